Background: an optimization exercise with open tools, aiming at small area and a short achievable clock period. Do not read the settings as production practice.
Only simulation tests tie the RTL to the original design; equivalence was not proved.
Runs are listed by start time; runs that overlapped did not see each other's results, and the first one shown may already differ from the original design.
Not every run is shown, and edits may drop behaviour that the tests do not exercise.

## flow/config.mk

```make
export PLATFORM = sky130hd
export DESIGN_NAME = filter
export DESIGN_NICKNAME = filter
export VERILOG_FILES = /design/flow/design.v
export SDC_FILE = /design/flow/constraint.sdc
export NUM_CORES = 4
export LEC_CHECK = 0
export CAP_MARGIN = 20
export CORE_MARGIN = 2
export CORE_UTILIZATION = 40
export SLEW_MARGIN = 20
```

## flow/constraint.sdc

```tcl
create_clock -name core_clock -period 10.5 [get_ports {clk}]
set_input_delay 2.1000 -clock core_clock [delete_from_list [all_inputs] [get_ports {clk}]]
set_output_delay 2.1000 -clock core_clock [all_outputs]
set_load 0.01 [all_outputs]
```

## flow/design.v

```verilog
module dff #(
    parameter DATA_WIDTH = 33
) (
    input clk,
    input rst_n,
    input [DATA_WIDTH-1:0] d,
    output reg [DATA_WIDTH-1:0] q
);
always @(posedge clk or negedge rst_n) begin
    if (!rst_n) begin
        q <= 0;
    end else begin
        q <= d;
    end
end
endmodule
module filter #(
    parameter DATA_WIDTH = 16
) 
(
    input                               clk,
    input                               rst_n,
    input   signed [DATA_WIDTH-1:0]     FilterIn,
    input                               ValidIn,
    output reg signed [32:0]           data_out,
    output reg                         ValidOut
);
localparam signed [16:0] h1     =   17'b00000001010110111; 
localparam signed [16:0] h2     =   17'b00000000011111101;
localparam signed [16:0] h3     =   17'b11111101100110010;
localparam signed [16:0] h4     =   17'b11111010111110110;
localparam signed [16:0] h5     =   17'b11111100100110101;
localparam signed [16:0] h6     =   17'b00000101000001001;
localparam signed [16:0] h7     =   17'b00010010100001000;
localparam signed [16:0] h8     =   17'b00011111001011110;
localparam signed [16:0] h9     =   17'b00100100010111110;
localparam signed [16:0] h10    =   17'b00011111001011110;
localparam signed [16:0] h11    =   17'b00010010100001000;
localparam signed [16:0] h12    =   17'b00000101000001001;
localparam signed [16:0] h13    =   17'b11111100100110101;
localparam signed [16:0] h14    =   17'b11111010111110110;
localparam signed [16:0] h15    =   17'b11111101100110010; 
localparam signed [16:0] h16    =   17'b00000000011111101;
localparam signed [16:0] h17    =   17'b00000001010110111;
reg signed [15:0] data_in_0;
wire signed [15:0] data_in_delay_0_0;
wire signed [32:0] data_in_delay_1;
wire signed [32:0] data_in_delay_2;
wire signed [32:0] data_in_delay_3;
wire signed [32:0] data_in_delay_4;
wire signed [32:0] data_in_delay_5;
wire signed [32:0] data_in_delay_6;
wire signed [32:0] data_in_delay_7;
wire signed [32:0] data_in_delay_8;
wire signed [32:0] data_in_delay_9;
wire signed [32:0] data_in_delay_10;
wire signed [32:0] data_in_delay_11;
wire signed [32:0] data_in_delay_12;
wire signed [32:0] data_in_delay_13;
wire signed [32:0] data_in_delay_14;
wire signed [32:0] data_in_delay_15;
wire signed [32:0] data_in_delay_16;
wire signed [32:0] mul1;
wire signed [32:0] mul2;
wire signed [32:0] mul3;    
wire signed [32:0] mul4;
wire signed [32:0] mul5;
wire signed [32:0] mul6;    
wire signed [32:0] mul7;
wire signed [32:0] mul8;
wire signed [32:0] mul9;
wire signed [32:0] mul10;
wire signed [32:0] mul11;
wire signed [32:0] mul12;
wire signed [32:0] mul13;
wire signed [32:0] mul14;
wire signed [32:0] mul15;
wire signed [32:0] mul16;
wire signed [32:0] mul17;
wire signed [32:0] add1;
wire signed [32:0] add2;
wire signed [32:0] add3;
wire signed [32:0] add4;
wire signed [32:0] add5;
wire signed [32:0] add6;
wire signed [32:0] add7;
wire signed [32:0] add8;
wire signed [32:0] add9;
wire signed [32:0] add10;
wire signed [32:0] add11;
wire signed [32:0] add12;
wire signed [32:0] add13;
wire signed [32:0] add14;
wire signed [32:0] add15;
wire signed [32:0] add16;
reg [4:0] num_taps_and_delay;
always @(*) begin
    if (ValidIn) begin
        data_in_0 = FilterIn;
    end else begin
        data_in_0 = 0;
    end
end
always @(posedge clk or negedge rst_n) begin
    if (!rst_n) begin
        ValidOut <= 0;
        data_out <= 0;
        num_taps_and_delay <= 0;
    end else if (ValidIn) begin
        ValidOut <= 1;
        data_out <= add16;
        num_taps_and_delay <= 5'd17;
    end else if (num_taps_and_delay > 1) begin
        num_taps_and_delay <= num_taps_and_delay - 1;
        ValidOut <= 1;
        data_out <= add16;
    end else begin
        ValidOut <= 0;
        data_out <= 0;
    end
end
dff dff_0 (.clk(clk), .rst_n(rst_n), .d(mul1), .q(data_in_delay_1));
dff dff_1 (.clk(clk), .rst_n(rst_n), .d(add1), .q(data_in_delay_2));
dff dff_2 (.clk(clk), .rst_n(rst_n), .d(add2), .q(data_in_delay_3));
dff dff_3 (.clk(clk), .rst_n(rst_n), .d(add3), .q(data_in_delay_4));
dff dff_4 (.clk(clk), .rst_n(rst_n), .d(add4), .q(data_in_delay_5));
dff dff_5 (.clk(clk), .rst_n(rst_n), .d(add5), .q(data_in_delay_6));
dff dff_6 (.clk(clk), .rst_n(rst_n), .d(add6), .q(data_in_delay_7));
dff dff_7 (.clk(clk), .rst_n(rst_n), .d(add7), .q(data_in_delay_8));
dff dff_8 (.clk(clk), .rst_n(rst_n), .d(add8), .q(data_in_delay_9));
dff dff_9 (.clk(clk), .rst_n(rst_n), .d(add9), .q(data_in_delay_10));
dff dff_10 (.clk(clk), .rst_n(rst_n), .d(add10), .q(data_in_delay_11));
dff dff_11 (.clk(clk), .rst_n(rst_n), .d(add11), .q(data_in_delay_12));
dff dff_12 (.clk(clk), .rst_n(rst_n), .d(add12), .q(data_in_delay_13));
dff dff_13 (.clk(clk), .rst_n(rst_n), .d(add13), .q(data_in_delay_14));
dff dff_14 (.clk(clk), .rst_n(rst_n), .d(add14), .q(data_in_delay_15));
dff dff_15 (.clk(clk), .rst_n(rst_n), .d(add15), .q(data_in_delay_16));
assign mul1     = data_in_0 * h17; 
assign mul2     = data_in_0 * h16;
assign mul3     = data_in_0 * h15;
assign mul4     = data_in_0 * h14;
assign mul5     = data_in_0 * h13;
assign mul6     = data_in_0 * h12; 
assign mul7     = data_in_0 * h11;
assign mul8     = data_in_0 * h10;
assign mul9     = data_in_0 * h9;
assign mul10    = data_in_0 * h8;
assign mul11    = data_in_0 * h7; 
assign mul12    = data_in_0 * h6;
assign mul13    = data_in_0 * h5;
assign mul14    = data_in_0 * h4;
assign mul15    = data_in_0 * h3;
assign mul16    = data_in_0 * h2;
assign mul17    = data_in_0 * h1;
assign add1 = data_in_delay_1 + mul2;
assign add2 = data_in_delay_2 + mul3;
assign add3 = data_in_delay_3 + mul4;
assign add4 = data_in_delay_4 + mul5;
assign add5 = data_in_delay_5 + mul6;
assign add6 = data_in_delay_6 + mul7;
assign add7 = data_in_delay_7 + mul8;
assign add8 = data_in_delay_8 + mul9;
assign add9 = data_in_delay_9 + mul10;
assign add10 = data_in_delay_10 + mul11;
assign add11 = data_in_delay_11 + mul12;
assign add12 = data_in_delay_12 + mul13;
assign add13 = data_in_delay_13 + mul14;
assign add14 = data_in_delay_14 + mul15;
assign add15 = data_in_delay_15 + mul16;
assign add16 = data_in_delay_16 + mul17;
endmodule
```

## flow/run.sh

```bash
#!/bin/bash
# synth_recipe.tcl (not shown) runs the flow's synth.tcl, then flattens the netlist and writes it again
# the make line also repeats each setting of config.mk as NAME=value (left out here)
make -C /OpenROAD-flow-scripts/flow DESIGN_CONFIG=/design/flow/config.mk WORK_HOME=/design/flow/orfs CLKGATE_MAP_FILE= SYNTH_SCRIPT=/design/flow/synth_recipe.tcl finish
```

==> summary.txt, run 1 <==
CTS buffer count=72; sequential cell area fraction in the yosys report=21.1%; Post-CTS Setup Inserts=0; Finished Layout Cells=9749; Period minus WS final=9810 ps; final period utilization=93.4%; Chip Width=410 um; Synth Register Bits=556; CP required=11100 ps; io pins=53; final slew viol count=0; DP HPWL=190000 um; CTS-repair resized insts=0; core area=163000 um^2; CP max FO=10; first-pass GRT wire length=341000 um; Final setup viols=0; outcome=complete, no violations; average size of a mapped cell=9.25 um^2; Pre-Repair DR Iteration Count=5; CP endpoint=dff_7.q[31]; gr ovfl total=0; Critical R2R Capture=dff_13.q[31]; CTS H-tree depth=3; num rows=148; Design Area, Final=73900 um^2; die height=410 um; dpl cell area=71500 um^2; Stages on worst setup path=30; Post-Syn Area=65800 um^2; RSZ-0062 raised after global routing=no; area leader, netlist=dfrtp_1; routed wire length=227000 um; skew final=30.6 ps; Cell variety after synth=95; fin util=45.3%; area growth from synthesis to layout=12.2%; FF-to-FF setup slack=6320 ps; Worst Setup SP=FilterIn[8]; crit-path max cell delay=840 ps; Rel. slew slack=14.4%; drt drc=0; hold depth=0; drt initial violations=4087; most common cell in the netlist=inv_1; Slowest-stage cell, CP=clkdlybuf4s50_1; Die ar.=168000 um^2; Ys Warns=2; IO buf count=52; WP buf/inv=5; Clock Path Buffers=3; GRT Overall Usage=27.0%; Crit Path Class=input port to flop; pin count of the biggest net entering global routing=158; Final Hold Vio Count=0; number of synthesized flops with an enable pin=0; cells taking the most area after synthesis=dfrtp_1, ha_1, fa_1; crit start category=input port; Max Cap Violations=0; top-area cell type share of the netlist area=21.1%; Skew-Pair Late Insertion Delay=700 ps; post-synthesis instance total=7120; crit path capture type=flop; Worst-Margin Slew=1270 ps; Synth top cells by count=inv_1, ha_1, xnor2_1; Synth Flop Type=dfrtp_1; Initial Util=40.4%; most frequent CP cell=fa_1; Final nets=9040; Worst Hold Class=flop to flop; vias in the first global route=55.0k; vias=53.2k; FFs w/ async S/R, synth=100%; DR vias/cell=5.46; share of cells above drive strength 1=7.46%; crit-path leading delay family=adder cells; CTS tree=yes; initial antenna violation count=7; cell count after placement=9620; hold buffer count at cts=0; r2r worst-path depth=15; clk root buf=clkbuf_16; Routed Antenna Nets=0; Worst EP arrival=10410 ps; syn nets=8641; drt wl/cell=23.3 um; TNS Setup=0 ps; worst r2r src=dff_12.q[2]; clock sink count=556; CTS clk-pin slew, worst paths=50 ps; max frequency=0.102 GHz; Routability Congestion=1.02
flip-flops by register name (all words and copies together), names as in the netlist, 28 cells and up:
signal	flops
data_out	33
dff_10.q	33
dff_11.q	33
dff_12.q	33
dff_13.q	33
dff_14.q	33
dff_15.q	33
dff_2.q	33
dff_3.q	33
dff_4.q	33
dff_5.q	33
dff_6.q	33
dff_7.q	33
dff_8.q	33
dff_9.q	33
dff_1.q	28
cell families (layout without fill, tap and decap cells):
| logic type | count (synthesis) | after routing | synth area share (%) |
|---|---|---|---|
| multiplexers | 12 | 12 | 0.184 |
| AO/OA/AOI/OAI | 1769 | 1769 | 17.5 |
| XOR/XNOR | 778 | 778 | 10.4 |
| buffers and inverters | 1098 | 1550 | 6.34 |
| flip-flops | 556 | 556 | 21.1 |
| adder cells (fa/ha/maj) | 1502 | 1502 | 34.3 |
| other | 0 | 2 | 0 |
| AND/OR/NAND/NOR | 1405 | 1405 | 10.2 |
layer usage:
layer	part of all wire, %	up-vias	GRT usage [%]
met3	5.1	382	3.19
met4	5.4	2	13.1
met5	0.0057	-	0
li1	-	25094	-
met1	43	26271	35.0
met2	46	1461	44.6
worst min-delay path by stage:
stage,slack [ps],endpoint,startpoint
finish,350,dff_6.q[0],dff_5.q[0]
global route,350,dff_8.q[0],dff_7.q[0]
CTS,350,dff_8.q[0],dff_7.q[0]
detailed placement,330,dff_6.q[0],dff_5.q[0]
global placement,330,dff_8.q[0],dff_7.q[0]
floorplan,330,dff_10.q[0],dff_9.q[0]
through the flow:
| stage | setup slack, ps | hold WS [ps] |
|---|---|---|
| finish | 692 | 346 |
| global route | 188 | 348 |
| CTS | 760 | 348 |
| detailed placement | 84.8 | 335 |
| global placement | 101 | 332 |
| floorplan | 10.1 | 331 |
area by class of cell:
cell class	instances	area [um^2]
antenna	2	5.00
clock inverter	30	338
timing repair buffer	413	3300
tap	2175	2720
sequential	556	13900
fill	15715	89200
clock buffer	97	2070
inverter	1010	3790
multi-input combinational	5466	47800
layout by cell type, fill, tap and decap left out, types with 90 or more instances in the layout:
cell      netlist  routed
nor2_1        415     414
a21o_1        309     309
nand2_1       348     348
nand3_1       112     112
dfrtp_1       556     556
buf_4           4     356
ha_1          998     998
o21ai_0       285     285
a21oi_1       555     555
xnor2_1       592     592
xor2_1        183     183
nand2b_1       94      94
nor3_1         95      95
and3_1         90      90
fa_1          504     504
inv_1        1001    1000
o21bai_1       98      98
Power of run 1 is left out: the tool's default activity adds up to more than one toggle a clock period on the data nets, which glitch-free logic cannot reach.
--- run 2: outline of the changes from run 1 ---
flow/design.v: 171 -> 3433 lines; modules unchanged: 1
  filter: edited, 155 -> 3413 lines, not shown
  fa_cell: new, 4 lines
==> module fa_cell as of run 2 <==
module fa_cell (input a, input b, input c, output s, output co);
assign s = a ^ b ^ c;
assign co = (a & b) | (a & c) | (b & c);
endmodule
--- a/flow/config.mk
+++ b/flow/config.mk
@@ -7,5 +7,6 @@
 export LEC_CHECK = 0
 export CAP_MARGIN = 20
 export CORE_MARGIN = 2
-export CORE_UTILIZATION = 40
+export CORE_UTILIZATION = 50
 export SLEW_MARGIN = 20
+export SYNTH_HIERARCHICAL = 1
==> summary.txt, run 2 <==
Worst-Margin Slew=1130 ps; sequential cell area fraction in the yosys report=34.7%; Pre-Repair DR Iteration Count=5; Clock Path Buffers=3; Cell variety after synth=68; CTS-repair resized insts=0; fill cell count=5788; crit path capture type=primary output; Crit Path Class=flop to primary output; DR vias/cell=5.57; Final setup viols=0; average size of a mapped cell=15.0 um^2; post-synthesis instance total=2460; Post-CTS Setup Inserts=0; drt wl/cell=27.7 um; share of cells above drive strength 1=6.93%; Routed Antenna Nets=0; CTS buffer count=57; cells taking the most area after synthesis=fa_1, dfrtp_1, ha_1; num rows=99; first-pass GRT wire length=148000 um; Worst EP arrival=4260 ps; Ant. Diodes=0; fin util=55.9%; CTS H-tree depth=2; final slew viol count=0; initial antenna violation count=5; Design Area, Final=40800 um^2; most common cell in the netlist=fa_1; dpl cell area=38600 um^2; Synth Register Bits=520; CTS clk-pin slew, worst paths=60 ps; top layer in use=met4; vias=19.9k; core area=73000 um^2; pin count of the biggest net entering global routing=163; Initial Util=50.5%; Final nets=3604; CTS tree=yes; DP HPWL=81100 um; CP max FO=3; Period minus WS final=6360 ps; wl on met1=39700 um; GRT Overall Usage=27.9%; io pins=53; hold buffer count at cts=0; vias in the first global route=23.1k; Routability Congestion=0.958; Rel. slew slack=23.5%; Chip Width=276 um; routed wire length=99000 um; crit start category=flop; final period utilization=60.6%; Final Hold Vio Count=0; Worst Hold Class=flop to flop; drt initial violations=1441; Post-Syn Area=36900 um^2; RSZ-0062 raised after global routing=no; Skew-Pair Late Insertion Delay=650 ps; syn nets=3499; area growth from synthesis to layout=10.6%; area leader, netlist=fa_1; commonest non-fill, non-tap cell in the layout=fa_1; DR WL met2=49500 um; Synth top cells by count=fa_1, dfrtp_1, inv_1; Ys Warns=7; Max Cap Violations=0; clock sink count=520; max frequency=0.157 GHz; Die ar.=75900 um^2; gr ovfl total=0; outcome=complete, no violations; IO buf count=52; most frequent cells in the layout=fa_1, dfrtp_1, inv_1, ha_1, xnor2_1; skew final=31.0 ps; worst-case hold slack=337 ps; TNS Setup=0 ps; top-area cell type share of the netlist area=44.0%; WL met3=6350 um; clk root buf=clkbuf_16; FFs w/ async S/R, synth=88.8%; number of synthesized flops with an enable pin=0; CP required=8400 ps; drt drc=0; Synth Flop Type=dfrtp_1; die height=276 um
==> run 2: changes by cell type after synthesis, sizes merged, moves of 84 or more <==
cell,change
fa,+306
inv,-770
o21ai,-229
xnor2,-506
nand2,-286
nor2,-356
dfrtp,-150
a21oi,-475
a21o,-261
nand3,-84
xor2,-150
ha,-788
nand2b,-85
==> run 2: area by class of cell <==
type                            count  area, um^2  area share (%)
Clock inverter                     37         599            1.47
Clock buffer                       70        1580            3.87
Multi-Input combinational cell   1696       23100            56.8
Inverter                          235         882            2.16
Sequential cell                   520       12800            31.4
Timing Repair Buffer               55         573            1.41
Tap cell                          959        1200            2.94
==> run 2: logic make-up (layout without fill, tap and decap cells) <==
logic type,Yosys count,in the layout,share of synthesized area (%)
flops,520,520,34.7
fa+ha+maj,1020,1020,51.1
buf+inv,244,397,2.50
simple gates,240,240,3.13
mux,1,1,0.0272
compound gates,316,316,5.69
xor+xnor,119,119,2.83
==> run 2: worst max-delay path, stage by stage (launching register included) <==
cell and delay [ps]:
dfxtp_1 310, ha_1 170, inv_1 50, fa_1 410, nor2b_1 200, o2111ai_2 210
a31oi_4 270, o221ai_2 190, a2111oi_2 600, o311ai_1 250, a21oi_1 210, xor2_1 170
clkdlybuf4s50_1 550
==> run 2: final timing paths <==
path                       startpoint      endpoint  slack, ps  cells past startpoint
hold / removal                 d10[8]        d11[8]        340                      0
hold reg to reg                d10[8]        d11[8]        340                      0
setup reg to reg              r1_13_0       r0_15_1       5400                     10
setup / recovery               r0_0_0  data_out[30]       4140                     12
min in group asynchronous       rst_n       r2_28_1       1500                      1
max in group asynchronous       rst_n         d2[1]       7590                      2
==> run 2: metrics by stage <==
step,setup WS [ps],instances
after CTS,4030,3572
after floorplan,5860,2460
after global placement,4800,3465
after detailed placement,4780,3465
final,4140,3572
after global routing,3920,3572
==> run 2: Yosys stat by module, one instance, submodules excluded <==
| module | flops+latches | area (um^2) | times used | cells inside |
|---|---|---|---|---|
| filter | 520 | 20800 | 1 | 1657 |
| fa_cell | 0 | 20.0 | 803 | 1 |
==> run 2: routing by layer <==
layer | GRT usage, % | up-vias
met5 | 0 | -
met2 | 46.7 | 664
met3 | 5.99 | 192
met1 | 36.5 | 10846
li1 | - | 8200
met4 | 9.02 | 0
Power of run 2 is left out for the same reason.
## Run 3: large edit since run 2, in outline
flow/design.v: 3433 -> 4940 lines; modules unchanged: 2
  filter: edited, 3413 -> 4920 lines, not shown
--- a/flow/config.mk
+++ b/flow/config.mk
@@ -8,5 +8,6 @@
 export CAP_MARGIN = 20
 export CORE_MARGIN = 2
 export CORE_UTILIZATION = 50
+export SETUP_SLACK_MARGIN = 5
 export SLEW_MARGIN = 20
 export SYNTH_HIERARCHICAL = 1
==> summary.txt, run 3 <==
outcome=complete, no violations; Ys Warns=7; DR vias/cell=5.56; Synth Area in XOR/XNOR=2.53%; vias in the first global route=22.8k; GRT Overall Usage=27.2%; most frequent cells in the layout=fa_1, dfrtp_1, inv_1, ha_1, a21oi_1; sequential cell area fraction in the yosys report=35.0%; hold buffer count at cts=0; CP required=8400 ps; Clock Path Buffers=3; Worst Hold Class=flop to flop; Synth Register Bits=523; Post-Syn Area=36700 um^2; syn nets=3431; crit path capture type=primary output; Compound-Gate Fraction of Synth Area=6.22%; simple-gate share of the synthesized area=3.05%; Final setup viols=0; CP cell instances=ha_4, fa_2, a211oi_4, o21ai_4, a31oi_4, a21oi_4, o41a_1, buf_6, a221oi_2, xor2_1, buf_2; area growth from synthesis to layout=10.4%; CTS tree=yes; core area=72800 um^2; first-pass GRT wire length=146000 um; cells taking the most area after synthesis=fa_1, dfrtp_1, ha_1; CTS buffer count=58; CP max FO=3; Skew-Pair Late Insertion Delay=630 ps; Chip Width=275 um; Pre-Repair DR Iteration Count=5; RSZ-0062 raised after global routing=yes; final period utilization=52.5%; pin count of the biggest net entering global routing=114; CTS H-tree depth=2; CTS clk-pin slew, worst paths=60 ps; io pins=53; Worst EP arrival=3410 ps; num rows=99; area leader, netlist=fa_1; clk root buf=clkbuf_16; FFs w/ async S/R, synth=88.3%; Routability Congestion=0.971; IO buf count=52; portion of netlist area occupied by mux cells=0.0819%; crit start category=flop; routed wire length=96500 um; clock sink count=523; Max Cap Violations=0; Synth Flop Type=dfrtp_1; TNS Setup=0 ps; vias=19.6k; Synth top cells by count=fa_1, dfrtp_1, inv_1; synthesized-area fraction occupied by adder cells=50.2%; Slowest-stage cell, CP=o41a_1; final slew viol count=0; initial antenna violation count=1; share of cells above drive strength 1=8.79%; Initial Util=50.4%; skew final=15.8 ps; DP HPWL=78400 um; drt drc=0; number of synthesized flops with an enable pin=0; Final nets=3524; commonest non-fill, non-tap cell in the layout=fa_1; Cell variety after synth=71; drt initial violations=1362; Die ar.=75600 um^2; post-synthesis instance total=2429; Period minus WS final=5510 ps; Rel. slew slack=36.6%; Crit Path Class=flop to primary output; Routed Antenna Nets=0; drt wl/cell=27.3 um; gr ovfl total=0; fill cell count=5818; Final Hold Vio Count=0; top-area cell type share of the netlist area=44.5%; most common cell in the netlist=fa_1; die height=275 um; crit-path max cell delay=480 ps; average size of a mapped cell=15.1 um^2; largest family of logic cells by synthesized area=adder cells; Worst-Margin Slew=952 ps; fin util=55.6%; max frequency=0.181 GHz
run 3: cell types whose count changed after synthesis, moves of 13 or more:
cell     change
ha_1        -43
o21ai_0     -16
inv_1       -30
nand3_1     -13
buf_4       +33
xnor2_1     -16
run 3: final timing paths:
| path | startpoint | to | slack, ps | cells after the start |
|---|---|---|---|---|
| min in group asynchronous | rst_n | d4[2] | 1530 | 1 |
| max in group asynchronous | rst_n | r1_1_0 | 7380 | 2 |
| worst max-delay path | r0_0_1 | data_out[32] | 4990 | 11 |
| worst max register to register | r1_11_1 | r0_19_1 | 5580 | 15 |
| worst min register to register | d5[3] | d6[3] | 340 | 0 |
| worst min-delay path | d5[3] | d6[3] | 340 | 0 |
run 3: metal layers:
layer | up-vias | wire length (um) | global-route usage, %
met5 | - | 0 | 0
met3 | 189 | 4960 | 4.31
li1 | 8071 | - | -
met4 | 0 | 3640 | 9.00
met1 | 10761 | 39700 | 36.5
met2 | 611 | 48200 | 45.7
run 3: what timing repair did:
action | 4_1_cts | 5_1_grt
buffers inserted | 10 | 4
resized for setup | 24 | 23
pin swaps | 12 | 13
hold endpoints to repair | 0 | 0
gates cloned | 0 | 0
endpoints found under the setup margin | 14 | 9
run 3: through the flow:
step / setup WS [ps] / hold WS [ps] / cell area [um^2] / cells
3_5_place_dp: 4810 / 336 / 38200 / 3406
2_1_floorplan: 5820 / 331 / 36700 / 2429
3_3_place_gp: 4880 / 332 / 38200 / 3406
6_report: 4990 / 341 / 40500 / 3534
4_1_cts: 4920 / 349 / 40300 / 3525
5_1_grt: 4900 / 340 / 40500 / 3530
run 3: cell type report:
class                   instances  area (um^2)  area share [%]
diodes                          4         10.0          0.0247
multi-input cells            1660        23000            56.7
well taps                     959         1200            2.96
clock buffers                  77         1650            4.06
repair buffers                 75          728            1.80
inverters                     204          766            1.89
clock inverters                32          349           0.862
flip-flops and latches        523        12900            31.7
run 3: kinds of logic after synthesis:
logic type / count (synthesis)
muxes: 3
DFF: 523
AOI/OAI and AO/OA: 335
xor gates and xnor gates: 106
and+or+nand+nor: 233
adders and majority gates: 983
buffers and inverters: 246
run 3: modules after synthesis, one instance, submodules excluded:
| module | times used | flip-flops and latches | cells | cell area (um^2) |
|---|---|---|---|---|
| fa_cell | 809 | 0 | 1 | 20.0 |
| filter | 1 | 523 | 1620 | 20500 |
run 3: worst max-delay path, delay by kind of cell (launching register included):
| kind | cells | cell delay (ps) |
|---|---|---|
| XOR/XNOR | 1 | 170 |
| flip-flops | 1 | 330 |
| buffers and inverters | 2 | 310 |
| adder cells (fa/ha/maj) | 2 | 540 |
| AO/OA/AOI/OAI | 6 | 1440 |
Power of run 3 is left out for the same reason.
==> run 4: changes to the inputs <==
--- a/flow/config.mk
+++ b/flow/config.mk
@@ -7,7 +7,8 @@
 export LEC_CHECK = 0
 export CAP_MARGIN = 20
 export CORE_MARGIN = 2
-export CORE_UTILIZATION = 50
+export CORE_UTILIZATION = 65
 export SETUP_SLACK_MARGIN = 5
 export SLEW_MARGIN = 20
 export SYNTH_HIERARCHICAL = 1
+export TNS_END_PERCENT = 100
==> summary.txt, run 4 <==
post-synthesis instance total=2429; Period minus WS final=5460 ps; Chip Width=242 um; Slowest-stage cell, CP=o41a_1; FFs w/ async S/R, synth=88.3%; Clock Path Buffers=3; gr ovfl total=0; Routability Congestion=1.04; commonest non-fill, non-tap cell in the layout=fa_1; WP buf/inv=1; top-area cell type share of the netlist area=44.5%; syn nets=3431; Design Area, Final=40100 um^2; Max Cap Violations=0; crit-path max cell delay=470 ps; hold buffer count at cts=0; drt wl/cell=27.7 um; max frequency=0.183 GHz; Cell variety after synth=71; num rows=87; vias=19.8k; Synth Register Bits=523; Initial Util=65.4%; CP max FO=4; Skew-Pair Late Insertion Delay=620 ps; share of cells above drive strength 1=8.36%; fin util=71.5%; Rel. slew slack=29.9%; crit path capture type=primary output; crit-path leading delay family=compound AO/OA/AOI/OAI gates; CTS buffer count=54; drt drc=0; DR vias/cell=5.99; Die ar.=58400 um^2; most common cell in the netlist=fa_1; IO buf count=52; Worst EP arrival=3360 ps; FF-to-FF setup slack=5530 ps; sequential cell area fraction in the yosys report=35.0%; average size of a mapped cell=15.1 um^2; Final Hold Vio Count=0; area growth from synthesis to layout=9.26%; first-pass GRT wire length=141000 um; Worst Hold Class=flop to flop; Min-Delay Startpoint=d10[4]; core area=56100 um^2; CTS H-tree depth=2; most frequent cells in the layout=fa_1, dfrtp_1, inv_1, ha_1, a21oi_1; worst r2r src=r1_11_0; CTS tree=yes; clock sink count=523; GRT Overall Usage=33.6%; final slew viol count=0; RSZ-0062 raised after global routing=yes; Ys Warns=7; CTS clk-pin slew, worst paths=60 ps; Post-Syn Area=36700 um^2; Worst Setup SP=r0_0_1; final period utilization=52.0%; Final nets=3507; die height=242 um; clk root buf=clkbuf_16; CP required=8400 ps; dpl cell area=37900 um^2; crit start category=flop; vias in the first global route=23.1k; TNS Setup=0 ps; initial antenna violation count=1; area leader, netlist=fa_1; Crit Path Class=flop to primary output; Pre-Repair DR Iteration Count=7; routed wire length=91600 um; Synth Flop Type=dfrtp_1; Synth top cells by count=fa_1, dfrtp_1, inv_1; DP HPWL=74100 um; Final setup viols=0; drt initial violations=1401; Routed Antenna Nets=0; CP cell instances=ha_4, fa_2, a211oi_2, o21ai_2, a31oi_4, a21oi_4, o41a_1, a221oi_2, xor2_1, buf_2; Worst-Margin Slew=1050 ps; cells taking the most area after synthesis=fa_1, dfrtp_1, ha_1; pin count of the biggest net entering global routing=174; number of synthesized flops with an enable pin=0; io pins=53; outcome=complete, no violations; skew final=21.0 ps
[run 4: timing repair]
action                     4_1_cts  5_1_grt
setup buffers                    5        3
pin swaps                       10       16
resized for setup               21       30
setup endpoints to repair       14       12
[run 4: area by class of cell]
cell class,instances,area (um^2)
inverter,204,766
timing repair buffer,62,619
antenna,1,2.50
sequential,523,12900
multi-input combinational,1660,23000
fill,3666,16000
tap,756,946
clock inverter,32,412
clock buffer,68,1520
[run 4: metal layers]
metal / vias up / share of wire (%) / global-route usage, %
met2: 803 / 50 / 55.5
met4: 0 / 4.6 / 13.5
met5: - / 0 / 0
met3: 234 / 7.1 / 6.53
li1: 8051 / - / -
met1: 10705 / 38 / 44.6
[run 4: worst register-to-register path: stages (launching register included)]
cell      delay, ps
dfrtp_1         370
ha_1            270
inv_1            40
ha_1            260
inv_1            50
fa_1            470
ha_1            350
a21oi_1         190
a21boi_1        130
o31a_1          300
o41ai_1         710
and2_1          240
xnor2_1         100
fa_1            450
fa_1            510
fa_1            400
[run 4: worst paths after layout]
path / endpoint / cells past startpoint
setup / recovery: data_out[32] / 10
max in group asynchronous: d14[4] / 2
setup reg to reg: r0_19_1 / 15
hold / removal: d11[4] / 0
min in group asynchronous: d3[14] / 1
hold reg to reg: d11[4] / 0
[run 4: Yosys stat by module, one instance, submodules excluded]
module,area [um^2],flip-flops and latches,copies in the design
filter,20500,523,1
fa_cell,20.0,0,809
[run 4: cell families (layout without fill, tap and decap cells)]
family,after synthesis,count (layout),synth area share [%]
muxes,3,3,0.0819
and+or+nand+nor,233,233,3.05
other,0,1,0
adders and majority gates,983,983,50.2
DFF,523,523,35.0
xor gates and xnor gates,106,106,2.53
buffers and inverters,246,366,2.85
AOI/OAI and AO/OA,335,335,6.22
[run 4: through the flow]
step,cells,hold WS [ps],setup slack (ps)
after floorplan,2429,331,5820
after global placement,3197,331,4890
after detailed placement,3197,335,4750
after CTS,3302,348,4900
after global routing,3305,349,4930
final,3306,347,5040
Power of run 4 is left out for the same reason.
==> run 5: changes to the inputs <==
==> flow/flow/run.sh (new file) <==
#!/bin/bash
# Layout: the standard flow (standard.sh) unchanged, except that timing repair
# aims at a larger setup margin (a shorter period than the 10.5 ns clock) and the
# port buffers are plain buffers instead of delay cells.  make's full output goes
# to make_finish.log here; each ORFS step keeps its own log under orfs/logs/.
set -uo pipefail
bash standard.sh SETUP_SLACK_MARGIN=6.5 'BUFFER_PORTS_ARGS=-buffer_cell sky130_fd_sc_hd__buf_4' finish > make_finish.log 2>&1
status=$?
tail -n 40 make_finish.log
exit $status
==> flow/standard.sh (new file) <==
#!/bin/bash
# synth_recipe.tcl (not shown) runs the flow's synth.tcl, then flattens the netlist and writes it again
# the make line also repeats each setting of config.mk as NAME=value (left out here)
make -C /OpenROAD-flow-scripts/flow DESIGN_CONFIG=/design/flow/config.mk WORK_HOME=/design/flow/orfs CLKGATE_MAP_FILE= SYNTH_SCRIPT=/design/flow/synth_recipe.tcl "${@:-finish}"
removed: flow/run.sh
==> summary.txt, run 5 <==
outcome=complete, no violations; Post-Syn Area=36700 um^2; Synth Register Bits=523; final slew viol count=0; die height=242 um; most frequent cells in the layout=fa_1, dfrtp_1, fa_2, buf_4, inv_1; dpl cell area=37900 um^2; Rel. slew slack=37.2%; Min-Delay Startpoint=d10[3]; drt wl/cell=29.7 um; Routed Antenna Nets=0; Finished Layout Cells=3497; share of cells above drive strength 1=33.0%; num rows=87; DR vias/cell=6.13; GRT Overall Usage=37.1%; clock sink count=523; crit start category=flop; Clock Path Buffers=3; FF+latch area=13100 um^2; Worst EP arrival=3310 ps; Worst-Margin Slew=942 ps; clk root buf=clkbuf_16; crit path capture type=primary output; commonest non-fill, non-tap cell in the layout=fa_1; Skew-Pair Late Insertion Delay=640 ps; first-pass GRT wire length=154000 um; initial antenna violation count=5; CP cell instances=ha_4, fa_2, a211oi_4, o21ai_2, a31oi_4, a21oi_4, o41a_1, a221oi_2, xor2_1, buf_4; skew final=40.8 ps; CTS clk-pin slew, worst paths=70 ps; Final nets=3698; syn nets=3431; CTS tree=yes; Multi-input gate area=24000 um^2; sequential cell area fraction in the yosys report=35.0%; RSZ-0062 raised after global routing=yes; cell count after placement=3201; area growth from synthesis to layout=17.1%; Routability Congestion=1.03; core area=56100 um^2; Synth top cells by count=fa_1, dfrtp_1, inv_1; Max Cap Violations=0; Chip Width=242 um; CTS buffer count=55; top-area cell type share of the netlist area=44.5%; Initial Util=65.4%; final period utilization=51.6%; vias in the first global route=24.3k; post-synthesis instance total=2429; Crit Path Class=flop to primary output; DP HPWL=78100 um; fill cell count=3265; hold depth=0; Worst Hold Class=flop to flop; Ys Warns=7; average size of a mapped cell=15.1 um^2; CTS H-tree depth=2; worst-case hold slack=339 ps; Cell variety after synth=71; drt drc=0; gr ovfl total=0; r2r worst-path depth=15; vias=21.4k; FF-to-FF setup slack=6010 ps; Period minus WS final=5410 ps; area leader, netlist=fa_1; cells taking the most area after synthesis=fa_1, dfrtp_1, ha_1; Slowest-stage cell, CP=o41a_1; max frequency=0.185 GHz; Final setup viols=0; Final Hold Vio Count=0; Min-Delay Endpoint=d11[3]; FFs w/ async S/R, synth=88.3%; worst r2r src=r1_11_0; Synth Flop Type=dfrtp_1; TNS Setup=0 ps; Pre-Repair DR Iteration Count=6; crit-path max cell delay=410 ps; io pins=53; pin count of the biggest net entering global routing=79; CP max FO=2; routed wire length=104000 um; most common cell in the netlist=fa_1; IO buf count=52; drt initial violations=1785; Design Area, Final=43000 um^2; CP required=8400 ps; Die ar.=58400 um^2; Critical R2R Capture=r0_17_1; number of synthesized flops with an enable pin=0
-- run 5: per-module statistics from Yosys (local to each module, per instance) --
module   area [um^2]  copies in the design  flops+latches  cells inside
filter         20500                     1            523          1620
fa_cell         20.0                   809              0             1
-- run 5: worst max path at each step --
stage	startpoint	to	slack, ps
2_1_floorplan	r0_0_0	data_out[32]	6030
3_3_place_gp	r0_0_0	data_out[32]	5730
3_5_place_dp	r0_0_0	data_out[32]	5710
4_1_cts	r0_0_1	data_out[32]	5060
5_1_grt	r0_0_1	data_out[32]	4980
6_report	r0_0_1	data_out[32]	5090
-- run 5: metal layers --
metal	part of all wire, %	track usage [%]	routed length (um)
met4	5.3	14.7	5560
met5	0	0	0
met3	7.1	5.94	7380
met2	50	62.5	52400
met1	37	49.1	38500
-- run 5: final cells by class --
| class | instances | area share (%) |
|---|---|---|
| Tap cell | 756 | 2.20 |
| Antenna cell | 2 | 0.0116 |
| Clock buffer | 68 | 3.43 |
| Inverter | 204 | 1.83 |
| Clock inverter | 32 | 0.935 |
| Timing Repair Buffer | 252 | 5.19 |
| Sequential cell | 523 | 30.5 |
| Multi-Input combinational cell | 1660 | 55.9 |
-- run 5: repair_timing --
item / 4_1_cts / 5_1_grt
resized for setup: 396 / 139
pin swaps: 128 / 114
buffers inserted: 120 / 74
hold buffers: 0 / 0
endpoints found under the setup margin: 103 / 132
-- run 5: critical path: cells and delay by family, from the launching register on --
kind	cells	cell delay (ps)
adder cells (fa/ha/maj)	2	540
XOR/XNOR	1	180
AO/OA/AOI/OAI	6	1490
buffers and inverters	1	150
flip-flops	1	330
-- run 5: through the flow --
step | worst slack [ps] | util (%)
final | 5090 | 76.6
after global routing | 4980 | 76.6
after CTS | 5060 | 74.7
after detailed placement | 5710 | 67.7
after global placement | 5730 | 67.7
after floorplan | 6030 | -
-- run 5: kinds of logic (layout without fill, tap and decap cells) --
| logic type | after synthesis | count (layout) | share of synthesized area, % |
|---|---|---|---|
| adder cells (fa/ha/maj) | 983 | 983 | 50.2 |
| flip-flops | 523 | 523 | 35.0 |
| AO/OA/AOI/OAI | 335 | 335 | 6.22 |
| buffers and inverters | 246 | 556 | 2.85 |
| AND/OR/NAND/NOR | 233 | 233 | 3.05 |
| XOR/XNOR | 106 | 106 | 2.53 |
| multiplexers | 3 | 3 | 0.0819 |
| other | 0 | 2 | 0 |
Power of run 5 is left out for the same reason.
==> run 6: changes to the inputs <==
==> flow/flow/run.sh (replaced) <==
#!/bin/bash
# Layout: the standard flow (standard.sh) unchanged, except that timing repair
# aims at a larger setup margin (a shorter period than the 10.5 ns clock) and the
# port buffers are plain buffers instead of delay cells.  make's full output goes
# to make_finish.log here; each ORFS step keeps its own log under orfs/logs/.
set -uo pipefail
bash standard.sh SETUP_SLACK_MARGIN=6.0 'BUFFER_PORTS_ARGS=-buffer_cell sky130_fd_sc_hd__buf_4' finish > make_finish.log 2>&1
status=$?
tail -n 40 make_finish.log
exit $status
==> summary.txt, run 6 <==
outcome=complete, no violations; Worst Hold Class=flop to flop; hold buffer count at cts=0; average size of a mapped cell=15.1 um^2; most common cell in the netlist=fa_1; post-synthesis instance total=2429; TNS Setup=0 ps; CTS clk-pin slew, worst paths=70 ps; Pre-Repair DR Iteration Count=5; cells taking the most area after synthesis=fa_1, dfrtp_1, ha_1; core area=56100 um^2; area growth from synthesis to layout=10.0%; Finished Layout Cells=3336; Routability Congestion=0.998; pin count of the biggest net entering global routing=175; vias in the first global route=23.5k; clk root buf=clkbuf_16; Rel. slew slack=30.1%; vias=20.4k; GRT Overall Usage=35.4%; FFs w/ async S/R, synth=88.3%; commonest non-fill, non-tap cell in the layout=fa_1; Die ar.=58400 um^2; RSZ-0062 raised after global routing=yes; clock sink count=523; CTS buffer count=55; sequential cell area fraction in the yosys report=35.0%; Crit Path Class=flop to primary output; drt wl/cell=29.3 um; Period minus WS final=5280 ps; DP HPWL=76800 um; IO buf count=52; final worst slack=5220 ps; initial antenna violation count=4; area leader, netlist=fa_1; Clock Path Buffers=3; CP max FO=2; Final Hold Vio Count=0; Final nets=3536; CP required=8400 ps; Cell variety after synth=71; DR vias/cell=6.11; io pins=53; Final setup viols=0; drt initial violations=1449; Worst-Margin Slew=1050 ps; drt drc=0; Synth Register Bits=523; Post-Syn Area=36700 um^2; Max Cap Violations=0; fin util=72.0%; Chip Width=242 um; first-pass GRT wire length=148000 um; CTS tree=yes; max frequency=0.190 GHz; Place WS=5610 ps; routed wire length=97600 um; skew final=17.1 ps; Multi-input gate area=23200 um^2; gr ovfl total=0; Ys Warns=7; crit path capture type=primary output; Initial Util=65.4%; CTS H-tree depth=2; Skew-Pair Late Insertion Delay=620 ps; final slew viol count=0; num rows=87; share of cells above drive strength 1=13.1%; most frequent cells in the layout=fa_1, dfrtp_1, inv_1, ha_1; top-area cell type share of the netlist area=44.5%; Synth Flop Type=dfrtp_1; final period utilization=50.2%; Routed Antenna Nets=0; syn nets=3431; crit start category=flop; Synth top cells by count=fa_1, dfrtp_1, inv_1; Worst EP arrival=3180 ps; die height=242 um; FF+latch area=12900 um^2; cell count after placement=3199; fill cell count=3587; number of synthesized flops with an enable pin=0
-- run 6: final cells by class --
class                           count  share of cell area [%]
Multi-Input combinational cell   1660                    57.5
Sequential cell                   523                    31.9
Tap cell                          756                    2.34
Antenna cell                        2                  0.0124
Timing Repair Buffer               90                    1.81
Clock inverter                     21                   0.437
Inverter                          204                    1.90
Clock buffer                       80                    4.10
-- run 6: metal layers --
metal / routed length, um / track usage (%)
met5: 0 / 0
met4: 4330 / 13.1
met3: 7450 / 6.85
met2: 49100 / 58.6
met1: 36800 / 47.7
-- run 6: path summary, 6_finish.rpt --
path	slack [ps]	cells past startpoint	end	from
worst min-delay path	340	0	d6[15]	d5[15]
min in group asynchronous	1500	1	d5[13]	rst_n
worst min register to register	340	0	d6[15]	d5[15]
worst max-delay path	5220	10	data_out[32]	r0_0_0
max in group asynchronous	6970	3	num_taps_and_delay[2]	rst_n
worst max register to register	6030	7	r2_18_2	pr4[11]
-- run 6: worst max-delay path: stages, from the launching register on --
cell and delay, ps:
dfxtp_2 330, ha_4 160, fa_2 390, a211oi_4 280, o21ai_4 100, a31oi_4 200
a21oi_4 100, o41a_1 400, a221oi_2 280, xor2_1 170, buf_4 140
-- run 6: metrics by stage --
stage | hold WS [ps] | area (um^2)
floorplan | 331 | 36700
global placement | 331 | 37800
detailed placement | 335 | 37800
CTS | 348 | 40100
global route | 354 | 40400
finish | 345 | 40400
-- run 6: cell families (layout without fill, tap and decap cells) --
group,after synthesis,count (layout),share of synthesized area [%]
compound gates,335,335,6.22
xor+xnor,106,106,2.53
fa+ha+maj,983,983,50.2
buf+inv,246,395,2.85
flops,523,523,35.0
mux,3,3,0.0819
other cells,0,2,0
simple gates,233,233,3.05
-- run 6: modules after synthesis, one instance, submodules excluded --
module | cell area (um^2) | cells
filter | 20500 | 1620
fa_cell | 20.0 | 1
-- run 6: what timing repair did --
action	in CTS	in global routing
setup buffers	19	15
cloned	0	0
pin swaps	31	35
setup endpoints to repair	41	58
gates resized for setup	59	50
Power of run 6 is left out for the same reason.
## Run 7: large edit since run 6, in outline
flow/design.v: 4940 -> 4846 lines; modules unchanged: 2
  filter: edited, 4920 -> 4826 lines, not shown
==> summary.txt, run 7 <==
outcome=complete, no violations; CTS H-tree depth=2; average size of a mapped cell=15.5 um^2; TNS Setup=0 ps; top-area cell type share of the netlist area=44.2%; Chip Width=242 um; IO buf count=52; worst r2r src=r1_9_1; CTS buffer count=57; CP max FO=3; FFs w/ async S/R, synth=83.1%; commonest non-fill, non-tap cell in the layout=fa_1; Final Hold Vio Count=0; Skew-Pair Late Insertion Delay=630 ps; Synth top cells by count=fa_1, dfrtp_1, inv_1; Synth Flop Type=dfrtp_1; Initial Util=65.6%; CP endpoint=data_out[30]; Routability Congestion=0.986; final slew viol count=0; Worst Setup SP=rg_1; Die ar.=58700 um^2; max frequency=0.213 GHz; vias in the first global route=23.2k; final period utilization=44.8%; Ant. Diodes=0; Final setup viols=0; CTS tree=yes; io pins=53; num rows=87; die height=242 um; drt wl/cell=29.1 um; Post-Syn Area=36900 um^2; crit start category=flop; drt drc=0; DR vias/cell=6.01; area leader, netlist=fa_1; share of cells above drive strength 1=14.3%; sequential cell area fraction in the yosys report=36.6%; clk root buf=clkbuf_16; drt initial violations=1515; Worst-Margin Slew=970 ps; pin count of the biggest net entering global routing=184; cells taking the most area after synthesis=fa_1, dfrtp_1, ha_1; FF-to-FF setup slack=5880 ps; DP HPWL=76400 um; post-synthesis instance total=2387; Synth Register Bits=556; Ys Warns=7; Cell variety after synth=65; Critical R2R Capture=rg_16; vias=19.8k; Clock Path Buffers=3; most common cell in the netlist=fa_1; Rel. slew slack=35.3%; GRT Overall Usage=34.8%; r2r worst-path depth=14; clock sink count=556; crit path capture type=primary output; Period minus WS final=4710 ps; initial antenna violation count=1; core area=56300 um^2; most frequent cells in the layout=fa_1, dfrtp_1, inv_1, ha_1, dfxtp_1; area growth from synthesis to layout=10.6%; gr ovfl total=0; Max Cap Violations=0; routed wire length=96000 um; Worst Hold Class=flop to flop; number of synthesized flops with an enable pin=0; Routed Antenna Nets=0; Worst EP arrival=2610 ps; Pre-Repair DR Iteration Count=7; Final nets=3500; Crit Path Class=flop to primary output; skew final=24.3 ps; RSZ-0062 raised after global routing=yes; syn nets=3390; CP required=8400 ps; fill cell count=3551; CTS clk-pin slew, worst paths=60 ps; first-pass GRT wire length=146000 um
[run 7: cell types whose count changed after synthesis, sizes merged, moves of 11 or more]
| cell | previous run | this run |
|---|---|---|
| nor2 | 63 | 51 |
| o21ai | 61 | 38 |
| nand2 | 62 | 50 |
| dfxtp | 61 | 94 |
| a21oi | 90 | 76 |
| and2 | 3 | 33 |
| inv | 204 | 193 |
[run 7: worst min path at each step]
stage                     startpoint      end  cells past startpoint
final                          d5[8]    d6[8]                      0
after global routing          d10[0]   d11[0]                      0
after CTS                    d10[14]  d11[14]                      0
after detailed placement     d10[14]  d11[14]                      0
after floorplan               d10[0]   d11[0]                      0
after global placement        d10[2]   d11[2]                      0
[run 7: final cells by class]
type	count	area (um^2)	share of cell area, %
multi-input cells	1602	23000	56.3
flip-flops and latches	556	13500	33.2
clock buffers	84	1680	4.12
well taps	756	946	2.32
inverters	193	739	1.81
repair buffers	87	718	1.76
clock inverters	21	218	0.533
[run 7: through the flow]
step / cell area (um^2) / setup WS, ps / hold WS (ps) / instances / utilization (%)
after global placement: 38100 / 5670 / 332 / 3162 / 67.7
after CTS: 40500 / 5750 / 348 / 3288 / 71.9
after detailed placement: 38100 / 5580 / 335 / 3162 / 67.7
after floorplan: 37000 / 6010 / 331 / 2387 / -
final: 40800 / 5790 / 347 / 3299 / 72.6
after global routing: 40800 / 5670 / 353 / 3299 / 72.6
[run 7: logic make-up (layout without fill, tap and decap cells)]
logic type               after synthesis  count (layout)  share of synthesized area [%]
AO/OA/AOI/OAI                        274             274                           5.01
XOR/XNOR                             105             105                           2.49
adder cells (fa/ha/maj)              984             984                           49.9
buffers and inverters                229             385                           2.66
flip-flops                           556             556                           36.6
multiplexers                           3               3                         0.0813
AND/OR/NAND/NOR                      236             236                           3.23
[run 7: what timing repair did]
| action | in CTS | in global routing |
|---|---|---|
| hold buffers | 0 | 0 |
| endpoints found under the setup margin | 41 | 61 |
| pin swaps | 45 | 50 |
| buffers inserted | 21 | 11 |
| gates resized for setup | 54 | 62 |
[run 7: worst max-delay path, stage by stage, from the launching register on]
cell and delay (ps):
dfxtp_2 320, a21o_1 170, a21o_4 240, a21oi_4 180, o21ai_4 100, a211o_1 330, o31a_1 300, xor2_1 190
buf_4 150
[run 7: metal layers]
layer | vias to the layer above | global-route usage, % | wire [um]
met5 | - | 0 | 13
met4 | 2 | 11.4 | 3440
met3 | 194 | 6.57 | 6260
met2 | 772 | 56.3 | 47400
met1 | 10969 | 48.7 | 38900
li1 | 7879 | - | -
[run 7: Yosys stat by module (local to each module, per instance)]
module / flip-flops and latches / cell area (um^2) / copies in the design / cells
fa_cell: 0 / 20.0 / 810 / 1
filter: 556 / 20700 / 1 / 1577
Power of run 7 is left out for the same reason.
==> run 8: changes to the inputs <==
--- a/flow/design.v
+++ b/flow/design.v
@@ -258,8 +258,6 @@
 reg rg_30;
 reg rg_31;
 reg rg_32;
-reg rq_2;
-reg rq_3;
 reg rq_4;
 reg rq_5;
 reg rq_6;
@@ -4037,196 +4035,196 @@
 assign g2106 = g2015 & r1_30_0;
 assign g2107 = 1'b1 & g2016;
 assign g2108 = 1'b1 & g2015;
-assign g2109 = rq_2 & rg_0;
-assign g2110 = rg_2 | g2109;
-assign g2111 = rq_2 & g1955;
-assign g2112 = rq_3 & rg_1;
-assign g2113 = rg_3 | g2112;
-assign g2114 = rq_3 & g2019;
-assign g2115 = rq_4 & rg_2;
-assign g2116 = rg_4 | g2115;
-assign g2117 = rq_4 & rq_2;
-assign g2118 = rq_5 & rg_3;
-assign g2119 = rg_5 | g2118;
-assign g2120 = rq_5 & rq_3;
-assign g2121 = rq_6 & rg_4;
-assign g2122 = rg_6 | g2121;
-assign g2123 = rq_6 & rq_4;
-assign g2124 = rq_7 & rg_5;
-assign g2125 = rg_7 | g2124;
-assign g2126 = rq_7 & rq_5;
-assign g2127 = rq_8 & rg_6;
-assign g2128 = rg_8 | g2127;
-assign g2129 = rq_8 & rq_6;
-assign g2130 = rq_9 & rg_7;
-assign g2131 = rg_9 | g2130;
-assign g2132 = rq_9 & rq_7;
-assign g2133 = rq_10 & rg_8;
-assign g2134 = rg_10 | g2133;
-assign g2135 = rq_10 & rq_8;
-assign g2136 = rq_11 & rg_9;
-assign g2137 = rg_11 | g2136;
-assign g2138 = rq_11 & rq_9;
-assign g2139 = rq_12 & rg_10;
-assign g2140 = rg_12 | g2139;
-assign g2141 = rq_12 & rq_10;
-assign g2142 = rq_13 & rg_11;
-assign g2143 = rg_13 | g2142;
-assign g2144 = rq_13 & rq_11;
-assign g2145 = rq_14 & rg_12;
-assign g2146 = rg_14 | g2145;
-assign g2147 = rq_14 & rq_12;
-assign g2148 = rq_15 & rg_13;
-assign g2149 = rg_15 | g2148;
-assign g2150 = rq_15 & rq_13;
-assign g2151 = rq_16 & rg_14;
-assign g2152 = rg_16 | g2151;
-assign g2153 = rq_16 & rq_14;
-assign g2154 = rq_17 & rg_15;
-assign g2155 = rg_17 | g2154;
-assign g2156 = rq_17 & rq_15;
-assign g2157 = rq_18 & rg_16;
-assign g2158 = rg_18 | g2157;
-assign g2159 = rq_18 & rq_16;
-assign g2160 = rq_19 & rg_17;
-assign g2161 = rg_19 | g2160;
-assign g2162 = rq_19 & rq_17;
-assign g2163 = rq_20 & rg_18;
-assign g2164 = rg_20 | g2163;
-assign g2165 = rq_20 & rq_18;
-assign g2166 = rq_21 & rg_19;
-assign g2167 = rg_21 | g2166;
-assign g2168 = rq_21 & rq_19;
-assign g2169 = rq_22 & rg_20;
-assign g2170 = rg_22 | g2169;
-assign g2171 = rq_22 & rq_20;
-assign g2172 = rq_23 & rg_21;
-assign g2173 = rg_23 | g2172;
-assign g2174 = rq_23 & rq_21;
-assign g2175 = rq_24 & rg_22;
-assign g2176 = rg_24 | g2175;
-assign g2177 = rq_24 & rq_22;
-assign g2178 = rq_25 & rg_23;
-assign g2179 = rg_25 | g2178;
-assign g2180 = rq_25 & rq_23;
-assign g2181 = rq_26 & rg_24;
-assign g2182 = rg_26 | g2181;
-assign g2183 = rq_26 & rq_24;
-assign g2184 = rq_27 & rg_25;
-assign g2185 = rg_27 | g2184;
-assign g2186 = rq_27 & rq_25;
-assign g2187 = rq_28 & rg_26;
-assign g2188 = rg_28 | g2187;
-assign g2189 = rq_28 & rq_26;
-assign g2190 = rq_29 & rg_27;
-assign g2191 = rg_29 | g2190;
-assign g2192 = rq_29 & rq_27;
-assign g2193 = rq_30 & rg_28;
-assign g2194 = rg_30 | g2193;
-assign g2195 = rq_30 & rq_28;
-assign g2196 = rq_31 & rg_29;
-assign g2197 = rg_31 | g2196;
-assign g2198 = rq_31 & rq_29;
-assign g2199 = rq_32 & rg_30;
-assign g2200 = rg_32 | g2199;
-assign g2201 = rq_32 & rq_30;
-assign g2202 = g2117 & rg_0;
-assign g2203 = g2116 | g2202;
-assign g2204 = g2117 & g1955;
-assign g2205 = g2120 & rg_1;
-assign g2206 = g2119 | g2205;
-assign g2207 = g2120 & g2019;
-assign g2208 = g2123 & g2110;
-assign g2209 = g2122 | g2208;
-assign g2210 = g2123 & g2111;
-assign g2211 = g2126 & g2113;
-assign g2212 = g2125 | g2211;
-assign g2213 = g2126 & g2114;
-assign g2214 = g2129 & g2116;
-assign g2215 = g2128 | g2214;
-assign g2216 = g2129 & g2117;
-assign g2217 = g2132 & g2119;
-assign g2218 = g2131 | g2217;
-assign g2219 = g2132 & g2120;
-assign g2220 = g2135 & g2122;
-assign g2221 = g2134 | g2220;
-assign g2222 = g2135 & g2123;
-assign g2223 = g2138 & g2125;
-assign g2224 = g2137 | g2223;
-assign g2225 = g2138 & g2126;
-assign g2226 = g2141 & g2128;
-assign g2227 = g2140 | g2226;
-assign g2228 = g2141 & g2129;
-assign g2229 = g2144 & g2131;
-assign g2230 = g2143 | g2229;
-assign g2231 = g2144 & g2132;
-assign g2232 = g2147 & g2134;
-assign g2233 = g2146 | g2232;
-assign g2234 = g2147 & g2135;
-assign g2235 = g2150 & g2137;
-assign g2236 = g2149 | g2235;
-assign g2237 = g2150 & g2138;
-assign g2238 = g2153 & g2140;
-assign g2239 = g2152 | g2238;
-assign g2240 = g2153 & g2141;
-assign g2241 = g2156 & g2143;
-assign g2242 = g2155 | g2241;
-assign g2243 = g2156 & g2144;
-assign g2244 = g2159 & g2146;
-assign g2245 = g2158 | g2244;
-assign g2246 = g2159 & g2147;
-assign g2247 = g2162 & g2149;
-assign g2248 = g2161 | g2247;
-assign g2249 = g2162 & g2150;
-assign g2250 = g2165 & g2152;
-assign g2251 = g2164 | g2250;
-assign g2252 = g2165 & g2153;
-assign g2253 = g2168 & g2155;
-assign g2254 = g2167 | g2253;
-assign g2255 = g2168 & g2156;
-assign g2256 = g2171 & g2158;
-assign g2257 = g2170 | g2256;
-assign g2258 = g2171 & g2159;
-assign g2259 = g2174 & g2161;
-assign g2260 = g2173 | g2259;
-assign g2261 = g2174 & g2162;
-assign g2262 = g2177 & g2164;
-assign g2263 = g2176 | g2262;
-assign g2264 = g2177 & g2165;
-assign g2265 = g2180 & g2167;
-assign g2266 = g2179 | g2265;
-assign g2267 = g2180 & g2168;
-assign g2268 = g2183 & g2170;
-assign g2269 = g2182 | g2268;
-assign g2270 = g2183 & g2171;
-assign g2271 = g2186 & g2173;
-assign g2272 = g2185 | g2271;
-assign g2273 = g2186 & g2174;
-assign g2274 = g2189 & g2176;
-assign g2275 = g2188 | g2274;
-assign g2276 = g2189 & g2177;
-assign g2277 = g2192 & g2179;
-assign g2278 = g2191 | g2277;
-assign g2279 = g2192 & g2180;
-assign g2280 = g2195 & g2182;
-assign g2281 = g2194 | g2280;
-assign g2282 = g2195 & g2183;
-assign g2283 = g2198 & g2185;
-assign g2284 = g2197 | g2283;
-assign g2285 = g2198 & g2186;
-assign g2286 = g2201 & g2188;
-assign g2287 = g2200 | g2286;
-assign g2288 = g2201 & g2189;
+assign g2109 = g2022 & g1956;
+assign g2110 = g2021 | g2109;
+assign g2111 = g2022 & g1955;
+assign g2112 = g2025 & g2018;
+assign g2113 = g2024 | g2112;
+assign g2114 = g2025 & g2019;
+assign g2115 = g2028 & g2021;
+assign g2116 = g2027 | g2115;
+assign g2117 = g2028 & g2022;
+assign g2118 = g2031 & g2024;
+assign g2119 = g2030 | g2118;
+assign g2120 = g2031 & g2025;
+assign g2121 = g2034 & g2027;
+assign g2122 = g2033 | g2121;
+assign g2123 = g2034 & g2028;
+assign g2124 = g2037 & g2030;
+assign g2125 = g2036 | g2124;
+assign g2126 = g2037 & g2031;
+assign g2127 = g2040 & g2033;
+assign g2128 = g2039 | g2127;
+assign g2129 = g2040 & g2034;
+assign g2130 = g2043 & g2036;
+assign g2131 = g2042 | g2130;
+assign g2132 = g2043 & g2037;
+assign g2133 = g2046 & g2039;
+assign g2134 = g2045 | g2133;
+assign g2135 = g2046 & g2040;
+assign g2136 = g2049 & g2042;
+assign g2137 = g2048 | g2136;
+assign g2138 = g2049 & g2043;
+assign g2139 = g2052 & g2045;
+assign g2140 = g2051 | g2139;
+assign g2141 = g2052 & g2046;
+assign g2142 = g2055 & g2048;
+assign g2143 = g2054 | g2142;
+assign g2144 = g2055 & g2049;
+assign g2145 = g2058 & g2051;
+assign g2146 = g2057 | g2145;
+assign g2147 = g2058 & g2052;
+assign g2148 = g2061 & g2054;
+assign g2149 = g2060 | g2148;
+assign g2150 = g2061 & g2055;
+assign g2151 = g2064 & g2057;
+assign g2152 = g2063 | g2151;
+assign g2153 = g2064 & g2058;
+assign g2154 = g2067 & g2060;
+assign g2155 = g2066 | g2154;
+assign g2156 = g2067 & g2061;
+assign g2157 = g2070 & g2063;
+assign g2158 = g2069 | g2157;
+assign g2159 = g2070 & g2064;
+assign g2160 = g2073 & g2066;
+assign g2161 = g2072 | g2160;
+assign g2162 = g2073 & g2067;
+assign g2163 = g2076 & g2069;
+assign g2164 = g2075 | g2163;
+assign g2165 = g2076 & g2070;
+assign g2166 = g2079 & g2072;
+assign g2167 = g2078 | g2166;
+assign g2168 = g2079 & g2073;
+assign g2169 = g2082 & g2075;
+assign g2170 = g2081 | g2169;
+assign g2171 = g2082 & g2076;
+assign g2172 = g2085 & g2078;
+assign g2173 = g2084 | g2172;
+assign g2174 = g2085 & g2079;
+assign g2175 = g2088 & g2081;
+assign g2176 = g2087 | g2175;
+assign g2177 = g2088 & g2082;
+assign g2178 = g2091 & g2084;
+assign g2179 = g2090 | g2178;
+assign g2180 = g2091 & g2085;
+assign g2181 = g2094 & g2087;
+assign g2182 = g2093 | g2181;
+assign g2183 = g2094 & g2088;
+assign g2184 = g2097 & g2090;
+assign g2185 = g2096 | g2184;
+assign g2186 = g2097 & g2091;
+assign g2187 = g2100 & g2093;
+assign g2188 = g2099 | g2187;
+assign g2189 = g2100 & g2094;
+assign g2190 = g2103 & g2096;
+assign g2191 = g2102 | g2190;
+assign g2192 = g2103 & g2097;
+assign g2193 = g2105 & g2099;
+assign g2194 = g2104 | g2193;
+assign g2195 = g2105 & g2100;
+assign g2196 = g2106 & g2102;
+assign g2197 = g2016 | g2196;
+assign g2198 = g2106 & g2103;
+assign g2199 = g2108 & g2104;
+assign g2200 = g2107 | g2199;
+assign g2201 = g2108 & g2105;
+assign g2202 = rq_4 & rg_0;
+assign g2203 = rg_4 | g2202;
+assign g2204 = rq_4 & g1955;
+assign g2205 = rq_5 & rg_1;
+assign g2206 = rg_5 | g2205;
+assign g2207 = rq_5 & g2019;
+assign g2208 = rq_6 & rg_2;
+assign g2209 = rg_6 | g2208;
+assign g2210 = rq_6 & g2111;
+assign g2211 = rq_7 & rg_3;
+assign g2212 = rg_7 | g2211;
+assign g2213 = rq_7 & g2114;
+assign g2214 = rq_8 & rg_4;
+assign g2215 = rg_8 | g2214;
+assign g2216 = rq_8 & rq_4;
+assign g2217 = rq_9 & rg_5;
+assign g2218 = rg_9 | g2217;
+assign g2219 = rq_9 & rq_5;
+assign g2220 = rq_10 & rg_6;
+assign g2221 = rg_10 | g2220;
+assign g2222 = rq_10 & rq_6;
+assign g2223 = rq_11 & rg_7;
+assign g2224 = rg_11 | g2223;
+assign g2225 = rq_11 & rq_7;
+assign g2226 = rq_12 & rg_8;
+assign g2227 = rg_12 | g2226;
+assign g2228 = rq_12 & rq_8;
+assign g2229 = rq_13 & rg_9;
+assign g2230 = rg_13 | g2229;
+assign g2231 = rq_13 & rq_9;
+assign g2232 = rq_14 & rg_10;
+assign g2233 = rg_14 | g2232;
+assign g2234 = rq_14 & rq_10;
+assign g2235 = rq_15 & rg_11;
+assign g2236 = rg_15 | g2235;
+assign g2237 = rq_15 & rq_11;
+assign g2238 = rq_16 & rg_12;
+assign g2239 = rg_16 | g2238;
+assign g2240 = rq_16 & rq_12;
+assign g2241 = rq_17 & rg_13;
+assign g2242 = rg_17 | g2241;
+assign g2243 = rq_17 & rq_13;
+assign g2244 = rq_18 & rg_14;
+assign g2245 = rg_18 | g2244;
+assign g2246 = rq_18 & rq_14;
+assign g2247 = rq_19 & rg_15;
+assign g2248 = rg_19 | g2247;
+assign g2249 = rq_19 & rq_15;
+assign g2250 = rq_20 & rg_16;
+assign g2251 = rg_20 | g2250;
+assign g2252 = rq_20 & rq_16;
+assign g2253 = rq_21 & rg_17;
+assign g2254 = rg_21 | g2253;
+assign g2255 = rq_21 & rq_17;
+assign g2256 = rq_22 & rg_18;
+assign g2257 = rg_22 | g2256;
+assign g2258 = rq_22 & rq_18;
+assign g2259 = rq_23 & rg_19;
+assign g2260 = rg_23 | g2259;
+assign g2261 = rq_23 & rq_19;
+assign g2262 = rq_24 & rg_20;
+assign g2263 = rg_24 | g2262;
+assign g2264 = rq_24 & rq_20;
+assign g2265 = rq_25 & rg_21;
+assign g2266 = rg_25 | g2265;
+assign g2267 = rq_25 & rq_21;
+assign g2268 = rq_26 & rg_22;
+assign g2269 = rg_26 | g2268;
+assign g2270 = rq_26 & rq_22;
+assign g2271 = rq_27 & rg_23;
+assign g2272 = rg_27 | g2271;
+assign g2273 = rq_27 & rq_23;
+assign g2274 = rq_28 & rg_24;
+assign g2275 = rg_28 | g2274;
+assign g2276 = rq_28 & rq_24;
+assign g2277 = rq_29 & rg_25;
+assign g2278 = rg_29 | g2277;
+assign g2279 = rq_29 & rq_25;
+assign g2280 = rq_30 & rg_26;
+assign g2281 = rg_30 | g2280;
+assign g2282 = rq_30 & rq_26;
+assign g2283 = rq_31 & rg_27;
+assign g2284 = rg_31 | g2283;
+assign g2285 = rq_31 & rq_27;
+assign g2286 = rq_32 & rg_28;
+assign g2287 = rg_32 | g2286;
+assign g2288 = rq_32 & rq_28;
 assign g2289 = g2216 & rg_0;
 assign g2290 = g2215 | g2289;
 assign g2291 = g2216 & g1955;
 assign g2292 = g2219 & rg_1;
 assign g2293 = g2218 | g2292;
 assign g2294 = g2219 & g2019;
-assign g2295 = g2222 & g2110;
+assign g2295 = g2222 & rg_2;
 assign g2296 = g2221 | g2295;
 assign g2297 = g2222 & g2111;
-assign g2298 = g2225 & g2113;
+assign g2298 = g2225 & rg_3;
 assign g2299 = g2224 | g2298;
 assign g2300 = g2225 & g2114;
 assign g2301 = g2228 & g2203;
@@ -4298,10 +4296,10 @@
 assign g2367 = g2318 & rg_1;
 assign g2368 = g2317 | g2367;
 assign g2369 = g2318 & g2019;
-assign g2370 = g2321 & g2110;
+assign g2370 = g2321 & rg_2;
 assign g2371 = g2320 | g2370;
 assign g2372 = g2321 & g2111;
-assign g2373 = g2324 & g2113;
+assign g2373 = g2324 & rg_3;
 assign g2374 = g2323 | g2373;
 assign g2375 = g2324 & g2114;
 assign g2376 = g2327 & g2203;
@@ -4348,8 +4346,8 @@
 assign g2417 = g2414 & g1955;
 assign g2418 = rp_1 ^ rg_0;
 assign g2419 = rp_2 ^ rg_1;
-assign g2420 = rp_3 ^ g2110;
-assign g2421 = rp_4 ^ g2113;
+assign g2420 = rp_3 ^ rg_2;
+assign g2421 = rp_4 ^ rg_3;
 assign g2422 = rp_5 ^ g2203;
 assign g2423 = rp_6 ^ g2206;
 assign g2424 = rp_7 ^ g2209;
@@ -4760,68 +4758,66 @@
   rp_31 <= g2015;
   rg_0 <= g1956;
   rg_1 <= g2018;
-  rg_2 <= g2021;
-  rg_3 <= g2024;
-  rg_4 <= g2027;
-  rg_5 <= g2030;
-  rg_6 <= g2033;
-  rg_7 <= g2036;
-  rg_8 <= g2039;
-  rg_9 <= g2042;
-  rg_10 <= g2045;
-  rg_11 <= g2048;
-  rg_12 <= g2051;
-  rg_13 <= g2054;
-  rg_14 <= g2057;
-  rg_15 <= g2060;
-  rg_16 <= g2063;
-  rg_17 <= g2066;
-  rg_18 <= g2069;
-  rg_19 <= g2072;
-  rg_20 <= g2075;
-  rg_21 <= g2078;
-  rg_22 <= g2081;
-  rg_23 <= g2084;
-  rg_24 <= g2087;
-  rg_25 <= g2090;
-  rg_26 <= g2093;
-  rg_27 <= g2096;
-  rg_28 <= g2099;
-  rg_29 <= g2102;
-  rg_30 <= g2104;
-  rg_31 <= g2016;
-  rg_32 <= g2107;
-  rq_2 <= g2022;
-  rq_3 <= g2025;
-  rq_4 <= g2028;
-  rq_5 <= g2031;
-  rq_6 <= g2034;
-  rq_7 <= g2037;
-  rq_8 <= g2040;
-  rq_9 <= g2043;
-  rq_10 <= g2046;
-  rq_11 <= g2049;
-  rq_12 <= g2052;
-  rq_13 <= g2055;
-  rq_14 <= g2058;
-  rq_15 <= g2061;
-  rq_16 <= g2064;
-  rq_17 <= g2067;
-  rq_18 <= g2070;
-  rq_19 <= g2073;
-  rq_20 <= g2076;
-  rq_21 <= g2079;
-  rq_22 <= g2082;
-  rq_23 <= g2085;
-  rq_24 <= g2088;
-  rq_25 <= g2091;
-  rq_26 <= g2094;
-  rq_27 <= g2097;
-  rq_28 <= g2100;
-  rq_29 <= g2103;
-  rq_30 <= g2105;
-  rq_31 <= g2106;
-  rq_32 <= g2108;
+  rg_2 <= g2110;
+  rg_3 <= g2113;
+  rg_4 <= g2116;
+  rg_5 <= g2119;
+  rg_6 <= g2122;
+  rg_7 <= g2125;
+  rg_8 <= g2128;
+  rg_9 <= g2131;
+  rg_10 <= g2134;
+  rg_11 <= g2137;
+  rg_12 <= g2140;
+  rg_13 <= g2143;
+  rg_14 <= g2146;
+  rg_15 <= g2149;
+  rg_16 <= g2152;
+  rg_17 <= g2155;
+  rg_18 <= g2158;
+  rg_19 <= g2161;
+  rg_20 <= g2164;
+  rg_21 <= g2167;
+  rg_22 <= g2170;
+  rg_23 <= g2173;
+  rg_24 <= g2176;
+  rg_25 <= g2179;
+  rg_26 <= g2182;
+  rg_27 <= g2185;
+  rg_28 <= g2188;
+  rg_29 <= g2191;
+  rg_30 <= g2194;
+  rg_31 <= g2197;
+  rg_32 <= g2200;
+  rq_4 <= g2117;
+  rq_5 <= g2120;
+  rq_6 <= g2123;
+  rq_7 <= g2126;
+  rq_8 <= g2129;
+  rq_9 <= g2132;
+  rq_10 <= g2135;
+  rq_11 <= g2138;
+  rq_12 <= g2141;
+  rq_13 <= g2144;
+  rq_14 <= g2147;
+  rq_15 <= g2150;
+  rq_16 <= g2153;
+  rq_17 <= g2156;
+  rq_18 <= g2159;
+  rq_19 <= g2162;
+  rq_20 <= g2165;
+  rq_21 <= g2168;
+  rq_22 <= g2171;
+  rq_23 <= g2174;
+  rq_24 <= g2177;
+  rq_25 <= g2180;
+  rq_26 <= g2183;
+  rq_27 <= g2186;
+  rq_28 <= g2189;
+  rq_29 <= g2192;
+  rq_30 <= g2195;
+  rq_31 <= g2198;
+  rq_32 <= g2201;
 end
 assign data_out = {g2449, g2448, g2447, g2446, g2445, g2444, g2443, g2442, g2441, g2440, g2439, g2438, g2437, g2436, g2435, g2434, g2433, g2432, g2431, g2430, g2429, g2428, g2427, g2426, g2425, g2424, g2423, g2422, g2421, g2420, g2419, g2418, rp_0};
 reg [4:0] num_taps_and_delay;
==> summary.txt, run 8 <==
hold buffer count at cts=0; Cell variety after synth=65; pin count of the biggest net entering global routing=124; Final nets=3545; CTS tree=yes; number of synthesized flops with an enable pin=0; average size of a mapped cell=15.1 um^2; crit path capture type=flop; outcome=complete, no violations; DR vias/cell=6.02; CP required=11060 ps; Routability Congestion=1.01; RSZ-0062 raised after global routing=yes; Min-Delay Startpoint=d5[7]; final worst slack=5960 ps; Post-Syn Area=37100 um^2; Min-Delay Endpoint=d6[7]; hold depth=0; CP cell instances=fa_1, fa_1, fa_2, a21o_1, a221oi_4, o21bai_2, a21oi_2, xnor2_1, ha_1, fa_1, fa_1, ha_4, nand2_1, o21ai_1; Routed Antenna Nets=0; most frequent CP cell=fa_1; Initial Util=65.8%; CTS buffer count=57; Place WS=5310 ps; vias in the first global route=23.3k; crit start category=flop; Synth top cells by count=fa_1, dfrtp_1, inv_1; Pre-Repair DR Iteration Count=5; initial antenna violation count=6; most frequent cells in the layout=fa_1, dfrtp_1, inv_1, ha_1; Worst Setup SP=r1_9_1; FF-to-FF setup slack=5960 ps; Max Cap Violations=0; Worst-Margin Slew=928 ps; die height=243 um; GRT Overall Usage=35.1%; Synth Flop Type=dfrtp_1; clock sink count=554; CP max FO=4; Chip Width=243 um; final slew viol count=0; IO buf count=52; skew final=21.2 ps; Rel. slew slack=38.1%; syn nets=3456; Skew-Pair Late Insertion Delay=630 ps; drt initial violations=1401; max frequency=0.220 GHz; crit-path max cell delay=530 ps; routed wire length=96800 um; first-pass GRT wire length=147000 um; cells taking the most area after synthesis=fa_1, dfrtp_1, ha_1; TNS Setup=0 ps; Synth Register Bits=554; vias=20.1k; Ys Warns=7; final period utilization=43.2%; Worst EP arrival=5100 ps; io pins=53; drt drc=0; clk root buf=clkbuf_16; r2r worst-path depth=14; core area=56400 um^2; Final setup viols=0; sequential cell area fraction in the yosys report=36.3%; drt wl/cell=28.9 um; gr ovfl total=0; area leader, netlist=fa_1; post-synthesis instance total=2453; CTS clk-pin slew, worst paths=60 ps; Clock Path Buffers=3; CTS H-tree depth=2; most common cell in the netlist=fa_1; Die ar.=59000 um^2; num rows=87; Crit Path Class=flop to flop; top-area cell type share of the netlist area=44.0%; Finished Layout Cells=3346; share of cells above drive strength 1=13.6%; Final Hold Vio Count=0; area growth from synthesis to layout=10.0%; Period minus WS final=4540 ps; FFs w/ async S/R, synth=83.4%; worst r2r src=r1_9_1; commonest non-fill, non-tap cell in the layout=fa_1; cell count after placement=3227; Slowest-stage cell, CP=dfstp_2; Worst Hold Class=flop to flop; Critical R2R Capture=rg_17; DP HPWL=78800 um
[run 8: how the worst max path moves through the flow]
stage                  to  slack [ps]  cells after the start
floorplan           rg_14        5950                      9
global placement    rg_14        5390                      9
detailed placement  rg_10        5310                      9
CTS                 rg_17        5950                     13
global route        rg_16        5810                     14
finish              rg_17        5960                     14
[run 8: repair_timing]
| action | CTS | global route |
|---|---|---|
| setup endpoints to repair | 45 | 42 |
| cloned | 0 | 0 |
| setup buffers | 8 | 4 |
| pin swaps | 13 | 26 |
| gates resized for setup | 38 | 62 |
[run 8: final cells by class]
type | count | area (um^2)
tap | 756 | 946
clock inverter | 24 | 312
inverter | 193 | 754
antenna | 2 | 5.00
multi-input combinational | 1668 | 23100
fill | 3659 | 15600
clock buffer | 81 | 1640
sequential | 554 | 13500
timing repair buffer | 68 | 538
[run 8: critical path, delay by kind of cell (launching register included)]
kind | cells | cell delay [ps]
simple gates | 1 | 90
compound gates | 5 | 880
fa+ha+maj | 7 | 2840
xor+xnor | 1 | 130
flops | 1 | 530
[run 8: logic make-up after synthesis]
group | Yosys count | share of synthesized area, %
AND/OR/NAND/NOR | 256 | 3.23
flip-flops | 554 | 36.3
multiplexers | 3 | 0.0810
AO/OA/AOI/OAI | 321 | 5.50
buffers and inverters | 231 | 2.69
adder cells (fa/ha/maj) | 984 | 49.7
XOR/XNOR | 104 | 2.46
[run 8: through the flow]
step / util, % / instance area [um^2] / hold slack (ps)
6_report: 72.4 / 40800 / 347
5_1_grt: 72.3 / 40800 / 351
4_1_cts: 72.0 / 40600 / 348
3_5_place_dp: 68.2 / 38400 / 335
3_3_place_gp: 68.2 / 38400 / 332
2_1_floorplan: - / 37400 / 331
[run 8: modules after synthesis (local to each module, per instance)]
module   times used  cells inside  flip-flops and latches  area [um^2]
fa_cell         810             1                       0         20.0
filter            1          1643                     554        20900
[run 8: routing by layer]
metal	GRT usage [%]	part of all wire [%]	routed length, um
met5	0	0	0
met4	13.9	4.7	4550
met3	8.08	7.8	7540
met2	57.5	50	48100
met1	46.4	38	36600
Power of run 8 is left out for the same reason.
==> run 9: too many edits to list; what changed since run 8 <==
flow/design.v: 4842 -> 5155 lines; modules unchanged: 2
  filter: edited, 4822 -> 5135 lines, not shown
==> flow/flow/run.sh (replaced) <==
#!/bin/bash
# Layout: the standard flow (standard.sh) unchanged, except that timing repair
# aims at a larger setup margin (a shorter period than the 10.5 ns clock) and the
# port buffers are plain buffers instead of delay cells.  make's full output goes
# to make_finish.log here; each ORFS step keeps its own log under orfs/logs/.
set -uo pipefail
bash standard.sh SETUP_SLACK_MARGIN=6.2 'BUFFER_PORTS_ARGS=-buffer_cell sky130_fd_sc_hd__buf_4' finish > make_finish.log 2>&1
status=$?
tail -n 40 make_finish.log
exit $status
==> summary.txt, run 9 <==
syn nets=3551; cells taking the most area after synthesis=fa_1, dfrtp_1, ha_1; clk root buf=clkbuf_16; crit start category=flop; routed wire length=96500 um; drt wl/cell=27.4 um; first-pass GRT wire length=149000 um; FFs w/ async S/R, synth=83.8%; core area=56500 um^2; CP max FO=3; Final Hold Vio Count=0; Ys Warns=7; Final setup viols=0; DP HPWL=77000 um; CTS clk-pin slew, worst paths=60 ps; CTS buffer count=57; Synth Area in XOR/XNOR=2.57%; drt initial violations=1529; largest family of logic cells by synthesized area=adder cells; drt drc=0; crit path capture type=primary output; Synth top cells by count=fa_1, dfrtp_1, inv_1; Chip Width=243 um; CTS H-tree depth=2; RSZ-0062 raised after global routing=yes; Initial Util=65.8%; synthesized-area fraction occupied by adder cells=46.7%; number of synthesized flops with an enable pin=0; Final nets=3680; Post-Syn Area=37100 um^2; Crit Path Class=flop to primary output; skew final=26.9 ps; outcome=complete, no violations; vias=20.9k; Pre-Repair DR Iteration Count=5; clock sink count=567; Routed Antenna Nets=0; Max Cap Violations=0; Clock Path Buffers=3; Routability Congestion=0.994; most common cell in the netlist=fa_1; fill cell count=3539; CP required=8400 ps; post-synthesis instance total=2589; pin count of the biggest net entering global routing=165; max frequency=0.221 GHz; top-area cell type share of the netlist area=39.9%; Compound-Gate Fraction of Synth Area=6.62%; Cell variety after synth=62; simple-gate share of the synthesized area=3.98%; initial antenna violation count=1; io pins=53; Synth Flop Type=dfrtp_1; gr ovfl total=0; Worst-Margin Slew=921 ps; commonest non-fill, non-tap cell in the layout=fa_1; share of cells above drive strength 1=16.6%; TNS Setup=0 ps; DR vias/cell=5.94; final slew viol count=0; Skew-Pair Late Insertion Delay=640 ps; hold buffer count at cts=0; Period minus WS final=4520 ps; sequential cell area fraction in the yosys report=37.2%; area growth from synthesis to layout=12.6%; most frequent cells in the layout=fa_1, dfrtp_1, inv_1, ha_1, a21oi_1; Die ar.=59100 um^2; Worst EP arrival=2420 ps; CTS tree=yes; area leader, netlist=fa_1; Worst Hold Class=flop to flop; Synth Register Bits=567; average size of a mapped cell=14.3 um^2; final period utilization=43.0%; Rel. slew slack=38.6%; Ant. Diodes=0; portion of netlist area occupied by mux cells=0.0269%; num rows=87; GRT Overall Usage=35.0%; IO buf count=52; die height=243 um; vias in the first global route=24.2k
run 9: what timing repair did:
item                                    4_1_cts  5_1_grt
endpoints found under the setup margin       79       67
cloned                                        2        0
buffers inserted                             40       15
gates resized for setup                     126       69
pin swaps                                    66       42
run 9: layer usage:
metal  global-route usage [%]  wire length [um]  part of all wire, %
met2                     58.8             48500                   50
met1                     44.4             36400                   38
met4                     16.9              5560                  5.8
met5                        0                 0                    0
met3                     6.48              5980                  6.2
run 9: per-module statistics from Yosys (local to each module, per instance):
module   flops+latches  cells
filter             567   1856
fa_cell              0      1
run 9: final cells by class:
| type | count | area (um^2) | area share (%) |
|---|---|---|---|
| Tap cell | 756 | 946 | 2.26 |
| Timing Repair Buffer | 113 | 955 | 2.28 |
| Clock buffer | 74 | 1650 | 3.93 |
| Multi-Input combinational cell | 1765 | 23100 | 55.3 |
| Inverter | 214 | 882 | 2.11 |
| Clock inverter | 34 | 403 | 0.963 |
| Sequential cell | 567 | 13900 | 33.2 |
run 9: stage by stage:
| stage | hold WS [ps] | util, % | area (um^2) | instances | setup WS (ps) |
|---|---|---|---|---|---|
| 2_1_floorplan | 331 | - | 37600 | 2589 | 5520 |
| 3_3_place_gp | 331 | 68.4 | 38600 | 3358 | 4910 |
| 3_5_place_dp | 335 | 68.4 | 38600 | 3358 | 4890 |
| 4_1_cts | 349 | 73.5 | 41500 | 3508 | 5900 |
| 5_1_grt | 350 | 74.0 | 41800 | 3523 | 5900 |
| 6_report | 344 | 74.0 | 41800 | 3523 | 5980 |
run 9: final timing paths:
check / start / end / slack (ps) / cells after the start
max: rq_4 / data_out[29] / 5980 / 7
min: d5[3] / d6[3] / 340 / 0
max reg2reg: r1_14_1 / rg_25 / 6270 / 14
min reg2reg: d5[3] / d6[3] / 340 / 0
max in group asynchronous: rst_n / r1_29_1 / 6800 / 3
min in group asynchronous: rst_n / d3[1] / 1520 / 1
run 9: kinds of logic after synthesis:
kind of cell	count (synthesis)
xor gates and xnor gates	109
muxes	1
adders and majority gates	943
AOI/OAI and AO/OA	393
DFF	567
buffers and inverters	257
and+or+nand+nor	319
run 9: critical path, stage by stage (launching register included):
cell	delay [ps]
dfxtp_2	310
a21o_1	210
a21oi_4	210
o211ai_1	220
or3_4	410
a31oi_4	150
xnor2_1	130
buf_4	140
Power of run 9 is left out for the same reason.
==> run 10: changes to the inputs <==
--- a/flow/design.v
+++ b/flow/design.v
@@ -250,10 +250,6 @@
 reg rg_30;
 reg rg_31;
 reg rg_32;
-reg rq_4;
-reg rq_5;
-reg rq_6;
-reg rq_7;
 reg rq_8;
 reg rq_9;
 reg rq_10;
@@ -4457,168 +4453,168 @@
 assign g2329 = g2238 & g2234;
 assign g2330 = g2237 | g2329;
 assign g2331 = g2238 & g2235;
-assign g2332 = rq_4 & rg_0;
-assign g2333 = rg_4 | g2332;
-assign g2334 = rq_4 & g2085;
-assign g2335 = rq_5 & rg_1;
-assign g2336 = rg_5 | g2335;
-assign g2337 = rq_5 & g2149;
-assign g2338 = rq_6 & rg_2;
-assign g2339 = rg_6 | g2338;
-assign g2340 = rq_6 & g2241;
-assign g2341 = rq_7 & rg_3;
-assign g2342 = rg_7 | g2341;
-assign g2343 = rq_7 & g2244;
-assign g2344 = rq_8 & rg_4;
-assign g2345 = rg_8 | g2344;
-assign g2346 = rq_8 & rq_4;
-assign g2347 = rq_9 & rg_5;
-assign g2348 = rg_9 | g2347;
-assign g2349 = rq_9 & rq_5;
-assign g2350 = rq_10 & rg_6;
-assign g2351 = rg_10 | g2350;
-assign g2352 = rq_10 & rq_6;
-assign g2353 = rq_11 & rg_7;
-assign g2354 = rg_11 | g2353;
-assign g2355 = rq_11 & rq_7;
-assign g2356 = rq_12 & rg_8;
-assign g2357 = rg_12 | g2356;
-assign g2358 = rq_12 & rq_8;
-assign g2359 = rq_13 & rg_9;
-assign g2360 = rg_13 | g2359;
-assign g2361 = rq_13 & rq_9;
-assign g2362 = rq_14 & rg_10;
-assign g2363 = rg_14 | g2362;
-assign g2364 = rq_14 & rq_10;
-assign g2365 = rq_15 & rg_11;
-assign g2366 = rg_15 | g2365;
-assign g2367 = rq_15 & rq_11;
-assign g2368 = rq_16 & rg_12;
-assign g2369 = rg_16 | g2368;
-assign g2370 = rq_16 & rq_12;
-assign g2371 = rq_17 & rg_13;
-assign g2372 = rg_17 | g2371;
-assign g2373 = rq_17 & rq_13;
-assign g2374 = rq_18 & rg_14;
-assign g2375 = rg_18 | g2374;
-assign g2376 = rq_18 & rq_14;
-assign g2377 = rq_19 & rg_15;
-assign g2378 = rg_19 | g2377;
-assign g2379 = rq_19 & rq_15;
-assign g2380 = rq_20 & rg_16;
-assign g2381 = rg_20 | g2380;
-assign g2382 = rq_20 & rq_16;
-assign g2383 = rq_21 & rg_17;
-assign g2384 = rg_21 | g2383;
-assign g2385 = rq_21 & rq_17;
-assign g2386 = rq_22 & rg_18;
-assign g2387 = rg_22 | g2386;
-assign g2388 = rq_22 & rq_18;
-assign g2389 = rq_23 & rg_19;
-assign g2390 = rg_23 | g2389;
-assign g2391 = rq_23 & rq_19;
-assign g2392 = rq_24 & rg_20;
-assign g2393 = rg_24 | g2392;
-assign g2394 = rq_24 & rq_20;
-assign g2395 = rq_25 & rg_21;
-assign g2396 = rg_25 | g2395;
-assign g2397 = rq_25 & rq_21;
-assign g2398 = rq_26 & rg_22;
-assign g2399 = rg_26 | g2398;
-assign g2400 = rq_26 & rq_22;
-assign g2401 = rq_27 & rg_23;
-assign g2402 = rg_27 | g2401;
-assign g2403 = rq_27 & rq_23;
-assign g2404 = rq_28 & rg_24;
-assign g2405 = rg_28 | g2404;
-assign g2406 = rq_28 & rq_24;
-assign g2407 = rq_29 & rg_25;
-assign g2408 = rg_29 | g2407;
-assign g2409 = rq_29 & rq_25;
-assign g2410 = rq_30 & rg_26;
-assign g2411 = rg_30 | g2410;
-assign g2412 = rq_30 & rq_26;
-assign g2413 = rq_31 & rg_27;
-assign g2414 = rg_31 | g2413;
-assign g2415 = rq_31 & rq_27;
-assign g2416 = rq_32 & rg_28;
-assign g2417 = rg_32 | g2416;
-assign g2418 = rq_32 & rq_28;
-assign g2419 = g2346 & rg_0;
-assign g2420 = g2345 | g2419;
-assign g2421 = g2346 & g2085;
-assign g2422 = g2349 & rg_1;
-assign g2423 = g2348 | g2422;
-assign g2424 = g2349 & g2149;
-assign g2425 = g2352 & rg_2;
-assign g2426 = g2351 | g2425;
-assign g2427 = g2352 & g2241;
-assign g2428 = g2355 & rg_3;
-assign g2429 = g2354 | g2428;
-assign g2430 = g2355 & g2244;
-assign g2431 = g2358 & g2333;
-assign g2432 = g2357 | g2431;
-assign g2433 = g2358 & g2334;
-assign g2434 = g2361 & g2336;
-assign g2435 = g2360 | g2434;
-assign g2436 = g2361 & g2337;
-assign g2437 = g2364 & g2339;
-assign g2438 = g2363 | g2437;
-assign g2439 = g2364 & g2340;
-assign g2440 = g2367 & g2342;
-assign g2441 = g2366 | g2440;
-assign g2442 = g2367 & g2343;
-assign g2443 = g2370 & g2345;
-assign g2444 = g2369 | g2443;
-assign g2445 = g2370 & g2346;
-assign g2446 = g2373 & g2348;
-assign g2447 = g2372 | g2446;
-assign g2448 = g2373 & g2349;
-assign g2449 = g2376 & g2351;
-assign g2450 = g2375 | g2449;
-assign g2451 = g2376 & g2352;
-assign g2452 = g2379 & g2354;
-assign g2453 = g2378 | g2452;
-assign g2454 = g2379 & g2355;
-assign g2455 = g2382 & g2357;
-assign g2456 = g2381 | g2455;
-assign g2457 = g2382 & g2358;
-assign g2458 = g2385 & g2360;
-assign g2459 = g2384 | g2458;
-assign g2460 = g2385 & g2361;
-assign g2461 = g2388 & g2363;
-assign g2462 = g2387 | g2461;
-assign g2463 = g2388 & g2364;
-assign g2464 = g2391 & g2366;
-assign g2465 = g2390 | g2464;
-assign g2466 = g2391 & g2367;
-assign g2467 = g2394 & g2369;
-assign g2468 = g2393 | g2467;
-assign g2469 = g2394 & g2370;
-assign g2470 = g2397 & g2372;
-assign g2471 = g2396 | g2470;
-assign g2472 = g2397 & g2373;
-assign g2473 = g2400 & g2375;
-assign g2474 = g2399 | g2473;
-assign g2475 = g2400 & g2376;
-assign g2476 = g2403 & g2378;
-assign g2477 = g2402 | g2476;
-assign g2478 = g2403 & g2379;
-assign g2479 = g2406 & g2381;
-assign g2480 = g2405 | g2479;
-assign g2481 = g2406 & g2382;
-assign g2482 = g2409 & g2384;
-assign g2483 = g2408 | g2482;
-assign g2484 = g2409 & g2385;
-assign g2485 = g2412 & g2387;
-assign g2486 = g2411 | g2485;
-assign g2487 = g2412 & g2388;
-assign g2488 = g2415 & g2390;
-assign g2489 = g2414 | g2488;
-assign g2490 = g2415 & g2391;
-assign g2491 = g2418 & g2393;
-assign g2492 = g2417 | g2491;
-assign g2493 = g2418 & g2394;
+assign g2332 = g2247 & g2086;
+assign g2333 = g2246 | g2332;
+assign g2334 = g2247 & g2085;
+assign g2335 = g2250 & g2148;
+assign g2336 = g2249 | g2335;
+assign g2337 = g2250 & g2149;
+assign g2338 = g2253 & g2240;
+assign g2339 = g2252 | g2338;
+assign g2340 = g2253 & g2241;
+assign g2341 = g2256 & g2243;
+assign g2342 = g2255 | g2341;
+assign g2343 = g2256 & g2244;
+assign g2344 = g2259 & g2246;
+assign g2345 = g2258 | g2344;
+assign g2346 = g2259 & g2247;
+assign g2347 = g2262 & g2249;
+assign g2348 = g2261 | g2347;
+assign g2349 = g2262 & g2250;
+assign g2350 = g2265 & g2252;
+assign g2351 = g2264 | g2350;
+assign g2352 = g2265 & g2253;
+assign g2353 = g2268 & g2255;
+assign g2354 = g2267 | g2353;
+assign g2355 = g2268 & g2256;
+assign g2356 = g2271 & g2258;
+assign g2357 = g2270 | g2356;
+assign g2358 = g2271 & g2259;
+assign g2359 = g2274 & g2261;
+assign g2360 = g2273 | g2359;
+assign g2361 = g2274 & g2262;
+assign g2362 = g2277 & g2264;
+assign g2363 = g2276 | g2362;
+assign g2364 = g2277 & g2265;
+assign g2365 = g2280 & g2267;
+assign g2366 = g2279 | g2365;
+assign g2367 = g2280 & g2268;
+assign g2368 = g2283 & g2270;
+assign g2369 = g2282 | g2368;
+assign g2370 = g2283 & g2271;
+assign g2371 = g2286 & g2273;
+assign g2372 = g2285 | g2371;
+assign g2373 = g2286 & g2274;
+assign g2374 = g2289 & g2276;
+assign g2375 = g2288 | g2374;
+assign g2376 = g2289 & g2277;
+assign g2377 = g2292 & g2279;
+assign g2378 = g2291 | g2377;
+assign g2379 = g2292 & g2280;
+assign g2380 = g2295 & g2282;
+assign g2381 = g2294 | g2380;
+assign g2382 = g2295 & g2283;
+assign g2383 = g2298 & g2285;
+assign g2384 = g2297 | g2383;
+assign g2385 = g2298 & g2286;
+assign g2386 = g2301 & g2288;
+assign g2387 = g2300 | g2386;
+assign g2388 = g2301 & g2289;
+assign g2389 = g2304 & g2291;
+assign g2390 = g2303 | g2389;
+assign g2391 = g2304 & g2292;
+assign g2392 = g2307 & g2294;
+assign g2393 = g2306 | g2392;
+assign g2394 = g2307 & g2295;
+assign g2395 = g2310 & g2297;
+assign g2396 = g2309 | g2395;
+assign g2397 = g2310 & g2298;
+assign g2398 = g2313 & g2300;
+assign g2399 = g2312 | g2398;
+assign g2400 = g2313 & g2301;
+assign g2401 = g2316 & g2303;
+assign g2402 = g2315 | g2401;
+assign g2403 = g2316 & g2304;
+assign g2404 = g2319 & g2306;
+assign g2405 = g2318 | g2404;
+assign g2406 = g2319 & g2307;
+assign g2407 = g2322 & g2309;
+assign g2408 = g2321 | g2407;
+assign g2409 = g2322 & g2310;
+assign g2410 = g2325 & g2312;
+assign g2411 = g2324 | g2410;
+assign g2412 = g2325 & g2313;
+assign g2413 = g2328 & g2315;
+assign g2414 = g2327 | g2413;
+assign g2415 = g2328 & g2316;
+assign g2416 = g2331 & g2318;
+assign g2417 = g2330 | g2416;
+assign g2418 = g2331 & g2319;
+assign g2419 = rq_8 & rg_0;
+assign g2420 = rg_8 | g2419;
+assign g2421 = rq_8 & g2085;
+assign g2422 = rq_9 & rg_1;
+assign g2423 = rg_9 | g2422;
+assign g2424 = rq_9 & g2149;
+assign g2425 = rq_10 & rg_2;
+assign g2426 = rg_10 | g2425;
+assign g2427 = rq_10 & g2241;
+assign g2428 = rq_11 & rg_3;
+assign g2429 = rg_11 | g2428;
+assign g2430 = rq_11 & g2244;
+assign g2431 = rq_12 & rg_4;
+assign g2432 = rg_12 | g2431;
+assign g2433 = rq_12 & g2334;
+assign g2434 = rq_13 & rg_5;
+assign g2435 = rg_13 | g2434;
+assign g2436 = rq_13 & g2337;
+assign g2437 = rq_14 & rg_6;
+assign g2438 = rg_14 | g2437;
+assign g2439 = rq_14 & g2340;
+assign g2440 = rq_15 & rg_7;
+assign g2441 = rg_15 | g2440;
+assign g2442 = rq_15 & g2343;
+assign g2443 = rq_16 & rg_8;
+assign g2444 = rg_16 | g2443;
+assign g2445 = rq_16 & rq_8;
+assign g2446 = rq_17 & rg_9;
+assign g2447 = rg_17 | g2446;
+assign g2448 = rq_17 & rq_9;
+assign g2449 = rq_18 & rg_10;
+assign g2450 = rg_18 | g2449;
+assign g2451 = rq_18 & rq_10;
+assign g2452 = rq_19 & rg_11;
+assign g2453 = rg_19 | g2452;
+assign g2454 = rq_19 & rq_11;
+assign g2455 = rq_20 & rg_12;
+assign g2456 = rg_20 | g2455;
+assign g2457 = rq_20 & rq_12;
+assign g2458 = rq_21 & rg_13;
+assign g2459 = rg_21 | g2458;
+assign g2460 = rq_21 & rq_13;
+assign g2461 = rq_22 & rg_14;
+assign g2462 = rg_22 | g2461;
+assign g2463 = rq_22 & rq_14;
+assign g2464 = rq_23 & rg_15;
+assign g2465 = rg_23 | g2464;
+assign g2466 = rq_23 & rq_15;
+assign g2467 = rq_24 & rg_16;
+assign g2468 = rg_24 | g2467;
+assign g2469 = rq_24 & rq_16;
+assign g2470 = rq_25 & rg_17;
+assign g2471 = rg_25 | g2470;
+assign g2472 = rq_25 & rq_17;
+assign g2473 = rq_26 & rg_18;
+assign g2474 = rg_26 | g2473;
+assign g2475 = rq_26 & rq_18;
+assign g2476 = rq_27 & rg_19;
+assign g2477 = rg_27 | g2476;
+assign g2478 = rq_27 & rq_19;
+assign g2479 = rq_28 & rg_20;
+assign g2480 = rg_28 | g2479;
+assign g2481 = rq_28 & rq_20;
+assign g2482 = rq_29 & rg_21;
+assign g2483 = rg_29 | g2482;
+assign g2484 = rq_29 & rq_21;
+assign g2485 = rq_30 & rg_22;
+assign g2486 = rg_30 | g2485;
+assign g2487 = rq_30 & rq_22;
+assign g2488 = rq_31 & rg_23;
+assign g2489 = rg_31 | g2488;
+assign g2490 = rq_31 & rq_23;
+assign g2491 = rq_32 & rg_24;
+assign g2492 = rg_32 | g2491;
+assign g2493 = rq_32 & rq_24;
 assign g2494 = g2445 & rg_0;
 assign g2495 = g2444 | g2494;
 assign g2496 = g2445 & g2085;
@@ -4631,16 +4627,16 @@
 assign g2503 = g2454 & rg_3;
 assign g2504 = g2453 | g2503;
 assign g2505 = g2454 & g2244;
-assign g2506 = g2457 & g2333;
+assign g2506 = g2457 & rg_4;
 assign g2507 = g2456 | g2506;
 assign g2508 = g2457 & g2334;
-assign g2509 = g2460 & g2336;
+assign g2509 = g2460 & rg_5;
 assign g2510 = g2459 | g2509;
 assign g2511 = g2460 & g2337;
-assign g2512 = g2463 & g2339;
+assign g2512 = g2463 & rg_6;
 assign g2513 = g2462 | g2512;
 assign g2514 = g2463 & g2340;
-assign g2515 = g2466 & g2342;
+assign g2515 = g2466 & rg_7;
 assign g2516 = g2465 | g2515;
 assign g2517 = g2466 & g2343;
 assign g2518 = g2469 & g2420;
@@ -4677,10 +4673,10 @@
 assign g2549 = rp_2 ^ rg_1;
 assign g2550 = rp_3 ^ rg_2;
 assign g2551 = rp_4 ^ rg_3;
-assign g2552 = rp_5 ^ g2333;
-assign g2553 = rp_6 ^ g2336;
-assign g2554 = rp_7 ^ g2339;
-assign g2555 = rp_8 ^ g2342;
+assign g2552 = rp_5 ^ rg_4;
+assign g2553 = rp_6 ^ rg_5;
+assign g2554 = rp_7 ^ rg_6;
+assign g2555 = rp_8 ^ rg_7;
 assign g2556 = rp_9 ^ g2420;
 assign g2557 = rp_10 ^ g2423;
 assign g2558 = rp_11 ^ g2426;
@@ -5073,64 +5069,60 @@
   rg_1 <= g2148;
   rg_2 <= g2240;
   rg_3 <= g2243;
-  rg_4 <= g2246;
-  rg_5 <= g2249;
-  rg_6 <= g2252;
-  rg_7 <= g2255;
-  rg_8 <= g2258;
-  rg_9 <= g2261;
-  rg_10 <= g2264;
-  rg_11 <= g2267;
-  rg_12 <= g2270;
-  rg_13 <= g2273;
-  rg_14 <= g2276;
-  rg_15 <= g2279;
-  rg_16 <= g2282;
-  rg_17 <= g2285;
-  rg_18 <= g2288;
-  rg_19 <= g2291;
-  rg_20 <= g2294;
-  rg_21 <= g2297;
-  rg_22 <= g2300;
-  rg_23 <= g2303;
-  rg_24 <= g2306;
-  rg_25 <= g2309;
-  rg_26 <= g2312;
-  rg_27 <= g2315;
-  rg_28 <= g2318;
-  rg_29 <= g2321;
-  rg_30 <= g2324;
-  rg_31 <= g2327;
-  rg_32 <= g2330;
-  rq_4 <= g2247;
-  rq_5 <= g2250;
-  rq_6 <= g2253;
-  rq_7 <= g2256;
-  rq_8 <= g2259;
-  rq_9 <= g2262;
-  rq_10 <= g2265;
-  rq_11 <= g2268;
-  rq_12 <= g2271;
-  rq_13 <= g2274;
-  rq_14 <= g2277;
-  rq_15 <= g2280;
-  rq_16 <= g2283;
-  rq_17 <= g2286;
-  rq_18 <= g2289;
-  rq_19 <= g2292;
-  rq_20 <= g2295;
-  rq_21 <= g2298;
-  rq_22 <= g2301;
-  rq_23 <= g2304;
-  rq_24 <= g2307;
-  rq_25 <= g2310;
-  rq_26 <= g2313;
-  rq_27 <= g2316;
-  rq_28 <= g2319;
-  rq_29 <= g2322;
-  rq_30 <= g2325;
-  rq_31 <= g2328;
-  rq_32 <= g2331;
+  rg_4 <= g2333;
+  rg_5 <= g2336;
+  rg_6 <= g2339;
+  rg_7 <= g2342;
+  rg_8 <= g2345;
+  rg_9 <= g2348;
+  rg_10 <= g2351;
+  rg_11 <= g2354;
+  rg_12 <= g2357;
+  rg_13 <= g2360;
+  rg_14 <= g2363;
+  rg_15 <= g2366;
+  rg_16 <= g2369;
+  rg_17 <= g2372;
+  rg_18 <= g2375;
+  rg_19 <= g2378;
+  rg_20 <= g2381;
+  rg_21 <= g2384;
+  rg_22 <= g2387;
+  rg_23 <= g2390;
+  rg_24 <= g2393;
+  rg_25 <= g2396;
+  rg_26 <= g2399;
+  rg_27 <= g2402;
+  rg_28 <= g2405;
+  rg_29 <= g2408;
+  rg_30 <= g2411;
+  rg_31 <= g2414;
+  rg_32 <= g2417;
+  rq_8 <= g2346;
+  rq_9 <= g2349;
+  rq_10 <= g2352;
+  rq_11 <= g2355;
+  rq_12 <= g2358;
+  rq_13 <= g2361;
+  rq_14 <= g2364;
+  rq_15 <= g2367;
+  rq_16 <= g2370;
+  rq_17 <= g2373;
+  rq_18 <= g2376;
+  rq_19 <= g2379;
+  rq_20 <= g2382;
+  rq_21 <= g2385;
+  rq_22 <= g2388;
+  rq_23 <= g2391;
+  rq_24 <= g2394;
+  rq_25 <= g2397;
+  rq_26 <= g2400;
+  rq_27 <= g2403;
+  rq_28 <= g2406;
+  rq_29 <= g2409;
+  rq_30 <= g2412;
+  rq_31 <= g2415;
+  rq_32 <= g2418;
 end
 assign data_out = {g2579, g2578, g2577, g2576, g2575, g2574, g2573, g2572, g2571, g2570, g2569, g2568, g2567, g2566, g2565, g2564, g2563, g2562, g2561, g2560, g2559, g2558, g2557, g2556, g2555, g2554, g2553, g2552, g2551, g2550, g2549, g2548, rp_0};
 reg [4:0] num_taps_and_delay;
==> summary.txt, run 10 <==
commonest non-fill, non-tap cell in the layout=fa_1; drt initial violations=1285; number of synthesized flops with an enable pin=0; Post-Syn Area=37300 um^2; crit-path max cell delay=540 ps; Critical R2R Capture=rg_28; IO buf count=52; Worst-Margin Slew=1070 ps; area leader, netlist=fa_1; Routed Antenna Nets=0; max frequency=0.218 GHz; CTS tree=yes; Skew-Pair Late Insertion Delay=660 ps; Synth top cells by count=fa_1, dfrtp_1, inv_1; CTS buffer count=59; Routability Congestion=0.984; clk root buf=clkbuf_16; outcome=complete, no violations; CP max FO=8; routed wire length=99800 um; fill cell count=3411; most frequent CP cell=fa_1; Synth Flop Type=dfrtp_1; io pins=53; Synth Register Bits=563; CTS H-tree depth=2; Ys Warns=7; Final setup viols=0; GRT Overall Usage=35.9%; final slew viol count=0; crit path capture type=flop; share of cells above drive strength 1=17.4%; Final nets=3684; pin count of the biggest net entering global routing=169; Crit Path Class=input port to flop; most frequent cells in the layout=fa_1, dfrtp_1, inv_1, ha_1, buf_4; Worst Hold Class=flop to flop; Max Cap Violations=0; DR vias/cell=6.06; worst r2r src=r1_14_2; average size of a mapped cell=14.4 um^2; Slowest-stage cell, CP=fa_1; clock sink count=563; CP required=11090 ps; gr ovfl total=0; post-synthesis instance total=2587; Initial Util=66.0%; final period utilization=43.6%; cells taking the most area after synthesis=fa_1, dfrtp_1, ha_1; first-pass GRT wire length=153000 um; CP cell instances=buf_16, nand2_8, inv_8, fa_1, fa_1, fa_1, fa_1, ha_4, nand4_1, buf_4, nor2_1; r2r worst-path depth=14; Ant. Diodes=0; core area=56500 um^2; Chip Width=243 um; drt wl/cell=28.3 um; vias in the first global route=24.9k; hold depth=0; top-area cell type share of the netlist area=39.7%; Min-Delay Endpoint=d11[9]; skew final=47.9 ps; Worst EP arrival=5170 ps; Cell variety after synth=67; Rel. slew slack=27.9%; most common cell in the netlist=fa_1; Pre-Repair DR Iteration Count=6; Clock Path Buffers=3; num rows=87; RSZ-0062 raised after global routing=yes; die height=243 um; Min-Delay Startpoint=d10[9]; sequential cell area fraction in the yosys report=36.8%; FF-to-FF setup slack=6150 ps; vias=21.4k; Final Hold Vio Count=0; CTS clk-pin slew, worst paths=60 ps; syn nets=3550; drt drc=0; FFs w/ async S/R, synth=84.4%; Period minus WS final=4580 ps; crit start category=input port; TNS Setup=0 ps; DP HPWL=79600 um; Die ar.=59300 um^2; area growth from synthesis to layout=13.3%; initial antenna violation count=3
[run 10: cell type report]
class | instances | area [um^2] | area share, %
multi-input combinational | 1764 | 23600 | 55.8
sequential | 563 | 13800 | 32.6
timing repair buffer | 117 | 982 | 2.33
clock inverter | 26 | 305 | 0.723
inverter | 216 | 920 | 2.18
clock buffer | 83 | 1740 | 4.12
tap | 756 | 946 | 2.24
[run 10: cell families after synthesis]
group                    count (synthesis)  synth area share, %
adder cells (fa/ha/maj)                944                 46.6
flip-flops                             563                 36.8
AO/OA/AOI/OAI                          394                 6.92
AND/OR/NAND/NOR                        305                 3.88
buffers and inverters                  260                 2.95
XOR/XNOR                               118                 2.77
multiplexers                             3               0.0806
[run 10: timing repair]
action | 4_1_cts | 5_1_grt
cloned | 2 | 0
pin swaps | 52 | 60
gates resized for setup | 86 | 88
buffers inserted | 29 | 29
setup endpoints to repair | 83 | 62
hold buffers | 0 | 0
[run 10: worst max path at each step]
stage                        from     to  slack (ps)  cells after the start
after floorplan           ValidIn  rg_17        5330                     11
after global placement    ValidIn  rg_21        4590                     12
after detailed placement  ValidIn  rg_21        4520                     13
after CTS                 ValidIn  rq_19        5940                     11
after global routing      ValidIn  rg_12        5840                     11
final                     ValidIn  rq_15        5920                     11
[run 10: layer usage]
metal,global-route usage (%),vias to the layer above,share of wire (%)
met5,0,-,0
met4,18.3,0,6.6
met3,6.16,347,6.2
met2,62.0,886,51
met1,44.1,11360,36
li1,-,8763,-
[run 10: worst max-delay path, delay by kind of cell]
kind / cells / cell delay, ps
fa+ha+maj: 5 / 2310
buf+inv: 3 / 380
simple gates: 3 / 370
[run 10: Yosys stat by module (local to each module, per instance)]
module | flops+latches | cells inside | times used
filter | 563 | 1854 | 1
fa_cell | 0 | 1 | 733
[run 10: per-stage QoR]
step	utilization [%]	cell area [um^2]	hold WS [ps]	cells	setup slack [ps]
finish	74.7	42200	313	3525	5920
global route	74.7	42200	336	3525	5840
CTS	73.8	41700	324	3496	5940
detailed placement	69.1	39100	335	3356	4520
global placement	69.1	39100	331	3356	4590
floorplan	-	38000	331	2587	5330
Power of run 10 is left out for the same reason.
==> run 11: changes to the inputs <==
==> flow/design.v: back to that of run 8 <==
==> flow/flow/run.sh (replaced) <==
#!/bin/bash
# Layout: the standard flow (standard.sh) unchanged, except that timing repair
# aims at a larger setup margin (a shorter period than the 10.5 ns clock) and the
# port buffers are plain buffers instead of delay cells.  make's full output goes
# to make_finish.log here; each ORFS step keeps its own log under orfs/logs/.
set -uo pipefail
bash standard.sh SETUP_SLACK_MARGIN=6.0 'BUFFER_PORTS_ARGS=-buffer_cell sky130_fd_sc_hd__buf_4' finish > make_finish.log 2>&1
status=$?
tail -n 40 make_finish.log
exit $status
--- a/flow/config.mk
+++ b/flow/config.mk
@@ -8,6 +8,8 @@
 export CAP_MARGIN = 20
 export CORE_MARGIN = 2
 export CORE_UTILIZATION = 65
+export CTS_BUF_LIST = sky130_fd_sc_hd__clkbuf_4 sky130_fd_sc_hd__clkbuf_8
+export CTS_CLUSTER_SIZE = 24
 export SETUP_SLACK_MARGIN = 5
 export SLEW_MARGIN = 20
 export SYNTH_HIERARCHICAL = 1
==> summary.txt, run 11 <==
clock sink count=554; CP max FO=4; area growth from synthesis to layout=10.6%; TNS Setup=0 ps; initial antenna violation count=5; FF-to-FF setup slack=5920 ps; fill cell count=3651; num rows=87; gr ovfl total=0; Pre-Repair DR Iteration Count=5; CP cell instances=fa_1, fa_1, fa_2, a21o_1, a221oi_4, o21bai_2, a21oi_2, xnor2_1, ha_1, fa_1, fa_1, ha_4, a21oi_2, o21ai_1; outcome=complete, no violations; CTS clk-pin slew, worst paths=60 ps; CTS buffer count=88; number of synthesized flops with an enable pin=0; hold depth=0; final worst slack=5920 ps; commonest non-fill, non-tap cell in the layout=fa_1; Post-Syn Area=37100 um^2; core area=56400 um^2; GRT Overall Usage=35.4%; cell count after placement=3227; die height=243 um; pin count of the biggest net entering global routing=124; Synth top cells by count=fa_1, dfrtp_1, inv_1; average size of a mapped cell=15.1 um^2; syn nets=3456; Routability Congestion=1.01; Rel. slew slack=37.2%; vias in the first global route=23.8k; first-pass GRT wire length=148000 um; final period utilization=43.6%; Finished Layout Cells=3416; hold buffer count at cts=0; Slowest-stage cell, CP=dfstp_2; portion of netlist area occupied by mux cells=0.0810%; Ys Warns=7; CP required=11080 ps; Routed Antenna Nets=0; vias=20.4k; skew final=35.1 ps; io pins=53; Final setup viols=0; Stages on worst setup path=14; RSZ-0062 raised after global routing=yes; cells taking the most area after synthesis=fa_1, dfrtp_1, ha_1; crit path capture type=flop; drt wl/cell=28.5 um; FFs w/ async S/R, synth=83.4%; most frequent cells in the layout=fa_1, dfrtp_1, inv_1, ha_1, clkbuf_8; WP buf/inv=0; crit-path max cell delay=530 ps; CTS tree=yes; most common cell in the netlist=fa_1; Worst Hold Class=flop to flop; Die ar.=59000 um^2; most frequent CP cell=fa_1; synthesized-area fraction occupied by adder cells=49.7%; Cell variety after synth=65; Worst EP arrival=5160 ps; Final Hold Vio Count=0; clk root buf=clkbuf_8; crit-path leading delay family=adder cells; Initial Util=65.8%; Final nets=3591; Clock Path Buffers=3; Place WS=5310 ps; Compound-Gate Fraction of Synth Area=5.50%; DR vias/cell=5.97; Worst-Margin Slew=941 ps; post-synthesis instance total=2453; largest family of logic cells by synthesized area=adder cells; area leader, netlist=fa_1; CTS H-tree depth=3; DP HPWL=78800 um; share of cells above drive strength 1=16.9%; Chip Width=243 um; routed wire length=97500 um; crit start category=flop; Crit Path Class=flop to flop; top-area cell type share of the netlist area=44.0%; Skew-Pair Late Insertion Delay=710 ps; Synth Flop Type=dfrtp_1; final slew viol count=0; Synth Register Bits=554; simple-gate share of the synthesized area=3.23%; IO buf count=52; drt initial violations=1519; drt drc=0; Max Cap Violations=0; Period minus WS final=4580 ps; max frequency=0.218 GHz; r2r worst-path depth=14; sequential cell area fraction in the yosys report=36.3%; Synth Area in XOR/XNOR=2.46%
[run 11: cell count changes in the layout (fill, tap and decap cells not counted), moves of 18 or more]
| cell | before | now |
|---|---|---|
| clkbuf_4 | 0 | 28 |
| inv_1 | 200 | 177 |
| fa_2 | 28 | 8 |
| nand4_1 | 25 | 7 |
| fa_1 | 712 | 808 |
| clkbuf_8 | 11 | 106 |
| ha_4 | 34 | 10 |
| o21a_1 | 28 | 8 |
| clkbuf_16 | 62 | 0 |
| buf_4 | 108 | 78 |
[run 11: timing repair]
item                       4_1_cts  5_1_grt
resized for setup               47       69
setup buffers                   19        8
pin swaps                       36       30
setup endpoints to repair       46       48
[run 11: kinds of logic after synthesis]
| family | Yosys count |
|---|---|
| fa+ha+maj | 984 |
| simple gates | 256 |
| flops | 554 |
| buf+inv | 231 |
| mux | 3 |
| xor+xnor | 104 |
| compound gates | 321 |
[run 11: routing by layer]
layer	share of wire [%]	up-vias	track usage (%)
li1	-	8200	-
met1	38	11048	46.2
met2	49	855	57.3
met3	7.8	274	8.78
met4	4.8	0	15.6
met5	0	-	0
[run 11: worst reg2reg max path: cells and delay by family (launching register included)]
kind | cells | cell delay, ps
DFF | 1 | 530
AOI/OAI and AO/OA | 6 | 1000
adders and majority gates | 7 | 2810
xor gates and xnor gates | 1 | 130
[run 11: path summary, 6_finish.rpt]
check | from | endpoint
max | r1_9_1 | rg_16
min | d5[0] | d6[0]
max reg2reg | r1_9_1 | rg_16
min reg2reg | d5[0] | d6[0]
max in group asynchronous | rst_n | d12[9]
min in group asynchronous | rst_n | d5[14]
[run 11: final cells by class]
class	instances	area, um^2	share of cell area (%)
Tap cell	756	946	2.31
Timing Repair Buffer	83	654	1.59
Multi-Input combinational cell	1668	23200	56.5
Clock inverter	27	322	0.784
Sequential cell	554	13500	32.9
Inverter	193	754	1.84
Clock buffer	134	1670	4.07
Antenna cell	1	2.50	0.00610
[run 11: through the flow]
step | hold WS, ps | cell area, um^2 | utilization, %
after global routing | 346 | 41000 | 72.8
after detailed placement | 335 | 38400 | 68.2
after floorplan | 331 | 37400 | -
final | 346 | 41000 | 72.8
after CTS | 346 | 40800 | 72.3
after global placement | 332 | 38400 | 68.2
[run 11: Yosys stat by module (local to each module, per instance)]
module,cell area [um^2],cells inside
filter,20900,1643
fa_cell,20.0,1
Power of run 11 is left out for the same reason.
==> run 12: changes to the inputs <==
==> flow/design.v: back to that of run 9 <==
==> summary.txt, run 12 <==
outcome=complete, no violations; Routability Congestion=0.973; Die ar.=59100 um^2; area growth from synthesis to layout=10.9%; Min-Delay Startpoint=d5[8]; CTS buffer count=94; busiest grt layer=met2; Clock Path Buffers=3; Ys Warns=7; CTS tree=yes; Worst EP arrival=2540 ps; Worst Hold Class=flop to flop; CTS H-tree depth=3; drt wl/cell=27.1 um; share of cells above drive strength 1=14.0%; cells taking the most area after synthesis=fa_1, dfrtp_1, ha_1; synthesized-area fraction occupied by adder cells=46.7%; max frequency=0.215 GHz; io pins=53; Synth Area in XOR/XNOR=2.57%; met2 Usage GRT=59.5%; num rows=87; die height=243 um; Pre-Repair DR Iteration Count=7; drt drc=0; CP required=8400 ps; Final setup viols=0; largest family of logic cells by synthesized area=adder cells; RSZ-0062 raised after global routing=yes; gr ovfl total=0; Initial Util=65.8%; post-synthesis instance total=2589; area leader, netlist=fa_1; Period minus WS final=4640 ps; portion of netlist area occupied by mux cells=0.0269%; clock sink count=567; hold buffer count at cts=0; crit start category=flop; initial antenna violation count=2; met1 usage=43.8%; drt initial violations=1440; syn nets=3551; Crit Path Class=flop to primary output; Skew-Pair Late Insertion Delay=700 ps; TNS Setup=0 ps; clk root buf=clkbuf_8; FFs w/ async S/R, synth=83.8%; routed wire length=96400 um; final slew viol count=0; Synth Register Bits=567; average size of a mapped cell=14.3 um^2; CTS clk-pin slew, worst paths=60 ps; FF-to-FF setup slack=6060 ps; hold depth=0; top-area cell type share of the netlist area=39.9%; IO buf count=52; DP HPWL=77500 um; number of synthesized flops with an enable pin=0; Worst-Margin Slew=944 ps; most common cell in the netlist=fa_1; Post-Syn Area=37100 um^2; Compound-Gate Fraction of Synth Area=6.62%; r2r worst-path depth=7; first-pass GRT wire length=148000 um; Final nets=3682; final period utilization=44.2%; pin count of the biggest net entering global routing=154; crit path capture type=primary output; Rel. slew slack=37.1%; Critical R2R Capture=r2_9_0; worst r2r src=pr7[2]; Min-Delay Endpoint=d6[8]; DR vias/cell=5.94; Chip Width=243 um; Max Cap Violations=0; core area=56500 um^2; simple-gate share of the synthesized area=3.98%; most frequent cells in the layout=fa_1, dfrtp_1, inv_1, ha_1, clkbuf_8; Routed Antenna Nets=0; CP max FO=3; Cell variety after synth=62; grt met3 use=6.09%; vias in the first global route=24.5k; vias=21.1k; skew final=34.8 ps; commonest non-fill, non-tap cell in the layout=fa_1; fill cell count=3631; sequential cell area fraction in the yosys report=37.2%; Final Hold Vio Count=0; Synth Flop Type=dfrtp_1; Synth top cells by count=fa_1, dfrtp_1, inv_1; GRT Overall Usage=34.9%
run 12: cell families (layout without fill, tap and decap cells):
| logic type | after synthesis | in the layout |
|---|---|---|
| and+or+nand+nor | 319 | 319 |
| adders and majority gates | 943 | 943 |
| DFF | 567 | 567 |
| muxes | 1 | 1 |
| other | 0 | 2 |
| buffers and inverters | 257 | 462 |
| AOI/OAI and AO/OA | 393 | 393 |
| xor gates and xnor gates | 109 | 109 |
run 12: metal layers:
metal / vias up / share of wire, % / wire length (um)
met2: 846 / 51 / 49100
met3: 250 / 6.0 / 5800
met1: 11258 / 38 / 36500
met4: 0 / 5.2 / 4980
li1: 8739 / - / -
met5: - / 0 / 0
run 12: cell type report:
type | instances | area (um^2) | area share [%]
diodes | 2 | 5.00 | 0.0122
clock buffers | 133 | 1710 | 4.16
clock inverters | 37 | 429 | 1.04
inverters | 214 | 852 | 2.07
multi-input cells | 1765 | 22800 | 55.3
flip-flops and latches | 567 | 13800 | 33.5
well taps | 756 | 946 | 2.30
repair buffers | 78 | 676 | 1.64
run 12: how the worst max path moves through the flow:
stage	endpoint	cells after the start	start	slack, ps
2_1_floorplan	rg_14	10	ValidIn	5520
3_3_place_gp	rg_17	11	ValidIn	4910
3_5_place_dp	rg_17	11	ValidIn	4810
4_1_cts	data_out[29]	7	rg_0	5740
5_1_grt	data_out[29]	7	rg_0	5760
6_report	data_out[29]	7	rg_0	5860
run 12: timing repair:
item                       CTS  global route
buffers inserted             7            13
gates cloned                 1             1
setup endpoints to repair   45            24
pin swaps                    9            11
resized for setup           29            28
run 12: per-module statistics from Yosys, one instance, submodules excluded:
module	copies in the design	cell area (um^2)
fa_cell	733	20.0
filter	1	22500
run 12: metrics by stage:
step | util [%] | setup slack, ps | instance area, um^2 | hold slack, ps | std cells
6_report | 72.9 | 5860 | 41200 | 340 | 3552
5_1_grt | 72.9 | 5760 | 41200 | 337 | 3551
4_1_cts | 72.5 | 5740 | 40900 | 323 | 3536
3_5_place_dp | 68.3 | 4810 | 38600 | 335 | 3358
3_3_place_gp | 68.3 | 4910 | 38600 | 332 | 3358
2_1_floorplan | - | 5520 | 37500 | 331 | 2589
run 12: worst max-delay path, cell delays in order (launching register included):
cell	delay, ps
dfxtp_1	320
a21o_1	210
a21oi_4	170
o211ai_1	230
or3_4	410
a31oi_4	190
xnor2_1	150
buf_4	150
Power of run 12 is left out for the same reason.
--- run 13: outline of the changes from run 12 ---
flow/design.v: 5155 -> 5012 lines; modules unchanged: 2
  filter: edited, 5135 -> 4992 lines, not shown
--- a/flow/config.mk
+++ b/flow/config.mk
@@ -8,8 +8,6 @@
 export CAP_MARGIN = 20
 export CORE_MARGIN = 2
 export CORE_UTILIZATION = 65
-export CTS_BUF_LIST = sky130_fd_sc_hd__clkbuf_4 sky130_fd_sc_hd__clkbuf_8
-export CTS_CLUSTER_SIZE = 24
 export SETUP_SLACK_MARGIN = 5
 export SLEW_MARGIN = 20
 export SYNTH_HIERARCHICAL = 1
==> summary.txt, run 13 <==
area leader, netlist=fa_1; drt initial violations=1373; Die ar.=58000 um^2; pin count of the biggest net entering global routing=109; most frequent cells in the layout=fa_1, dfrtp_1, ha_1, inv_1, a21oi_1; Synth Register Bits=557; Worst-Margin Slew=919 ps; Compound-Gate Fraction of Synth Area=5.73%; first-pass GRT wire length=137000 um; die height=241 um; average size of a mapped cell=14.6 um^2; Post-Syn Area=36400 um^2; io pins=53; final period utilization=42.4%; synthesized-area fraction occupied by adder cells=47.7%; Skew-Pair Late Insertion Delay=640 ps; outcome=complete, no violations; Worst Hold Class=flop to flop; hold buffer count at cts=0; TNS Setup=0 ps; area growth from synthesis to layout=10.3%; portion of netlist area occupied by mux cells=0.110%; Synth Area in XOR/XNOR=2.74%; CTS tree=yes; syn nets=3453; core area=55300 um^2; Synth top cells by count=fa_1, dfrtp_1, inv_1; DP HPWL=73400 um; DR vias/cell=5.91; Pre-Repair DR Iteration Count=6; clock sink count=557; RSZ-0062 raised after global routing=no; Design Area, Final=40200 um^2; r2r worst-path depth=7; Max Cap Violations=0; post-synthesis instance total=2491; Routability Congestion=0.991; IO buf count=52; max frequency=0.224 GHz; FFs w/ async S/R, synth=83.3%; initial antenna violation count=2; Final setup viols=0; Worst EP arrival=4930 ps; Ys Warns=7; sequential cell area fraction in the yosys report=37.2%; Final Hold Vio Count=0; crit start category=flop; skew final=22.5 ps; Final nets=3541; drt drc=0; CTS buffer count=57; routed wire length=90200 um; Initial Util=65.9%; hold depth=0; most common cell in the netlist=fa_1; Crit Path Class=flop to flop; simple-gate share of the synthesized area=3.64%; Chip Width=241 um; GRT Overall Usage=33.3%; Period minus WS final=4460 ps; CTS H-tree depth=2; dpl cell area=37800 um^2; Cell variety after synth=63; CP required=10970 ps; drt wl/cell=26.7 um; final slew viol count=0; Synth Flop Type=dfrtp_1; Routed Antenna Nets=0; Clock Path Buffers=3; cells taking the most area after synthesis=fa_1, dfrtp_1, ha_1; CTS clk-pin slew, worst paths=80 ps; vias=19.9k; crit path capture type=flop; vias in the first global route=22.6k; gr ovfl total=0; Rel. slew slack=38.7%; num rows=86; clk root buf=clkbuf_16; share of cells above drive strength 1=12.7%; commonest non-fill, non-tap cell in the layout=fa_1; top-area cell type share of the netlist area=40.9%; number of synthesized flops with an enable pin=0; CP max FO=6; largest family of logic cells by synthesized area=adder cells
-- run 13: cell count changes after synthesis, sizes merged, moves of 11 or more --
cell	previous run	this run
a21o	42	31
o21ai	93	78
o21a	24	12
nand2	105	90
inv	214	201
dfrtp	417	405
-- run 13: path summary, 6_finish.rpt --
path | slack, ps | start | to
worst max-delay path | 6040 | pr4[10] | r2_15_1
worst min-delay path | 340 | d10[2] | d11[2]
worst max register to register | 6040 | pr4[10] | r2_15_1
worst min register to register | 340 | d10[2] | d11[2]
max in group asynchronous | 6910 | rst_n | pl2[14]
min in group asynchronous | 1490 | rst_n | d4[13]
-- run 13: layout make-up --
type	count	area, um^2
inverter	201	781
multi-input combinational	1690	22300
clock inverter	30	369
antenna	1	2.50
clock buffer	77	1680
timing repair buffer	72	563
sequential	557	13600
fill	3614	15100
tap	748	936
-- run 13: modules after synthesis (local to each module, per instance) --
module | cells | cell area (um^2)
fa_cell | 1 | 20.0
filter | 1753 | 21700
-- run 13: worst max-delay path, stage by stage, from the launching register on --
cell     delay [ps]
dfrtp_1         790
fa_1            590
fa_1            540
fa_1            440
fa_1            490
fa_1            430
fa_1            520
fa_1            480
-- run 13: stage by stage --
step                      utilization, %  hold slack [ps]  setup WS, ps  instances
after floorplan                        -              331          5860       2491
after global placement              68.4              332          5190       3254
after detailed placement            68.4              335          5100       3254
after CTS                           72.4              339          6000       3366
after global routing                72.7              346          5980       3375
final                               72.7              343          6040       3376
-- run 13: layer usage --
metal / global-route usage (%) / up-vias / wire (um)
met3: 6.03 / 207 / 5530
met5: 0 / - / 0
met4: 12.6 / 0 / 3900
met2: 55.0 / 724 / 44600
met1: 45.0 / 10757 / 36300
li1: - / 8258 / -
-- run 13: timing repair --
action	in CTS	in global routing
buffers inserted	5	9
endpoints found under the setup margin	39	29
pin swaps	17	17
gates resized for setup	28	35
-- run 13: cells by family after synthesis --
logic type	Yosys count
flip-flops	557
multiplexers	4
adder cells (fa/ha/maj)	944
XOR/XNOR	114
buffers and inverters	244
AO/OA/AOI/OAI	340
AND/OR/NAND/NOR	288
Power of run 13 is left out for the same reason.
==> run 14: changes to the inputs <==
--- a/flow/design.v
+++ b/flow/design.v
@@ -241,10 +241,6 @@
 reg rg_30;
 reg rg_31;
 reg rg_32;
-reg rq_4;
-reg rq_5;
-reg rq_6;
-reg rq_7;
 reg rq_8;
 reg rq_9;
 reg rq_10;
@@ -4333,168 +4329,168 @@
 assign g2274 = g2183 & g2176;
 assign g2275 = g2182 | g2274;
 assign g2276 = g2183 & g2177;
-assign g2277 = rq_4 & rg_0;
-assign g2278 = rg_4 | g2277;
-assign g2279 = rq_4 & g2022;
-assign g2280 = rq_5 & rg_1;
-assign g2281 = rg_5 | g2280;
-assign g2282 = rq_5 & g2090;
-assign g2283 = rq_6 & rg_2;
-assign g2284 = rg_6 | g2283;
-assign g2285 = rq_6 & g2186;
-assign g2286 = rq_7 & rg_3;
-assign g2287 = rg_7 | g2286;
-assign g2288 = rq_7 & g2189;
-assign g2289 = rq_8 & rg_4;
-assign g2290 = rg_8 | g2289;
-assign g2291 = rq_8 & rq_4;
-assign g2292 = rq_9 & rg_5;
-assign g2293 = rg_9 | g2292;
-assign g2294 = rq_9 & rq_5;
-assign g2295 = rq_10 & rg_6;
-assign g2296 = rg_10 | g2295;
-assign g2297 = rq_10 & rq_6;
-assign g2298 = rq_11 & rg_7;
-assign g2299 = rg_11 | g2298;
-assign g2300 = rq_11 & rq_7;
-assign g2301 = rq_12 & rg_8;
-assign g2302 = rg_12 | g2301;
-assign g2303 = rq_12 & rq_8;
-assign g2304 = rq_13 & rg_9;
-assign g2305 = rg_13 | g2304;
-assign g2306 = rq_13 & rq_9;
-assign g2307 = rq_14 & rg_10;
-assign g2308 = rg_14 | g2307;
-assign g2309 = rq_14 & rq_10;
-assign g2310 = rq_15 & rg_11;
-assign g2311 = rg_15 | g2310;
-assign g2312 = rq_15 & rq_11;
-assign g2313 = rq_16 & rg_12;
-assign g2314 = rg_16 | g2313;
-assign g2315 = rq_16 & rq_12;
-assign g2316 = rq_17 & rg_13;
-assign g2317 = rg_17 | g2316;
-assign g2318 = rq_17 & rq_13;
-assign g2319 = rq_18 & rg_14;
-assign g2320 = rg_18 | g2319;
-assign g2321 = rq_18 & rq_14;
-assign g2322 = rq_19 & rg_15;
-assign g2323 = rg_19 | g2322;
-assign g2324 = rq_19 & rq_15;
-assign g2325 = rq_20 & rg_16;
-assign g2326 = rg_20 | g2325;
-assign g2327 = rq_20 & rq_16;
-assign g2328 = rq_21 & rg_17;
-assign g2329 = rg_21 | g2328;
-assign g2330 = rq_21 & rq_17;
-assign g2331 = rq_22 & rg_18;
-assign g2332 = rg_22 | g2331;
-assign g2333 = rq_22 & rq_18;
-assign g2334 = rq_23 & rg_19;
-assign g2335 = rg_23 | g2334;
-assign g2336 = rq_23 & rq_19;
-assign g2337 = rq_24 & rg_20;
-assign g2338 = rg_24 | g2337;
-assign g2339 = rq_24 & rq_20;
-assign g2340 = rq_25 & rg_21;
-assign g2341 = rg_25 | g2340;
-assign g2342 = rq_25 & rq_21;
-assign g2343 = rq_26 & rg_22;
-assign g2344 = rg_26 | g2343;
-assign g2345 = rq_26 & rq_22;
-assign g2346 = rq_27 & rg_23;
-assign g2347 = rg_27 | g2346;
-assign g2348 = rq_27 & rq_23;
-assign g2349 = rq_28 & rg_24;
-assign g2350 = rg_28 | g2349;
-assign g2351 = rq_28 & rq_24;
-assign g2352 = rq_29 & rg_25;
-assign g2353 = rg_29 | g2352;
-assign g2354 = rq_29 & rq_25;
-assign g2355 = rq_30 & rg_26;
-assign g2356 = rg_30 | g2355;
-assign g2357 = rq_30 & rq_26;
-assign g2358 = rq_31 & rg_27;
-assign g2359 = rg_31 | g2358;
-assign g2360 = rq_31 & rq_27;
-assign g2361 = rq_32 & rg_28;
-assign g2362 = rg_32 | g2361;
-assign g2363 = rq_32 & rq_28;
-assign g2364 = g2291 & rg_0;
-assign g2365 = g2290 | g2364;
-assign g2366 = g2291 & g2022;
-assign g2367 = g2294 & rg_1;
-assign g2368 = g2293 | g2367;
-assign g2369 = g2294 & g2090;
-assign g2370 = g2297 & rg_2;
-assign g2371 = g2296 | g2370;
-assign g2372 = g2297 & g2186;
-assign g2373 = g2300 & rg_3;
-assign g2374 = g2299 | g2373;
-assign g2375 = g2300 & g2189;
-assign g2376 = g2303 & g2278;
-assign g2377 = g2302 | g2376;
-assign g2378 = g2303 & g2279;
-assign g2379 = g2306 & g2281;
-assign g2380 = g2305 | g2379;
-assign g2381 = g2306 & g2282;
-assign g2382 = g2309 & g2284;
-assign g2383 = g2308 | g2382;
-assign g2384 = g2309 & g2285;
-assign g2385 = g2312 & g2287;
-assign g2386 = g2311 | g2385;
-assign g2387 = g2312 & g2288;
-assign g2388 = g2315 & g2290;
-assign g2389 = g2314 | g2388;
-assign g2390 = g2315 & g2291;
-assign g2391 = g2318 & g2293;
-assign g2392 = g2317 | g2391;
-assign g2393 = g2318 & g2294;
-assign g2394 = g2321 & g2296;
-assign g2395 = g2320 | g2394;
-assign g2396 = g2321 & g2297;
-assign g2397 = g2324 & g2299;
-assign g2398 = g2323 | g2397;
-assign g2399 = g2324 & g2300;
-assign g2400 = g2327 & g2302;
-assign g2401 = g2326 | g2400;
-assign g2402 = g2327 & g2303;
-assign g2403 = g2330 & g2305;
-assign g2404 = g2329 | g2403;
-assign g2405 = g2330 & g2306;
-assign g2406 = g2333 & g2308;
-assign g2407 = g2332 | g2406;
-assign g2408 = g2333 & g2309;
-assign g2409 = g2336 & g2311;
-assign g2410 = g2335 | g2409;
-assign g2411 = g2336 & g2312;
-assign g2412 = g2339 & g2314;
-assign g2413 = g2338 | g2412;
-assign g2414 = g2339 & g2315;
-assign g2415 = g2342 & g2317;
-assign g2416 = g2341 | g2415;
-assign g2417 = g2342 & g2318;
-assign g2418 = g2345 & g2320;
-assign g2419 = g2344 | g2418;
-assign g2420 = g2345 & g2321;
-assign g2421 = g2348 & g2323;
-assign g2422 = g2347 | g2421;
-assign g2423 = g2348 & g2324;
-assign g2424 = g2351 & g2326;
-assign g2425 = g2350 | g2424;
-assign g2426 = g2351 & g2327;
-assign g2427 = g2354 & g2329;
-assign g2428 = g2353 | g2427;
-assign g2429 = g2354 & g2330;
-assign g2430 = g2357 & g2332;
-assign g2431 = g2356 | g2430;
-assign g2432 = g2357 & g2333;
-assign g2433 = g2360 & g2335;
-assign g2434 = g2359 | g2433;
-assign g2435 = g2360 & g2336;
-assign g2436 = g2363 & g2338;
-assign g2437 = g2362 | g2436;
-assign g2438 = g2363 & g2339;
+assign g2277 = g2192 & g2023;
+assign g2278 = g2191 | g2277;
+assign g2279 = g2192 & g2022;
+assign g2280 = g2195 & g2089;
+assign g2281 = g2194 | g2280;
+assign g2282 = g2195 & g2090;
+assign g2283 = g2198 & g2185;
+assign g2284 = g2197 | g2283;
+assign g2285 = g2198 & g2186;
+assign g2286 = g2201 & g2188;
+assign g2287 = g2200 | g2286;
+assign g2288 = g2201 & g2189;
+assign g2289 = g2204 & g2191;
+assign g2290 = g2203 | g2289;
+assign g2291 = g2204 & g2192;
+assign g2292 = g2207 & g2194;
+assign g2293 = g2206 | g2292;
+assign g2294 = g2207 & g2195;
+assign g2295 = g2210 & g2197;
+assign g2296 = g2209 | g2295;
+assign g2297 = g2210 & g2198;
+assign g2298 = g2213 & g2200;
+assign g2299 = g2212 | g2298;
+assign g2300 = g2213 & g2201;
+assign g2301 = g2216 & g2203;
+assign g2302 = g2215 | g2301;
+assign g2303 = g2216 & g2204;
+assign g2304 = g2219 & g2206;
+assign g2305 = g2218 | g2304;
+assign g2306 = g2219 & g2207;
+assign g2307 = g2222 & g2209;
+assign g2308 = g2221 | g2307;
+assign g2309 = g2222 & g2210;
+assign g2310 = g2225 & g2212;
+assign g2311 = g2224 | g2310;
+assign g2312 = g2225 & g2213;
+assign g2313 = g2228 & g2215;
+assign g2314 = g2227 | g2313;
+assign g2315 = g2228 & g2216;
+assign g2316 = g2231 & g2218;
+assign g2317 = g2230 | g2316;
+assign g2318 = g2231 & g2219;
+assign g2319 = g2234 & g2221;
+assign g2320 = g2233 | g2319;
+assign g2321 = g2234 & g2222;
+assign g2322 = g2237 & g2224;
+assign g2323 = g2236 | g2322;
+assign g2324 = g2237 & g2225;
+assign g2325 = g2240 & g2227;
+assign g2326 = g2239 | g2325;
+assign g2327 = g2240 & g2228;
+assign g2328 = g2243 & g2230;
+assign g2329 = g2242 | g2328;
+assign g2330 = g2243 & g2231;
+assign g2331 = g2246 & g2233;
+assign g2332 = g2245 | g2331;
+assign g2333 = g2246 & g2234;
+assign g2334 = g2249 & g2236;
+assign g2335 = g2248 | g2334;
+assign g2336 = g2249 & g2237;
+assign g2337 = g2252 & g2239;
+assign g2338 = g2251 | g2337;
+assign g2339 = g2252 & g2240;
+assign g2340 = g2255 & g2242;
+assign g2341 = g2254 | g2340;
+assign g2342 = g2255 & g2243;
+assign g2343 = g2258 & g2245;
+assign g2344 = g2257 | g2343;
+assign g2345 = g2258 & g2246;
+assign g2346 = g2261 & g2248;
+assign g2347 = g2260 | g2346;
+assign g2348 = g2261 & g2249;
+assign g2349 = g2264 & g2251;
+assign g2350 = g2263 | g2349;
+assign g2351 = g2264 & g2252;
+assign g2352 = g2267 & g2254;
+assign g2353 = g2266 | g2352;
+assign g2354 = g2267 & g2255;
+assign g2355 = g2270 & g2257;
+assign g2356 = g2269 | g2355;
+assign g2357 = g2270 & g2258;
+assign g2358 = g2273 & g2260;
+assign g2359 = g2272 | g2358;
+assign g2360 = g2273 & g2261;
+assign g2361 = g2276 & g2263;
+assign g2362 = g2275 | g2361;
+assign g2363 = g2276 & g2264;
+assign g2364 = rq_8 & rg_0;
+assign g2365 = rg_8 | g2364;
+assign g2366 = rq_8 & g2022;
+assign g2367 = rq_9 & rg_1;
+assign g2368 = rg_9 | g2367;
+assign g2369 = rq_9 & g2090;
+assign g2370 = rq_10 & rg_2;
+assign g2371 = rg_10 | g2370;
+assign g2372 = rq_10 & g2186;
+assign g2373 = rq_11 & rg_3;
+assign g2374 = rg_11 | g2373;
+assign g2375 = rq_11 & g2189;
+assign g2376 = rq_12 & rg_4;
+assign g2377 = rg_12 | g2376;
+assign g2378 = rq_12 & g2279;
+assign g2379 = rq_13 & rg_5;
+assign g2380 = rg_13 | g2379;
+assign g2381 = rq_13 & g2282;
+assign g2382 = rq_14 & rg_6;
+assign g2383 = rg_14 | g2382;
+assign g2384 = rq_14 & g2285;
+assign g2385 = rq_15 & rg_7;
+assign g2386 = rg_15 | g2385;
+assign g2387 = rq_15 & g2288;
+assign g2388 = rq_16 & rg_8;
+assign g2389 = rg_16 | g2388;
+assign g2390 = rq_16 & rq_8;
+assign g2391 = rq_17 & rg_9;
+assign g2392 = rg_17 | g2391;
+assign g2393 = rq_17 & rq_9;
+assign g2394 = rq_18 & rg_10;
+assign g2395 = rg_18 | g2394;
+assign g2396 = rq_18 & rq_10;
+assign g2397 = rq_19 & rg_11;
+assign g2398 = rg_19 | g2397;
+assign g2399 = rq_19 & rq_11;
+assign g2400 = rq_20 & rg_12;
+assign g2401 = rg_20 | g2400;
+assign g2402 = rq_20 & rq_12;
+assign g2403 = rq_21 & rg_13;
+assign g2404 = rg_21 | g2403;
+assign g2405 = rq_21 & rq_13;
+assign g2406 = rq_22 & rg_14;
+assign g2407 = rg_22 | g2406;
+assign g2408 = rq_22 & rq_14;
+assign g2409 = rq_23 & rg_15;
+assign g2410 = rg_23 | g2409;
+assign g2411 = rq_23 & rq_15;
+assign g2412 = rq_24 & rg_16;
+assign g2413 = rg_24 | g2412;
+assign g2414 = rq_24 & rq_16;
+assign g2415 = rq_25 & rg_17;
+assign g2416 = rg_25 | g2415;
+assign g2417 = rq_25 & rq_17;
+assign g2418 = rq_26 & rg_18;
+assign g2419 = rg_26 | g2418;
+assign g2420 = rq_26 & rq_18;
+assign g2421 = rq_27 & rg_19;
+assign g2422 = rg_27 | g2421;
+assign g2423 = rq_27 & rq_19;
+assign g2424 = rq_28 & rg_20;
+assign g2425 = rg_28 | g2424;
+assign g2426 = rq_28 & rq_20;
+assign g2427 = rq_29 & rg_21;
+assign g2428 = rg_29 | g2427;
+assign g2429 = rq_29 & rq_21;
+assign g2430 = rq_30 & rg_22;
+assign g2431 = rg_30 | g2430;
+assign g2432 = rq_30 & rq_22;
+assign g2433 = rq_31 & rg_23;
+assign g2434 = rg_31 | g2433;
+assign g2435 = rq_31 & rq_23;
+assign g2436 = rq_32 & rg_24;
+assign g2437 = rg_32 | g2436;
+assign g2438 = rq_32 & rq_24;
 assign g2439 = g2390 & rg_0;
 assign g2440 = g2389 | g2439;
 assign g2441 = g2390 & g2022;
@@ -4507,16 +4503,16 @@
 assign g2448 = g2399 & rg_3;
 assign g2449 = g2398 | g2448;
 assign g2450 = g2399 & g2189;
-assign g2451 = g2402 & g2278;
+assign g2451 = g2402 & rg_4;
 assign g2452 = g2401 | g2451;
 assign g2453 = g2402 & g2279;
-assign g2454 = g2405 & g2281;
+assign g2454 = g2405 & rg_5;
 assign g2455 = g2404 | g2454;
 assign g2456 = g2405 & g2282;
-assign g2457 = g2408 & g2284;
+assign g2457 = g2408 & rg_6;
 assign g2458 = g2407 | g2457;
 assign g2459 = g2408 & g2285;
-assign g2460 = g2411 & g2287;
+assign g2460 = g2411 & rg_7;
 assign g2461 = g2410 | g2460;
 assign g2462 = g2411 & g2288;
 assign g2463 = g2414 & g2365;
@@ -4553,10 +4549,10 @@
 assign g2494 = rp_2 ^ rg_1;
 assign g2495 = rp_3 ^ rg_2;
 assign g2496 = rp_4 ^ rg_3;
-assign g2497 = rp_5 ^ g2278;
-assign g2498 = rp_6 ^ g2281;
-assign g2499 = rp_7 ^ g2284;
-assign g2500 = rp_8 ^ g2287;
+assign g2497 = rp_5 ^ rg_4;
+assign g2498 = rp_6 ^ rg_5;
+assign g2499 = rp_7 ^ rg_6;
+assign g2500 = rp_8 ^ rg_7;
 assign g2501 = rp_9 ^ g2365;
 assign g2502 = rp_10 ^ g2368;
 assign g2503 = rp_11 ^ g2371;
@@ -4930,64 +4926,60 @@
   rg_1 <= g2089;
   rg_2 <= g2185;
   rg_3 <= g2188;
-  rg_4 <= g2191;
-  rg_5 <= g2194;
-  rg_6 <= g2197;
-  rg_7 <= g2200;
-  rg_8 <= g2203;
-  rg_9 <= g2206;
-  rg_10 <= g2209;
-  rg_11 <= g2212;
-  rg_12 <= g2215;
-  rg_13 <= g2218;
-  rg_14 <= g2221;
-  rg_15 <= g2224;
-  rg_16 <= g2227;
-  rg_17 <= g2230;
-  rg_18 <= g2233;
-  rg_19 <= g2236;
-  rg_20 <= g2239;
-  rg_21 <= g2242;
-  rg_22 <= g2245;
-  rg_23 <= g2248;
-  rg_24 <= g2251;
-  rg_25 <= g2254;
-  rg_26 <= g2257;
-  rg_27 <= g2260;
-  rg_28 <= g2263;
-  rg_29 <= g2266;
-  rg_30 <= g2269;
-  rg_31 <= g2272;
-  rg_32 <= g2275;
-  rq_4 <= g2192;
-  rq_5 <= g2195;
-  rq_6 <= g2198;
-  rq_7 <= g2201;
-  rq_8 <= g2204;
-  rq_9 <= g2207;
-  rq_10 <= g2210;
-  rq_11 <= g2213;
-  rq_12 <= g2216;
-  rq_13 <= g2219;
-  rq_14 <= g2222;
-  rq_15 <= g2225;
-  rq_16 <= g2228;
-  rq_17 <= g2231;
-  rq_18 <= g2234;
-  rq_19 <= g2237;
-  rq_20 <= g2240;
-  rq_21 <= g2243;
-  rq_22 <= g2246;
-  rq_23 <= g2249;
-  rq_24 <= g2252;
-  rq_25 <= g2255;
-  rq_26 <= g2258;
-  rq_27 <= g2261;
-  rq_28 <= g2264;
-  rq_29 <= g2267;
-  rq_30 <= g2270;
-  rq_31 <= g2273;
-  rq_32 <= g2276;
+  rg_4 <= g2278;
+  rg_5 <= g2281;
+  rg_6 <= g2284;
+  rg_7 <= g2287;
+  rg_8 <= g2290;
+  rg_9 <= g2293;
+  rg_10 <= g2296;
+  rg_11 <= g2299;
+  rg_12 <= g2302;
+  rg_13 <= g2305;
+  rg_14 <= g2308;
+  rg_15 <= g2311;
+  rg_16 <= g2314;
+  rg_17 <= g2317;
+  rg_18 <= g2320;
+  rg_19 <= g2323;
+  rg_20 <= g2326;
+  rg_21 <= g2329;
+  rg_22 <= g2332;
+  rg_23 <= g2335;
+  rg_24 <= g2338;
+  rg_25 <= g2341;
+  rg_26 <= g2344;
+  rg_27 <= g2347;
+  rg_28 <= g2350;
+  rg_29 <= g2353;
+  rg_30 <= g2356;
+  rg_31 <= g2359;
+  rg_32 <= g2362;
+  rq_8 <= g2291;
+  rq_9 <= g2294;
+  rq_10 <= g2297;
+  rq_11 <= g2300;
+  rq_12 <= g2303;
+  rq_13 <= g2306;
+  rq_14 <= g2309;
+  rq_15 <= g2312;
+  rq_16 <= g2315;
+  rq_17 <= g2318;
+  rq_18 <= g2321;
+  rq_19 <= g2324;
+  rq_20 <= g2327;
+  rq_21 <= g2330;
+  rq_22 <= g2333;
+  rq_23 <= g2336;
+  rq_24 <= g2339;
+  rq_25 <= g2342;
+  rq_26 <= g2345;
+  rq_27 <= g2348;
+  rq_28 <= g2351;
+  rq_29 <= g2354;
+  rq_30 <= g2357;
+  rq_31 <= g2360;
+  rq_32 <= g2363;
 end
 assign data_out = {g2524, g2523, g2522, g2521, g2520, g2519, g2518, g2517, g2516, g2515, g2514, g2513, g2512, g2511, g2510, g2509, g2508, g2507, g2506, g2505, g2504, g2503, g2502, g2501, g2500, g2499, g2498, g2497, g2496, g2495, g2494, g2493, rp_0};
 reg [4:0] num_taps_and_delay;
==> summary.txt, run 14 <==
outcome=complete, no violations; Worst EP arrival=4980 ps; drt wl/cell=28.2 um; most frequent cells in the layout=fa_1, dfrtp_1, inv_1, ha_1, a21oi_1; DR WL met2=47600 um; Clock Path Buffers=3; Max Cap Violations=0; first-pass GRT wire length=143000 um; clk root buf=clkbuf_16; number of synthesized flops with an enable pin=0; gr ovfl total=0; portion of netlist area occupied by mux cells=0.109%; Synth Flop Type=dfrtp_1; Cell variety after synth=66; Synth top cells by count=fa_1, dfrtp_1, inv_1; area growth from synthesis to layout=10.0%; core area=55400 um^2; Compound-Gate Fraction of Synth Area=6.60%; CTS clk-pin slew, worst paths=60 ps; hold buffer count at cts=0; Pre-Repair DR Iteration Count=5; final period utilization=42.4%; largest family of logic cells by synthesized area=adder cells; CTS buffer count=56; GRT Overall Usage=34.8%; synthesized-area fraction occupied by adder cells=47.5%; Synth Area in XOR/XNOR=3.01%; share of cells above drive strength 1=12.1%; Skew-Pair Late Insertion Delay=610 ps; Worst Hold Class=flop to flop; Ys Warns=7; CTS tree=yes; CTS H-tree depth=2; RSZ-0062 raised after global routing=yes; Final nets=3523; pin count of the biggest net entering global routing=147; Routability Congestion=0.981; crit start category=input port; cells taking the most area after synthesis=fa_1, dfrtp_1, ha_1; top-area cell type share of the netlist area=40.7%; clock sink count=553; num rows=86; DR vias/cell=6.00; Ant. Diodes=0; routed wire length=94400 um; Worst-Margin Slew=920 ps; Routed Antenna Nets=0; initial antenna violation count=0; most common cell in the netlist=fa_1; drt initial violations=1387; Multi-input gate area=22600 um^2; TNS Setup=0 ps; vias=20.1k; FFs w/ async S/R, synth=83.9%; skew final=19.0 ps; simple-gate share of the synthesized area=3.06%; final slew viol count=0; die height=241 um; Rel. slew slack=38.7%; vias in the first global route=23.1k; Final setup viols=0; area leader, netlist=fa_1; Period minus WS final=4450 ps; crit path capture type=flop; Final Hold Vio Count=0; top layer in use=met4; syn nets=3454; commonest non-fill, non-tap cell in the layout=fa_1; Initial Util=66.1%; WL met3=6030 um; CP max FO=32; io pins=53; average size of a mapped cell=14.7 um^2; wl on met1=35900 um; Post-Syn Area=36600 um^2; Crit Path Class=input port to flop; post-synthesis instance total=2492; Chip Width=241 um; sequential cell area fraction in the yosys report=36.8%; Synth Register Bits=553; max frequency=0.225 GHz; DP HPWL=76200 um; fill cell count=3557; drt drc=0; FF+latch area=13500 um^2; Die ar.=58200 um^2; CP required=11030 ps; IO buf count=52
[run 14: changes by cell type in the layout (fill, tap and decap cells not counted), sizes merged, moves of 8 or more]
cell    previous run  this run
o21a              12        24
a21o              31        70
nor2              90        57
clkinv            14         6
nand2             90        80
a21oi            133       124
nand4              5        29
buf               72        61
o21ai             78        66
xor2              42        56
[run 14: area by class of cell]
cell class / count / share of cell area [%]
clock buffer: 83 / 4.21
tap: 748 / 2.32
inverter: 205 / 2.01
multi-input combinational: 1684 / 56.1
clock inverter: 19 / 0.693
timing repair buffer: 61 / 1.24
sequential: 553 / 33.4
[run 14: final timing paths]
kind                          from       to  slack [ps]  cells after the start
max                        ValidIn    rg_28        6050                     11
min                          d5[6]    d6[6]         350                      0
max reg2reg                  d6[6]  r2_13_1        6070                      7
min reg2reg                  d5[6]    d6[6]         350                      0
max in group asynchronous    rst_n  r1_17_0        6740                      3
min in group asynchronous    rst_n   d4[12]        1520                      1
[run 14: through the flow]
stage / area [um^2] / setup WS, ps / cells / util, % / hold slack, ps
2_1_floorplan: 37200 / 5760 / 2492 / - / 331
3_3_place_gp: 38200 / 5070 / 3248 / 68.9 / 332
3_5_place_dp: 38200 / 4980 / 3248 / 68.9 / 335
4_1_cts: 40200 / 6000 / 3350 / 72.5 / 349
5_1_grt: 40300 / 5960 / 3353 / 72.7 / 353
6_report: 40300 / 6050 / 3353 / 72.7 / 349
[run 14: cell families after synthesis]
kind of cell	after synthesis
mux	4
compound gates	376
buf+inv	255
fa+ha+maj	943
flops	553
xor+xnor	126
simple gates	235
[run 14: routing by layer]
layer  GRT usage [%]  vias up
li1                -     8263
met1            44.9    10828
met2            58.8      774
met3            6.15      255
met4            15.5        0
met5               0        -
[run 14: modules after synthesis, one instance, submodules excluded]
| module | copies in the design | cell area [um^2] |
|---|---|---|
| fa_cell | 738 | 20.0 |
| filter | 1 | 21800 |
[run 14: worst max-delay path, cell delays in order]
cell and delay [ps]:
buf_16 240, nand2_8 150, fa_2 370, fa_1 520
fa_2 470, ha_4 340, a21oi_2 70, o21bai_1 220
a21oi_2 110, o21a_1 170, o21ai_0 160
[run 14: repair_timing]
action	4_1_cts	5_1_grt
cloned	0	0
buffers inserted	0	3
pin swaps	2	8
endpoints found under the setup margin	51	38
resized for setup	6	18
Power of run 14 is left out for the same reason.
==> run 15: changes to the inputs <==
==> flow/design.v: back to that of run 13 <==
==> flow/flow/run.sh (replaced) <==
#!/bin/bash
# Layout: the standard flow (standard.sh) unchanged, except that timing repair
# aims at a larger setup margin (a shorter period than the 10.5 ns clock) and the
# port buffers are plain buffers instead of delay cells.  make's full output goes
# to make_finish.log here; each ORFS step keeps its own log under orfs/logs/.
set -uo pipefail
bash standard.sh SETUP_SLACK_MARGIN=6.25 'BUFFER_PORTS_ARGS=-buffer_cell sky130_fd_sc_hd__buf_4' finish > make_finish.log 2>&1
status=$?
tail -n 40 make_finish.log
exit $status
==> summary.txt, run 15 <==
crit start category=flop; cells taking the most area after synthesis=fa_1, dfrtp_1, ha_1; final period utilization=41.4%; Skew-Pair Late Insertion Delay=640 ps; most frequent cells in the layout=fa_1, dfrtp_1, ha_1, inv_1, a21oi_1; number of synthesized flops with an enable pin=0; crit-path leading delay family=compound AO/OA/AOI/OAI gates; Ys Warns=7; CTS tree=yes; DR vias/cell=5.89; Place WS=5040 ps; average size of a mapped cell=14.6 um^2; RSZ-0062 raised after global routing=yes; DP HPWL=73100 um; Initial Util=65.9%; Worst-Margin Slew=934 ps; Routed Antenna Nets=0; clock sink count=557; share of cells above drive strength 1=16.3%; pin count of the biggest net entering global routing=161; FFs w/ async S/R, synth=83.3%; Synth Register Bits=557; drt initial violations=1350; clk root buf=clkbuf_16; GRT Overall Usage=34.0%; most common cell in the netlist=fa_1; drt drc=0; final worst slack=6150 ps; routed wire length=91000 um; top-area cell type share of the netlist area=40.9%; WP buf/inv=1; final slew viol count=0; die height=241 um; Synth top cells by count=fa_1, dfrtp_1, inv_1; Clock Path Buffers=3; worst-case hold slack=344 ps; syn nets=3453; Rel. slew slack=37.7%; Final Hold Vio Count=0; max frequency=0.230 GHz; sequential cell area fraction in the yosys report=37.2%; Worst Hold Class=flop to flop; CTS buffer count=58; core area=55300 um^2; vias in the first global route=23.0k; Worst EP arrival=2250 ps; TNS Setup=0 ps; most frequent CP cell=a21oi_4; hold buffer count at cts=0; IO buf count=52; area growth from synthesis to layout=11.2%; CP cell instances=a21oi_4, o21bai_2, a21o_1, a21oi_4, o21ai_4, a21oi_2, xnor2_1, buf_4; Cell variety after synth=63; Routability Congestion=0.991; Period minus WS final=4350 ps; Synth Flop Type=dfrtp_1; Slowest-stage cell, CP=dfxtp_2; crit-path max cell delay=340 ps; CP required=8400 ps; io pins=53; drt wl/cell=26.8 um; num rows=86; Post-Syn Area=36400 um^2; CP max FO=3; outcome=complete, no violations; CTS H-tree depth=2; vias=20.0k; skew final=16.7 ps; Pre-Repair DR Iteration Count=5; post-synthesis instance total=2491; Final nets=3553; CTS clk-pin slew, worst paths=60 ps; Chip Width=241 um; Final setup viols=0; commonest non-fill, non-tap cell in the layout=fa_1; crit path capture type=primary output; Die ar.=58000 um^2; Max Cap Violations=0; area leader, netlist=fa_1; gr ovfl total=0; first-pass GRT wire length=140000 um; Crit Path Class=flop to primary output; initial antenna violation count=4
-- run 15: area by class of cell --
cell class | instances | area [um^2]
fillers | 3571 | 14800
multi-input cells | 1690 | 22500
diodes | 2 | 5.00
clock buffers | 78 | 1640
well taps | 748 | 936
flip-flops and latches | 557 | 13700
repair buffers | 83 | 663
inverters | 201 | 786
clock inverters | 31 | 343
-- run 15: cell families after synthesis --
kind of cell             count (synthesis)  share of synthesized area, %
adder cells (fa/ha/maj)                944                          47.7
buffers and inverters                  244                          2.87
flip-flops                             557                          37.2
AO/OA/AOI/OAI                          340                          5.73
multiplexers                             4                         0.110
AND/OR/NAND/NOR                        288                          3.64
XOR/XNOR                               114                          2.74
-- run 15: metrics by stage --
| stage | area (um^2) | instances | util [%] |
|---|---|---|---|
| 2_1_floorplan | 36900 | 2491 | - |
| 3_3_place_gp | 37900 | 3252 | 68.6 |
| 3_5_place_dp | 37900 | 3252 | 68.6 |
| 4_1_cts | 40300 | 3376 | 72.8 |
| 5_1_grt | 40500 | 3388 | 73.2 |
| 6_report | 40500 | 3390 | 73.2 |
-- run 15: worst register-to-register path, cell delays in order (launching register included) --
cell,delay (ps)
dfrtp_4,590
fa_1,620
fa_1,460
fa_1,550
fa_1,440
fa_1,440
fa_1,570
fa_1,430
-- run 15: Yosys stat by module (local to each module, per instance) --
module,cell area [um^2],flops+latches,cells inside,copies in the design
fa_cell,20.0,0,1,738
filter,21700,557,1753,1
-- run 15: layer usage --
| layer | GRT usage, % | wire length (um) |
|---|---|---|
| met5 | 0 | 0 |
| met4 | 14.4 | 4600 |
| met3 | 6.93 | 6340 |
| met2 | 55.7 | 44100 |
| met1 | 45.1 | 36000 |
-- run 15: worst paths after layout --
| check | cells past startpoint | start | to | slack, ps |
|---|---|---|---|---|
| max in group asynchronous | 3 | rst_n | d13[11] | 6860 |
| min reg2reg | 0 | d5[8] | d6[8] | 340 |
| max reg2reg | 7 | d6[2] | r2_9_0 | 6270 |
| max | 8 | rg_0 | data_out[29] | 6150 |
| min in group asynchronous | 1 | rst_n | d4[2] | 1500 |
| min | 0 | d5[8] | d6[8] | 340 |
-- run 15: what timing repair did --
item / in CTS / in global routing
setup endpoints to repair: 89 / 51
gates resized for setup: 90 / 63
pin swaps: 29 / 15
buffers inserted: 15 / 12
Power of run 15 is left out for the same reason.
==> run 16: changes to the inputs <==
==> flow/design.v: back to that of run 14 <==
==> summary.txt, run 16 <==
outcome=complete, no violations; DR vias/cell=6.01; Die ar.=58200 um^2; post-synthesis instance total=2492; average size of a mapped cell=14.7 um^2; Period minus WS final=4280 ps; most common cell in the netlist=fa_1; final slew viol count=0; Crit Path Class=flop to flop; Chip Width=241 um; crit start category=flop; FFs w/ async S/R, synth=83.9%; skew final=19.4 ps; first-pass GRT wire length=145000 um; IO buf count=52; vias=20.2k; Max Cap Violations=0; DP HPWL=77100 um; Cell variety after synth=66; share of cells above drive strength 1=15.5%; core area=55400 um^2; Multi-input gate area=22700 um^2; final period utilization=40.8%; dpl cell area=38200 um^2; drt drc=0; CP required=11070 ps; Routability Congestion=0.986; Synth top cells by count=fa_1, dfrtp_1, inv_1; portion of netlist area occupied by mux cells=0.109%; sequential cell area fraction in the yosys report=36.8%; FF-to-FF setup slack=6220 ps; Post-Syn Area=36600 um^2; Min-Delay Startpoint=d10[15]; worst r2r src=r1_9_1; Worst Hold Class=flop to flop; drt initial violations=1440; Synth Flop Type=dfrtp_1; Worst EP arrival=4850 ps; CTS H-tree depth=2; fill cell count=3461; Synth Register Bits=553; Final Hold Vio Count=0; Design Area, Final=40600 um^2; top-area cell type share of the netlist area=40.7%; crit path capture type=flop; gr ovfl total=0; r2r worst-path depth=16; synthesized-area fraction occupied by adder cells=47.5%; CTS tree=yes; RSZ-0062 raised after global routing=yes; wl on met1=36500 um; Pre-Repair DR Iteration Count=5; clock sink count=553; drt wl/cell=28.4 um; pin count of the biggest net entering global routing=156; Skew-Pair Late Insertion Delay=630 ps; CP max FO=8; hold buffer count at cts=0; Rel. slew slack=36.8%; Routed Antenna Nets=0; routed wire length=95600 um; simple-gate share of the synthesized area=3.06%; vias in the first global route=23.4k; largest family of logic cells by synthesized area=adder cells; commonest non-fill, non-tap cell in the layout=fa_1; FF+latch area=13500 um^2; max frequency=0.234 GHz; WL met3=5870 um; CTS clk-pin slew, worst paths=60 ps; Critical R2R Capture=rg_19; hold depth=0; CTS buffer count=55; area leader, netlist=fa_1; Initial Util=66.1%; TNS Setup=0 ps; Synth Area in XOR/XNOR=3.01%; area growth from synthesis to layout=10.9%; initial antenna violation count=3; Clock Path Buffers=3; top layer in use=met5; Final nets=3538; Ys Warns=7; Ant. Diodes=0; Final setup viols=0; num rows=86; syn nets=3454; DR WL met2=49400 um; Compound-Gate Fraction of Synth Area=6.60%; die height=241 um; cells taking the most area after synthesis=fa_1, dfrtp_1, ha_1; Min-Delay Endpoint=d11[15]; number of synthesized flops with an enable pin=0; clk root buf=clkbuf_16; Worst-Margin Slew=936 ps; most frequent cells in the layout=fa_1, dfrtp_1, inv_1, ha_1, a21oi_1; GRT Overall Usage=35.3%; io pins=53
==> run 16: changes by cell type in the layout (fill, tap and decap cells not counted), sizes merged, moves of 7 or more <==
| cell | change |
|---|---|
| o21a | +12 |
| xor2 | +14 |
| nor2 | -33 |
| buf | -7 |
| nand2 | -10 |
| o21ai | -12 |
| a21oi | -9 |
| a21o | +39 |
| nand3 | -7 |
| o21bai | +7 |
| nand4 | +24 |
==> run 16: area by class of cell <==
type	instances	area share, %
well taps	748	2.31
clock inverters	17	0.493
flip-flops and latches	553	33.4
multi-input cells	1684	56.0
inverters	205	2.02
clock buffers	83	4.13
repair buffers	77	1.71
==> run 16: what timing repair did <==
action,CTS,global route
endpoints found under the setup margin,94,63
gates resized for setup,65,60
buffers inserted,9,8
gates cloned,2,0
pin swaps,14,39
==> run 16: worst max-delay path: stages, from the launching register on <==
cell	delay, ps
dfrtp_1	370
ha_2	190
fa_2	350
a21o_1	180
a21oi_2	170
inv_2	60
a21oi_2	170
o21ai_2	80
a21o_1	190
a21o_1	190
fa_2	540
fa_2	440
fa_1	480
ha_4	350
nand4_1	190
nand2b_1	200
nand2_1	50
==> run 16: metal layers <==
| layer | vias up | global-route usage [%] |
|---|---|---|
| li1 | 8297 | - |
| met1 | 10906 | 45.6 |
| met2 | 804 | 60.6 |
| met3 | 219 | 6.72 |
| met4 | 2 | 13.1 |
| met5 | - | 0 |
==> run 16: Yosys stat by module, one instance, submodules excluded <==
module / flip-flops and latches / cell area [um^2]
fa_cell: 0 / 20.0
filter: 553 / 21800
==> run 16: cells by family after synthesis <==
logic type | Yosys count
compound gates | 376
xor+xnor | 126
fa+ha+maj | 943
buf+inv | 255
flops | 553
mux | 4
simple gates | 235
==> run 16: through the flow <==
stage | utilization (%) | std cells | setup WS (ps) | hold slack [ps]
2_1_floorplan | - | 2492 | 5760 | 331
6_report | 73.3 | 3367 | 6220 | 345
5_1_grt | 73.3 | 3367 | 6100 | 351
3_5_place_dp | 68.9 | 3248 | 5000 | 336
3_3_place_gp | 68.9 | 3248 | 5060 | 332
4_1_cts | 72.9 | 3359 | 6210 | 338
==> run 16: how the worst max path moves through the flow <==
stage | from | endpoint | slack, ps | depth (start not counted)
finish | r1_9_1 | rg_19 | 6220 | 16
global route | r1_9_1 | rg_19 | 6100 | 16
global placement | ValidIn | rg_16 | 5060 | 11
detailed placement | ValidIn | rg_15 | 5000 | 10
CTS | ValidIn | rg_15 | 6210 | 10
floorplan | ValidIn | rg_15 | 5760 | 11
Power of run 16 is left out for the same reason.
==> run 17: changes to the inputs <==
==> flow/flow/run.sh (replaced) <==
#!/bin/bash
# Layout: the standard flow (standard.sh) unchanged, except that timing repair
# aims at a larger setup margin (a shorter period than the 10.5 ns clock) and the
# port buffers are plain buffers instead of delay cells.  make's full output goes
# to make_finish.log here; each ORFS step keeps its own log under orfs/logs/.
set -uo pipefail
bash standard.sh SETUP_SLACK_MARGIN=6.5 'BUFFER_PORTS_ARGS=-buffer_cell sky130_fd_sc_hd__buf_4' finish > make_finish.log 2>&1
status=$?
tail -n 40 make_finish.log
exit $status
==> summary.txt, run 17 <==
outcome=complete, no violations; CP required=11000 ps; wl on met1=37800 um; Pre-Repair DR Iteration Count=5; syn nets=3454; hold buffer count at cts=0; vias=21.0k; fill cell count=3220; gr ovfl total=0; Chip Width=241 um; FF+latch area=13600 um^2; Post-Syn Area=36600 um^2; Finished Layout Cells=3497; Multi-input gate area=23500 um^2; Final nets=3664; vias in the first global route=23.9k; core area=55400 um^2; Initial Util=66.1%; cells taking the most area after synthesis=fa_1, dfrtp_1, ha_1; routed wire length=101000 um; Routed Antenna Nets=0; CTS tree=yes; final period utilization=41.1%; RSZ-0062 raised after global routing=yes; pin count of the biggest net entering global routing=172; Worst-Margin Slew=954 ps; area leader, netlist=fa_1; final slew viol count=0; Worst Hold Class=flop to flop; most common cell in the netlist=fa_1; Die ar.=58200 um^2; Worst EP arrival=4810 ps; post-synthesis instance total=2492; top-area cell type share of the netlist area=40.7%; Clock Path Buffers=3; FFs w/ async S/R, synth=83.9%; most frequent cells in the layout=fa_1, dfrtp_1, inv_1, buf_4, fa_2; drt drc=0; share of cells above drive strength 1=28.9%; Rel. slew slack=36.4%; CTS buffer count=55; drt wl/cell=28.8 um; skew final=31.7 ps; crit start category=flop; crit path capture type=flop; Crit Path Class=flop to flop; first-pass GRT wire length=150000 um; Synth top cells by count=fa_1, dfrtp_1, inv_1; drt initial violations=1528; commonest non-fill, non-tap cell in the layout=fa_1; GRT Overall Usage=36.7%; Routability Congestion=0.970; WL met3=6490 um; DR vias/cell=5.99; io pins=53; sequential cell area fraction in the yosys report=36.8%; CTS clk-pin slew, worst paths=70 ps; area growth from synthesis to layout=16.5%; top layer in use=met4; clk root buf=clkbuf_16; IO buf count=52; die height=241 um; number of synthesized flops with an enable pin=0; num rows=86; Final Hold Vio Count=0; Final setup viols=0; max frequency=0.232 GHz; CP max FO=7; Max Cap Violations=0; Synth Flop Type=dfrtp_1; DP HPWL=77200 um; Cell variety after synth=66; TNS Setup=0 ps; dpl cell area=38300 um^2; Design Area, Final=42600 um^2; Period minus WS final=4310 ps; Skew-Pair Late Insertion Delay=630 ps; average size of a mapped cell=14.7 um^2; initial antenna violation count=2; cell count after placement=3247; DR WL met2=51200 um; Ys Warns=7; Synth Register Bits=553; clock sink count=553; CTS H-tree depth=2
## run 17: cell types whose count changed in the layout (fill, tap and decap cells not counted), sizes merged
cell / previous run / this run
buf: 76 / 202
inv: 208 / 204
bufinv: 3 / 6
diode: 0 / 1
clkinv: 9 / 20
clkbuf: 83 / 70
clkinvlp: 2 / 8
## run 17: final timing paths
kind / start / end / slack (ps) / depth (start not counted)
max: r1_9_1 / rg_25 / 6190 / 16
min: d10[14] / d11[14] / 330 / 0
max reg2reg: r1_9_1 / rg_25 / 6190 / 16
min reg2reg: d10[14] / d11[14] / 330 / 0
max in group asynchronous: rst_n / pl2[12] / 6990 / 3
min in group asynchronous: rst_n / d5[14] / 1460 / 1
## run 17: metrics by stage
step | setup slack [ps] | hold WS, ps | util [%]
2_1_floorplan | 5760 | 331 | -
3_3_place_gp | 5050 | 332 | 69.0
3_5_place_dp | 5020 | 335 | 69.0
4_1_cts | 6080 | 340 | 75.6
5_1_grt | 6070 | 343 | 77.0
6_report | 6190 | 328 | 77.0
## run 17: modules after synthesis (local to each module, per instance)
module	area [um^2]	times used	cells inside	flops+latches
fa_cell	20.0	738	1	0
filter	21800	1	1754	553
## run 17: cell families (layout without fill, tap and decap cells)
logic type               after synthesis  after routing  share of synthesized area, %
AND/OR/NAND/NOR                      235            235                          3.06
AO/OA/AOI/OAI                        376            376                          6.60
multiplexers                           4              4                         0.109
buffers and inverters                255            511                          2.96
other                                  0              1                             0
XOR/XNOR                             126            126                          3.01
adder cells (fa/ha/maj)              943            943                          47.5
flip-flops                           553            553                          36.8
## run 17: worst max-delay path, cell delays in order, from the launching register on
cell	delay, ps
dfrtp_1	410
ha_4	180
fa_2	340
a21o_1	190
a21oi_2	180
inv_2	60
a21oi_2	160
o21ai_2	90
a21o_1	180
a21o_1	180
fa_2	550
fa_2	450
fa_2	580
ha_4	230
a21oi_4	140
o21a_1	180
o21ai_0	90
## run 17: final cells by class
type	count	area share [%]
Multi-Input combinational cell	1684	55.2
Clock inverter	33	0.827
Clock buffer	70	3.63
Timing Repair Buffer	203	4.19
Sequential cell	553	32.0
Inverter	205	2.03
Antenna cell	1	0.00587
Tap cell	748	2.19
## run 17: per-layer routing
layer	track usage, %	vias up
met4	15.2	0
met5	0	-
met2	62.9	904
met1	47.3	11228
li1	-	8559
met3	6.22	263
## run 17: timing repair
| action | CTS | global route |
|---|---|---|
| pin swaps | 121 | 104 |
| cloned | 2 | 0 |
| endpoints found under the setup margin | 141 | 109 |
| resized for setup | 328 | 116 |
| setup buffers | 101 | 43 |
Power of run 17 is left out for the same reason.
==> run 18: changes to the inputs <==
==> flow/flow/run.sh (replaced) <==
#!/bin/bash
# Layout: the standard flow (standard.sh) unchanged, except that timing repair
# aims at a larger setup margin (a shorter period than the 10.5 ns clock) and the
# port buffers are plain buffers instead of delay cells.  make's full output goes
# to make_finish.log here; each ORFS step keeps its own log under orfs/logs/.
set -uo pipefail
bash standard.sh SETUP_SLACK_MARGIN=6.8 'BUFFER_PORTS_ARGS=-buffer_cell sky130_fd_sc_hd__buf_4' finish > make_finish.log 2>&1
status=$?
tail -n 40 make_finish.log
exit $status
==> summary.txt, run 18 <==
outcome=complete, no violations; Worst EP arrival=4950 ps; Clock Path Buffers=3; CTS clk-pin slew, worst paths=60 ps; core area=55400 um^2; num rows=86; FFs w/ async S/R, synth=83.9%; io pins=53; post-synthesis instance total=2492; skew final=42.8 ps; gr ovfl total=0; TNS Setup=0 ps; Routability Congestion=0.993; GRT Overall Usage=38.7%; Skew-Pair Late Insertion Delay=660 ps; vias=22.0k; final period utilization=42.3%; crit start category=flop; crit path capture type=flop; number of synthesized flops with an enable pin=0; CTS tree=yes; commonest non-fill, non-tap cell in the layout=fa_1; Final nets=3715; DP HPWL=78900 um; first-pass GRT wire length=158000 um; syn nets=3454; die height=241 um; Die ar.=58200 um^2; drt wl/cell=30.4 um; Synth Register Bits=553; share of cells above drive strength 1=36.4%; Crit Path Class=flop to flop; Synth top cells by count=fa_1, dfrtp_1, inv_1; hold buffer count at cts=0; fin util=79.1%; drt drc=0; area growth from synthesis to layout=19.7%; most common cell in the netlist=fa_1; CP max FO=8; Final Hold Vio Count=0; CTS buffer count=56; DR vias/cell=6.19; most frequent cells in the layout=fa_1, fa_2, dfrtp_1, buf_4, inv_1; final slew viol count=0; IO buf count=52; Post-Syn Area=36600 um^2; top-area cell type share of the netlist area=40.7%; Worst Hold Class=flop to flop; Routed Antenna Nets=0; initial antenna violation count=3; sequential cell area fraction in the yosys report=36.8%; Period minus WS final=4440 ps; Synth Flop Type=dfrtp_1; Design Area, Final=43800 um^2; CP required=11010 ps; RSZ-0062 raised after global routing=yes; cells taking the most area after synthesis=fa_1, dfrtp_1, ha_1; Pre-Repair DR Iteration Count=5; dpl cell area=38700 um^2; pin count of the biggest net entering global routing=161; clk root buf=clkbuf_16; Cell variety after synth=66; Final setup viols=0; Initial Util=66.1%; routed wire length=108000 um; CTS H-tree depth=2; area leader, netlist=fa_1; clock sink count=553; Ant. Diodes=0; Max Cap Violations=0; Rel. slew slack=39.2%; max frequency=0.225 GHz; Worst-Margin Slew=911 ps; average size of a mapped cell=14.7 um^2; Chip Width=241 um; vias in the first global route=24.9k; Ys Warns=7; drt initial violations=1754
run 18: cell counts after synthesis:
Identical to the previous run, type by type.
run 18: final cells by class:
| cell class | instances | area [um^2] |
|---|---|---|
| Tap cell | 748 | 936 |
| Sequential cell | 553 | 13700 |
| Fill cell | 2917 | 11600 |
| Clock buffer | 74 | 1620 |
| Clock inverter | 32 | 314 |
| Timing Repair Buffer | 253 | 2330 |
| Inverter | 205 | 876 |
| Multi-Input combinational cell | 1684 | 24100 |
run 18: critical path, cell delays in order (launching register included):
cell,delay (ps)
dfrtp_1,410
ha_4,170
fa_2,350
a21o_1,220
a21oi_2,190
inv_2,70
a21oi_2,140
o21ai_2,90
a21o_1,190
a21o_1,200
fa_2,540
fa_2,440
fa_2,560
ha_4,240
a21oi_4,180
o21a_1,200
o21ai_1,90
run 18: final timing paths:
path / start / end / slack (ps) / cells past startpoint
min: d5[1] / d6[1] / 350 / 0
max reg2reg: r1_9_1 / rg_25 / 6060 / 16
min in group asynchronous: rst_n / d5[1] / 1480 / 1
max: r1_9_1 / rg_25 / 6060 / 16
min reg2reg: d5[1] / d6[1] / 350 / 0
max in group asynchronous: rst_n / d13[14] / 7150 / 3
run 18: cells by family (layout without fill, tap and decap cells):
| family | Yosys count | after routing | share of synthesized area, % |
|---|---|---|---|
| adder cells (fa/ha/maj) | 943 | 943 | 47.5 |
| flip-flops | 553 | 553 | 36.8 |
| AO/OA/AOI/OAI | 376 | 376 | 6.60 |
| buffers and inverters | 255 | 564 | 2.96 |
| AND/OR/NAND/NOR | 235 | 235 | 3.06 |
| XOR/XNOR | 126 | 126 | 3.01 |
| multiplexers | 4 | 4 | 0.109 |
run 18: layer usage:
metal / GRT usage, % / wire (um)
met2: 66.2 / 54900
met4: 19.6 / 6770
met3: 6.98 / 7540
met5: 0 / 14
met1: 48.1 / 38700
run 18: modules after synthesis, one instance, submodules excluded:
module / area, um^2 / times used / flops+latches
filter: 21800 / 1 / 553
fa_cell: 20.0 / 738 / 0
run 18: timing repair:
| item | CTS | global route |
|---|---|---|
| gates cloned | 2 | 0 |
| setup buffers | 157 | 36 |
| gates resized for setup | 339 | 118 |
| hold endpoints to repair | 0 | 0 |
| pin swaps | 179 | 166 |
| setup endpoints to repair | 264 | 235 |
run 18: stage by stage:
step	instances	hold WS [ps]	worst slack, ps
after floorplan	2492	331	5760
after global placement	3248	331	5030
final	3549	346	6060
after detailed placement	3248	335	4920
after global routing	3549	354	5960
after CTS	3513	349	6190
Power of run 18 is left out for the same reason.
==> run 19: changes to the inputs <==
--- a/flow/design.v
+++ b/flow/design.v
@@ -3596,67 +3596,67 @@
 assign c1265 = pl2[9] & pl2[6];
 fa_cell us1266 (.a(pl2[10]), .b(pl2[7]), .c(pl2[6]), .s(s1266), .co(c1267));
 fa_cell us1268 (.a(pl2[11]), .b(pl2[8]), .c(pl2[7]), .s(s1268), .co(c1269));
-assign s1270 = ~pr3[11] ^ ~pr3[9];
-assign c1271 = ~pr3[11] & ~pr3[9];
+assign s1270 = pr3[11] ^ pr3[9];
+assign c1271 = pr3[11] & pr3[9];
 fa_cell us1272 (.a(pl2[12]), .b(pl2[9]), .c(pl2[8]), .s(s1272), .co(c1273));
-assign s1274 = ~pr3[12] ^ ~pr3[10];
-assign c1275 = ~pr3[12] & ~pr3[10];
+assign s1274 = pr3[12] ^ pr3[10];
+assign c1275 = pr3[12] & pr3[10];
 fa_cell us1276 (.a(pl2[13]), .b(pl2[10]), .c(pl2[9]), .s(s1276), .co(c1277));
-fa_cell us1278 (.a(~pr3[13]), .b(~pr3[11]), .c(~pr3[5]), .s(s1278), .co(c1279));
+fa_cell us1278 (.a(pr3[13]), .b(pr3[11]), .c(pr3[5]), .s(s1278), .co(c1279));
 fa_cell us1280 (.a(pl2[14]), .b(pl2[11]), .c(pl2[10]), .s(s1280), .co(c1281));
-fa_cell us1282 (.a(~pr3[14]), .b(~pr3[12]), .c(~pr3[6]), .s(s1282), .co(c1283));
-assign s1284 = ~pr3[4] ^ r2_15_0;
-assign c1285 = ~pr3[4] & r2_15_0;
+fa_cell us1282 (.a(pr3[14]), .b(pr3[12]), .c(pr3[6]), .s(s1282), .co(c1283));
+assign s1284 = pr3[4] ^ r2_15_0;
+assign c1285 = pr3[4] & r2_15_0;
 fa_cell us1286 (.a(pl2[15]), .b(pl2[12]), .c(pl2[11]), .s(s1286), .co(c1287));
-fa_cell us1288 (.a(~pr3[15]), .b(~pr3[13]), .c(~pr3[7]), .s(s1288), .co(c1289));
-fa_cell us1290 (.a(pl2[13]), .b(pl2[12]), .c(pr3[16]), .s(s1290), .co(c1291));
-assign s1292 = ~pr3[14] ^ ~pr3[8];
-assign c1293 = ~pr3[14] & ~pr3[8];
+fa_cell us1288 (.a(pr3[15]), .b(pr3[13]), .c(pr3[7]), .s(s1288), .co(c1289));
+fa_cell us1290 (.a(pl2[13]), .b(pl2[12]), .c(~pr3[16]), .s(s1290), .co(c1291));
+assign s1292 = pr3[14] ^ pr3[8];
+assign c1293 = pr3[14] & pr3[8];
 fa_cell us1294 (.a(pl2[7]), .b(pl2[4]), .c(pl2[3]), .s(s1294), .co(c1295));
 fa_cell us1296 (.a(pl2[8]), .b(pl2[5]), .c(pl2[4]), .s(s1296), .co(c1297));
-assign s1298 = ~pr3[8] ^ ~pr3[6];
-assign c1299 = ~pr3[8] & ~pr3[6];
-fa_cell us1300 (.a(pl2[5]), .b(~pr3[9]), .c(~pr3[7]), .s(s1300), .co(c1301));
-fa_cell us1302 (.a(~pr3[1]), .b(r2_10_0), .c(r2_10_1), .s(s1302), .co(c1303));
+assign s1298 = pr3[8] ^ pr3[6];
+assign c1299 = pr3[8] & pr3[6];
+fa_cell us1300 (.a(pl2[5]), .b(pr3[9]), .c(pr3[7]), .s(s1300), .co(c1301));
+fa_cell us1302 (.a(pr3[1]), .b(r2_10_0), .c(r2_10_1), .s(s1302), .co(c1303));
 fa_cell us1304 (.a(n1223), .b(n1224), .c(n1225), .s(s1304), .co(c1305));
-fa_cell us1306 (.a(~pr3[10]), .b(~pr3[8]), .c(~pr3[2]), .s(s1306), .co(c1307));
-fa_cell us1308 (.a(~pr3[0]), .b(r2_11_0), .c(r2_11_1), .s(s1308), .co(c1309));
+fa_cell us1306 (.a(pr3[10]), .b(pr3[8]), .c(pr3[2]), .s(s1306), .co(c1307));
+fa_cell us1308 (.a(pr3[0]), .b(r2_11_0), .c(r2_11_1), .s(s1308), .co(c1309));
 fa_cell us1310 (.a(n1226), .b(n1227), .c(c1265), .s(s1310), .co(c1311));
-fa_cell us1312 (.a(~pr3[3]), .b(~pr3[1]), .c(r2_12_0), .s(s1312), .co(c1313));
+fa_cell us1312 (.a(pr3[3]), .b(pr3[1]), .c(r2_12_0), .s(s1312), .co(c1313));
 fa_cell us1314 (.a(r2_12_1), .b(r2_12_2), .c(n1228), .s(s1314), .co(c1315));
 fa_cell us1316 (.a(n1229), .b(s1270), .c(c1267), .s(s1316), .co(c1317));
-fa_cell us1318 (.a(~pr3[4]), .b(~pr3[2]), .c(r2_13_0), .s(s1318), .co(c1319));
+fa_cell us1318 (.a(pr3[4]), .b(pr3[2]), .c(r2_13_0), .s(s1318), .co(c1319));
 fa_cell us1320 (.a(r2_13_1), .b(n1230), .c(n1231), .s(s1320), .co(c1321));
 fa_cell us1322 (.a(c1271), .b(s1274), .c(c1269), .s(s1322), .co(c1323));
-fa_cell us1324 (.a(~pr3[3]), .b(r2_14_0), .c(r2_14_1), .s(s1324), .co(c1325));
+fa_cell us1324 (.a(pr3[3]), .b(r2_14_0), .c(r2_14_1), .s(s1324), .co(c1325));
 fa_cell us1326 (.a(n1232), .b(n1233), .c(n1234), .s(s1326), .co(c1327));
 fa_cell us1328 (.a(c1275), .b(c1273), .c(s1276), .s(s1328), .co(c1329));
 fa_cell us1330 (.a(r2_15_1), .b(n1235), .c(n1236), .s(s1330), .co(c1331));
 fa_cell us1332 (.a(n1237), .b(n1238), .c(s1284), .s(s1332), .co(c1333));
 fa_cell us1334 (.a(c1277), .b(c1279), .c(s1280), .s(s1334), .co(c1335));
-fa_cell us1336 (.a(~pr3[5]), .b(r2_16_0), .c(r2_16_1), .s(s1336), .co(c1337));
+fa_cell us1336 (.a(pr3[5]), .b(r2_16_0), .c(r2_16_1), .s(s1336), .co(c1337));
 fa_cell us1338 (.a(n1239), .b(n1240), .c(n1241), .s(s1338), .co(c1339));
 fa_cell us1340 (.a(c1285), .b(c1281), .c(c1283), .s(s1340), .co(c1341));
 assign s1342 = s1286 ^ s1288;
 assign c1343 = s1286 & s1288;
-fa_cell us1344 (.a(~pr3[6]), .b(r2_17_0), .c(r2_17_1), .s(s1344), .co(c1345));
+fa_cell us1344 (.a(pr3[6]), .b(r2_17_0), .c(r2_17_1), .s(s1344), .co(c1345));
 fa_cell us1346 (.a(n1242), .b(n1243), .c(n1244), .s(s1346), .co(c1347));
 fa_cell us1348 (.a(n1245), .b(s1292), .c(c1287), .s(s1348), .co(c1349));
 assign s1350 = c1289 ^ s1290;
 assign c1351 = c1289 & s1290;
-fa_cell us1352 (.a(pl2[14]), .b(pl2[13]), .c(~pr3[15]), .s(s1352), .co(c1353));
-fa_cell us1354 (.a(~pr3[9]), .b(~pr3[7]), .c(r2_18_0), .s(s1354), .co(c1355));
+fa_cell us1352 (.a(pl2[14]), .b(pl2[13]), .c(pr3[15]), .s(s1352), .co(c1353));
+fa_cell us1354 (.a(pr3[9]), .b(pr3[7]), .c(r2_18_0), .s(s1354), .co(c1355));
 fa_cell us1356 (.a(r2_18_1), .b(n1246), .c(n1247), .s(s1356), .co(c1357));
 assign s1358 = c1293 ^ c1291;
 assign c1359 = c1293 & c1291;
-fa_cell us1360 (.a(pl2[15]), .b(pl2[14]), .c(pr3[16]), .s(s1360), .co(c1361));
-fa_cell us1362 (.a(~pr3[10]), .b(~pr3[8]), .c(r2_19_0), .s(s1362), .co(c1363));
+fa_cell us1360 (.a(pl2[15]), .b(pl2[14]), .c(~pr3[16]), .s(s1360), .co(c1361));
+fa_cell us1362 (.a(pr3[10]), .b(pr3[8]), .c(r2_19_0), .s(s1362), .co(c1363));
 fa_cell us1364 (.a(r2_19_1), .b(r2_19_2), .c(n1248), .s(s1364), .co(c1365));
-fa_cell us1366 (.a(pl2[15]), .b(~pr3[11]), .c(~pr3[9]), .s(s1366), .co(c1367));
+fa_cell us1366 (.a(pl2[15]), .b(pr3[11]), .c(pr3[9]), .s(s1366), .co(c1367));
 assign s1368 = r2_20_0 ^ r2_20_1;
 assign c1369 = r2_20_0 & r2_20_1;
-assign s1370 = ~pr3[12] ^ ~pr3[10];
-assign c1371 = ~pr3[12] & ~pr3[10];
+assign s1370 = pr3[12] ^ pr3[10];
+assign c1371 = pr3[12] & pr3[10];
 assign s1372 = c1301 ^ c1303;
 assign c1373 = c1301 & c1303;
 fa_cell us1374 (.a(c1307), .b(c1309), .c(s1312), .s(s1374), .co(c1375));
@@ -3674,18 +3674,18 @@
 assign c1391 = n1250 & n1251;
 assign s1392 = r2_21_0 ^ r2_21_1;
 assign c1393 = r2_21_0 & r2_21_1;
-assign s1394 = ~pr3[13] ^ ~pr3[11];
-assign c1395 = ~pr3[13] & ~pr3[11];
-fa_cell us1396 (.a(pl2[3]), .b(pl2[0]), .c(~pr3[3]), .s(s1396), .co(c1397));
+assign s1394 = pr3[13] ^ pr3[11];
+assign c1395 = pr3[13] & pr3[11];
+fa_cell us1396 (.a(pl2[3]), .b(pl2[0]), .c(pr3[3]), .s(s1396), .co(c1397));
 fa_cell us1398 (.a(pl2[4]), .b(pl2[1]), .c(pl2[0]), .s(s1398), .co(c1399));
-fa_cell us1400 (.a(~pr3[4]), .b(~pr3[2]), .c(r2_5_0), .s(s1400), .co(c1401));
+fa_cell us1400 (.a(pr3[4]), .b(pr3[2]), .c(r2_5_0), .s(s1400), .co(c1401));
 fa_cell us1402 (.a(pl2[5]), .b(pl2[2]), .c(pl2[1]), .s(s1402), .co(c1403));
-fa_cell us1404 (.a(~pr3[5]), .b(~pr3[3]), .c(r2_6_0), .s(s1404), .co(c1405));
+fa_cell us1404 (.a(pr3[5]), .b(pr3[3]), .c(r2_6_0), .s(s1404), .co(c1405));
 fa_cell us1406 (.a(pl2[6]), .b(pl2[3]), .c(pl2[2]), .s(s1406), .co(c1407));
-fa_cell us1408 (.a(~pr3[6]), .b(~pr3[4]), .c(r2_7_0), .s(s1408), .co(c1409));
-fa_cell us1410 (.a(~pr3[7]), .b(~pr3[5]), .c(r2_8_0), .s(s1410), .co(c1411));
+fa_cell us1408 (.a(pr3[6]), .b(pr3[4]), .c(r2_7_0), .s(s1408), .co(c1409));
+fa_cell us1410 (.a(pr3[7]), .b(pr3[5]), .c(r2_8_0), .s(s1410), .co(c1411));
 fa_cell us1412 (.a(r2_8_1), .b(n1221), .c(s1294), .s(s1412), .co(c1413));
-fa_cell us1414 (.a(~pr3[0]), .b(r2_9_0), .c(n1222), .s(s1414), .co(c1415));
+fa_cell us1414 (.a(pr3[0]), .b(r2_9_0), .c(n1222), .s(s1414), .co(c1415));
 fa_cell us1416 (.a(s1298), .b(c1295), .c(s1296), .s(s1416), .co(c1417));
 fa_cell us1418 (.a(c1299), .b(s1264), .c(c1297), .s(s1418), .co(c1419));
 fa_cell us1420 (.a(s1300), .b(s1302), .c(s1304), .s(s1420), .co(c1421));
@@ -3723,11 +3723,11 @@
 fa_cell us1476 (.a(n1257), .b(n1258), .c(c1393), .s(s1476), .co(c1477));
 assign s1478 = c1371 ^ s1394;
 assign c1479 = c1371 & s1394;
-fa_cell us1480 (.a(~pr3[14]), .b(~pr3[12]), .c(r2_23_0), .s(s1480), .co(c1481));
+fa_cell us1480 (.a(pr3[14]), .b(pr3[12]), .c(r2_23_0), .s(s1480), .co(c1481));
 fa_cell us1482 (.a(r2_23_1), .b(n1259), .c(n1260), .s(s1482), .co(c1483));
 assign s1484 = n1261 ^ c1395;
 assign c1485 = n1261 & c1395;
-fa_cell us1486 (.a(pl2[16]), .b(~pr3[15]), .c(~pr3[13]), .s(s1486), .co(c1487));
+fa_cell us1486 (.a(pl2[16]), .b(pr3[15]), .c(pr3[13]), .s(s1486), .co(c1487));
 fa_cell us1488 (.a(r2_24_0), .b(r2_24_1), .c(r2_24_2), .s(s1488), .co(c1489));
 assign s1490 = n1220 ^ c1399;
 assign c1491 = n1220 & c1399;
@@ -3751,14 +3751,14 @@
 fa_cell us1524 (.a(c1479), .b(s1480), .c(s1484), .s(s1524), .co(c1525));
 assign s1526 = n1262 ^ c1481;
 assign c1527 = n1262 & c1481;
-assign s1528 = pr3[16] ^ ~pr3[14];
-assign c1529 = pr3[16] & ~pr3[14];
-assign s1530 = pl2[1] ^ ~pr3[1];
-assign c1531 = pl2[1] & ~pr3[1];
-fa_cell us1532 (.a(pl2[2]), .b(~pr3[2]), .c(~pr3[0]), .s(s1532), .co(c1533));
+assign s1528 = ~pr3[16] ^ pr3[14];
+assign c1529 = ~pr3[16] & pr3[14];
+assign s1530 = pl2[1] ^ pr3[1];
+assign c1531 = pl2[1] & pr3[1];
+fa_cell us1532 (.a(pl2[2]), .b(pr3[2]), .c(pr3[0]), .s(s1532), .co(c1533));
 assign s1534 = r2_3_0 ^ xm[3];
 assign c1535 = r2_3_0 & xm[3];
-fa_cell us1536 (.a(~pr3[1]), .b(r2_4_0), .c(n1218), .s(s1536), .co(c1537));
+fa_cell us1536 (.a(pr3[1]), .b(r2_4_0), .c(n1218), .s(s1536), .co(c1537));
 fa_cell us1538 (.a(s1396), .b(xm[4]), .c(~xm[2]), .s(s1538), .co(c1539));
 fa_cell us1540 (.a(n1219), .b(c1397), .c(s1398), .s(s1540), .co(c1541));
 fa_cell us1542 (.a(s1400), .b(xm[5]), .c(~xm[3]), .s(s1542), .co(c1543));
@@ -3802,13 +3802,13 @@
 fa_cell us1618 (.a(c1483), .b(s1526), .c(c1525), .s(s1618), .co(c1619));
 fa_cell us1620 (.a(r2_25_0), .b(n1263), .c(s1528), .s(s1620), .co(c1621));
 fa_cell us1622 (.a(c1487), .b(c1489), .c(c1527), .s(s1622), .co(c1623));
-fa_cell us1624 (.a(pl2[16]), .b(~pr3[15]), .c(r2_26_0), .s(s1624), .co(c1625));
+fa_cell us1624 (.a(pl2[16]), .b(pr3[15]), .c(r2_26_0), .s(s1624), .co(c1625));
 assign s1626 = r2_26_1 ^ c1529;
 assign c1627 = r2_26_1 & c1529;
-assign s1628 = pr3[16] ^ r2_27_0;
-assign c1629 = pr3[16] & r2_27_0;
-assign s1630 = pl2[0] ^ ~pr3[0];
-assign c1631 = pl2[0] & ~pr3[0];
+assign s1628 = ~pr3[16] ^ r2_27_0;
+assign c1629 = ~pr3[16] & r2_27_0;
+assign s1630 = pl2[0] ^ pr3[0];
+assign c1631 = pl2[0] & pr3[0];
 fa_cell us1632 (.a(r2_2_0), .b(s1530), .c(xm[2]), .s(s1632), .co(c1633));
 fa_cell us1634 (.a(c1531), .b(s1532), .c(~xm[1]), .s(s1634), .co(c1635));
 fa_cell us1636 (.a(c1533), .b(s1536), .c(c1535), .s(s1636), .co(c1637));
@@ -4597,7 +4597,7 @@
     pr5 <= 17'd0;
     pr6 <= 17'd0;
     pr7 <= 17'd0;
-    pr3 <= 17'd0;
+    pr3 <= 17'h1ffff;
     pl2 <= 17'd0;
     r2_0_0 <= 1'b0;
     r2_0_1 <= 1'b0;
@@ -4747,11 +4747,11 @@
     d12 <= d11;
     d13 <= d12;
     d14 <= d13;
-    pr4 <= {d1[15], d1} + {d9[15], d9};
-    pr5 <= {d2[15], d2} + {d8[15], d8};
-    pr6 <= {d3[15], d3} + {d7[15], d7};
-    pr7 <= {d4[15], d4} + {d6[15], d6};
-    pr3 <= {d1[15], d1} + {d11[15], d11};
+    pr4 <= ({d1[15], d1} + {d9[15], d9});
+    pr5 <= ({d2[15], d2} + {d8[15], d8});
+    pr6 <= ({d3[15], d3} + {d7[15], d7});
+    pr7 <= ({d4[15], d4} + {d6[15], d6});
+    pr3 <= ~({d1[15], d1} + {d11[15], d11});
     pl2 <= {g1216, g1215, g1214, g1213, g1212, g1211, g1210, g1209, g1208, g1207, g1206, g1205, g1204, g1203, g1202, g1201, g1005};
     r2_0_0 <= s1;
     r2_0_1 <= d14[0];
==> flow/flow/run.sh (replaced) <==
#!/bin/bash
# Layout: the standard flow (standard.sh) unchanged, except that timing repair
# aims at a larger setup margin (a shorter period than the 10.5 ns clock) and the
# port buffers are plain buffers instead of delay cells.  make's full output goes
# to make_finish.log here; each ORFS step keeps its own log under orfs/logs/.
set -uo pipefail
bash standard.sh SETUP_SLACK_MARGIN=6.25 'BUFFER_PORTS_ARGS=-buffer_cell sky130_fd_sc_hd__buf_4' finish > make_finish.log 2>&1
status=$?
tail -n 40 make_finish.log
exit $status
==> summary.txt, run 19 <==
outcome=complete, no violations; r2r worst-path depth=18; core area=56200 um^2; crit-path leading delay family=adder cells; Ys Warns=7; final period utilization=40.7%; CP cell instances=buf_16, buf_12, nand2_8, inv_2, ha_1, fa_1, fa_2, ha_4, a21oi_2, o21bai_1, a21oi_2, o21bai_1, a21oi_1, o21ai_0; area leader, netlist=fa_1; commonest non-fill, non-tap cell in the layout=fa_1; skew final=24.0 ps; most common cell in the netlist=fa_1; max frequency=0.234 GHz; drt initial violations=1418; RSZ-0062 raised after global routing=yes; Clock Path Buffers=3; worst-case hold slack=334 ps; GRT Overall Usage=33.5%; Final Hold Vio Count=0; crit-path max cell delay=560 ps; first-pass GRT wire length=142000 um; TNS Setup=0 ps; gr ovfl total=0; Slowest-stage cell, CP=fa_2; IO buf count=52; Worst EP arrival=4780 ps; CTS H-tree depth=2; Pre-Repair DR Iteration Count=5; Period minus WS final=4270 ps; hold buffer count at cts=0; share of cells above drive strength 1=16.4%; Finished Layout Cells=3408; clk root buf=clkbuf_16; fin util=72.7%; WP buf/inv=3; most frequent cells in the layout=fa_1, dfrtp_1, inv_1, ha_1, a21oi_1; top-area cell type share of the netlist area=40.5%; Cell variety after synth=68; average size of a mapped cell=14.7 um^2; Rel. slew slack=40.4%; syn nets=3467; hold depth=0; drt drc=0; Worst Hold Class=flop to flop; Final setup viols=0; CTS clk-pin slew, worst paths=60 ps; crit start category=input port; Routed Antenna Nets=0; Initial Util=65.4%; cells taking the most area after synthesis=fa_1, dfrtp_1, ha_1; num rows=87; FFs w/ async S/R, synth=83.9%; Synth top cells by count=fa_1, dfrtp_1, inv_1; CTS buffer count=57; CTS tree=yes; fill cell count=3620; pin count of the biggest net entering global routing=163; cell count after placement=3275; Chip Width=242 um; Worst-Margin Slew=893 ps; crit path capture type=flop; number of synthesized flops with an enable pin=0; CP required=11000 ps; post-synthesis instance total=2505; DR vias/cell=5.92; clock sink count=553; Die ar.=58400 um^2; Stages on worst setup path=14; sequential cell area fraction in the yosys report=36.7%; vias in the first global route=23.0k; Synth Flop Type=dfrtp_1; area growth from synthesis to layout=11.2%; drt wl/cell=27.3 um; CP max FO=8; Skew-Pair Late Insertion Delay=630 ps; Routability Congestion=0.980; die height=242 um; Post-Syn Area=36700 um^2; Synth Register Bits=553; initial antenna violation count=4; Crit Path Class=input port to flop; routed wire length=93000 um; io pins=53; final slew viol count=0; vias=20.2k; Max Cap Violations=0; DP HPWL=75300 um; Final nets=3564
==> run 19: changes by cell type in the layout (fill, tap and decap cells not counted), sizes merged, moves of 9 or more <==
cell / change
buf: -173
dfrtp: -17
dfstp: +17
o21ai: +17
clkbuf: +14
a21o: -13
clkinv: -9
nor2: +9
==> run 19: cell type report <==
class                      instances  area [um^2]  share of cell area, %
multi-input combinational       1708        22900                   56.0
sequential                       553        13600                   33.2
clock buffer                      87         1750                   4.29
tap                              756          946                   2.32
inverter                         202          807                   1.98
timing repair buffer              80          716                   1.75
clock inverter                    20          164                  0.401
antenna                            2         5.00                 0.0123
==> run 19: layer usage <==
metal	vias to the layer above	track usage, %	wire length [um]
met4	0	12.0	3890
met2	752	56.6	46800
met5	-	0	0
li1	8391	-	-
met1	10814	44.8	36200
met3	208	5.65	6080
==> run 19: cells by family (layout without fill, tap and decap cells) <==
family | count (synthesis) | count (layout) | synth area share, %
other | 0 | 2 | 0
flip-flops | 553 | 553 | 36.7
AO/OA/AOI/OAI | 368 | 368 | 6.49
XOR/XNOR | 120 | 120 | 2.86
adder cells (fa/ha/maj) | 943 | 943 | 47.3
AND/OR/NAND/NOR | 274 | 274 | 3.68
buffers and inverters | 244 | 389 | 2.85
multiplexers | 3 | 3 | 0.0817
==> run 19: final timing paths <==
check / from / end / slack, ps
min in group asynchronous: rst_n / d7[15] / 1500
max in group asynchronous: rst_n / d14[6] / 7540
worst max-delay path: ValidIn / rg_28 / 6230
worst min-delay path: d10[15] / d11[15] / 330
worst min register to register: d10[15] / d11[15] / 330
worst max register to register: r1_10_0 / rg_28 / 6250
==> run 19: timing repair <==
item / 4_1_cts / 5_1_grt
gates cloned: 1 / 1
gates resized for setup: 61 / 77
pin swaps: 11 / 48
setup buffers: 6 / 16
setup endpoints to repair: 79 / 54
==> run 19: stage by stage <==
stage / worst slack [ps] / cell area, um^2
floorplan: 5760 / 37300
global placement: 5020 / 38300
detailed placement: 4930 / 38300
CTS: 6170 / 40500
global route: 6090 / 40800
finish: 6230 / 40800
==> run 19: per-module statistics from Yosys, one instance, submodules excluded <==
module	flops+latches	area [um^2]	copies in the design	cells inside
fa_cell	0	20.0	738	1
filter	553	22000	1	1767
Power of run 19 is left out for the same reason.
==> run 20: changes to the inputs <==
==> flow/design.v: back to that of run 14 <==
==> flow/flow/run.sh (replaced) <==
#!/bin/bash
# Layout: the standard flow (standard.sh) unchanged, except that timing repair
# aims at a larger setup margin (a shorter period than the 10.5 ns clock) and the
# port buffers are plain buffers instead of delay cells.  make's full output goes
# to make_finish.log here; each ORFS step keeps its own log under orfs/logs/.
set -uo pipefail
bash standard.sh SETUP_SLACK_MARGIN=6.35 'BUFFER_PORTS_ARGS=-buffer_cell sky130_fd_sc_hd__buf_4' finish > make_finish.log 2>&1
status=$?
tail -n 40 make_finish.log
exit $status
==> summary.txt, run 20 <==
Crit Path Class=flop to flop; max frequency=0.235 GHz; CP required=11020 ps; Final nets=3599; syn nets=3454; Period minus WS final=4250 ps; vias in the first global route=23.3k; drt wl/cell=28.4 um; routed wire length=97500 um; clk root buf=clkbuf_16; vias=20.6k; GRT Overall Usage=35.4%; Critical R2R Capture=rg_17; final period utilization=40.4%; Chip Width=241 um; Rel. slew slack=37.2%; io pins=53; number of synthesized flops with an enable pin=0; Final setup viols=0; crit start category=flop; die height=241 um; Skew-Pair Late Insertion Delay=640 ps; Synth top cells by count=fa_1, dfrtp_1, inv_1; Synth Register Bits=553; RSZ-0062 raised after global routing=yes; Die ar.=58200 um^2; outcome=complete, no violations; crit path capture type=flop; Final Hold Vio Count=0; Ys Warns=7; CTS clk-pin slew, worst paths=60 ps; grt met3 use=6.12%; FFs w/ async S/R, synth=83.9%; IO buf count=52; FF-to-FF setup slack=6250 ps; sequential cell area fraction in the yosys report=36.8%; Routability Congestion=0.987; most common cell in the netlist=fa_1; CP endpoint=rg_17; num rows=86; Ant. Diodes=0; drt drc=0; CTS buffer count=55; CP max FO=7; area leader, netlist=fa_1; clock sink count=553; Routed Antenna Nets=0; average size of a mapped cell=14.7 um^2; Cell variety after synth=66; Pre-Repair DR Iteration Count=5; pin count of the biggest net entering global routing=175; Min-Delay Startpoint=d10[11]; Post-Syn Area=36600 um^2; DR vias/cell=5.99; Worst Setup SP=r1_9_0; Synth Flop Type=dfrtp_1; CTS tree=yes; post-synthesis instance total=2492; fill cell count=3331; r2r worst-path depth=17; area growth from synthesis to layout=13.8%; core area=55400 um^2; DP HPWL=76600 um; drt initial violations=1619; Max Cap Violations=0; met2 Usage GRT=60.9%; initial antenna violation count=0; Worst EP arrival=4770 ps; share of cells above drive strength 1=21.6%; CTS H-tree depth=2; top-area cell type share of the netlist area=40.7%; Worst-Margin Slew=930 ps; worst r2r src=r1_9_0; commonest non-fill, non-tap cell in the layout=fa_1; gr ovfl total=0; most frequent cells in the layout=fa_1, dfrtp_1, inv_1, ha_1, buf_4; met1 usage=45.0%; Initial Util=66.1%; cells taking the most area after synthesis=fa_1, dfrtp_1, ha_1; busiest grt layer=met2; skew final=41.8 ps; final slew viol count=0; TNS Setup=0 ps; Clock Path Buffers=3; Worst Hold Class=flop to flop; first-pass GRT wire length=145000 um
run 20: cell type report:
type / instances / area, um^2 / area share [%]
clock inverters: 32 / 457 / 1.10
flip-flops and latches: 553 / 13600 / 32.7
inverters: 205 / 841 / 2.02
well taps: 748 / 936 / 2.25
clock buffers: 71 / 1550 / 3.71
multi-input cells: 1684 / 23000 / 55.3
repair buffers: 138 / 1230 / 2.96
run 20: metrics by stage:
stage	hold WS, ps	cells	setup slack, ps	instance area [um^2]	util (%)
after CTS	332	3374	6270	40800	73.6
after floorplan	331	2492	5760	37200	-
after detailed placement	335	3248	4870	38200	69.0
final	331	3431	6250	41700	75.2
after global placement	332	3248	4930	38200	69.0
after global routing	353	3431	6130	41700	75.2
run 20: what timing repair did:
action	in CTS	in global routing
buffers inserted	21	57
gates cloned	2	0
setup endpoints to repair	115	69
pin swaps	28	59
gates resized for setup	132	134
hold buffers	0	0
run 20: worst min path at each step:
stage | to | slack (ps) | cells after the start
global placement | d6[4] | 330 | 0
floorplan | d11[0] | 330 | 0
CTS | d11[11] | 330 | 0
finish | d11[11] | 330 | 0
global route | d11[15] | 350 | 0
detailed placement | d11[10] | 330 | 0
run 20: worst max-delay path: stages, from the launching register on:
cell and delay (ps):
dfstp_2 370, ha_2 190, fa_2 340, a21o_1 170
a21oi_2 160, inv_2 60, buf_4 120, a21o_1 180
a21oi_2 180, xnor2_2 110, fa_2 580, fa_1 430
fa_1 550, ha_4 250, a21oi_4 160, o21ai_1 70
inv_1 110, o21ai_1 80
run 20: routing by layer:
| metal | wire [um] | vias to the layer above | share of wire [%] |
|---|---|---|---|
| met4 | 4560 | 0 | 4.7 |
| li1 | - | 8427 | - |
| met3 | 6300 | 246 | 6.5 |
| met1 | 37000 | 11046 | 38 |
| met2 | 49600 | 849 | 51 |
| met5 | 0 | - | 0 |
run 20: cell families after synthesis:
kind of cell             after synthesis  share of synthesized area, %
XOR/XNOR                             126                          3.01
flip-flops                           553                          36.8
adder cells (fa/ha/maj)              943                          47.5
AND/OR/NAND/NOR                      235                          3.06
multiplexers                           4                         0.109
buffers and inverters                255                          2.96
AO/OA/AOI/OAI                        376                          6.60
run 20: Yosys stat by module (local to each module, per instance):
module,cells inside,copies in the design,area (um^2)
fa_cell,1,738,20.0
filter,1754,1,21800
Power of run 20 is left out for the same reason.
==> run 21: changes to the inputs <==
==> flow/flow/run.sh (replaced) <==
#!/bin/bash
# Layout: the standard flow (standard.sh) unchanged, except that timing repair
# aims at a larger setup margin (a shorter period than the 10.5 ns clock) and the
# port buffers are plain buffers instead of delay cells.  make's full output goes
# to make_finish.log here; each ORFS step keeps its own log under orfs/logs/.
set -uo pipefail
bash standard.sh SETUP_SLACK_MARGIN=6.25 'BUFFER_PORTS_ARGS=-buffer_cell sky130_fd_sc_hd__buf_4' finish > make_finish.log 2>&1
status=$?
tail -n 40 make_finish.log
exit $status
--- a/flow/config.mk
+++ b/flow/config.mk
@@ -7,7 +7,7 @@
 export LEC_CHECK = 0
 export CAP_MARGIN = 20
 export CORE_MARGIN = 2
-export CORE_UTILIZATION = 65
+export CORE_UTILIZATION = 75
 export SETUP_SLACK_MARGIN = 5
 export SLEW_MARGIN = 20
 export SYNTH_HIERARCHICAL = 1
==> summary.txt, run 21 <==
cells taking the most area after synthesis=fa_1, dfrtp_1, ha_1; gr ovfl total=0; number of synthesized flops with an enable pin=0; io pins=53; Max Cap Violations=0; CTS clk-pin slew, worst paths=70 ps; Chip Width=225 um; vias=22.5k; DP HPWL=79700 um; Clock Path Buffers=3; clock sink count=553; GRT Overall Usage=44.7%; CTS buffer count=55; commonest non-fill, non-tap cell in the layout=fa_1; area growth from synthesis to layout=11.4%; Worst EP arrival=5320 ps; Final nets=3554; max frequency=0.207 GHz; outcome=complete, no violations; die height=225 um; hold depth=0; Critical R2R Capture=rg_18; initial antenna violation count=5; final slew viol count=0; first-pass GRT wire length=159000 um; FFs w/ async S/R, synth=83.9%; Worst Hold Class=flop to flop; Post-Syn Area=36600 um^2; sequential cell area fraction in the yosys report=36.8%; Min-Delay Startpoint=d5[14]; core area=47900 um^2; Synth top cells by count=fa_1, dfrtp_1, inv_1; top-area cell type share of the netlist area=40.7%; crit-path max cell delay=780 ps; Rel. slew slack=35.9%; r2r worst-path depth=16; syn nets=3454; Synth Flop Type=dfrtp_1; vias in the first global route=25.2k; TNS Setup=0 ps; Worst-Margin Slew=954 ps; Final setup viols=0; share of cells above drive strength 1=17.2%; CP max FO=6; Period minus WS final=4830 ps; Final Hold Vio Count=0; CP required=10990 ps; most common cell in the netlist=fa_1; drt wl/cell=34.3 um; Crit Path Class=flop to flop; DR vias/cell=6.91; Synth Register Bits=553; Routability Congestion=1.01; most frequent cells in the layout=fa_1, dfrtp_1, inv_1, ha_1, dfxtp_1; fill cell count=2060; Min-Delay Endpoint=d6[14]; area leader, netlist=fa_1; drt initial violations=2620; crit path capture type=flop; pin count of the biggest net entering global routing=175; clk root buf=clkbuf_16; CP cell instances=ha_1, a21o_1, a21oi_2, o21bai_1, a21oi_2, buf_4, o21bai_1, xor2_1, fa_2, fa_1, fa_1, ha_4, a21oi_4, o21ai_2, inv_1, o21ai_1; num rows=80; Slowest-stage cell, CP=fa_1; average size of a mapped cell=14.7 um^2; IO buf count=52; Initial Util=76.4%; skew final=54.3 ps; post-synthesis instance total=2492; worst r2r src=r1_10_0; drt drc=0; RSZ-0062 raised after global routing=yes; CTS tree=yes; Skew-Pair Late Insertion Delay=640 ps; Ys Warns=7; Die ar.=50600 um^2; routed wire length=112000 um; Cell variety after synth=66; final period utilization=46.0%; CTS H-tree depth=2; Pre-Repair DR Iteration Count=8; crit start category=flop; FF-to-FF setup slack=5670 ps; Routed Antenna Nets=0
run 21: kinds of logic after synthesis:
group,Yosys count,synth area share (%)
buffers and inverters,255,2.96
AOI/OAI and AO/OA,376,6.60
adders and majority gates,943,47.5
and+or+nand+nor,235,3.06
xor gates and xnor gates,126,3.01
muxes,4,0.109
DFF,553,36.8
run 21: final cells by class:
class	count	area, um^2	area share [%]
diodes	1	2.50	0.00614
multi-input cells	1684	22900	56.2
clock buffers	78	1580	3.86
repair buffers	93	865	2.12
well taps	615	769	1.89
clock inverters	24	290	0.712
inverters	205	820	2.01
flip-flops and latches	553	13500	33.2
run 21: critical path: cells and delay by family (launching register included):
family / cells / cell delay, ps
compound gates: 8 / 1270
fa+ha+maj: 5 / 2230
buf+inv: 2 / 430
xor+xnor: 1 / 170
flops: 1 / 580
run 21: worst max-delay path by stage:
stage	cells past startpoint	slack, ps	to	from
global route	17	5620	rg_18	r1_9_1
finish	16	5670	rg_18	r1_10_0
floorplan	11	5760	rg_15	ValidIn
detailed placement	10	4930	rg_17	ValidIn
CTS	17	6110	rg_23	r1_9_1
global placement	11	5100	rg_16	ValidIn
run 21: timing repair:
item,CTS,global route
hold buffers,0,0
setup buffers,16,18
endpoints found under the setup margin,96,73
gates resized for setup,77,98
pin swaps,45,66
cloned,2,0
run 21: per-stage QoR:
step	instance area [um^2]	instances	utilization (%)	hold slack (ps)	worst slack [ps]
2_1_floorplan	37200	2492	-	331	5760
3_3_place_gp	38000	3114	79.3	332	5100
3_5_place_dp	38000	3114	79.3	335	4930
4_1_cts	40300	3234	84.1	342	6110
5_1_grt	40800	3252	85.1	350	5620
6_report	40800	3253	85.1	344	5670
run 21: metal layers:
layer	share of wire, %	wire length, um	global-route usage (%)
met1	33	36700	54.9
met5	0.063	70	0
met4	7.5	8330	25.5
met3	10	11300	10.4
met2	49	55100	74.3
run 21: per-module statistics from Yosys (local to each module, per instance):
module,cells inside,flip-flops and latches,times used
filter,1754,553,1
fa_cell,1,0,738
Power of run 21 is left out for the same reason.
==> run 22: changes to the inputs <==
--- a/flow/config.mk
+++ b/flow/config.mk
@@ -7,7 +7,7 @@
 export LEC_CHECK = 0
 export CAP_MARGIN = 20
 export CORE_MARGIN = 2
-export CORE_UTILIZATION = 75
+export CORE_UTILIZATION = 50
 export SETUP_SLACK_MARGIN = 5
 export SLEW_MARGIN = 20
 export SYNTH_HIERARCHICAL = 1
==> summary.txt, run 22 <==
outcome=complete, no violations; Final setup viols=0; Rel. slew slack=35.1%; Crit Path Class=flop to flop; Max Cap Violations=0; Skew-Pair Late Insertion Delay=640 ps; Worst EP arrival=4750 ps; Clock Path Buffers=3; CTS clk-pin slew, worst paths=60 ps; Initial Util=50.4%; crit path capture type=flop; skew final=18.3 ps; core area=72700 um^2; final slew viol count=0; TNS Setup=0 ps; worst-case hold slack=344 ps; hold buffer count at cts=0; FF+latch area=13600 um^2; average size of a mapped cell=14.7 um^2; FFs w/ async S/R, synth=83.9%; crit start category=flop; area leader, netlist=fa_1; Worst Hold Class=flop to flop; GRT Overall Usage=28.3%; max frequency=0.236 GHz; Pre-Repair DR Iteration Count=7; Slowest-stage cell, CP=dfrtp_1; Cell variety after synth=66; fin util=56.6%; CTS tree=yes; first-pass GRT wire length=151000 um; pin count of the biggest net entering global routing=175; vias in the first global route=23.0k; drt drc=0; gr ovfl total=0; cells taking the most area after synthesis=fa_1, dfrtp_1, ha_1; Chip Width=275 um; Routability Congestion=0.969; final period utilization=40.3%; final worst slack=6260 ps; Final nets=3547; most common cell in the netlist=fa_1; DP HPWL=82900 um; CP max FO=4; num rows=99; Synth top cells by count=fa_1, dfrtp_1, inv_1; top-area cell type share of the netlist area=40.7%; RSZ-0062 raised after global routing=yes; most frequent CP cell=fa_1; Final Hold Vio Count=0; drt wl/cell=28.1 um; Ys Warns=7; fill cell count=5810; CTS H-tree depth=2; routed wire length=101000 um; Multi-input gate area=22700 um^2; Worst-Margin Slew=974 ps; area growth from synthesis to layout=12.5%; clk root buf=clkbuf_16; Synth Register Bits=553; IO buf count=52; Routed Antenna Nets=0; io pins=53; DR vias/cell=5.55; most frequent cells in the layout=fa_1, dfrtp_1, inv_1, ha_1, a21oi_1; sequential cell area fraction in the yosys report=36.8%; post-synthesis instance total=2492; initial antenna violation count=1; syn nets=3454; CTS buffer count=61; number of synthesized flops with an enable pin=0; Synth Flop Type=dfrtp_1; Place WS=4960 ps; drt initial violations=1254; CP required=11010 ps; crit-path max cell delay=650 ps; clock sink count=553; die height=275 um; share of cells above drive strength 1=16.4%; Die ar.=75400 um^2; Period minus WS final=4240 ps; Ant. Diodes=0; Post-Syn Area=36600 um^2; vias=19.9k; commonest non-fill, non-tap cell in the layout=fa_1; CP cell instances=fa_1, fa_1, fa_1, fa_1, fa_1, fa_1, fa_1
## run 22: cell type report
class / instances / area share [%]
Multi-Input combinational cell: 1684 / 55.2
Sequential cell: 553 / 32.9
Clock inverter: 28 / 0.866
Clock buffer: 86 / 4.41
Tap cell: 959 / 2.91
Timing Repair Buffer: 80 / 1.70
Inverter: 205 / 2.00
## run 22: Yosys stat by module (local to each module, per instance)
| module | cells inside | times used |
|---|---|---|
| filter | 1754 | 1 |
| fa_cell | 1 | 738 |
## run 22: worst paths after layout
check / startpoint / endpoint / slack [ps] / depth (start not counted)
min in group asynchronous: rst_n / d6[1] / 1410 / 1
min: d5[0] / d6[0] / 340 / 0
max in group asynchronous: rst_n / d13[8] / 7560 / 2
min reg2reg: d5[0] / d6[0] / 340 / 0
max: pr6[9] / r2_20_1 / 6260 / 7
max reg2reg: pr6[9] / r2_20_1 / 6260 / 7
## run 22: kinds of logic after synthesis
group | count (synthesis) | share of synthesized area [%]
simple gates | 235 | 3.06
xor+xnor | 126 | 3.01
mux | 4 | 0.109
buf+inv | 255 | 2.96
fa+ha+maj | 943 | 47.5
flops | 553 | 36.8
compound gates | 376 | 6.60
## run 22: through the flow
stage          cell area (um^2)  std cells
6_report                  41200       3595
3_3_place_gp              38500       3459
2_1_floorplan             37200       2492
3_5_place_dp              38500       3459
4_1_cts                   40900       3583
5_1_grt                   41200       3595
## run 22: critical path, delay by kind of cell (launching register included)
family,cells,cell delay [ps]
flip-flops,1,650
adder cells (fa/ha/maj),7,3470
## run 22: metal layers
| metal | track usage, % | share of wire, % |
|---|---|---|
| met3 | 4.20 | 4.8 |
| met4 | 9.27 | 3.6 |
| met5 | 0 | 0 |
| met2 | 48.7 | 51 |
| met1 | 37.1 | 41 |
## run 22: what timing repair did
action | 4_1_cts | 5_1_grt
gates resized for setup | 75 | 62
gates cloned | 2 | 0
buffers inserted | 8 | 12
setup endpoints to repair | 99 | 58
pin swaps | 8 | 33
Power of run 22 is left out for the same reason.
==> run 23: changes to the inputs <==
--- a/flow/design.v
+++ b/flow/design.v
@@ -3868,26 +3868,26 @@
 fa_cell us1742 (.a(r2_29_0), .b(r2_29_1), .c(r2_29_2), .s(s1742), .co(c1743));
 assign s1744 = r2_30_0 ^ r2_30_1;
 assign c1745 = r2_30_0 & r2_30_1;
-assign g1746 = r1_9_0 ^ r1_9_1;
-assign g1747 = r1_9_0 & r1_9_1;
-assign g1748 = r1_10_0 ^ r1_10_1;
-assign g1749 = r1_10_0 & r1_10_1;
-assign g1750 = r1_11_0 ^ r1_11_1;
-assign g1751 = r1_11_0 & r1_11_1;
-assign g1752 = r1_12_0 ^ r1_12_1;
-assign g1753 = r1_12_0 & r1_12_1;
-assign g1754 = r1_13_0 ^ r1_13_1;
-assign g1755 = r1_13_0 & r1_13_1;
-assign g1756 = r1_14_0 ^ r1_14_1;
-assign g1757 = r1_14_0 & r1_14_1;
-assign g1758 = r1_15_0 ^ r1_15_1;
-assign g1759 = r1_15_0 & r1_15_1;
+assign g1746 = ~r1_9_0 ^ r1_9_1;
+assign g1747 = ~r1_9_0 & r1_9_1;
+assign g1748 = ~r1_10_0 ^ r1_10_1;
+assign g1749 = ~r1_10_0 & r1_10_1;
+assign g1750 = ~r1_11_0 ^ r1_11_1;
+assign g1751 = ~r1_11_0 & r1_11_1;
+assign g1752 = ~r1_12_0 ^ r1_12_1;
+assign g1753 = ~r1_12_0 & r1_12_1;
+assign g1754 = ~r1_13_0 ^ r1_13_1;
+assign g1755 = ~r1_13_0 & r1_13_1;
+assign g1756 = ~r1_14_0 ^ r1_14_1;
+assign g1757 = ~r1_14_0 & r1_14_1;
+assign g1758 = ~r1_15_0 ^ ~r1_15_1;
+assign g1759 = ~r1_15_0 & ~r1_15_1;
 assign g1760 = r1_16_0 ^ r1_16_1;
 assign g1761 = r1_16_0 & r1_16_1;
-assign g1762 = r1_17_0 ^ r1_17_1;
-assign g1763 = r1_17_0 & r1_17_1;
-assign g1764 = r1_18_0 ^ r1_18_1;
-assign g1765 = r1_18_0 & r1_18_1;
+assign g1762 = r1_17_0 ^ ~r1_17_1;
+assign g1763 = r1_17_0 & ~r1_17_1;
+assign g1764 = ~r1_18_0 ^ ~r1_18_1;
+assign g1765 = ~r1_18_0 & ~r1_18_1;
 assign g1766 = g1748 & g1747;
 assign g1767 = g1749 | g1766;
 assign g1768 = g1748 & g1746;
@@ -3972,12 +3972,12 @@
 assign g1847 = g1760 ^ g1824;
 assign g1848 = g1762 ^ g1827;
 assign g1849 = g1764 ^ g1836;
-assign s1850 = r1_6_0 ^ r1_6_1;
-assign c1851 = r1_6_0 & r1_6_1;
-fa_cell us1852 (.a(r1_7_0), .b(r1_7_1), .c(~xm[7]), .s(s1852), .co(c1853));
+assign s1850 = r1_6_0 ^ ~r1_6_1;
+assign c1851 = r1_6_0 & ~r1_6_1;
+fa_cell us1852 (.a(r1_7_0), .b(~r1_7_1), .c(~xm[7]), .s(s1852), .co(c1853));
 assign s1854 = ~xm[4] ^ xm[1];
 assign c1855 = ~xm[4] & xm[1];
-fa_cell us1856 (.a(r1_8_0), .b(r1_8_1), .c(~xm[8]), .s(s1856), .co(c1857));
+fa_cell us1856 (.a(~r1_8_0), .b(r1_8_1), .c(~xm[8]), .s(s1856), .co(c1857));
 fa_cell us1858 (.a(~xm[5]), .b(xm[2]), .c(xm[1]), .s(s1858), .co(c1859));
 fa_cell us1860 (.a(g1746), .b(~xm[9]), .c(~xm[6]), .s(s1860), .co(c1861));
 fa_cell us1862 (.a(xm[3]), .b(xm[2]), .c(xm[0]), .s(s1862), .co(c1863));
@@ -4004,17 +4004,17 @@
 assign c1899 = xm[11] & xm[9];
 fa_cell us1900 (.a(r1_19_0), .b(r1_19_1), .c(g1839), .s(s1900), .co(c1901));
 fa_cell us1902 (.a(xm[13]), .b(xm[12]), .c(xm[10]), .s(s1902), .co(c1903));
-fa_cell us1904 (.a(r1_20_0), .b(r1_20_1), .c(xm[14]), .s(s1904), .co(c1905));
+fa_cell us1904 (.a(~r1_20_0), .b(r1_20_1), .c(xm[14]), .s(s1904), .co(c1905));
 assign s1906 = xm[13] ^ xm[11];
 assign c1907 = xm[13] & xm[11];
-fa_cell us1908 (.a(r1_21_0), .b(r1_21_1), .c(~xm[15]), .s(s1908), .co(c1909));
+fa_cell us1908 (.a(~r1_21_0), .b(~r1_21_1), .c(~xm[15]), .s(s1908), .co(c1909));
 assign s1910 = xm[14] ^ xm[12];
 assign c1911 = xm[14] & xm[12];
-fa_cell us1912 (.a(r1_22_0), .b(r1_22_1), .c(~xm[15]), .s(s1912), .co(c1913));
+fa_cell us1912 (.a(r1_22_0), .b(~r1_22_1), .c(~xm[15]), .s(s1912), .co(c1913));
 assign s1914 = r1_3_0 ^ r1_3_1;
 assign c1915 = r1_3_0 & r1_3_1;
-fa_cell us1916 (.a(r1_4_0), .b(r1_4_1), .c(~xm[4]), .s(s1916), .co(c1917));
-fa_cell us1918 (.a(r1_5_0), .b(r1_5_1), .c(~xm[5]), .s(s1918), .co(c1919));
+fa_cell us1916 (.a(~r1_4_0), .b(~r1_4_1), .c(~xm[4]), .s(s1916), .co(c1917));
+fa_cell us1918 (.a(r1_5_0), .b(~r1_5_1), .c(~xm[5]), .s(s1918), .co(c1919));
 fa_cell us1920 (.a(s1850), .b(~xm[6]), .c(~xm[3]), .s(s1920), .co(c1921));
 fa_cell us1922 (.a(c1851), .b(xm[0]), .c(s1854), .s(s1922), .co(c1923));
 fa_cell us1924 (.a(c1855), .b(c1853), .c(s1856), .s(s1924), .co(c1925));
@@ -4035,10 +4035,10 @@
 fa_cell us1954 (.a(r1_23_0), .b(r1_23_1), .c(xm[14]), .s(s1954), .co(c1955));
 assign s1956 = r1_24_0 ^ r1_24_1;
 assign c1957 = r1_24_0 & r1_24_1;
-assign s1958 = r1_0_0 ^ r1_0_1;
-assign c1959 = r1_0_0 & r1_0_1;
+assign s1958 = ~r1_0_0 ^ r1_0_1;
+assign c1959 = ~r1_0_0 & r1_0_1;
 fa_cell us1960 (.a(r1_1_0), .b(r1_1_1), .c(~xm[1]), .s(s1960), .co(c1961));
-fa_cell us1962 (.a(r1_2_0), .b(r1_2_1), .c(~xm[2]), .s(s1962), .co(c1963));
+fa_cell us1962 (.a(~r1_2_0), .b(~r1_2_1), .c(~xm[2]), .s(s1962), .co(c1963));
 fa_cell us1964 (.a(s1914), .b(~xm[3]), .c(~xm[0]), .s(s1964), .co(c1965));
 fa_cell us1966 (.a(c1915), .b(~xm[1]), .c(s1916), .s(s1966), .co(c1967));
 fa_cell us1968 (.a(~xm[2]), .b(c1917), .c(s1918), .s(s1968), .co(c1969));
@@ -4061,19 +4061,19 @@
 fa_cell us2002 (.a(s1912), .b(c1951), .c(s1952), .s(s2002), .co(c2003));
 fa_cell us2004 (.a(c1913), .b(s1954), .c(c1953), .s(s2004), .co(c2005));
 fa_cell us2006 (.a(s1956), .b(~xm[15]), .c(c1955), .s(s2006), .co(c2007));
-fa_cell us2008 (.a(r1_25_0), .b(r1_25_1), .c(c1957), .s(s2008), .co(c2009));
-assign s2010 = r1_26_0 ^ r1_26_1;
-assign c2011 = r1_26_0 & r1_26_1;
-assign s2012 = r1_27_0 ^ r1_27_1;
-assign c2013 = r1_27_0 & r1_27_1;
-assign s2014 = r1_28_0 ^ r1_28_1;
-assign c2015 = r1_28_0 & r1_28_1;
-assign s2016 = r1_29_0 ^ r1_29_1;
-assign c2017 = r1_29_0 & r1_29_1;
-assign s2018 = r1_30_0 ^ r1_30_1;
-assign c2019 = r1_30_0 & r1_30_1;
-assign s2020 = r1_31_0 ^ r1_31_1;
-assign c2021 = r1_31_0 & r1_31_1;
+fa_cell us2008 (.a(~r1_25_0), .b(r1_25_1), .c(c1957), .s(s2008), .co(c2009));
+assign s2010 = ~r1_26_0 ^ r1_26_1;
+assign c2011 = ~r1_26_0 & r1_26_1;
+assign s2012 = ~r1_27_0 ^ r1_27_1;
+assign c2013 = ~r1_27_0 & r1_27_1;
+assign s2014 = r1_28_0 ^ ~r1_28_1;
+assign c2015 = r1_28_0 & ~r1_28_1;
+assign s2016 = r1_29_0 ^ ~r1_29_1;
+assign c2017 = r1_29_0 & ~r1_29_1;
+assign s2018 = r1_30_0 ^ ~r1_30_1;
+assign c2019 = r1_30_0 & ~r1_30_1;
+assign s2020 = r1_31_0 ^ ~r1_31_1;
+assign c2021 = r1_31_0 & ~r1_31_1;
 assign g2022 = s1958 ^ ~xm[0];
 assign g2023 = s1958 & ~xm[0];
 assign g2024 = c1959 ^ s1960;
@@ -4668,70 +4668,70 @@
     r2_30_0 <= 1'b1;
     r2_30_1 <= 1'b0;
     r2_31_0 <= 1'b1;
-    r1_0_0 <= 1'b1;
+    r1_0_0 <= 1'b0;
     r1_0_1 <= 1'b0;
     r1_1_0 <= 1'b0;
     r1_1_1 <= 1'b0;
-    r1_2_0 <= 1'b1;
-    r1_2_1 <= 1'b1;
+    r1_2_0 <= 1'b0;
+    r1_2_1 <= 1'b0;
     r1_3_0 <= 1'b0;
     r1_3_1 <= 1'b0;
-    r1_4_0 <= 1'b1;
-    r1_4_1 <= 1'b1;
+    r1_4_0 <= 1'b0;
+    r1_4_1 <= 1'b0;
     r1_5_0 <= 1'b0;
-    r1_5_1 <= 1'b1;
+    r1_5_1 <= 1'b0;
     r1_6_0 <= 1'b0;
-    r1_6_1 <= 1'b1;
+    r1_6_1 <= 1'b0;
     r1_7_0 <= 1'b0;
-    r1_7_1 <= 1'b1;
-    r1_8_0 <= 1'b1;
+    r1_7_1 <= 1'b0;
+    r1_8_0 <= 1'b0;
     r1_8_1 <= 1'b0;
-    r1_9_0 <= 1'b1;
+    r1_9_0 <= 1'b0;
     r1_9_1 <= 1'b0;
-    r1_10_0 <= 1'b1;
+    r1_10_0 <= 1'b0;
     r1_10_1 <= 1'b0;
-    r1_11_0 <= 1'b1;
+    r1_11_0 <= 1'b0;
     r1_11_1 <= 1'b0;
-    r1_12_0 <= 1'b1;
+    r1_12_0 <= 1'b0;
     r1_12_1 <= 1'b0;
-    r1_13_0 <= 1'b1;
+    r1_13_0 <= 1'b0;
     r1_13_1 <= 1'b0;
-    r1_14_0 <= 1'b1;
+    r1_14_0 <= 1'b0;
     r1_14_1 <= 1'b0;
-    r1_15_0 <= 1'b1;
-    r1_15_1 <= 1'b1;
+    r1_15_0 <= 1'b0;
+    r1_15_1 <= 1'b0;
     r1_16_0 <= 1'b0;
     r1_16_1 <= 1'b0;
     r1_17_0 <= 1'b0;
-    r1_17_1 <= 1'b1;
-    r1_18_0 <= 1'b1;
-    r1_18_1 <= 1'b1;
+    r1_17_1 <= 1'b0;
+    r1_18_0 <= 1'b0;
+    r1_18_1 <= 1'b0;
     r1_19_0 <= 1'b0;
     r1_19_1 <= 1'b0;
-    r1_20_0 <= 1'b1;
+    r1_20_0 <= 1'b0;
     r1_20_1 <= 1'b0;
-    r1_21_0 <= 1'b1;
-    r1_21_1 <= 1'b1;
+    r1_21_0 <= 1'b0;
+    r1_21_1 <= 1'b0;
     r1_22_0 <= 1'b0;
-    r1_22_1 <= 1'b1;
+    r1_22_1 <= 1'b0;
     r1_23_0 <= 1'b0;
     r1_23_1 <= 1'b0;
     r1_24_0 <= 1'b0;
     r1_24_1 <= 1'b0;
-    r1_25_0 <= 1'b1;
+    r1_25_0 <= 1'b0;
     r1_25_1 <= 1'b0;
-    r1_26_0 <= 1'b1;
+    r1_26_0 <= 1'b0;
     r1_26_1 <= 1'b0;
-    r1_27_0 <= 1'b1;
+    r1_27_0 <= 1'b0;
     r1_27_1 <= 1'b0;
     r1_28_0 <= 1'b0;
-    r1_28_1 <= 1'b1;
+    r1_28_1 <= 1'b0;
     r1_29_0 <= 1'b0;
-    r1_29_1 <= 1'b1;
+    r1_29_1 <= 1'b0;
     r1_30_0 <= 1'b0;
-    r1_30_1 <= 1'b1;
+    r1_30_1 <= 1'b0;
     r1_31_0 <= 1'b0;
-    r1_31_1 <= 1'b1;
+    r1_31_1 <= 1'b0;
   end else begin
     d1 <= xm;
     d2 <= d1;
@@ -4747,11 +4747,11 @@
     d12 <= d11;
     d13 <= d12;
     d14 <= d13;
-    pr4 <= {d1[15], d1} + {d9[15], d9};
-    pr5 <= {d2[15], d2} + {d8[15], d8};
-    pr6 <= {d3[15], d3} + {d7[15], d7};
-    pr7 <= {d4[15], d4} + {d6[15], d6};
-    pr3 <= {d1[15], d1} + {d11[15], d11};
+    pr4 <= ({d1[15], d1} + {d9[15], d9});
+    pr5 <= ({d2[15], d2} + {d8[15], d8});
+    pr6 <= ({d3[15], d3} + {d7[15], d7});
+    pr7 <= ({d4[15], d4} + {d6[15], d6});
+    pr3 <= ({d1[15], d1} + {d11[15], d11});
     pl2 <= {g1216, g1215, g1214, g1213, g1212, g1211, g1210, g1209, g1208, g1207, g1206, g1205, g1204, g1203, g1202, g1201, g1005};
     r2_0_0 <= s1;
     r2_0_1 <= d14[0];
@@ -4822,70 +4822,70 @@
     r2_30_0 <= g586;
     r2_30_1 <= c736;
     r2_31_0 <= g587;
-    r1_0_0 <= s1684;
+    r1_0_0 <= ~s1684;
     r1_0_1 <= xm[0];
     r1_1_0 <= c1685;
     r1_1_1 <= s1686;
-    r1_2_0 <= c1687;
-    r1_2_1 <= s1688;
+    r1_2_0 <= ~c1687;
+    r1_2_1 <= ~s1688;
     r1_3_0 <= c1689;
     r1_3_1 <= s1690;
-    r1_4_0 <= c1691;
-    r1_4_1 <= s1692;
+    r1_4_0 <= ~c1691;
+    r1_4_1 <= ~s1692;
     r1_5_0 <= c1693;
-    r1_5_1 <= s1694;
+    r1_5_1 <= ~s1694;
     r1_6_0 <= c1695;
-    r1_6_1 <= s1696;
+    r1_6_1 <= ~s1696;
     r1_7_0 <= c1697;
-    r1_7_1 <= s1698;
-    r1_8_0 <= c1699;
+    r1_7_1 <= ~s1698;
+    r1_8_0 <= ~c1699;
     r1_8_1 <= s1700;
-    r1_9_0 <= c1701;
+    r1_9_0 <= ~c1701;
     r1_9_1 <= s1702;
-    r1_10_0 <= c1703;
+    r1_10_0 <= ~c1703;
     r1_10_1 <= s1704;
-    r1_11_0 <= c1705;
+    r1_11_0 <= ~c1705;
     r1_11_1 <= s1706;
-    r1_12_0 <= c1707;
+    r1_12_0 <= ~c1707;
     r1_12_1 <= s1708;
-    r1_13_0 <= c1709;
+    r1_13_0 <= ~c1709;
     r1_13_1 <= s1710;
-    r1_14_0 <= c1711;
+    r1_14_0 <= ~c1711;
     r1_14_1 <= s1712;
-    r1_15_0 <= c1713;
-    r1_15_1 <= s1714;
+    r1_15_0 <= ~c1713;
+    r1_15_1 <= ~s1714;
     r1_16_0 <= c1715;
     r1_16_1 <= s1716;
     r1_17_0 <= c1717;
-    r1_17_1 <= s1718;
-    r1_18_0 <= c1719;
-    r1_18_1 <= s1720;
+    r1_17_1 <= ~s1718;
+    r1_18_0 <= ~c1719;
+    r1_18_1 <= ~s1720;
     r1_19_0 <= c1721;
     r1_19_1 <= s1722;
-    r1_20_0 <= c1723;
+    r1_20_0 <= ~c1723;
     r1_20_1 <= s1724;
-    r1_21_0 <= c1725;
-    r1_21_1 <= s1726;
+    r1_21_0 <= ~c1725;
+    r1_21_1 <= ~s1726;
     r1_22_0 <= c1727;
-    r1_22_1 <= s1728;
+    r1_22_1 <= ~s1728;
     r1_23_0 <= c1729;
     r1_23_1 <= s1730;
     r1_24_0 <= c1731;
     r1_24_1 <= s1732;
-    r1_25_0 <= c1733;
+    r1_25_0 <= ~c1733;
     r1_25_1 <= s1734;
-    r1_26_0 <= c1735;
+    r1_26_0 <= ~c1735;
     r1_26_1 <= s1736;
-    r1_27_0 <= c1737;
+    r1_27_0 <= ~c1737;
     r1_27_1 <= s1738;
     r1_28_0 <= c1739;
-    r1_28_1 <= s1740;
+    r1_28_1 <= ~s1740;
     r1_29_0 <= c1741;
-    r1_29_1 <= s1742;
+    r1_29_1 <= ~s1742;
     r1_30_0 <= c1743;
-    r1_30_1 <= s1744;
+    r1_30_1 <= ~s1744;
     r1_31_0 <= c1745;
-    r1_31_1 <= r2_31_0;
+    r1_31_1 <= ~r2_31_0;
   end
 end
 always @(posedge clk) begin
--- a/flow/config.mk
+++ b/flow/config.mk
@@ -7,7 +7,7 @@
 export LEC_CHECK = 0
 export CAP_MARGIN = 20
 export CORE_MARGIN = 2
-export CORE_UTILIZATION = 50
+export CORE_UTILIZATION = 65
 export SETUP_SLACK_MARGIN = 5
 export SLEW_MARGIN = 20
 export SYNTH_HIERARCHICAL = 1
==> summary.txt, run 23 <==
CTS H-tree depth=2; met1 usage=44.7%; CP max FO=7; outcome=complete, no violations; skew final=29.2 ps; commonest non-fill, non-tap cell in the layout=fa_1; most common cell in the netlist=fa_1; CTS buffer count=57; Synth top cells by count=fa_1, dfrtp_1, inv_1; Routability Congestion=0.965; CP required=11020 ps; final slew viol count=0; drt drc=0; max frequency=0.236 GHz; syn nets=3507; RSZ-0062 raised after global routing=yes; num rows=87; grt met3 use=5.59%; hold buffer count at cts=0; vias=20.2k; CP cell instances=buf_16, buf_12, nand2_8, clkinv_8, fa_2, fa_1, fa_1, ha_4, a21oi_4, o21a_1, o21ai_1; clk root buf=clkbuf_16; Slowest-stage cell, CP=fa_1; worst-case hold slack=340 ps; TNS Setup=0 ps; Initial Util=65.5%; Final Hold Vio Count=0; drt wl/cell=26.7 um; area leader, netlist=fa_1; area growth from synthesis to layout=11.7%; crit-path max cell delay=600 ps; met2 Usage GRT=56.9%; top-area cell type share of the netlist area=40.6%; sequential cell area fraction in the yosys report=36.6%; Max Cap Violations=0; io pins=53; average size of a mapped cell=14.4 um^2; DR vias/cell=5.83; IO buf count=52; CTS tree=yes; most frequent cells in the layout=fa_1, dfrtp_1, inv_1, ha_1, a21oi_1; post-synthesis instance total=2545; Place WS=4950 ps; Die ar.=58400 um^2; Worst-Margin Slew=973 ps; Post-Syn Area=36700 um^2; Skew-Pair Late Insertion Delay=650 ps; core area=56100 um^2; Cell variety after synth=59; Rel. slew slack=35.1%; initial antenna violation count=4; cells taking the most area after synthesis=fa_1, dfrtp_1, ha_1; gr ovfl total=0; pin count of the biggest net entering global routing=175; first-pass GRT wire length=143000 um; Ant. Diodes=0; Synth Flop Type=dfrtp_1; DP HPWL=74500 um; CTS clk-pin slew, worst paths=60 ps; Ys Warns=7; Pre-Repair DR Iteration Count=7; die height=242 um; GRT Overall Usage=33.8%; Chip Width=242 um; crit path capture type=flop; Worst EP arrival=4750 ps; most frequent CP cell=fa_1; Crit Path Class=input port to flop; Routed Antenna Nets=0; Synth Register Bits=553; number of synthesized flops with an enable pin=0; drt initial violations=1238; Final setup viols=0; vias in the first global route=23.2k; crit start category=input port; Final nets=3619; clock sink count=553; FFs w/ async S/R, synth=83.9%; final worst slack=6260 ps; share of cells above drive strength 1=14.9%; routed wire length=92400 um; Clock Path Buffers=3; busiest grt layer=met2; Period minus WS final=4240 ps; Worst Hold Class=flop to flop; final period utilization=40.4%
run 23: path summary, 6_finish.rpt:
| check | slack, ps | cells after the start | end | from |
|---|---|---|---|---|
| max | 6260 | 11 | rg_14 | ValidIn |
| max in group asynchronous | 7140 | 4 | pr7[15] | rst_n |
| min in group asynchronous | 1410 | 1 | d3[3] | rst_n |
| max reg2reg | 6290 | 7 | r2_14_1 | pr5[3] |
| min | 340 | 0 | d6[6] | d5[6] |
| min reg2reg | 340 | 0 | d6[6] | d5[6] |
run 23: repair_timing:
action | in CTS | in global routing
setup endpoints to repair | 90 | 65
gates resized for setup | 75 | 67
gates cloned | 2 | 0
buffers inserted | 7 | 27
pin swaps | 24 | 42
run 23: kinds of logic after synthesis:
| family | Yosys count | share of synthesized area (%) |
|---|---|---|
| flops | 553 | 36.6 |
| mux | 1 | 0.0273 |
| xor+xnor | 126 | 3.01 |
| compound gates | 360 | 6.26 |
| buf+inv | 319 | 3.60 |
| simple gates | 242 | 3.10 |
| fa+ha+maj | 944 | 47.4 |
run 23: per-module statistics from Yosys, one instance, submodules excluded:
| module | flops+latches | times used |
|---|---|---|
| fa_cell | 0 | 738 |
| filter | 553 | 1 |
run 23: layer usage:
metal / vias to the layer above / routed length, um
met5: - / 0
met4: 0 / 4550
met3: 221 / 5620
met2: 716 / 46100
met1: 10785 / 36100
li1: 8442 / -
run 23: critical path, delay by kind of cell:
family	cells	cell delay (ps)
AOI/OAI and AO/OA	3	480
buffers and inverters	3	360
and+or+nand+nor	1	100
adders and majority gates	4	1710
run 23: area by class of cell:
type / instances / area (um^2)
multi-input cells: 1673 / 22600
clock buffers: 73 / 1560
fillers: 3559 / 15100
repair buffers: 95 / 847
inverters: 277 / 1100
well taps: 756 / 946
clock inverters: 31 / 394
flip-flops and latches: 553 / 13500
run 23: stage by stage:
stage	instance area, um^2	util (%)	instances
floorplan	37300	-	2545
global placement	38300	68.3	3317
detailed placement	38300	68.3	3317
CTS	40600	72.4	3430
global route	41000	73.1	3458
finish	41000	73.1	3458
Power of run 23 is left out for the same reason.
==> run 24: changes to the inputs <==
==> flow/design.v: back to that of run 14 <==
--- a/flow/config.mk
+++ b/flow/config.mk
@@ -7,7 +7,7 @@
 export LEC_CHECK = 0
 export CAP_MARGIN = 20
 export CORE_MARGIN = 2
-export CORE_UTILIZATION = 65
+export CORE_UTILIZATION = 40
 export SETUP_SLACK_MARGIN = 5
 export SLEW_MARGIN = 20
 export SYNTH_HIERARCHICAL = 1
==> summary.txt, run 24 <==
CP max FO=4; number of synthesized flops with an enable pin=0; gr ovfl total=0; most frequent CP cell=fa_1; routed wire length=96000 um; drt initial violations=1165; Ant. Diodes=0; Worst Hold Class=flop to flop; CTS tree=yes; dpl cell area=38700 um^2; Worst-Margin Slew=1030 ps; commonest non-fill, non-tap cell in the layout=fa_1; post-synthesis instance total=2492; cells taking the most area after synthesis=fa_1, dfrtp_1, ha_1; average size of a mapped cell=14.7 um^2; Clock Path Buffers=3; FF-to-FF setup slack=6310 ps; Design Area, Final=41300 um^2; clock sink count=553; crit path capture type=flop; WP buf/inv=0; first-pass GRT wire length=146000 um; r2r worst-path depth=7; core area=90400 um^2; Min-Delay Endpoint=d6[2]; TNS Setup=0 ps; Critical R2R Capture=r2_16_1; FFs w/ async S/R, synth=83.9%; vias=19.9k; Skew-Pair Late Insertion Delay=660 ps; top-area cell type share of the netlist area=40.7%; Final nets=3551; Rel. slew slack=31.7%; drt drc=0; IO buf count=52; die height=307 um; clk root buf=clkbuf_16; Chip Width=307 um; Worst Setup SP=pr5[10]; CP required=11070 ps; Synth Register Bits=553; DR vias/cell=5.21; max frequency=0.238 GHz; sequential cell area fraction in the yosys report=36.8%; fin util=45.7%; crit-path max cell delay=640 ps; skew final=41.2 ps; GRT Overall Usage=21.2%; initial antenna violation count=3; worst r2r src=pr5[10]; Final setup viols=0; syn nets=3454; Period minus WS final=4190 ps; Ys Warns=7; outcome=complete, no violations; most common cell in the netlist=fa_1; hold depth=0; pin count of the biggest net entering global routing=169; final period utilization=39.9%; RSZ-0062 raised after global routing=yes; crit start category=flop; crit-path leading delay family=adder cells; final slew viol count=0; Synth Flop Type=dfrtp_1; Initial Util=40.5%; CTS buffer count=61; Synth top cells by count=fa_1, dfrtp_1, inv_1; share of cells above drive strength 1=16.2%; worst-case hold slack=338 ps; drt wl/cell=25.2 um; CP cell instances=fa_1, fa_1, fa_1, fa_1, fa_1, fa_1, fa_1; Cell variety after synth=66; Final Hold Vio Count=0; vias in the first global route=23.1k; area leader, netlist=fa_1; Routability Congestion=0.937; Crit Path Class=flop to flop; Max Cap Violations=0; DP HPWL=78600 um; num rows=110; Routed Antenna Nets=0; Die ar.=94000 um^2; CTS H-tree depth=2; CTS clk-pin slew, worst paths=60 ps; most frequent cells in the layout=fa_1, dfrtp_1, inv_1, ha_1, a21oi_1; Min-Delay Startpoint=d5[2]; Post-Syn Area=36600 um^2; Slowest-stage cell, CP=dfrtp_1; io pins=53; Pre-Repair DR Iteration Count=5; Worst EP arrival=4760 ps; area growth from synthesis to layout=12.8%
==> run 24: changes by cell type after synthesis, sizes merged, moves of 6 or more <==
cell and delta:
a21o +17, clkbuf +6, dfrtp -31, dfstp +31, inv -72, nand2 +11, nor2 -11, nor3 -7
o21bai -12, xnor2 -8, xor2 +8
==> run 24: how the worst max path moves through the flow <==
| stage | slack, ps | endpoint | cells past startpoint |
|---|---|---|---|
| 2_1_floorplan | 5760 | rg_15 | 11 |
| 3_3_place_gp | 5030 | rg_16 | 11 |
| 3_5_place_dp | 4930 | rg_16 | 11 |
| 4_1_cts | 6260 | r2_9_0 | 7 |
| 5_1_grt | 6180 | rg_23 | 17 |
| 6_report | 6310 | r2_16_1 | 7 |
==> run 24: timing repair <==
action                                  CTS  global route
pin swaps                                 8            26
gates resized for setup                  57            59
hold buffers                              0             0
setup buffers                             4            20
endpoints found under the setup margin   92            52
cloned                                    1             1
==> run 24: modules after synthesis, one instance, submodules excluded <==
module,times used,flip-flops and latches,cells,cell area (um^2)
filter,1,553,1754,21800
fa_cell,738,0,1,20.0
==> run 24: per-stage QoR <==
step / instances / worst slack (ps)
after global placement: 3676 / 5030
after global routing: 3815 / 6180
final: 3815 / 6310
after floorplan: 2492 / 5760
after detailed placement: 3676 / 4930
after CTS: 3794 / 6260
==> run 24: area by class of cell <==
type / count / area (um^2)
sequential: 553 / 13600
inverter: 205 / 813
fill: 7863 / 49100
clock inverter: 32 / 289
multi-input combinational: 1684 / 22700
tap: 1176 / 1470
timing repair buffer: 84 / 751
clock buffer: 81 / 1770
==> run 24: logic make-up after synthesis <==
kind of cell	after synthesis	share of synthesized area, %
simple gates	235	3.06
fa+ha+maj	943	47.5
buf+inv	255	2.96
flops	553	36.8
mux	4	0.109
compound gates	376	6.60
xor+xnor	126	3.01
==> run 24: per-layer routing <==
| layer | GRT usage, % | share of wire, % | up-vias |
|---|---|---|---|
| li1 | - | - | 8339 |
| met4 | 6.45 | 3.2 | 0 |
| met5 | 0 | 0 | - |
| met3 | 4.93 | 6.7 | 180 |
| met2 | 35.1 | 48 | 652 |
| met1 | 28.0 | 42 | 10704 |
Power of run 24 is left out for the same reason.
==> run 25: changes to the inputs <==
--- a/flow/design.v
+++ b/flow/design.v
@@ -2287,94 +2287,94 @@
 wire c2019;
 wire s2020;
 wire c2021;
-wire g2022;
-wire g2023;
+wire u2022;
+wire u2023;
 wire g2024;
 wire g2025;
-wire g2026;
-wire g2027;
-wire g2028;
-wire g2029;
+wire u2026;
+wire u2027;
+wire u2028;
+wire u2029;
 wire g2030;
 wire g2031;
-wire g2032;
-wire g2033;
-wire g2034;
-wire g2035;
-wire g2036;
-wire g2037;
-wire g2038;
-wire g2039;
-wire g2040;
-wire g2041;
-wire g2042;
-wire g2043;
-wire g2044;
-wire g2045;
-wire g2046;
-wire g2047;
-wire g2048;
-wire g2049;
-wire g2050;
-wire g2051;
-wire g2052;
-wire g2053;
-wire g2054;
-wire g2055;
-wire g2056;
-wire g2057;
-wire g2058;
-wire g2059;
-wire g2060;
-wire g2061;
-wire g2062;
-wire g2063;
-wire g2064;
-wire g2065;
-wire g2066;
-wire g2067;
-wire g2068;
-wire g2069;
-wire g2070;
-wire g2071;
-wire g2072;
-wire g2073;
-wire g2074;
-wire g2075;
-wire g2076;
-wire g2077;
+wire u2032;
+wire u2033;
+wire u2034;
+wire u2035;
+wire u2036;
+wire u2037;
+wire u2038;
+wire u2039;
+wire u2040;
+wire u2041;
+wire u2042;
+wire u2043;
+wire u2044;
+wire u2045;
+wire u2046;
+wire u2047;
+wire u2048;
+wire u2049;
+wire u2050;
+wire u2051;
+wire u2052;
+wire u2053;
+wire u2054;
+wire u2055;
+wire u2056;
+wire u2057;
+wire u2058;
+wire u2059;
+wire u2060;
+wire u2061;
+wire u2062;
+wire u2063;
+wire u2064;
+wire u2065;
+wire u2066;
+wire u2067;
+wire u2068;
+wire u2069;
+wire u2070;
+wire u2071;
+wire u2072;
+wire u2073;
+wire u2074;
+wire u2075;
+wire u2076;
+wire u2077;
 wire g2078;
 wire g2079;
-wire g2080;
-wire g2081;
-wire g2082;
-wire g2083;
+wire u2080;
+wire u2081;
+wire u2082;
+wire u2083;
 wire g2084;
 wire g2085;
-wire g2086;
-wire g2087;
-wire g2088;
-wire g2089;
+wire u2086;
+wire u2087;
+wire u2088;
+wire u2089;
 wire g2090;
 wire g2091;
-wire g2092;
-wire g2093;
+wire u2092;
+wire u2093;
 wire g2094;
 wire g2095;
-wire g2096;
-wire g2097;
+wire u2096;
+wire u2097;
 wire g2098;
 wire g2099;
-wire g2100;
-wire g2101;
+wire u2100;
+wire u2101;
 wire g2102;
 wire g2103;
-wire g2104;
-wire g2105;
+wire u2104;
+wire u2105;
 wire g2106;
 wire g2107;
-wire g2108;
-wire g2109;
+wire u2108;
+wire u2109;
 wire g2110;
 wire g2111;
 wire g2112;
@@ -2790,6 +2790,96 @@
 wire g2522;
 wire g2523;
 wire g2524;
+wire g2525;
+wire g2526;
+wire g2527;
+wire g2528;
+wire g2529;
+wire g2530;
+wire g2531;
+wire g2532;
+wire g2533;
+wire g2534;
+wire g2535;
+wire g2536;
+wire g2537;
+wire g2538;
+wire g2539;
+wire g2540;
+wire g2541;
+wire g2542;
+wire g2543;
+wire g2544;
+wire g2545;
+wire g2546;
+wire g2547;
+wire g2548;
+wire g2549;
+wire g2550;
+wire g2551;
+wire g2552;
+wire g2553;
+wire g2554;
+wire g2555;
+wire g2556;
+wire g2557;
+wire g2558;
+wire g2559;
+wire g2560;
+wire g2561;
+wire g2562;
+wire g2563;
+wire g2564;
+wire g2565;
+wire g2566;
+wire g2567;
+wire g2568;
+wire g2569;
+wire g2570;
+wire g2571;
+wire g2572;
+wire g2573;
+wire g2574;
+wire g2575;
+wire g2576;
+wire g2577;
+wire g2578;
+wire g2579;
+wire g2580;
+wire g2581;
+wire g2582;
+wire g2583;
+wire g2584;
+wire g2585;
+wire g2586;
+wire g2587;
+wire g2588;
+wire g2589;
+wire g2590;
+wire g2591;
+wire g2592;
+wire g2593;
+wire g2594;
+wire g2595;
+wire g2596;
+wire g2597;
+wire g2598;
+wire g2599;
+wire g2600;
+wire g2601;
+wire g2602;
+wire g2603;
+wire g2604;
+wire g2605;
+wire g2606;
+wire g2607;
+wire g2608;
+wire g2609;
+wire g2610;
+wire g2611;
+wire g2612;
+wire g2613;
+wire g2614;
 wire [32:0] pbin;
 fa_cell us1 (.a(pr4[0]), .b(pr5[0]), .c(d13[0]), .s(s1), .co(c2));
 fa_cell us3 (.a(pr4[1]), .b(pr5[1]), .c(d13[1]), .s(s3), .co(c4));
@@ -3868,26 +3958,26 @@
 fa_cell us1742 (.a(r2_29_0), .b(r2_29_1), .c(r2_29_2), .s(s1742), .co(c1743));
 assign s1744 = r2_30_0 ^ r2_30_1;
 assign c1745 = r2_30_0 & r2_30_1;
-assign g1746 = r1_9_0 ^ r1_9_1;
-assign g1747 = r1_9_0 & r1_9_1;
-assign g1748 = r1_10_0 ^ r1_10_1;
-assign g1749 = r1_10_0 & r1_10_1;
-assign g1750 = r1_11_0 ^ r1_11_1;
-assign g1751 = r1_11_0 & r1_11_1;
-assign g1752 = r1_12_0 ^ r1_12_1;
-assign g1753 = r1_12_0 & r1_12_1;
-assign g1754 = r1_13_0 ^ r1_13_1;
-assign g1755 = r1_13_0 & r1_13_1;
-assign g1756 = r1_14_0 ^ r1_14_1;
-assign g1757 = r1_14_0 & r1_14_1;
-assign g1758 = r1_15_0 ^ r1_15_1;
-assign g1759 = r1_15_0 & r1_15_1;
+assign g1746 = ~r1_9_0 ^ r1_9_1;
+assign g1747 = ~r1_9_0 & r1_9_1;
+assign g1748 = ~r1_10_0 ^ r1_10_1;
+assign g1749 = ~r1_10_0 & r1_10_1;
+assign g1750 = ~r1_11_0 ^ r1_11_1;
+assign g1751 = ~r1_11_0 & r1_11_1;
+assign g1752 = ~r1_12_0 ^ r1_12_1;
+assign g1753 = ~r1_12_0 & r1_12_1;
+assign g1754 = ~r1_13_0 ^ r1_13_1;
+assign g1755 = ~r1_13_0 & r1_13_1;
+assign g1756 = ~r1_14_0 ^ r1_14_1;
+assign g1757 = ~r1_14_0 & r1_14_1;
+assign g1758 = ~r1_15_0 ^ ~r1_15_1;
+assign g1759 = ~r1_15_0 & ~r1_15_1;
 assign g1760 = r1_16_0 ^ r1_16_1;
 assign g1761 = r1_16_0 & r1_16_1;
-assign g1762 = r1_17_0 ^ r1_17_1;
-assign g1763 = r1_17_0 & r1_17_1;
-assign g1764 = r1_18_0 ^ r1_18_1;
-assign g1765 = r1_18_0 & r1_18_1;
+assign g1762 = r1_17_0 ^ ~r1_17_1;
+assign g1763 = r1_17_0 & ~r1_17_1;
+assign g1764 = ~r1_18_0 ^ ~r1_18_1;
+assign g1765 = ~r1_18_0 & ~r1_18_1;
 assign g1766 = g1748 & g1747;
 assign g1767 = g1749 | g1766;
 assign g1768 = g1748 & g1746;
@@ -3972,49 +4062,127 @@
 assign g1847 = g1760 ^ g1824;
 assign g1848 = g1762 ^ g1827;
 assign g1849 = g1764 ^ g1836;
-assign s1850 = r1_6_0 ^ r1_6_1;
-assign c1851 = r1_6_0 & r1_6_1;
-fa_cell us1852 (.a(r1_7_0), .b(r1_7_1), .c(~xm[7]), .s(s1852), .co(c1853));
-assign s1854 = ~xm[4] ^ xm[1];
-assign c1855 = ~xm[4] & xm[1];
-fa_cell us1856 (.a(r1_8_0), .b(r1_8_1), .c(~xm[8]), .s(s1856), .co(c1857));
-fa_cell us1858 (.a(~xm[5]), .b(xm[2]), .c(xm[1]), .s(s1858), .co(c1859));
-fa_cell us1860 (.a(g1746), .b(~xm[9]), .c(~xm[6]), .s(s1860), .co(c1861));
-fa_cell us1862 (.a(xm[3]), .b(xm[2]), .c(xm[0]), .s(s1862), .co(c1863));
-fa_cell us1864 (.a(g1841), .b(~xm[10]), .c(~xm[7]), .s(s1864), .co(c1865));
-fa_cell us1866 (.a(xm[4]), .b(xm[3]), .c(xm[1]), .s(s1866), .co(c1867));
-fa_cell us1868 (.a(g1842), .b(~xm[11]), .c(~xm[8]), .s(s1868), .co(c1869));
-fa_cell us1870 (.a(xm[5]), .b(xm[4]), .c(xm[2]), .s(s1870), .co(c1871));
-fa_cell us1872 (.a(g1843), .b(~xm[12]), .c(~xm[9]), .s(s1872), .co(c1873));
-fa_cell us1874 (.a(xm[6]), .b(xm[5]), .c(xm[3]), .s(s1874), .co(c1875));
-fa_cell us1876 (.a(g1844), .b(~xm[13]), .c(~xm[10]), .s(s1876), .co(c1877));
-fa_cell us1878 (.a(xm[7]), .b(xm[6]), .c(xm[4]), .s(s1878), .co(c1879));
-fa_cell us1880 (.a(g1845), .b(~xm[14]), .c(~xm[11]), .s(s1880), .co(c1881));
-fa_cell us1882 (.a(xm[8]), .b(xm[7]), .c(xm[5]), .s(s1882), .co(c1883));
-fa_cell us1884 (.a(g1846), .b(xm[15]), .c(~xm[12]), .s(s1884), .co(c1885));
-fa_cell us1886 (.a(xm[9]), .b(xm[8]), .c(xm[6]), .s(s1886), .co(c1887));
-fa_cell us1888 (.a(g1847), .b(~xm[13]), .c(xm[10]), .s(s1888), .co(c1889));
-assign s1890 = xm[9] ^ xm[7];
-assign c1891 = xm[9] & xm[7];
-fa_cell us1892 (.a(g1848), .b(~xm[14]), .c(xm[11]), .s(s1892), .co(c1893));
-assign s1894 = xm[10] ^ xm[8];
-assign c1895 = xm[10] & xm[8];
-fa_cell us1896 (.a(g1849), .b(xm[15]), .c(xm[12]), .s(s1896), .co(c1897));
-assign s1898 = xm[11] ^ xm[9];
-assign c1899 = xm[11] & xm[9];
+assign s1850 = r1_6_0 ^ ~r1_6_1;
+assign c1851 = r1_6_0 & ~r1_6_1;
+fa_cell uu2022 (.a(r1_7_0), .b(~r1_7_1), .c(~FilterIn[7]), .s(u2022), .co(u2023));
+assign g2024 = ~(r1_7_0 ^ ~r1_7_1);
+assign g2025 = r1_7_0 | ~r1_7_1;
+assign s1852 = ValidIn ? u2022 : g2024;
+assign c1853 = ValidIn ? u2023 : g2025;
+assign u2026 = ~FilterIn[4] ^ FilterIn[1];
+assign u2027 = ~FilterIn[4] & FilterIn[1];
+assign s1854 = u2026 | ~ValidIn;
+assign c1855 = u2027 & ValidIn;
+fa_cell uu2028 (.a(~r1_8_0), .b(r1_8_1), .c(~FilterIn[8]), .s(u2028), .co(u2029));
+assign g2030 = ~(~r1_8_0 ^ r1_8_1);
+assign g2031 = ~r1_8_0 | r1_8_1;
+assign s1856 = ValidIn ? u2028 : g2030;
+assign c1857 = ValidIn ? u2029 : g2031;
+fa_cell uu2032 (.a(~FilterIn[5]), .b(FilterIn[2]), .c(FilterIn[1]), .s(u2032), .co(u2033));
+assign s1858 = u2032 | ~ValidIn;
+assign c1859 = u2033 & ValidIn;
+fa_cell uu2034 (.a(g1746), .b(~FilterIn[9]), .c(~FilterIn[6]), .s(u2034), .co(u2035));
+assign s1860 = ValidIn ? u2034 : g1746;
+assign c1861 = u2035 | ~ValidIn;
+fa_cell uu2036 (.a(FilterIn[3]), .b(FilterIn[2]), .c(FilterIn[0]), .s(u2036), .co(u2037));
+assign s1862 = u2036 & ValidIn;
+assign c1863 = u2037 & ValidIn;
+fa_cell uu2038 (.a(g1841), .b(~FilterIn[10]), .c(~FilterIn[7]), .s(u2038), .co(u2039));
+assign s1864 = ValidIn ? u2038 : g1841;
+assign c1865 = u2039 | ~ValidIn;
+fa_cell uu2040 (.a(FilterIn[4]), .b(FilterIn[3]), .c(FilterIn[1]), .s(u2040), .co(u2041));
+assign s1866 = u2040 & ValidIn;
+assign c1867 = u2041 & ValidIn;
+fa_cell uu2042 (.a(g1842), .b(~FilterIn[11]), .c(~FilterIn[8]), .s(u2042), .co(u2043));
+assign s1868 = ValidIn ? u2042 : g1842;
+assign c1869 = u2043 | ~ValidIn;
+fa_cell uu2044 (.a(FilterIn[5]), .b(FilterIn[4]), .c(FilterIn[2]), .s(u2044), .co(u2045));
+assign s1870 = u2044 & ValidIn;
+assign c1871 = u2045 & ValidIn;
+fa_cell uu2046 (.a(g1843), .b(~FilterIn[12]), .c(~FilterIn[9]), .s(u2046), .co(u2047));
+assign s1872 = ValidIn ? u2046 : g1843;
+assign c1873 = u2047 | ~ValidIn;
+fa_cell uu2048 (.a(FilterIn[6]), .b(FilterIn[5]), .c(FilterIn[3]), .s(u2048), .co(u2049));
+assign s1874 = u2048 & ValidIn;
+assign c1875 = u2049 & ValidIn;
+fa_cell uu2050 (.a(g1844), .b(~FilterIn[13]), .c(~FilterIn[10]), .s(u2050), .co(u2051));
+assign s1876 = ValidIn ? u2050 : g1844;
+assign c1877 = u2051 | ~ValidIn;
+fa_cell uu2052 (.a(FilterIn[7]), .b(FilterIn[6]), .c(FilterIn[4]), .s(u2052), .co(u2053));
+assign s1878 = u2052 & ValidIn;
+assign c1879 = u2053 & ValidIn;
+fa_cell uu2054 (.a(g1845), .b(~FilterIn[14]), .c(~FilterIn[11]), .s(u2054), .co(u2055));
+assign s1880 = ValidIn ? u2054 : g1845;
+assign c1881 = u2055 | ~ValidIn;
+fa_cell uu2056 (.a(FilterIn[8]), .b(FilterIn[7]), .c(FilterIn[5]), .s(u2056), .co(u2057));
+assign s1882 = u2056 & ValidIn;
+assign c1883 = u2057 & ValidIn;
+fa_cell uu2058 (.a(g1846), .b(FilterIn[15]), .c(~FilterIn[12]), .s(u2058), .co(u2059));
+assign s1884 = ValidIn ? u2058 : ~g1846;
+assign c1885 = ValidIn ? u2059 : g1846;
+fa_cell uu2060 (.a(FilterIn[9]), .b(FilterIn[8]), .c(FilterIn[6]), .s(u2060), .co(u2061));
+assign s1886 = u2060 & ValidIn;
+assign c1887 = u2061 & ValidIn;
+fa_cell uu2062 (.a(g1847), .b(~FilterIn[13]), .c(FilterIn[10]), .s(u2062), .co(u2063));
+assign s1888 = ValidIn ? u2062 : ~g1847;
+assign c1889 = ValidIn ? u2063 : g1847;
+assign u2064 = FilterIn[9] ^ FilterIn[7];
+assign u2065 = FilterIn[9] & FilterIn[7];
+assign s1890 = u2064 & ValidIn;
+assign c1891 = u2065 & ValidIn;
+fa_cell uu2066 (.a(g1848), .b(~FilterIn[14]), .c(FilterIn[11]), .s(u2066), .co(u2067));
+assign s1892 = ValidIn ? u2066 : ~g1848;
+assign c1893 = ValidIn ? u2067 : g1848;
+assign u2068 = FilterIn[10] ^ FilterIn[8];
+assign u2069 = FilterIn[10] & FilterIn[8];
+assign s1894 = u2068 & ValidIn;
+assign c1895 = u2069 & ValidIn;
+fa_cell uu2070 (.a(g1849), .b(FilterIn[15]), .c(FilterIn[12]), .s(u2070), .co(u2071));
+assign s1896 = ValidIn ? u2070 : g1849;
+assign c1897 = u2071 & ValidIn;
+assign u2072 = FilterIn[11] ^ FilterIn[9];
+assign u2073 = FilterIn[11] & FilterIn[9];
+assign s1898 = u2072 & ValidIn;
+assign c1899 = u2073 & ValidIn;
 fa_cell us1900 (.a(r1_19_0), .b(r1_19_1), .c(g1839), .s(s1900), .co(c1901));
-fa_cell us1902 (.a(xm[13]), .b(xm[12]), .c(xm[10]), .s(s1902), .co(c1903));
-fa_cell us1904 (.a(r1_20_0), .b(r1_20_1), .c(xm[14]), .s(s1904), .co(c1905));
-assign s1906 = xm[13] ^ xm[11];
-assign c1907 = xm[13] & xm[11];
-fa_cell us1908 (.a(r1_21_0), .b(r1_21_1), .c(~xm[15]), .s(s1908), .co(c1909));
-assign s1910 = xm[14] ^ xm[12];
-assign c1911 = xm[14] & xm[12];
-fa_cell us1912 (.a(r1_22_0), .b(r1_22_1), .c(~xm[15]), .s(s1912), .co(c1913));
+fa_cell uu2074 (.a(FilterIn[13]), .b(FilterIn[12]), .c(FilterIn[10]), .s(u2074), .co(u2075));
+assign s1902 = u2074 & ValidIn;
+assign c1903 = u2075 & ValidIn;
+fa_cell uu2076 (.a(~r1_20_0), .b(r1_20_1), .c(FilterIn[14]), .s(u2076), .co(u2077));
+assign g2078 = ~r1_20_0 ^ r1_20_1;
+assign g2079 = ~r1_20_0 & r1_20_1;
+assign s1904 = ValidIn ? u2076 : g2078;
+assign c1905 = ValidIn ? u2077 : g2079;
+assign u2080 = FilterIn[13] ^ FilterIn[11];
+assign u2081 = FilterIn[13] & FilterIn[11];
+assign s1906 = u2080 & ValidIn;
+assign c1907 = u2081 & ValidIn;
+fa_cell uu2082 (.a(~r1_21_0), .b(~r1_21_1), .c(~FilterIn[15]), .s(u2082), .co(u2083));
+assign g2084 = ~(~r1_21_0 ^ ~r1_21_1);
+assign g2085 = ~r1_21_0 | ~r1_21_1;
+assign s1908 = ValidIn ? u2082 : g2084;
+assign c1909 = ValidIn ? u2083 : g2085;
+assign u2086 = FilterIn[14] ^ FilterIn[12];
+assign u2087 = FilterIn[14] & FilterIn[12];
+assign s1910 = u2086 & ValidIn;
+assign c1911 = u2087 & ValidIn;
+fa_cell uu2088 (.a(r1_22_0), .b(~r1_22_1), .c(~FilterIn[15]), .s(u2088), .co(u2089));
+assign g2090 = ~(r1_22_0 ^ ~r1_22_1);
+assign g2091 = r1_22_0 | ~r1_22_1;
+assign s1912 = ValidIn ? u2088 : g2090;
+assign c1913 = ValidIn ? u2089 : g2091;
 assign s1914 = r1_3_0 ^ r1_3_1;
 assign c1915 = r1_3_0 & r1_3_1;
-fa_cell us1916 (.a(r1_4_0), .b(r1_4_1), .c(~xm[4]), .s(s1916), .co(c1917));
-fa_cell us1918 (.a(r1_5_0), .b(r1_5_1), .c(~xm[5]), .s(s1918), .co(c1919));
+fa_cell uu2092 (.a(~r1_4_0), .b(~r1_4_1), .c(~FilterIn[4]), .s(u2092), .co(u2093));
+assign g2094 = ~(~r1_4_0 ^ ~r1_4_1);
+assign g2095 = ~r1_4_0 | ~r1_4_1;
+assign s1916 = ValidIn ? u2092 : g2094;
+assign c1917 = ValidIn ? u2093 : g2095;
+fa_cell uu2096 (.a(r1_5_0), .b(~r1_5_1), .c(~FilterIn[5]), .s(u2096), .co(u2097));
+assign g2098 = ~(r1_5_0 ^ ~r1_5_1);
+assign g2099 = r1_5_0 | ~r1_5_1;
+assign s1918 = ValidIn ? u2096 : g2098;
+assign c1919 = ValidIn ? u2097 : g2099;
 fa_cell us1920 (.a(s1850), .b(~xm[6]), .c(~xm[3]), .s(s1920), .co(c1921));
 fa_cell us1922 (.a(c1851), .b(xm[0]), .c(s1854), .s(s1922), .co(c1923));
 fa_cell us1924 (.a(c1855), .b(c1853), .c(s1856), .s(s1924), .co(c1925));
@@ -4032,13 +4200,25 @@
 fa_cell us1948 (.a(c1901), .b(s1906), .c(c1903), .s(s1948), .co(c1949));
 fa_cell us1950 (.a(c1907), .b(s1910), .c(c1905), .s(s1950), .co(c1951));
 fa_cell us1952 (.a(xm[13]), .b(c1911), .c(c1909), .s(s1952), .co(c1953));
-fa_cell us1954 (.a(r1_23_0), .b(r1_23_1), .c(xm[14]), .s(s1954), .co(c1955));
+fa_cell uu2100 (.a(r1_23_0), .b(r1_23_1), .c(FilterIn[14]), .s(u2100), .co(u2101));
+assign g2102 = r1_23_0 ^ r1_23_1;
+assign g2103 = r1_23_0 & r1_23_1;
+assign s1954 = ValidIn ? u2100 : g2102;
+assign c1955 = ValidIn ? u2101 : g2103;
 assign s1956 = r1_24_0 ^ r1_24_1;
 assign c1957 = r1_24_0 & r1_24_1;
-assign s1958 = r1_0_0 ^ r1_0_1;
-assign c1959 = r1_0_0 & r1_0_1;
-fa_cell us1960 (.a(r1_1_0), .b(r1_1_1), .c(~xm[1]), .s(s1960), .co(c1961));
-fa_cell us1962 (.a(r1_2_0), .b(r1_2_1), .c(~xm[2]), .s(s1962), .co(c1963));
+assign s1958 = ~r1_0_0 ^ r1_0_1;
+assign c1959 = ~r1_0_0 & r1_0_1;
+fa_cell uu2104 (.a(r1_1_0), .b(r1_1_1), .c(~FilterIn[1]), .s(u2104), .co(u2105));
+assign g2106 = ~(r1_1_0 ^ r1_1_1);
+assign g2107 = r1_1_0 | r1_1_1;
+assign s1960 = ValidIn ? u2104 : g2106;
+assign c1961 = ValidIn ? u2105 : g2107;
+fa_cell uu2108 (.a(~r1_2_0), .b(~r1_2_1), .c(~FilterIn[2]), .s(u2108), .co(u2109));
+assign g2110 = ~(~r1_2_0 ^ ~r1_2_1);
+assign g2111 = ~r1_2_0 | ~r1_2_1;
+assign s1962 = ValidIn ? u2108 : g2110;
+assign c1963 = ValidIn ? u2109 : g2111;
 fa_cell us1964 (.a(s1914), .b(~xm[3]), .c(~xm[0]), .s(s1964), .co(c1965));
 fa_cell us1966 (.a(c1915), .b(~xm[1]), .c(s1916), .s(s1966), .co(c1967));
 fa_cell us1968 (.a(~xm[2]), .b(c1917), .c(s1918), .s(s1968), .co(c1969));
@@ -4061,522 +4241,522 @@
 fa_cell us2002 (.a(s1912), .b(c1951), .c(s1952), .s(s2002), .co(c2003));
 fa_cell us2004 (.a(c1913), .b(s1954), .c(c1953), .s(s2004), .co(c2005));
 fa_cell us2006 (.a(s1956), .b(~xm[15]), .c(c1955), .s(s2006), .co(c2007));
-fa_cell us2008 (.a(r1_25_0), .b(r1_25_1), .c(c1957), .s(s2008), .co(c2009));
-assign s2010 = r1_26_0 ^ r1_26_1;
-assign c2011 = r1_26_0 & r1_26_1;
-assign s2012 = r1_27_0 ^ r1_27_1;
-assign c2013 = r1_27_0 & r1_27_1;
-assign s2014 = r1_28_0 ^ r1_28_1;
-assign c2015 = r1_28_0 & r1_28_1;
-assign s2016 = r1_29_0 ^ r1_29_1;
-assign c2017 = r1_29_0 & r1_29_1;
-assign s2018 = r1_30_0 ^ r1_30_1;
-assign c2019 = r1_30_0 & r1_30_1;
-assign s2020 = r1_31_0 ^ r1_31_1;
-assign c2021 = r1_31_0 & r1_31_1;
-assign g2022 = s1958 ^ ~xm[0];
-assign g2023 = s1958 & ~xm[0];
-assign g2024 = c1959 ^ s1960;
-assign g2025 = c1959 & s1960;
-assign g2026 = c1961 ^ s1962;
-assign g2027 = c1961 & s1962;
-assign g2028 = c1963 ^ s1964;
-assign g2029 = c1963 & s1964;
-assign g2030 = c1965 ^ s1966;
-assign g2031 = c1965 & s1966;
-assign g2032 = c1967 ^ s1968;
-assign g2033 = c1967 & s1968;
-assign g2034 = c1969 ^ s1970;
-assign g2035 = c1969 & s1970;
-assign g2036 = c1971 ^ s1972;
-assign g2037 = c1971 & s1972;
-assign g2038 = c1973 ^ s1974;
-assign g2039 = c1973 & s1974;
-assign g2040 = c1975 ^ s1976;
-assign g2041 = c1975 & s1976;
-assign g2042 = c1977 ^ s1978;
-assign g2043 = c1977 & s1978;
-assign g2044 = c1979 ^ s1980;
-assign g2045 = c1979 & s1980;
-assign g2046 = c1981 ^ s1982;
-assign g2047 = c1981 & s1982;
-assign g2048 = c1983 ^ s1984;
-assign g2049 = c1983 & s1984;
-assign g2050 = c1985 ^ s1986;
-assign g2051 = c1985 & s1986;
-assign g2052 = c1987 ^ s1988;
-assign g2053 = c1987 & s1988;
-assign g2054 = c1989 ^ s1990;
-assign g2055 = c1989 & s1990;
-assign g2056 = c1991 ^ s1992;
-assign g2057 = c1991 & s1992;
-assign g2058 = c1993 ^ s1994;
-assign g2059 = c1993 & s1994;
-assign g2060 = c1995 ^ s1996;
-assign g2061 = c1995 & s1996;
-assign g2062 = c1997 ^ s1998;
-assign g2063 = c1997 & s1998;
-assign g2064 = c1999 ^ s2000;
-assign g2065 = c1999 & s2000;
-assign g2066 = c2001 ^ s2002;
-assign g2067 = c2001 & s2002;
-assign g2068 = c2003 ^ s2004;
-assign g2069 = c2003 & s2004;
-assign g2070 = c2005 ^ s2006;
-assign g2071 = c2005 & s2006;
-assign g2072 = c2007 ^ s2008;
-assign g2073 = c2007 & s2008;
-assign g2074 = c2009 ^ s2010;
-assign g2075 = c2009 & s2010;
-assign g2076 = c2011 ^ s2012;
-assign g2077 = c2011 & s2012;
-assign g2078 = c2013 ^ s2014;
-assign g2079 = c2013 & s2014;
-assign g2080 = c2015 ^ s2016;
-assign g2081 = c2015 & s2016;
-assign g2082 = c2017 ^ s2018;
-assign g2083 = c2017 & s2018;
-assign g2084 = c2019 ^ s2020;
-assign g2085 = c2019 & s2020;
-assign g2086 = c2021 ^ 1'b1;
-assign g2087 = c2021 & 1'b1;
-assign g2088 = g2024 & g2023;
-assign g2089 = g2025 | g2088;
-assign g2090 = g2024 & g2022;
-assign g2091 = g2026 & g2025;
-assign g2092 = g2027 | g2091;
-assign g2093 = g2026 & g2024;
-assign g2094 = g2028 & g2027;
-assign g2095 = g2029 | g2094;
-assign g2096 = g2028 & g2026;
-assign g2097 = g2030 & g2029;
-assign g2098 = g2031 | g2097;
-assign g2099 = g2030 & g2028;
-assign g2100 = g2032 & g2031;
-assign g2101 = g2033 | g2100;
-assign g2102 = g2032 & g2030;
-assign g2103 = g2034 & g2033;
-assign g2104 = g2035 | g2103;
-assign g2105 = g2034 & g2032;
-assign g2106 = g2036 & g2035;
-assign g2107 = g2037 | g2106;
-assign g2108 = g2036 & g2034;
-assign g2109 = g2038 & g2037;
-assign g2110 = g2039 | g2109;
-assign g2111 = g2038 & g2036;
-assign g2112 = g2040 & g2039;
-assign g2113 = g2041 | g2112;
-assign g2114 = g2040 & g2038;
-assign g2115 = g2042 & g2041;
-assign g2116 = g2043 | g2115;
-assign g2117 = g2042 & g2040;
-assign g2118 = g2044 & g2043;
-assign g2119 = g2045 | g2118;
-assign g2120 = g2044 & g2042;
-assign g2121 = g2046 & g2045;
-assign g2122 = g2047 | g2121;
-assign g2123 = g2046 & g2044;
-assign g2124 = g2048 & g2047;
-assign g2125 = g2049 | g2124;
-assign g2126 = g2048 & g2046;
-assign g2127 = g2050 & g2049;
-assign g2128 = g2051 | g2127;
-assign g2129 = g2050 & g2048;
-assign g2130 = g2052 & g2051;
-assign g2131 = g2053 | g2130;
-assign g2132 = g2052 & g2050;
-assign g2133 = g2054 & g2053;
-assign g2134 = g2055 | g2133;
-assign g2135 = g2054 & g2052;
-assign g2136 = g2056 & g2055;
-assign g2137 = g2057 | g2136;
-assign g2138 = g2056 & g2054;
-assign g2139 = g2058 & g2057;
-assign g2140 = g2059 | g2139;
-assign g2141 = g2058 & g2056;
-assign g2142 = g2060 & g2059;
-assign g2143 = g2061 | g2142;
-assign g2144 = g2060 & g2058;
-assign g2145 = g2062 & g2061;
-assign g2146 = g2063 | g2145;
-assign g2147 = g2062 & g2060;
-assign g2148 = g2064 & g2063;
-assign g2149 = g2065 | g2148;
-assign g2150 = g2064 & g2062;
-assign g2151 = g2066 & g2065;
-assign g2152 = g2067 | g2151;
-assign g2153 = g2066 & g2064;
-assign g2154 = g2068 & g2067;
-assign g2155 = g2069 | g2154;
-assign g2156 = g2068 & g2066;
-assign g2157 = g2070 & g2069;
-assign g2158 = g2071 | g2157;
-assign g2159 = g2070 & g2068;
-assign g2160 = g2072 & g2071;
-assign g2161 = g2073 | g2160;
-assign g2162 = g2072 & g2070;
-assign g2163 = g2074 & g2073;
-assign g2164 = g2075 | g2163;
-assign g2165 = g2074 & g2072;
-assign g2166 = g2076 & g2075;
-assign g2167 = g2077 | g2166;
-assign g2168 = g2076 & g2074;
-assign g2169 = g2078 & g2077;
-assign g2170 = g2079 | g2169;
-assign g2171 = g2078 & g2076;
-assign g2172 = g2080 & g2079;
-assign g2173 = g2081 | g2172;
-assign g2174 = g2080 & g2078;
-assign g2175 = g2082 & g2081;
-assign g2176 = g2083 | g2175;
-assign g2177 = g2082 & g2080;
-assign g2178 = g2084 & g2083;
-assign g2179 = g2085 | g2178;
-assign g2180 = g2084 & g2082;
-assign g2181 = g2086 & g2085;
-assign g2182 = g2087 | g2181;
-assign g2183 = g2086 & g2084;
-assign g2184 = g2093 & g2023;
-assign g2185 = g2092 | g2184;
-assign g2186 = g2093 & g2022;
-assign g2187 = g2096 & g2089;
-assign g2188 = g2095 | g2187;
-assign g2189 = g2096 & g2090;
-assign g2190 = g2099 & g2092;
-assign g2191 = g2098 | g2190;
-assign g2192 = g2099 & g2093;
-assign g2193 = g2102 & g2095;
-assign g2194 = g2101 | g2193;
-assign g2195 = g2102 & g2096;
-assign g2196 = g2105 & g2098;
-assign g2197 = g2104 | g2196;
-assign g2198 = g2105 & g2099;
-assign g2199 = g2108 & g2101;
-assign g2200 = g2107 | g2199;
-assign g2201 = g2108 & g2102;
-assign g2202 = g2111 & g2104;
-assign g2203 = g2110 | g2202;
-assign g2204 = g2111 & g2105;
-assign g2205 = g2114 & g2107;
-assign g2206 = g2113 | g2205;
-assign g2207 = g2114 & g2108;
-assign g2208 = g2117 & g2110;
-assign g2209 = g2116 | g2208;
-assign g2210 = g2117 & g2111;
-assign g2211 = g2120 & g2113;
-assign g2212 = g2119 | g2211;
-assign g2213 = g2120 & g2114;
-assign g2214 = g2123 & g2116;
-assign g2215 = g2122 | g2214;
-assign g2216 = g2123 & g2117;
-assign g2217 = g2126 & g2119;
-assign g2218 = g2125 | g2217;
-assign g2219 = g2126 & g2120;
-assign g2220 = g2129 & g2122;
-assign g2221 = g2128 | g2220;
-assign g2222 = g2129 & g2123;
-assign g2223 = g2132 & g2125;
-assign g2224 = g2131 | g2223;
-assign g2225 = g2132 & g2126;
-assign g2226 = g2135 & g2128;
-assign g2227 = g2134 | g2226;
-assign g2228 = g2135 & g2129;
-assign g2229 = g2138 & g2131;
-assign g2230 = g2137 | g2229;
-assign g2231 = g2138 & g2132;
-assign g2232 = g2141 & g2134;
-assign g2233 = g2140 | g2232;
-assign g2234 = g2141 & g2135;
-assign g2235 = g2144 & g2137;
-assign g2236 = g2143 | g2235;
-assign g2237 = g2144 & g2138;
-assign g2238 = g2147 & g2140;
-assign g2239 = g2146 | g2238;
-assign g2240 = g2147 & g2141;
-assign g2241 = g2150 & g2143;
-assign g2242 = g2149 | g2241;
-assign g2243 = g2150 & g2144;
-assign g2244 = g2153 & g2146;
-assign g2245 = g2152 | g2244;
-assign g2246 = g2153 & g2147;
-assign g2247 = g2156 & g2149;
-assign g2248 = g2155 | g2247;
-assign g2249 = g2156 & g2150;
-assign g2250 = g2159 & g2152;
-assign g2251 = g2158 | g2250;
-assign g2252 = g2159 & g2153;
-assign g2253 = g2162 & g2155;
-assign g2254 = g2161 | g2253;
-assign g2255 = g2162 & g2156;
-assign g2256 = g2165 & g2158;
-assign g2257 = g2164 | g2256;
-assign g2258 = g2165 & g2159;
-assign g2259 = g2168 & g2161;
-assign g2260 = g2167 | g2259;
-assign g2261 = g2168 & g2162;
-assign g2262 = g2171 & g2164;
-assign g2263 = g2170 | g2262;
-assign g2264 = g2171 & g2165;
-assign g2265 = g2174 & g2167;
+fa_cell us2008 (.a(~r1_25_0), .b(r1_25_1), .c(c1957), .s(s2008), .co(c2009));
+assign s2010 = ~r1_26_0 ^ r1_26_1;
+assign c2011 = ~r1_26_0 & r1_26_1;
+assign s2012 = ~r1_27_0 ^ r1_27_1;
+assign c2013 = ~r1_27_0 & r1_27_1;
+assign s2014 = r1_28_0 ^ ~r1_28_1;
+assign c2015 = r1_28_0 & ~r1_28_1;
+assign s2016 = r1_29_0 ^ ~r1_29_1;
+assign c2017 = r1_29_0 & ~r1_29_1;
+assign s2018 = r1_30_0 ^ ~r1_30_1;
+assign c2019 = r1_30_0 & ~r1_30_1;
+assign s2020 = r1_31_0 ^ ~r1_31_1;
+assign c2021 = r1_31_0 & ~r1_31_1;
+assign g2112 = s1958 ^ ~xm[0];
+assign g2113 = s1958 & ~xm[0];
+assign g2114 = c1959 ^ s1960;
+assign g2115 = c1959 & s1960;
+assign g2116 = c1961 ^ s1962;
+assign g2117 = c1961 & s1962;
+assign g2118 = c1963 ^ s1964;
+assign g2119 = c1963 & s1964;
+assign g2120 = c1965 ^ s1966;
+assign g2121 = c1965 & s1966;
+assign g2122 = c1967 ^ s1968;
+assign g2123 = c1967 & s1968;
+assign g2124 = c1969 ^ s1970;
+assign g2125 = c1969 & s1970;
+assign g2126 = c1971 ^ s1972;
+assign g2127 = c1971 & s1972;
+assign g2128 = c1973 ^ s1974;
+assign g2129 = c1973 & s1974;
+assign g2130 = c1975 ^ s1976;
+assign g2131 = c1975 & s1976;
+assign g2132 = c1977 ^ s1978;
+assign g2133 = c1977 & s1978;
+assign g2134 = c1979 ^ s1980;
+assign g2135 = c1979 & s1980;
+assign g2136 = c1981 ^ s1982;
+assign g2137 = c1981 & s1982;
+assign g2138 = c1983 ^ s1984;
+assign g2139 = c1983 & s1984;
+assign g2140 = c1985 ^ s1986;
+assign g2141 = c1985 & s1986;
+assign g2142 = c1987 ^ s1988;
+assign g2143 = c1987 & s1988;
+assign g2144 = c1989 ^ s1990;
+assign g2145 = c1989 & s1990;
+assign g2146 = c1991 ^ s1992;
+assign g2147 = c1991 & s1992;
+assign g2148 = c1993 ^ s1994;
+assign g2149 = c1993 & s1994;
+assign g2150 = c1995 ^ s1996;
+assign g2151 = c1995 & s1996;
+assign g2152 = c1997 ^ s1998;
+assign g2153 = c1997 & s1998;
+assign g2154 = c1999 ^ s2000;
+assign g2155 = c1999 & s2000;
+assign g2156 = c2001 ^ s2002;
+assign g2157 = c2001 & s2002;
+assign g2158 = c2003 ^ s2004;
+assign g2159 = c2003 & s2004;
+assign g2160 = c2005 ^ s2006;
+assign g2161 = c2005 & s2006;
+assign g2162 = c2007 ^ s2008;
+assign g2163 = c2007 & s2008;
+assign g2164 = c2009 ^ s2010;
+assign g2165 = c2009 & s2010;
+assign g2166 = c2011 ^ s2012;
+assign g2167 = c2011 & s2012;
+assign g2168 = c2013 ^ s2014;
+assign g2169 = c2013 & s2014;
+assign g2170 = c2015 ^ s2016;
+assign g2171 = c2015 & s2016;
+assign g2172 = c2017 ^ s2018;
+assign g2173 = c2017 & s2018;
+assign g2174 = c2019 ^ s2020;
+assign g2175 = c2019 & s2020;
+assign g2176 = c2021 ^ 1'b1;
+assign g2177 = c2021 & 1'b1;
+assign g2178 = g2114 & g2113;
+assign g2179 = g2115 | g2178;
+assign g2180 = g2114 & g2112;
+assign g2181 = g2116 & g2115;
+assign g2182 = g2117 | g2181;
+assign g2183 = g2116 & g2114;
+assign g2184 = g2118 & g2117;
+assign g2185 = g2119 | g2184;
+assign g2186 = g2118 & g2116;
+assign g2187 = g2120 & g2119;
+assign g2188 = g2121 | g2187;
+assign g2189 = g2120 & g2118;
+assign g2190 = g2122 & g2121;
+assign g2191 = g2123 | g2190;
+assign g2192 = g2122 & g2120;
+assign g2193 = g2124 & g2123;
+assign g2194 = g2125 | g2193;
+assign g2195 = g2124 & g2122;
+assign g2196 = g2126 & g2125;
+assign g2197 = g2127 | g2196;
+assign g2198 = g2126 & g2124;
+assign g2199 = g2128 & g2127;
+assign g2200 = g2129 | g2199;
+assign g2201 = g2128 & g2126;
+assign g2202 = g2130 & g2129;
+assign g2203 = g2131 | g2202;
+assign g2204 = g2130 & g2128;
+assign g2205 = g2132 & g2131;
+assign g2206 = g2133 | g2205;
+assign g2207 = g2132 & g2130;
+assign g2208 = g2134 & g2133;
+assign g2209 = g2135 | g2208;
+assign g2210 = g2134 & g2132;
+assign g2211 = g2136 & g2135;
+assign g2212 = g2137 | g2211;
+assign g2213 = g2136 & g2134;
+assign g2214 = g2138 & g2137;
+assign g2215 = g2139 | g2214;
+assign g2216 = g2138 & g2136;
+assign g2217 = g2140 & g2139;
+assign g2218 = g2141 | g2217;
+assign g2219 = g2140 & g2138;
+assign g2220 = g2142 & g2141;
+assign g2221 = g2143 | g2220;
+assign g2222 = g2142 & g2140;
+assign g2223 = g2144 & g2143;
+assign g2224 = g2145 | g2223;
+assign g2225 = g2144 & g2142;
+assign g2226 = g2146 & g2145;
+assign g2227 = g2147 | g2226;
+assign g2228 = g2146 & g2144;
+assign g2229 = g2148 & g2147;
+assign g2230 = g2149 | g2229;
+assign g2231 = g2148 & g2146;
+assign g2232 = g2150 & g2149;
+assign g2233 = g2151 | g2232;
+assign g2234 = g2150 & g2148;
+assign g2235 = g2152 & g2151;
+assign g2236 = g2153 | g2235;
+assign g2237 = g2152 & g2150;
+assign g2238 = g2154 & g2153;
+assign g2239 = g2155 | g2238;
+assign g2240 = g2154 & g2152;
+assign g2241 = g2156 & g2155;
+assign g2242 = g2157 | g2241;
+assign g2243 = g2156 & g2154;
+assign g2244 = g2158 & g2157;
+assign g2245 = g2159 | g2244;
+assign g2246 = g2158 & g2156;
+assign g2247 = g2160 & g2159;
+assign g2248 = g2161 | g2247;
+assign g2249 = g2160 & g2158;
+assign g2250 = g2162 & g2161;
+assign g2251 = g2163 | g2250;
+assign g2252 = g2162 & g2160;
+assign g2253 = g2164 & g2163;
+assign g2254 = g2165 | g2253;
+assign g2255 = g2164 & g2162;
+assign g2256 = g2166 & g2165;
+assign g2257 = g2167 | g2256;
+assign g2258 = g2166 & g2164;
+assign g2259 = g2168 & g2167;
+assign g2260 = g2169 | g2259;
+assign g2261 = g2168 & g2166;
+assign g2262 = g2170 & g2169;
+assign g2263 = g2171 | g2262;
+assign g2264 = g2170 & g2168;
+assign g2265 = g2172 & g2171;
 assign g2266 = g2173 | g2265;
-assign g2267 = g2174 & g2168;
-assign g2268 = g2177 & g2170;
-assign g2269 = g2176 | g2268;
-assign g2270 = g2177 & g2171;
-assign g2271 = g2180 & g2173;
-assign g2272 = g2179 | g2271;
-assign g2273 = g2180 & g2174;
-assign g2274 = g2183 & g2176;
+assign g2267 = g2172 & g2170;
+assign g2268 = g2174 & g2173;
+assign g2269 = g2175 | g2268;
+assign g2270 = g2174 & g2172;
+assign g2271 = g2176 & g2175;
+assign g2272 = g2177 | g2271;
+assign g2273 = g2176 & g2174;
+assign g2274 = g2183 & g2113;
 assign g2275 = g2182 | g2274;
-assign g2276 = g2183 & g2177;
-assign g2277 = g2192 & g2023;
-assign g2278 = g2191 | g2277;
-assign g2279 = g2192 & g2022;
-assign g2280 = g2195 & g2089;
-assign g2281 = g2194 | g2280;
-assign g2282 = g2195 & g2090;
-assign g2283 = g2198 & g2185;
-assign g2284 = g2197 | g2283;
-assign g2285 = g2198 & g2186;
-assign g2286 = g2201 & g2188;
-assign g2287 = g2200 | g2286;
-assign g2288 = g2201 & g2189;
-assign g2289 = g2204 & g2191;
-assign g2290 = g2203 | g2289;
-assign g2291 = g2204 & g2192;
-assign g2292 = g2207 & g2194;
-assign g2293 = g2206 | g2292;
-assign g2294 = g2207 & g2195;
-assign g2295 = g2210 & g2197;
-assign g2296 = g2209 | g2295;
-assign g2297 = g2210 & g2198;
-assign g2298 = g2213 & g2200;
-assign g2299 = g2212 | g2298;
-assign g2300 = g2213 & g2201;
-assign g2301 = g2216 & g2203;
-assign g2302 = g2215 | g2301;
-assign g2303 = g2216 & g2204;
-assign g2304 = g2219 & g2206;
-assign g2305 = g2218 | g2304;
-assign g2306 = g2219 & g2207;
-assign g2307 = g2222 & g2209;
-assign g2308 = g2221 | g2307;
-assign g2309 = g2222 & g2210;
-assign g2310 = g2225 & g2212;
-assign g2311 = g2224 | g2310;
-assign g2312 = g2225 & g2213;
-assign g2313 = g2228 & g2215;
-assign g2314 = g2227 | g2313;
-assign g2315 = g2228 & g2216;
-assign g2316 = g2231 & g2218;
-assign g2317 = g2230 | g2316;
-assign g2318 = g2231 & g2219;
-assign g2319 = g2234 & g2221;
-assign g2320 = g2233 | g2319;
-assign g2321 = g2234 & g2222;
-assign g2322 = g2237 & g2224;
-assign g2323 = g2236 | g2322;
-assign g2324 = g2237 & g2225;
-assign g2325 = g2240 & g2227;
-assign g2326 = g2239 | g2325;
-assign g2327 = g2240 & g2228;
-assign g2328 = g2243 & g2230;
-assign g2329 = g2242 | g2328;
-assign g2330 = g2243 & g2231;
-assign g2331 = g2246 & g2233;
-assign g2332 = g2245 | g2331;
-assign g2333 = g2246 & g2234;
-assign g2334 = g2249 & g2236;
-assign g2335 = g2248 | g2334;
-assign g2336 = g2249 & g2237;
-assign g2337 = g2252 & g2239;
-assign g2338 = g2251 | g2337;
-assign g2339 = g2252 & g2240;
-assign g2340 = g2255 & g2242;
-assign g2341 = g2254 | g2340;
-assign g2342 = g2255 & g2243;
-assign g2343 = g2258 & g2245;
-assign g2344 = g2257 | g2343;
-assign g2345 = g2258 & g2246;
-assign g2346 = g2261 & g2248;
-assign g2347 = g2260 | g2346;
-assign g2348 = g2261 & g2249;
-assign g2349 = g2264 & g2251;
-assign g2350 = g2263 | g2349;
-assign g2351 = g2264 & g2252;
-assign g2352 = g2267 & g2254;
-assign g2353 = g2266 | g2352;
-assign g2354 = g2267 & g2255;
-assign g2355 = g2270 & g2257;
-assign g2356 = g2269 | g2355;
-assign g2357 = g2270 & g2258;
-assign g2358 = g2273 & g2260;
-assign g2359 = g2272 | g2358;
-assign g2360 = g2273 & g2261;
-assign g2361 = g2276 & g2263;
-assign g2362 = g2275 | g2361;
-assign g2363 = g2276 & g2264;
-assign g2364 = rq_8 & rg_0;
-assign g2365 = rg_8 | g2364;
-assign g2366 = rq_8 & g2022;
-assign g2367 = rq_9 & rg_1;
-assign g2368 = rg_9 | g2367;
-assign g2369 = rq_9 & g2090;
-assign g2370 = rq_10 & rg_2;
-assign g2371 = rg_10 | g2370;
-assign g2372 = rq_10 & g2186;
-assign g2373 = rq_11 & rg_3;
-assign g2374 = rg_11 | g2373;
-assign g2375 = rq_11 & g2189;
-assign g2376 = rq_12 & rg_4;
-assign g2377 = rg_12 | g2376;
-assign g2378 = rq_12 & g2279;
-assign g2379 = rq_13 & rg_5;
-assign g2380 = rg_13 | g2379;
-assign g2381 = rq_13 & g2282;
-assign g2382 = rq_14 & rg_6;
-assign g2383 = rg_14 | g2382;
-assign g2384 = rq_14 & g2285;
-assign g2385 = rq_15 & rg_7;
-assign g2386 = rg_15 | g2385;
-assign g2387 = rq_15 & g2288;
-assign g2388 = rq_16 & rg_8;
-assign g2389 = rg_16 | g2388;
-assign g2390 = rq_16 & rq_8;
-assign g2391 = rq_17 & rg_9;
-assign g2392 = rg_17 | g2391;
-assign g2393 = rq_17 & rq_9;
-assign g2394 = rq_18 & rg_10;
-assign g2395 = rg_18 | g2394;
-assign g2396 = rq_18 & rq_10;
-assign g2397 = rq_19 & rg_11;
-assign g2398 = rg_19 | g2397;
-assign g2399 = rq_19 & rq_11;
-assign g2400 = rq_20 & rg_12;
-assign g2401 = rg_20 | g2400;
-assign g2402 = rq_20 & rq_12;
-assign g2403 = rq_21 & rg_13;
-assign g2404 = rg_21 | g2403;
-assign g2405 = rq_21 & rq_13;
-assign g2406 = rq_22 & rg_14;
-assign g2407 = rg_22 | g2406;
-assign g2408 = rq_22 & rq_14;
-assign g2409 = rq_23 & rg_15;
-assign g2410 = rg_23 | g2409;
-assign g2411 = rq_23 & rq_15;
-assign g2412 = rq_24 & rg_16;
-assign g2413 = rg_24 | g2412;
-assign g2414 = rq_24 & rq_16;
-assign g2415 = rq_25 & rg_17;
-assign g2416 = rg_25 | g2415;
-assign g2417 = rq_25 & rq_17;
-assign g2418 = rq_26 & rg_18;
-assign g2419 = rg_26 | g2418;
-assign g2420 = rq_26 & rq_18;
-assign g2421 = rq_27 & rg_19;
-assign g2422 = rg_27 | g2421;
-assign g2423 = rq_27 & rq_19;
-assign g2424 = rq_28 & rg_20;
-assign g2425 = rg_28 | g2424;
-assign g2426 = rq_28 & rq_20;
-assign g2427 = rq_29 & rg_21;
-assign g2428 = rg_29 | g2427;
-assign g2429 = rq_29 & rq_21;
-assign g2430 = rq_30 & rg_22;
-assign g2431 = rg_30 | g2430;
-assign g2432 = rq_30 & rq_22;
-assign g2433 = rq_31 & rg_23;
-assign g2434 = rg_31 | g2433;
-assign g2435 = rq_31 & rq_23;
-assign g2436 = rq_32 & rg_24;
-assign g2437 = rg_32 | g2436;
-assign g2438 = rq_32 & rq_24;
-assign g2439 = g2390 & rg_0;
-assign g2440 = g2389 | g2439;
-assign g2441 = g2390 & g2022;
-assign g2442 = g2393 & rg_1;
-assign g2443 = g2392 | g2442;
-assign g2444 = g2393 & g2090;
-assign g2445 = g2396 & rg_2;
-assign g2446 = g2395 | g2445;
-assign g2447 = g2396 & g2186;
-assign g2448 = g2399 & rg_3;
-assign g2449 = g2398 | g2448;
-assign g2450 = g2399 & g2189;
-assign g2451 = g2402 & rg_4;
-assign g2452 = g2401 | g2451;
-assign g2453 = g2402 & g2279;
-assign g2454 = g2405 & rg_5;
-assign g2455 = g2404 | g2454;
-assign g2456 = g2405 & g2282;
-assign g2457 = g2408 & rg_6;
-assign g2458 = g2407 | g2457;
-assign g2459 = g2408 & g2285;
-assign g2460 = g2411 & rg_7;
-assign g2461 = g2410 | g2460;
-assign g2462 = g2411 & g2288;
-assign g2463 = g2414 & g2365;
-assign g2464 = g2413 | g2463;
-assign g2465 = g2414 & g2366;
-assign g2466 = g2417 & g2368;
-assign g2467 = g2416 | g2466;
-assign g2468 = g2417 & g2369;
-assign g2469 = g2420 & g2371;
-assign g2470 = g2419 | g2469;
-assign g2471 = g2420 & g2372;
-assign g2472 = g2423 & g2374;
-assign g2473 = g2422 | g2472;
-assign g2474 = g2423 & g2375;
-assign g2475 = g2426 & g2377;
-assign g2476 = g2425 | g2475;
-assign g2477 = g2426 & g2378;
-assign g2478 = g2429 & g2380;
-assign g2479 = g2428 | g2478;
-assign g2480 = g2429 & g2381;
-assign g2481 = g2432 & g2383;
-assign g2482 = g2431 | g2481;
-assign g2483 = g2432 & g2384;
-assign g2484 = g2435 & g2386;
-assign g2485 = g2434 | g2484;
-assign g2486 = g2435 & g2387;
-assign g2487 = g2438 & g2389;
-assign g2488 = g2437 | g2487;
-assign g2489 = g2438 & g2390;
-assign g2490 = g2489 & rg_0;
-assign g2491 = g2488 | g2490;
-assign g2492 = g2489 & g2022;
-assign g2493 = rp_1 ^ rg_0;
-assign g2494 = rp_2 ^ rg_1;
-assign g2495 = rp_3 ^ rg_2;
-assign g2496 = rp_4 ^ rg_3;
-assign g2497 = rp_5 ^ rg_4;
-assign g2498 = rp_6 ^ rg_5;
-assign g2499 = rp_7 ^ rg_6;
-assign g2500 = rp_8 ^ rg_7;
-assign g2501 = rp_9 ^ g2365;
-assign g2502 = rp_10 ^ g2368;
-assign g2503 = rp_11 ^ g2371;
-assign g2504 = rp_12 ^ g2374;
-assign g2505 = rp_13 ^ g2377;
-assign g2506 = rp_14 ^ g2380;
-assign g2507 = rp_15 ^ g2383;
-assign g2508 = rp_16 ^ g2386;
-assign g2509 = rp_17 ^ g2440;
-assign g2510 = rp_18 ^ g2443;
-assign g2511 = rp_19 ^ g2446;
-assign g2512 = rp_20 ^ g2449;
-assign g2513 = rp_21 ^ g2452;
-assign g2514 = rp_22 ^ g2455;
-assign g2515 = rp_23 ^ g2458;
-assign g2516 = rp_24 ^ g2461;
-assign g2517 = rp_25 ^ g2464;
-assign g2518 = rp_26 ^ g2467;
-assign g2519 = rp_27 ^ g2470;
-assign g2520 = rp_28 ^ g2473;
-assign g2521 = rp_29 ^ g2476;
-assign g2522 = rp_30 ^ g2479;
-assign g2523 = rp_31 ^ g2482;
-assign g2524 = rp_32 ^ g2485;
+assign g2276 = g2183 & g2112;
+assign g2277 = g2186 & g2179;
+assign g2278 = g2185 | g2277;
+assign g2279 = g2186 & g2180;
+assign g2280 = g2189 & g2182;
+assign g2281 = g2188 | g2280;
+assign g2282 = g2189 & g2183;
+assign g2283 = g2192 & g2185;
+assign g2284 = g2191 | g2283;
+assign g2285 = g2192 & g2186;
+assign g2286 = g2195 & g2188;
+assign g2287 = g2194 | g2286;
+assign g2288 = g2195 & g2189;
+assign g2289 = g2198 & g2191;
+assign g2290 = g2197 | g2289;
+assign g2291 = g2198 & g2192;
+assign g2292 = g2201 & g2194;
+assign g2293 = g2200 | g2292;
+assign g2294 = g2201 & g2195;
+assign g2295 = g2204 & g2197;
+assign g2296 = g2203 | g2295;
+assign g2297 = g2204 & g2198;
+assign g2298 = g2207 & g2200;
+assign g2299 = g2206 | g2298;
+assign g2300 = g2207 & g2201;
+assign g2301 = g2210 & g2203;
+assign g2302 = g2209 | g2301;
+assign g2303 = g2210 & g2204;
+assign g2304 = g2213 & g2206;
+assign g2305 = g2212 | g2304;
+assign g2306 = g2213 & g2207;
+assign g2307 = g2216 & g2209;
+assign g2308 = g2215 | g2307;
+assign g2309 = g2216 & g2210;
+assign g2310 = g2219 & g2212;
+assign g2311 = g2218 | g2310;
+assign g2312 = g2219 & g2213;
+assign g2313 = g2222 & g2215;
+assign g2314 = g2221 | g2313;
+assign g2315 = g2222 & g2216;
+assign g2316 = g2225 & g2218;
+assign g2317 = g2224 | g2316;
+assign g2318 = g2225 & g2219;
+assign g2319 = g2228 & g2221;
+assign g2320 = g2227 | g2319;
+assign g2321 = g2228 & g2222;
+assign g2322 = g2231 & g2224;
+assign g2323 = g2230 | g2322;
+assign g2324 = g2231 & g2225;
+assign g2325 = g2234 & g2227;
+assign g2326 = g2233 | g2325;
+assign g2327 = g2234 & g2228;
+assign g2328 = g2237 & g2230;
+assign g2329 = g2236 | g2328;
+assign g2330 = g2237 & g2231;
+assign g2331 = g2240 & g2233;
+assign g2332 = g2239 | g2331;
+assign g2333 = g2240 & g2234;
+assign g2334 = g2243 & g2236;
+assign g2335 = g2242 | g2334;
+assign g2336 = g2243 & g2237;
+assign g2337 = g2246 & g2239;
+assign g2338 = g2245 | g2337;
+assign g2339 = g2246 & g2240;
+assign g2340 = g2249 & g2242;
+assign g2341 = g2248 | g2340;
+assign g2342 = g2249 & g2243;
+assign g2343 = g2252 & g2245;
+assign g2344 = g2251 | g2343;
+assign g2345 = g2252 & g2246;
+assign g2346 = g2255 & g2248;
+assign g2347 = g2254 | g2346;
+assign g2348 = g2255 & g2249;
+assign g2349 = g2258 & g2251;
+assign g2350 = g2257 | g2349;
+assign g2351 = g2258 & g2252;
+assign g2352 = g2261 & g2254;
+assign g2353 = g2260 | g2352;
+assign g2354 = g2261 & g2255;
+assign g2355 = g2264 & g2257;
+assign g2356 = g2263 | g2355;
+assign g2357 = g2264 & g2258;
+assign g2358 = g2267 & g2260;
+assign g2359 = g2266 | g2358;
+assign g2360 = g2267 & g2261;
+assign g2361 = g2270 & g2263;
+assign g2362 = g2269 | g2361;
+assign g2363 = g2270 & g2264;
+assign g2364 = g2273 & g2266;
+assign g2365 = g2272 | g2364;
+assign g2366 = g2273 & g2267;
+assign g2367 = g2282 & g2113;
+assign g2368 = g2281 | g2367;
+assign g2369 = g2282 & g2112;
+assign g2370 = g2285 & g2179;
+assign g2371 = g2284 | g2370;
+assign g2372 = g2285 & g2180;
+assign g2373 = g2288 & g2275;
+assign g2374 = g2287 | g2373;
+assign g2375 = g2288 & g2276;
+assign g2376 = g2291 & g2278;
+assign g2377 = g2290 | g2376;
+assign g2378 = g2291 & g2279;
+assign g2379 = g2294 & g2281;
+assign g2380 = g2293 | g2379;
+assign g2381 = g2294 & g2282;
+assign g2382 = g2297 & g2284;
+assign g2383 = g2296 | g2382;
+assign g2384 = g2297 & g2285;
+assign g2385 = g2300 & g2287;
+assign g2386 = g2299 | g2385;
+assign g2387 = g2300 & g2288;
+assign g2388 = g2303 & g2290;
+assign g2389 = g2302 | g2388;
+assign g2390 = g2303 & g2291;
+assign g2391 = g2306 & g2293;
+assign g2392 = g2305 | g2391;
+assign g2393 = g2306 & g2294;
+assign g2394 = g2309 & g2296;
+assign g2395 = g2308 | g2394;
+assign g2396 = g2309 & g2297;
+assign g2397 = g2312 & g2299;
+assign g2398 = g2311 | g2397;
+assign g2399 = g2312 & g2300;
+assign g2400 = g2315 & g2302;
+assign g2401 = g2314 | g2400;
+assign g2402 = g2315 & g2303;
+assign g2403 = g2318 & g2305;
+assign g2404 = g2317 | g2403;
+assign g2405 = g2318 & g2306;
+assign g2406 = g2321 & g2308;
+assign g2407 = g2320 | g2406;
+assign g2408 = g2321 & g2309;
+assign g2409 = g2324 & g2311;
+assign g2410 = g2323 | g2409;
+assign g2411 = g2324 & g2312;
+assign g2412 = g2327 & g2314;
+assign g2413 = g2326 | g2412;
+assign g2414 = g2327 & g2315;
+assign g2415 = g2330 & g2317;
+assign g2416 = g2329 | g2415;
+assign g2417 = g2330 & g2318;
+assign g2418 = g2333 & g2320;
+assign g2419 = g2332 | g2418;
+assign g2420 = g2333 & g2321;
+assign g2421 = g2336 & g2323;
+assign g2422 = g2335 | g2421;
+assign g2423 = g2336 & g2324;
+assign g2424 = g2339 & g2326;
+assign g2425 = g2338 | g2424;
+assign g2426 = g2339 & g2327;
+assign g2427 = g2342 & g2329;
+assign g2428 = g2341 | g2427;
+assign g2429 = g2342 & g2330;
+assign g2430 = g2345 & g2332;
+assign g2431 = g2344 | g2430;
+assign g2432 = g2345 & g2333;
+assign g2433 = g2348 & g2335;
+assign g2434 = g2347 | g2433;
+assign g2435 = g2348 & g2336;
+assign g2436 = g2351 & g2338;
+assign g2437 = g2350 | g2436;
+assign g2438 = g2351 & g2339;
+assign g2439 = g2354 & g2341;
+assign g2440 = g2353 | g2439;
+assign g2441 = g2354 & g2342;
+assign g2442 = g2357 & g2344;
+assign g2443 = g2356 | g2442;
+assign g2444 = g2357 & g2345;
+assign g2445 = g2360 & g2347;
+assign g2446 = g2359 | g2445;
+assign g2447 = g2360 & g2348;
+assign g2448 = g2363 & g2350;
+assign g2449 = g2362 | g2448;
+assign g2450 = g2363 & g2351;
+assign g2451 = g2366 & g2353;
+assign g2452 = g2365 | g2451;
+assign g2453 = g2366 & g2354;
+assign g2454 = rq_8 & rg_0;
+assign g2455 = rg_8 | g2454;
+assign g2456 = rq_8 & g2112;
+assign g2457 = rq_9 & rg_1;
+assign g2458 = rg_9 | g2457;
+assign g2459 = rq_9 & g2180;
+assign g2460 = rq_10 & rg_2;
+assign g2461 = rg_10 | g2460;
+assign g2462 = rq_10 & g2276;
+assign g2463 = rq_11 & rg_3;
+assign g2464 = rg_11 | g2463;
+assign g2465 = rq_11 & g2279;
+assign g2466 = rq_12 & rg_4;
+assign g2467 = rg_12 | g2466;
+assign g2468 = rq_12 & g2369;
+assign g2469 = rq_13 & rg_5;
+assign g2470 = rg_13 | g2469;
+assign g2471 = rq_13 & g2372;
+assign g2472 = rq_14 & rg_6;
+assign g2473 = rg_14 | g2472;
+assign g2474 = rq_14 & g2375;
+assign g2475 = rq_15 & rg_7;
+assign g2476 = rg_15 | g2475;
+assign g2477 = rq_15 & g2378;
+assign g2478 = rq_16 & rg_8;
+assign g2479 = rg_16 | g2478;
+assign g2480 = rq_16 & rq_8;
+assign g2481 = rq_17 & rg_9;
+assign g2482 = rg_17 | g2481;
+assign g2483 = rq_17 & rq_9;
+assign g2484 = rq_18 & rg_10;
+assign g2485 = rg_18 | g2484;
+assign g2486 = rq_18 & rq_10;
+assign g2487 = rq_19 & rg_11;
+assign g2488 = rg_19 | g2487;
+assign g2489 = rq_19 & rq_11;
+assign g2490 = rq_20 & rg_12;
+assign g2491 = rg_20 | g2490;
+assign g2492 = rq_20 & rq_12;
+assign g2493 = rq_21 & rg_13;
+assign g2494 = rg_21 | g2493;
+assign g2495 = rq_21 & rq_13;
+assign g2496 = rq_22 & rg_14;
+assign g2497 = rg_22 | g2496;
+assign g2498 = rq_22 & rq_14;
+assign g2499 = rq_23 & rg_15;
+assign g2500 = rg_23 | g2499;
+assign g2501 = rq_23 & rq_15;
+assign g2502 = rq_24 & rg_16;
+assign g2503 = rg_24 | g2502;
+assign g2504 = rq_24 & rq_16;
+assign g2505 = rq_25 & rg_17;
+assign g2506 = rg_25 | g2505;
+assign g2507 = rq_25 & rq_17;
+assign g2508 = rq_26 & rg_18;
+assign g2509 = rg_26 | g2508;
+assign g2510 = rq_26 & rq_18;
+assign g2511 = rq_27 & rg_19;
+assign g2512 = rg_27 | g2511;
+assign g2513 = rq_27 & rq_19;
+assign g2514 = rq_28 & rg_20;
+assign g2515 = rg_28 | g2514;
+assign g2516 = rq_28 & rq_20;
+assign g2517 = rq_29 & rg_21;
+assign g2518 = rg_29 | g2517;
+assign g2519 = rq_29 & rq_21;
+assign g2520 = rq_30 & rg_22;
+assign g2521 = rg_30 | g2520;
+assign g2522 = rq_30 & rq_22;
+assign g2523 = rq_31 & rg_23;
+assign g2524 = rg_31 | g2523;
+assign g2525 = rq_31 & rq_23;
+assign g2526 = rq_32 & rg_24;
+assign g2527 = rg_32 | g2526;
+assign g2528 = rq_32 & rq_24;
+assign g2529 = g2480 & rg_0;
+assign g2530 = g2479 | g2529;
+assign g2531 = g2480 & g2112;
+assign g2532 = g2483 & rg_1;
+assign g2533 = g2482 | g2532;
+assign g2534 = g2483 & g2180;
+assign g2535 = g2486 & rg_2;
+assign g2536 = g2485 | g2535;
+assign g2537 = g2486 & g2276;
+assign g2538 = g2489 & rg_3;
+assign g2539 = g2488 | g2538;
+assign g2540 = g2489 & g2279;
+assign g2541 = g2492 & rg_4;
+assign g2542 = g2491 | g2541;
+assign g2543 = g2492 & g2369;
+assign g2544 = g2495 & rg_5;
+assign g2545 = g2494 | g2544;
+assign g2546 = g2495 & g2372;
+assign g2547 = g2498 & rg_6;
+assign g2548 = g2497 | g2547;
+assign g2549 = g2498 & g2375;
+assign g2550 = g2501 & rg_7;
+assign g2551 = g2500 | g2550;
+assign g2552 = g2501 & g2378;
+assign g2553 = g2504 & g2455;
+assign g2554 = g2503 | g2553;
+assign g2555 = g2504 & g2456;
+assign g2556 = g2507 & g2458;
+assign g2557 = g2506 | g2556;
+assign g2558 = g2507 & g2459;
+assign g2559 = g2510 & g2461;
+assign g2560 = g2509 | g2559;
+assign g2561 = g2510 & g2462;
+assign g2562 = g2513 & g2464;
+assign g2563 = g2512 | g2562;
+assign g2564 = g2513 & g2465;
+assign g2565 = g2516 & g2467;
+assign g2566 = g2515 | g2565;
+assign g2567 = g2516 & g2468;
+assign g2568 = g2519 & g2470;
+assign g2569 = g2518 | g2568;
+assign g2570 = g2519 & g2471;
+assign g2571 = g2522 & g2473;
+assign g2572 = g2521 | g2571;
+assign g2573 = g2522 & g2474;
+assign g2574 = g2525 & g2476;
+assign g2575 = g2524 | g2574;
+assign g2576 = g2525 & g2477;
+assign g2577 = g2528 & g2479;
+assign g2578 = g2527 | g2577;
+assign g2579 = g2528 & g2480;
+assign g2580 = g2579 & rg_0;
+assign g2581 = g2578 | g2580;
+assign g2582 = g2579 & g2112;
+assign g2583 = rp_1 ^ rg_0;
+assign g2584 = rp_2 ^ rg_1;
+assign g2585 = rp_3 ^ rg_2;
+assign g2586 = rp_4 ^ rg_3;
+assign g2587 = rp_5 ^ rg_4;
+assign g2588 = rp_6 ^ rg_5;
+assign g2589 = rp_7 ^ rg_6;
+assign g2590 = rp_8 ^ rg_7;
+assign g2591 = rp_9 ^ g2455;
+assign g2592 = rp_10 ^ g2458;
+assign g2593 = rp_11 ^ g2461;
+assign g2594 = rp_12 ^ g2464;
+assign g2595 = rp_13 ^ g2467;
+assign g2596 = rp_14 ^ g2470;
+assign g2597 = rp_15 ^ g2473;
+assign g2598 = rp_16 ^ g2476;
+assign g2599 = rp_17 ^ g2530;
+assign g2600 = rp_18 ^ g2533;
+assign g2601 = rp_19 ^ g2536;
+assign g2602 = rp_20 ^ g2539;
+assign g2603 = rp_21 ^ g2542;
+assign g2604 = rp_22 ^ g2545;
+assign g2605 = rp_23 ^ g2548;
+assign g2606 = rp_24 ^ g2551;
+assign g2607 = rp_25 ^ g2554;
+assign g2608 = rp_26 ^ g2557;
+assign g2609 = rp_27 ^ g2560;
+assign g2610 = rp_28 ^ g2563;
+assign g2611 = rp_29 ^ g2566;
+assign g2612 = rp_30 ^ g2569;
+assign g2613 = rp_31 ^ g2572;
+assign g2614 = rp_32 ^ g2575;
 always @(posedge clk or negedge rst_n) begin
   if (!rst_n) begin
     d1 <= 16'd0;
@@ -4668,70 +4848,70 @@
     r2_30_0 <= 1'b1;
     r2_30_1 <= 1'b0;
     r2_31_0 <= 1'b1;
-    r1_0_0 <= 1'b1;
+    r1_0_0 <= 1'b0;
     r1_0_1 <= 1'b0;
     r1_1_0 <= 1'b0;
     r1_1_1 <= 1'b0;
-    r1_2_0 <= 1'b1;
-    r1_2_1 <= 1'b1;
+    r1_2_0 <= 1'b0;
+    r1_2_1 <= 1'b0;
     r1_3_0 <= 1'b0;
     r1_3_1 <= 1'b0;
-    r1_4_0 <= 1'b1;
-    r1_4_1 <= 1'b1;
+    r1_4_0 <= 1'b0;
+    r1_4_1 <= 1'b0;
     r1_5_0 <= 1'b0;
-    r1_5_1 <= 1'b1;
+    r1_5_1 <= 1'b0;
     r1_6_0 <= 1'b0;
-    r1_6_1 <= 1'b1;
+    r1_6_1 <= 1'b0;
     r1_7_0 <= 1'b0;
-    r1_7_1 <= 1'b1;
-    r1_8_0 <= 1'b1;
+    r1_7_1 <= 1'b0;
+    r1_8_0 <= 1'b0;
     r1_8_1 <= 1'b0;
-    r1_9_0 <= 1'b1;
+    r1_9_0 <= 1'b0;
     r1_9_1 <= 1'b0;
-    r1_10_0 <= 1'b1;
+    r1_10_0 <= 1'b0;
     r1_10_1 <= 1'b0;
-    r1_11_0 <= 1'b1;
+    r1_11_0 <= 1'b0;
     r1_11_1 <= 1'b0;
-    r1_12_0 <= 1'b1;
+    r1_12_0 <= 1'b0;
     r1_12_1 <= 1'b0;
-    r1_13_0 <= 1'b1;
+    r1_13_0 <= 1'b0;
     r1_13_1 <= 1'b0;
-    r1_14_0 <= 1'b1;
+    r1_14_0 <= 1'b0;
     r1_14_1 <= 1'b0;
-    r1_15_0 <= 1'b1;
-    r1_15_1 <= 1'b1;
+    r1_15_0 <= 1'b0;
+    r1_15_1 <= 1'b0;
     r1_16_0 <= 1'b0;
     r1_16_1 <= 1'b0;
     r1_17_0 <= 1'b0;
-    r1_17_1 <= 1'b1;
-    r1_18_0 <= 1'b1;
-    r1_18_1 <= 1'b1;
+    r1_17_1 <= 1'b0;
+    r1_18_0 <= 1'b0;
+    r1_18_1 <= 1'b0;
     r1_19_0 <= 1'b0;
     r1_19_1 <= 1'b0;
-    r1_20_0 <= 1'b1;
+    r1_20_0 <= 1'b0;
     r1_20_1 <= 1'b0;
-    r1_21_0 <= 1'b1;
-    r1_21_1 <= 1'b1;
+    r1_21_0 <= 1'b0;
+    r1_21_1 <= 1'b0;
     r1_22_0 <= 1'b0;
-    r1_22_1 <= 1'b1;
+    r1_22_1 <= 1'b0;
     r1_23_0 <= 1'b0;
     r1_23_1 <= 1'b0;
     r1_24_0 <= 1'b0;
     r1_24_1 <= 1'b0;
-    r1_25_0 <= 1'b1;
+    r1_25_0 <= 1'b0;
     r1_25_1 <= 1'b0;
-    r1_26_0 <= 1'b1;
+    r1_26_0 <= 1'b0;
     r1_26_1 <= 1'b0;
-    r1_27_0 <= 1'b1;
+    r1_27_0 <= 1'b0;
     r1_27_1 <= 1'b0;
     r1_28_0 <= 1'b0;
-    r1_28_1 <= 1'b1;
+    r1_28_1 <= 1'b0;
     r1_29_0 <= 1'b0;
-    r1_29_1 <= 1'b1;
+    r1_29_1 <= 1'b0;
     r1_30_0 <= 1'b0;
-    r1_30_1 <= 1'b1;
+    r1_30_1 <= 1'b0;
     r1_31_0 <= 1'b0;
-    r1_31_1 <= 1'b1;
+    r1_31_1 <= 1'b0;
   end else begin
     d1 <= xm;
     d2 <= d1;
@@ -4747,11 +4927,11 @@
     d12 <= d11;
     d13 <= d12;
     d14 <= d13;
-    pr4 <= {d1[15], d1} + {d9[15], d9};
-    pr5 <= {d2[15], d2} + {d8[15], d8};
-    pr6 <= {d3[15], d3} + {d7[15], d7};
-    pr7 <= {d4[15], d4} + {d6[15], d6};
-    pr3 <= {d1[15], d1} + {d11[15], d11};
+    pr4 <= ({d1[15], d1} + {d9[15], d9});
+    pr5 <= ({d2[15], d2} + {d8[15], d8});
+    pr6 <= ({d3[15], d3} + {d7[15], d7});
+    pr7 <= ({d4[15], d4} + {d6[15], d6});
+    pr3 <= ({d1[15], d1} + {d11[15], d11});
     pl2 <= {g1216, g1215, g1214, g1213, g1212, g1211, g1210, g1209, g1208, g1207, g1206, g1205, g1204, g1203, g1202, g1201, g1005};
     r2_0_0 <= s1;
     r2_0_1 <= d14[0];
@@ -4822,166 +5002,166 @@
     r2_30_0 <= g586;
     r2_30_1 <= c736;
     r2_31_0 <= g587;
-    r1_0_0 <= s1684;
+    r1_0_0 <= ~s1684;
     r1_0_1 <= xm[0];
     r1_1_0 <= c1685;
     r1_1_1 <= s1686;
-    r1_2_0 <= c1687;
-    r1_2_1 <= s1688;
+    r1_2_0 <= ~c1687;
+    r1_2_1 <= ~s1688;
     r1_3_0 <= c1689;
     r1_3_1 <= s1690;
-    r1_4_0 <= c1691;
-    r1_4_1 <= s1692;
+    r1_4_0 <= ~c1691;
+    r1_4_1 <= ~s1692;
     r1_5_0 <= c1693;
-    r1_5_1 <= s1694;
+    r1_5_1 <= ~s1694;
     r1_6_0 <= c1695;
-    r1_6_1 <= s1696;
+    r1_6_1 <= ~s1696;
     r1_7_0 <= c1697;
-    r1_7_1 <= s1698;
-    r1_8_0 <= c1699;
+    r1_7_1 <= ~s1698;
+    r1_8_0 <= ~c1699;
     r1_8_1 <= s1700;
-    r1_9_0 <= c1701;
+    r1_9_0 <= ~c1701;
     r1_9_1 <= s1702;
-    r1_10_0 <= c1703;
+    r1_10_0 <= ~c1703;
     r1_10_1 <= s1704;
-    r1_11_0 <= c1705;
+    r1_11_0 <= ~c1705;
     r1_11_1 <= s1706;
-    r1_12_0 <= c1707;
+    r1_12_0 <= ~c1707;
     r1_12_1 <= s1708;
-    r1_13_0 <= c1709;
+    r1_13_0 <= ~c1709;
     r1_13_1 <= s1710;
-    r1_14_0 <= c1711;
+    r1_14_0 <= ~c1711;
     r1_14_1 <= s1712;
-    r1_15_0 <= c1713;
-    r1_15_1 <= s1714;
+    r1_15_0 <= ~c1713;
+    r1_15_1 <= ~s1714;
     r1_16_0 <= c1715;
     r1_16_1 <= s1716;
     r1_17_0 <= c1717;
-    r1_17_1 <= s1718;
-    r1_18_0 <= c1719;
-    r1_18_1 <= s1720;
+    r1_17_1 <= ~s1718;
+    r1_18_0 <= ~c1719;
+    r1_18_1 <= ~s1720;
     r1_19_0 <= c1721;
     r1_19_1 <= s1722;
-    r1_20_0 <= c1723;
+    r1_20_0 <= ~c1723;
     r1_20_1 <= s1724;
-    r1_21_0 <= c1725;
-    r1_21_1 <= s1726;
+    r1_21_0 <= ~c1725;
+    r1_21_1 <= ~s1726;
     r1_22_0 <= c1727;
-    r1_22_1 <= s1728;
+    r1_22_1 <= ~s1728;
     r1_23_0 <= c1729;
     r1_23_1 <= s1730;
     r1_24_0 <= c1731;
     r1_24_1 <= s1732;
-    r1_25_0 <= c1733;
+    r1_25_0 <= ~c1733;
     r1_25_1 <= s1734;
-    r1_26_0 <= c1735;
+    r1_26_0 <= ~c1735;
     r1_26_1 <= s1736;
-    r1_27_0 <= c1737;
+    r1_27_0 <= ~c1737;
     r1_27_1 <= s1738;
     r1_28_0 <= c1739;
-    r1_28_1 <= s1740;
+    r1_28_1 <= ~s1740;
     r1_29_0 <= c1741;
-    r1_29_1 <= s1742;
+    r1_29_1 <= ~s1742;
     r1_30_0 <= c1743;
-    r1_30_1 <= s1744;
+    r1_30_1 <= ~s1744;
     r1_31_0 <= c1745;
-    r1_31_1 <= r2_31_0;
+    r1_31_1 <= ~r2_31_0;
   end
 end
 always @(posedge clk) begin
-  rp_0 <= g2022;
-  rp_1 <= g2024;
-  rp_2 <= g2026;
-  rp_3 <= g2028;
-  rp_4 <= g2030;
-  rp_5 <= g2032;
-  rp_6 <= g2034;
-  rp_7 <= g2036;
-  rp_8 <= g2038;
-  rp_9 <= g2040;
-  rp_10 <= g2042;
-  rp_11 <= g2044;
-  rp_12 <= g2046;
-  rp_13 <= g2048;
-  rp_14 <= g2050;
-  rp_15 <= g2052;
-  rp_16 <= g2054;
-  rp_17 <= g2056;
-  rp_18 <= g2058;
-  rp_19 <= g2060;
-  rp_20 <= g2062;
-  rp_21 <= g2064;
-  rp_22 <= g2066;
-  rp_23 <= g2068;
-  rp_24 <= g2070;
-  rp_25 <= g2072;
-  rp_26 <= g2074;
-  rp_27 <= g2076;
-  rp_28 <= g2078;
-  rp_29 <= g2080;
-  rp_30 <= g2082;
-  rp_31 <= g2084;
-  rp_32 <= g2086;
-  rg_0 <= g2023;
-  rg_1 <= g2089;
-  rg_2 <= g2185;
-  rg_3 <= g2188;
-  rg_4 <= g2278;
-  rg_5 <= g2281;
-  rg_6 <= g2284;
-  rg_7 <= g2287;
-  rg_8 <= g2290;
-  rg_9 <= g2293;
-  rg_10 <= g2296;
-  rg_11 <= g2299;
-  rg_12 <= g2302;
-  rg_13 <= g2305;
-  rg_14 <= g2308;
-  rg_15 <= g2311;
-  rg_16 <= g2314;
-  rg_17 <= g2317;
-  rg_18 <= g2320;
-  rg_19 <= g2323;
-  rg_20 <= g2326;
-  rg_21 <= g2329;
-  rg_22 <= g2332;
-  rg_23 <= g2335;
-  rg_24 <= g2338;
-  rg_25 <= g2341;
-  rg_26 <= g2344;
-  rg_27 <= g2347;
-  rg_28 <= g2350;
-  rg_29 <= g2353;
-  rg_30 <= g2356;
-  rg_31 <= g2359;
-  rg_32 <= g2362;
-  rq_8 <= g2291;
-  rq_9 <= g2294;
-  rq_10 <= g2297;
-  rq_11 <= g2300;
-  rq_12 <= g2303;
-  rq_13 <= g2306;
-  rq_14 <= g2309;
-  rq_15 <= g2312;
-  rq_16 <= g2315;
-  rq_17 <= g2318;
-  rq_18 <= g2321;
-  rq_19 <= g2324;
-  rq_20 <= g2327;
-  rq_21 <= g2330;
-  rq_22 <= g2333;
-  rq_23 <= g2336;
-  rq_24 <= g2339;
-  rq_25 <= g2342;
-  rq_26 <= g2345;
-  rq_27 <= g2348;
-  rq_28 <= g2351;
-  rq_29 <= g2354;
-  rq_30 <= g2357;
-  rq_31 <= g2360;
-  rq_32 <= g2363;
+  rp_0 <= g2112;
+  rp_1 <= g2114;
+  rp_2 <= g2116;
+  rp_3 <= g2118;
+  rp_4 <= g2120;
+  rp_5 <= g2122;
+  rp_6 <= g2124;
+  rp_7 <= g2126;
+  rp_8 <= g2128;
+  rp_9 <= g2130;
+  rp_10 <= g2132;
+  rp_11 <= g2134;
+  rp_12 <= g2136;
+  rp_13 <= g2138;
+  rp_14 <= g2140;
+  rp_15 <= g2142;
+  rp_16 <= g2144;
+  rp_17 <= g2146;
+  rp_18 <= g2148;
+  rp_19 <= g2150;
+  rp_20 <= g2152;
+  rp_21 <= g2154;
+  rp_22 <= g2156;
+  rp_23 <= g2158;
+  rp_24 <= g2160;
+  rp_25 <= g2162;
+  rp_26 <= g2164;
+  rp_27 <= g2166;
+  rp_28 <= g2168;
+  rp_29 <= g2170;
+  rp_30 <= g2172;
+  rp_31 <= g2174;
+  rp_32 <= g2176;
+  rg_0 <= g2113;
+  rg_1 <= g2179;
+  rg_2 <= g2275;
+  rg_3 <= g2278;
+  rg_4 <= g2368;
+  rg_5 <= g2371;
+  rg_6 <= g2374;
+  rg_7 <= g2377;
+  rg_8 <= g2380;
+  rg_9 <= g2383;
+  rg_10 <= g2386;
+  rg_11 <= g2389;
+  rg_12 <= g2392;
+  rg_13 <= g2395;
+  rg_14 <= g2398;
+  rg_15 <= g2401;
+  rg_16 <= g2404;
+  rg_17 <= g2407;
+  rg_18 <= g2410;
+  rg_19 <= g2413;
+  rg_20 <= g2416;
+  rg_21 <= g2419;
+  rg_22 <= g2422;
+  rg_23 <= g2425;
+  rg_24 <= g2428;
+  rg_25 <= g2431;
+  rg_26 <= g2434;
+  rg_27 <= g2437;
+  rg_28 <= g2440;
+  rg_29 <= g2443;
+  rg_30 <= g2446;
+  rg_31 <= g2449;
+  rg_32 <= g2452;
+  rq_8 <= g2381;
+  rq_9 <= g2384;
+  rq_10 <= g2387;
+  rq_11 <= g2390;
+  rq_12 <= g2393;
+  rq_13 <= g2396;
+  rq_14 <= g2399;
+  rq_15 <= g2402;
+  rq_16 <= g2405;
+  rq_17 <= g2408;
+  rq_18 <= g2411;
+  rq_19 <= g2414;
+  rq_20 <= g2417;
+  rq_21 <= g2420;
+  rq_22 <= g2423;
+  rq_23 <= g2426;
+  rq_24 <= g2429;
+  rq_25 <= g2432;
+  rq_26 <= g2435;
+  rq_27 <= g2438;
+  rq_28 <= g2441;
+  rq_29 <= g2444;
+  rq_30 <= g2447;
+  rq_31 <= g2450;
+  rq_32 <= g2453;
 end
-assign data_out = {g2524, g2523, g2522, g2521, g2520, g2519, g2518, g2517, g2516, g2515, g2514, g2513, g2512, g2511, g2510, g2509, g2508, g2507, g2506, g2505, g2504, g2503, g2502, g2501, g2500, g2499, g2498, g2497, g2496, g2495, g2494, g2493, rp_0};
+assign data_out = {g2614, g2613, g2612, g2611, g2610, g2609, g2608, g2607, g2606, g2605, g2604, g2603, g2602, g2601, g2600, g2599, g2598, g2597, g2596, g2595, g2594, g2593, g2592, g2591, g2590, g2589, g2588, g2587, g2586, g2585, g2584, g2583, rp_0};
 reg [4:0] num_taps_and_delay;
 always @(posedge clk or negedge rst_n) begin
     if (!rst_n) begin
--- a/flow/config.mk
+++ b/flow/config.mk
@@ -7,7 +7,7 @@
 export LEC_CHECK = 0
 export CAP_MARGIN = 20
 export CORE_MARGIN = 2
-export CORE_UTILIZATION = 40
+export CORE_UTILIZATION = 65
 export SETUP_SLACK_MARGIN = 5
 export SLEW_MARGIN = 20
 export SYNTH_HIERARCHICAL = 1
==> summary.txt, run 25 <==
area growth from synthesis to layout=11.3%; FF+latch area=13500 um^2; Skew-Pair Late Insertion Delay=640 ps; DP HPWL=77700 um; Rel. slew slack=23.0%; drt drc=0; max frequency=0.230 GHz; Cell variety after synth=72; clock sink count=553; skew final=41.6 ps; Initial Util=65.5%; FFs w/ async S/R, synth=83.9%; Final setup viols=0; TNS Setup=0 ps; average size of a mapped cell=14.0 um^2; RSZ-0062 raised after global routing=yes; vias=21.2k; Worst Hold Class=flop to flop; share of cells above drive strength 1=14.0%; most common cell in the netlist=fa_1; final period utilization=41.5%; Crit Path Class=flop to flop; CTS buffer count=58; Chip Width=244 um; Synth Register Bits=553; outcome=complete, no violations; Worst-Margin Slew=1150 ps; Worst Setup SP=r1_9_0; Post-Syn Area=37600 um^2; Ant. Diodes=0; Ys Warns=7; top-area cell type share of the netlist area=39.6%; number of synthesized flops with an enable pin=0; final slew viol count=0; crit start category=flop; most frequent cells in the layout=fa_1, dfrtp_1, inv_1, ha_1, a21oi_1; Final Hold Vio Count=0; Pre-Repair DR Iteration Count=7; cells taking the most area after synthesis=fa_1, dfrtp_1, ha_1; area leader, netlist=fa_1; Synth top cells by count=fa_1, dfrtp_1, inv_1; routed wire length=97000 um; Max Cap Violations=0; CTS tree=yes; die height=244 um; vias in the first global route=24.4k; Die ar.=59700 um^2; gr ovfl total=0; GRT Overall Usage=34.5%; Final nets=3749; commonest non-fill, non-tap cell in the layout=fa_1; Synth Flop Type=dfrtp_1; worst-case hold slack=345 ps; CTS clk-pin slew, worst paths=60 ps; Design Area, Final=41800 um^2; pin count of the biggest net entering global routing=183; drt wl/cell=27.0 um; core area=57400 um^2; DR vias/cell=5.90; Worst EP arrival=4910 ps; Multi-input gate area=23400 um^2; drt initial violations=1362; IO buf count=52; crit path capture type=flop; io pins=53; post-synthesis instance total=2690; Clock Path Buffers=3; clk root buf=clkbuf_16; syn nets=3665; num rows=88; fill cell count=3678; CTS H-tree depth=2; Routability Congestion=0.973; initial antenna violation count=1; Min-Delay Startpoint=d5[4]; CP required=11050 ps; Routed Antenna Nets=0; dpl cell area=39100 um^2; worst r2r src=r1_9_0; Period minus WS final=4350 ps; CP max FO=8; sequential cell area fraction in the yosys report=35.7%; first-pass GRT wire length=148000 um
## run 25: repair_timing
action,in CTS,in global routing
pin swaps,34,69
setup buffers,5,17
hold buffers,0,0
gates cloned,0,1
setup endpoints to repair,84,64
gates resized for setup,71,84
## run 25: worst paths after layout
path                           end  cells after the start  slack (ps)
max                          rg_22                     18        6150
min                          d6[4]                      0         350
max reg2reg                  rg_22                     18        6150
min reg2reg                  d6[4]                      0         350
max in group asynchronous  r1_30_1                      2        7370
min in group asynchronous    d6[2]                      1        1570
## run 25: logic make-up (layout without fill, tap and decap cells)
family	Yosys count	after routing	synth area share, %
AOI/OAI and AO/OA	373	373	6.29
xor gates and xnor gates	115	115	2.68
adders and majority gates	957	957	46.7
buffers and inverters	347	480	3.81
DFF	553	553	35.7
muxes	17	17	0.490
and+or+nand+nor	328	328	4.25
## run 25: layout make-up
type,count,share of cell area [%]
clock inverters,27,1.04
repair buffers,77,1.65
well taps,765,2.29
multi-input cells,1790,55.9
inverters,294,2.83
clock buffers,82,3.96
flip-flops and latches,553,32.3
## run 25: stage by stage
step | utilization [%] | setup WS, ps | cells
after global routing | 72.9 | 5990 | 3588
after floorplan | - | 5880 | 2690
after global placement | 68.2 | 5110 | 3456
after detailed placement | 68.2 | 5020 | 3456
final | 72.9 | 6150 | 3588
after CTS | 72.2 | 6160 | 3570
## run 25: modules after synthesis (local to each module, per instance)
| module | cells inside | flops+latches | times used |
|---|---|---|---|
| fa_cell | 1 | 0 | 738 |
| filter | 1952 | 553 | 1 |
## run 25: per-layer routing
metal	vias to the layer above	track usage (%)	wire length, um
met2	750	59.6	49400
met3	258	5.43	5580
met5	-	0	0
met4	0	15.0	5120
met1	11294	43.8	36900
li1	8860	-	-
## run 25: worst max-delay path: stages (launching register included)
cell and delay [ps]:
dfrtp_1 360, inv_1 60, ha_2 190, buf_4 110
a21o_1 120, a21oi_2 70, o21bai_2 200, a211oi_2 100
or3_4 400, xnor2_2 170, fa_2 380, mux2_4 280
fa_1 480, fa_1 530, ha_4 350, nand2_2 60
o21ai_1 160, inv_2 80, o21ai_1 150
Power of run 25 is left out for the same reason.
==> run 26: changes to the inputs <==
==> flow/design.v: back to that of run 14 <==
--- a/flow/config.mk
+++ b/flow/config.mk
@@ -7,7 +7,7 @@
 export LEC_CHECK = 0
 export CAP_MARGIN = 20
 export CORE_MARGIN = 2
-export CORE_UTILIZATION = 65
+export CORE_UTILIZATION = 30
 export SETUP_SLACK_MARGIN = 5
 export SLEW_MARGIN = 20
 export SYNTH_HIERARCHICAL = 1
==> summary.txt, run 26 <==
vias=19.7k; Worst EP arrival=4700 ps; num rows=128; Multi-input gate area=22700 um^2; CTS buffer count=57; FF+latch area=13600 um^2; io pins=53; DR vias/cell=4.63; average size of a mapped cell=14.7 um^2; vias in the first global route=22.3k; Final nets=3532; most frequent cells in the layout=fa_1, dfrtp_1, inv_1, ha_1, a21oi_1; crit-path max cell delay=560 ps; Critical R2R Capture=r2_15_1; CTS tree=yes; Period minus WS final=4190 ps; Clock Path Buffers=3; Routability Congestion=0.906; area growth from synthesis to layout=13.7%; Ant. Diodes=0; Initial Util=30.2%; commonest non-fill, non-tap cell in the layout=fa_1; share of cells above drive strength 1=15.6%; Synth Flop Type=dfrtp_1; GRT Overall Usage=15.4%; core area=121000 um^2; top-area cell type share of the netlist area=40.7%; syn nets=3454; Final Hold Vio Count=0; drt drc=0; Rel. slew slack=32.5%; Synth top cells by count=fa_1, dfrtp_1, inv_1; Chip Width=353 um; r2r worst-path depth=7; final slew viol count=0; Pre-Repair DR Iteration Count=5; area leader, netlist=fa_1; RSZ-0062 raised after global routing=yes; sequential cell area fraction in the yosys report=36.8%; Final setup viols=0; FF-to-FF setup slack=6310 ps; fill cell count=11.7k; cells taking the most area after synthesis=fa_1, dfrtp_1, ha_1; worst r2r src=pr4[9]; crit start category=input port; drt wl/cell=22.2 um; drt initial violations=1418; hold depth=0; Cell variety after synth=66; gr ovfl total=0; Worst Hold Class=flop to flop; IO buf count=52; CTS clk-pin slew, worst paths=70 ps; die height=353 um; CP required=11010 ps; Ys Warns=7; CTS H-tree depth=2; Worst-Margin Slew=1010 ps; hold buffer count at cts=0; crit path capture type=flop; pin count of the biggest net entering global routing=175; Max Cap Violations=0; outcome=complete, no violations; post-synthesis instance total=2492; Routed Antenna Nets=0; TNS Setup=0 ps; Slowest-stage cell, CP=fa_2; clk root buf=clkbuf_16; skew final=21.2 ps; clock sink count=553; Crit Path Class=input port to flop; Die ar.=125000 um^2; routed wire length=94200 um; Skew-Pair Late Insertion Delay=640 ps; initial antenna violation count=2; first-pass GRT wire length=144000 um; most common cell in the netlist=fa_1; DP HPWL=77100 um; max frequency=0.239 GHz; Min-Delay Startpoint=d10[1]; Min-Delay Endpoint=d11[1]; FFs w/ async S/R, synth=83.9%; Post-Syn Area=36600 um^2; number of synthesized flops with an enable pin=0; final period utilization=39.9%; Synth Register Bits=553; CP max FO=8; CP cell instances=buf_16, nand2_4, inv_4, ha_1, fa_1, fa_2, ha_4, a21oi_2, o21bai_1, a21oi_1, o21a_1, o21ai_0
[run 26: final cells by class]
type | count | area share (%)
Multi-Input combinational cell | 1684 | 54.5
Sequential cell | 553 | 32.6
Tap cell | 1625 | 4.88
Clock buffer | 77 | 3.90
Inverter | 205 | 1.95
Timing Repair Buffer | 69 | 1.52
Clock inverter | 31 | 0.691
[run 26: stage by stage]
step | hold slack, ps | instances | worst slack [ps] | instance area [um^2] | utilization, %
floorplan | 331 | 2492 | 5760 | 37200 | -
global placement | 331 | 4124 | 5030 | 39300 | 32.4
detailed placement | 335 | 4124 | 4920 | 39300 | 32.4
CTS | 335 | 4236 | 6260 | 41400 | 34.1
global route | 338 | 4244 | 6240 | 41600 | 34.3
finish | 335 | 4244 | 6310 | 41600 | 34.3
[run 26: cell families (layout without fill, tap and decap cells)]
kind of cell	Yosys count	after routing	share of synthesized area [%]
adders and majority gates	943	943	47.5
DFF	553	553	36.8
AOI/OAI and AO/OA	376	376	6.60
buffers and inverters	255	382	2.96
and+or+nand+nor	235	235	3.06
xor gates and xnor gates	126	126	3.01
muxes	4	4	0.109
[run 26: modules after synthesis (local to each module, per instance)]
module	area, um^2	flip-flops and latches
filter	21800	553
fa_cell	20.0	0
[run 26: worst max path at each step]
stage,from,endpoint,depth (start not counted)
3_3_place_gp,ValidIn,rg_12,10
6_report,ValidIn,rg_28,12
5_1_grt,r1_9_0,rg_19,16
2_1_floorplan,ValidIn,rg_15,11
4_1_cts,pr7[13],r2_20_1,7
3_5_place_dp,ValidIn,rg_17,10
[run 26: timing repair]
action / CTS / global route
cloned: 1 / 1
setup endpoints to repair: 90 / 42
pin swaps: 12 / 19
resized for setup: 63 / 50
buffers inserted: 3 / 6
[run 26: worst max-delay path, delay by kind of cell]
family / cells / cell delay [ps]
buf+inv: 2 / 320
compound gates: 5 / 620
simple gates: 1 / 120
fa+ha+maj: 4 / 1490
[run 26: routing by layer]
metal	global-route usage (%)	wire, um
met4	3.86	2350
met3	3.65	6740
met1	22.1	42400
met2	23.7	42700
met5	0	0
Power of run 26 is left out for the same reason.
==> run 27: changes to the inputs <==
--- a/flow/config.mk
+++ b/flow/config.mk
@@ -7,7 +7,7 @@
 export LEC_CHECK = 0
 export CAP_MARGIN = 20
 export CORE_MARGIN = 2
-export CORE_UTILIZATION = 30
+export CORE_UTILIZATION = 20
 export SETUP_SLACK_MARGIN = 5
 export SLEW_MARGIN = 20
 export SYNTH_HIERARCHICAL = 1
==> summary.txt, run 27 <==
outcome=complete, no violations; gr ovfl total=0; Ys Warns=7; DP HPWL=79200 um; most common cell in the netlist=fa_1; Cell variety after synth=66; crit start category=flop; crit-path max cell delay=530 ps; num rows=157; hold buffer count at cts=0; CP required=11080 ps; drt drc=0; dpl cell area=40200 um^2; drt wl/cell=19.4 um; vias in the first global route=22.2k; crit-path leading delay family=adder cells; number of synthesized flops with an enable pin=0; IO buf count=52; most frequent CP cell=fa_1; Worst Hold Class=flop to flop; drt initial violations=1536; Place WS=4940 ps; sequential cell area fraction in the yosys report=36.8%; Post-Syn Area=36600 um^2; Clock Path Buffers=3; Skew-Pair Late Insertion Delay=650 ps; skew final=39.9 ps; Synth Register Bits=553; hold depth=0; final worst slack=6240 ps; CTS clk-pin slew, worst paths=70 ps; final period utilization=40.6%; Rel. slew slack=28.7%; CTS tree=yes; Routability Congestion=0.922; Crit Path Class=flop to flop; Chip Width=432 um; clock sink count=553; first-pass GRT wire length=146000 um; syn nets=3454; Initial Util=20.1%; Final nets=3533; crit path capture type=flop; Pre-Repair DR Iteration Count=8; TNS Setup=0 ps; Final setup viols=0; r2r worst-path depth=16; Stages on worst setup path=16; core area=182000 um^2; cells taking the most area after synthesis=fa_1, dfrtp_1, ha_1; top-area cell type share of the netlist area=40.7%; Ant. Diodes=0; CTS buffer count=57; Period minus WS final=4260 ps; Die ar.=186000 um^2; RSZ-0062 raised after global routing=yes; share of cells above drive strength 1=15.0%; GRT Overall Usage=10.5%; CTS H-tree depth=2; vias=19.7k; initial antenna violation count=2; DR vias/cell=3.94; final slew viol count=0; Design Area, Final=42600 um^2; pin count of the biggest net entering global routing=180; Worst-Margin Slew=1070 ps; worst-case hold slack=346 ps; routed wire length=97100 um; CP max FO=7; post-synthesis instance total=2492; Synth top cells by count=fa_1, dfrtp_1, inv_1; area leader, netlist=fa_1; die height=432 um; Synth Flop Type=dfrtp_1; clk root buf=clkbuf_16; Slowest-stage cell, CP=fa_1; FFs w/ async S/R, synth=83.9%; WP buf/inv=3; commonest non-fill, non-tap cell in the layout=fa_1; Final Hold Vio Count=0; Routed Antenna Nets=0; max frequency=0.235 GHz; average size of a mapped cell=14.7 um^2; io pins=53; area growth from synthesis to layout=16.4%; Max Cap Violations=0; CP cell instances=ha_4, fa_2, a21o_1, a21oi_2, inv_2, buf_6, a21o_1, a21oi_2, xnor2_2, fa_1, fa_1, fa_1, ha_4, buf_6, nand4_1, o21ai_1; most frequent cells in the layout=fa_1, dfrtp_1, inv_1, ha_1, a21oi_1; fill cell count=18.8k; Worst EP arrival=4840 ps
[run 27: final timing paths]
kind                         from  endpoint  slack, ps
max in group asynchronous   rst_n    r1_1_0       7480
hold / removal             d5[13]    d6[13]        350
min in group asynchronous   rst_n     d4[5]       1500
hold reg to reg            d5[13]    d6[13]        350
setup reg to reg           r1_9_1     rg_18       6240
setup / recovery           r1_9_1     rg_18       6240
[run 27: layer usage]
metal	share of wire, %	vias up	GRT usage [%]
li1	-	8277	-
met1	44	10659	14.3
met2	47	619	17.0
met3	6.5	150	2.23
met4	2.6	2	2.67
met5	0.021	-	0
[run 27: area by class of cell]
type	count	area, um^2	area share (%)
Tap cell	2385	2980	7.00
Clock buffer	82	1700	4.00
Sequential cell	553	13500	31.8
Clock inverter	25	189	0.443
Multi-Input combinational cell	1684	22700	53.3
Inverter	205	813	1.91
Timing Repair Buffer	70	666	1.56
[run 27: repair_timing]
item                                    4_1_cts  5_1_grt
endpoints found under the setup margin       91       57
setup buffers                                 6        7
hold endpoints to repair                      0        0
gates cloned                                  1        1
resized for setup                            63       48
pin swaps                                    11       29
[run 27: stage by stage]
step,std cells,util (%)
global route,5004,23.3
CTS,4996,23.2
finish,5004,23.3
floorplan,2492,-
detailed placement,4882,22.1
global placement,4882,22.1
[run 27: cells by family after synthesis]
logic type / synth area share (%)
muxes: 0.109
buffers and inverters: 2.96
AOI/OAI and AO/OA: 6.60
adders and majority gates: 47.5
DFF: 36.8
and+or+nand+nor: 3.06
xor gates and xnor gates: 3.01
[run 27: per-module statistics from Yosys (local to each module, per instance)]
module   flip-flops and latches  cells  copies in the design  cell area (um^2)
filter                      553   1754                     1             21800
fa_cell                       0      1                   738              20.0
Power of run 27 is left out for the same reason.
==> run 28: changes to the inputs <==
--- a/flow/config.mk
+++ b/flow/config.mk
@@ -7,7 +7,7 @@
 export LEC_CHECK = 0
 export CAP_MARGIN = 20
 export CORE_MARGIN = 2
-export CORE_UTILIZATION = 20
+export CORE_UTILIZATION = 25
 export SETUP_SLACK_MARGIN = 5
 export SLEW_MARGIN = 20
 export SYNTH_HIERARCHICAL = 1
==> summary.txt, run 28 <==
number of synthesized flops with an enable pin=0; crit path capture type=flop; initial antenna violation count=3; dpl cell area=39700 um^2; Chip Width=387 um; RSZ-0062 raised after global routing=yes; Die ar.=150000 um^2; CTS H-tree depth=2; top-area cell type share of the netlist area=40.7%; Worst Hold Class=flop to flop; clock sink count=553; drt initial violations=1348; cell count after placement=4415; pin count of the biggest net entering global routing=158; sequential cell area fraction in the yosys report=36.8%; average size of a mapped cell=14.7 um^2; Period minus WS final=4190 ps; Min-Delay Startpoint=d5[7]; die height=387 um; Synth top cells by count=fa_1, dfrtp_1, inv_1; IO buf count=52; CTS tree=yes; Synth Register Bits=553; fin util=28.8%; Routed Antenna Nets=0; share of cells above drive strength 1=14.9%; area leader, netlist=fa_1; syn nets=3454; Routability Congestion=0.945; io pins=53; Final Hold Vio Count=0; Post-Syn Area=36600 um^2; Worst-Margin Slew=964 ps; Finished Layout Cells=4530; DP HPWL=77400 um; gr ovfl total=0; Initial Util=25.2%; Crit Path Class=flop to flop; CP required=11070 ps; commonest non-fill, non-tap cell in the layout=fa_1; most common cell in the netlist=fa_1; outcome=complete, no violations; CTS buffer count=56; final period utilization=39.9%; Worst Setup SP=r1_10_0; Final setup viols=0; FFs w/ async S/R, synth=83.9%; Final nets=3533; Ys Warns=7; Cell variety after synth=66; Multi-input gate area=22700 um^2; CP max FO=8; fill cell count=14.5k; routed wire length=94600 um; core area=146000 um^2; FF+latch area=13500 um^2; drt drc=0; most frequent cells in the layout=fa_1, dfrtp_1, inv_1, ha_1, a21oi_1; Rel. slew slack=35.7%; CTS clk-pin slew, worst paths=70 ps; first-pass GRT wire length=144000 um; worst r2r src=r1_10_0; Synth Flop Type=dfrtp_1; post-synthesis instance total=2492; Max Cap Violations=0; clk root buf=clkbuf_16; DR vias/cell=4.32; Skew-Pair Late Insertion Delay=640 ps; cells taking the most area after synthesis=fa_1, dfrtp_1, ha_1; Pre-Repair DR Iteration Count=5; GRT Overall Usage=12.8%; vias=19.6k; Design Area, Final=41900 um^2; drt wl/cell=20.9 um; crit start category=flop; Worst EP arrival=4770 ps; vias in the first global route=22.1k; final slew viol count=0; num rows=140; skew final=19.1 ps; TNS Setup=0 ps; max frequency=0.238 GHz; area growth from synthesis to layout=14.5%; Clock Path Buffers=3
[run 28: layout make-up]
class	instances	area share, %
Antenna cell	2	0.0119
Clock buffer	76	3.69
Clock inverter	22	0.654
Inverter	205	1.97
Multi-Input combinational cell	1684	54.2
Sequential cell	553	32.3
Tap cell	1917	5.72
Timing Repair Buffer	71	1.48
[run 28: per-module statistics from Yosys (local to each module, per instance)]
module / cell area [um^2] / times used
filter: 21800 / 1
fa_cell: 20.0 / 738
[run 28: metrics by stage]
| step | hold WS (ps) | setup WS (ps) |
|---|---|---|
| 6_report | 346 | 6310 |
| 5_1_grt | 352 | 6130 |
| 4_1_cts | 345 | 6180 |
| 3_5_place_dp | 335 | 4950 |
| 3_3_place_gp | 332 | 5000 |
| 2_1_floorplan | 331 | 5760 |
[run 28: worst paths after layout]
check | depth (start not counted) | to | slack (ps)
setup / recovery | 15 | rg_19 | 6310
hold / removal | 0 | d6[7] | 350
setup reg to reg | 15 | rg_19 | 6310
hold reg to reg | 0 | d6[7] | 350
max in group asynchronous | 3 | pr7[8] | 7100
min in group asynchronous | 1 | d4[5] | 1440
[run 28: kinds of logic (layout without fill, tap and decap cells)]
family          after synthesis  count (layout)  share of synthesized area, %
xor+xnor                    126             126                          3.01
other cells                   0               2                             0
compound gates              376             376                          6.60
fa+ha+maj                   943             943                          47.5
simple gates                235             235                          3.06
mux                           4               4                         0.109
flops                       553             553                          36.8
buf+inv                     255             374                          2.96
[run 28: timing repair]
item | in CTS | in global routing
pin swaps | 14 | 11
hold buffers | 0 | 0
gates cloned | 1 | 1
gates resized for setup | 67 | 45
buffers inserted | 7 | 6
endpoints found under the setup margin | 98 | 59
[run 28: critical path, cell delays in order, from the launching register on]
cell,delay [ps]
dfstp_2,550
ha_1,230
a21o_1,200
a21oi_2,170
o21bai_1,100
a21oi_2,230
o21ai_0,110
a21oi_1,190
xnor2_1,110
fa_1,470
fa_1,560
fa_1,450
ha_4,340
nand4_1,180
nand2b_1,190
nand2_1,60
[run 28: metal layers]
layer | wire length, um | GRT usage (%) | share of wire (%) | up-vias
met4 | 2620 | 3.04 | 2.8 | 0
met2 | 42900 | 20.2 | 45 | 673
met5 | 0 | 0 | 0 | -
met1 | 42600 | 18.3 | 45 | 10463
li1 | - | - | - | 8278
met3 | 6510 | 2.49 | 6.9 | 167
Power of run 28 is left out for the same reason.
==> run 29: changes to the inputs <==
--- a/flow/config.mk
+++ b/flow/config.mk
@@ -8,6 +8,7 @@
 export CAP_MARGIN = 20
 export CORE_MARGIN = 2
 export CORE_UTILIZATION = 25
+export PLACE_DENSITY = 0.8
 export SETUP_SLACK_MARGIN = 5
 export SLEW_MARGIN = 20
 export SYNTH_HIERARCHICAL = 1
==> summary.txt, run 29 <==
outcome=complete, no violations; Synth top cells by count=fa_1, dfrtp_1, inv_1; Routed Antenna Nets=0; FFs w/ async S/R, synth=83.9%; Die ar.=150000 um^2; vias in the first global route=23.0k; Final Hold Vio Count=0; GRT Overall Usage=13.0%; DR vias/cell=4.45; CTS clk-pin slew, worst paths=80 ps; CTS H-tree depth=2; Routability Congestion=0.954; top-area cell type share of the netlist area=40.7%; first-pass GRT wire length=146000 um; crit start category=flop; Initial Util=25.2%; gr ovfl total=0; Chip Width=387 um; Final nets=3545; CTS buffer count=55; max frequency=0.237 GHz; Period minus WS final=4220 ps; Ys Warns=7; Clock Path Buffers=3; commonest non-fill, non-tap cell in the layout=fa_1; sequential cell area fraction in the yosys report=36.8%; crit path capture type=flop; drt wl/cell=21.2 um; Worst-Margin Slew=1010 ps; routed wire length=96200 um; syn nets=3454; pin count of the biggest net entering global routing=185; RSZ-0062 raised after global routing=yes; TNS Setup=0 ps; skew final=55.3 ps; Skew-Pair Late Insertion Delay=640 ps; Worst Hold Class=flop to flop; area leader, netlist=fa_1; CP required=11070 ps; Rel. slew slack=31.2%; Crit Path Class=flop to flop; drt initial violations=1735; IO buf count=52; clk root buf=clkbuf_16; drt drc=0; most common cell in the netlist=fa_1; cells taking the most area after synthesis=fa_1, dfrtp_1, ha_1; final period utilization=40.2%; Synth Register Bits=553; Max Cap Violations=0; initial antenna violation count=6; CTS tree=yes; average size of a mapped cell=14.7 um^2; core area=146000 um^2; Post-Syn Area=36600 um^2; die height=387 um; Ant. Diodes=0; share of cells above drive strength 1=16.7%; area growth from synthesis to layout=15.5%; Worst EP arrival=4790 ps; vias=20.2k; most frequent cells in the layout=fa_1, dfrtp_1, inv_1, ha_1, dfxtp_1; Synth Flop Type=dfrtp_1; clock sink count=553; DP HPWL=77300 um; Place WS=5020 ps; Final setup viols=0; hold buffer count at cts=0; final slew viol count=0; final worst slack=6280 ps; io pins=53; post-synthesis instance total=2492; num rows=140; number of synthesized flops with an enable pin=0; Pre-Repair DR Iteration Count=7; Cell variety after synth=66; CP max FO=6
## run 29: cell counts after synthesis
No cell type changed its count.
## run 29: metal layers
layer  vias up  global-route usage (%)  routed length, um
li1       8309                       -                  -
met1     10921                    17.1              39700
met2       803                    21.2              45900
met3       200                    3.10               7440
met4         2                    3.61               3150
met5         -                       0                  7
## run 29: cells by family (layout without fill, tap and decap cells)
group                    Yosys count  in the layout  synth area share (%)
buffers and inverters            255            392                  2.96
AND/OR/NAND/NOR                  235            235                  3.06
adder cells (fa/ha/maj)          943            943                  47.5
AO/OA/AOI/OAI                    376            376                  6.60
flip-flops                       553            553                  36.8
XOR/XNOR                         126            126                  3.01
multiplexers                       4              4                 0.109
## run 29: worst max-delay path: stages (launching register included)
cell     delay [ps]
dfrtp_4         600
fa_1            570
fa_1            450
fa_1            430
fa_1            470
fa_2            610
fa_1            470
fa_2            580
## run 29: worst paths after layout
kind                       cells after the start      end  startpoint  slack (ps)
setup reg to reg                               7  r2_18_1      pr4[8]        6280
hold / removal                                 0    d6[6]       d5[6]         340
min in group asynchronous                      1   pr7[8]       rst_n        1560
max in group asynchronous                      3   d13[7]       rst_n        7450
setup / recovery                               7  r2_18_1      pr4[8]        6280
hold reg to reg                                0    d6[6]       d5[6]         340
## run 29: per-stage QoR
step	util, %	instances	hold WS (ps)	area (um^2)
floorplan	-	2492	331	37200
global placement	27.2	4413	331	39600
detailed placement	27.2	4413	335	39600
CTS	28.8	4524	335	41900
global route	29.1	4546	357	42300
finish	29.1	4546	335	42300
## run 29: Yosys stat by module (local to each module, per instance)
module	flip-flops and latches	area (um^2)
filter	553	21800
fa_cell	0	20.0
## run 29: what timing repair did
| action | in CTS | in global routing |
|---|---|---|
| gates cloned | 2 | 0 |
| gates resized for setup | 69 | 88 |
| endpoints found under the setup margin | 97 | 53 |
| pin swaps | 14 | 48 |
| setup buffers | 6 | 21 |
## run 29: final cells by class
class	count	area, um^2
clock inverter	29	429
timing repair buffer	84	764
clock buffer	74	1520
inverter	205	820
sequential	553	13600
fill	14194	103000
tap	1917	2400
multi-input combinational	1684	22800
Power of run 29 is left out for the same reason.
==> run 30: changes to the inputs <==
--- a/flow/config.mk
+++ b/flow/config.mk
@@ -8,7 +8,7 @@
 export CAP_MARGIN = 20
 export CORE_MARGIN = 2
 export CORE_UTILIZATION = 25
-export PLACE_DENSITY = 0.8
+export PLACE_DENSITY = 0.45
 export SETUP_SLACK_MARGIN = 5
 export SLEW_MARGIN = 20
 export SYNTH_HIERARCHICAL = 1
==> summary.txt, run 30 <==
RSZ-0062 raised after global routing=yes; Min-Delay Startpoint=d5[8]; num rows=140; FF-to-FF setup slack=6290 ps; Chip Width=387 um; area growth from synthesis to layout=15.6%; drt drc=0; outcome=complete, no violations; share of cells above drive strength 1=16.2%; IO buf count=52; Slowest-stage cell, CP=dfrtp_1; Final setup viols=0; core area=146000 um^2; top-area cell type share of the netlist area=40.7%; sequential cell area fraction in the yosys report=36.8%; Final nets=3540; most frequent CP cell=fa_1; routed wire length=103000 um; r2r worst-path depth=7; clk root buf=clkbuf_16; drt initial violations=1127; Post-Syn Area=36600 um^2; number of synthesized flops with an enable pin=0; crit-path leading delay family=adder cells; Cell variety after synth=66; FFs w/ async S/R, synth=83.9%; Synth Register Bits=553; vias in the first global route=22.1k; crit-path max cell delay=660 ps; first-pass GRT wire length=154000 um; hold buffer count at cts=0; gr ovfl total=0; crit start category=flop; CTS tree=yes; io pins=53; GRT Overall Usage=14.1%; Worst Setup SP=pr6[6]; Die ar.=150000 um^2; Clock Path Buffers=3; area leader, netlist=fa_1; pin count of the biggest net entering global routing=171; CP required=11090 ps; Period minus WS final=4210 ps; TNS Setup=0 ps; Critical R2R Capture=r2_18_1; initial antenna violation count=5; most frequent cells in the layout=fa_1, dfrtp_1, inv_1, ha_1, a21oi_1; fill cell count=14.6k; Routed Antenna Nets=0; syn nets=3454; WP buf/inv=0; most common cell in the netlist=fa_1; final slew viol count=0; clock sink count=553; Skew-Pair Late Insertion Delay=660 ps; CTS clk-pin slew, worst paths=70 ps; Max Cap Violations=0; commonest non-fill, non-tap cell in the layout=fa_1; Worst EP arrival=4790 ps; Ys Warns=7; average size of a mapped cell=14.7 um^2; CP max FO=4; Routability Congestion=0.851; DR vias/cell=4.21; Synth Flop Type=dfrtp_1; Initial Util=25.2%; Pre-Repair DR Iteration Count=5; vias=19.2k; Synth top cells by count=fa_1, dfrtp_1, inv_1; die height=387 um; post-synthesis instance total=2492; hold depth=0; max frequency=0.238 GHz; crit path capture type=flop; Final Hold Vio Count=0; Crit Path Class=flop to flop; CTS buffer count=60; drt wl/cell=22.8 um; final period utilization=40.1%; Min-Delay Endpoint=d6[8]; DP HPWL=84300 um; Worst Hold Class=flop to flop; cells taking the most area after synthesis=fa_1, dfrtp_1, ha_1; worst r2r src=pr6[6]; CTS H-tree depth=2; Worst-Margin Slew=960 ps; CP cell instances=fa_1, fa_1, fa_1, fa_1, fa_1, fa_1, fa_1; skew final=29.6 ps; Rel. slew slack=36.0%
-- run 30: cell count changes in the layout (fill, tap and decap cells not counted), moves of 6 or more --
| cell | delta |
|---|---|
| clkbuf_16 | +7 |
| dfrtp_2 | +7 |
| fa_2 | -8 |
| a21oi_2 | -7 |
| a21oi_1 | +9 |
| o21ai_0 | +7 |
| buf_4 | -8 |
| o21ai_1 | -6 |
| fa_1 | +8 |
| dfrtp_1 | -8 |
| clkinv_2 | -6 |
-- run 30: routing by layer --
metal | wire, um | up-vias | GRT usage, %
met5 | 0 | - | 0
met4 | 2550 | 0 | 3.46
met3 | 6060 | 130 | 3.23
li1 | - | 8322 | -
met2 | 46000 | 438 | 21.6
met1 | 48900 | 10284 | 20.1
-- run 30: kinds of logic after synthesis --
family	synth area share (%)
compound gates	6.60
xor+xnor	3.01
fa+ha+maj	47.5
buf+inv	2.96
flops	36.8
mux	0.109
simple gates	3.06
-- run 30: metrics by stage --
step	hold slack (ps)	instance area (um^2)	setup WS (ps)	std cells	util (%)
detailed placement	335	39700	4900	4417	27.3
floorplan	331	37200	5760	2492	-
CTS	329	42100	6140	4537	28.9
global placement	331	39700	4960	4417	27.3
finish	343	42300	6290	4549	29.1
global route	353	42300	6150	4546	29.1
-- run 30: final cells by class --
type                            count  area [um^2]  area share [%]
Clock buffer                       84         1730            4.10
Inverter                          205          818            1.93
Antenna cell                        3         7.51          0.0177
Clock inverter                     29          410           0.970
Sequential cell                   553        13600            32.1
Multi-Input combinational cell   1684        22700            53.7
Timing Repair Buffer               74          663            1.57
Tap cell                         1917         2400            5.67
-- run 30: modules after synthesis, one instance, submodules excluded --
module | cell area, um^2 | cells inside | times used
fa_cell | 20.0 | 1 | 738
filter | 21800 | 1754 | 1
-- run 30: repair_timing --
item,in CTS,in global routing
setup buffers,6,8
pin swaps,19,25
endpoints found under the hold margin,0,0
gates cloned,1,1
endpoints found under the setup margin,99,61
resized for setup,70,62
-- run 30: how the worst max path moves through the flow --
stage | to | cells after the start
detailed placement | rg_16 | 11
CTS | rg_21 | 16
finish | r2_18_1 | 7
global placement | rg_16 | 11
global route | rg_21 | 16
floorplan | rg_15 | 11
-- run 30: worst reg2reg max path: stages (launching register included) --
cell and delay (ps):
dfrtp_1 660, fa_1 540, fa_1 550, fa_1 520, fa_1 500, fa_1 390
fa_1 460, fa_1 540
Power of run 30 is left out for the same reason.
==> run 31: changes to the inputs <==
==> flow/flow/run.sh (replaced) <==
#!/bin/bash
# Layout: the standard flow (standard.sh) unchanged, except that timing repair
# aims at a larger setup margin (a shorter period than the 10.5 ns clock) and the
# port buffers are plain buffers instead of delay cells.  make's full output goes
# to make_finish.log here; each ORFS step keeps its own log under orfs/logs/.
set -uo pipefail
bash standard.sh SETUP_SLACK_MARGIN=6.3 'BUFFER_PORTS_ARGS=-buffer_cell sky130_fd_sc_hd__buf_4' finish > make_finish.log 2>&1
status=$?
tail -n 40 make_finish.log
exit $status
--- a/flow/config.mk
+++ b/flow/config.mk
@@ -8,7 +8,6 @@
 export CAP_MARGIN = 20
 export CORE_MARGIN = 2
 export CORE_UTILIZATION = 25
-export PLACE_DENSITY = 0.45
 export SETUP_SLACK_MARGIN = 5
 export SLEW_MARGIN = 20
 export SYNTH_HIERARCHICAL = 1
==> summary.txt, run 31 <==
outcome=complete, no violations; Cell variety after synth=66; skew final=34.1 ps; FFs w/ async S/R, synth=83.9%; CTS tree=yes; Pre-Repair DR Iteration Count=5; Post-Syn Area=36600 um^2; io pins=53; drt wl/cell=21.1 um; TNS Setup=0 ps; GRT Overall Usage=13.0%; portion of netlist area occupied by mux cells=0.109%; synthesized-area fraction occupied by adder cells=47.5%; CP max FO=8; Period minus WS final=4230 ps; core area=146000 um^2; crit-path max cell delay=610 ps; drt initial violations=1403; pin count of the biggest net entering global routing=185; Max Cap Violations=0; Final Hold Vio Count=0; final period utilization=40.3%; CP required=11020 ps; die height=387 um; routed wire length=95900 um; Compound-Gate Fraction of Synth Area=6.60%; drt drc=0; simple-gate share of the synthesized area=3.06%; Crit Path Class=flop to flop; sequential cell area fraction in the yosys report=36.8%; crit start category=flop; Skew-Pair Late Insertion Delay=650 ps; CP cell instances=ha_4, fa_2, a21o_1, a21oi_2, inv_2, buf_6, a21o_1, a21oi_2, xnor2_2, fa_1, fa_1, fa_2, ha_4, a21oi_4, o21ai_1, inv_1, o21ai_1; top-area cell type share of the netlist area=40.7%; FF+latch area=13600 um^2; Synth Register Bits=553; IO buf count=52; share of cells above drive strength 1=17.6%; Synth Area in XOR/XNOR=3.01%; commonest non-fill, non-tap cell in the layout=fa_1; DP HPWL=78200 um; Synth Flop Type=dfrtp_1; syn nets=3454; Worst Hold Class=flop to flop; number of synthesized flops with an enable pin=0; Rel. slew slack=33.0%; Slowest-stage cell, CP=fa_2; Final setup viols=0; clock sink count=553; hold buffer count at cts=0; most common cell in the netlist=fa_1; Ys Warns=7; CTS H-tree depth=2; most frequent cells in the layout=fa_1, dfrtp_1, inv_1, ha_1, a21oi_1; Worst-Margin Slew=1000 ps; Synth top cells by count=fa_1, dfrtp_1, inv_1; vias=19.7k; area growth from synthesis to layout=15.5%; post-synthesis instance total=2492; initial antenna violation count=3; Routability Congestion=0.939; largest family of logic cells by synthesized area=adder cells; Worst EP arrival=4750 ps; RSZ-0062 raised after global routing=yes; Multi-input gate area=22800 um^2; fill cell count=14.5k; CTS buffer count=55; crit path capture type=flop; average size of a mapped cell=14.7 um^2; cells taking the most area after synthesis=fa_1, dfrtp_1, ha_1; CTS clk-pin slew, worst paths=70 ps; gr ovfl total=0; Final nets=3550; Die ar.=150000 um^2; final slew viol count=0; Routed Antenna Nets=0; max frequency=0.236 GHz; Chip Width=387 um; num rows=140; clk root buf=clkbuf_16; first-pass GRT wire length=145000 um; DR vias/cell=4.33; Clock Path Buffers=3; vias in the first global route=22.3k; area leader, netlist=fa_1; Initial Util=25.2%
==> run 31: cell counts after synthesis <==
No cell type changed its count.
==> run 31: cells by family (layout without fill, tap and decap cells) <==
logic type,Yosys count,count (layout)
muxes,4,4
adders and majority gates,943,943
other,0,1
and+or+nand+nor,235,235
DFF,553,553
xor gates and xnor gates,126,126
AOI/OAI and AO/OA,376,376
buffers and inverters,255,395
==> run 31: worst max-delay path: cells and delay by family (launching register included) <==
family / cells / cell delay [ps]
buffers and inverters: 3 / 280
AO/OA/AOI/OAI: 7 / 970
flip-flops: 1 / 400
XOR/XNOR: 1 / 140
adder cells (fa/ha/maj): 6 / 2310
==> run 31: metal layers <==
layer  vias to the layer above  wire length (um)  GRT usage (%)
met3                       165              5920           2.64
met4                         2              2800           3.34
li1                       8318                 -              -
met2                       606             43800           20.5
met1                     10628             43300           18.2
met5                         -                13              0
==> run 31: Yosys stat by module (local to each module, per instance) <==
| module | times used | flip-flops and latches | area, um^2 |
|---|---|---|---|
| fa_cell | 738 | 0 | 20.0 |
| filter | 1 | 553 | 21800 |
==> run 31: cell type report <==
class | count | area share (%)
multi-input cells | 1684 | 53.9
flip-flops and latches | 553 | 32.1
well taps | 1917 | 5.67
clock buffers | 78 | 3.97
inverters | 205 | 1.96
repair buffers | 89 | 1.88
clock inverters | 23 | 0.438
diodes | 1 | 0.00592
==> run 31: path summary, 6_finish.rpt <==
check,startpoint,end,slack (ps),depth (start not counted)
min,d5[15],d6[15],330,0
max in group asynchronous,rst_n,d14[11],6910,3
min reg2reg,d5[15],d6[15],330,0
max reg2reg,r1_9_1,rg_21,6270,17
min in group asynchronous,rst_n,d5[5],1480,1
max,r1_9_1,rg_21,6270,17
==> run 31: per-stage QoR <==
stage	std cells	worst slack, ps	hold slack (ps)	utilization, %	instance area, um^2
finish	4550	6270	329	29.0	42300
CTS	4526	6200	335	28.8	41900
global route	4549	6150	349	29.0	42300
floorplan	2492	5760	331	-	37200
global placement	4415	5030	332	27.2	39700
detailed placement	4415	4930	335	27.2	39700
==> run 31: timing repair <==
action | CTS | global route
gates cloned | 2 | 0
pin swaps | 21 | 32
hold endpoints to repair | 0 | 0
resized for setup | 84 | 85
endpoints found under the setup margin | 102 | 61
setup buffers | 8 | 23
Power of run 31 is left out for the same reason.
==> run 32: changes to the inputs <==
==> flow/flow/run.sh (replaced) <==
#!/bin/bash
# Layout: the standard flow (standard.sh) unchanged, except that timing repair
# aims at a larger setup margin (a shorter period than the 10.5 ns clock) and the
# port buffers are plain buffers instead of delay cells.  make's full output goes
# to make_finish.log here; each ORFS step keeps its own log under orfs/logs/.
set -uo pipefail
bash standard.sh SETUP_SLACK_MARGIN=6.15 'BUFFER_PORTS_ARGS=-buffer_cell sky130_fd_sc_hd__buf_4' finish > make_finish.log 2>&1
status=$?
tail -n 40 make_finish.log
exit $status
==> summary.txt, run 32 <==
outcome=complete, no violations; Worst Hold Class=flop to flop; drt initial violations=1461; Synth top cells by count=fa_1, dfrtp_1, inv_1; post-synthesis instance total=2492; most common cell in the netlist=fa_1; Synth Flop Type=dfrtp_1; area growth from synthesis to layout=14.2%; clk root buf=clkbuf_16; Initial Util=25.2%; Max Cap Violations=0; Post-Syn Area=36600 um^2; Crit Path Class=flop to flop; Finished Layout Cells=4528; Final nets=3525; routed wire length=94700 um; cell count after placement=4415; skew final=34.8 ps; FFs w/ async S/R, synth=83.9%; CP max FO=5; DP HPWL=77600 um; core area=146000 um^2; max frequency=0.232 GHz; crit start category=flop; pin count of the biggest net entering global routing=183; most frequent CP cell=fa_1; dpl cell area=39700 um^2; CTS H-tree depth=2; Routed Antenna Nets=0; GRT Overall Usage=12.8%; io pins=53; Final setup viols=0; most frequent cells in the layout=fa_1, dfrtp_1, inv_1, ha_1, a21oi_1; Design Area, Final=41800 um^2; syn nets=3454; Pre-Repair DR Iteration Count=5; Die ar.=150000 um^2; IO buf count=52; die height=387 um; worst-case hold slack=341 ps; Skew-Pair Late Insertion Delay=640 ps; sequential cell area fraction in the yosys report=36.8%; CTS buffer count=56; Worst EP arrival=4870 ps; Slowest-stage cell, CP=dfrtp_1; CTS tree=yes; Ys Warns=7; crit-path max cell delay=750 ps; clock sink count=553; initial antenna violation count=2; crit path capture type=flop; WP buf/inv=0; first-pass GRT wire length=144000 um; area leader, netlist=fa_1; average size of a mapped cell=14.7 um^2; top-area cell type share of the netlist area=40.7%; CP cell instances=fa_1, fa_1, fa_1, fa_1, fa_1, fa_1, fa_1; RSZ-0062 raised after global routing=yes; number of synthesized flops with an enable pin=0; Worst-Margin Slew=968 ps; Synth Register Bits=553; crit-path leading delay family=adder cells; Final Hold Vio Count=0; hold buffer count at cts=0; vias in the first global route=22.3k; num rows=140; DR vias/cell=4.33; cells taking the most area after synthesis=fa_1, dfrtp_1, ha_1; drt wl/cell=20.9 um; Routability Congestion=0.938; Cell variety after synth=66; vias=19.6k; drt drc=0; final period utilization=41.0%; Chip Width=387 um; commonest non-fill, non-tap cell in the layout=fa_1; CTS clk-pin slew, worst paths=60 ps; final slew viol count=0; CP required=11070 ps; TNS Setup=0 ps; gr ovfl total=0; share of cells above drive strength 1=13.2%; Clock Path Buffers=3; Period minus WS final=4310 ps; Rel. slew slack=35.5%
==> run 32: cell counts after synthesis <==
Identical to the previous run, type by type.
==> run 32: final cells by class <==
cell class,instances,area [um^2]
clock inverters,15,171
repair buffers,63,556
diodes,1,2.50
multi-input cells,1684,22600
fillers,14553,104000
clock buffers,90,1760
flip-flops and latches,553,13500
inverters,205,811
well taps,1917,2400
==> run 32: Yosys stat by module (local to each module, per instance) <==
module   flip-flops and latches  copies in the design  area, um^2
filter                      553                     1       21800
fa_cell                       0                   738        20.0
==> run 32: worst paths after layout <==
check | start | to | slack, ps | cells past startpoint
min reg2reg | d5[6] | d6[6] | 340 | 0
min in group asynchronous | rst_n | d3[8] | 1510 | 1
max reg2reg | pr7[5] | r2_11_1 | 6190 | 7
max | pr7[5] | r2_11_1 | 6190 | 7
min | d5[6] | d6[6] | 340 | 0
max in group asynchronous | rst_n | d1[14] | 7040 | 3
==> run 32: repair_timing <==
action	in CTS	in global routing
buffers inserted	2	3
gates cloned	1	1
pin swaps	8	6
setup endpoints to repair	69	37
gates resized for setup	26	32
endpoints found under the hold margin	0	0
==> run 32: worst reg2reg max path: stages, from the launching register on <==
cell and delay [ps]:
dfrtp_1 750, fa_1 570, fa_1 440, fa_1 600
fa_1 450, fa_1 510, fa_1 420, fa_1 520
==> run 32: cell families after synthesis <==
family | Yosys count | synth area share [%]
adders and majority gates | 943 | 47.5
DFF | 553 | 36.8
AOI/OAI and AO/OA | 376 | 6.60
buffers and inverters | 255 | 2.96
and+or+nand+nor | 235 | 3.06
xor gates and xnor gates | 126 | 3.01
muxes | 4 | 0.109
==> run 32: through the flow <==
stage	worst slack, ps	utilization [%]
finish	6190	28.7
global placement	5010	27.2
floorplan	5760	-
global route	6130	28.7
CTS	6150	28.7
detailed placement	4960	27.2
==> run 32: per-layer routing <==
layer  wire length (um)  up-vias  GRT usage, %
met5                  0        -             0
met4               2460        0          3.39
met3               5420      145          2.23
met2              43600      578          20.2
met1              43200    10591          18.1
li1                   -     8275             -
Power of run 32 is left out for the same reason.
==> run 33: changes to the inputs <==
==> flow/design.v: back to that of run 23 <==
==> flow/flow/run.sh (replaced) <==
#!/bin/bash
# Layout: the standard flow (standard.sh) unchanged, except that timing repair
# aims at a larger setup margin (a shorter period than the 10.5 ns clock) and the
# port buffers are plain buffers instead of delay cells.  make's full output goes
# to make_finish.log here; each ORFS step keeps its own log under orfs/logs/.
set -uo pipefail
bash standard.sh SETUP_SLACK_MARGIN=6.25 'BUFFER_PORTS_ARGS=-buffer_cell sky130_fd_sc_hd__buf_4' finish > make_finish.log 2>&1
status=$?
tail -n 40 make_finish.log
exit $status
==> summary.txt, run 33 <==
pin count of the biggest net entering global routing=171; Routability Congestion=0.911; DR vias/cell=4.29; Final setup viols=0; DP HPWL=76700 um; drt drc=0; vias in the first global route=22.7k; Min-Delay Endpoint=d6[12]; post-synthesis instance total=2545; final period utilization=40.4%; Synth top cells by count=fa_1, dfrtp_1, inv_1; WP buf/inv=3; skew final=14.3 ps; Min-Delay Startpoint=d5[12]; r2r worst-path depth=8; io pins=53; CTS clk-pin slew, worst paths=70 ps; Rel. slew slack=37.9%; share of cells above drive strength 1=16.7%; num rows=140; Clock Path Buffers=3; Worst Hold Class=flop to flop; clk root buf=clkbuf_16; hold depth=0; TNS Setup=0 ps; Pre-Repair DR Iteration Count=8; RSZ-0062 raised after global routing=yes; sequential cell area fraction in the yosys report=36.6%; CTS H-tree depth=2; clock sink count=553; Slowest-stage cell, CP=fa_2; most frequent cells in the layout=fa_1, dfrtp_1, inv_1, ha_1, buf_4; Final Hold Vio Count=0; top-area cell type share of the netlist area=40.6%; CP cell instances=buf_16, buf_4, nand2_4, inv_6, fa_2, fa_2, fa_2, ha_4, a21oi_4, o21ai_4, a21o_1; Cell variety after synth=59; gr ovfl total=0; CTS tree=yes; max frequency=0.236 GHz; Synth Register Bits=553; Post-Syn Area=36700 um^2; first-pass GRT wire length=145000 um; cells taking the most area after synthesis=fa_1, dfrtp_1, ha_1; Skew-Pair Late Insertion Delay=640 ps; area growth from synthesis to layout=16.5%; routed wire length=94400 um; Die ar.=150000 um^2; number of synthesized flops with an enable pin=0; drt wl/cell=20.4 um; outcome=complete, no violations; Routed Antenna Nets=0; CTS buffer count=57; Final nets=3634; hold buffer count at cts=0; most frequent CP cell=fa_2; Worst EP arrival=4770 ps; Period minus WS final=4240 ps; CP max FO=8; syn nets=3507; Critical R2R Capture=r2_17_1; Chip Width=387 um; Ys Warns=7; commonest non-fill, non-tap cell in the layout=fa_1; area leader, netlist=fa_1; crit path capture type=flop; die height=387 um; Synth Flop Type=dfrtp_1; vias=19.9k; Worst-Margin Slew=932 ps; Initial Util=25.2%; Max Cap Violations=0; most common cell in the netlist=fa_1; GRT Overall Usage=12.9%; final slew viol count=0; crit start category=input port; crit-path leading delay family=adder cells; core area=146000 um^2; FF-to-FF setup slack=6310 ps; FFs w/ async S/R, synth=83.9%; IO buf count=52; average size of a mapped cell=14.4 um^2; crit-path max cell delay=600 ps; drt initial violations=1386; worst r2r src=d6[1]; Ant. Diodes=0; Crit Path Class=input port to flop; initial antenna violation count=1; CP required=11030 ps
run 33: cell types whose count changed after synthesis, sizes merged, moves of 6 or more:
cell / change
xnor2: +8
clkbuf: -6
xor2: -8
dfrtp: +31
a21o: -17
nor3: +7
nor2: +11
dfstp: -31
nand2: -11
inv: +72
o21bai: +12
run 33: kinds of logic after synthesis:
logic type | count (synthesis) | synth area share [%]
adders and majority gates | 944 | 47.4
DFF | 553 | 36.6
AOI/OAI and AO/OA | 360 | 6.26
buffers and inverters | 319 | 3.60
and+or+nand+nor | 242 | 3.10
xor gates and xnor gates | 126 | 3.01
muxes | 1 | 0.0273
run 33: worst reg2reg max path: cells and delay by family (launching register included):
family | cells | cell delay (ps)
buffers and inverters | 1 | 170
adder cells (fa/ha/maj) | 7 | 3410
flip-flops | 1 | 560
run 33: worst max path at each step:
stage          cells after the start  endpoint  slack (ps)  startpoint
3_3_place_gp                      11     rg_16        4920     ValidIn
4_1_cts                           11     rg_14        6200     ValidIn
6_report                          11     rg_15        6260     ValidIn
3_5_place_dp                      11     rg_14        4900     ValidIn
5_1_grt                           11     rg_17        6190     ValidIn
2_1_floorplan                     13     rg_28        5720     ValidIn
run 33: area by class of cell:
type	count	area, um^2
clock inverters	24	229
repair buffers	110	995
multi-input cells	1673	22700
inverters	277	1100
flip-flops and latches	553	13500
well taps	1917	2400
fillers	14578	103000
clock buffers	83	1770
run 33: metal layers:
metal	track usage, %	vias up	wire, um
li1	-	8479	-
met1	17.4	10716	42300
met2	20.8	549	43800
met3	3.03	144	5830
met4	3.46	0	2430
met5	0	-	0
run 33: Yosys stat by module (local to each module, per instance):
module,cells inside,cell area [um^2],flops+latches,copies in the design
filter,1807,21900,553,1
fa_cell,1,20.0,0,738
run 33: what timing repair did:
| action | 4_1_cts | 5_1_grt |
|---|---|---|
| setup endpoints to repair | 96 | 73 |
| resized for setup | 66 | 112 |
| buffers inserted | 10 | 41 |
| gates cloned | 1 | 1 |
| pin swaps | 9 | 68 |
run 33: metrics by stage:
step	instance area (um^2)	worst slack [ps]	util [%]	hold WS (ps)	instances
2_1_floorplan	37300	5720	-	331	2545
3_3_place_gp	39800	4920	27.3	332	4477
3_5_place_dp	39800	4900	27.3	335	4477
4_1_cts	42100	6200	28.9	344	4595
5_1_grt	42700	6190	29.3	353	4637
6_report	42700	6260	29.3	341	4637
Power of run 33 is left out for the same reason.
==> run 34: changes to the inputs <==
==> flow/design.v: back to that of run 19 <==
==> summary.txt, run 34 <==
synthesized-area fraction occupied by adder cells=47.3%; number of synthesized flops with an enable pin=0; Final Hold Vio Count=0; Initial Util=25.2%; most common cell in the netlist=fa_1; outcome=complete, no violations; CP max FO=8; average size of a mapped cell=14.7 um^2; Rel. slew slack=37.1%; final slew viol count=0; CTS H-tree depth=2; worst-case hold slack=330 ps; vias in the first global route=22.3k; FFs w/ async S/R, synth=83.9%; Clock Path Buffers=3; top-area cell type share of the netlist area=40.5%; commonest non-fill, non-tap cell in the layout=fa_1; simple-gate share of the synthesized area=3.68%; Final setup viols=0; Synth top cells by count=fa_1, dfrtp_1, inv_1; Period minus WS final=4280 ps; Crit Path Class=input port to flop; Max Cap Violations=0; clock sink count=553; GRT Overall Usage=12.8%; Die ar.=150000 um^2; Final nets=3565; final worst slack=6220 ps; CTS buffer count=55; IO buf count=52; skew final=36.2 ps; Skew-Pair Late Insertion Delay=640 ps; crit start category=input port; clk root buf=clkbuf_16; drt wl/cell=20.8 um; io pins=53; max frequency=0.234 GHz; CP required=10990 ps; first-pass GRT wire length=144000 um; TNS Setup=0 ps; drt initial violations=1472; crit path capture type=flop; fill cell count=14.6k; CTS tree=yes; most frequent cells in the layout=fa_1, dfrtp_1, inv_1, ha_1, dfxtp_1; Routability Congestion=0.917; Cell variety after synth=68; Synth Area in XOR/XNOR=2.86%; Place WS=4980 ps; Routed Antenna Nets=0; pin count of the biggest net entering global routing=171; Synth Register Bits=553; cells taking the most area after synthesis=fa_1, dfrtp_1, ha_1; die height=387 um; largest family of logic cells by synthesized area=adder cells; area growth from synthesis to layout=15.3%; num rows=140; drt drc=0; Compound-Gate Fraction of Synth Area=6.49%; Post-Syn Area=36700 um^2; sequential cell area fraction in the yosys report=36.7%; CTS clk-pin slew, worst paths=60 ps; syn nets=3467; Worst-Margin Slew=944 ps; vias=19.7k; DP HPWL=78100 um; area leader, netlist=fa_1; post-synthesis instance total=2505; gr ovfl total=0; Pre-Repair DR Iteration Count=5; Ys Warns=7; Chip Width=387 um; Worst Hold Class=flop to flop; core area=146000 um^2; Ant. Diodes=0; DR vias/cell=4.32; Worst EP arrival=4770 ps; Synth Flop Type=dfrtp_1; RSZ-0062 raised after global routing=yes; final period utilization=40.8%; portion of netlist area occupied by mux cells=0.0817%; routed wire length=94900 um; initial antenna violation count=5; share of cells above drive strength 1=16.6%
## run 34: final cells by class
cell class                 count  area [um^2]  share of cell area, %
multi-input combinational   1708        22900                   54.1
clock inverter                22          273                  0.644
tap                         1917         2400                   5.66
inverter                     202          805                   1.90
timing repair buffer          83          749                   1.77
sequential                   553        13600                   32.0
clock buffer                  82         1650                   3.90
## run 34: critical path, cell delays in order
cell and delay (ps):
buf_16 140, buf_4 160, nand2_8 80, inv_4 80, fa_2 400, fa_2 410, fa_2 390, ha_4 280
a21oi_2 150, o21bai_1 90, a21oi_2 150, o21bai_1 80, a21oi_1 140, o21ai_0 100
## run 34: what timing repair did
item | in CTS | in global routing
hold buffers | 0 | 0
setup endpoints to repair | 92 | 47
buffers inserted | 8 | 17
resized for setup | 66 | 70
cloned | 1 | 1
pin swaps | 10 | 43
## run 34: cells by family (layout without fill, tap and decap cells)
group           count (synthesis)  after routing
mux                             3              3
simple gates                  274            274
fa+ha+maj                     943            943
compound gates                368            368
buf+inv                       244            389
xor+xnor                      120            120
flops                         553            553
## run 34: path summary, 6_finish.rpt
path	to	start	cells after the start	slack, ps
worst min-delay path	d11[1]	d10[1]	0	330
worst max-delay path	rg_28	ValidIn	14	6220
worst min register to register	d11[1]	d10[1]	0	330
max in group asynchronous	pr4[3]	rst_n	3	6830
worst max register to register	rg_25	r1_9_1	16	6250
min in group asynchronous	d4[7]	rst_n	1	1480
## run 34: stage by stage
step | cells | utilization, % | cell area, um^2
global placement | 4436 | 27.3 | 39800
finish | 4567 | 29.1 | 42300
floorplan | 2505 | - | 37300
global route | 4567 | 29.1 | 42300
detailed placement | 4436 | 27.3 | 39800
CTS | 4549 | 28.8 | 42000
## run 34: layer usage
layer,vias to the layer above,GRT usage [%],routed length (um)
met5,-,0,8
met4,2,3.48,2780
met3,166,2.94,6200
met2,612,20.2,43600
met1,10568,17.6,42300
li1,8396,-,-
## run 34: Yosys stat by module, one instance, submodules excluded
module   flops+latches  times used  area, um^2
fa_cell              0         738        20.0
filter             553           1       22000
Power of run 34 is left out for the same reason.
==> run 35: too many edits to list; what changed since run 34 <==
flow/design.v: 5004 -> 4967 lines; modules unchanged: 2
  filter: edited, 4984 -> 4947 lines, not shown
==> summary.txt, run 35 <==
outcome=complete, no violations; hold buffer count at cts=0; Final Hold Vio Count=0; Final setup viols=0; routed wire length=98500 um; Rel. slew slack=40.6%; core area=145000 um^2; number of synthesized flops with an enable pin=0; CTS clk-pin slew, worst paths=60 ps; die height=386 um; hold depth=0; cells taking the most area after synthesis=fa_1, dfrtp_1, ha_1; drt drc=0; Cell variety after synth=66; clock sink count=542; CTS buffer count=54; crit path capture type=flop; IO buf count=52; Worst EP arrival=5040 ps; crit start category=flop; first-pass GRT wire length=149000 um; top-area cell type share of the netlist area=40.8%; CTS tree=yes; TNS Setup=0 ps; area leader, netlist=fa_1; area growth from synthesis to layout=18.3%; FF+latch area=13400 um^2; Routed Antenna Nets=0; vias=20.3k; fill cell count=14.5k; drt wl/cell=21.1 um; post-synthesis instance total=2529; gr ovfl total=0; RSZ-0062 raised after global routing=yes; Period minus WS final=4540 ps; Skew-Pair Late Insertion Delay=650 ps; pin count of the biggest net entering global routing=176; GRT Overall Usage=13.6%; skew final=38.2 ps; Routability Congestion=0.934; drt initial violations=1489; share of cells above drive strength 1=24.7%; CP required=11000 ps; final slew viol count=0; final period utilization=43.3%; Post-Syn Area=36500 um^2; num rows=140; vias in the first global route=22.9k; Ys Warns=7; Min-Delay Startpoint=d5[12]; FFs w/ async S/R, synth=83.6%; r2r worst-path depth=8; Max Cap Violations=0; Multi-input gate area=23300 um^2; Die ar.=149000 um^2; clk root buf=clkbuf_16; DP HPWL=79000 um; Worst Setup SP=d6[3]; Synth top cells by count=fa_1, dfrtp_1, inv_1; io pins=53; Synth Register Bits=542; average size of a mapped cell=14.5 um^2; Clock Path Buffers=3; most common cell in the netlist=fa_1; initial antenna violation count=3; Synth Flop Type=dfrtp_1; worst r2r src=d6[3]; syn nets=3490; Worst-Margin Slew=892 ps; sequential cell area fraction in the yosys report=36.1%; Chip Width=386 um; Crit Path Class=flop to flop; Initial Util=25.1%; Final nets=3666; max frequency=0.220 GHz; most frequent cells in the layout=fa_1, dfrtp_1, inv_1, ha_1, buf_4; Worst Hold Class=flop to flop; CP max FO=5; Pre-Repair DR Iteration Count=7; CTS H-tree depth=2; DR vias/cell=4.35; commonest non-fill, non-tap cell in the layout=fa_1
-- run 35: worst max-delay path, stage by stage (launching register included) --
cell,delay (ps)
dfrtp_4,570
fa_1,470
fa_1,420
fa_1,490
fa_1,450
fa_1,580
fa_1,480
fa_1,520
fa_2,430
-- run 35: final timing paths --
| path | to | slack [ps] |
|---|---|---|
| worst max-delay path | r2_17_1 | 5960 |
| worst min-delay path | d6[12] | 340 |
| worst max register to register | r2_17_1 | 5960 |
| worst min register to register | d6[12] | 340 |
| max in group asynchronous | ValidOut | 6840 |
| min in group asynchronous | pr7[14] | 1530 |
-- run 35: kinds of logic (layout without fill, tap and decap cells) --
logic type	after synthesis	after routing	share of synthesized area (%)
buffers and inverters	269	491	3.11
AND/OR/NAND/NOR	283	283	3.80
AO/OA/AOI/OAI	368	368	6.44
multiplexers	1	1	0.0274
XOR/XNOR	122	122	2.92
other	0	1	0
adder cells (fa/ha/maj)	944	944	47.6
flip-flops	542	542	36.1
-- run 35: layout make-up --
type | instances | area share [%]
repair buffers | 166 | 3.32
clock inverters | 21 | 0.431
multi-input cells | 1718 | 54.0
flip-flops and latches | 542 | 30.9
well taps | 1917 | 5.55
diodes | 1 | 0.00579
clock buffers | 81 | 3.79
inverters | 223 | 2.03
-- run 35: metrics by stage --
stage / setup slack [ps] / hold WS, ps / util, % / instance area, um^2 / cells
after floorplan: 5610 / 331 / - / 37100 / 2529
after global routing: 5900 / 350 / 29.7 / 43200 / 4668
after global placement: 4990 / 332 / 27.2 / 39600 / 4457
after detailed placement: 4960 / 335 / 27.2 / 39600 / 4457
final: 5960 / 341 / 29.7 / 43200 / 4669
after CTS: 5970 / 346 / 29.3 / 42700 / 4634
-- run 35: modules after synthesis, one instance, submodules excluded --
module / flip-flops and latches / cells
fa_cell: 0 / 1
filter: 542 / 1791
-- run 35: per-layer routing --
metal	track usage, %	part of all wire, %
met3	2.70	7.0
met5	0	0
met1	19.1	45
met2	21.1	45
met4	4.22	3.3
-- run 35: what timing repair did --
action	CTS	global route
cloned	2	0
gates resized for setup	227	84
endpoints found under the setup margin	87	68
pin swaps	45	77
setup buffers	73	34
Power of run 35 is left out for the same reason.
==> run 36: changes to the inputs <==
==> flow/design.v: back to that of run 13 <==
==> summary.txt, run 36 <==
top-area cell type share of the netlist area=40.9%; CTS tree=yes; Routability Congestion=0.920; worst r2r src=pr6[6]; drt initial violations=1155; TNS Setup=0 ps; routed wire length=91900 um; Chip Width=386 um; Die ar.=149000 um^2; DR vias/cell=4.27; Max Cap Violations=0; clk root buf=clkbuf_16; CTS clk-pin slew, worst paths=60 ps; Synth Register Bits=557; r2r worst-path depth=7; area leader, netlist=fa_1; num rows=140; skew final=25.0 ps; hold depth=0; die height=386 um; Min-Delay Startpoint=d5[5]; cells taking the most area after synthesis=fa_1, dfrtp_1, ha_1; RSZ-0062 raised after global routing=yes; WP buf/inv=1; Synth top cells by count=fa_1, dfrtp_1, inv_1; Post-Syn Area=36400 um^2; vias=19.5k; commonest non-fill, non-tap cell in the layout=fa_1; vias in the first global route=22.1k; Initial Util=25.1%; average size of a mapped cell=14.6 um^2; Crit Path Class=flop to primary output; Routed Antenna Nets=0; Cell variety after synth=63; max frequency=0.225 GHz; final slew viol count=0; Worst Hold Class=flop to flop; post-synthesis instance total=2491; Worst-Margin Slew=850 ps; CP max FO=3; Worst EP arrival=2340 ps; area growth from synthesis to layout=16.0%; io pins=53; hold buffer count at cts=0; Pre-Repair DR Iteration Count=4; most frequent cells in the layout=fa_1, dfrtp_1, ha_1, inv_1, a21oi_1; most frequent CP cell=a21oi_4; Final setup viols=0; drt drc=0; CTS H-tree depth=2; IO buf count=52; first-pass GRT wire length=141000 um; Rel. slew slack=43.3%; number of synthesized flops with an enable pin=0; FFs w/ async S/R, synth=83.3%; crit-path leading delay family=compound AO/OA/AOI/OAI gates; core area=145000 um^2; Skew-Pair Late Insertion Delay=650 ps; most common cell in the netlist=fa_1; Worst Setup SP=rq_6; Synth Flop Type=dfrtp_1; sequential cell area fraction in the yosys report=37.2%; DP HPWL=75700 um; crit-path max cell delay=330 ps; Slowest-stage cell, CP=dfxtp_2; clock sink count=557; CTS buffer count=58; gr ovfl total=0; pin count of the biggest net entering global routing=99; Ys Warns=7; crit start category=flop; fin util=29.1%; Period minus WS final=4440 ps; Final nets=3566; Clock Path Buffers=3; outcome=complete, no violations; initial antenna violation count=2; syn nets=3453; final period utilization=42.3%; GRT Overall Usage=12.8%; share of cells above drive strength 1=17.0%; CP required=8400 ps; CP cell instances=a21oi_4, o21bai_4, a21o_1, a21oi_4, o21ai_4, a21oi_2, xnor2_2, buf_4; crit path capture type=primary output; Stages on worst setup path=8; drt wl/cell=20.1 um; Final Hold Vio Count=0
run 36: changes by cell type in the layout (fill, tap and decap cells not counted), sizes merged, moves of 16 or more:
cell | before | now
nand4 | 29 | 5
inv | 224 | 208
buf | 166 | 96
nand2 | 73 | 90
nor2 | 74 | 90
o21bai | 43 | 18
o21ai | 62 | 78
a21o | 49 | 31
run 36: metrics by stage:
step / cell area [um^2] / setup slack (ps) / hold WS, ps / std cells
final: 42300 / 6060 / 345 / 4570
after global routing: 42300 / 5900 / 352 / 4569
after CTS: 41900 / 5930 / 343 / 4548
after detailed placement: 39400 / 5030 / 335 / 4424
after global placement: 39400 / 5070 / 332 / 4424
after floorplan: 36900 / 5860 / 331 / 2491
run 36: layout make-up:
| cell class | count | area (um^2) |
|---|---|---|
| Timing Repair Buffer | 96 | 768 |
| Tap cell | 1917 | 2400 |
| Multi-Input combinational cell | 1690 | 22600 |
| Sequential cell | 557 | 13700 |
| Antenna cell | 1 | 2.50 |
| Inverter | 201 | 788 |
| Clock buffer | 79 | 1660 |
| Clock inverter | 29 | 370 |
| Fill cell | 14360 | 103000 |
run 36: final timing paths:
path                                         endpoint  slack (ps)
worst max register to register                r2_11_1        6310
worst min register to register                  d6[5]         340
worst min-delay path                            d6[5]         340
worst max-delay path                     data_out[31]        6060
max in group asynchronous       num_taps_and_delay[2]        7170
min in group asynchronous                     pr7[15]        1470
run 36: per-layer routing:
layer	global-route usage, %	share of wire (%)
met1	17.7	45
met3	2.39	5.9
met5	0	0
met2	20.4	46
met4	3.86	3.3
run 36: modules after synthesis, one instance, submodules excluded:
module	flip-flops and latches	copies in the design
filter	557	1
fa_cell	0	738
run 36: kinds of logic after synthesis:
logic type | count (synthesis) | synth area share, %
buffers and inverters | 244 | 2.87
flip-flops | 557 | 37.2
adder cells (fa/ha/maj) | 944 | 47.7
XOR/XNOR | 114 | 2.74
multiplexers | 4 | 0.110
AND/OR/NAND/NOR | 288 | 3.64
AO/OA/AOI/OAI | 340 | 5.73
run 36: repair_timing:
action	CTS	global route
pin swaps	36	28
setup buffers	16	21
endpoints found under the setup margin	91	49
resized for setup	101	72
Power of run 36 is left out for the same reason.

## separate check: timing with driven ports
Ports are ideal in the flow. The routed layouts listed here were re-timed in OpenROAD. Step 1: set_driving_cell puts a clkbuf_16 on clk and a buf_2 on each other input, an assumption about the parent block. Step 2 moves the port delays by t, midway between the first and last clock arrival at a register: inputs arrive t later, outputs are due t later. That takes back most of the time a late clock gives input paths. Three values: no drivers, after step 1, after step 2; two values: the first two.
run	t, ns	setup slack, ns	slew at the worst register clock pin (ns)	cell pins on the clock port's net
run 1	0.770	0.692 / 0.610 / -0.160	0.08 / 0.08	1
run 2	0.706	4.142 / 4.070 / 4.776	0.07 / 0.07	1
run 3	0.686	4.990 / 4.925 / 4.890	0.07 / 0.07	1
run 4	0.675	5.043 / 4.977 / 4.772	0.07 / 0.07	1
run 5	0.682	5.086 / 5.022 / 5.704	0.07 / 0.07	1
run 6	0.675	5.225 / 5.161 / 5.769	0.07 / 0.07	1
run 7	0.689	5.795 / 5.729 / 5.540	0.07 / 0.07	1
run 8	0.683	5.964 / 5.964 / 5.444	0.07 / 0.07	1
run 9	0.690	5.980 / 5.878 / 5.189	0.07 / 0.07	1
run 10	0.704	5.918 / 5.751 / 5.047	0.07 / 0.07	1
run 11	0.746	5.918 / 5.918 / 5.417	0.07 / 0.07	1
run 12	0.752	5.860 / 5.797 / 5.209	0.07 / 0.07	1
run 13	0.689	6.044 / 6.023 / 5.454	0.08 / 0.08	1
run 14	0.671	6.051 / 6.024 / 5.354	0.07 / 0.07	1
run 15	0.696	6.151 / 6.086 / 5.651	0.07 / 0.07	1
run 16	0.683	6.220 / 6.144 / 5.461	0.07 / 0.07	1
run 17	0.680	6.188 / 6.104 / 5.424	0.07 / 0.07	1
run 18	0.706	6.062 / 6.062 / 5.370	0.07 / 0.07	1
run 19	0.683	6.226 / 6.105 / 5.422	0.07 / 0.07	1
run 20	0.681	6.253 / 6.166 / 5.485	0.07 / 0.07	1
run 21	0.675	5.668 / 5.594 / 4.919	0.08 / 0.08	1
run 22	0.704	6.263 / 6.176 / 5.472	0.07 / 0.07	1
run 23	0.698	6.261 / 6.129 / 5.431	0.07 / 0.07	1
run 24	0.705	6.306 / 6.207 / 5.502	0.08 / 0.08	1
run 25	0.685	6.147 / 6.147 / 5.482	0.07 / 0.07	1
run 26	0.698	6.309 / 6.167 / 5.469	0.07 / 0.07	1
run 27	0.695	6.241 / 6.165 / 5.470	0.07 / 0.07	1
run 28	0.694	6.306 / 6.199 / 5.505	0.07 / 0.07	1
run 29	0.674	6.282 / 6.133 / 5.458	0.08 / 0.08	1
run 30	0.723	6.292 / 6.198 / 5.475	0.08 / 0.08	1
run 31	0.699	6.270 / 6.163 / 5.464	0.07 / 0.07	1
run 32	0.692	6.193 / 6.193 / 5.509	0.07 / 0.07	1
run 33	0.704	6.260 / 6.121 / 5.418	0.07 / 0.07	1
run 34	0.685	6.219 / 6.043 / 5.357	0.08 / 0.08	1
run 35	0.701	5.956 / 5.956 / 5.260	0.07 / 0.07	1
run 36	0.702	6.059 / 5.990 / 5.619	0.07 / 0.07	1
With both steps, setup timing fails in run 1, where it was met with ideal ports. The setup slack of run 10, which loses most, moves by -0.167 ns with the drivers and by -0.871 ns with both steps.
